This design comes from an exercise in tuning for small area on the open sky130 flow, not from production work. RTL that was checked went through simulation tests only; none was proved equivalent to the original. The runs stand in the order in which they began. Some may have run side by side, so a run need not build on the results above it, and the first need not be the original design. The series may have gaps, and a smaller design here may also do less where the tests do not look. Only the layout flow was run in runs 2, 10 and 15; the RTL was not checked for function there.

$ cat config.mk
export PLATFORM = sky130hd
export DESIGN_NAME = synapse
export DESIGN_NICKNAME = synapse
export VERILOG_FILES = /design/flow/design.v
export SDC_FILE = /design/flow/constraint.sdc
export NUM_CORES = 4
export LEC_CHECK = 0
export CAP_MARGIN = 20
export CORE_MARGIN = 2
export CORE_UTILIZATION = 40
export SLEW_MARGIN = 20
$ cat constraint.sdc
create_clock -name core_clock -period 10.0 [get_ports {clk}]
set_input_delay 2.0000 -clock core_clock [delete_from_list [all_inputs] [get_ports {clk}]]
set_output_delay 2.0000 -clock core_clock [all_outputs]
set_load 0.01 [all_outputs]
$ cat design.v
`timescale 1ns / 1ps
module rotator_16 (
  input wire clk,
  input wire rst,
  input wire init,
  input wire [4:0] iteration,
  input wire signed [16:0] tangle,
  input wire signed  [17:0]    x_i,
  input wire signed  [17:0]    y_i,
  input wire signed  [16:0] z_i,
  output wire signed [17:0]    x_o,
  output wire signed [17:0]    y_o,
  output wire signed [16:0] z_o
  );
  reg signed [17:0] x_1;
  reg signed [17:0] y_1;
  reg signed [16:0] z_1;
  wire signed [17:0] x_i_shifted;
  wire signed [17:0] y_i_shifted;
  assign x_i_shifted = x_i >>> (iteration+1);
  assign y_i_shifted = y_i >>> (iteration+1);
  always @ (posedge clk)
    if (rst) begin
      x_1 <= 0;
      y_1 <= 0;
      z_1 <= 0;
    end else begin
      if (init) begin
        x_1 <= x_i;
        y_1 <= y_i;
        z_1 <= z_i;
      end else
      if (z_i < 0) begin
        x_1 <= x_i - y_i_shifted;  
        y_1 <= y_i - x_i_shifted;  
        z_1 <= z_i + tangle;
      end else begin
        x_1 <= x_i + y_i_shifted;  
        y_1 <= y_i + x_i_shifted;  
        z_1 <= z_i - tangle;
      end
    end
  assign x_o = x_1;
  assign y_o = y_1;
  assign z_o = z_1;
endmodule
module cordic_16 (
  input wire clk,
  input wire rst,
  input wire init,
  input wire signed [17:0]    x_i,
  input wire signed [17:0]    y_i,
  input wire signed [16:0] theta_i,
  output wire signed [17:0]    x_o,
  output wire signed [17:0]    y_o,
  output wire signed [16:0] theta_o,
  output wire signed [17:0]    exp_o,
  output reg done
);
function [16:0] tanangle;
  input [4:0] i;
  begin
    case (i)
    5'd00: tanangle = 17'd17999;    
    5'd01: tanangle = 17'd8369;    
    5'd02: tanangle = 17'd4117;      
    5'd03: tanangle = 17'd2050;      
    5'd04: tanangle = 17'd1024;      
    5'd05: tanangle = 17'd512;      
    5'd06: tanangle = 17'd256;       
    5'd07: tanangle = 17'd128;       
    5'd08: tanangle = 17'd64;       
    5'd09: tanangle = 17'd32;        
    5'd10: tanangle = 17'd16;        
    5'd11: tanangle = 17'd8;        
    5'd12: tanangle = 17'd4;         
    5'd13: tanangle = 17'd2;         
    5'd14: tanangle = 17'd1;         
    5'd15: tanangle = 17'd0;         
    default:tanangle = 17'd0;
    endcase
  end
endfunction
  reg [4:0] iteration;
  reg repeat_3;
  reg repeat_12;
  wire signed [17:0] x,y;
  wire signed [16:0] z;
  assign x = init ? x_i : x_o;
  assign y = init ? y_i : y_o;
  assign z = init ? theta_i : theta_o;
    always @ (posedge clk)
    if (init || rst) 
    begin
    iteration <= 0;
    repeat_3  <= 0;
    repeat_12 <= 0;
    end
    else if(repeat_3 == 0 && iteration == 3)
    begin
    repeat_3  <= 1;
    iteration <= 3;
    end
    else if(repeat_12 == 0 && iteration == 12)
    begin
    repeat_12 <=1;
    iteration <=12;
    end
    else 
    begin
    iteration <= iteration + 1;
    repeat_3  <= 0;
    repeat_12 <= 0;
    end
  always @ (posedge clk  )
  if (rst) done <= 0;
    else if (!init && iteration == (16-1)) done <= 1;
    else done<=0;
  rotator_16 U (clk,rst,init,iteration,tanangle(iteration),x,y,z,x_o,y_o,theta_o);
  assign exp_o = x_o+y_o;
endmodule
`timescale 1ns / 1ps
module mult_betaw (
    input wire CLK,
    input wire signed [15:0] A,
    input wire signed [15:0] B,
    input wire CE,
    output reg signed [16:0] P
);
    wire signed [31:0] prod = A * B;
    always @(posedge CLK)
        if (CE) P <= prod[31:15];
endmodule
module mult_gen_0 (
    input wire CLK,
    input wire signed [4:0] A,
    input wire signed [17:0] B,
    input wire CE,
    output reg signed [22:0] P
);
    wire signed [22:0] prod = A * B;
    always @(posedge CLK)
        if (CE) P <= prod;
endmodule
module mult_gen_1 (
    input wire CLK,
    input wire signed [15:0] A,
    input wire signed [15:0] B,
    output reg signed [15:0] P
);
    wire signed [31:0] prod = A * B;
    always @(posedge CLK)
        P <= prod[30:15];
endmodule
`timescale 1ns / 1ps
module synapse #(
    parameter DW = 16, T_DW = 4
)(
    input wire clk,
    input wire rst,
    input wire en,
    input wire [DW - 1 : 0] weights_w,
    input wire write_enable,
    output reg [DW - 1 : 0] weights_r,
    input wire read_enable,
    input wire pre_spiking,
    output reg signed [DW - 1 : 0] spking_value,
    output reg post_en,
    input wire update_en,
    input wire signed [DW - 1 : 0] learning_rate
    );
    localparam IDLE = 3'b000;
    localparam FORWARD = 3'b001;
    localparam COMPUTE = 3'b010;
    localparam UPDATE = 3'b011;
    reg [2 : 0] fsm_state;
    reg [2 : 0] fsm_next_state;
    reg compute_finish;
    always@(posedge clk) begin
        if(rst) begin
            fsm_state <= IDLE;
        end
        else if(en) fsm_state <= fsm_next_state;
    end
    always@(*) begin
        case(fsm_state)
            IDLE: begin
                if(en) begin
                    fsm_next_state = FORWARD;
                end
                else fsm_next_state = fsm_state;
            end
            FORWARD: begin
                if(en) begin
                    if(update_en) fsm_next_state = COMPUTE;
                    else fsm_next_state = fsm_state;
                end
                else fsm_next_state = fsm_state;
            end
            COMPUTE: begin
                if(en) begin
                   if(compute_finish) fsm_next_state = UPDATE;
                   else fsm_next_state = fsm_state;
                end
                else fsm_next_state = fsm_state;                
            end
            UPDATE: begin
                if(en) fsm_next_state = FORWARD;
                else fsm_next_state = fsm_state;                
            end
            default: fsm_next_state = IDLE;
        endcase
    end
    reg [T_DW - 1 : 0] pre_trace;
    reg [T_DW - 1 : 0] post_trace;
    always@(posedge clk) begin
        if (rst) begin
            pre_trace <= 0;
        end
        else begin
            if (en) begin
                if(pre_spiking) pre_trace <= pre_trace + 1;
            end
        end
    end
    reg signed [DW - 1 : 0] weights;
    always@(posedge clk) begin
        if(rst) begin 
            spking_value <= 0;
            post_en <= 0;
        end
        else if(en) begin
            if(pre_spiking)begin
                spking_value <= weights;
                post_en <= 1'b1;
            end
            else post_en <= 1'b0;
        end
    end
    wire signed [DW - 1 : 0] beta = 16'he667;  
    wire signed [DW : 0] betaw;
    mult_betaw beta_w (clk,beta,weights,1'b1,betaw);
    wire signed [DW - 1 : 0] wmax = 16'h7fff;  
    wire signed [DW - 1 : 0] wmax_w;
    assign wmax_w = wmax - weights;
    wire signed [DW : 0] betawmaxw;
    mult_betaw beta_wmax_w (clk,beta,wmax_w,1'b1,betawmaxw);
    wire cordic_opa;  
    wire signed [DW + 1 : 0] expbetaw;
    wire signed [DW + 1 : 0] expbetawmax_w;
    wire cordic_betaw_finish;
    wire cordic_betawmax_w_finish;
    assign cordic_opa = ~(fsm_state == COMPUTE);
    reg cordic_temp;
    reg cordic_init;
    always@(posedge clk) begin
        if(rst) cordic_temp <= 1'b0;
        else cordic_temp <= cordic_opa;
    end
    always@(posedge clk) begin
        if(rst) cordic_init <= 1'b0;
        else if (~cordic_opa) cordic_init <= cordic_opa ^ cordic_temp;
    end
    cordic_16 cordic_betaw (
    .clk(clk),.rst(cordic_opa),.init(cordic_init),.x_i(18'd39567),.y_i(0),.theta_i(betaw),.exp_o(expbetaw),.done(cordic_betaw_finish)
    );
    cordic_16 cordic_betawmax_w (
    .clk(clk),.rst(cordic_opa),.init(cordic_init),.x_i(18'd39567),.y_i(0),.theta_i(betawmaxw),.exp_o(expbetawmax_w),.done(cordic_betawmax_w_finish)
    );
    reg delay_for_mul1, delay_for_mul2;  
    always@(posedge clk) begin
        if(rst) delay_for_mul1 <= 0;
        else if(en) delay_for_mul1 <= cordic_betaw_finish & cordic_betawmax_w_finish;
    end
    always@(posedge clk) begin
        if(rst) delay_for_mul2 <= 0;
        else if(en) delay_for_mul2 <= delay_for_mul1;
    end       
    always@(posedge clk) begin
        if(rst) compute_finish <= 0;
        else if(en) compute_finish <= delay_for_mul2;
    end 
    reg [T_DW - 1 : 0] pre_trace_temp;
    always@(posedge clk) begin
        if(rst) begin
            pre_trace_temp <= 0;
        end
        else if(en) begin
            if(update_en) pre_trace_temp <= pre_trace;
        end
    end
    wire signed [DW + 1 : 0] diff;
    assign diff = expbetaw - expbetawmax_w;
    wire signed [DW + T_DW + 2 : 0] diff_trace;
    mult_gen_0 difftrace (clk, {1'b0,pre_trace_temp}, diff, 1'b1, diff_trace);
    wire signed [DW - 1 : 0] derta_w;
    mult_gen_1 dertaw (clk,diff_trace[DW + T_DW + 1 : T_DW + 2],learning_rate,derta_w);
    always@(posedge clk) begin
        if(rst) begin
            weights <= 0;
            weights_r <= 0;
        end
        else if(en) begin
            if(fsm_state == UPDATE) begin 
                weights <= weights + derta_w;
            end
            else if(read_enable) weights_r <= weights;
        end
        else if(write_enable) weights <= weights_w;
    end
endmodule
$ cat run.sh
#!/bin/bash
# synth_recipe.tcl (not shown) runs the flow's synth.tcl, then flattens the netlist and writes it again
# the make line also repeats each setting of config.mk as NAME=value (left out here)
make -C /OpenROAD-flow-scripts/flow DESIGN_CONFIG=/design/flow/config.mk WORK_HOME=/design/flow/orfs CLKGATE_MAP_FILE= SYNTH_SCRIPT=/design/flow/synth_recipe.tcl finish
==> reports/results.tsv, run 1 <==
metric	value	unit
antenna_found_initial	1	
dieArea	0.106	mm^2
gr-usage-all-layers	21.6	%
synthTopCellsByArea	fa_1, ha_1, dfxtp_1	
io_buffer_count	71	
synth_edf_count	0	
synthMuxAreaShare	3.56	%
cp_slowest_stage_delay	0.95	ns
min_period_over_period	80.3	%
path_common_cell	fa_1	
status	timing/DRC/antenna clean	
cts_resized	0	
async_flop_share	0	%
cts_tree	built	
skew	0.0375	ns
yosys.area_share.simple	16.3	%
syn_nets	5970	
worst_ep_arrival_time	8.52	ns
htreeDepth	2	
final_cell_mix	inv_1, fa_1, ha_1, nand2_1, nor2_1	
core_area	0.102	mm^2
tightest_slew	1.14	ns
synthDistinctLibCells	96	
place_congestion	0.936	
root_buffer	clkbuf_16	
ys_warn_count	8	
start_util	40.5	%
hold_viol	0	
ys.flop_type	dfxtp_1	
fp.dieH	325	um
drtIter0Drc	2071	
slew_headroom	23.6	%
fin_crit	8.03	ns
critPathMaxFanout	16	
routedWlPerCell	18.0	um
die-width	325	um
insertion_delay	0.57	ns
critical_path.cell_chain	clkdlybuf4s50_1 -> nand2_1 -> fa_1 -> inv_1 -> fa_1 -> inv_1 -> fa_1 -> inv_1 -> fa_1 -> inv_1 -> fa_1 -> inv_1 -> fa_1 -> ha_1 -> a21o_1 -> a21o_1 -> a2111o_1 -> and3_1 -> a21boi_0 -> nor2b_1 -> o21a_1 -> nor2_1 -> xnor2_1	
grt_max_degree	77	
drtPass1Iterations	6	
n_fill_cell	10200	
nets	5943	
synth_compound_area_share	13.3	%
cap_violations	0	
worstSetupEndpointType	register	
avgSynthCellArea	8.40	um^2
synth_top_family_by_area	adder cells	
cp-start-kind	primary input	
clkSinkCount	248	
grt_pass1_wl	185000	um
seq_area_frac_synth	12.0	%
synth_xor_area_share	5.14	%
crit_type	primary input to register	
cpMaxStageDelayCell	clkdlybuf4s50_1	
path_clk_slew	0.06	ns
drc_errors	0	
drive_above_1_share	4.09	%
slew_violations	0	
synth_area	0.0413	mm^2
setup_tns	0	ns
required	10.48	ns
netlist_instances	4919	
hpwl	90500	um
vias_per_cell	5.28	
grt_remaining_overflow	0	
grt_pass1_vias	33900	
setup_viol	0	
wl	113000	um
final_antenna_net_count	0	
postCtsHoldBufs	0	
synthAdderAreaFrac	40.1	%
cts_setup_buffers	0	
clock.fmax	0.124	GHz
vias	33200	
ys_seq_elements	248	
clockBufferDepth	3	
rsz0062_at_grt	false	
layout_commonest_cell	inv_1	
ios	72	
yosys.area.top_type_share	25.1	%
cts-buffers-inserted	34	
synth_top_area_cell	fa_1	
rows	117	
hp-class	register to register	
syn2layout_area_growth	7.87	%
[cells by family after synthesis]
family,after synthesis
AO/OA/AOI/OAI,854
flip-flops,248
XOR/XNOR,239
buffers and inverters,1048
multiplexers,116
AND/OR/NAND/NOR,1402
adder cells (fa/ha/maj),1012
[path summary, 6_finish.rpt]
kind	to	from	cells past startpoint	slack (ns)
setup / recovery	dertaw.P[5]	learning_rate[5]	23	1.97
hold / removal	cordic_betawmax_w.U.z_1[0]	beta_wmax_w.P[0]	2	0.44
setup reg to reg	cordic_betawmax_w.U.x_1[17]	cordic_betawmax_w.iteration[0]	25	2.46
hold reg to reg	cordic_betawmax_w.U.z_1[0]	beta_wmax_w.P[0]	2	0.44
[metal layers]
metal | GRT usage [%] | wire length (um) | share of wire [%]
met4 | 7.41 | 4110 | 3.6
met2 | 36.6 | 53300 | 47
met3 | 2.09 | 4810 | 4.3
met1 | 28.8 | 50800 | 45
met5 | 0 | 0 | 0
[sequential cells by signal, summed over array words and instances (netlist names), 16 cells and up]
register / count
cordic_betaw.U.z_1: 17
cordic_betaw.U.x_1: 18
cordic_betaw.U.y_1: 18
weights_r: 16
dertaw.P: 16
cordic_betawmax_w.U.y_1: 18
cordic_betawmax_w.U.x_1: 18
weights: 16
cordic_betawmax_w.U.z_1: 17
spking_value: 16
difftrace.P: 16
[synthesized netlist by cell type, drive strengths merged, types with 38 or more instances]
cell type  number
nand2         465
inv           867
ha            494
xnor2         142
nor3           95
mux2i          70
and2          153
nand3          72
fa            518
o21ai         179
o211ai         39
nor2          321
nor2b          66
a21oi         273
a21o           46
nand2b         53
xor2           95
o21a           40
dfxtp         248
buf            49
clkbuf        132
a211oi         38
[per-stage QoR]
step	instance area [um^2]	cells	hold slack [ns]	worst slack, ns	utilization, %
after floorplan	41300	4919	0.440	2.42	-
after global placement	43400	6224	0.448	1.43	42.5
after detailed placement	43400	6224	0.450	1.47	42.5
after CTS	44500	6286	0.444	2.05	43.7
after global routing	44500	6286	0.484	1.58	43.7
final	44500	6287	0.442	1.97	43.7
[cell type report]
type | instances | area, um^2 | area share, %
Sequential cell | 248 | 4970 | 11.2
Clock inverter | 17 | 215 | 0.483
Multi-Input combinational cell | 3623 | 32400 | 72.6
Clock buffer | 45 | 973 | 2.19
Timing Repair Buffer | 118 | 1060 | 2.38
Inverter | 867 | 3250 | 7.31
Tap cell | 1368 | 1710 | 3.84
Antenna cell | 1 | 2.50 | 0.00562
[critical path: cells and delay by family]
| kind | cells | cell delay, ns |
|---|---|---|
| AOI/OAI and AO/OA | 5 | 1.32 |
| buffers and inverters | 6 | 1.20 |
| adders and majority gates | 7 | 3.23 |
| xor gates and xnor gates | 1 | 0.13 |
| and+or+nand+nor | 4 | 0.64 |
Power of run 1 is not shown: the default activity estimate is doubtful for this run.
==> inputs of run 2 (changes only) <==
==> design.v (replaced) <==
`timescale 1ns / 1ps
`timescale 1ns / 1ps
`timescale 1ns / 1ps
module synapse #(
    parameter DW = 16, T_DW = 4
)(
    input wire clk,
    input wire rst,
    input wire en,
    input wire [DW - 1 : 0] weights_w,
    input wire write_enable,
    output reg [DW - 1 : 0] weights_r,
    input wire read_enable,
    input wire pre_spiking,
    output reg signed [DW - 1 : 0] spking_value,
    output reg post_en,
    input wire update_en,
    input wire signed [DW - 1 : 0] learning_rate
);
    localparam IDLE = 2'd0, FORWARD = 2'd1, COMPUTE = 2'd2, UPDATE = 2'd3;
    reg [1:0] fsm_state;
    reg compute_finish, delay_for_mul1, delay_for_mul2;
    reg [T_DW-1:0] pre_trace, pre_trace_temp;
    reg signed [DW-1:0] weights;
    always @(posedge clk)
        if (rst) fsm_state <= IDLE;
        else if (en) case (fsm_state)
            IDLE:    fsm_state <= FORWARD;
            FORWARD: if (update_en) fsm_state <= COMPUTE;
            COMPUTE: if (compute_finish) fsm_state <= UPDATE;
            default: fsm_state <= FORWARD;
        endcase
    always @(posedge clk)
        if (rst) pre_trace <= 0;
        else if (en && pre_spiking) pre_trace <= pre_trace + 1'b1;
    always @(posedge clk)
        if (rst) begin
            spking_value <= 0;
            post_en <= 0;
        end else if (en) begin
            if (pre_spiking) spking_value <= weights;
            post_en <= pre_spiking;
        end
    wire run = (fsm_state == COMPUTE);
    reg [4:0] iteration;
    reg repeated;
    always @(posedge clk)
        if (!run) begin
            iteration <= 5'd30;
            repeated <= 1'b1;
        end else if (!repeated && (iteration == 5'd3 || iteration == 5'd12))
            repeated <= 1'b1;
        else begin
            iteration <= iteration + 1'b1;
            repeated <= 1'b0;
        end
    wire done = (iteration == 5'd16);
    wire first = run & repeated & iteration[4];
    reg [15:0] tangle;
    always @(*)
        case (iteration)
            5'd0: tangle = 16'd17999;
            5'd1: tangle = 16'd8369;
            5'd2: tangle = 16'd4117;
            5'd3: tangle = 16'd2050;
            5'd4: tangle = 16'd1024;
            5'd5: tangle = 16'd512;
            5'd6: tangle = 16'd256;
            5'd7: tangle = 16'd128;
            5'd8: tangle = 16'd64;
            5'd9: tangle = 16'd32;
            5'd10: tangle = 16'd16;
            5'd11: tangle = 16'd8;
            5'd12: tangle = 16'd4;
            5'd13: tangle = 16'd2;
            5'd14: tangle = 16'd1;
            default: tangle = 16'd0;
        endcase
    reg signed [15:0] diff_trace, derta_w;
    wire to_update = compute_finish & en;
    wire theta_a = ~fsm_state[1];
    wire theta_b = first & ~to_update;
    wire sel_beta = theta_a | theta_b;
    wire signed [15:0] m_a = sel_beta ? 16'he667 : diff_trace;
    wire signed [15:0] m_b = theta_a ? weights : theta_b ? (weights ^ 16'h7fff) : learning_rate;
    wire signed [31:0] m_p = m_a * m_b;
    wire [15:0] m_q = m_p[30:15];
    reg signed [17:0] xa, ya, xb, yb;
    reg signed [15:0] za, zb;
    wire [17:0] xas, yas, xbs, ybs;
    shr18 s0 (.d(xa), .it(iteration), .q(xas));
    shr18 s1 (.d(ya), .it(iteration), .q(yas));
    shr18 s2 (.d(xb), .it(iteration), .q(xbs));
    shr18 s3 (.d(yb), .it(iteration), .q(ybs));
    wire [17:0] xa_n, ya_n, xb_n, yb_n;
    wire [15:0] za_n, zb_n;
    addsub #(18) a0 (.a(xa), .b(yas), .sub(za[15]), .s(xa_n));
    addsub #(18) a1 (.a(ya), .b(xas), .sub(za[15]), .s(ya_n));
    addsub #(16) a2 (.a(za), .b(tangle), .sub(~za[15]), .s(za_n));
    addsub #(18) a3 (.a(xb), .b(ybs), .sub(zb[15]), .s(xb_n));
    addsub #(18) a4 (.a(yb), .b(xbs), .sub(zb[15]), .s(yb_n));
    addsub #(16) a5 (.a(zb), .b(tangle), .sub(~zb[15]), .s(zb_n));
    always @(posedge clk) begin
        if (!run) begin
            xa <= 18'd39567; ya <= 0;
            xb <= 18'd39567; yb <= 0;
        end else begin
            xa <= xa_n; ya <= ya_n;
            xb <= xb_n; yb <= yb_n;
        end
        if (theta_a) za <= m_q;
        else za <= za_n;
        if (!run | theta_b) zb <= m_q;
        else zb <= zb_n;
    end
    always @(posedge clk)
        if (rst) begin
            delay_for_mul1 <= 0; delay_for_mul2 <= 0; compute_finish <= 0;
            pre_trace_temp <= 0;
        end else if (en) begin
            delay_for_mul1 <= done;
            delay_for_mul2 <= delay_for_mul1;
            compute_finish <= delay_for_mul2;
            if (update_en) pre_trace_temp <= pre_trace;
        end
    wire [17:0] ea, eb, diff;
    addsub #(18) e0 (.a(xa), .b(ya), .sub(1'b0), .s(ea));
    addsub #(18) e1 (.a(xb), .b(yb), .sub(1'b0), .s(eb));
    addsub #(18) e2 (.a(ea), .b(eb), .sub(1'b1), .s(diff));
    wire [21:0] dx = {{4{diff[17]}}, diff};
    wire [21:0] r0 = pre_trace_temp[0] ? dx : 22'd0;
    wire [21:0] r1 = pre_trace_temp[1] ? {dx[20:0], 1'b0} : 22'd0;
    wire [21:0] r2 = pre_trace_temp[2] ? {dx[19:0], 2'b0} : 22'd0;
    wire [21:0] r3 = pre_trace_temp[3] ? {dx[18:0], 3'b0} : 22'd0;
    wire [21:0] q0, q1, q2;
    addsub #(22) p0 (.a(r0), .b(r1), .sub(1'b0), .s(q0));
    addsub #(22) p1 (.a(q0), .b(r2), .sub(1'b0), .s(q1));
    addsub #(22) p2 (.a(q1), .b(r3), .sub(1'b0), .s(q2));
    always @(posedge clk) begin
        diff_trace <= q2[21:6];
        derta_w <= m_q;
    end
    wire [15:0] w_sum;
    addsub #(16) wa (.a(weights), .b(derta_w), .sub(1'b0), .s(w_sum));
    always @(posedge clk)
        if (rst) begin
            weights <= 0;
            weights_r <= 0;
        end else if (en) begin
            if (fsm_state == UPDATE) weights <= w_sum;
            else if (read_enable) weights_r <= weights;
        end else if (write_enable) weights <= weights_w;
endmodule
module addsub #(parameter W = 16) (
    input wire [W-1:0] a,
    input wire [W-1:0] b,
    input wire sub,
    output wire [W-1:0] s
);
    wire [W:0] c;
    assign c[0] = sub;
    genvar i;
    generate for (i = 0; i < W; i = i + 1) begin : bit_
        wire bb = b[i] ^ sub;
        assign s[i] = a[i] ^ bb ^ c[i];
        assign c[i+1] = (a[i] & bb) | (a[i] & c[i]) | (bb & c[i]);
    end endgenerate
endmodule
module shr18 (
    input wire [17:0] d,
    input wire [4:0] it,
    output wire [17:0] q
);
    wire signed [17:0] sd = d;
    wire signed [17:0] d1 = sd >>> 1;
    assign q = d1 >>> it;
endmodule
==> reports/results.tsv, run 2 <==
metric	value	unit
cp-start-kind	register	
setup_tns	-0.754	ns
skew	0.0187	ns
path_delay_family	adder cells	
cts_tree	built	
syn_nets	3422	
worstSetupEndpointType	register	
root_buffer	clkbuf_16	
synth_area	0.0258	mm^2
vias	19400	
start_util	40.2	%
yosys.area.top_type_share	35.8	%
die-width	258	um
synthTopCellsByArea	fa_1, dfxtp_1, inv_1	
grt_remaining_overflow	0	
grt_pass1_wl	113000	um
synth_top_area_cell	fa_1	
rows	93	
clockBufferDepth	3	
gr-usage-all-layers	21.5	%
setup_viol	2	
worst-path-buf-inv	3	
so.violations	negative setup slack	
ios	72	
place_congestion	0.922	
clock.fmax	0.0945	GHz
synthDistinctLibCells	70	
rsz0062_at_grt	true	
drc_errors	0	
synth_edf_count	0	
required	10.49	ns
ys_seq_elements	219	
fin_crit	10.58	ns
avgSynthCellArea	9.11	um^2
final_antenna_net_count	0	
hold_viol	0	
synth_most_common_cell	inv_1	
wl	69900	um
nets	3478	
crit_cells	33	
grt_pass1_vias	20700	
layout_commonest_cell	inv_1	
syn2layout_area_growth	12.0	%
ys.flop_type	dfxtp_1	
netlist_instances	2831	
drtPass1Iterations	5	
async_flop_share	0	%
grt_max_degree	63	
hpwl	57100	um
io_buffer_count	71	
hp-class	register to register	
ys_warn_count	1	
slew_violations	0	
antenna_found_initial	2	
drtIter0Drc	1558	
postCtsHoldBufs	0	
worst_ep_arrival_time	11.07	ns
path_common_cell	fa_2	
min_path_cells	2	
core_area	0.0641	mm^2
cp_slowest_stage_delay	0.54	ns
synth_common_cells	inv_1, fa_1, nand2_1	
n_fill_cell	6148	
tightest_slew	1.02	ns
htreeDepth	1	
seq_area_frac_synth	17.0	%
r2r_cells	33	
cap_violations	0	
insertion_delay	0.56	ns
path_clk_slew	0.06	ns
cts-buffers-inserted	26	
vias_per_cell	5.15	
critPathMaxFanout	2	
final_cell_mix	inv_1, nand2_1, fa_1, nor2_1, dfxtp_1	
cpMaxStageDelayCell	fa_2	
finalWorstSetupSlack	-0.580	ns
min_period_over_period	106	%
fp.dieH	258	um
status	failed layout checks	
clkSinkCount	219	
crit_type	register to register	
routedWlPerCell	18.6	um
dieArea	0.0665	mm^2
drive_above_1_share	11.2	%
slew_headroom	31.7	%
[run 2: cell type report]
class / instances / area (um^2) / share of cell area, %
flip-flops and latches: 219 / 4400 / 15.2
well taps: 855 / 1070 / 3.70
diodes: 2 / 5.00 / 0.0173
clock buffers: 30 / 676 / 2.34
repair buffers: 171 / 1480 / 5.12
inverters: 479 / 1800 / 6.22
multi-input cells: 1990 / 19300 / 66.7
clock inverters: 16 / 189 / 0.654
[run 2: final timing paths]
path | startpoint | to | slack [ns]
max | ya[0] | diff_trace[15] | -0.58
min | weights_r[8] | weights_r[8] | 0.46
max reg2reg | ya[0] | diff_trace[15] | -0.58
min reg2reg | weights_r[8] | weights_r[8] | 0.46
[run 2: worst reg2reg max path, delay by kind of cell, from the launching register on]
| kind | cells | cell delay (ns) |
|---|---|---|
| fa+ha+maj | 25 | 9.27 |
| simple gates | 1 | 0.16 |
| flops | 1 | 0.33 |
| xor+xnor | 4 | 0.64 |
| buf+inv | 3 | 0.14 |
[run 2: logic make-up after synthesis]
logic type | Yosys count | share of synthesized area (%)
and+or+nand+nor | 798 | 13.4
buffers and inverters | 622 | 9.18
adders and majority gates | 553 | 40.2
AOI/OAI and AO/OA | 359 | 8.53
DFF | 219 | 17.0
xor gates and xnor gates | 149 | 5.06
muxes | 131 | 6.58
[run 2: timing repair]
action / CTS / global route
setup endpoints to repair: 2 / 8
gates resized for setup: 5 / 9
pin swaps: 2 / 5
buffers inserted: 0 / 3
cloned: 0 / 0
[run 2: through the flow]
| step | cells | setup WS [ns] | hold WS [ns] | util (%) | area [um^2] |
|---|---|---|---|---|---|
| after floorplan | 2831 | -0.430 | 0.446 | - | 26000 |
| after global placement | 3711 | -0.590 | 0.444 | 43.6 | 28000 |
| after detailed placement | 3711 | -0.716 | 0.452 | 43.6 | 28000 |
| after CTS | 3757 | -0.633 | 0.461 | 45.0 | 28800 |
| after global routing | 3761 | -0.949 | 0.476 | 45.1 | 28900 |
| final | 3762 | -0.580 | 0.460 | 45.1 | 28900 |
[run 2: per-layer routing]
metal,global-route usage (%),part of all wire (%),vias up
met5,0,0,-
met4,7.90,3.9,0
met3,2.45,5.4,133
met2,36.7,49,624
met1,28.2,42,9732
li1,-,-,8868
Power of run 2 is left out: the tool's default activity adds up to more than one toggle a clock period on the data nets, which glitch-free logic cannot reach.
--- run 3: outline of the changes from run 2 ---
design.v: 177 -> 2140 lines; modules unchanged: 0
  synapse: edited, 150 -> 2137 lines, shown in part
  removed: addsub, shr18
==> module synapse, changes in run 3, first 45 of 2138 lines <==
@@ -18,7 +18,7 @@
     reg [1:0] fsm_state;
     reg compute_finish, delay_for_mul1, delay_for_mul2;
     reg [T_DW-1:0] pre_trace, pre_trace_temp;
-    reg signed [DW-1:0] weights;
+    reg [DW-1:0] weights;
     always @(posedge clk)
         if (rst) fsm_state <= IDLE;
         else if (en) case (fsm_state)
@@ -53,54 +53,2056 @@
         end
     wire done = (iteration == 5'd16);
     wire first = run & repeated & iteration[4];
-    reg [15:0] tangle;
-    always @(*)
-        case (iteration)
-            5'd0: tangle = 16'd17999;
-            5'd1: tangle = 16'd8369;
-            5'd2: tangle = 16'd4117;
-            5'd3: tangle = 16'd2050;
-            5'd4: tangle = 16'd1024;
-            5'd5: tangle = 16'd512;
-            5'd6: tangle = 16'd256;
-            5'd7: tangle = 16'd128;
-            5'd8: tangle = 16'd64;
-            5'd9: tangle = 16'd32;
-            5'd10: tangle = 16'd16;
-            5'd11: tangle = 16'd8;
-            5'd12: tangle = 16'd4;
-            5'd13: tangle = 16'd2;
-            5'd14: tangle = 16'd1;
-            default: tangle = 16'd0;
-        endcase
-    reg signed [15:0] diff_trace, derta_w;
-    wire to_update = compute_finish & en;
+    wire [15:0] tangle = iteration[4] ? 16'd0 :
+                         iteration[3:2] != 2'd0 ? (16'h4000 >> iteration[3:0]) :
+                         iteration[1] ? (iteration[0] ? 16'd2050 : 16'd4117) :
+                                        (iteration[0] ? 16'd8369 : 16'd17999);
+    reg [15:0] diff_trace, derta_w;
     wire theta_a = ~fsm_state[1];
-    wire theta_b = first & ~to_update;
+    wire theta_b = first;
     wire sel_beta = theta_a | theta_b;
-    wire signed [15:0] m_a = sel_beta ? 16'he667 : diff_trace;
==> reports/results.tsv, run 3 <==
metric	value	unit
status	timing/DRC/antenna clean	
critPathMaxFanout	4	
ys_seq_elements	204	
wl	69900	um
syn_nets	3207	
synthDistinctLibCells	67	
min_path_cells	2	
endpoint	diff_trace[14]	
syn2layout_area_growth	10.3	%
ys.flop_type	dfxtp_1	
dpl_cell_area	0.0250	mm^2
synth_top_area_cell	fa_1	
timing.rr.start	xa[1]	
cts-buffers-inserted	25	
reg2reg_slack	0.61	ns
root_buffer	clkbuf_16	
netlist_instances	2692	
seq_area_frac_synth	17.4	%
drive_above_1_share	5.69	%
rsz0062_at_grt	false	
routedWlPerCell	20.1	um
fin_crit	9.39	ns
final_cell_count_no_fill	3473	
cp-start-kind	register	
drc_errors	0	
grt_max_degree	63	
synth_common_cells	inv_1, fa_1, nor2_1	
ios	72	
reg2reg_to	diff_trace[14]	
drtIter0Drc	1302	
dieArea	0.0607	mm^2
path_common_cell	fa_1	
r2r_cells	35	
cap_violations	0	
fin_area	0.0259	mm^2
gr-usage-all-layers	23.7	%
async_flop_share	0	%
slew_violations	0	
layout_commonest_cell	inv_1	
synthTopCellsByArea	fa_1, dfxtp_1, inv_1	
hpwl	55000	um
crit_type	register to register	
grt_pass1_wl	111000	um
setup_tns	0	ns
final_antenna_net_count	0	
io_buffer_count	71	
antenna_cells	0	
path_clk_slew	0.07	ns
slew_headroom	23.9	%
cts_tree	built	
required	10.44	ns
core_area	0.0579	mm^2
setup_viol	0	
clockBufferDepth	3	
path_delay_family	adder cells	
cp_slowest_stage_delay	0.55	ns
rows	88	
tightest_slew	1.14	ns
skew	0.0315	ns
die-width	246	um
clkSinkCount	204	
dp.cells	3428	
start_util	40.5	%
grt_pass1_vias	19000	
antenna_found_initial	0	
ys_warn_count	1	
synth_area	0.0235	mm^2
avgSynthCellArea	8.72	um^2
vias_per_cell	5.33	
crit_start	xa[1]	
htreeDepth	1	
drtPass1Iterations	6	
cts_setup_buffers	0	
synth_edf_count	0	
cpMaxStageDelayCell	fa_2	
place_congestion	0.983	
hold_viol	0	
min_period_over_period	93.9	%
nets	3205	
worstSetupEndpointType	register	
grt_remaining_overflow	0	
clock.fmax	0.107	GHz
yosys.area.top_type_share	33.9	%
synth_most_common_cell	inv_1	
hp-class	register to register	
crit_cells	35	
worst_ep_arrival_time	9.83	ns
vias	18500	
worst-path-buf-inv	7	
fp.dieH	246	um
insertion_delay	0.56	ns
final_cell_mix	inv_1, fa_1, nor2_1, nand2_1, dfxtp_1	
## run 3: cell count changes in the layout (fill, tap and decap cells not counted), moves of 40 or more
cell	delta
o21ai_0	-79
o21ai_1	+42
xnor2_1	-40
nor2_1	+97
nand2_1	-79
buf_4	-49
fa_2	-84
## run 3: worst min path at each step
stage / from / end / slack (ns)
final: spking_value[13] / spking_value[13] / 0.45
after global routing: spking_value[13] / spking_value[13] / 0.47
after CTS: spking_value[13] / spking_value[13] / 0.46
after detailed placement: spking_value[13] / spking_value[13] / 0.45
after global placement: spking_value[6] / spking_value[6] / 0.45
after floorplan: compute_finish / compute_finish / 0.45
## run 3: stage by stage
step                      hold WS [ns]  utilization, %  setup slack (ns)
final                            0.454            44.7             0.612
after global routing             0.466            44.7            0.0688
after CTS                        0.456            44.7             0.400
after detailed placement         0.448            43.1             0.387
after global placement           0.446            43.1             0.530
after floorplan                  0.455               -              1.37
## run 3: area by class of cell
cell class              count  area, um^2
well taps                 765         957
clock buffers              31         678
fillers                  5670       32000
multi-input cells        1890       17100
flip-flops and latches    204        4100
inverters                 448        1680
repair buffers            121        1090
clock inverters            14         243
## run 3: worst reg2reg max path: cells and delay by family, from the launching register on
family	cells	cell delay [ns]
AO/OA/AOI/OAI	7	1.20
adder cells (fa/ha/maj)	18	6.83
buffers and inverters	7	0.45
flip-flops	1	0.46
AND/OR/NAND/NOR	3	0.36
## run 3: cells by family after synthesis
group           count (synthesis)  synth area share, %
fa+ha+maj                     479                 38.2
flops                         204                 17.4
buf+inv                       598                 9.70
xor+xnor                      132                 4.92
simple gates                  809                 14.7
compound gates                376                 9.92
mux                            94                 5.15
## run 3: per-layer routing
metal  GRT usage (%)  vias to the layer above  part of all wire, %
li1                -                     8405                    -
met1            33.6                     9272                   44
met2            36.3                      670                   44
met3            4.43                      154                  7.8
met4            8.20                        0                  3.9
met5               0                        -                    0
## run 3: timing repair
action                                  CTS  global route
endpoints found under the setup margin    0             1
hold buffers                              0             0
resized for setup                         0             2
Power of run 3 is left out for the same reason.
==> inputs of run 4 (changes only) <==
--- a/design.v
+++ b/design.v
@@ -846,72 +846,72 @@
     wire n767 = (ya[1] & n731) | (ya[1] & n697) | (n731 & n697);
     wire n768 = xa[1] ^ n699 ^ n700;
     wire n769 = (xa[1] & n699) | (xa[1] & n700) | (n699 & n700);
-    wire n770 = n701 ^ n702 ^ n734;
-    wire n771 = (n701 & n702) | (n701 & n734) | (n702 & n734);
-    wire n772 = n703 ^ n704 ^ n736;
-    wire n773 = (n703 & n704) | (n703 & n736) | (n704 & n736);
-    wire n774 = n705 ^ n706 ^ n738;
-    wire n775 = (n705 & n706) | (n705 & n738) | (n706 & n738);
-    wire n776 = n707 ^ n708 ^ n740;
-    wire n777 = (n707 & n708) | (n707 & n740) | (n708 & n740);
-    wire n778 = n709 ^ n710 ^ n742;
-    wire n779 = (n709 & n710) | (n709 & n742) | (n710 & n742);
-    wire n780 = n711 ^ n712 ^ n744;
-    wire n781 = (n711 & n712) | (n711 & n744) | (n712 & n744);
-    wire n782 = n713 ^ n714 ^ n746;
-    wire n783 = (n713 & n714) | (n713 & n746) | (n714 & n746);
-    wire n784 = n715 ^ n716 ^ n748;
-    wire n785 = (n715 & n716) | (n715 & n748) | (n716 & n748);
-    wire n786 = n717 ^ n718 ^ n750;
-    wire n787 = (n717 & n718) | (n717 & n750) | (n718 & n750);
-    wire n788 = n719 ^ n720 ^ n752;
-    wire n789 = (n719 & n720) | (n719 & n752) | (n720 & n752);
-    wire n790 = n721 ^ n722 ^ n754;
-    wire n791 = (n721 & n722) | (n721 & n754) | (n722 & n754);
-    wire n792 = n723 ^ n724 ^ n756;
-    wire n793 = (n723 & n724) | (n723 & n756) | (n724 & n756);
-    wire n794 = n725 ^ n726 ^ n758;
-    wire n795 = (n725 & n726) | (n725 & n758) | (n726 & n758);
-    wire n796 = n727 ^ n728 ^ n760;
-    wire n797 = (n727 & n728) | (n727 & n760) | (n728 & n760);
-    wire n798 = n729 ^ n730 ^ n762;
-    wire n799 = (n729 & n730) | (n729 & n762) | (n730 & n762);
+    wire n770 = n701 ^ n702 ^ n733;
+    wire n771 = (n701 & n702) | (n701 & n733) | (n702 & n733);
+    wire n772 = n703 ^ n704 ^ n735;
+    wire n773 = (n703 & n704) | (n703 & n735) | (n704 & n735);
+    wire n774 = n705 ^ n706 ^ n737;
+    wire n775 = (n705 & n706) | (n705 & n737) | (n706 & n737);
+    wire n776 = n707 ^ n708 ^ n739;
+    wire n777 = (n707 & n708) | (n707 & n739) | (n708 & n739);
+    wire n778 = n709 ^ n710 ^ n741;
+    wire n779 = (n709 & n710) | (n709 & n741) | (n710 & n741);
+    wire n780 = n711 ^ n712 ^ n743;
+    wire n781 = (n711 & n712) | (n711 & n743) | (n712 & n743);
+    wire n782 = n713 ^ n714 ^ n745;
+    wire n783 = (n713 & n714) | (n713 & n745) | (n714 & n745);
+    wire n784 = n715 ^ n716 ^ n747;
+    wire n785 = (n715 & n716) | (n715 & n747) | (n716 & n747);
+    wire n786 = n717 ^ n718 ^ n749;
+    wire n787 = (n717 & n718) | (n717 & n749) | (n718 & n749);
+    wire n788 = n719 ^ n720 ^ n751;
+    wire n789 = (n719 & n720) | (n719 & n751) | (n720 & n751);
+    wire n790 = n721 ^ n722 ^ n753;
+    wire n791 = (n721 & n722) | (n721 & n753) | (n722 & n753);
+    wire n792 = n723 ^ n724 ^ n755;
+    wire n793 = (n723 & n724) | (n723 & n755) | (n724 & n755);
+    wire n794 = n725 ^ n726 ^ n757;
+    wire n795 = (n725 & n726) | (n725 & n757) | (n726 & n757);
+    wire n796 = n727 ^ n728 ^ n759;
+    wire n797 = (n727 & n728) | (n727 & n759) | (n728 & n759);
+    wire n798 = n729 ^ n730 ^ n761;
+    wire n799 = (n729 & n730) | (n729 & n761) | (n730 & n761);
     wire n800 = n695 ^ n696;
     wire n801 = n695 & n696;
     wire n802 = n698 ^ n765 ^ n766;
     wire n803 = (n698 & n765) | (n698 & n766) | (n765 & n766);
     wire n804 = n732 ^ n767 ^ n768;
     wire n805 = (n732 & n767) | (n732 & n768) | (n767 & n768);
-    wire n806 = n733 ^ n769 ^ n770;
-    wire n807 = (n733 & n769) | (n733 & n770) | (n769 & n770);
-    wire n808 = n735 ^ n771 ^ n772;
-    wire n809 = (n735 & n771) | (n735 & n772) | (n771 & n772);
-    wire n810 = n737 ^ n773 ^ n774;
-    wire n811 = (n737 & n773) | (n737 & n774) | (n773 & n774);
-    wire n812 = n739 ^ n775 ^ n776;
-    wire n813 = (n739 & n775) | (n739 & n776) | (n775 & n776);
-    wire n814 = n741 ^ n777 ^ n778;
-    wire n815 = (n741 & n777) | (n741 & n778) | (n777 & n778);
-    wire n816 = n743 ^ n779 ^ n780;
-    wire n817 = (n743 & n779) | (n743 & n780) | (n779 & n780);
-    wire n818 = n745 ^ n781 ^ n782;
-    wire n819 = (n745 & n781) | (n745 & n782) | (n781 & n782);
-    wire n820 = n747 ^ n783 ^ n784;
-    wire n821 = (n747 & n783) | (n747 & n784) | (n783 & n784);
-    wire n822 = n749 ^ n785 ^ n786;
-    wire n823 = (n749 & n785) | (n749 & n786) | (n785 & n786);
-    wire n824 = n751 ^ n787 ^ n788;
-    wire n825 = (n751 & n787) | (n751 & n788) | (n787 & n788);
-    wire n826 = n753 ^ n789 ^ n790;
-    wire n827 = (n753 & n789) | (n753 & n790) | (n789 & n790);
-    wire n828 = n755 ^ n791 ^ n792;
-    wire n829 = (n755 & n791) | (n755 & n792) | (n791 & n792);
-    wire n830 = n757 ^ n793 ^ n794;
-    wire n831 = (n757 & n793) | (n757 & n794) | (n793 & n794);
-    wire n832 = n759 ^ n795 ^ n796;
-    wire n833 = (n759 & n795) | (n759 & n796) | (n795 & n796);
-    wire n834 = n761 ^ n797 ^ n798;
-    wire n835 = (n761 & n797) | (n761 & n798) | (n797 & n798);
+    wire n806 = n734 ^ n769 ^ n770;
+    wire n807 = (n734 & n769) | (n734 & n770) | (n769 & n770);
+    wire n808 = n736 ^ n771 ^ n772;
+    wire n809 = (n736 & n771) | (n736 & n772) | (n771 & n772);
+    wire n810 = n738 ^ n773 ^ n774;
+    wire n811 = (n738 & n773) | (n738 & n774) | (n773 & n774);
+    wire n812 = n740 ^ n775 ^ n776;
+    wire n813 = (n740 & n775) | (n740 & n776) | (n775 & n776);
+    wire n814 = n742 ^ n777 ^ n778;
+    wire n815 = (n742 & n777) | (n742 & n778) | (n777 & n778);
+    wire n816 = n744 ^ n779 ^ n780;
+    wire n817 = (n744 & n779) | (n744 & n780) | (n779 & n780);
+    wire n818 = n746 ^ n781 ^ n782;
+    wire n819 = (n746 & n781) | (n746 & n782) | (n781 & n782);
+    wire n820 = n748 ^ n783 ^ n784;
+    wire n821 = (n748 & n783) | (n748 & n784) | (n783 & n784);
+    wire n822 = n750 ^ n785 ^ n786;
+    wire n823 = (n750 & n785) | (n750 & n786) | (n785 & n786);
+    wire n824 = n752 ^ n787 ^ n788;
+    wire n825 = (n752 & n787) | (n752 & n788) | (n787 & n788);
+    wire n826 = n754 ^ n789 ^ n790;
+    wire n827 = (n754 & n789) | (n754 & n790) | (n789 & n790);
+    wire n828 = n756 ^ n791 ^ n792;
+    wire n829 = (n756 & n791) | (n756 & n792) | (n791 & n792);
+    wire n830 = n758 ^ n793 ^ n794;
+    wire n831 = (n758 & n793) | (n758 & n794) | (n793 & n794);
+    wire n832 = n760 ^ n795 ^ n796;
+    wire n833 = (n760 & n795) | (n760 & n796) | (n795 & n796);
+    wire n834 = n762 ^ n797 ^ n798;
+    wire n835 = (n762 & n797) | (n762 & n798) | (n797 & n798);
     wire n836 = n800 ^ n764;
     wire n837 = n800 & n764;
     wire n838 = n802 ^ n801 ^ n837;
@@ -1479,620 +1479,621 @@
     wire n1400 = (n1195 & n1210) | (n1195 & n1225) | (n1210 & n1225);
     wire n1401 = n1240 ^ n1255;
     wire n1402 = n1240 & n1255;
-    wire n1403 = ~(n1166 ^ n1181);
-    wire n1404 = n1166 | n1181;
-    wire n1405 = n1196 ^ n1211 ^ n1226;
-    wire n1406 = (n1196 & n1211) | (n1196 & n1226) | (n1211 & n1226);
-    wire n1407 = n1241 ^ n1256 ^ n1271;
-    wire n1408 = (n1241 & n1256) | (n1241 & n1271) | (n1256 & n1271);
-    wire n1409 = n1182 ^ n1197 ^ n1212;
-    wire n1410 = (n1182 & n1197) | (n1182 & n1212) | (n1197 & n1212);
-    wire n1411 = n1227 ^ n1242 ^ n1257;
-    wire n1412 = (n1227 & n1242) | (n1227 & n1257) | (n1242 & n1257);
-    wire n1413 = n1198 ^ n1213 ^ n1228;
-    wire n1414 = (n1198 & n1213) | (n1198 & n1228) | (n1213 & n1228);
-    wire n1415 = n1144 ^ n1159;
-    wire n1416 = n1144 & n1159;
-    wire n1417 = n1145 ^ n1160 ^ n1175;
-    wire n1418 = (n1145 & n1160) | (n1145 & n1175) | (n1160 & n1175);
-    wire n1419 = n1190 ^ n1205;
-    wire n1420 = n1190 & n1205;
-    wire n1421 = n1146 ^ n1161 ^ n1176;
-    wire n1422 = (n1146 & n1161) | (n1146 & n1176) | (n1161 & n1176);
-    wire n1423 = n1191 ^ n1206 ^ n1221;
-    wire n1424 = (n1191 & n1206) | (n1191 & n1221) | (n1206 & n1221);
-    wire n1425 = n1236 ^ n1251;
-    wire n1426 = n1236 & n1251;
-    wire n1427 = n1147 ^ n1162 ^ n1177;
-    wire n1428 = (n1147 & n1162) | (n1147 & n1177) | (n1162 & n1177);
-    wire n1429 = n1192 ^ n1207 ^ n1222;
-    wire n1430 = (n1192 & n1207) | (n1192 & n1222) | (n1207 & n1222);
-    wire n1431 = n1237 ^ n1252 ^ n1267;
-    wire n1432 = (n1237 & n1252) | (n1237 & n1267) | (n1252 & n1267);
-    wire n1433 = n1282 ^ n1297;
-    wire n1434 = n1282 & n1297;
-    wire n1435 = n1178 ^ n1193 ^ n1208;
-    wire n1436 = (n1178 & n1193) | (n1178 & n1208) | (n1193 & n1208);
-    wire n1437 = n1223 ^ n1238 ^ n1253;
-    wire n1438 = (n1223 & n1238) | (n1223 & n1253) | (n1238 & n1253);
-    wire n1439 = n1268 ^ n1283 ^ n1298;
-    wire n1440 = (n1268 & n1283) | (n1268 & n1298) | (n1283 & n1298);
-    wire n1441 = n1313 ^ n1328 ^ n1343;
-    wire n1442 = (n1313 & n1328) | (n1313 & n1343) | (n1328 & n1343);
-    wire n1443 = n1224 ^ n1239 ^ n1254;
-    wire n1444 = (n1224 & n1239) | (n1224 & n1254) | (n1239 & n1254);
-    wire n1445 = n1269 ^ n1284 ^ n1299;
-    wire n1446 = (n1269 & n1284) | (n1269 & n1299) | (n1284 & n1299);
-    wire n1447 = n1314 ^ n1329 ^ n1344;
-    wire n1448 = (n1314 & n1329) | (n1314 & n1344) | (n1329 & n1344);
-    wire n1449 = n1359 ^ n1395 ^ n1392;
-    wire n1450 = (n1359 & n1395) | (n1359 & n1392) | (n1395 & n1392);
-    wire n1451 = n1270 ^ n1285 ^ n1300;
-    wire n1452 = (n1270 & n1285) | (n1270 & n1300) | (n1285 & n1300);
-    wire n1453 = n1315 ^ n1330 ^ n1345;
-    wire n1454 = (n1315 & n1330) | (n1315 & n1345) | (n1330 & n1345);
-    wire n1455 = n1360 ^ n1375 ^ n1401;
-    wire n1456 = (n1360 & n1375) | (n1360 & n1401) | (n1375 & n1401);
-    wire n1457 = n1396 ^ n1394 ^ n1397;
-    wire n1458 = (n1396 & n1394) | (n1396 & n1397) | (n1394 & n1397);
-    wire n1459 = n1286 ^ n1301 ^ n1316;
-    wire n1460 = (n1286 & n1301) | (n1286 & n1316) | (n1301 & n1316);
-    wire n1461 = n1331 ^ n1346 ^ n1361;
-    wire n1462 = (n1331 & n1346) | (n1331 & n1361) | (n1346 & n1361);
-    wire n1463 = n1376 ^ n1403 ^ n1402;
-    wire n1464 = (n1376 & n1403) | (n1376 & n1402) | (n1403 & n1402);
-    wire n1465 = n1398 ^ n1400 ^ n1405;
-    wire n1466 = (n1398 & n1400) | (n1398 & n1405) | (n1400 & n1405);
-    wire n1467 = n1272 ^ n1287 ^ n1302;
-    wire n1468 = (n1272 & n1287) | (n1272 & n1302) | (n1287 & n1302);
-    wire n1469 = n1317 ^ n1332 ^ n1347;
-    wire n1470 = (n1317 & n1332) | (n1317 & n1347) | (n1332 & n1347);
-    wire n1471 = n1362 ^ n1377 ^ n1404;
-    wire n1472 = (n1362 & n1377) | (n1362 & n1404) | (n1377 & n1404);
-    wire n1473 = n1406 ^ n1408 ^ n1409;
-    wire n1474 = (n1406 & n1408) | (n1406 & n1409) | (n1408 & n1409);
-    wire n1475 = n1243 ^ n1258 ^ n1273;
-    wire n1476 = (n1243 & n1258) | (n1243 & n1273) | (n1258 & n1273);
-    wire n1477 = n1288 ^ n1303 ^ n1318;
-    wire n1478 = (n1288 & n1303) | (n1288 & n1318) | (n1303 & n1318);
-    wire n1479 = n1333 ^ n1348 ^ n1363;
-    wire n1480 = (n1333 & n1348) | (n1333 & n1363) | (n1348 & n1363);
-    wire n1481 = n1378 ^ n1410 ^ n1412;
-    wire n1482 = (n1378 & n1410) | (n1378 & n1412) | (n1410 & n1412);
-    wire n1483 = n1214 ^ n1229 ^ n1244;
-    wire n1484 = (n1214 & n1229) | (n1214 & n1244) | (n1229 & n1244);
-    wire n1485 = n1259 ^ n1274 ^ n1289;
-    wire n1486 = (n1259 & n1274) | (n1259 & n1289) | (n1274 & n1289);
-    wire n1487 = n1304 ^ n1319 ^ n1334;
-    wire n1488 = (n1304 & n1319) | (n1304 & n1334) | (n1319 & n1334);
-    wire n1489 = n1349 ^ n1364 ^ n1379;
-    wire n1490 = (n1349 & n1364) | (n1349 & n1379) | (n1364 & n1379);
-    wire n1491 = n1230 ^ n1245 ^ n1260;
-    wire n1492 = (n1230 & n1245) | (n1230 & n1260) | (n1245 & n1260);
-    wire n1493 = n1275 ^ n1290 ^ n1305;
-    wire n1494 = (n1275 & n1290) | (n1275 & n1305) | (n1290 & n1305);
-    wire n1495 = n1320 ^ n1335 ^ n1350;
-    wire n1496 = (n1320 & n1335) | (n1320 & n1350) | (n1335 & n1350);
-    wire n1497 = n1246 ^ n1261 ^ n1276;
-    wire n1498 = (n1246 & n1261) | (n1246 & n1276) | (n1261 & n1276);
-    wire n1499 = n1291 ^ n1306 ^ n1321;
-    wire n1500 = (n1291 & n1306) | (n1291 & n1321) | (n1306 & n1321);
-    wire n1501 = n1262 ^ n1277 ^ n1292;
-    wire n1502 = (n1262 & n1277) | (n1262 & n1292) | (n1277 & n1292);
-    wire n1503 = n1141 ^ n1156;
-    wire n1504 = n1141 & n1156;
-    wire n1505 = n1142 ^ n1157 ^ n1172;
-    wire n1506 = (n1142 & n1157) | (n1142 & n1172) | (n1157 & n1172);
-    wire n1507 = n1187 ^ n1202;
-    wire n1508 = n1187 & n1202;
-    wire n1509 = n1143 ^ n1158 ^ n1173;
-    wire n1510 = (n1143 & n1158) | (n1143 & n1173) | (n1158 & n1173);
-    wire n1511 = n1188 ^ n1203 ^ n1218;
-    wire n1512 = (n1188 & n1203) | (n1188 & n1218) | (n1203 & n1218);
-    wire n1513 = n1233 ^ n1248;
-    wire n1514 = n1233 & n1248;
-    wire n1515 = n1174 ^ n1189 ^ n1204;
-    wire n1516 = (n1174 & n1189) | (n1174 & n1204) | (n1189 & n1204);
-    wire n1517 = n1219 ^ n1234 ^ n1249;
-    wire n1518 = (n1219 & n1234) | (n1219 & n1249) | (n1234 & n1249);
-    wire n1519 = n1264 ^ n1279 ^ n1415;
-    wire n1520 = (n1264 & n1279) | (n1264 & n1415) | (n1279 & n1415);
-    wire n1521 = n1220 ^ n1235 ^ n1250;
-    wire n1522 = (n1220 & n1235) | (n1220 & n1250) | (n1235 & n1250);
-    wire n1523 = n1265 ^ n1280 ^ n1295;
-    wire n1524 = (n1265 & n1280) | (n1265 & n1295) | (n1280 & n1295);
-    wire n1525 = n1419 ^ n1416 ^ n1417;
-    wire n1526 = (n1419 & n1416) | (n1419 & n1417) | (n1416 & n1417);
-    wire n1527 = n1266 ^ n1281 ^ n1296;
-    wire n1528 = (n1266 & n1281) | (n1266 & n1296) | (n1281 & n1296);
-    wire n1529 = n1311 ^ n1425 ^ n1420;
-    wire n1530 = (n1311 & n1425) | (n1311 & n1420) | (n1425 & n1420);
-    wire n1531 = n1418 ^ n1421 ^ n1423;
-    wire n1532 = (n1418 & n1421) | (n1418 & n1423) | (n1421 & n1423);
-    wire n1533 = n1312 ^ n1327 ^ n1433;
-    wire n1534 = (n1312 & n1327) | (n1312 & n1433) | (n1327 & n1433);
-    wire n1535 = n1426 ^ n1422 ^ n1424;
-    wire n1536 = (n1426 & n1422) | (n1426 & n1424) | (n1422 & n1424);
-    wire n1537 = n1427 ^ n1429 ^ n1431;
-    wire n1538 = (n1427 & n1429) | (n1427 & n1431) | (n1429 & n1431);
-    wire n1539 = n1391 ^ n1434 ^ n1428;
-    wire n1540 = (n1391 & n1434) | (n1391 & n1428) | (n1434 & n1428);
-    wire n1541 = n1430 ^ n1432 ^ n1435;
-    wire n1542 = (n1430 & n1432) | (n1430 & n1435) | (n1432 & n1435);
-    wire n1543 = n1437 ^ n1439 ^ n1441;
-    wire n1544 = (n1437 & n1439) | (n1437 & n1441) | (n1439 & n1441);
-    wire n1545 = n1436 ^ n1438 ^ n1440;
-    wire n1546 = (n1436 & n1438) | (n1436 & n1440) | (n1438 & n1440);
-    wire n1547 = n1442 ^ n1443 ^ n1445;
-    wire n1548 = (n1442 & n1443) | (n1442 & n1445) | (n1443 & n1445);
-    wire n1549 = n1447 ^ n1393 ^ n1449;
-    wire n1550 = (n1447 & n1393) | (n1447 & n1449) | (n1393 & n1449);
-    wire n1551 = n1444 ^ n1446 ^ n1448;
-    wire n1552 = (n1444 & n1446) | (n1444 & n1448) | (n1446 & n1448);
-    wire n1553 = n1451 ^ n1453 ^ n1399;
-    wire n1554 = (n1451 & n1453) | (n1451 & n1399) | (n1453 & n1399);
-    wire n1555 = n1450 ^ n1455 ^ n1457;
-    wire n1556 = (n1450 & n1455) | (n1450 & n1457) | (n1455 & n1457);
-    wire n1557 = n1452 ^ n1454 ^ n1459;
-    wire n1558 = (n1452 & n1454) | (n1452 & n1459) | (n1454 & n1459);
-    wire n1559 = n1461 ^ n1407 ^ n1456;
-    wire n1560 = (n1461 & n1407) | (n1461 & n1456) | (n1407 & n1456);
-    wire n1561 = n1463 ^ n1458 ^ n1465;
-    wire n1562 = (n1463 & n1458) | (n1463 & n1465) | (n1458 & n1465);
-    wire n1563 = n1460 ^ n1462 ^ n1467;
-    wire n1564 = (n1460 & n1462) | (n1460 & n1467) | (n1462 & n1467);
-    wire n1565 = n1469 ^ n1411 ^ n1471;
-    wire n1566 = (n1469 & n1411) | (n1469 & n1471) | (n1411 & n1471);
-    wire n1567 = n1464 ^ n1466 ^ n1473;
-    wire n1568 = (n1464 & n1466) | (n1464 & n1473) | (n1466 & n1473);
-    wire n1569 = n1468 ^ n1470 ^ n1475;
-    wire n1570 = (n1468 & n1470) | (n1468 & n1475) | (n1470 & n1475);
-    wire n1571 = n1477 ^ n1479 ^ n1413;
-    wire n1572 = (n1477 & n1479) | (n1477 & n1413) | (n1479 & n1413);
-    wire n1573 = n1472 ^ n1481 ^ n1474;
-    wire n1574 = (n1472 & n1481) | (n1472 & n1474) | (n1481 & n1474);
-    wire n1575 = n1414 ^ n1476 ^ n1478;
-    wire n1576 = (n1414 & n1476) | (n1414 & n1478) | (n1476 & n1478);
-    wire n1577 = n1480 ^ n1483 ^ n1485;
-    wire n1578 = (n1480 & n1483) | (n1480 & n1485) | (n1483 & n1485);
-    wire n1579 = n1487 ^ n1489 ^ n1482;
-    wire n1580 = (n1487 & n1489) | (n1487 & n1482) | (n1489 & n1482);
-    wire n1581 = n1365 ^ n1380 ^ n1484;
-    wire n1582 = (n1365 & n1380) | (n1365 & n1484) | (n1380 & n1484);
-    wire n1583 = n1486 ^ n1488 ^ n1490;
-    wire n1584 = (n1486 & n1488) | (n1486 & n1490) | (n1488 & n1490);
-    wire n1585 = n1491 ^ n1493 ^ n1495;
-    wire n1586 = (n1491 & n1493) | (n1491 & n1495) | (n1493 & n1495);
-    wire n1587 = n1336 ^ n1351 ^ n1366;
-    wire n1588 = (n1336 & n1351) | (n1336 & n1366) | (n1351 & n1366);
-    wire n1589 = n1381 ^ n1492 ^ n1494;
-    wire n1590 = (n1381 & n1492) | (n1381 & n1494) | (n1492 & n1494);
-    wire n1591 = n1496 ^ n1497 ^ n1499;
-    wire n1592 = (n1496 & n1497) | (n1496 & n1499) | (n1497 & n1499);
-    wire n1593 = n1307 ^ n1322 ^ n1337;
-    wire n1594 = (n1307 & n1322) | (n1307 & n1337) | (n1322 & n1337);
-    wire n1595 = n1352 ^ n1367 ^ n1382;
-    wire n1596 = (n1352 & n1367) | (n1352 & n1382) | (n1367 & n1382);
-    wire n1597 = n1498 ^ n1500 ^ n1501;
-    wire n1598 = (n1498 & n1500) | (n1498 & n1501) | (n1500 & n1501);
-    wire n1599 = n1278 ^ n1293 ^ n1308;
-    wire n1600 = (n1278 & n1293) | (n1278 & n1308) | (n1293 & n1308);
-    wire n1601 = n1323 ^ n1338 ^ n1353;
-    wire n1602 = (n1323 & n1338) | (n1323 & n1353) | (n1338 & n1353);
-    wire n1603 = n1368 ^ n1383 ^ n1502;
-    wire n1604 = (n1368 & n1383) | (n1368 & n1502) | (n1383 & n1502);
-    wire n1605 = n1294 ^ n1309 ^ n1324;
-    wire n1606 = (n1294 & n1309) | (n1294 & n1324) | (n1309 & n1324);
-    wire n1607 = n1339 ^ n1354 ^ n1369;
-    wire n1608 = (n1339 & n1354) | (n1339 & n1369) | (n1354 & n1369);
-    wire n1609 = n1310 ^ n1325 ^ n1340;
-    wire n1610 = (n1310 & n1325) | (n1310 & n1340) | (n1325 & n1340);
-    wire n1611 = n1139 ^ n1154;
-    wire n1612 = n1139 & n1154;
-    wire n1613 = n1140 ^ n1155 ^ n1170;
-    wire n1614 = (n1140 & n1155) | (n1140 & n1170) | (n1155 & n1170);
-    wire n1615 = n1185 ^ n1200;
-    wire n1616 = n1185 & n1200;
-    wire n1617 = n1171 ^ n1186 ^ n1201;
-    wire n1618 = (n1171 & n1186) | (n1171 & n1201) | (n1186 & n1201);
-    wire n1619 = n1216 ^ n1231 ^ n1503;
-    wire n1620 = (n1216 & n1231) | (n1216 & n1503) | (n1231 & n1503);
-    wire n1621 = n1217 ^ n1232 ^ n1247;
-    wire n1622 = (n1217 & n1232) | (n1217 & n1247) | (n1232 & n1247);
-    wire n1623 = n1507 ^ n1504 ^ n1505;
-    wire n1624 = (n1507 & n1504) | (n1507 & n1505) | (n1504 & n1505);
-    wire n1625 = n1263 ^ n1513 ^ n1508;
-    wire n1626 = (n1263 & n1513) | (n1263 & n1508) | (n1513 & n1508);
-    wire n1627 = n1506 ^ n1509 ^ n1511;
-    wire n1628 = (n1506 & n1509) | (n1506 & n1511) | (n1509 & n1511);
-    wire n1629 = n1514 ^ n1510 ^ n1512;
-    wire n1630 = (n1514 & n1510) | (n1514 & n1512) | (n1510 & n1512);
-    wire n1631 = n1515 ^ n1517 ^ n1519;
-    wire n1632 = (n1515 & n1517) | (n1515 & n1519) | (n1517 & n1519);
-    wire n1633 = n1516 ^ n1518 ^ n1521;
-    wire n1634 = (n1516 & n1518) | (n1516 & n1521) | (n1518 & n1521);
-    wire n1635 = n1523 ^ n1520 ^ n1525;
-    wire n1636 = (n1523 & n1520) | (n1523 & n1525) | (n1520 & n1525);
-    wire n1637 = n1522 ^ n1524 ^ n1527;
-    wire n1638 = (n1522 & n1524) | (n1522 & n1527) | (n1524 & n1527);
-    wire n1639 = n1529 ^ n1526 ^ n1531;
-    wire n1640 = (n1529 & n1526) | (n1529 & n1531) | (n1526 & n1531);
-    wire n1641 = n1528 ^ n1530 ^ n1533;
-    wire n1642 = (n1528 & n1530) | (n1528 & n1533) | (n1530 & n1533);
-    wire n1643 = n1535 ^ n1532 ^ n1537;
-    wire n1644 = (n1535 & n1532) | (n1535 & n1537) | (n1532 & n1537);
-    wire n1645 = n1534 ^ n1536 ^ n1539;
-    wire n1646 = (n1534 & n1536) | (n1534 & n1539) | (n1536 & n1539);
-    wire n1647 = n1538 ^ n1541 ^ n1543;
-    wire n1648 = (n1538 & n1541) | (n1538 & n1543) | (n1541 & n1543);
-    wire n1649 = n1540 ^ n1545 ^ n1542;
-    wire n1650 = (n1540 & n1545) | (n1540 & n1542) | (n1545 & n1542);
-    wire n1651 = n1544 ^ n1547 ^ n1549;
-    wire n1652 = (n1544 & n1547) | (n1544 & n1549) | (n1547 & n1549);
-    wire n1653 = n1546 ^ n1551 ^ n1548;
-    wire n1654 = (n1546 & n1551) | (n1546 & n1548) | (n1551 & n1548);
-    wire n1655 = n1553 ^ n1550 ^ n1555;
-    wire n1656 = (n1553 & n1550) | (n1553 & n1555) | (n1550 & n1555);
-    wire n1657 = n1552 ^ n1554 ^ n1557;
-    wire n1658 = (n1552 & n1554) | (n1552 & n1557) | (n1554 & n1557);
-    wire n1659 = n1559 ^ n1556 ^ n1561;
-    wire n1660 = (n1559 & n1556) | (n1559 & n1561) | (n1556 & n1561);
-    wire n1661 = n1558 ^ n1563 ^ n1565;
-    wire n1662 = (n1558 & n1563) | (n1558 & n1565) | (n1563 & n1565);
-    wire n1663 = n1560 ^ n1562 ^ n1567;
-    wire n1664 = (n1560 & n1562) | (n1560 & n1567) | (n1562 & n1567);
-    wire n1665 = n1564 ^ n1569 ^ n1571;
-    wire n1666 = (n1564 & n1569) | (n1564 & n1571) | (n1569 & n1571);
-    wire n1667 = n1566 ^ n1573 ^ n1568;
-    wire n1668 = (n1566 & n1573) | (n1566 & n1568) | (n1573 & n1568);
-    wire n1669 = n1575 ^ n1570 ^ n1572;
-    wire n1670 = (n1575 & n1570) | (n1575 & n1572) | (n1570 & n1572);
-    wire n1671 = n1577 ^ n1579 ^ n1574;
-    wire n1672 = (n1577 & n1579) | (n1577 & n1574) | (n1579 & n1574);
-    wire n1673 = n1576 ^ n1581 ^ n1583;
-    wire n1674 = (n1576 & n1581) | (n1576 & n1583) | (n1581 & n1583);
-    wire n1675 = n1578 ^ n1585 ^ n1580;
-    wire n1676 = (n1578 & n1585) | (n1578 & n1580) | (n1585 & n1580);
-    wire n1677 = n1587 ^ n1582 ^ n1584;
-    wire n1678 = (n1587 & n1582) | (n1587 & n1584) | (n1582 & n1584);
-    wire n1679 = n1589 ^ n1586 ^ n1591;
-    wire n1680 = (n1589 & n1586) | (n1589 & n1591) | (n1586 & n1591);
-    wire n1681 = n1588 ^ n1593 ^ n1595;
-    wire n1682 = (n1588 & n1593) | (n1588 & n1595) | (n1593 & n1595);
-    wire n1683 = n1590 ^ n1592 ^ n1597;
-    wire n1684 = (n1590 & n1592) | (n1590 & n1597) | (n1592 & n1597);
-    wire n1685 = n1594 ^ n1596 ^ n1599;
-    wire n1686 = (n1594 & n1596) | (n1594 & n1599) | (n1596 & n1599);
-    wire n1687 = n1601 ^ n1603 ^ n1598;
-    wire n1688 = (n1601 & n1603) | (n1601 & n1598) | (n1603 & n1598);
-    wire n1689 = n1384 ^ n1600 ^ n1602;
-    wire n1690 = (n1384 & n1600) | (n1384 & n1602) | (n1600 & n1602);
-    wire n1691 = n1605 ^ n1607 ^ n1604;
-    wire n1692 = (n1605 & n1607) | (n1605 & n1604) | (n1607 & n1604);
-    wire n1693 = n1355 ^ n1370 ^ n1385;
-    wire n1694 = (n1355 & n1370) | (n1355 & n1385) | (n1370 & n1385);
-    wire n1695 = n1606 ^ n1608 ^ n1609;
-    wire n1696 = (n1606 & n1608) | (n1606 & n1609) | (n1608 & n1609);
-    wire n1697 = n1326 ^ n1341 ^ n1356;
-    wire n1698 = (n1326 & n1341) | (n1326 & n1356) | (n1341 & n1356);
-    wire n1699 = n1371 ^ n1386 ^ n1610;
-    wire n1700 = (n1371 & n1386) | (n1371 & n1610) | (n1386 & n1610);
-    wire n1701 = n1342 ^ n1357 ^ n1372;
-    wire n1702 = (n1342 & n1357) | (n1342 & n1372) | (n1357 & n1372);
-    wire n1703 = n1138 ^ n1153;
-    wire n1704 = n1138 & n1153;
-    wire n1705 = n1169 ^ n1184 ^ n1199;
-    wire n1706 = (n1169 & n1184) | (n1169 & n1199) | (n1184 & n1199);
-    wire n1707 = n1215 ^ n1615 ^ n1612;
-    wire n1708 = (n1215 & n1615) | (n1215 & n1612) | (n1615 & n1612);
-    wire n1709 = n1616 ^ n1614 ^ n1617;
-    wire n1710 = (n1616 & n1614) | (n1616 & n1617) | (n1614 & n1617);
-    wire n1711 = n1618 ^ n1621 ^ n1620;
-    wire n1712 = (n1618 & n1621) | (n1618 & n1620) | (n1621 & n1620);
-    wire n1713 = n1622 ^ n1625 ^ n1624;
-    wire n1714 = (n1622 & n1625) | (n1622 & n1624) | (n1625 & n1624);
-    wire n1715 = n1626 ^ n1629 ^ n1628;
-    wire n1716 = (n1626 & n1629) | (n1626 & n1628) | (n1629 & n1628);
-    wire n1717 = n1630 ^ n1633 ^ n1632;
-    wire n1718 = (n1630 & n1633) | (n1630 & n1632) | (n1633 & n1632);
-    wire n1719 = n1634 ^ n1637 ^ n1636;
-    wire n1720 = (n1634 & n1637) | (n1634 & n1636) | (n1637 & n1636);
-    wire n1721 = n1638 ^ n1641 ^ n1640;
-    wire n1722 = (n1638 & n1641) | (n1638 & n1640) | (n1641 & n1640);
-    wire n1723 = n1642 ^ n1645 ^ n1644;
-    wire n1724 = (n1642 & n1645) | (n1642 & n1644) | (n1645 & n1644);
-    wire n1725 = n1646 ^ n1649 ^ n1648;
-    wire n1726 = (n1646 & n1649) | (n1646 & n1648) | (n1649 & n1648);
-    wire n1727 = n1650 ^ n1653 ^ n1652;
-    wire n1728 = (n1650 & n1653) | (n1650 & n1652) | (n1653 & n1652);
-    wire n1729 = n1654 ^ n1657 ^ n1656;
-    wire n1730 = (n1654 & n1657) | (n1654 & n1656) | (n1657 & n1656);
-    wire n1731 = n1658 ^ n1661 ^ n1660;
-    wire n1732 = (n1658 & n1661) | (n1658 & n1660) | (n1661 & n1660);
-    wire n1733 = n1665 ^ n1662 ^ n1664;
-    wire n1734 = (n1665 & n1662) | (n1665 & n1664) | (n1662 & n1664);
-    wire n1735 = n1669 ^ n1666 ^ n1671;
-    wire n1736 = (n1669 & n1666) | (n1669 & n1671) | (n1666 & n1671);
-    wire n1737 = n1670 ^ n1673 ^ n1675;
-    wire n1738 = (n1670 & n1673) | (n1670 & n1675) | (n1673 & n1675);
-    wire n1739 = n1677 ^ n1674 ^ n1679;
-    wire n1740 = (n1677 & n1674) | (n1677 & n1679) | (n1674 & n1679);
-    wire n1741 = n1681 ^ n1678 ^ n1680;
-    wire n1742 = (n1681 & n1678) | (n1681 & n1680) | (n1678 & n1680);
-    wire n1743 = n1682 ^ n1685 ^ n1687;
-    wire n1744 = (n1682 & n1685) | (n1682 & n1687) | (n1685 & n1687);
-    wire n1745 = n1689 ^ n1686 ^ n1691;
-    wire n1746 = (n1689 & n1686) | (n1689 & n1691) | (n1686 & n1691);
-    wire n1747 = n1693 ^ n1690 ^ n1695;
-    wire n1748 = (n1693 & n1690) | (n1693 & n1695) | (n1690 & n1695);
-    wire n1749 = n1694 ^ n1697 ^ n1699;
-    wire n1750 = (n1694 & n1697) | (n1694 & n1699) | (n1697 & n1699);
-    wire n1751 = n1387 ^ n1698 ^ n1701;
-    wire n1752 = (n1387 & n1698) | (n1387 & n1701) | (n1698 & n1701);
-    wire n1753 = n1358 ^ n1373 ^ n1388;
-    wire n1754 = (n1358 & n1373) | (n1358 & n1388) | (n1373 & n1388);
-    wire n1755 = n1137 ^ n1152;
-    wire n1756 = n1137 & n1152;
-    wire n1757 = n1168 ^ n1183 ^ n1703;
-    wire n1758 = (n1168 & n1183) | (n1168 & n1703) | (n1183 & n1703);
-    wire n1759 = n1611 ^ n1704 ^ n1705;
-    wire n1760 = (n1611 & n1704) | (n1611 & n1705) | (n1704 & n1705);
-    wire n1761 = n1706 ^ n1613 ^ n1707;
-    wire n1762 = (n1706 & n1613) | (n1706 & n1707) | (n1613 & n1707);
-    wire n1763 = n1708 ^ n1619 ^ n1709;
-    wire n1764 = (n1708 & n1619) | (n1708 & n1709) | (n1619 & n1709);
-    wire n1765 = n1710 ^ n1623 ^ n1711;
-    wire n1766 = (n1710 & n1623) | (n1710 & n1711) | (n1623 & n1711);
-    wire n1767 = n1627 ^ n1712 ^ n1713;
-    wire n1768 = (n1627 & n1712) | (n1627 & n1713) | (n1712 & n1713);
-    wire n1769 = n1631 ^ n1714 ^ n1715;
-    wire n1770 = (n1631 & n1714) | (n1631 & n1715) | (n1714 & n1715);
-    wire n1771 = n1716 ^ n1635 ^ n1717;
-    wire n1772 = (n1716 & n1635) | (n1716 & n1717) | (n1635 & n1717);
-    wire n1773 = n1639 ^ n1718 ^ n1719;
-    wire n1774 = (n1639 & n1718) | (n1639 & n1719) | (n1718 & n1719);
-    wire n1775 = n1643 ^ n1720 ^ n1721;
-    wire n1776 = (n1643 & n1720) | (n1643 & n1721) | (n1720 & n1721);
-    wire n1777 = n1647 ^ n1722 ^ n1723;
-    wire n1778 = (n1647 & n1722) | (n1647 & n1723) | (n1722 & n1723);
-    wire n1779 = n1651 ^ n1724 ^ n1725;
-    wire n1780 = (n1651 & n1724) | (n1651 & n1725) | (n1724 & n1725);
-    wire n1781 = n1726 ^ n1655 ^ n1727;
-    wire n1782 = (n1726 & n1655) | (n1726 & n1727) | (n1655 & n1727);
-    wire n1783 = n1659 ^ n1728 ^ n1729;
-    wire n1784 = (n1659 & n1728) | (n1659 & n1729) | (n1728 & n1729);
-    wire n1785 = n1663 ^ n1730 ^ n1731;
-    wire n1786 = (n1663 & n1730) | (n1663 & n1731) | (n1730 & n1731);
-    wire n1787 = n1667 ^ n1732 ^ n1733;
-    wire n1788 = (n1667 & n1732) | (n1667 & n1733) | (n1732 & n1733);
-    wire n1789 = n1668 ^ n1734 ^ n1735;
-    wire n1790 = (n1668 & n1734) | (n1668 & n1735) | (n1734 & n1735);
-    wire n1791 = n1672 ^ n1737 ^ n1736;
-    wire n1792 = (n1672 & n1737) | (n1672 & n1736) | (n1737 & n1736);
-    wire n1793 = n1676 ^ n1739 ^ n1738;
-    wire n1794 = (n1676 & n1739) | (n1676 & n1738) | (n1739 & n1738);
-    wire n1795 = n1683 ^ n1740 ^ n1741;
-    wire n1796 = (n1683 & n1740) | (n1683 & n1741) | (n1740 & n1741);
-    wire n1797 = n1684 ^ n1742 ^ n1743;
-    wire n1798 = (n1684 & n1742) | (n1684 & n1743) | (n1742 & n1743);
-    wire n1799 = n1688 ^ n1745 ^ n1744;
-    wire n1800 = (n1688 & n1745) | (n1688 & n1744) | (n1745 & n1744);
-    wire n1801 = n1692 ^ n1747 ^ n1746;
-    wire n1802 = (n1692 & n1747) | (n1692 & n1746) | (n1747 & n1746);
-    wire n1803 = n1696 ^ n1749 ^ n1748;
-    wire n1804 = (n1696 & n1749) | (n1696 & n1748) | (n1749 & n1748);
-    wire n1805 = n1700 ^ n1751 ^ n1750;
-    wire n1806 = (n1700 & n1751) | (n1700 & n1750) | (n1751 & n1750);
-    wire n1807 = n1702 ^ n1753 ^ n1752;
-    wire n1808 = (n1702 & n1753) | (n1702 & n1752) | (n1753 & n1752);
-    wire n1809 = n1374 ^ n1389 ^ n1754;
-    wire n1810 = (n1374 & n1389) | (n1374 & n1754) | (n1389 & n1754);
-    wire n1811 = n1136 ^ n1151;
-    wire n1812 = n1136 & n1151;
-    wire n1813 = n1755 ^ n1167 ^ n1812;
-    wire n1814 = (n1755 & n1167) | (n1755 & n1812) | (n1167 & n1812);
-    wire n1815 = n1757 ^ n1756 ^ n1814;
-    wire n1816 = (n1757 & n1756) | (n1757 & n1814) | (n1756 & n1814);
-    wire n1817 = n1759 ^ n1758 ^ n1816;
-    wire n1818 = (n1759 & n1758) | (n1759 & n1816) | (n1758 & n1816);
-    wire n1819 = n1761 ^ n1760 ^ n1818;
-    wire n1820 = (n1761 & n1760) | (n1761 & n1818) | (n1760 & n1818);
-    wire n1821 = n1763 ^ n1762 ^ n1820;
-    wire n1822 = (n1763 & n1762) | (n1763 & n1820) | (n1762 & n1820);
-    wire n1823 = n1765 ^ n1764 ^ n1822;
-    wire n1824 = (n1765 & n1764) | (n1765 & n1822) | (n1764 & n1822);
-    wire n1825 = n1767 ^ n1766;
-    wire n1826 = n1767 & n1766;
-    wire n1827 = n1769 ^ n1768;
-    wire n1828 = n1769 & n1768;
-    wire n1829 = n1771 ^ n1770;
-    wire n1830 = n1771 & n1770;
-    wire n1831 = n1773 ^ n1772;
-    wire n1832 = n1773 & n1772;
-    wire n1833 = n1775 ^ n1774;
-    wire n1834 = n1775 & n1774;
-    wire n1835 = n1777 ^ n1776;
-    wire n1836 = n1777 & n1776;
-    wire n1837 = n1779 ^ n1778;
-    wire n1838 = n1779 & n1778;
-    wire n1839 = n1781 ^ n1780;
-    wire n1840 = n1781 & n1780;
-    wire n1841 = n1783 ^ n1782;
-    wire n1842 = n1783 & n1782;
-    wire n1843 = n1785 ^ n1784;
-    wire n1844 = n1785 & n1784;
-    wire n1845 = n1787 ^ n1786;
-    wire n1846 = n1787 & n1786;
-    wire n1847 = n1789 ^ n1788;
-    wire n1848 = n1789 & n1788;
-    wire n1849 = n1791 ^ n1790;
-    wire n1850 = n1791 & n1790;
-    wire n1851 = n1793 ^ n1792;
-    wire n1852 = n1793 & n1792;
-    wire n1853 = n1795 ^ n1794;
-    wire n1854 = n1795 & n1794;
-    wire n1855 = n1797 ^ n1796;
-    wire n1856 = n1797 & n1796;
-    wire n1857 = n1799 ^ n1798;
-    wire n1858 = n1799 & n1798;
-    wire n1859 = n1801 ^ n1800;
-    wire n1860 = n1801 & n1800;
-    wire n1861 = n1803 ^ n1802;
-    wire n1862 = n1803 & n1802;
-    wire n1863 = n1805 ^ n1804;
-    wire n1864 = n1805 & n1804;
-    wire n1865 = n1807 ^ n1806;
-    wire n1866 = n1807 & n1806;
-    wire n1867 = n1809 ^ n1808;
-    wire n1868 = n1809 & n1808;
-    wire n1869 = n1390 ^ n1810;
-    wire n1870 = n1390 & n1810;
-    wire n1871 = n1825 & n1824;
-    wire n1872 = n1826 | n1871;
-    wire n1873 = n1827 & n1872;
-    wire n1874 = n1828 | n1873;
-    wire n1875 = n1831 & n1830;
-    wire n1876 = n1832 | n1875;
-    wire n1877 = n1831 & n1829;
-    wire n1878 = n1835 & n1834;
-    wire n1879 = n1836 | n1878;
-    wire n1880 = n1835 & n1833;
-    wire n1881 = n1839 & n1838;
-    wire n1882 = n1840 | n1881;
-    wire n1883 = n1839 & n1837;
-    wire n1884 = n1843 & n1842;
-    wire n1885 = n1844 | n1884;
-    wire n1886 = n1843 & n1841;
-    wire n1887 = n1847 & n1846;
-    wire n1888 = n1848 | n1887;
-    wire n1889 = n1847 & n1845;
-    wire n1890 = n1851 & n1850;
-    wire n1891 = n1852 | n1890;
-    wire n1892 = n1851 & n1849;
-    wire n1893 = n1855 & n1854;
-    wire n1894 = n1856 | n1893;
-    wire n1895 = n1855 & n1853;
-    wire n1896 = n1859 & n1858;
-    wire n1897 = n1860 | n1896;
-    wire n1898 = n1859 & n1857;
-    wire n1899 = n1863 & n1862;
-    wire n1900 = n1864 | n1899;
-    wire n1901 = n1863 & n1861;
-    wire n1902 = n1867 & n1866;
-    wire n1903 = n1868 | n1902;
-    wire n1904 = n1867 & n1865;
-    wire n1905 = n1877 & n1874;
-    wire n1906 = n1876 | n1905;
-    wire n1907 = n1883 & n1879;
-    wire n1908 = n1882 | n1907;
-    wire n1909 = n1883 & n1880;
-    wire n1910 = n1889 & n1885;
-    wire n1911 = n1888 | n1910;
-    wire n1912 = n1889 & n1886;
-    wire n1913 = n1895 & n1891;
-    wire n1914 = n1894 | n1913;
-    wire n1915 = n1895 & n1892;
-    wire n1916 = n1901 & n1897;
-    wire n1917 = n1900 | n1916;
-    wire n1918 = n1901 & n1898;
-    wire n1919 = n1909 & n1906;
-    wire n1920 = n1908 | n1919;
-    wire n1921 = n1915 & n1911;
-    wire n1922 = n1914 | n1921;
-    wire n1923 = n1915 & n1912;
-    wire n1924 = n1923 & n1920;
-    wire n1925 = n1922 | n1924;
-    wire n1926 = n1912 & n1920;
-    wire n1927 = n1911 | n1926;
-    wire n1928 = n1918 & n1925;
-    wire n1929 = n1917 | n1928;
-    wire n1930 = n1880 & n1906;
-    wire n1931 = n1879 | n1930;
-    wire n1932 = n1886 & n1920;
-    wire n1933 = n1885 | n1932;
-    wire n1934 = n1892 & n1927;
-    wire n1935 = n1891 | n1934;
-    wire n1936 = n1898 & n1925;
-    wire n1937 = n1897 | n1936;
-    wire n1938 = n1904 & n1929;
-    wire n1939 = n1903 | n1938;
-    wire n1940 = n1829 & n1874;
-    wire n1941 = n1830 | n1940;
-    wire n1942 = n1833 & n1906;
-    wire n1943 = n1834 | n1942;
-    wire n1944 = n1837 & n1931;
-    wire n1945 = n1838 | n1944;
-    wire n1946 = n1841 & n1920;
-    wire n1947 = n1842 | n1946;
-    wire n1948 = n1845 & n1933;
-    wire n1949 = n1846 | n1948;
-    wire n1950 = n1849 & n1927;
-    wire n1951 = n1850 | n1950;
-    wire n1952 = n1853 & n1935;
-    wire n1953 = n1854 | n1952;
-    wire n1954 = n1857 & n1925;
-    wire n1955 = n1858 | n1954;
-    wire n1956 = n1861 & n1937;
-    wire n1957 = n1862 | n1956;
-    wire n1958 = n1865 & n1929;
-    wire n1959 = n1866 | n1958;
-    wire n1960 = n1869 & n1939;
-    wire n1961 = n1870 | n1960;
-    wire n1962 = n1825 ^ n1824;
-    wire n1963 = n1827 ^ n1872;
-    wire n1964 = n1829 ^ n1874;
-    wire n1965 = n1831 ^ n1941;
-    wire n1966 = n1833 ^ n1906;
-    wire n1967 = n1835 ^ n1943;
-    wire n1968 = n1837 ^ n1931;
-    wire n1969 = n1839 ^ n1945;
-    wire n1970 = n1841 ^ n1920;
-    wire n1971 = n1843 ^ n1947;
-    wire n1972 = n1845 ^ n1933;
-    wire n1973 = n1847 ^ n1949;
-    wire n1974 = n1849 ^ n1927;
-    wire n1975 = n1851 ^ n1951;
-    wire n1976 = n1853 ^ n1935;
-    wire n1977 = n1855 ^ n1953;
-    wire n1978 = n1857 ^ n1925;
-    wire n1979 = n1859 ^ n1955;
-    wire n1980 = n1861 ^ n1937;
-    wire n1981 = n1863 ^ n1957;
-    wire n1982 = n1865 ^ n1929;
-    wire n1983 = n1867 ^ n1959;
-    wire n1984 = n1869 ^ n1939;
-    wire n1985 = weights[0] ^ derta_w[0];
-    wire n1986 = weights[0] & derta_w[0];
-    wire n1987 = weights[1] ^ derta_w[1] ^ n1986;
-    wire n1988 = (weights[1] & derta_w[1]) | (weights[1] & n1986) | (derta_w[1] & n1986);
-    wire n1989 = weights[2] ^ derta_w[2] ^ n1988;
-    wire n1990 = (weights[2] & derta_w[2]) | (weights[2] & n1988) | (derta_w[2] & n1988);
-    wire n1991 = weights[3] ^ derta_w[3] ^ n1990;
-    wire n1992 = (weights[3] & derta_w[3]) | (weights[3] & n1990) | (derta_w[3] & n1990);
-    wire n1993 = weights[4] ^ derta_w[4] ^ n1992;
-    wire n1994 = (weights[4] & derta_w[4]) | (weights[4] & n1992) | (derta_w[4] & n1992);
-    wire n1995 = weights[5] ^ derta_w[5] ^ n1994;
-    wire n1996 = (weights[5] & derta_w[5]) | (weights[5] & n1994) | (derta_w[5] & n1994);
-    wire n1997 = weights[6] ^ derta_w[6] ^ n1996;
-    wire n1998 = (weights[6] & derta_w[6]) | (weights[6] & n1996) | (derta_w[6] & n1996);
-    wire n1999 = weights[7] ^ derta_w[7] ^ n1998;
-    wire n2000 = (weights[7] & derta_w[7]) | (weights[7] & n1998) | (derta_w[7] & n1998);
-    wire n2001 = weights[8] ^ derta_w[8] ^ n2000;
-    wire n2002 = (weights[8] & derta_w[8]) | (weights[8] & n2000) | (derta_w[8] & n2000);
-    wire n2003 = weights[9] ^ derta_w[9] ^ n2002;
-    wire n2004 = (weights[9] & derta_w[9]) | (weights[9] & n2002) | (derta_w[9] & n2002);
-    wire n2005 = weights[10] ^ derta_w[10] ^ n2004;
-    wire n2006 = (weights[10] & derta_w[10]) | (weights[10] & n2004) | (derta_w[10] & n2004);
-    wire n2007 = weights[11] ^ derta_w[11] ^ n2006;
-    wire n2008 = (weights[11] & derta_w[11]) | (weights[11] & n2006) | (derta_w[11] & n2006);
-    wire n2009 = weights[12] ^ derta_w[12] ^ n2008;
-    wire n2010 = (weights[12] & derta_w[12]) | (weights[12] & n2008) | (derta_w[12] & n2008);
-    wire n2011 = weights[13] ^ derta_w[13] ^ n2010;
-    wire n2012 = (weights[13] & derta_w[13]) | (weights[13] & n2010) | (derta_w[13] & n2010);
-    wire n2013 = weights[14] ^ derta_w[14] ^ n2012;
-    wire n2014 = (weights[14] & derta_w[14]) | (weights[14] & n2012) | (derta_w[14] & n2012);
-    wire n2015 = weights[15] ^ derta_w[15] ^ n2014;
-    wire n2016 = (weights[15] & derta_w[15]) | (weights[15] & n2014) | (derta_w[15] & n2014);
+    wire n1403 = n1166 ^ n1181;
+    wire n1404 = ~n1403;
+    wire n1405 = n1166 | n1181;
+    wire n1406 = n1196 ^ n1211 ^ n1226;
+    wire n1407 = (n1196 & n1211) | (n1196 & n1226) | (n1211 & n1226);
+    wire n1408 = n1241 ^ n1256 ^ n1271;
+    wire n1409 = (n1241 & n1256) | (n1241 & n1271) | (n1256 & n1271);
+    wire n1410 = n1182 ^ n1197 ^ n1212;
+    wire n1411 = (n1182 & n1197) | (n1182 & n1212) | (n1197 & n1212);
+    wire n1412 = n1227 ^ n1242 ^ n1257;
+    wire n1413 = (n1227 & n1242) | (n1227 & n1257) | (n1242 & n1257);
+    wire n1414 = n1198 ^ n1213 ^ n1228;
+    wire n1415 = (n1198 & n1213) | (n1198 & n1228) | (n1213 & n1228);
+    wire n1416 = n1144 ^ n1159;
+    wire n1417 = n1144 & n1159;
+    wire n1418 = n1145 ^ n1160 ^ n1175;
+    wire n1419 = (n1145 & n1160) | (n1145 & n1175) | (n1160 & n1175);
+    wire n1420 = n1190 ^ n1205;
+    wire n1421 = n1190 & n1205;
+    wire n1422 = n1146 ^ n1161 ^ n1176;
+    wire n1423 = (n1146 & n1161) | (n1146 & n1176) | (n1161 & n1176);
+    wire n1424 = n1191 ^ n1206 ^ n1221;
+    wire n1425 = (n1191 & n1206) | (n1191 & n1221) | (n1206 & n1221);
+    wire n1426 = n1236 ^ n1251;
+    wire n1427 = n1236 & n1251;
+    wire n1428 = n1147 ^ n1162 ^ n1177;
+    wire n1429 = (n1147 & n1162) | (n1147 & n1177) | (n1162 & n1177);
+    wire n1430 = n1192 ^ n1207 ^ n1222;
+    wire n1431 = (n1192 & n1207) | (n1192 & n1222) | (n1207 & n1222);
+    wire n1432 = n1237 ^ n1252 ^ n1267;
+    wire n1433 = (n1237 & n1252) | (n1237 & n1267) | (n1252 & n1267);
+    wire n1434 = n1282 ^ n1297;
+    wire n1435 = n1282 & n1297;
+    wire n1436 = n1178 ^ n1193 ^ n1208;
+    wire n1437 = (n1178 & n1193) | (n1178 & n1208) | (n1193 & n1208);
+    wire n1438 = n1223 ^ n1238 ^ n1253;
+    wire n1439 = (n1223 & n1238) | (n1223 & n1253) | (n1238 & n1253);
+    wire n1440 = n1268 ^ n1283 ^ n1298;
+    wire n1441 = (n1268 & n1283) | (n1268 & n1298) | (n1283 & n1298);
+    wire n1442 = n1313 ^ n1328 ^ n1343;
+    wire n1443 = (n1313 & n1328) | (n1313 & n1343) | (n1328 & n1343);
+    wire n1444 = n1224 ^ n1239 ^ n1254;
+    wire n1445 = (n1224 & n1239) | (n1224 & n1254) | (n1239 & n1254);
+    wire n1446 = n1269 ^ n1284 ^ n1299;
+    wire n1447 = (n1269 & n1284) | (n1269 & n1299) | (n1284 & n1299);
+    wire n1448 = n1314 ^ n1329 ^ n1344;
+    wire n1449 = (n1314 & n1329) | (n1314 & n1344) | (n1329 & n1344);
+    wire n1450 = n1359 ^ n1392 ^ n1395;
+    wire n1451 = (n1359 & n1392) | (n1359 & n1395) | (n1392 & n1395);
+    wire n1452 = n1270 ^ n1285 ^ n1300;
+    wire n1453 = (n1270 & n1285) | (n1270 & n1300) | (n1285 & n1300);
+    wire n1454 = n1315 ^ n1330 ^ n1345;
+    wire n1455 = (n1315 & n1330) | (n1315 & n1345) | (n1330 & n1345);
+    wire n1456 = n1360 ^ n1375 ^ n1396;
+    wire n1457 = (n1360 & n1375) | (n1360 & n1396) | (n1375 & n1396);
+    wire n1458 = n1401 ^ n1394 ^ n1397;
+    wire n1459 = (n1401 & n1394) | (n1401 & n1397) | (n1394 & n1397);
+    wire n1460 = n1286 ^ n1301 ^ n1316;
+    wire n1461 = (n1286 & n1301) | (n1286 & n1316) | (n1301 & n1316);
+    wire n1462 = n1331 ^ n1346 ^ n1361;
+    wire n1463 = (n1331 & n1346) | (n1331 & n1361) | (n1346 & n1361);
+    wire n1464 = n1376 ^ n1402 ^ n1404;
+    wire n1465 = (n1376 & n1402) | (n1376 & n1404) | (n1402 & n1404);
+    wire n1466 = n1398 ^ n1400 ^ n1406;
+    wire n1467 = (n1398 & n1400) | (n1398 & n1406) | (n1400 & n1406);
+    wire n1468 = n1272 ^ n1287 ^ n1302;
+    wire n1469 = (n1272 & n1287) | (n1272 & n1302) | (n1287 & n1302);
+    wire n1470 = n1317 ^ n1332 ^ n1347;
+    wire n1471 = (n1317 & n1332) | (n1317 & n1347) | (n1332 & n1347);
+    wire n1472 = n1362 ^ n1377 ^ n1405;
+    wire n1473 = (n1362 & n1377) | (n1362 & n1405) | (n1377 & n1405);
+    wire n1474 = n1407 ^ n1409 ^ n1410;
+    wire n1475 = (n1407 & n1409) | (n1407 & n1410) | (n1409 & n1410);
+    wire n1476 = n1243 ^ n1258 ^ n1273;
+    wire n1477 = (n1243 & n1258) | (n1243 & n1273) | (n1258 & n1273);
+    wire n1478 = n1288 ^ n1303 ^ n1318;
+    wire n1479 = (n1288 & n1303) | (n1288 & n1318) | (n1303 & n1318);
+    wire n1480 = n1333 ^ n1348 ^ n1363;
+    wire n1481 = (n1333 & n1348) | (n1333 & n1363) | (n1348 & n1363);
+    wire n1482 = n1378 ^ n1411 ^ n1413;
+    wire n1483 = (n1378 & n1411) | (n1378 & n1413) | (n1411 & n1413);
+    wire n1484 = n1214 ^ n1229 ^ n1244;
+    wire n1485 = (n1214 & n1229) | (n1214 & n1244) | (n1229 & n1244);
+    wire n1486 = n1259 ^ n1274 ^ n1289;
+    wire n1487 = (n1259 & n1274) | (n1259 & n1289) | (n1274 & n1289);
+    wire n1488 = n1304 ^ n1319 ^ n1334;
+    wire n1489 = (n1304 & n1319) | (n1304 & n1334) | (n1319 & n1334);
+    wire n1490 = n1349 ^ n1364 ^ n1379;
+    wire n1491 = (n1349 & n1364) | (n1349 & n1379) | (n1364 & n1379);
+    wire n1492 = n1230 ^ n1245 ^ n1260;
+    wire n1493 = (n1230 & n1245) | (n1230 & n1260) | (n1245 & n1260);
+    wire n1494 = n1275 ^ n1290 ^ n1305;
+    wire n1495 = (n1275 & n1290) | (n1275 & n1305) | (n1290 & n1305);
+    wire n1496 = n1320 ^ n1335 ^ n1350;
+    wire n1497 = (n1320 & n1335) | (n1320 & n1350) | (n1335 & n1350);
+    wire n1498 = n1246 ^ n1261 ^ n1276;
+    wire n1499 = (n1246 & n1261) | (n1246 & n1276) | (n1261 & n1276);
+    wire n1500 = n1291 ^ n1306 ^ n1321;
+    wire n1501 = (n1291 & n1306) | (n1291 & n1321) | (n1306 & n1321);
+    wire n1502 = n1262 ^ n1277 ^ n1292;
+    wire n1503 = (n1262 & n1277) | (n1262 & n1292) | (n1277 & n1292);
+    wire n1504 = n1141 ^ n1156;
+    wire n1505 = n1141 & n1156;
+    wire n1506 = n1142 ^ n1157 ^ n1172;
+    wire n1507 = (n1142 & n1157) | (n1142 & n1172) | (n1157 & n1172);
+    wire n1508 = n1187 ^ n1202;
+    wire n1509 = n1187 & n1202;
+    wire n1510 = n1143 ^ n1158 ^ n1173;
+    wire n1511 = (n1143 & n1158) | (n1143 & n1173) | (n1158 & n1173);
+    wire n1512 = n1188 ^ n1203 ^ n1218;
+    wire n1513 = (n1188 & n1203) | (n1188 & n1218) | (n1203 & n1218);
+    wire n1514 = n1233 ^ n1248;
+    wire n1515 = n1233 & n1248;
+    wire n1516 = n1174 ^ n1189 ^ n1204;
+    wire n1517 = (n1174 & n1189) | (n1174 & n1204) | (n1189 & n1204);
+    wire n1518 = n1219 ^ n1234 ^ n1249;
+    wire n1519 = (n1219 & n1234) | (n1219 & n1249) | (n1234 & n1249);
+    wire n1520 = n1264 ^ n1279 ^ n1416;
+    wire n1521 = (n1264 & n1279) | (n1264 & n1416) | (n1279 & n1416);
+    wire n1522 = n1220 ^ n1235 ^ n1250;
+    wire n1523 = (n1220 & n1235) | (n1220 & n1250) | (n1235 & n1250);
+    wire n1524 = n1265 ^ n1280 ^ n1295;
+    wire n1525 = (n1265 & n1280) | (n1265 & n1295) | (n1280 & n1295);
+    wire n1526 = n1417 ^ n1420 ^ n1418;
+    wire n1527 = (n1417 & n1420) | (n1417 & n1418) | (n1420 & n1418);
+    wire n1528 = n1266 ^ n1281 ^ n1296;
+    wire n1529 = (n1266 & n1281) | (n1266 & n1296) | (n1281 & n1296);
+    wire n1530 = n1311 ^ n1421 ^ n1426;
+    wire n1531 = (n1311 & n1421) | (n1311 & n1426) | (n1421 & n1426);
+    wire n1532 = n1419 ^ n1422 ^ n1424;
+    wire n1533 = (n1419 & n1422) | (n1419 & n1424) | (n1422 & n1424);
+    wire n1534 = n1312 ^ n1327 ^ n1427;
+    wire n1535 = (n1312 & n1327) | (n1312 & n1427) | (n1327 & n1427);
+    wire n1536 = n1434 ^ n1423 ^ n1425;
+    wire n1537 = (n1434 & n1423) | (n1434 & n1425) | (n1423 & n1425);
+    wire n1538 = n1428 ^ n1430 ^ n1432;
+    wire n1539 = (n1428 & n1430) | (n1428 & n1432) | (n1430 & n1432);
+    wire n1540 = n1435 ^ n1391 ^ n1429;
+    wire n1541 = (n1435 & n1391) | (n1435 & n1429) | (n1391 & n1429);
+    wire n1542 = n1431 ^ n1433 ^ n1436;
+    wire n1543 = (n1431 & n1433) | (n1431 & n1436) | (n1433 & n1436);
+    wire n1544 = n1438 ^ n1440 ^ n1442;
+    wire n1545 = (n1438 & n1440) | (n1438 & n1442) | (n1440 & n1442);
+    wire n1546 = n1437 ^ n1439 ^ n1441;
+    wire n1547 = (n1437 & n1439) | (n1437 & n1441) | (n1439 & n1441);
+    wire n1548 = n1443 ^ n1444 ^ n1446;
+    wire n1549 = (n1443 & n1444) | (n1443 & n1446) | (n1444 & n1446);
+    wire n1550 = n1448 ^ n1393 ^ n1450;
+    wire n1551 = (n1448 & n1393) | (n1448 & n1450) | (n1393 & n1450);
+    wire n1552 = n1445 ^ n1447 ^ n1449;
+    wire n1553 = (n1445 & n1447) | (n1445 & n1449) | (n1447 & n1449);
+    wire n1554 = n1452 ^ n1454 ^ n1399;
+    wire n1555 = (n1452 & n1454) | (n1452 & n1399) | (n1454 & n1399);
+    wire n1556 = n1456 ^ n1451 ^ n1458;
+    wire n1557 = (n1456 & n1451) | (n1456 & n1458) | (n1451 & n1458);
+    wire n1558 = n1453 ^ n1455 ^ n1460;
+    wire n1559 = (n1453 & n1455) | (n1453 & n1460) | (n1455 & n1460);
+    wire n1560 = n1462 ^ n1408 ^ n1457;
+    wire n1561 = (n1462 & n1408) | (n1462 & n1457) | (n1408 & n1457);
+    wire n1562 = n1464 ^ n1459 ^ n1466;
+    wire n1563 = (n1464 & n1459) | (n1464 & n1466) | (n1459 & n1466);
+    wire n1564 = n1461 ^ n1463 ^ n1468;
+    wire n1565 = (n1461 & n1463) | (n1461 & n1468) | (n1463 & n1468);
+    wire n1566 = n1470 ^ n1412 ^ n1472;
+    wire n1567 = (n1470 & n1412) | (n1470 & n1472) | (n1412 & n1472);
+    wire n1568 = n1465 ^ n1467 ^ n1474;
+    wire n1569 = (n1465 & n1467) | (n1465 & n1474) | (n1467 & n1474);
+    wire n1570 = n1469 ^ n1471 ^ n1476;
+    wire n1571 = (n1469 & n1471) | (n1469 & n1476) | (n1471 & n1476);
+    wire n1572 = n1478 ^ n1480 ^ n1414;
+    wire n1573 = (n1478 & n1480) | (n1478 & n1414) | (n1480 & n1414);
+    wire n1574 = n1473 ^ n1482 ^ n1475;
+    wire n1575 = (n1473 & n1482) | (n1473 & n1475) | (n1482 & n1475);
+    wire n1576 = n1415 ^ n1477 ^ n1479;
+    wire n1577 = (n1415 & n1477) | (n1415 & n1479) | (n1477 & n1479);
+    wire n1578 = n1481 ^ n1484 ^ n1486;
+    wire n1579 = (n1481 & n1484) | (n1481 & n1486) | (n1484 & n1486);
+    wire n1580 = n1488 ^ n1490 ^ n1483;
+    wire n1581 = (n1488 & n1490) | (n1488 & n1483) | (n1490 & n1483);
+    wire n1582 = n1365 ^ n1380 ^ n1485;
+    wire n1583 = (n1365 & n1380) | (n1365 & n1485) | (n1380 & n1485);
+    wire n1584 = n1487 ^ n1489 ^ n1491;
+    wire n1585 = (n1487 & n1489) | (n1487 & n1491) | (n1489 & n1491);
+    wire n1586 = n1492 ^ n1494 ^ n1496;
+    wire n1587 = (n1492 & n1494) | (n1492 & n1496) | (n1494 & n1496);
+    wire n1588 = n1336 ^ n1351 ^ n1366;
+    wire n1589 = (n1336 & n1351) | (n1336 & n1366) | (n1351 & n1366);
+    wire n1590 = n1381 ^ n1493 ^ n1495;
+    wire n1591 = (n1381 & n1493) | (n1381 & n1495) | (n1493 & n1495);
+    wire n1592 = n1497 ^ n1498 ^ n1500;
+    wire n1593 = (n1497 & n1498) | (n1497 & n1500) | (n1498 & n1500);
+    wire n1594 = n1307 ^ n1322 ^ n1337;
+    wire n1595 = (n1307 & n1322) | (n1307 & n1337) | (n1322 & n1337);
+    wire n1596 = n1352 ^ n1367 ^ n1382;
+    wire n1597 = (n1352 & n1367) | (n1352 & n1382) | (n1367 & n1382);
+    wire n1598 = n1499 ^ n1501 ^ n1502;
+    wire n1599 = (n1499 & n1501) | (n1499 & n1502) | (n1501 & n1502);
+    wire n1600 = n1278 ^ n1293 ^ n1308;
+    wire n1601 = (n1278 & n1293) | (n1278 & n1308) | (n1293 & n1308);
+    wire n1602 = n1323 ^ n1338 ^ n1353;
+    wire n1603 = (n1323 & n1338) | (n1323 & n1353) | (n1338 & n1353);
+    wire n1604 = n1368 ^ n1383 ^ n1503;
+    wire n1605 = (n1368 & n1383) | (n1368 & n1503) | (n1383 & n1503);
+    wire n1606 = n1294 ^ n1309 ^ n1324;
+    wire n1607 = (n1294 & n1309) | (n1294 & n1324) | (n1309 & n1324);
+    wire n1608 = n1339 ^ n1354 ^ n1369;
+    wire n1609 = (n1339 & n1354) | (n1339 & n1369) | (n1354 & n1369);
+    wire n1610 = n1310 ^ n1325 ^ n1340;
+    wire n1611 = (n1310 & n1325) | (n1310 & n1340) | (n1325 & n1340);
+    wire n1612 = n1139 ^ n1154;
+    wire n1613 = n1139 & n1154;
+    wire n1614 = n1140 ^ n1155 ^ n1170;
+    wire n1615 = (n1140 & n1155) | (n1140 & n1170) | (n1155 & n1170);
+    wire n1616 = n1185 ^ n1200;
+    wire n1617 = n1185 & n1200;
+    wire n1618 = n1171 ^ n1186 ^ n1201;
+    wire n1619 = (n1171 & n1186) | (n1171 & n1201) | (n1186 & n1201);
+    wire n1620 = n1216 ^ n1231 ^ n1504;
+    wire n1621 = (n1216 & n1231) | (n1216 & n1504) | (n1231 & n1504);
+    wire n1622 = n1217 ^ n1232 ^ n1247;
+    wire n1623 = (n1217 & n1232) | (n1217 & n1247) | (n1232 & n1247);
+    wire n1624 = n1505 ^ n1508 ^ n1506;
+    wire n1625 = (n1505 & n1508) | (n1505 & n1506) | (n1508 & n1506);
+    wire n1626 = n1263 ^ n1509 ^ n1514;
+    wire n1627 = (n1263 & n1509) | (n1263 & n1514) | (n1509 & n1514);
+    wire n1628 = n1507 ^ n1510 ^ n1512;
+    wire n1629 = (n1507 & n1510) | (n1507 & n1512) | (n1510 & n1512);
+    wire n1630 = n1515 ^ n1511 ^ n1513;
+    wire n1631 = (n1515 & n1511) | (n1515 & n1513) | (n1511 & n1513);
+    wire n1632 = n1516 ^ n1518 ^ n1520;
+    wire n1633 = (n1516 & n1518) | (n1516 & n1520) | (n1518 & n1520);
+    wire n1634 = n1517 ^ n1519 ^ n1522;
+    wire n1635 = (n1517 & n1519) | (n1517 & n1522) | (n1519 & n1522);
+    wire n1636 = n1524 ^ n1521 ^ n1526;
+    wire n1637 = (n1524 & n1521) | (n1524 & n1526) | (n1521 & n1526);
+    wire n1638 = n1523 ^ n1525 ^ n1528;
+    wire n1639 = (n1523 & n1525) | (n1523 & n1528) | (n1525 & n1528);
+    wire n1640 = n1530 ^ n1527 ^ n1532;
+    wire n1641 = (n1530 & n1527) | (n1530 & n1532) | (n1527 & n1532);
+    wire n1642 = n1529 ^ n1534 ^ n1531;
+    wire n1643 = (n1529 & n1534) | (n1529 & n1531) | (n1534 & n1531);
+    wire n1644 = n1536 ^ n1533 ^ n1538;
+    wire n1645 = (n1536 & n1533) | (n1536 & n1538) | (n1533 & n1538);
+    wire n1646 = n1535 ^ n1537 ^ n1540;
+    wire n1647 = (n1535 & n1537) | (n1535 & n1540) | (n1537 & n1540);
+    wire n1648 = n1539 ^ n1542 ^ n1544;
+    wire n1649 = (n1539 & n1542) | (n1539 & n1544) | (n1542 & n1544);
+    wire n1650 = n1541 ^ n1546 ^ n1543;
+    wire n1651 = (n1541 & n1546) | (n1541 & n1543) | (n1546 & n1543);
+    wire n1652 = n1545 ^ n1548 ^ n1550;
+    wire n1653 = (n1545 & n1548) | (n1545 & n1550) | (n1548 & n1550);
+    wire n1654 = n1547 ^ n1552 ^ n1549;
+    wire n1655 = (n1547 & n1552) | (n1547 & n1549) | (n1552 & n1549);
+    wire n1656 = n1554 ^ n1551 ^ n1556;
+    wire n1657 = (n1554 & n1551) | (n1554 & n1556) | (n1551 & n1556);
+    wire n1658 = n1553 ^ n1555 ^ n1558;
+    wire n1659 = (n1553 & n1555) | (n1553 & n1558) | (n1555 & n1558);
+    wire n1660 = n1560 ^ n1557 ^ n1562;
+    wire n1661 = (n1560 & n1557) | (n1560 & n1562) | (n1557 & n1562);
+    wire n1662 = n1559 ^ n1564 ^ n1561;
+    wire n1663 = (n1559 & n1564) | (n1559 & n1561) | (n1564 & n1561);
+    wire n1664 = n1566 ^ n1563 ^ n1568;
+    wire n1665 = (n1566 & n1563) | (n1566 & n1568) | (n1563 & n1568);
+    wire n1666 = n1565 ^ n1570 ^ n1572;
+    wire n1667 = (n1565 & n1570) | (n1565 & n1572) | (n1570 & n1572);
+    wire n1668 = n1567 ^ n1574 ^ n1569;
+    wire n1669 = (n1567 & n1574) | (n1567 & n1569) | (n1574 & n1569);
+    wire n1670 = n1576 ^ n1571 ^ n1573;
+    wire n1671 = (n1576 & n1571) | (n1576 & n1573) | (n1571 & n1573);
+    wire n1672 = n1578 ^ n1580 ^ n1575;
+    wire n1673 = (n1578 & n1580) | (n1578 & n1575) | (n1580 & n1575);
+    wire n1674 = n1577 ^ n1582 ^ n1584;
+    wire n1675 = (n1577 & n1582) | (n1577 & n1584) | (n1582 & n1584);
+    wire n1676 = n1579 ^ n1586 ^ n1581;
+    wire n1677 = (n1579 & n1586) | (n1579 & n1581) | (n1586 & n1581);
+    wire n1678 = n1588 ^ n1583 ^ n1585;
+    wire n1679 = (n1588 & n1583) | (n1588 & n1585) | (n1583 & n1585);
+    wire n1680 = n1590 ^ n1587 ^ n1592;
+    wire n1681 = (n1590 & n1587) | (n1590 & n1592) | (n1587 & n1592);
+    wire n1682 = n1589 ^ n1594 ^ n1596;
+    wire n1683 = (n1589 & n1594) | (n1589 & n1596) | (n1594 & n1596);
+    wire n1684 = n1591 ^ n1593 ^ n1598;
+    wire n1685 = (n1591 & n1593) | (n1591 & n1598) | (n1593 & n1598);
+    wire n1686 = n1595 ^ n1597 ^ n1600;
+    wire n1687 = (n1595 & n1597) | (n1595 & n1600) | (n1597 & n1600);
+    wire n1688 = n1602 ^ n1604 ^ n1599;
+    wire n1689 = (n1602 & n1604) | (n1602 & n1599) | (n1604 & n1599);
+    wire n1690 = n1384 ^ n1601 ^ n1603;
+    wire n1691 = (n1384 & n1601) | (n1384 & n1603) | (n1601 & n1603);
+    wire n1692 = n1606 ^ n1608 ^ n1605;
+    wire n1693 = (n1606 & n1608) | (n1606 & n1605) | (n1608 & n1605);
+    wire n1694 = n1355 ^ n1370 ^ n1385;
+    wire n1695 = (n1355 & n1370) | (n1355 & n1385) | (n1370 & n1385);
+    wire n1696 = n1607 ^ n1609 ^ n1610;
+    wire n1697 = (n1607 & n1609) | (n1607 & n1610) | (n1609 & n1610);
+    wire n1698 = n1326 ^ n1341 ^ n1356;
+    wire n1699 = (n1326 & n1341) | (n1326 & n1356) | (n1341 & n1356);
+    wire n1700 = n1371 ^ n1386 ^ n1611;
+    wire n1701 = (n1371 & n1386) | (n1371 & n1611) | (n1386 & n1611);
+    wire n1702 = n1342 ^ n1357 ^ n1372;
+    wire n1703 = (n1342 & n1357) | (n1342 & n1372) | (n1357 & n1372);
+    wire n1704 = n1138 ^ n1153;
+    wire n1705 = n1138 & n1153;
+    wire n1706 = n1169 ^ n1184 ^ n1199;
+    wire n1707 = (n1169 & n1184) | (n1169 & n1199) | (n1184 & n1199);
+    wire n1708 = n1215 ^ n1613 ^ n1616;
+    wire n1709 = (n1215 & n1613) | (n1215 & n1616) | (n1613 & n1616);
+    wire n1710 = n1617 ^ n1615 ^ n1618;
+    wire n1711 = (n1617 & n1615) | (n1617 & n1618) | (n1615 & n1618);
+    wire n1712 = n1619 ^ n1622 ^ n1621;
+    wire n1713 = (n1619 & n1622) | (n1619 & n1621) | (n1622 & n1621);
+    wire n1714 = n1623 ^ n1626 ^ n1625;
+    wire n1715 = (n1623 & n1626) | (n1623 & n1625) | (n1626 & n1625);
+    wire n1716 = n1627 ^ n1630 ^ n1629;
+    wire n1717 = (n1627 & n1630) | (n1627 & n1629) | (n1630 & n1629);
+    wire n1718 = n1631 ^ n1634 ^ n1633;
+    wire n1719 = (n1631 & n1634) | (n1631 & n1633) | (n1634 & n1633);
+    wire n1720 = n1635 ^ n1638 ^ n1637;
+    wire n1721 = (n1635 & n1638) | (n1635 & n1637) | (n1638 & n1637);
+    wire n1722 = n1639 ^ n1642 ^ n1641;
+    wire n1723 = (n1639 & n1642) | (n1639 & n1641) | (n1642 & n1641);
+    wire n1724 = n1643 ^ n1646 ^ n1645;
+    wire n1725 = (n1643 & n1646) | (n1643 & n1645) | (n1646 & n1645);
+    wire n1726 = n1647 ^ n1650 ^ n1649;
+    wire n1727 = (n1647 & n1650) | (n1647 & n1649) | (n1650 & n1649);
+    wire n1728 = n1651 ^ n1654 ^ n1653;
+    wire n1729 = (n1651 & n1654) | (n1651 & n1653) | (n1654 & n1653);
+    wire n1730 = n1655 ^ n1658 ^ n1657;
+    wire n1731 = (n1655 & n1658) | (n1655 & n1657) | (n1658 & n1657);
+    wire n1732 = n1659 ^ n1662 ^ n1661;
+    wire n1733 = (n1659 & n1662) | (n1659 & n1661) | (n1662 & n1661);
+    wire n1734 = n1663 ^ n1666 ^ n1665;
+    wire n1735 = (n1663 & n1666) | (n1663 & n1665) | (n1666 & n1665);
+    wire n1736 = n1670 ^ n1667 ^ n1672;
+    wire n1737 = (n1670 & n1667) | (n1670 & n1672) | (n1667 & n1672);
+    wire n1738 = n1671 ^ n1674 ^ n1676;
+    wire n1739 = (n1671 & n1674) | (n1671 & n1676) | (n1674 & n1676);
+    wire n1740 = n1678 ^ n1675 ^ n1680;
+    wire n1741 = (n1678 & n1675) | (n1678 & n1680) | (n1675 & n1680);
+    wire n1742 = n1682 ^ n1679 ^ n1681;
+    wire n1743 = (n1682 & n1679) | (n1682 & n1681) | (n1679 & n1681);
+    wire n1744 = n1683 ^ n1686 ^ n1688;
+    wire n1745 = (n1683 & n1686) | (n1683 & n1688) | (n1686 & n1688);
+    wire n1746 = n1690 ^ n1687 ^ n1692;
+    wire n1747 = (n1690 & n1687) | (n1690 & n1692) | (n1687 & n1692);
+    wire n1748 = n1694 ^ n1691 ^ n1696;
+    wire n1749 = (n1694 & n1691) | (n1694 & n1696) | (n1691 & n1696);
+    wire n1750 = n1695 ^ n1698 ^ n1700;
+    wire n1751 = (n1695 & n1698) | (n1695 & n1700) | (n1698 & n1700);
+    wire n1752 = n1387 ^ n1699 ^ n1702;
+    wire n1753 = (n1387 & n1699) | (n1387 & n1702) | (n1699 & n1702);
+    wire n1754 = n1358 ^ n1373 ^ n1388;
+    wire n1755 = (n1358 & n1373) | (n1358 & n1388) | (n1373 & n1388);
+    wire n1756 = n1137 ^ n1152;
+    wire n1757 = n1137 & n1152;
+    wire n1758 = n1168 ^ n1183 ^ n1704;
+    wire n1759 = (n1168 & n1183) | (n1168 & n1704) | (n1183 & n1704);
+    wire n1760 = n1705 ^ n1612 ^ n1706;
+    wire n1761 = (n1705 & n1612) | (n1705 & n1706) | (n1612 & n1706);
+    wire n1762 = n1707 ^ n1614 ^ n1708;
+    wire n1763 = (n1707 & n1614) | (n1707 & n1708) | (n1614 & n1708);
+    wire n1764 = n1709 ^ n1620 ^ n1710;
+    wire n1765 = (n1709 & n1620) | (n1709 & n1710) | (n1620 & n1710);
+    wire n1766 = n1711 ^ n1624 ^ n1712;
+    wire n1767 = (n1711 & n1624) | (n1711 & n1712) | (n1624 & n1712);
+    wire n1768 = n1628 ^ n1713 ^ n1714;
+    wire n1769 = (n1628 & n1713) | (n1628 & n1714) | (n1713 & n1714);
+    wire n1770 = n1632 ^ n1715 ^ n1716;
+    wire n1771 = (n1632 & n1715) | (n1632 & n1716) | (n1715 & n1716);
+    wire n1772 = n1717 ^ n1636 ^ n1718;
+    wire n1773 = (n1717 & n1636) | (n1717 & n1718) | (n1636 & n1718);
+    wire n1774 = n1640 ^ n1719 ^ n1720;
+    wire n1775 = (n1640 & n1719) | (n1640 & n1720) | (n1719 & n1720);
+    wire n1776 = n1644 ^ n1721 ^ n1722;
+    wire n1777 = (n1644 & n1721) | (n1644 & n1722) | (n1721 & n1722);
+    wire n1778 = n1648 ^ n1723 ^ n1724;
+    wire n1779 = (n1648 & n1723) | (n1648 & n1724) | (n1723 & n1724);
+    wire n1780 = n1652 ^ n1725 ^ n1726;
+    wire n1781 = (n1652 & n1725) | (n1652 & n1726) | (n1725 & n1726);
+    wire n1782 = n1727 ^ n1656 ^ n1728;
+    wire n1783 = (n1727 & n1656) | (n1727 & n1728) | (n1656 & n1728);
+    wire n1784 = n1660 ^ n1729 ^ n1730;
+    wire n1785 = (n1660 & n1729) | (n1660 & n1730) | (n1729 & n1730);
+    wire n1786 = n1664 ^ n1731 ^ n1732;
+    wire n1787 = (n1664 & n1731) | (n1664 & n1732) | (n1731 & n1732);
+    wire n1788 = n1668 ^ n1733 ^ n1734;
+    wire n1789 = (n1668 & n1733) | (n1668 & n1734) | (n1733 & n1734);
+    wire n1790 = n1669 ^ n1735 ^ n1736;
+    wire n1791 = (n1669 & n1735) | (n1669 & n1736) | (n1735 & n1736);
+    wire n1792 = n1673 ^ n1738 ^ n1737;
+    wire n1793 = (n1673 & n1738) | (n1673 & n1737) | (n1738 & n1737);
+    wire n1794 = n1677 ^ n1740 ^ n1739;
+    wire n1795 = (n1677 & n1740) | (n1677 & n1739) | (n1740 & n1739);
+    wire n1796 = n1684 ^ n1741 ^ n1742;
+    wire n1797 = (n1684 & n1741) | (n1684 & n1742) | (n1741 & n1742);
+    wire n1798 = n1685 ^ n1743 ^ n1744;
+    wire n1799 = (n1685 & n1743) | (n1685 & n1744) | (n1743 & n1744);
+    wire n1800 = n1689 ^ n1746 ^ n1745;
+    wire n1801 = (n1689 & n1746) | (n1689 & n1745) | (n1746 & n1745);
+    wire n1802 = n1693 ^ n1748 ^ n1747;
+    wire n1803 = (n1693 & n1748) | (n1693 & n1747) | (n1748 & n1747);
+    wire n1804 = n1697 ^ n1750 ^ n1749;
+    wire n1805 = (n1697 & n1750) | (n1697 & n1749) | (n1750 & n1749);
+    wire n1806 = n1701 ^ n1752 ^ n1751;
+    wire n1807 = (n1701 & n1752) | (n1701 & n1751) | (n1752 & n1751);
+    wire n1808 = n1703 ^ n1754 ^ n1753;
+    wire n1809 = (n1703 & n1754) | (n1703 & n1753) | (n1754 & n1753);
+    wire n1810 = n1374 ^ n1389 ^ n1755;
+    wire n1811 = (n1374 & n1389) | (n1374 & n1755) | (n1389 & n1755);
+    wire n1812 = n1136 ^ n1151;
+    wire n1813 = n1136 & n1151;
+    wire n1814 = n1756 ^ n1167 ^ n1813;
+    wire n1815 = (n1756 & n1167) | (n1756 & n1813) | (n1167 & n1813);
+    wire n1816 = n1758 ^ n1757 ^ n1815;
+    wire n1817 = (n1758 & n1757) | (n1758 & n1815) | (n1757 & n1815);
+    wire n1818 = n1760 ^ n1759 ^ n1817;
+    wire n1819 = (n1760 & n1759) | (n1760 & n1817) | (n1759 & n1817);
+    wire n1820 = n1762 ^ n1761 ^ n1819;
+    wire n1821 = (n1762 & n1761) | (n1762 & n1819) | (n1761 & n1819);
+    wire n1822 = n1764 ^ n1763 ^ n1821;
+    wire n1823 = (n1764 & n1763) | (n1764 & n1821) | (n1763 & n1821);
+    wire n1824 = n1766 ^ n1765 ^ n1823;
+    wire n1825 = (n1766 & n1765) | (n1766 & n1823) | (n1765 & n1823);
+    wire n1826 = n1768 ^ n1767;
+    wire n1827 = n1768 & n1767;
+    wire n1828 = n1770 ^ n1769;
+    wire n1829 = n1770 & n1769;
+    wire n1830 = n1772 ^ n1771;
+    wire n1831 = n1772 & n1771;
+    wire n1832 = n1774 ^ n1773;
+    wire n1833 = n1774 & n1773;
+    wire n1834 = n1776 ^ n1775;
+    wire n1835 = n1776 & n1775;
+    wire n1836 = n1778 ^ n1777;
+    wire n1837 = n1778 & n1777;
+    wire n1838 = n1780 ^ n1779;
+    wire n1839 = n1780 & n1779;
+    wire n1840 = n1782 ^ n1781;
+    wire n1841 = n1782 & n1781;
+    wire n1842 = n1784 ^ n1783;
+    wire n1843 = n1784 & n1783;
+    wire n1844 = n1786 ^ n1785;
+    wire n1845 = n1786 & n1785;
+    wire n1846 = n1788 ^ n1787;
+    wire n1847 = n1788 & n1787;
+    wire n1848 = n1790 ^ n1789;
+    wire n1849 = n1790 & n1789;
+    wire n1850 = n1792 ^ n1791;
+    wire n1851 = n1792 & n1791;
+    wire n1852 = n1794 ^ n1793;
+    wire n1853 = n1794 & n1793;
+    wire n1854 = n1796 ^ n1795;
+    wire n1855 = n1796 & n1795;
+    wire n1856 = n1798 ^ n1797;
+    wire n1857 = n1798 & n1797;
+    wire n1858 = n1800 ^ n1799;
+    wire n1859 = n1800 & n1799;
+    wire n1860 = n1802 ^ n1801;
+    wire n1861 = n1802 & n1801;
+    wire n1862 = n1804 ^ n1803;
+    wire n1863 = n1804 & n1803;
+    wire n1864 = n1806 ^ n1805;
+    wire n1865 = n1806 & n1805;
+    wire n1866 = n1808 ^ n1807;
+    wire n1867 = n1808 & n1807;
+    wire n1868 = n1810 ^ n1809;
+    wire n1869 = n1810 & n1809;
+    wire n1870 = n1390 ^ n1811;
+    wire n1871 = n1390 & n1811;
+    wire n1872 = n1826 & n1825;
+    wire n1873 = n1827 | n1872;
+    wire n1874 = n1828 & n1873;
+    wire n1875 = n1829 | n1874;
+    wire n1876 = n1832 & n1831;
+    wire n1877 = n1833 | n1876;
+    wire n1878 = n1832 & n1830;
+    wire n1879 = n1836 & n1835;
+    wire n1880 = n1837 | n1879;
+    wire n1881 = n1836 & n1834;
+    wire n1882 = n1840 & n1839;
+    wire n1883 = n1841 | n1882;
+    wire n1884 = n1840 & n1838;
+    wire n1885 = n1844 & n1843;
+    wire n1886 = n1845 | n1885;
+    wire n1887 = n1844 & n1842;
+    wire n1888 = n1848 & n1847;
+    wire n1889 = n1849 | n1888;
+    wire n1890 = n1848 & n1846;
+    wire n1891 = n1852 & n1851;
+    wire n1892 = n1853 | n1891;
+    wire n1893 = n1852 & n1850;
+    wire n1894 = n1856 & n1855;
+    wire n1895 = n1857 | n1894;
+    wire n1896 = n1856 & n1854;
+    wire n1897 = n1860 & n1859;
+    wire n1898 = n1861 | n1897;
+    wire n1899 = n1860 & n1858;
+    wire n1900 = n1864 & n1863;
+    wire n1901 = n1865 | n1900;
+    wire n1902 = n1864 & n1862;
+    wire n1903 = n1868 & n1867;
+    wire n1904 = n1869 | n1903;
+    wire n1905 = n1868 & n1866;
+    wire n1906 = n1878 & n1875;
+    wire n1907 = n1877 | n1906;
+    wire n1908 = n1884 & n1880;
+    wire n1909 = n1883 | n1908;
+    wire n1910 = n1884 & n1881;
+    wire n1911 = n1890 & n1886;
+    wire n1912 = n1889 | n1911;
+    wire n1913 = n1890 & n1887;
+    wire n1914 = n1896 & n1892;
+    wire n1915 = n1895 | n1914;
+    wire n1916 = n1896 & n1893;
+    wire n1917 = n1902 & n1898;
+    wire n1918 = n1901 | n1917;
+    wire n1919 = n1902 & n1899;
+    wire n1920 = n1910 & n1907;
+    wire n1921 = n1909 | n1920;
+    wire n1922 = n1916 & n1912;
+    wire n1923 = n1915 | n1922;
+    wire n1924 = n1916 & n1913;
+    wire n1925 = n1924 & n1921;
+    wire n1926 = n1923 | n1925;
+    wire n1927 = n1913 & n1921;
+    wire n1928 = n1912 | n1927;
+    wire n1929 = n1919 & n1926;
+    wire n1930 = n1918 | n1929;
+    wire n1931 = n1881 & n1907;
+    wire n1932 = n1880 | n1931;
+    wire n1933 = n1887 & n1921;
+    wire n1934 = n1886 | n1933;
+    wire n1935 = n1893 & n1928;
+    wire n1936 = n1892 | n1935;
+    wire n1937 = n1899 & n1926;
+    wire n1938 = n1898 | n1937;
+    wire n1939 = n1905 & n1930;
+    wire n1940 = n1904 | n1939;
+    wire n1941 = n1830 & n1875;
+    wire n1942 = n1831 | n1941;
+    wire n1943 = n1834 & n1907;
+    wire n1944 = n1835 | n1943;
+    wire n1945 = n1838 & n1932;
+    wire n1946 = n1839 | n1945;
+    wire n1947 = n1842 & n1921;
+    wire n1948 = n1843 | n1947;
+    wire n1949 = n1846 & n1934;
+    wire n1950 = n1847 | n1949;
+    wire n1951 = n1850 & n1928;
+    wire n1952 = n1851 | n1951;
+    wire n1953 = n1854 & n1936;
+    wire n1954 = n1855 | n1953;
+    wire n1955 = n1858 & n1926;
+    wire n1956 = n1859 | n1955;
+    wire n1957 = n1862 & n1938;
+    wire n1958 = n1863 | n1957;
+    wire n1959 = n1866 & n1930;
+    wire n1960 = n1867 | n1959;
+    wire n1961 = n1870 & n1940;
+    wire n1962 = n1871 | n1961;
+    wire n1963 = n1826 ^ n1825;
+    wire n1964 = n1828 ^ n1873;
+    wire n1965 = n1830 ^ n1875;
+    wire n1966 = n1832 ^ n1942;
+    wire n1967 = n1834 ^ n1907;
+    wire n1968 = n1836 ^ n1944;
+    wire n1969 = n1838 ^ n1932;
+    wire n1970 = n1840 ^ n1946;
+    wire n1971 = n1842 ^ n1921;
+    wire n1972 = n1844 ^ n1948;
+    wire n1973 = n1846 ^ n1934;
+    wire n1974 = n1848 ^ n1950;
+    wire n1975 = n1850 ^ n1928;
+    wire n1976 = n1852 ^ n1952;
+    wire n1977 = n1854 ^ n1936;
+    wire n1978 = n1856 ^ n1954;
+    wire n1979 = n1858 ^ n1926;
+    wire n1980 = n1860 ^ n1956;
+    wire n1981 = n1862 ^ n1938;
+    wire n1982 = n1864 ^ n1958;
+    wire n1983 = n1866 ^ n1930;
+    wire n1984 = n1868 ^ n1960;
+    wire n1985 = n1870 ^ n1940;
+    wire n1986 = weights[0] ^ derta_w[0];
+    wire n1987 = weights[0] & derta_w[0];
+    wire n1988 = weights[1] ^ derta_w[1] ^ n1987;
+    wire n1989 = (weights[1] & derta_w[1]) | (weights[1] & n1987) | (derta_w[1] & n1987);
+    wire n1990 = weights[2] ^ derta_w[2] ^ n1989;
+    wire n1991 = (weights[2] & derta_w[2]) | (weights[2] & n1989) | (derta_w[2] & n1989);
+    wire n1992 = weights[3] ^ derta_w[3] ^ n1991;
+    wire n1993 = (weights[3] & derta_w[3]) | (weights[3] & n1991) | (derta_w[3] & n1991);
+    wire n1994 = weights[4] ^ derta_w[4] ^ n1993;
+    wire n1995 = (weights[4] & derta_w[4]) | (weights[4] & n1993) | (derta_w[4] & n1993);
+    wire n1996 = weights[5] ^ derta_w[5] ^ n1995;
+    wire n1997 = (weights[5] & derta_w[5]) | (weights[5] & n1995) | (derta_w[5] & n1995);
+    wire n1998 = weights[6] ^ derta_w[6] ^ n1997;
+    wire n1999 = (weights[6] & derta_w[6]) | (weights[6] & n1997) | (derta_w[6] & n1997);
+    wire n2000 = weights[7] ^ derta_w[7] ^ n1999;
+    wire n2001 = (weights[7] & derta_w[7]) | (weights[7] & n1999) | (derta_w[7] & n1999);
+    wire n2002 = weights[8] ^ derta_w[8] ^ n2001;
+    wire n2003 = (weights[8] & derta_w[8]) | (weights[8] & n2001) | (derta_w[8] & n2001);
+    wire n2004 = weights[9] ^ derta_w[9] ^ n2003;
+    wire n2005 = (weights[9] & derta_w[9]) | (weights[9] & n2003) | (derta_w[9] & n2003);
+    wire n2006 = weights[10] ^ derta_w[10] ^ n2005;
+    wire n2007 = (weights[10] & derta_w[10]) | (weights[10] & n2005) | (derta_w[10] & n2005);
+    wire n2008 = weights[11] ^ derta_w[11] ^ n2007;
+    wire n2009 = (weights[11] & derta_w[11]) | (weights[11] & n2007) | (derta_w[11] & n2007);
+    wire n2010 = weights[12] ^ derta_w[12] ^ n2009;
+    wire n2011 = (weights[12] & derta_w[12]) | (weights[12] & n2009) | (derta_w[12] & n2009);
+    wire n2012 = weights[13] ^ derta_w[13] ^ n2011;
+    wire n2013 = (weights[13] & derta_w[13]) | (weights[13] & n2011) | (derta_w[13] & n2011);
+    wire n2014 = weights[14] ^ derta_w[14] ^ n2013;
+    wire n2015 = (weights[14] & derta_w[14]) | (weights[14] & n2013) | (derta_w[14] & n2013);
+    wire n2016 = weights[15] ^ derta_w[15] ^ n2015;
+    wire n2017 = (weights[15] & derta_w[15]) | (weights[15] & n2015) | (derta_w[15] & n2015);
     assign xa_n = {n229, n228, n227, n226, n205, n203, n201, n199, n197, n195, n193, n191, n189, n187, n185, n183, n181, n179};
     assign ya_n = {n298, n297, n296, n295, n274, n272, n270, n268, n266, n264, n262, n260, n258, n256, n254, n252, n250, n248};
     assign za_n = {n346, n344, n342, n340, n338, n336, n334, n332, n330, n328, n326, n324, n322, n320, n318, n316};
@@ -2100,8 +2101,8 @@
     assign yb_n = {n645, n644, n643, n642, n621, n619, n617, n615, n613, n611, n609, n607, n605, n603, n601, n599, n597, n595};
     assign zb_n = {n693, n691, n689, n687, n685, n683, n681, n679, n677, n675, n673, n671, n669, n667, n665, n663};
     assign dt_n = {n1134, n1133, n1132, n1131, n1130, n1129, n1128, n1127, n1126, n1125, n1073, n1071, n1069, n1067, n1065, n1063};
-    assign m_q = {n1984, n1983, n1982, n1981, n1980, n1979, n1978, n1977, n1976, n1975, n1974, n1973, n1972, n1971, n1970, n1969};
-    assign w_sum = {n2015, n2013, n2011, n2009, n2007, n2005, n2003, n2001, n1999, n1997, n1995, n1993, n1991, n1989, n1987, n1985};
+    assign m_q = {n1985, n1984, n1983, n1982, n1981, n1980, n1979, n1978, n1977, n1976, n1975, n1974, n1973, n1972, n1971, n1970};
+    assign w_sum = {n2016, n2014, n2012, n2010, n2008, n2006, n2004, n2002, n2000, n1998, n1996, n1994, n1992, n1990, n1988, n1986};
     always @(posedge clk) begin
         if (!run) begin
             xa <= 18'd39567; ya <= 18'd0;
--- a/config.mk
+++ b/config.mk
@@ -5,7 +5,9 @@
 export SDC_FILE = /design/flow/constraint.sdc
 export NUM_CORES = 4
 export LEC_CHECK = 0
-export CAP_MARGIN = 20
+export ABC_AREA = 1
+export CAP_MARGIN = 0
 export CORE_MARGIN = 2
 export CORE_UTILIZATION = 40
-export SLEW_MARGIN = 20
+export CTS_BUF_LIST = sky130_fd_sc_hd__clkbuf_4
+export SLEW_MARGIN = 0
==> reports/results.tsv, run 4 <==
metric	value	unit
synth_most_common_cell	nand2_1	
synth_top_area_cell	fa_1	
clockBufferDepth	3	
rsz0062_at_grt	false	
slew_headroom	35.4	%
status	timing/DRC/antenna clean	
dieArea	0.0590	mm^2
yosys.area.top_type_share	34.9	%
cts_resized	0	
drtPass1Iterations	5	
setup_viol	0	
ios	72	
worst_ep_arrival_time	10.01	ns
place_congestion	0.978	
wl	72600	um
postCtsHoldBufs	0	
wl_met1	31200	um
drive_above_1_share	5.75	%
hp-class	register to register	
grt_pass1_vias	19600	
netlist_instances	2884	
path_common_cell	fa_1	
top_layer	met5	
grt_max_degree	59	
syn2layout_area_growth	10.2	%
cp_slowest_stage_delay	0.55	ns
fin_crit	9.33	ns
crit_type	register to register	
dpl_cell_area	0.0244	mm^2
vias	19100	
ys_warn_count	1	
met2_length	31900	um
grt_remaining_overflow	0	
htreeDepth	2	
cts_setup_buffers	0	
required	10.68	ns
skew	0.0767	ns
cts_tree	built	
clock.fmax	0.107	GHz
critPathMaxFanout	4	
async_flop_share	0	%
r2r_cells	35	
min_period_over_period	93.3	%
routedWlPerCell	19.4	um
fp.dieH	243	um
start_util	40.5	%
cpMaxStageDelayCell	fa_1	
path_clk_slew	0.06	ns
dr_wl_met3	6400	um
slew_violations	0	
regArea	0.00409	mm^2
insertion_delay	0.83	ns
drc_errors	0	
rows	87	
hpwl	57100	um
synthDistinctLibCells	39	
synth_edf_count	0	
grt_pass1_wl	114000	um
synth_area	0.0228	mm^2
ys.flop_type	dfxtp_1	
gr-usage-all-layers	25.2	%
drtIter0Drc	1798	
io_buffer_count	71	
nets	3457	
synthTopCellsByArea	fa_1, dfxtp_1, nand2_1	
antenna_found_initial	2	
crit_cells	35	
multiInputGateArea	0.0161	mm^2
root_buffer	clkbuf_4	
cp-start-kind	register	
tightest_slew	0.967	ns
vias_per_cell	5.10	
die-width	243	um
core_area	0.0564	mm^2
hold_viol	0	
syn_nets	3399	
worstSetupEndpointType	register	
n_fill_cell	5807	
path_delay_family	adder cells	
cap_violations	0	
setup_tns	0	ns
worst-path-buf-inv	6	
layout_commonest_cell	nand2_1	
final_antenna_net_count	0	
fin_area	0.0252	mm^2
synth_common_cells	nand2_1, inv_1, fa_1	
clkSinkCount	204	
seq_area_frac_synth	17.9	%
min_path_cells	2	
cts-buffers-inserted	60	
avgSynthCellArea	7.92	um^2
ys_seq_elements	204	
final_cell_mix	nand2_1, inv_1, fa_1, o21ai_0, nor2_1	
[run 4: cell count changes after synthesis, moves of 22 or more]
cell      delta
nand2_1    +296
o21ai_0    +246
inv_1      +111
a21oi_1     -83
mux2i_1     -56
xnor2_1     -56
nor2_1      -50
o21ai_1     -43
xor2_1      +41
nand2b_1    -32
and2_1      -28
a211oi_1    -22
[run 4: path summary, 6_finish.rpt]
check,startpoint,endpoint,slack [ns]
worst min-delay path,weights_r[12],weights_r[12],0.46
worst min register to register,weights_r[12],weights_r[12],0.46
worst max-delay path,xa[1],diff_trace[14],0.67
worst max register to register,xa[1],diff_trace[14],0.67
[run 4: area by class of cell]
| type | count | share of cell area (%) |
|---|---|---|
| clock inverter | 24 | 0.438 |
| timing repair buffer | 122 | 4.35 |
| clock buffer | 87 | 2.60 |
| sequential | 204 | 16.2 |
| antenna | 1 | 0.00994 |
| inverter | 567 | 8.47 |
| multi-input combinational | 1987 | 64.1 |
| tap | 756 | 3.76 |
[run 4: worst register-to-register path, delay by kind of cell (launching register included)]
family                   cells  cell delay, ns
adder cells (fa/ha/maj)     18            6.79
AND/OR/NAND/NOR              7            0.48
buffers and inverters        6            0.43
AO/OA/AOI/OAI                4            1.06
flip-flops                   1            0.49
[run 4: kinds of logic (layout without fill, tap and decap cells)]
group,count (synthesis),in the layout,share of synthesized area [%]
multiplexers,12,12,0.526
XOR/XNOR,117,117,4.49
AND/OR/NAND/NOR,949,949,16.3
AO/OA/AOI/OAI,433,433,10.2
other,0,1,0
flip-flops,204,204,17.9
adder cells (fa/ha/maj),476,476,39.2
buffers and inverters,693,800,11.4
[run 4: metal layers]
layer | up-vias | GRT usage (%)
met1 | 9301 | 34.1
met2 | 769 | 38.2
met3 | 171 | 6.40
li1 | 8854 | -
met4 | 2 | 10.6
met5 | - | 0
[run 4: metrics by stage]
| stage | util [%] | hold slack, ns | std cells | setup WS (ns) |
|---|---|---|---|---|
| 6_report | 44.6 | 0.461 | 3748 | 0.669 |
| 3_3_place_gp | 43.3 | 0.442 | 3636 | 0.756 |
| 5_1_grt | 44.6 | 0.480 | 3748 | 0.103 |
| 2_1_floorplan | - | 0.417 | 2884 | 1.29 |
| 3_5_place_dp | 43.3 | 0.452 | 3636 | 0.598 |
| 4_1_cts | 44.6 | 0.467 | 3747 | 0.623 |
Power of run 4 is left out for the same reason.
==> inputs of run 5 (changes only) <==
==> flow/run.sh (new file) <==
#!/bin/bash
set -euo pipefail
R=orfs/results/${FLOW_PLATFORM:-sky130hd}/synapse/base
bash standard.sh synth > std_synth.log 2>&1
cp $R/1_2_yosys.v synth_standard.v
if python3 flow/polarity.py synth_standard.v synth_polarity.v > polarity.log 2>&1 \
   && bash flow/cec.sh synth_standard.v synth_polarity.v "${FLOW_TOP:-synapse}" > cec.log 2>&1 \
   && grep -q "Networks are equivalent" cec.log; then
  sleep 1
  cp synth_polarity.v $R/1_2_yosys.v
  echo "using the polarity-optimised netlist" >> polarity.log
else
  echo "keeping the standard netlist" >> polarity.log
fi
bash standard.sh > std_layout.log 2>&1
==> flow/cec.sh (new file) <==
#!/bin/bash
# cec.sh A.v B.v TOP: combinational equivalence of two mapped netlists with
# the same registers (register outputs and inputs are cut points), ABC cec.
set -euo pipefail
L=${FLOW_HOME:-/OpenROAD-flow-scripts/flow}/platforms/sky130hd/lib/sky130_fd_sc_hd__tt_025C_1v80.lib
D=$(mktemp -d -p .)
for x in A B; do
  f=$1; [ $x = B ] && f=$2
  yosys -q -l cec_yosys_$x.log -p "
read_liberty -ignore_miss_func $L
read_verilog $f
hierarchy -top $3
flatten; proc; opt_clean
techmap; opt_clean
setundef -zero
write_blif $D/$x.blif
"
done
yosys-abc -c "cec $D/A.blif $D/B.blif"
rm -rf $D
==> flow/polarity.py (new file) <==
"""Polarity optimisation of a mapped sky130 netlist.

A full adder is self-dual: FA(~a, ~b, ~c) = (~sum, ~cout).  Synthesis leaves
many inverters between full-adder cells.  This script chooses, for every
fa cell, whether it works on true or complemented signals so that as few
inverters as possible are needed, then rebuilds the inverters.  The logic
function of the netlist is unchanged; registers and ports are untouched.

usage: polarity.py IN.v OUT.v"""
import re
import sys
import random

src = open(sys.argv[1]).read()

cell_re = re.compile(r'^(\s*)(sky130_fd_sc_hd__(\w+))\s+(\S+)\s*\((.*?)\);\n', re.S | re.M)
pin_re = re.compile(r'\.(\w+)\(([^()]*)\)')
OUTPINS = {"X", "Y", "Q", "Q_N", "SUM", "COUT", "HI", "LO"}

cells = []   # dict: type, name, pins{pin: net}, span
for m in cell_re.finditer(src):
    pins = {p: n.strip() for p, n in pin_re.findall(m.group(5))}
    cells.append(dict(type=m.group(3), name=m.group(4), pins=pins, span=m.span(), indent=m.group(1),
                      full=m.group(2)))

assign_re = re.compile(r'^\s*assign\s+(.+?)\s*=\s*(.+?)\s*;\s*$', re.M)
assigns = [(m.group(1).strip(), m.group(2).strip(), m.span()) for m in assign_re.finditer(src)]

def esc(n):
    return n + " " if n.startswith("\\") else n


def is_const(n):
    return bool(re.match(r"^\d+'[bh][01xz]+$", n))

driver = {}
for i, c in enumerate(cells):
    for p, n in c['pins'].items():
        if p in OUTPINS:
            driver[n] = (i, p)

# inverters that may be rebuilt: inv_* whose output net is used only by cell pins
pinned = set()
for lhs, rhs, _ in assigns:
    pinned.add(lhs)
    pinned.add(rhs)
port_names = set()
for m in re.finditer(r'^\s*(input|output|inout)\s+(?:\[[^\]]*\]\s*)?([^;]+);', src, re.M):
    for nm in m.group(2).split(','):
        port_names.add(nm.strip())
def base_name(n):
    return re.sub(r'\s*\[\d+\]$', '', n)
removable = set()
for i, c in enumerate(cells):
    if c['type'].startswith('inv_'):
        y = c['pins']['Y']
        if y not in pinned and base_name(y) not in port_names:
            removable.add(i)

def resolve(n):
    """(root net, parity): n == root ^ parity through removable inverters."""
    par = 0
    seen = 0
    while n in driver and driver[n][0] in removable and seen < 100:
        n = cells[driver[n][0]]['pins']['A']
        par ^= 1
        seen += 1
    return n, par

fas = [i for i, c in enumerate(cells) if c['type'].startswith('fa_')]
fa_index = {i: k for k, i in enumerate(fas)}
FA_IN = ("A", "B", "CIN")

# consumers: (cell index or ('assign', k), pin, root, parity, fa_k or None)
cons_by_root = {}
consumers = []
for i, c in enumerate(cells):
    if i in removable:
        continue
    for p, n in c['pins'].items():
        if p in OUTPINS or is_const(n) or n == '':
            continue
        r, par = resolve(n)
        fk = fa_index.get(i) if p in FA_IN else None
        consumers.append((i, p, r, par, fk))
        cons_by_root.setdefault(r, []).append(len(consumers) - 1)
for k, (lhs, rhs, _) in enumerate(assigns):
    if is_const(rhs):
        continue
    r, par = resolve(rhs)
    consumers.append((('assign', k), None, r, par, None))
    cons_by_root.setdefault(r, []).append(len(consumers) - 1)

flip = [0] * len(fas)

def avail(r):
    d = driver.get(r)
    if d is not None and d[0] in fa_index:
        return flip[fa_index[d[0]]]
    return 0

def root_cost(r):
    a = avail(r)
    for ci in cons_by_root.get(r, ()):
        _, _, _, par, fk = consumers[ci]
        need = par ^ (flip[fk] if fk is not None else 0)
        if need != a:
            return 1
    return 0

# roots touched by each fa: its output roots and its input roots
fa_roots = []
for k, i in enumerate(fas):
    c = cells[i]
    rs = set()
    for p in ("SUM", "COUT"):
        if p in c['pins']:
            rs.add(c['pins'][p])
    for p in FA_IN:
        n = c['pins'][p]
        if not is_const(n):
            rs.add(resolve(n)[0])
    fa_roots.append(rs)

def total():
    return sum(root_cost(r) for r in cons_by_root)

before = sum(1 for i in removable)
improved = True
it = 0
while improved and it < 50:
    improved = False
    it += 1
    order = list(range(len(fas)))
    random.Random(it).shuffle(order)
    for k in order:
        rs = fa_roots[k]
        c0 = sum(root_cost(r) for r in rs)
        flip[k] ^= 1
        c1 = sum(root_cost(r) for r in rs)
        if c1 < c0:
            improved = True
        else:
            flip[k] ^= 1
after = total()
sys.stderr.write("polarity: %d fa cells, %d flipped, inverters %d -> %d\n" % (len(fas), sum(flip), before, after))

# rebuild
new_inv = {}   # root -> net name carrying ~avail
new_cells = []
ninv = 0
def net_for(r, need):
    global ninv
    a = avail(r)
    if need == a:
        return r
    if r not in new_inv:
        ninv += 1
        nm = "polinv_%d_" % ninv
        new_inv[r] = nm
        new_cells.append("  sky130_fd_sc_hd__inv_1 polinv_cell_%d_ (\n    .A(%s),\n    .Y(%s)\n  );\n" % (ninv, esc(r), nm))
    return new_inv[r]

edits = []  # (start, end, text)
for i in removable:
    edits.append((cells[i]['span'][0], cells[i]['span'][1], ""))
# new pin connections
newpins = {}
for ci, (i, p, r, par, fk) in enumerate(consumers):
    need = par ^ (flip[fk] if fk is not None else 0)
    nm = net_for(r, need)
    if isinstance(i, tuple):
        k = i[1]
        lhs, rhs, span = assigns[k]
        if nm != rhs:
            edits.append((span[0], span[1], "\n  assign %s = %s;" % (esc(lhs), esc(nm)) if src[span[0]] == '\n' else "  assign %s = %s;" % (esc(lhs), esc(nm))))
    else:
        newpins.setdefault(i, {})[p] = nm
for k, i in enumerate(fas):
    if flip[k]:
        for p in FA_IN:
            n = cells[i]['pins'][p]
            if is_const(n):
                newpins.setdefault(i, {})[p] = "1'h1" if n.endswith("0") else "1'h0"
for i, pm in newpins.items():
    c = cells[i]
    pins = dict(c['pins'])
    changed = False
    for p, n in pm.items():
        if pins[p] != n:
            pins[p] = n
            changed = True
    if changed:
        text = "%s%s %s (\n%s\n%s);\n" % (c['indent'], c['full'], c['name'],
                                          ",\n".join("    .%s(%s)" % (p, esc(n)) for p, n in pins.items()), c['indent'])
        edits.append((c['span'][0], c['span'][1], text))

edits.sort()
out = []
pos = 0
for s, e, t in edits:
    assert s >= pos, "overlapping edits"
    out.append(src[pos:s])
    out.append(t)
    pos = e
out.append(src[pos:])
res = "".join(out)
# declare the new nets and add the new cells before endmodule
decl = "".join("  wire %s;\n" % nm for nm in new_inv.values())
idx = res.rfind("endmodule")
res = res[:idx] + decl + "".join(new_cells) + res[idx:]
open(sys.argv[2], "w").write(res)
==> standard.sh (new file) <==
#!/bin/bash
# synth_recipe.tcl (not shown) runs the flow's synth.tcl, then flattens the netlist and writes it again
# the make line also repeats each setting of config.mk as NAME=value (left out here)
make -C /OpenROAD-flow-scripts/flow DESIGN_CONFIG=/design/flow/config.mk WORK_HOME=/design/flow/orfs CLKGATE_MAP_FILE= SYNTH_SCRIPT=/design/flow/synth_recipe.tcl "${@:-finish}"
removed: run.sh
==> reports/results.tsv, run 5 <==
metric	value	unit
status	timing/DRC/antenna clean	
io_buffer_count	71	
dieArea	0.0569	mm^2
vias_per_cell	5.34	
path_common_cell	fa_1	
core_area	0.0541	mm^2
drtIter0Drc	1588	
start_util	40.6	%
nets	3234	
root_buffer	clkbuf_4	
drc_errors	0	
grt_remaining_overflow	0	
final_cell_mix	nand2_1, fa_1, inv_1, o21ai_0, nor2_1	
rows	85	
grt_max_degree	59	
place_congestion	0.932	
worstSetupEndpointType	register	
final_cell_count_no_fill	3462	
die-width	239	um
clock.fmax	0.104	GHz
cpMaxStageDelayCell	fa_1	
synth_area	0.0220	mm^2
tightest_slew	1.14	ns
wl	69600	um
dp.cells	3352	
grt_pass1_wl	109000	um
insertion_delay	0.85	ns
hpwl	54400	um
clkSinkCount	204	
hold_viol	0	
slew_headroom	23.8	%
required	10.69	ns
path_delay_family	adder cells	
ios	72	
setup_viol	0	
cp-start-kind	register	
clockBufferDepth	3	
cts_tree	built	
syn_nets	3177	
fp.dieH	239	um
drtPass1Iterations	6	
critPathMaxFanout	3	
routedWlPerCell	20.1	um
cap_violations	0	
worst_ep_arrival_time	10.29	ns
fin_crit	9.60	ns
drive_above_1_share	6.22	%
cp_slowest_stage_delay	0.57	ns
path_clk_slew	0.06	ns
rsz0062_at_grt	false	
syn2layout_area_growth	10.2	%
skew	0.0929	ns
hp-class	register to register	
avgSynthCellArea	8.26	um^2
setup_tns	0	ns
postCtsHoldBufs	0	
grt_pass1_vias	19000	
gr-usage-all-layers	25.3	%
ys_warn_count	1	
layout_commonest_cell	nand2_1	
min_period_over_period	96.0	%
slew_violations	0	
netlist_instances	2662	
htreeDepth	2	
worst-path-buf-inv	4	
cts-buffers-inserted	60	
antenna_found_initial	1	
vias	18500	
crit_type	register to register	
final_antenna_net_count	0	
run 5: cell types whose count changed in the layout (fill, tap and decap cells not counted), moves of 4 or more:
cell | before | now
inv_1 | 553 | 332
clkbuf_4 | 87 | 77
a211oi_1 | 7 | 3
a211oi_2 | 0 | 4
clkinv_2 | 2 | 6
fa_1 | 398 | 394
fa_2 | 0 | 4
run 5: final timing paths:
check	endpoint	start	cells after the start	slack (ns)
min	weights_r[0]	weights_r[0]	2	0.46
max	diff_trace[14]	xa[1]	33	0.40
min reg2reg	weights_r[0]	weights_r[0]	2	0.46
max reg2reg	diff_trace[14]	xa[1]	33	0.40
run 5: worst reg2reg max path: cells and delay by family (launching register included):
family          cells  cell delay, ns
compound gates      4            0.95
fa+ha+maj          18            7.52
buf+inv             4            0.27
flops               1            0.34
simple gates        7            0.44
run 5: metrics by stage:
stage          setup slack [ns]  hold slack (ns)  instance area, um^2  util (%)
4_1_cts                  0.0455            0.464                24200      44.7
5_1_grt                  0.0331            0.485                24200      44.8
3_5_place_dp             0.0956            0.447                23500      43.4
2_1_floorplan             0.559            0.417                22000         -
6_report                  0.403            0.464                24200      44.8
3_3_place_gp              0.192            0.448                23500      43.4
run 5: timing repair:
item                       CTS  global route
setup endpoints to repair    0             4
buffers inserted             0             1
gates resized for setup      0             9
run 5: per-layer routing:
layer / global-route usage, % / part of all wire (%) / vias to the layer above / routed length, um
li1: - / - / 8398 / -
met1: 35.1 / 44 / 9101 / 30300
met2: 38.4 / 44 / 837 / 30700
met3: 6.09 / 9.1 / 133 / 6340
met4: 9.05 / 3.1 / 4 / 2140
met5: 0.606 / 0.13 / - / 90
run 5: cell type report:
type / instances / area, um^2
clock inverters: 30 / 135
multi-input cells: 1987 / 16200
fillers: 5375 / 29900
repair buffers: 121 / 1100
diodes: 2 / 5.00
flip-flops and latches: 204 / 4090
well taps: 696 / 871
inverters: 345 / 1290
clock buffers: 77 / 578
Power of run 5 is left out for the same reason.
==> inputs of run 6 (changes only) <==
==> flow/polarity.py (replaced) <==
"""Polarity optimisation of a mapped sky130 netlist.

A full adder is self-dual: FA(~a, ~b, ~c) = (~sum, ~cout).  Synthesis leaves
many inverters between full-adder cells.  This script chooses, for every fa
cell, whether it works on true or complemented signals, and for some simple
gates whether they drive the true or the complemented value (xor2 <-> xnor2,
nand2 <-> and2, ...), so that the inverters plus the gate changes cost the
least area; then it rebuilds the inverters.  The logic function is
unchanged; registers and ports are untouched.

usage: polarity.py IN.v OUT.v"""
import re
import sys
import random

src = open(sys.argv[1]).read()

cell_re = re.compile(r'^(\s*)sky130_fd_sc_hd__(\w+)\s+(\S+)\s*\((.*?)\);\n', re.S | re.M)
pin_re = re.compile(r'\.(\w+)\(([^()]*)\)')
OUTPINS = {"X", "Y", "Q", "Q_N", "SUM", "COUT", "HI", "LO"}
INV_AREA = 3.7536
# gate -> (complementary gate, its output pin, area change)
DUAL = {}
def dual(a, pa, area_a, b, pb, area_b):
    DUAL[a] = (b, pb, area_b - area_a, pa)
    DUAL[b] = (a, pa, area_a - area_b, pb)
dual("xor2_1", "X", 8.7584, "xnor2_1", "Y", 8.7584)
dual("nand2_1", "Y", 3.7536, "and2_1", "X", 6.256)
dual("nor2_1", "Y", 3.7536, "or2_1", "X", 6.256)
dual("a21oi_1", "Y", 5.0048, "a21o_1", "X", 7.5072)
dual("o21ai_0", "Y", 5.0048, "o21a_1", "X", 7.5072)
dual("nand3_1", "Y", 5.0048, "and3_1", "X", 6.256)
dual("nor3_1", "Y", 5.0048, "or3_1", "X", 6.256)


def esc(n):
    return n + " " if n.startswith("\\") else n


def is_const(n):
    return bool(re.match(r"^\d+'[bh][01xz]+$", n))


cells = []
for m in cell_re.finditer(src):
    pins = [(p, n.strip()) for p, n in pin_re.findall(m.group(4))]
    cells.append(dict(type=m.group(2), name=m.group(3), pins=pins, span=m.span(), indent=m.group(1)))

assign_re = re.compile(r'^\s*assign\s+(.+?)\s*=\s*(.+?)\s*;\s*$', re.M)
assigns = [(m.group(1).strip(), m.group(2).strip(), m.span()) for m in assign_re.finditer(src)]

driver = {}
for i, c in enumerate(cells):
    for p, n in c['pins']:
        if p in OUTPINS:
            driver[n] = (i, p)

pinned = set()
for lhs, rhs, _ in assigns:
    pinned.add(lhs)
    pinned.add(rhs)
port_names = set()
for m in re.finditer(r'^\s*(input|output|inout)\s+(?:\[[^\]]*\]\s*)?([^;]+);', src, re.M):
    for nm in m.group(2).split(','):
        port_names.add(nm.strip())


def base_name(n):
    return re.sub(r'\s*\[\d+\]$', '', n)


def is_port(n):
    return base_name(n) in port_names or n in port_names


removable = set()
for i, c in enumerate(cells):
    if c['type'].startswith('inv_'):
        y = dict(c['pins'])['Y']
        if y not in pinned and not is_port(y):
            removable.add(i)


def resolve(n):
    par = 0
    for _ in range(100):
        if n in driver and driver[n][0] in removable:
            n = dict(cells[driver[n][0]]['pins'])['A']
            par ^= 1
        else:
            break
    return n, par


# flippable objects: fa cells (inputs and outputs flip) and dual gates (output flips)
FA_IN = ("A", "B", "CIN")
objs = []            # (cell index, kind)
obj_of = {}
for i, c in enumerate(cells):
    if i in removable:
        continue
    if c['type'].startswith('fa_'):
        obj_of[i] = len(objs)
        objs.append((i, 'fa'))
    elif c['type'] in DUAL:
        outn = [n for p, n in c['pins'] if p in OUTPINS][0]
        if outn not in pinned and not is_port(outn):
            obj_of[i] = len(objs)
            objs.append((i, 'gate'))
flip = [0] * len(objs)
flip_cost = [0.0 if k == 'fa' else DUAL[cells[i]['type']][2] for i, k in objs]

consumers = []
cons_by_root = {}
for i, c in enumerate(cells):
    if i in removable:
        continue
    for p, n in c['pins']:
        if p in OUTPINS or is_const(n) or n == '':
            continue
        r, par = resolve(n)
        fk = obj_of.get(i) if (p in FA_IN and c['type'].startswith('fa_')) else None
        consumers.append((i, p, r, par, fk))
        cons_by_root.setdefault(r, []).append(len(consumers) - 1)
for k, (lhs, rhs, _) in enumerate(assigns):
    if is_const(rhs):
        continue
    r, par = resolve(rhs)
    consumers.append((('assign', k), None, r, par, None))
    cons_by_root.setdefault(r, []).append(len(consumers) - 1)


def avail(r):
    d = driver.get(r)
    if d is not None and d[0] in obj_of:
        return flip[obj_of[d[0]]]
    return 0


def root_cost(r):
    a = avail(r)
    for ci in cons_by_root.get(r, ()):
        _, _, _, par, fk = consumers[ci]
        if par ^ (flip[fk] if fk is not None else 0) != a:
            return INV_AREA
    return 0.0


obj_roots = []
for i, kind in objs:
    c = cells[i]
    rs = set(n for p, n in c['pins'] if p in OUTPINS)
    if kind == 'fa':
        for p, n in c['pins']:
            if p in FA_IN and not is_const(n):
                rs.add(resolve(n)[0])
    obj_roots.append([r for r in rs if r in cons_by_root or r in driver])


def total():
    return sum(root_cost(r) for r in cons_by_root) + sum(f * c for f, c in zip(flip, flip_cost))


def local_search(rng, temp0):
    cur = total()
    best, best_flip = cur, list(flip)
    steps = 40 * len(objs)
    for s in range(steps):
        temp = temp0 * (1 - s / steps)
        k = rng.randrange(len(objs))
        rs = obj_roots[k]
        c0 = sum(root_cost(r) for r in rs) + flip[k] * flip_cost[k]
        flip[k] ^= 1
        c1 = sum(root_cost(r) for r in rs) + flip[k] * flip_cost[k]
        d = c1 - c0
        if d < -1e-9 or (temp > 0 and rng.random() < pow(2.718, -max(d, 0) / temp)):
            cur += d
            if cur < best - 1e-9:
                best, best_flip = cur, list(flip)
        else:
            flip[k] ^= 1
    return best, best_flip


start = len(removable) * INV_AREA
best_all, best_flip_all = total(), list(flip)
for seed in range(6):
    rng = random.Random(seed)
    for k in range(len(objs)):
        flip[k] = 0 if seed == 0 else rng.randrange(2)
    b, bf = local_search(rng, 0.0 if seed == 0 else 4.0)
    if b < best_all:
        best_all, best_flip_all = b, bf
flip[:] = best_flip_all
nflip_fa = sum(f for f, (i, k) in zip(flip, objs) if k == 'fa')
nflip_g = sum(f for f, (i, k) in zip(flip, objs) if k == 'gate')
sys.stderr.write("polarity: %d fa, %d gates; flipped %d fa, %d gates; inverter+gate area %.1f -> %.1f\n"
                 % (sum(1 for o in objs if o[1] == 'fa'), sum(1 for o in objs if o[1] == 'gate'),
                    nflip_fa, nflip_g, start, total()))

# rebuild
new_inv = {}
new_cells = []
counter = [0]


def net_for(r, need):
    if need == avail(r):
        return r
    if r not in new_inv:
        counter[0] += 1
        nm = "polinv_%d_" % counter[0]
        new_inv[r] = nm
        new_cells.append("  sky130_fd_sc_hd__inv_1 polinv_cell_%d_ (\n    .A(%s),\n    .Y(%s)\n  );\n"
                         % (counter[0], esc(r), nm))
    return new_inv[r]


edits = []
for i in removable:
    edits.append((cells[i]['span'][0], cells[i]['span'][1], ""))
newpins = {}
for (i, p, r, par, fk) in consumers:
    need = par ^ (flip[fk] if fk is not None else 0)
    nm = net_for(r, need)
    if isinstance(i, tuple):
        lhs, rhs, span = assigns[i[1]]
        if nm != rhs:
            lead = "\n" if src[span[0]] == "\n" else ""
            edits.append((span[0], span[1], "%s  assign %s = %s;" % (lead, esc(lhs), esc(nm))))
    else:
        newpins.setdefault(i, {})[p] = nm
for k, (i, kind) in enumerate(objs):
    if flip[k] and kind == 'fa':
        for p, n in cells[i]['pins']:
            if p in FA_IN and is_const(n):
                newpins.setdefault(i, {})[p] = "1'h1" if n.endswith("0") else "1'h0"
for i in set(newpins) | set(i for k, (i, kind) in enumerate(objs) if flip[k] and kind == 'gate'):
    c = cells[i]
    typ = c['type']
    pins = list(c['pins'])
    pm = newpins.get(i, {})
    pins = [(p, pm.get(p, n)) for p, n in pins]
    k = obj_of.get(i)
    if k is not None and flip[k] and objs[k][1] == 'gate':
        ntyp, npin, _, opin = DUAL[typ]
        pins = [((npin if p == opin else p), n) for p, n in pins]
        typ = ntyp
    if typ == c['type'] and pins == c['pins']:
        continue
    text = "%ssky130_fd_sc_hd__%s %s (\n%s\n%s);\n" % (
        c['indent'], typ, c['name'], ",\n".join("    .%s(%s)" % (p, esc(n)) for p, n in pins), c['indent'])
    edits.append((c['span'][0], c['span'][1], text))

edits.sort()
out = []
pos = 0
for s, e, t in edits:
    assert s >= pos, "overlapping edits"
    out.append(src[pos:s])
    out.append(t)
    pos = e
out.append(src[pos:])
res = "".join(out)
decl = "".join("  wire %s;\n" % nm for nm in new_inv.values())
idx = res.rfind("endmodule")
res = res[:idx] + decl + "".join(new_cells) + res[idx:]
open(sys.argv[2], "w").write(res)
==> reports/results.tsv, run 6 <==
metric	value	unit
min_period_over_period	95.5	%
dp.cells	3270	
cp_slowest_stage_delay	0.56	ns
cts-buffers-inserted	57	
cts_tree	built	
slew_headroom	21.3	%
core_area	0.0540	mm^2
crit_type	register to register	
slew_violations	0	
drc_errors	0	
clkSinkCount	204	
cap_violations	0	
ios	72	
cp-start-kind	register	
hold_viol	0	
status	timing/DRC/antenna clean	
grt_max_degree	120	
hpwl	53800	um
clock.fmax	0.105	GHz
use_met3	4.47	%
drtPass1Iterations	6	
fin_crit	9.55	ns
hold_path_end	pre_trace[3]	
synth_area	0.0220	mm^2
grt_pass1_vias	18700	
cpMaxStageDelayCell	fa_1	
rows	85	
r2r_cells	32	
drive_above_1_share	6.08	%
setup_tns	0	ns
routedWlPerCell	20.4	um
reg2reg_slack	0.45	ns
wl	69100	um
n_fill_cell	5331	
required	10.70	ns
avgSynthCellArea	8.51	um^2
worstHoldStart	pre_trace[3]	
final_cell_count_no_fill	3379	
syn2layout_area_growth	10.1	%
dieArea	0.0568	mm^2
final_cell_mix	nand2_1, fa_1, o21ai_0, nor2_1, inv_1	
netlist_instances	2583	
worstSetupEndpointType	register	
gr-usage-all-layers	25.1	%
busiest_layer	met2	
fp.dieH	238	um
syn_nets	3098	
grt_pass1_wl	109000	um
clockBufferDepth	3	
hp-class	register to register	
vias_per_cell	5.38	
nets	3148	
grt_use_met1	36.4	%
insertion_delay	0.82	ns
tightest_slew	1.18	ns
layout_commonest_cell	nand2_1	
path_common_cell	fa_1	
grtUsageMet2	37.8	%
io_buffer_count	71	
min_path_cells	1	
timing.rr.start	xa[1]	
path_clk_slew	0.07	ns
grt_remaining_overflow	0	
antenna_found_initial	2	
start_util	40.7	%
root_buffer	clkbuf_4	
worst_ep_arrival_time	10.25	ns
critPathMaxFanout	4	
vias	18200	
reg2reg_to	diff_trace[14]	
crit_start	xa[1]	
place_congestion	0.932	
ys_warn_count	1	
htreeDepth	2	
skew	0.0637	ns
final_antenna_net_count	0	
setup_viol	0	
drtIter0Drc	1777	
rsz0062_at_grt	false	
die-width	238	um
[run 6: layout make-up]
cell class / count / area (um^2) / area share (%)
Multi-Input combinational cell: 1987 / 16400 / 67.9
Sequential cell: 204 / 4090 / 16.9
Timing Repair Buffer: 117 / 1080 / 4.47
Inverter: 266 / 998 / 4.13
Tap cell: 696 / 871 / 3.60
Clock buffer: 81 / 608 / 2.51
Clock inverter: 27 / 116 / 0.481
Antenna cell: 1 / 2.50 / 0.0103
[run 6: worst max-delay path by stage]
| stage | to | slack [ns] | cells past startpoint |
|---|---|---|---|
| 2_1_floorplan | diff_trace[14] | 0.66 | 32 |
| 3_3_place_gp | diff_trace[14] | 0.22 | 33 |
| 3_5_place_dp | diff_trace[14] | 0.14 | 32 |
| 4_1_cts | diff_trace[14] | 0.15 | 32 |
| 5_1_grt | diff_trace[14] | 0.01 | 32 |
| 6_report | diff_trace[14] | 0.45 | 32 |
[run 6: metal layers]
metal  share of wire (%)  routed length [um]
met3                 7.7                5340
met2                  44               30200
met5                   0                   0
met4                 3.3                2260
met1                  45               31300
[run 6: repair_timing]
action,4_1_cts,5_1_grt
endpoints found under the setup margin,0,4
hold buffers,0,0
gates resized for setup,0,5
buffers inserted,0,0
[run 6: critical path, delay by kind of cell, from the launching register on]
| family | cells | cell delay (ns) |
|---|---|---|
| compound gates | 4 | 0.69 |
| fa+ha+maj | 18 | 7.62 |
| buf+inv | 3 | 0.25 |
| simple gates | 7 | 0.57 |
| flops | 1 | 0.36 |
[run 6: per-stage QoR]
step,utilization [%],hold WS (ns),instance area [um^2],worst slack (ns)
floorplan,-,0.417,22000,0.658
global placement,43.4,0.448,23500,0.217
detailed placement,43.4,0.444,23500,0.136
CTS,44.7,0.461,24200,0.147
global route,44.8,0.484,24200,0.0119
finish,44.8,0.460,24200,0.446
Power of run 6 is left out for the same reason.
==> inputs of run 7 (changes only) <==
--- a/config.mk
+++ b/config.mk
@@ -8,6 +8,9 @@
 export ABC_AREA = 1
 export CAP_MARGIN = 0
 export CORE_MARGIN = 2
-export CORE_UTILIZATION = 40
-export CTS_BUF_LIST = sky130_fd_sc_hd__clkbuf_4
+export CORE_UTILIZATION = 55
+export CTS_BUF_LIST = sky130_fd_sc_hd__clkbuf_8
+export CTS_CLUSTER_DIAMETER = 60
+export CTS_CLUSTER_SIZE = 20
+export PLACE_DENSITY = 0.7
 export SLEW_MARGIN = 0
==> reports/results.tsv, run 7 <==
metric	value	unit
status	timing/DRC/antenna clean	
final_cell_count_no_fill	3141	
required	10.50	ns
rows	73	
clkSinkCount	204	
clockBufferDepth	3	
drc_errors	0	
hp-class	register to register	
antenna_cells	0	
holdWs	0.466	ns
grtUsageMet2	47.2	%
antenna_found_initial	1	
grt_max_degree	90	
drive_above_1_share	4.78	%
fp.dieH	204	um
timing.rr.start	xa[1]	
cts_tree	built	
cpMaxStageDelayCell	fa_1	
cts-buffers-inserted	23	
syn_nets	3098	
reg2reg_slack	0.44	ns
routedWlPerCell	21.1	um
start_util	55.6	%
hold_viol	0	
wl	66200	um
crit_type	register to register	
io_buffer_count	71	
use_met3	8.80	%
critPathMaxFanout	4	
layout_commonest_cell	nand2_1	
busiest_layer	met1	
synth_area	0.0220	mm^2
insertion_delay	0.60	ns
core_area	0.0395	mm^2
syn2layout_area_growth	8.67	%
path_common_cell	fa_1	
clock.fmax	0.105	GHz
place_congestion	1.02	
root_buffer	clkbuf_8	
dp.cells	3099	
r2r_cells	33	
dieArea	0.0416	mm^2
grt_use_met1	48.2	%
gr-usage-all-layers	32.9	%
worst_ep_arrival_time	10.06	ns
netlist_instances	2583	
slew_headroom	28.4	%
fin_crit	9.56	ns
cap_violations	0	
worstSetupEndpointType	register	
htreeDepth	1	
cp_slowest_stage_delay	0.57	ns
drtIter0Drc	1702	
reg2reg_to	diff_trace[14]	
avgSynthCellArea	8.51	um^2
dpl_cell_area	0.0232	mm^2
slew_violations	0	
ys_warn_count	1	
vias	18100	
grt_pass1_vias	18200	
final_antenna_net_count	0	
drtPass1Iterations	5	
hold_path_end	pre_trace[3]	
die-width	204	um
worstHoldStart	pre_trace[3]	
fin_area	0.0239	mm^2
final_core_util	60.4	%
n_fill_cell	3498	
cp-start-kind	register	
vias_per_cell	5.75	
grt_remaining_overflow	0	
skew	0.0258	ns
final_cell_mix	nand2_1, fa_1, o21ai_0, nor2_1, inv_1	
min_period_over_period	95.6	%
ios	72	
tightest_slew	1.07	ns
nets	3116	
grt_pass1_wl	104000	um
hpwl	52300	um
setup_viol	0	
path_clk_slew	0.12	ns
min_path_cells	1	
[run 7: changes by cell type in the layout (fill, tap and decap cells not counted), sizes merged]
cell / delta
clkinv: -19
clkinvlp: -1
inv: +8
bufinv: +2
clkbuf: -58
buf: +2
diode: -1
[run 7: routing by layer]
metal / up-vias / part of all wire, %
met5: - / 0
met3: 169 / 11
met2: 959 / 42
met1: 8822 / 43
met4: 0 / 4.0
li1: 8119 / -
[run 7: timing repair]
item                                    CTS  global route
buffers inserted                          0             2
gates resized for setup                   0            13
endpoints found under the setup margin    0             5
hold buffers                              0             0
[run 7: worst max-delay path by stage]
stage                     startpoint  depth (start not counted)             end  slack (ns)
after floorplan                xa[1]                         32  diff_trace[14]        0.66
after global placement         xa[1]                         33  diff_trace[14]        0.24
after detailed placement       xa[1]                         33  diff_trace[14]        0.07
after CTS                      xa[1]                         33  diff_trace[14]        0.01
after global routing           xa[1]                         33  diff_trace[14]       -0.03
final                          xa[1]                         33  diff_trace[14]        0.44
[run 7: area by class of cell]
cell class / count / area, um^2 / share of cell area (%)
clock buffer: 23 / 317 / 1.33
timing repair buffer: 119 / 1100 / 4.59
clock inverter: 17 / 272 / 1.14
multi-input combinational: 1987 / 16400 / 68.9
tap: 525 / 657 / 2.75
inverter: 266 / 998 / 4.18
sequential: 204 / 4090 / 17.1
[run 7: critical path: cells and delay by family, from the launching register on]
kind | cells | cell delay (ns)
flip-flops | 1 | 0.38
AO/OA/AOI/OAI | 4 | 0.80
buffers and inverters | 4 | 0.29
AND/OR/NAND/NOR | 7 | 0.51
adder cells (fa/ha/maj) | 18 | 7.47
[run 7: stage by stage]
stage	setup TNS, ns	worst slack (ns)
final	0	0.438
after global routing	-0.0251	-0.0251
after CTS	0	0.0143
after detailed placement	0	0.0735
after global placement	0	0.245
after floorplan	0	0.658
Power of run 7 is left out for the same reason.
==> inputs of run 8 (changes only) <==
==> flow/run.sh (replaced) <==
#!/bin/bash
# Own layout flow: the standard flow, with two extra steps after the
# standard synthesis, each kept only if ABC's cec finds the result
# equivalent to the standard netlist (registers as cut points):
#  1. polarity.py re-chooses the polarity of the full-adder cells (a full
#     adder is self-dual) and of some simple gates to drop inverters;
#  2. resyn.sh re-maps the logic between the adders and registers with an
#     area-oriented ABC script.
# Each tool's output goes to a log file of its own in this folder.
set -euo pipefail
R=orfs/results/${FLOW_PLATFORM:-sky130hd}/synapse/base
TOP=${FLOW_TOP:-synapse}
bash standard.sh synth > std_synth.log 2>&1
cp $R/1_2_yosys.v synth_standard.v
cur=synth_standard.v
if python3 flow/polarity.py $cur synth_polarity.v > polarity.log 2>&1 \
   && bash flow/cec.sh synth_standard.v synth_polarity.v $TOP > cec_polarity.log 2>&1 \
   && grep -q "Networks are equivalent" cec_polarity.log; then
  cur=synth_polarity.v
fi
if bash flow/resyn.sh $cur synth_resyn.v $TOP > resyn.log 2>&1 \
   && bash flow/cec.sh synth_standard.v synth_resyn.v $TOP > cec_resyn.log 2>&1 \
   && grep -q "Networks are equivalent" cec_resyn.log; then
  cur=synth_resyn.v
fi
echo "netlist used: $cur" > netlist_used.log
if [[ $cur != synth_standard.v ]]; then
  sleep 1
  cp $cur $R/1_2_yosys.v
fi
bash standard.sh > std_layout.log 2>&1
--- a/flow/cec.sh
+++ b/flow/cec.sh
@@ -6,7 +6,7 @@
 D=$(mktemp -d -p .)
 for x in A B; do
   f=$1; [ $x = B ] && f=$2
-  yosys -q -l cec_yosys_$x.log -p "
+  yosys -q -l cec_yosys_${2%.v}_$x.log -p "
 read_liberty -ignore_miss_func $L
 read_verilog $f
 hierarchy -top $3
--- a/flow/polarity.py
+++ b/flow/polarity.py
@@ -75,7 +75,7 @@
 
 removable = set()
 for i, c in enumerate(cells):
-    if c['type'].startswith('inv_'):
+    if c['type'].startswith(('inv_', 'clkinv_')):
         y = dict(c['pins'])['Y']
         if y not in pinned and not is_port(y):
             removable.add(i)
@@ -202,6 +202,10 @@
 new_inv = {}
 new_cells = []
 counter = [0]
+tag = 0
+while "pol%d_" % tag in src:
+    tag += 1
+PFX = "pol%d_" % tag
 
 
 def net_for(r, need):
@@ -209,10 +213,10 @@
         return r
     if r not in new_inv:
         counter[0] += 1
-        nm = "polinv_%d_" % counter[0]
+        nm = "%sinv_%d_" % (PFX, counter[0])
         new_inv[r] = nm
-        new_cells.append("  sky130_fd_sc_hd__inv_1 polinv_cell_%d_ (\n    .A(%s),\n    .Y(%s)\n  );\n"
-                         % (counter[0], esc(r), nm))
+        new_cells.append("  sky130_fd_sc_hd__inv_1 %scell_%d_ (\n    .A(%s),\n    .Y(%s)\n  );\n"
+                         % (PFX, counter[0], esc(r), nm))
     return new_inv[r]
 
 
==> flow/resyn.abc (new file) <==
strash
dc2
dch -f
map -a
mfs2
strash
dch -f
map -a
topo
dnsize
==> flow/resyn.sh (new file) <==
#!/bin/bash
# resyn.sh IN.v OUT.v TOP: re-map the combinational logic of a mapped netlist
# with an area-oriented ABC script. Full adders, half adders, flip-flops and
# tie cells are kept as they are (so every register keeps its cell and name);
# the logic between them is read as the library's cell functions and mapped
# again onto the platform's cells, leaving out its don't-use cells.
set -euo pipefail
FH=${FLOW_HOME:-/OpenROAD-flow-scripts/flow}
L=$FH/platforms/sky130hd/lib/sky130_fd_sc_hd__tt_025C_1v80.lib
DU=$(sed -n '/^export DONT_USE_CELLS += /,/^#/p' $FH/platforms/sky130hd/config.mk \
     | grep -o "sky130_fd_sc_hd__[a-z0-9_]*" | sed 's/^/-dont_use /' | tr '\n' ' ')
printf 'set_driving_cell sky130_fd_sc_hd__buf_1\nset_load 5\n' > resyn_abc.constr
yosys -q -l resyn_yosys.log -p "
read_liberty -ignore_miss_func $L
setattr -mod -set keep_hierarchy 1 sky130_fd_sc_hd__fa_1 sky130_fd_sc_hd__ha_1 sky130_fd_sc_hd__dfxtp_1 sky130_fd_sc_hd__conb_1
read_verilog $1
hierarchy -top $3
flatten
opt_clean
abc -D 10000 -liberty $L $DU -constr resyn_abc.constr -script flow/resyn.abc
opt_clean -purge
select $3
write_verilog -noattr -selected $2
"
==> config.mk (replaced) <==
export PLATFORM = sky130hd
export DESIGN_NAME = synapse
export DESIGN_NICKNAME = synapse
export VERILOG_FILES = /design/flow/design.v
export SDC_FILE = /design/flow/constraint.sdc
export NUM_CORES = 4
export LEC_CHECK = 0
export ABC_AREA = 1
export CAP_MARGIN = 0
export CORE_MARGIN = 2
export CORE_UTILIZATION = 40
export CTS_BUF_LIST = sky130_fd_sc_hd__clkbuf_4
export SLEW_MARGIN = 0
==> reports/results.tsv, run 8 <==
metric	value	unit
status	timing/DRC/antenna clean	
drive_above_1_share	7.08	%
final_cell_mix	fa_1, nand2_1, nor2_1, clkinv_1, o21ai_0	
io_buffer_count	71	
path_clk_slew	0.06	ns
dieArea	0.0538	mm^2
wl	65300	um
synth_area	0.0208	mm^2
slew_headroom	35.3	%
cp_slowest_stage_delay	0.53	ns
netlist_instances	2319	
vias	17200	
critPathMaxFanout	4	
core_area	0.0514	mm^2
worst_ep_arrival_time	10.23	ns
htreeDepth	2	
start_util	40.5	%
syn_nets	2834	
cap_violations	0	
ys_warn_count	1	
cpMaxStageDelayCell	fa_1	
avgSynthCellArea	8.97	um^2
hpwl	52600	um
holdWs	0.460	ns
layout_commonest_cell	fa_1	
finalWorstSetupSlack	0.399	ns
cts_tree	built	
clkSinkCount	204	
final_antenna_net_count	0	
antenna_found_initial	2	
clockBufferDepth	3	
drc_errors	0	
insertion_delay	0.81	ns
grt_remaining_overflow	0	
rows	83	
grt_pass1_vias	18200	
die-width	232	um
drtPass1Iterations	5	
tightest_slew	0.966	ns
clock.fmax	0.104	GHz
hold_viol	0	
grt_max_degree	65	
fp.dieH	232	um
setup_tns	0	ns
place_congestion	0.949	
slew_violations	0	
cts-buffers-inserted	58	
grt_pass1_wl	103000	um
syn2layout_area_growth	13.7	%
hp-class	register to register	
min_period_over_period	96.0	%
fin_crit	9.60	ns
dp.cells	3135	
routedWlPerCell	20.2	um
cp-start-kind	register	
root_buffer	clkbuf_4	
worstSetupEndpointType	register	
setup_viol	0	
required	10.63	ns
rsz0062_at_grt	true	
vias_per_cell	5.32	
ios	72	
final_cell_count_no_fill	3238	
drtIter0Drc	1253	
crit_type	register to register	
skew	0.0678	ns
gr-usage-all-layers	25.2	%
nets	3033	
path_common_cell	fa_1	
place_ws	-0.0500	ns
## run 8: critical path: cells and delay by family, from the launching register on
| kind | cells | cell delay (ns) |
|---|---|---|
| adder cells (fa/ha/maj) | 18 | 7.55 |
| AND/OR/NAND/NOR | 1 | 0.18 |
| AO/OA/AOI/OAI | 7 | 1.10 |
| buffers and inverters | 2 | 0.23 |
| flip-flops | 1 | 0.35 |
## run 8: repair_timing
item                                   in CTS  in global routing
buffers inserted                            0                  3
hold buffers                                0                  0
endpoints found under the hold margin       0                  0
setup endpoints to repair                   1                 12
gates resized for setup                     1                 14
pin swaps                                   0                  2
## run 8: routing by layer
metal	up-vias	track usage, %	wire length (um)
met2	707	42.1	31200
met4	0	10.8	2680
met5	-	0	0
met1	8465	31.8	26500
li1	7926	-	-
met3	126	4.83	4910
## run 8: cell type report
cell class / count / area (um^2)
inverter: 270 / 1020
sequential: 204 / 4090
timing repair buffer: 139 / 1250
multi-input combinational: 1845 / 15800
tap: 680 / 851
antenna: 1 / 2.50
clock inverter: 22 / 124
clock buffer: 77 / 578
fill: 5101 / 27700
## run 8: path summary, 6_finish.rpt
check                               startpoint             end  slack (ns)  depth (start not counted)
worst max register to register           xb[1]  diff_trace[14]        0.40                         28
worst min-delay path            delay_for_mul1  delay_for_mul2        0.46                          2
worst min register to register  delay_for_mul1  delay_for_mul2        0.46                          2
worst max-delay path                     xb[1]  diff_trace[14]        0.40                         28
## run 8: metrics by stage
step	util [%]	instance area [um^2]
after floorplan	-	20800
after global placement	44.5	22900
after detailed placement	44.5	22900
after CTS	45.9	23600
after global routing	46.0	23700
final	46.0	23700
Power of run 8 is left out for the same reason.
==> inputs of run 9 (changes only) <==
--- a/config.mk
+++ b/config.mk
@@ -8,6 +8,9 @@
 export ABC_AREA = 1
 export CAP_MARGIN = 0
 export CORE_MARGIN = 2
-export CORE_UTILIZATION = 40
-export CTS_BUF_LIST = sky130_fd_sc_hd__clkbuf_4
+export CORE_UTILIZATION = 55
+export CTS_BUF_LIST = sky130_fd_sc_hd__clkbuf_8
+export CTS_CLUSTER_DIAMETER = 60
+export CTS_CLUSTER_SIZE = 16
+export PLACE_DENSITY = 0.7
 export SLEW_MARGIN = 0
==> reports/results.tsv, run 9 <==
metric	value	unit
fin_crit	9.56	ns
timing.rr.start	xa[1]	
wl	65600	um
rows	71	
syn_nets	2834	
grt_remaining_overflow	0	
cts_resized	0	
path_common_cell	fa_1	
drtIter0Drc	1676	
drive_above_1_share	5.19	%
final_cell_mix	fa_1, nor2_1, nand2_1, clkinv_1, o21ai_0	
cap_violations	0	
finalWorstSetupSlack	0.442	ns
root_buffer	clkbuf_8	
routedWlPerCell	21.7	um
ys_warn_count	1	
r2r_cells	28	
setup_viol	0	
worstSetupEndpointType	register	
hold_path_end	delay_for_mul2	
vias_per_cell	5.70	
multiInputGateArea	0.0157	mm^2
cts-buffers-inserted	25	
grt_pass1_vias	17700	
io_buffer_count	71	
core_area	0.0375	mm^2
ios	72	
reg2reg_to	diff_trace[14]	
insertion_delay	0.64	ns
htreeDepth	1	
start_util	55.5	%
hp-class	register to register	
reg2reg_slack	0.44	ns
avgSynthCellArea	8.97	um^2
clockBufferDepth	3	
fp.dieH	198	um
clkSinkCount	204	
cts_tree	built	
antenna_cells	0	
gr-usage-all-layers	34.9	%
postCtsHoldBufs	0	
critPathMaxFanout	4	
grt_max_degree	74	
rsz0062_at_grt	false	
antenna_found_initial	0	
regArea	0.00409	mm^2
final_cell_count_no_fill	3016	
path_clk_slew	0.09	ns
vias	17200	
layout_commonest_cell	fa_1	
worstHoldStart	delay_for_mul1	
dieArea	0.0394	mm^2
cp_slowest_stage_delay	0.56	ns
place_congestion	0.948	
crit_type	register to register	
min_path_cells	2	
dp.cells	2971	
cp-start-kind	register	
skew	0.0591	ns
slew_headroom	10.7	%
clock.fmax	0.105	GHz
worst_ep_arrival_time	10.04	ns
setup_tns	0	ns
drtPass1Iterations	5	
final_core_util	62.2	%
nets	3002	
syn2layout_area_growth	12.1	%
grt_pass1_wl	103000	um
tightest_slew	1.33	ns
min_period_over_period	95.6	%
hold_viol	0	
netlist_instances	2319	
die-width	198	um
slew_violations	0	
status	timing/DRC/antenna clean	
final_antenna_net_count	0	
cpMaxStageDelayCell	fa_1	
place_ws	0.230	ns
n_fill_cell	3430	
hpwl	52700	um
synth_area	0.0208	mm^2
cts_setup_buffers	0	
drc_errors	0	
required	10.48	ns
-- run 9: cell types whose count changed in the layout (fill, tap and decap cells not counted), moves of 4 or more --
cell / before / now
clkbuf_4: 77 / 0
clkbuf_8: 0 / 26
clkinv_1: 282 / 267
nor2_1: 360 / 365
nor2_2: 5 / 0
clkinv_2: 6 / 2
inv_6: 1 / 5
inv_8: 0 / 4
-- run 9: cell type report --
class	instances	area share (%)
clock buffer	26	1.54
clock inverter	19	0.950
inverter	270	4.36
multi-input combinational	1845	67.4
sequential	204	17.5
tap	511	2.74
timing repair buffer	141	5.46
-- run 9: routing by layer --
layer  share of wire, %  vias up  global-route usage [%]
met5                  0        -                       0
met1                 42     8436                    48.8
met4                4.1        0                    12.7
li1                   -     7811                       -
met2                 44      820                    54.3
met3                9.6      129                    6.99
-- run 9: metrics by stage --
step,area (um^2),hold WS (ns)
4_1_cts,23300,0.460
6_report,23300,0.453
3_3_place_gp,22700,0.442
3_5_place_dp,22700,0.443
2_1_floorplan,20800,0.422
5_1_grt,23300,0.482
-- run 9: worst max path at each step --
stage                     cells after the start  slack (ns)             start        endpoint
after global routing                         27       0.004      iteration[0]          yb[17]
after detailed placement                     28        0.23             xa[1]  diff_trace[14]
after floorplan                              29       -0.03      fsm_state[1]          zb[14]
final                                        28        0.44             xa[1]  diff_trace[14]
after CTS                                    28        0.20             xa[1]  diff_trace[14]
after global placement                       26        0.36  learning_rate[3]          zb[13]
-- run 9: critical path: cells and delay by family (launching register included) --
family / cells / cell delay [ns]
and+or+nand+nor: 1 / 0.17
DFF: 1 / 0.40
buffers and inverters: 2 / 0.15
adders and majority gates: 18 / 7.49
AOI/OAI and AO/OA: 7 / 1.16
Power of run 9 is left out for the same reason.
--- run 10: outline of the changes from run 9 ---
design.v: 2141 -> 2082 lines; modules unchanged: 0
  synapse: edited, 2138 -> 2079 lines, shown in part
==> module synapse as of run 10, first 54 of 2079 lines <==
module synapse #(
    parameter DW = 16, T_DW = 4
)(
    input wire clk,
    input wire rst,
    input wire en,
    input wire [DW - 1 : 0] weights_w,
    input wire write_enable,
    output reg [DW - 1 : 0] weights_r,
    input wire read_enable,
    input wire pre_spiking,
    output reg signed [DW - 1 : 0] spking_value,
    output reg post_en,
    input wire update_en,
    input wire signed [DW - 1 : 0] learning_rate
);
    localparam IDLE = 2'd0, FORWARD = 2'd1, COMPUTE = 2'd2, UPDATE = 2'd3;
    reg [1:0] fsm_state;
    reg compute_finish, delay_for_mul1, delay_for_mul2;
    reg [T_DW-1:0] pre_trace, pre_trace_temp;
    reg [DW-1:0] weights;
    always @(posedge clk)
        if (rst) fsm_state <= IDLE;
        else if (en) case (fsm_state)
            IDLE:    fsm_state <= FORWARD;
            FORWARD: if (update_en) fsm_state <= COMPUTE;
            COMPUTE: if (compute_finish) fsm_state <= UPDATE;
            default: fsm_state <= FORWARD;
        endcase
    always @(posedge clk)
        if (rst) pre_trace <= 0;
        else if (en && pre_spiking) pre_trace <= pre_trace + 1'b1;
    always @(posedge clk)
        if (rst) begin
            spking_value <= 0;
            post_en <= 0;
        end else if (en) begin
            if (pre_spiking) spking_value <= weights;
            post_en <= pre_spiking;
        end
    wire run = (fsm_state == COMPUTE);
    reg [4:0] iteration;
    reg repeated;
    always @(posedge clk)
        if (!run) begin
            iteration <= 5'd30;
            repeated <= 1'b1;
        end else if (!repeated && (iteration == 5'd3 || iteration == 5'd12))
            repeated <= 1'b1;
        else begin
            iteration <= iteration + 1'b1;
            repeated <= 1'b0;
        end
    wire done = (iteration == 5'd16);
==> reports/results.tsv, run 10 <==
metric	value	unit
status	timing/DRC/antenna clean	
holdWs	0.461	ns
vias	17300	
grt_pass1_vias	18300	
root_buffer	clkbuf_8	
path_common_cell	fa_1	
drc_errors	0	
fin_crit	9.64	ns
avgSynthCellArea	8.81	um^2
final_cell_mix	nand2_1, fa_1, clkinv_1, nor2_1, dfxtp_1	
clkSinkCount	204	
place_congestion	0.978	
ys_warn_count	1	
rows	71	
cts_tree	built	
cts_setup_buffers	0	
syn_nets	2907	
skew	0.0269	ns
drtIter0Drc	1197	
ios	72	
cap_violations	0	
syn2layout_area_growth	11.9	%
nets	3071	
dpl_cell_area	0.0230	mm^2
worstSetupEndpointType	register	
slew_headroom	23.0	%
grt_pass1_wl	101000	um
core_area	0.0377	mm^2
gr-usage-all-layers	33.2	%
setup_viol	0	
antenna_found_initial	0	
wl_met1	25000	um
top_layer	met4	
crit_type	register to register	
layout_commonest_cell	nand2_1	
drive_above_1_share	5.09	%
routedWlPerCell	20.3	um
final_antenna_net_count	0	
cp_slowest_stage_delay	0.60	ns
insertion_delay	0.61	ns
hold_viol	0	
netlist_instances	2392	
slew_violations	0	
antenna_cells	0	
clock.fmax	0.104	GHz
dieArea	0.0399	mm^2
n_fill_cell	3429	
start_util	56.0	%
cts_resized	0	
cts-buffers-inserted	25	
tightest_slew	1.15	ns
clockBufferDepth	3	
io_buffer_count	71	
wl	62500	um
cp-start-kind	register	
fp.dieH	200	um
synth_area	0.0211	mm^2
htreeDepth	1	
grt_remaining_overflow	0	
dr_wl_met3	3540	um
vias_per_cell	5.62	
drtPass1Iterations	7	
grt_max_degree	96	
die-width	200	um
met2_length	30900	um
fin_area	0.0236	mm^2
cpMaxStageDelayCell	fa_1	
min_period_over_period	96.4	%
hp-class	register to register	
worst_ep_arrival_time	10.12	ns
critPathMaxFanout	4	
path_clk_slew	0.09	ns
hpwl	50200	um
postCtsHoldBufs	0	
required	10.48	ns
-- run 10: cell types whose count changed in the layout (fill, tap and decap cells not counted), moves of 20 or more --
cell      change
a21oi_1      -20
nor2_1       -37
o21ai_0      -47
nand2_1      +82
clkinv_1     +64
-- run 10: metrics by stage --
stage                     TNS (ns)  setup WS, ns  instances  util, %
after floorplan                  0         0.169       2392        -
after global placement           0         0.213       3040     61.0
after detailed placement         0         0.167       3040     61.0
after CTS                        0         0.166       3084     62.6
after global routing       -0.0178       -0.0178       3084     62.6
final                            0         0.358       3084     62.6
-- run 10: layout make-up --
| type | count | area [um^2] | share of cell area, % |
|---|---|---|---|
| multi-input combinational | 1854 | 15800 | 67.0 |
| sequential | 204 | 4090 | 17.3 |
| tap | 511 | 639 | 2.71 |
| timing repair buffer | 137 | 1210 | 5.15 |
| clock inverter | 17 | 228 | 0.966 |
| clock buffer | 27 | 372 | 1.58 |
| inverter | 334 | 1260 | 5.33 |
-- run 10: layer usage --
layer,vias to the layer above,track usage [%]
li1,7929,-
met1,8582,42.7
met2,645,57.5
met3,188,3.75
met4,0,13.9
met5,-,0
-- run 10: worst paths after layout --
check                                       to  slack, ns  depth (start not counted)            from
worst min register to register  delay_for_mul2       0.46                          2  delay_for_mul1
worst max register to register  diff_trace[14]       0.36                         33           xb[1]
worst max-delay path            diff_trace[14]       0.36                         33           xb[1]
worst min-delay path            delay_for_mul2       0.46                          2  delay_for_mul1
-- run 10: critical path, delay by kind of cell, from the launching register on --
family,cells,cell delay [ns]
AOI/OAI and AO/OA,8,1.09
buffers and inverters,6,0.54
adders and majority gates,18,7.41
DFF,1,0.35
and+or+nand+nor,1,0.11
Power of run 10 is left out for the same reason.
==> inputs of run 11 (changes only) <==
==> design.v: back to that of run 4 <==
--- a/config.mk
+++ b/config.mk
@@ -12,5 +12,6 @@
 export CTS_BUF_LIST = sky130_fd_sc_hd__clkbuf_8
 export CTS_CLUSTER_DIAMETER = 60
 export CTS_CLUSTER_SIZE = 16
+export GPL_TIMING_DRIVEN = 0
 export PLACE_DENSITY = 0.7
 export SLEW_MARGIN = 0
==> reports/results.tsv, run 11 <==
metric	value	unit
status	timing/DRC/antenna clean	
min_period_over_period	96.0	%
ios	72	
grt_remaining_overflow	0	
regArea	0.00410	mm^2
drc_errors	0	
cap_violations	0	
layout_commonest_cell	fa_1	
cts_tree	built	
synth_area	0.0208	mm^2
tightest_slew	1.23	ns
ys_warn_count	1	
hpwl	47900	um
worstSetupEndpointType	register	
critPathMaxFanout	4	
cp-start-kind	register	
rsz0062_at_grt	false	
nets	2951	
syn_nets	2834	
vias_per_cell	5.74	
routedWlPerCell	20.7	um
skew	0.0648	ns
start_util	55.5	%
place_congestion	0.989	
final_antenna_net_count	0	
place_ws	-3.56	ns
dieArea	0.0394	mm^2
slew_headroom	17.7	%
worst-path-buf-inv	1	
insertion_delay	0.62	ns
cts-buffers-inserted	24	
clkSinkCount	204	
gr-usage-all-layers	32.6	%
wl	61500	um
multiInputGateArea	0.0159	mm^2
drive_above_1_share	5.38	%
grt_use_met1	44.3	%
grtUsageMet2	50.3	%
postCtsHoldBufs	0	
hp-class	register to register	
cpMaxStageDelayCell	fa_2	
crit_type	register to register	
io_buffer_count	71	
final_cell_mix	fa_1, nand2_1, nor2_1, clkinv_1, o21ai_0	
worst_ep_arrival_time	10.04	ns
antenna_found_initial	0	
cp_slowest_stage_delay	0.57	ns
n_fill_cell	3237	
grt_pass1_wl	97600	um
netlist_instances	2319	
timing.rr.start	xa[1]	
vias	17000	
grt_pass1_vias	17600	
core_area	0.0375	mm^2
crit_start	xa[1]	
fp.dieH	198	um
die-width	198	um
rows	71	
finalWorstSetupSlack	0.401	ns
clockBufferDepth	3	
worstHoldStart	pre_trace[3]	
use_met3	7.48	%
final_core_util	61.8	%
path_common_cell	fa_1	
htreeDepth	1	
drtIter0Drc	1355	
busiest_layer	met2	
required	10.44	ns
path_delay_family	adder cells	
grt_max_degree	85	
root_buffer	clkbuf_8	
hold_viol	0	
setup_viol	0	
drtPass1Iterations	5	
syn2layout_area_growth	11.4	%
antenna_cells	0	
avgSynthCellArea	8.97	um^2
fin_crit	9.60	ns
path_clk_slew	0.10	ns
slew_violations	0	
clock.fmax	0.104	GHz
[run 11: worst paths after layout]
path,slack [ns],cells past startpoint,endpoint
min,0.46,2,pre_trace_temp[3]
max,0.40,28,diff_trace[14]
max reg2reg,0.40,28,diff_trace[14]
min reg2reg,0.46,2,pre_trace_temp[3]
[run 11: layout make-up]
type,instances,share of cell area [%]
Timing Repair Buffer,91,4.02
Multi-Input combinational cell,1845,68.5
Sequential cell,204,17.7
Tap cell,511,2.76
Clock inverter,15,0.750
Clock buffer,28,1.66
Inverter,270,4.62
[run 11: per-layer routing]
layer | part of all wire, % | vias to the layer above
met1 | 41 | 8333
met2 | 45 | 814
met4 | 4.8 | 0
met5 | 0 | -
met3 | 9.8 | 152
li1 | - | 7706
[run 11: worst reg2reg max path: cells and delay by family (launching register included)]
kind            cells  cell delay (ns)
fa+ha+maj          18             7.60
compound gates      8             1.21
flops               1             0.38
simple gates        1             0.15
buf+inv             1             0.06
[run 11: through the flow]
| stage | instances | area (um^2) | hold WS, ns | setup TNS (ns) |
|---|---|---|---|---|
| finish | 2964 | 23200 | 0.463 | 0 |
| global route | 2964 | 23200 | 0.487 | 0 |
| CTS | 2960 | 23000 | 0.463 | -0.0895 |
| detailed placement | 2908 | 22300 | 0.447 | -152.60 |
| global placement | 2901 | 22200 | 0.443 | -180.79 |
| floorplan | 2319 | 20800 | 0.422 | -0.0296 |
[run 11: what timing repair did]
| item | 4_1_cts | 5_1_grt |
|---|---|---|
| gates resized for setup | 32 | 39 |
| endpoints found under the setup margin | 73 | 29 |
| cloned | 0 | 0 |
| buffers inserted | 9 | 4 |
| pin swaps | 4 | 6 |
Power of run 11 is left out for the same reason.
--- run 12: outline of the changes from run 11 ---
design.v: 2141 -> 1783 lines; modules unchanged: 0
  synapse: edited, 2138 -> 1780 lines, shown in part
==> module synapse as of run 12, first 54 of 1780 lines <==
module synapse #(
    parameter DW = 16, T_DW = 4
)(
    input wire clk,
    input wire rst,
    input wire en,
    input wire [DW - 1 : 0] weights_w,
    input wire write_enable,
    output reg [DW - 1 : 0] weights_r,
    input wire read_enable,
    input wire pre_spiking,
    output reg signed [DW - 1 : 0] spking_value,
    output reg post_en,
    input wire update_en,
    input wire signed [DW - 1 : 0] learning_rate
);
    localparam IDLE = 2'd0, FORWARD = 2'd1, COMPUTE = 2'd2, UPDATE = 2'd3;
    reg [1:0] fsm_state;
    reg compute_finish, delay_for_mul1, delay_for_mul2;
    reg [T_DW-1:0] pre_trace, pre_trace_temp;
    reg [DW-1:0] weights;
    always @(posedge clk)
        if (rst) fsm_state <= IDLE;
        else if (en) case (fsm_state)
            IDLE:    fsm_state <= FORWARD;
            FORWARD: if (update_en) fsm_state <= COMPUTE;
            COMPUTE: if (compute_finish) fsm_state <= UPDATE;
            default: fsm_state <= FORWARD;
        endcase
    always @(posedge clk)
        if (rst) pre_trace <= 0;
        else if (en && pre_spiking) pre_trace <= pre_trace + 1'b1;
    always @(posedge clk)
        if (rst) begin
            spking_value <= 0;
            post_en <= 0;
        end else if (en) begin
            if (pre_spiking) spking_value <= weights;
            post_en <= pre_spiking;
        end
    wire run = (fsm_state == COMPUTE);
    reg [4:0] iteration;
    reg repeated;
    always @(posedge clk)
        if (!run) begin
            iteration <= 5'd30;
            repeated <= 1'b1;
        end else if (!repeated && (iteration == 5'd3 || iteration == 5'd12))
            repeated <= 1'b1;
        else begin
            iteration <= iteration + 1'b1;
            repeated <= 1'b0;
        end
    wire done = (iteration == 5'd16);
--- a/config.mk
+++ b/config.mk
@@ -12,6 +12,5 @@
 export CTS_BUF_LIST = sky130_fd_sc_hd__clkbuf_8
 export CTS_CLUSTER_DIAMETER = 60
 export CTS_CLUSTER_SIZE = 16
-export GPL_TIMING_DRIVEN = 0
 export PLACE_DENSITY = 0.7
 export SLEW_MARGIN = 0
==> reports/results.tsv, run 12 <==
metric	value	unit
status	timing/DRC/antenna clean	
final_cell_count_no_fill	2877	
slew_violations	0	
dp.cells	2830	
cp-start-kind	register	
clkSinkCount	204	
routedWlPerCell	20.0	um
syn_nets	2653	
worst_ep_arrival_time	10.04	ns
min_path_cells	2	
clockBufferDepth	3	
vias	16900	
ys_warn_count	1	
drc_errors	0	
worstHoldStart	delay_for_mul1	
io_buffer_count	71	
drtPass1Iterations	5	
htreeDepth	1	
skew	0.0724	ns
netlist_instances	2240	
setup_viol	0	
cts-buffers-inserted	26	
drtIter0Drc	1310	
grt_pass1_vias	17500	
reg2reg_slack	0.41	ns
gr-usage-all-layers	31.3	%
grt_max_degree	67	
regArea	0.00409	mm^2
final_antenna_net_count	0	
tightest_slew	1.12	ns
fin_crit	9.59	ns
syn2layout_area_growth	12.1	%
postCtsHoldBufs	0	
grt_remaining_overflow	0	
cpMaxStageDelayCell	fa_1	
clock.fmax	0.104	GHz
min_period_over_period	95.9	%
finalWorstSetupSlack	0.410	ns
antenna_cells	0	
slew_headroom	25.2	%
start_util	55.7	%
reg2reg_to	diff_trace[14]	
synth_area	0.0198	mm^2
timing.rr.start	xb[1]	
antenna_found_initial	0	
hpwl	44800	um
cp_slowest_stage_delay	0.54	ns
hp-class	register to register	
path_common_cell	fa_1	
ios	72	
grt_pass1_wl	93700	um
r2r_cells	29	
rows	69	
hold_path_end	delay_for_mul2	
final_cell_mix	nand2_1, fa_1, clkinv_1, xor2_1, o21ai_0	
place_congestion	0.965	
root_buffer	clkbuf_8	
nets	2812	
critPathMaxFanout	3	
cap_violations	0	
n_fill_cell	3146	
worstSetupEndpointType	register	
crit_type	register to register	
multiInputGateArea	0.0148	mm^2
wl	57400	um
place_ws	0.305	ns
avgSynthCellArea	8.83	um^2
fp.dieH	194	um
hold_viol	0	
insertion_delay	0.64	ns
dieArea	0.0375	mm^2
required	10.45	ns
path_clk_slew	0.10	ns
cts_tree	built	
layout_commonest_cell	nand2_1	
drive_above_1_share	5.26	%
core_area	0.0355	mm^2
die-width	194	um
vias_per_cell	5.87	
## run 12: routing by layer
| layer | vias up | GRT usage [%] | part of all wire (%) |
|---|---|---|---|
| met3 | 145 | 3.79 | 5.9 |
| met4 | 0 | 17.8 | 6.1 |
| met5 | - | 0 | 0 |
| met1 | 8226 | 39.1 | 40 |
| met2 | 641 | 52.8 | 48 |
| li1 | 7863 | - | - |
## run 12: per-stage QoR
| step | TNS, ns | hold WS, ns | instance area (um^2) | util (%) |
|---|---|---|---|---|
| floorplan | 0 | 0.422 | 19800 | - |
| global placement | 0 | 0.440 | 21500 | 60.7 |
| detailed placement | 0 | 0.451 | 21500 | 60.7 |
| CTS | 0 | 0.460 | 22200 | 62.4 |
| global route | -0.00798 | 0.476 | 22200 | 62.5 |
| finish | 0 | 0.459 | 22200 | 62.5 |
## run 12: layout make-up
| cell class | instances | share of cell area, % |
|---|---|---|
| well taps | 461 | 2.60 |
| clock inverters | 19 | 1.18 |
| repair buffers | 131 | 5.21 |
| inverters | 253 | 4.29 |
| flip-flops and latches | 204 | 18.4 |
| multi-input cells | 1783 | 66.7 |
| clock buffers | 26 | 1.61 |
## run 12: worst max path at each step
stage / from / end / slack [ns] / cells after the start
floorplan: iteration[4] / xa[17] / 0.1 / 28
global placement: xa[1] / diff_trace[14] / 0.46 / 29
detailed placement: xa[1] / diff_trace[14] / 0.30 / 29
CTS: xa[1] / diff_trace[14] / 0.21 / 29
global route: xb[1] / diff_trace[14] / -0.008 / 29
finish: xb[1] / diff_trace[14] / 0.41 / 29
## run 12: repair_timing
action / 4_1_cts / 5_1_grt
gates resized for setup: 0 / 4
buffers inserted: 0 / 2
setup endpoints to repair: 0 / 2
## run 12: worst max-delay path: cells and delay by family, from the launching register on
family	cells	cell delay, ns
simple gates	1	0.15
fa+ha+maj	18	7.62
buf+inv	2	0.26
compound gates	8	1.05
flops	1	0.32
Power of run 12 is left out for the same reason.
==> inputs of run 13 (changes only) <==
--- a/config.mk
+++ b/config.mk
@@ -9,8 +9,8 @@
 export CAP_MARGIN = 0
 export CORE_MARGIN = 2
 export CORE_UTILIZATION = 55
-export CTS_BUF_LIST = sky130_fd_sc_hd__clkbuf_8
-export CTS_CLUSTER_DIAMETER = 60
-export CTS_CLUSTER_SIZE = 16
+export CTS_BUF_LIST = sky130_fd_sc_hd__clkbuf_16
+export CTS_CLUSTER_DIAMETER = 80
+export CTS_CLUSTER_SIZE = 30
 export PLACE_DENSITY = 0.7
 export SLEW_MARGIN = 0
==> reports/results.tsv, run 13 <==
metric	value	unit
drive_above_1_share	4.54	%
antenna_cells	0	
vias	16800	
worst_ep_arrival_time	9.90	ns
drtIter0Drc	1300	
min_period_over_period	95.3	%
path_common_cell	fa_1	
ys_warn_count	1	
grt_pass1_vias	17400	
cpMaxStageDelayCell	fa_1	
netlist_instances	2240	
synth_area	0.0198	mm^2
routedWlPerCell	20.0	um
place_congestion	0.965	
layout_commonest_cell	nand2_1	
hpwl	44800	um
reg2reg_slack	0.47	ns
dieArea	0.0375	mm^2
gr-usage-all-layers	31.2	%
ios	72	
clockBufferDepth	3	
setup_tns	0	ns
grt_pass1_wl	93300	um
setup_viol	0	
wl	57200	um
final_antenna_net_count	0	
clkSinkCount	204	
avgSynthCellArea	8.83	um^2
antenna_found_initial	0	
start_util	55.7	%
root_buffer	clkbuf_16	
status	timing/DRC/antenna clean	
final_cell_mix	nand2_1, fa_1, clkinv_1, xor2_1, o21ai_0	
grt_remaining_overflow	0	
slew_violations	0	
fp.dieH	194	um
fin_crit	9.53	ns
io_buffer_count	71	
path_delay_family	adder cells	
rows	69	
slew_headroom	25.5	%
core_area	0.0355	mm^2
htreeDepth	1	
holdWs	0.457	ns
cts-buffers-inserted	17	
vias_per_cell	5.86	
postCtsHoldBufs	0	
cap_violations	0	
cp_slowest_stage_delay	0.56	ns
grt_max_degree	67	
required	10.37	ns
hp-class	register to register	
drc_errors	0	
crit_type	register to register	
skew	0.0441	ns
tightest_slew	1.12	ns
path_clk_slew	0.09	ns
drtPass1Iterations	8	
insertion_delay	0.52	ns
clock.fmax	0.105	GHz
syn_nets	2653	
syn2layout_area_growth	11.8	%
die-width	194	um
cts_tree	built	
worst-path-buf-inv	2	
cp-start-kind	register	
hold_viol	0	
worstSetupEndpointType	register	
rsz0062_at_grt	false	
nets	2802	
critPathMaxFanout	3	
==> run 13: path summary, 6_finish.rpt <==
check / end / cells after the start / from
worst max-delay path: diff_trace[14] / 29 / xa[1]
worst min register to register: delay_for_mul2 / 2 / delay_for_mul1
worst max register to register: diff_trace[14] / 29 / xa[1]
worst min-delay path: delay_for_mul2 / 2 / delay_for_mul1
==> run 13: timing repair <==
action	in CTS	in global routing
setup endpoints to repair	0	2
buffers inserted	0	1
resized for setup	0	3
==> run 13: cell type report <==
cell class                      instances  area, um^2
Fill cell                            3144       13400
Tap cell                              461         577
Inverter                              253         951
Clock inverter                         12         128
Sequential cell                       204        4080
Multi-Input combinational cell       1783       14800
Clock buffer                           17         425
Timing Repair Buffer                  130        1150
==> run 13: through the flow <==
step | utilization [%] | worst slack [ns] | cell area, um^2 | instances
after floorplan | - | 0.0954 | 19800 | 2240
after global placement | 60.7 | 0.460 | 21500 | 2830
after detailed placement | 60.7 | 0.305 | 21500 | 2830
after CTS | 62.2 | 0.281 | 22100 | 2859
after global routing | 62.3 | 0.0110 | 22100 | 2860
final | 62.3 | 0.471 | 22100 | 2860
==> run 13: per-layer routing <==
| layer | vias up | wire length (um) | GRT usage (%) |
|---|---|---|---|
| met4 | 0 | 3530 | 16.9 |
| li1 | 7824 | - | - |
| met3 | 146 | 3330 | 3.44 |
| met5 | - | 0 | 0 |
| met1 | 8137 | 22700 | 39.2 |
| met2 | 665 | 27600 | 52.9 |
==> run 13: tightest hold or removal path: stages, from the launching register on <==
cell,delay (ns)
dfxtp_1,0.31
clkinv_1,0.05
a211oi_1,0.05
Power of run 13 is left out for the same reason.
==> inputs of run 14 (changes only) <==
--- a/flow/run.sh
+++ b/flow/run.sh
@@ -5,7 +5,7 @@
 #  1. polarity.py re-chooses the polarity of the full-adder cells (a full
 #     adder is self-dual) and of some simple gates to drop inverters;
 #  2. resyn.sh re-maps the logic between the adders and registers with an
-#     area-oriented ABC script.
+#     area-oriented ABC script, twice (the second pass still finds savings).
 # Each tool's output goes to a log file of its own in this folder.
 set -euo pipefail
 R=orfs/results/${FLOW_PLATFORM:-sky130hd}/synapse/base
@@ -18,11 +18,13 @@
    && grep -q "Networks are equivalent" cec_polarity.log; then
   cur=synth_polarity.v
 fi
-if bash flow/resyn.sh $cur synth_resyn.v $TOP > resyn.log 2>&1 \
-   && bash flow/cec.sh synth_standard.v synth_resyn.v $TOP > cec_resyn.log 2>&1 \
-   && grep -q "Networks are equivalent" cec_resyn.log; then
-  cur=synth_resyn.v
-fi
+for pass in 1 2; do
+  if bash flow/resyn.sh $cur synth_resyn$pass.v $TOP > resyn$pass.log 2>&1 \
+     && bash flow/cec.sh synth_standard.v synth_resyn$pass.v $TOP > cec_resyn$pass.log 2>&1 \
+     && grep -q "Networks are equivalent" cec_resyn$pass.log; then
+    cur=synth_resyn$pass.v
+  fi
+done
 echo "netlist used: $cur" > netlist_used.log
 if [[ $cur != synth_standard.v ]]; then
   sleep 1
--- a/flow/resyn.sh
+++ b/flow/resyn.sh
@@ -10,7 +10,7 @@
 DU=$(sed -n '/^export DONT_USE_CELLS += /,/^#/p' $FH/platforms/sky130hd/config.mk \
      | grep -o "sky130_fd_sc_hd__[a-z0-9_]*" | sed 's/^/-dont_use /' | tr '\n' ' ')
 printf 'set_driving_cell sky130_fd_sc_hd__buf_1\nset_load 5\n' > resyn_abc.constr
-yosys -q -l resyn_yosys.log -p "
+yosys -q -l resyn_yosys_$(basename $2 .v).log -p "
 read_liberty -ignore_miss_func $L
 setattr -mod -set keep_hierarchy 1 sky130_fd_sc_hd__fa_1 sky130_fd_sc_hd__ha_1 sky130_fd_sc_hd__dfxtp_1 sky130_fd_sc_hd__conb_1
 read_verilog $1
==> reports/results.tsv, run 14 <==
metric	value	unit
n_fill_cell	3092	
rows	69	
required	10.37	ns
worst_ep_arrival_time	9.89	ns
wl	57700	um
syn2layout_area_growth	12.0	%
syn_nets	2622	
rsz0062_at_grt	false	
crit_type	register to register	
vias_per_cell	5.90	
slew_violations	0	
grt_pass1_vias	17100	
min_path_cells	2	
final_cell_mix	nand2_1, fa_1, clkinv_1, xor2_1, o21ai_0	
clkSinkCount	204	
cts-buffers-inserted	15	
cts_resized	0	
clockBufferDepth	3	
netlist_instances	2209	
postCtsHoldBufs	0	
layout_commonest_cell	nand2_1	
antenna_cells	0	
root_buffer	clkbuf_16	
cp_slowest_stage_delay	0.55	ns
r2r_cells	29	
avgSynthCellArea	8.88	um^2
fin_crit	9.52	ns
hpwl	44900	um
cap_violations	0	
grt_pass1_wl	92400	um
setup_viol	0	
clock.fmax	0.105	GHz
slew_headroom	5.64	%
io_buffer_count	71	
cp-start-kind	register	
path_delay_family	adder cells	
antenna_found_initial	0	
worstSetupEndpointType	register	
worst-path-buf-inv	3	
path_clk_slew	0.09	ns
dieArea	0.0372	mm^2
grt_remaining_overflow	0	
drtIter0Drc	1181	
hold_viol	0	
setup_tns	0	ns
skew	0.0297	ns
cpMaxStageDelayCell	fa_1	
ys_warn_count	1	
ios	72	
drc_errors	0	
fp.dieH	193	um
final_antenna_net_count	0	
routedWlPerCell	20.4	um
cts_setup_buffers	0	
critPathMaxFanout	3	
core_area	0.0353	mm^2
hp-class	register to register	
synth_area	0.0196	mm^2
vias	16700	
tightest_slew	1.41	ns
gr-usage-all-layers	32.1	%
insertion_delay	0.50	ns
min_period_over_period	95.2	%
nets	2770	
start_util	55.5	%
die-width	193	um
grt_max_degree	57	
drive_above_1_share	4.86	%
place_congestion	0.985	
drtPass1Iterations	5	
htreeDepth	1	
status	timing/DRC/antenna clean	
cts_tree	built	
path_common_cell	fa_1	
crit_cells	29	
==> run 14: worst reg2reg max path, delay by kind of cell (launching register included) <==
family                     cells  cell delay, ns
adders and majority gates     18            7.69
and+or+nand+nor                1            0.09
buffers and inverters          3            0.23
AOI/OAI and AO/OA              7            0.99
DFF                            1            0.38
==> run 14: worst paths after layout <==
path               endpoint  slack, ns      startpoint
min          delay_for_mul2       0.46  delay_for_mul2
max          diff_trace[14]       0.48           xa[1]
max reg2reg  diff_trace[14]       0.48           xa[1]
min reg2reg  delay_for_mul2       0.46  delay_for_mul2
==> run 14: area by class of cell <==
class	count	area, um^2	area share [%]
clock buffers	15	375	1.71
clock inverters	10	161	0.735
multi-input cells	1766	14700	66.9
flip-flops and latches	204	4080	18.6
well taps	461	577	2.63
repair buffers	131	1160	5.29
inverters	239	900	4.10
==> run 14: per-layer routing <==
metal	global-route usage (%)	vias to the layer above	wire (um)	share of wire (%)
met5	0	-	0	0
met4	17.4	0	3390	5.9
met3	2.95	172	3250	5.6
met2	55.2	643	28200	49
met1	39.8	8139	22900	40
li1	-	7718	-	-
==> run 14: through the flow <==
stage / setup WS (ns) / area, um^2 / instances / utilization [%] / hold WS (ns)
CTS: 0.264 / 21900 / 2826 / 62.2 / 0.469
global route: 0.0378 / 22000 / 2826 / 62.2 / 0.490
detailed placement: 0.284 / 21400 / 2801 / 60.6 / 0.447
global placement: 0.502 / 21400 / 2801 / 60.6 / 0.440
floorplan: 0.0193 / 19600 / 2209 / - / 0.432
finish: 0.475 / 22000 / 2826 / 62.2 / 0.462
Power of run 14 is left out for the same reason.
==> inputs of run 15 (changes only) <==
==> design.v (replaced) <==
`timescale 1ns / 1ps
`timescale 1ns / 1ps
`timescale 1ns / 1ps
module synapse #(
    parameter DW = 16, T_DW = 4
)(
    input wire clk,
    input wire rst,
    input wire en,
    input wire [DW - 1 : 0] weights_w,
    input wire write_enable,
    output reg [DW - 1 : 0] weights_r,
    input wire read_enable,
    input wire pre_spiking,
    output reg signed [DW - 1 : 0] spking_value,
    output reg post_en,
    input wire update_en,
    input wire signed [DW - 1 : 0] learning_rate
);
    localparam IDLE = 2'd0, FORWARD = 2'd1, COMPUTE = 2'd2, UPDATE = 2'd3;
    reg [1:0] fsm_state;
    reg compute_finish, delay_for_mul1, delay_for_mul2;
    reg [T_DW-1:0] pre_trace, pre_trace_temp;
    reg [DW-1:0] weights;
    always @(posedge clk)
        if (rst) fsm_state <= IDLE;
        else if (en) case (fsm_state)
            IDLE:    fsm_state <= FORWARD;
            FORWARD: if (update_en) fsm_state <= COMPUTE;
            COMPUTE: if (compute_finish) fsm_state <= UPDATE;
            default: fsm_state <= FORWARD;
        endcase
    always @(posedge clk)
        if (rst) pre_trace <= 0;
        else if (en && pre_spiking) pre_trace <= pre_trace + 1'b1;
    always @(posedge clk)
        if (rst) begin
            spking_value <= 0;
            post_en <= 0;
        end else if (en) begin
            if (pre_spiking) spking_value <= weights;
            post_en <= pre_spiking;
        end
    wire run = (fsm_state == COMPUTE);
    reg [4:0] iteration;
    reg repeated;
    always @(posedge clk)
        if (!run) begin
            iteration <= 5'd30;
            repeated <= 1'b1;
        end else if (!repeated && (iteration == 5'd3 || iteration == 5'd12))
            repeated <= 1'b1;
        else begin
            iteration <= iteration + 1'b1;
            repeated <= 1'b0;
        end
    wire done = (iteration == 5'd16);
    wire [3:0] it_sat = iteration[3:0] | {4{iteration[4]}};
    wire first = run & repeated & iteration[4];
    wire [15:0] tangle = iteration[4] ? 16'd0 :
                         iteration[3:2] != 2'd0 ? (16'h4000 >> iteration[3:0]) :
                         iteration[1] ? (iteration[0] ? 16'd2050 : 16'd4117) :
                                        (iteration[0] ? 16'd8369 : 16'd17999);
    reg [15:0] diff_trace, derta_w;
    wire theta_a = ~fsm_state[1];
    wire theta_b = first;
    wire sel_beta = theta_a | theta_b;
    wire [15:0] m_a = sel_beta ? 16'he667 : diff_trace;
    wire [15:0] m_b = theta_a ? weights : theta_b ? (weights ^ 16'h7fff) : learning_rate;
    reg [17:0] xa, ya, xb, yb;
    reg [15:0] za, zb;
    wire [17:0] xa_n;
    wire [17:0] ya_n;
    wire [15:0] za_n;
    wire [17:0] xb_n;
    wire [17:0] yb_n;
    wire [15:0] zb_n;
    wire [15:0] dt_n;
    wire [15:0] m_q;
    wire [15:0] w_sum;
    wire n1 = it_sat[0] ? xa[2] : xa[1];
    wire n2 = it_sat[0] ? xa[3] : xa[2];
    wire n3 = it_sat[0] ? xa[4] : xa[3];
    wire n4 = it_sat[0] ? xa[5] : xa[4];
    wire n5 = it_sat[0] ? xa[6] : xa[5];
    wire n6 = it_sat[0] ? xa[7] : xa[6];
    wire n7 = it_sat[0] ? xa[8] : xa[7];
    wire n8 = it_sat[0] ? xa[9] : xa[8];
    wire n9 = it_sat[0] ? xa[10] : xa[9];
    wire n10 = it_sat[0] ? xa[11] : xa[10];
    wire n11 = it_sat[0] ? xa[12] : xa[11];
    wire n12 = it_sat[0] ? xa[13] : xa[12];
    wire n13 = it_sat[0] ? xa[14] : xa[13];
    wire n14 = it_sat[0] ? xa[15] : xa[14];
    wire n15 = it_sat[0] ? xa[16] : xa[15];
    wire n16 = it_sat[0] ? xa[17] : xa[16];
    wire n17 = it_sat[1] ? n3 : n1;
    wire n18 = it_sat[1] ? n4 : n2;
    wire n19 = it_sat[1] ? n5 : n3;
    wire n20 = it_sat[1] ? n6 : n4;
    wire n21 = it_sat[1] ? n7 : n5;
    wire n22 = it_sat[1] ? n8 : n6;
    wire n23 = it_sat[1] ? n9 : n7;
    wire n24 = it_sat[1] ? n10 : n8;
    wire n25 = it_sat[1] ? n11 : n9;
    wire n26 = it_sat[1] ? n12 : n10;
    wire n27 = it_sat[1] ? n13 : n11;
    wire n28 = it_sat[1] ? n14 : n12;
    wire n29 = it_sat[1] ? n15 : n13;
    wire n30 = it_sat[1] ? n16 : n14;
    wire n31 = it_sat[1] ? xa[17] : n15;
    wire n32 = it_sat[1] ? xa[17] : n16;
    wire n33 = it_sat[2] ? n21 : n17;
    wire n34 = it_sat[2] ? n22 : n18;
    wire n35 = it_sat[2] ? n23 : n19;
    wire n36 = it_sat[2] ? n24 : n20;
    wire n37 = it_sat[2] ? n25 : n21;
    wire n38 = it_sat[2] ? n26 : n22;
    wire n39 = it_sat[2] ? n27 : n23;
    wire n40 = it_sat[2] ? n28 : n24;
    wire n41 = it_sat[2] ? n29 : n25;
    wire n42 = it_sat[2] ? n30 : n26;
    wire n43 = it_sat[2] ? n31 : n27;
    wire n44 = it_sat[2] ? n32 : n28;
    wire n45 = it_sat[2] ? xa[17] : n29;
    wire n46 = it_sat[2] ? xa[17] : n30;
    wire n47 = it_sat[2] ? xa[17] : n31;
    wire n48 = it_sat[2] ? xa[17] : n32;
    wire n49 = it_sat[3] ? n41 : n33;
    wire n50 = it_sat[3] ? n42 : n34;
    wire n51 = it_sat[3] ? n43 : n35;
    wire n52 = it_sat[3] ? n44 : n36;
    wire n53 = it_sat[3] ? n45 : n37;
    wire n54 = it_sat[3] ? n46 : n38;
    wire n55 = it_sat[3] ? n47 : n39;
    wire n56 = it_sat[3] ? n48 : n40;
    wire n57 = it_sat[3] ? xa[17] : n41;
    wire n58 = it_sat[3] ? xa[17] : n42;
    wire n59 = it_sat[3] ? xa[17] : n43;
    wire n60 = it_sat[3] ? xa[17] : n44;
    wire n61 = it_sat[3] ? xa[17] : n45;
    wire n62 = it_sat[3] ? xa[17] : n46;
    wire n63 = it_sat[3] ? xa[17] : n47;
    wire n64 = it_sat[3] ? xa[17] : n48;
    wire n65 = iteration[4] ? xa[17] : n49;
    wire n66 = it_sat[0] ? ya[2] : ya[1];
    wire n67 = it_sat[0] ? ya[3] : ya[2];
    wire n68 = it_sat[0] ? ya[4] : ya[3];
    wire n69 = it_sat[0] ? ya[5] : ya[4];
    wire n70 = it_sat[0] ? ya[6] : ya[5];
    wire n71 = it_sat[0] ? ya[7] : ya[6];
    wire n72 = it_sat[0] ? ya[8] : ya[7];
    wire n73 = it_sat[0] ? ya[9] : ya[8];
    wire n74 = it_sat[0] ? ya[10] : ya[9];
    wire n75 = it_sat[0] ? ya[11] : ya[10];
    wire n76 = it_sat[0] ? ya[12] : ya[11];
    wire n77 = it_sat[0] ? ya[13] : ya[12];
    wire n78 = it_sat[0] ? ya[14] : ya[13];
    wire n79 = it_sat[0] ? ya[15] : ya[14];
    wire n80 = it_sat[0] ? ya[16] : ya[15];
    wire n81 = it_sat[0] ? ya[17] : ya[16];
    wire n82 = it_sat[1] ? n68 : n66;
    wire n83 = it_sat[1] ? n69 : n67;
    wire n84 = it_sat[1] ? n70 : n68;
    wire n85 = it_sat[1] ? n71 : n69;
    wire n86 = it_sat[1] ? n72 : n70;
    wire n87 = it_sat[1] ? n73 : n71;
    wire n88 = it_sat[1] ? n74 : n72;
    wire n89 = it_sat[1] ? n75 : n73;
    wire n90 = it_sat[1] ? n76 : n74;
    wire n91 = it_sat[1] ? n77 : n75;
    wire n92 = it_sat[1] ? n78 : n76;
    wire n93 = it_sat[1] ? n79 : n77;
    wire n94 = it_sat[1] ? n80 : n78;
    wire n95 = it_sat[1] ? n81 : n79;
    wire n96 = it_sat[1] ? ya[17] : n80;
    wire n97 = it_sat[1] ? ya[17] : n81;
    wire n98 = it_sat[2] ? n86 : n82;
    wire n99 = it_sat[2] ? n87 : n83;
    wire n100 = it_sat[2] ? n88 : n84;
    wire n101 = it_sat[2] ? n89 : n85;
    wire n102 = it_sat[2] ? n90 : n86;
    wire n103 = it_sat[2] ? n91 : n87;
    wire n104 = it_sat[2] ? n92 : n88;
    wire n105 = it_sat[2] ? n93 : n89;
    wire n106 = it_sat[2] ? n94 : n90;
    wire n107 = it_sat[2] ? n95 : n91;
    wire n108 = it_sat[2] ? n96 : n92;
    wire n109 = it_sat[2] ? n97 : n93;
    wire n110 = it_sat[2] ? ya[17] : n94;
    wire n111 = it_sat[2] ? ya[17] : n95;
    wire n112 = it_sat[2] ? ya[17] : n96;
    wire n113 = it_sat[2] ? ya[17] : n97;
    wire n114 = it_sat[3] ? n106 : n98;
    wire n115 = it_sat[3] ? n107 : n99;
    wire n116 = it_sat[3] ? n108 : n100;
    wire n117 = it_sat[3] ? n109 : n101;
    wire n118 = it_sat[3] ? n110 : n102;
    wire n119 = it_sat[3] ? n111 : n103;
    wire n120 = it_sat[3] ? n112 : n104;
    wire n121 = it_sat[3] ? n113 : n105;
    wire n122 = it_sat[3] ? ya[17] : n106;
    wire n123 = it_sat[3] ? ya[17] : n107;
    wire n124 = it_sat[3] ? ya[17] : n108;
    wire n125 = it_sat[3] ? ya[17] : n109;
    wire n126 = it_sat[3] ? ya[17] : n110;
    wire n127 = it_sat[3] ? ya[17] : n111;
    wire n128 = it_sat[3] ? ya[17] : n112;
    wire n129 = it_sat[3] ? ya[17] : n113;
    wire n130 = iteration[4] ? ya[17] : n114;
    wire n131 = n130 ^ za[15];
    wire n132 = n115 ^ za[15];
    wire n133 = n116 ^ za[15];
    wire n134 = n117 ^ za[15];
    wire n135 = n118 ^ za[15];
    wire n136 = n119 ^ za[15];
    wire n137 = n120 ^ za[15];
    wire n138 = n121 ^ za[15];
    wire n139 = n122 ^ za[15];
    wire n140 = n123 ^ za[15];
    wire n141 = n124 ^ za[15];
    wire n142 = n125 ^ za[15];
    wire n143 = n126 ^ za[15];
    wire n144 = n127 ^ za[15];
    wire n145 = n128 ^ za[15];
    wire n146 = n129 ^ za[15];
    wire n147 = ya[17] ^ za[15];
    wire n148 = ya[17] ^ za[15];
    wire n149 = xa[0] ^ n131 ^ za[15];
    wire n150 = (xa[0] & n131) | (xa[0] & za[15]) | (n131 & za[15]);
    wire n151 = xa[1] ^ n132 ^ n150;
    wire n152 = (xa[1] & n132) | (xa[1] & n150) | (n132 & n150);
    wire n153 = xa[2] ^ n133 ^ n152;
    wire n154 = (xa[2] & n133) | (xa[2] & n152) | (n133 & n152);
    wire n155 = xa[3] ^ n134 ^ n154;
    wire n156 = (xa[3] & n134) | (xa[3] & n154) | (n134 & n154);
    wire n157 = xa[4] ^ n135 ^ n156;
    wire n158 = (xa[4] & n135) | (xa[4] & n156) | (n135 & n156);
    wire n159 = xa[5] ^ n136 ^ n158;
    wire n160 = (xa[5] & n136) | (xa[5] & n158) | (n136 & n158);
    wire n161 = xa[6] ^ n137 ^ n160;
    wire n162 = (xa[6] & n137) | (xa[6] & n160) | (n137 & n160);
    wire n163 = xa[7] ^ n138 ^ n162;
    wire n164 = (xa[7] & n138) | (xa[7] & n162) | (n138 & n162);
    wire n165 = xa[8] ^ n139 ^ n164;
    wire n166 = (xa[8] & n139) | (xa[8] & n164) | (n139 & n164);
    wire n167 = xa[9] ^ n140 ^ n166;
    wire n168 = (xa[9] & n140) | (xa[9] & n166) | (n140 & n166);
    wire n169 = xa[10] ^ n141 ^ n168;
    wire n170 = (xa[10] & n141) | (xa[10] & n168) | (n141 & n168);
    wire n171 = xa[11] ^ n142 ^ n170;
    wire n172 = (xa[11] & n142) | (xa[11] & n170) | (n142 & n170);
    wire n173 = xa[12] ^ n143 ^ n172;
    wire n174 = (xa[12] & n143) | (xa[12] & n172) | (n143 & n172);
    wire n175 = xa[13] ^ n144 ^ n174;
    wire n176 = (xa[13] & n144) | (xa[13] & n174) | (n144 & n174);
    wire n177 = xa[14] ^ n145 ^ n176;
    wire n178 = (xa[14] & n145) | (xa[14] & n176) | (n145 & n176);
    wire n179 = xa[15] ^ n146;
    wire n180 = xa[15] & n146;
    wire n181 = xa[16] ^ n147;
    wire n182 = xa[16] & n147;
    wire n183 = xa[17] ^ n148;
    wire n184 = xa[17] & n148;
    wire n185 = n179 & n178;
    wire n186 = n180 | n185;
    wire n187 = n181 & n186;
    wire n188 = n182 | n187;
    wire n189 = n183 & n188;
    wire n190 = n184 | n189;
    wire n191 = n179 ^ n178;
    wire n192 = n181 ^ n186;
    wire n193 = n183 ^ n188;
    wire n194 = n65 ^ za[15];
    wire n195 = n50 ^ za[15];
    wire n196 = n51 ^ za[15];
    wire n197 = n52 ^ za[15];
    wire n198 = n53 ^ za[15];
    wire n199 = n54 ^ za[15];
    wire n200 = n55 ^ za[15];
    wire n201 = n56 ^ za[15];
    wire n202 = n57 ^ za[15];
    wire n203 = n58 ^ za[15];
    wire n204 = n59 ^ za[15];
    wire n205 = n60 ^ za[15];
    wire n206 = n61 ^ za[15];
    wire n207 = n62 ^ za[15];
    wire n208 = n63 ^ za[15];
    wire n209 = n64 ^ za[15];
    wire n210 = xa[17] ^ za[15];
    wire n211 = xa[17] ^ za[15];
    wire n212 = ya[0] ^ n194 ^ za[15];
    wire n213 = (ya[0] & n194) | (ya[0] & za[15]) | (n194 & za[15]);
    wire n214 = ya[1] ^ n195 ^ n213;
    wire n215 = (ya[1] & n195) | (ya[1] & n213) | (n195 & n213);
    wire n216 = ya[2] ^ n196 ^ n215;
    wire n217 = (ya[2] & n196) | (ya[2] & n215) | (n196 & n215);
    wire n218 = ya[3] ^ n197 ^ n217;
    wire n219 = (ya[3] & n197) | (ya[3] & n217) | (n197 & n217);
    wire n220 = ya[4] ^ n198 ^ n219;
    wire n221 = (ya[4] & n198) | (ya[4] & n219) | (n198 & n219);
    wire n222 = ya[5] ^ n199 ^ n221;
    wire n223 = (ya[5] & n199) | (ya[5] & n221) | (n199 & n221);
    wire n224 = ya[6] ^ n200 ^ n223;
    wire n225 = (ya[6] & n200) | (ya[6] & n223) | (n200 & n223);
    wire n226 = ya[7] ^ n201 ^ n225;
    wire n227 = (ya[7] & n201) | (ya[7] & n225) | (n201 & n225);
    wire n228 = ya[8] ^ n202 ^ n227;
    wire n229 = (ya[8] & n202) | (ya[8] & n227) | (n202 & n227);
    wire n230 = ya[9] ^ n203 ^ n229;
    wire n231 = (ya[9] & n203) | (ya[9] & n229) | (n203 & n229);
    wire n232 = ya[10] ^ n204 ^ n231;
    wire n233 = (ya[10] & n204) | (ya[10] & n231) | (n204 & n231);
    wire n234 = ya[11] ^ n205 ^ n233;
    wire n235 = (ya[11] & n205) | (ya[11] & n233) | (n205 & n233);
    wire n236 = ya[12] ^ n206 ^ n235;
    wire n237 = (ya[12] & n206) | (ya[12] & n235) | (n206 & n235);
    wire n238 = ya[13] ^ n207 ^ n237;
    wire n239 = (ya[13] & n207) | (ya[13] & n237) | (n207 & n237);
    wire n240 = ya[14] ^ n208 ^ n239;
    wire n241 = (ya[14] & n208) | (ya[14] & n239) | (n208 & n239);
    wire n242 = ya[15] ^ n209;
    wire n243 = ya[15] & n209;
    wire n244 = ya[16] ^ n210;
    wire n245 = ya[16] & n210;
    wire n246 = ya[17] ^ n211;
    wire n247 = ya[17] & n211;
    wire n248 = n242 & n241;
    wire n249 = n243 | n248;
    wire n250 = n244 & n249;
    wire n251 = n245 | n250;
    wire n252 = n246 & n251;
    wire n253 = n247 | n252;
    wire n254 = n242 ^ n241;
    wire n255 = n244 ^ n249;
    wire n256 = n246 ^ n251;
    wire n257 = ~za[15];
    wire n258 = tangle[0] ^ n257;
    wire n259 = tangle[1] ^ n257;
    wire n260 = tangle[2] ^ n257;
    wire n261 = tangle[3] ^ n257;
    wire n262 = tangle[4] ^ n257;
    wire n263 = tangle[5] ^ n257;
    wire n264 = tangle[6] ^ n257;
    wire n265 = tangle[7] ^ n257;
    wire n266 = tangle[8] ^ n257;
    wire n267 = tangle[9] ^ n257;
    wire n268 = tangle[10] ^ n257;
    wire n269 = tangle[11] ^ n257;
    wire n270 = tangle[12] ^ n257;
    wire n271 = tangle[13] ^ n257;
    wire n272 = tangle[14] ^ n257;
    wire n273 = tangle[15] ^ n257;
    wire n274 = za[0] ^ n258 ^ n257;
    wire n275 = (za[0] & n258) | (za[0] & n257) | (n258 & n257);
    wire n276 = za[1] ^ n259 ^ n275;
    wire n277 = (za[1] & n259) | (za[1] & n275) | (n259 & n275);
    wire n278 = za[2] ^ n260 ^ n277;
    wire n279 = (za[2] & n260) | (za[2] & n277) | (n260 & n277);
    wire n280 = za[3] ^ n261 ^ n279;
    wire n281 = (za[3] & n261) | (za[3] & n279) | (n261 & n279);
    wire n282 = za[4] ^ n262 ^ n281;
    wire n283 = (za[4] & n262) | (za[4] & n281) | (n262 & n281);
    wire n284 = za[5] ^ n263 ^ n283;
    wire n285 = (za[5] & n263) | (za[5] & n283) | (n263 & n283);
    wire n286 = za[6] ^ n264 ^ n285;
    wire n287 = (za[6] & n264) | (za[6] & n285) | (n264 & n285);
    wire n288 = za[7] ^ n265 ^ n287;
    wire n289 = (za[7] & n265) | (za[7] & n287) | (n265 & n287);
    wire n290 = za[8] ^ n266 ^ n289;
    wire n291 = (za[8] & n266) | (za[8] & n289) | (n266 & n289);
    wire n292 = za[9] ^ n267 ^ n291;
    wire n293 = (za[9] & n267) | (za[9] & n291) | (n267 & n291);
    wire n294 = za[10] ^ n268 ^ n293;
    wire n295 = (za[10] & n268) | (za[10] & n293) | (n268 & n293);
    wire n296 = za[11] ^ n269 ^ n295;
    wire n297 = (za[11] & n269) | (za[11] & n295) | (n269 & n295);
    wire n298 = za[12] ^ n270 ^ n297;
    wire n299 = (za[12] & n270) | (za[12] & n297) | (n270 & n297);
    wire n300 = za[13] ^ n271 ^ n299;
    wire n301 = (za[13] & n271) | (za[13] & n299) | (n271 & n299);
    wire n302 = za[14] ^ n272 ^ n301;
    wire n303 = (za[14] & n272) | (za[14] & n301) | (n272 & n301);
    wire n304 = za[15] ^ n273 ^ n303;
    wire n305 = (za[15] & n273) | (za[15] & n303) | (n273 & n303);
    wire n306 = it_sat[0] ? xb[2] : xb[1];
    wire n307 = it_sat[0] ? xb[3] : xb[2];
    wire n308 = it_sat[0] ? xb[4] : xb[3];
    wire n309 = it_sat[0] ? xb[5] : xb[4];
    wire n310 = it_sat[0] ? xb[6] : xb[5];
    wire n311 = it_sat[0] ? xb[7] : xb[6];
    wire n312 = it_sat[0] ? xb[8] : xb[7];
    wire n313 = it_sat[0] ? xb[9] : xb[8];
    wire n314 = it_sat[0] ? xb[10] : xb[9];
    wire n315 = it_sat[0] ? xb[11] : xb[10];
    wire n316 = it_sat[0] ? xb[12] : xb[11];
    wire n317 = it_sat[0] ? xb[13] : xb[12];
    wire n318 = it_sat[0] ? xb[14] : xb[13];
    wire n319 = it_sat[0] ? xb[15] : xb[14];
    wire n320 = it_sat[0] ? xb[16] : xb[15];
    wire n321 = it_sat[0] ? xb[17] : xb[16];
    wire n322 = it_sat[1] ? n308 : n306;
    wire n323 = it_sat[1] ? n309 : n307;
    wire n324 = it_sat[1] ? n310 : n308;
    wire n325 = it_sat[1] ? n311 : n309;
    wire n326 = it_sat[1] ? n312 : n310;
    wire n327 = it_sat[1] ? n313 : n311;
    wire n328 = it_sat[1] ? n314 : n312;
    wire n329 = it_sat[1] ? n315 : n313;
    wire n330 = it_sat[1] ? n316 : n314;
    wire n331 = it_sat[1] ? n317 : n315;
    wire n332 = it_sat[1] ? n318 : n316;
    wire n333 = it_sat[1] ? n319 : n317;
    wire n334 = it_sat[1] ? n320 : n318;
    wire n335 = it_sat[1] ? n321 : n319;
    wire n336 = it_sat[1] ? xb[17] : n320;
    wire n337 = it_sat[1] ? xb[17] : n321;
    wire n338 = it_sat[2] ? n326 : n322;
    wire n339 = it_sat[2] ? n327 : n323;
    wire n340 = it_sat[2] ? n328 : n324;
    wire n341 = it_sat[2] ? n329 : n325;
    wire n342 = it_sat[2] ? n330 : n326;
    wire n343 = it_sat[2] ? n331 : n327;
    wire n344 = it_sat[2] ? n332 : n328;
    wire n345 = it_sat[2] ? n333 : n329;
    wire n346 = it_sat[2] ? n334 : n330;
    wire n347 = it_sat[2] ? n335 : n331;
    wire n348 = it_sat[2] ? n336 : n332;
    wire n349 = it_sat[2] ? n337 : n333;
    wire n350 = it_sat[2] ? xb[17] : n334;
    wire n351 = it_sat[2] ? xb[17] : n335;
    wire n352 = it_sat[2] ? xb[17] : n336;
    wire n353 = it_sat[2] ? xb[17] : n337;
    wire n354 = it_sat[3] ? n346 : n338;
    wire n355 = it_sat[3] ? n347 : n339;
    wire n356 = it_sat[3] ? n348 : n340;
    wire n357 = it_sat[3] ? n349 : n341;
    wire n358 = it_sat[3] ? n350 : n342;
    wire n359 = it_sat[3] ? n351 : n343;
    wire n360 = it_sat[3] ? n352 : n344;
    wire n361 = it_sat[3] ? n353 : n345;
    wire n362 = it_sat[3] ? xb[17] : n346;
    wire n363 = it_sat[3] ? xb[17] : n347;
    wire n364 = it_sat[3] ? xb[17] : n348;
    wire n365 = it_sat[3] ? xb[17] : n349;
    wire n366 = it_sat[3] ? xb[17] : n350;
    wire n367 = it_sat[3] ? xb[17] : n351;
    wire n368 = it_sat[3] ? xb[17] : n352;
    wire n369 = it_sat[3] ? xb[17] : n353;
    wire n370 = iteration[4] ? xb[17] : n354;
    wire n371 = it_sat[0] ? yb[2] : yb[1];
    wire n372 = it_sat[0] ? yb[3] : yb[2];
    wire n373 = it_sat[0] ? yb[4] : yb[3];
    wire n374 = it_sat[0] ? yb[5] : yb[4];
    wire n375 = it_sat[0] ? yb[6] : yb[5];
    wire n376 = it_sat[0] ? yb[7] : yb[6];
    wire n377 = it_sat[0] ? yb[8] : yb[7];
    wire n378 = it_sat[0] ? yb[9] : yb[8];
    wire n379 = it_sat[0] ? yb[10] : yb[9];
    wire n380 = it_sat[0] ? yb[11] : yb[10];
    wire n381 = it_sat[0] ? yb[12] : yb[11];
    wire n382 = it_sat[0] ? yb[13] : yb[12];
    wire n383 = it_sat[0] ? yb[14] : yb[13];
    wire n384 = it_sat[0] ? yb[15] : yb[14];
    wire n385 = it_sat[0] ? yb[16] : yb[15];
    wire n386 = it_sat[0] ? yb[17] : yb[16];
    wire n387 = it_sat[1] ? n373 : n371;
    wire n388 = it_sat[1] ? n374 : n372;
    wire n389 = it_sat[1] ? n375 : n373;
    wire n390 = it_sat[1] ? n376 : n374;
    wire n391 = it_sat[1] ? n377 : n375;
    wire n392 = it_sat[1] ? n378 : n376;
    wire n393 = it_sat[1] ? n379 : n377;
    wire n394 = it_sat[1] ? n380 : n378;
    wire n395 = it_sat[1] ? n381 : n379;
    wire n396 = it_sat[1] ? n382 : n380;
    wire n397 = it_sat[1] ? n383 : n381;
    wire n398 = it_sat[1] ? n384 : n382;
    wire n399 = it_sat[1] ? n385 : n383;
    wire n400 = it_sat[1] ? n386 : n384;
    wire n401 = it_sat[1] ? yb[17] : n385;
    wire n402 = it_sat[1] ? yb[17] : n386;
    wire n403 = it_sat[2] ? n391 : n387;
    wire n404 = it_sat[2] ? n392 : n388;
    wire n405 = it_sat[2] ? n393 : n389;
    wire n406 = it_sat[2] ? n394 : n390;
    wire n407 = it_sat[2] ? n395 : n391;
    wire n408 = it_sat[2] ? n396 : n392;
    wire n409 = it_sat[2] ? n397 : n393;
    wire n410 = it_sat[2] ? n398 : n394;
    wire n411 = it_sat[2] ? n399 : n395;
    wire n412 = it_sat[2] ? n400 : n396;
    wire n413 = it_sat[2] ? n401 : n397;
    wire n414 = it_sat[2] ? n402 : n398;
    wire n415 = it_sat[2] ? yb[17] : n399;
    wire n416 = it_sat[2] ? yb[17] : n400;
    wire n417 = it_sat[2] ? yb[17] : n401;
    wire n418 = it_sat[2] ? yb[17] : n402;
    wire n419 = it_sat[3] ? n411 : n403;
    wire n420 = it_sat[3] ? n412 : n404;
    wire n421 = it_sat[3] ? n413 : n405;
    wire n422 = it_sat[3] ? n414 : n406;
    wire n423 = it_sat[3] ? n415 : n407;
    wire n424 = it_sat[3] ? n416 : n408;
    wire n425 = it_sat[3] ? n417 : n409;
    wire n426 = it_sat[3] ? n418 : n410;
    wire n427 = it_sat[3] ? yb[17] : n411;
    wire n428 = it_sat[3] ? yb[17] : n412;
    wire n429 = it_sat[3] ? yb[17] : n413;
    wire n430 = it_sat[3] ? yb[17] : n414;
    wire n431 = it_sat[3] ? yb[17] : n415;
    wire n432 = it_sat[3] ? yb[17] : n416;
    wire n433 = it_sat[3] ? yb[17] : n417;
    wire n434 = it_sat[3] ? yb[17] : n418;
    wire n435 = iteration[4] ? yb[17] : n419;
    wire n436 = n435 ^ zb[15];
    wire n437 = n420 ^ zb[15];
    wire n438 = n421 ^ zb[15];
    wire n439 = n422 ^ zb[15];
    wire n440 = n423 ^ zb[15];
    wire n441 = n424 ^ zb[15];
    wire n442 = n425 ^ zb[15];
    wire n443 = n426 ^ zb[15];
    wire n444 = n427 ^ zb[15];
    wire n445 = n428 ^ zb[15];
    wire n446 = n429 ^ zb[15];
    wire n447 = n430 ^ zb[15];
    wire n448 = n431 ^ zb[15];
    wire n449 = n432 ^ zb[15];
    wire n450 = n433 ^ zb[15];
    wire n451 = n434 ^ zb[15];
    wire n452 = yb[17] ^ zb[15];
    wire n453 = yb[17] ^ zb[15];
    wire n454 = xb[0] ^ n436 ^ zb[15];
    wire n455 = (xb[0] & n436) | (xb[0] & zb[15]) | (n436 & zb[15]);
    wire n456 = xb[1] ^ n437 ^ n455;
    wire n457 = (xb[1] & n437) | (xb[1] & n455) | (n437 & n455);
    wire n458 = xb[2] ^ n438 ^ n457;
    wire n459 = (xb[2] & n438) | (xb[2] & n457) | (n438 & n457);
    wire n460 = xb[3] ^ n439 ^ n459;
    wire n461 = (xb[3] & n439) | (xb[3] & n459) | (n439 & n459);
    wire n462 = xb[4] ^ n440 ^ n461;
    wire n463 = (xb[4] & n440) | (xb[4] & n461) | (n440 & n461);
    wire n464 = xb[5] ^ n441 ^ n463;
    wire n465 = (xb[5] & n441) | (xb[5] & n463) | (n441 & n463);
    wire n466 = xb[6] ^ n442 ^ n465;
    wire n467 = (xb[6] & n442) | (xb[6] & n465) | (n442 & n465);
    wire n468 = xb[7] ^ n443 ^ n467;
    wire n469 = (xb[7] & n443) | (xb[7] & n467) | (n443 & n467);
    wire n470 = xb[8] ^ n444 ^ n469;
    wire n471 = (xb[8] & n444) | (xb[8] & n469) | (n444 & n469);
    wire n472 = xb[9] ^ n445 ^ n471;
    wire n473 = (xb[9] & n445) | (xb[9] & n471) | (n445 & n471);
    wire n474 = xb[10] ^ n446 ^ n473;
    wire n475 = (xb[10] & n446) | (xb[10] & n473) | (n446 & n473);
    wire n476 = xb[11] ^ n447 ^ n475;
    wire n477 = (xb[11] & n447) | (xb[11] & n475) | (n447 & n475);
    wire n478 = xb[12] ^ n448 ^ n477;
    wire n479 = (xb[12] & n448) | (xb[12] & n477) | (n448 & n477);
    wire n480 = xb[13] ^ n449 ^ n479;
    wire n481 = (xb[13] & n449) | (xb[13] & n479) | (n449 & n479);
    wire n482 = xb[14] ^ n450 ^ n481;
    wire n483 = (xb[14] & n450) | (xb[14] & n481) | (n450 & n481);
    wire n484 = xb[15] ^ n451;
    wire n485 = xb[15] & n451;
    wire n486 = xb[16] ^ n452;
    wire n487 = xb[16] & n452;
    wire n488 = xb[17] ^ n453;
    wire n489 = xb[17] & n453;
    wire n490 = n484 & n483;
    wire n491 = n485 | n490;
    wire n492 = n486 & n491;
    wire n493 = n487 | n492;
    wire n494 = n488 & n493;
    wire n495 = n489 | n494;
    wire n496 = n484 ^ n483;
    wire n497 = n486 ^ n491;
    wire n498 = n488 ^ n493;
    wire n499 = n370 ^ zb[15];
    wire n500 = n355 ^ zb[15];
    wire n501 = n356 ^ zb[15];
    wire n502 = n357 ^ zb[15];
    wire n503 = n358 ^ zb[15];
    wire n504 = n359 ^ zb[15];
    wire n505 = n360 ^ zb[15];
    wire n506 = n361 ^ zb[15];
    wire n507 = n362 ^ zb[15];
    wire n508 = n363 ^ zb[15];
    wire n509 = n364 ^ zb[15];
    wire n510 = n365 ^ zb[15];
    wire n511 = n366 ^ zb[15];
    wire n512 = n367 ^ zb[15];
    wire n513 = n368 ^ zb[15];
    wire n514 = n369 ^ zb[15];
    wire n515 = xb[17] ^ zb[15];
    wire n516 = xb[17] ^ zb[15];
    wire n517 = yb[0] ^ n499 ^ zb[15];
    wire n518 = (yb[0] & n499) | (yb[0] & zb[15]) | (n499 & zb[15]);
    wire n519 = yb[1] ^ n500 ^ n518;
    wire n520 = (yb[1] & n500) | (yb[1] & n518) | (n500 & n518);
    wire n521 = yb[2] ^ n501 ^ n520;
    wire n522 = (yb[2] & n501) | (yb[2] & n520) | (n501 & n520);
    wire n523 = yb[3] ^ n502 ^ n522;
    wire n524 = (yb[3] & n502) | (yb[3] & n522) | (n502 & n522);
    wire n525 = yb[4] ^ n503 ^ n524;
    wire n526 = (yb[4] & n503) | (yb[4] & n524) | (n503 & n524);
    wire n527 = yb[5] ^ n504 ^ n526;
    wire n528 = (yb[5] & n504) | (yb[5] & n526) | (n504 & n526);
    wire n529 = yb[6] ^ n505 ^ n528;
    wire n530 = (yb[6] & n505) | (yb[6] & n528) | (n505 & n528);
    wire n531 = yb[7] ^ n506 ^ n530;
    wire n532 = (yb[7] & n506) | (yb[7] & n530) | (n506 & n530);
    wire n533 = yb[8] ^ n507 ^ n532;
    wire n534 = (yb[8] & n507) | (yb[8] & n532) | (n507 & n532);
    wire n535 = yb[9] ^ n508 ^ n534;
    wire n536 = (yb[9] & n508) | (yb[9] & n534) | (n508 & n534);
    wire n537 = yb[10] ^ n509 ^ n536;
    wire n538 = (yb[10] & n509) | (yb[10] & n536) | (n509 & n536);
    wire n539 = yb[11] ^ n510 ^ n538;
    wire n540 = (yb[11] & n510) | (yb[11] & n538) | (n510 & n538);
    wire n541 = yb[12] ^ n511 ^ n540;
    wire n542 = (yb[12] & n511) | (yb[12] & n540) | (n511 & n540);
    wire n543 = yb[13] ^ n512 ^ n542;
    wire n544 = (yb[13] & n512) | (yb[13] & n542) | (n512 & n542);
    wire n545 = yb[14] ^ n513 ^ n544;
    wire n546 = (yb[14] & n513) | (yb[14] & n544) | (n513 & n544);
    wire n547 = yb[15] ^ n514;
    wire n548 = yb[15] & n514;
    wire n549 = yb[16] ^ n515;
    wire n550 = yb[16] & n515;
    wire n551 = yb[17] ^ n516;
    wire n552 = yb[17] & n516;
    wire n553 = n547 & n546;
    wire n554 = n548 | n553;
    wire n555 = n549 & n554;
    wire n556 = n550 | n555;
    wire n557 = n551 & n556;
    wire n558 = n552 | n557;
    wire n559 = n547 ^ n546;
    wire n560 = n549 ^ n554;
    wire n561 = n551 ^ n556;
    wire n562 = ~zb[15];
    wire n563 = tangle[0] ^ n562;
    wire n564 = tangle[1] ^ n562;
    wire n565 = tangle[2] ^ n562;
    wire n566 = tangle[3] ^ n562;
    wire n567 = tangle[4] ^ n562;
    wire n568 = tangle[5] ^ n562;
    wire n569 = tangle[6] ^ n562;
    wire n570 = tangle[7] ^ n562;
    wire n571 = tangle[8] ^ n562;
    wire n572 = tangle[9] ^ n562;
    wire n573 = tangle[10] ^ n562;
    wire n574 = tangle[11] ^ n562;
    wire n575 = tangle[12] ^ n562;
    wire n576 = tangle[13] ^ n562;
    wire n577 = tangle[14] ^ n562;
    wire n578 = tangle[15] ^ n562;
    wire n579 = zb[0] ^ n563 ^ n562;
    wire n580 = (zb[0] & n563) | (zb[0] & n562) | (n563 & n562);
    wire n581 = zb[1] ^ n564 ^ n580;
    wire n582 = (zb[1] & n564) | (zb[1] & n580) | (n564 & n580);
    wire n583 = zb[2] ^ n565 ^ n582;
    wire n584 = (zb[2] & n565) | (zb[2] & n582) | (n565 & n582);
    wire n585 = zb[3] ^ n566 ^ n584;
    wire n586 = (zb[3] & n566) | (zb[3] & n584) | (n566 & n584);
    wire n587 = zb[4] ^ n567 ^ n586;
    wire n588 = (zb[4] & n567) | (zb[4] & n586) | (n567 & n586);
    wire n589 = zb[5] ^ n568 ^ n588;
    wire n590 = (zb[5] & n568) | (zb[5] & n588) | (n568 & n588);
    wire n591 = zb[6] ^ n569 ^ n590;
    wire n592 = (zb[6] & n569) | (zb[6] & n590) | (n569 & n590);
    wire n593 = zb[7] ^ n570 ^ n592;
    wire n594 = (zb[7] & n570) | (zb[7] & n592) | (n570 & n592);
    wire n595 = zb[8] ^ n571 ^ n594;
    wire n596 = (zb[8] & n571) | (zb[8] & n594) | (n571 & n594);
    wire n597 = zb[9] ^ n572 ^ n596;
    wire n598 = (zb[9] & n572) | (zb[9] & n596) | (n572 & n596);
    wire n599 = zb[10] ^ n573 ^ n598;
    wire n600 = (zb[10] & n573) | (zb[10] & n598) | (n573 & n598);
    wire n601 = zb[11] ^ n574 ^ n600;
    wire n602 = (zb[11] & n574) | (zb[11] & n600) | (n574 & n600);
    wire n603 = zb[12] ^ n575 ^ n602;
    wire n604 = (zb[12] & n575) | (zb[12] & n602) | (n575 & n602);
    wire n605 = zb[13] ^ n576 ^ n604;
    wire n606 = (zb[13] & n576) | (zb[13] & n604) | (n576 & n604);
    wire n607 = zb[14] ^ n577 ^ n606;
    wire n608 = (zb[14] & n577) | (zb[14] & n606) | (n577 & n606);
    wire n609 = zb[15] ^ n578 ^ n608;
    wire n610 = (zb[15] & n578) | (zb[15] & n608) | (n578 & n608);
    wire n611 = ~xb[0];
    wire n612 = ~yb[0];
    wire n613 = ~xb[1];
    wire n614 = ~yb[1];
    wire n615 = ~xb[2];
    wire n616 = ~yb[2];
    wire n617 = ~xb[3];
    wire n618 = ~yb[3];
    wire n619 = ~xb[4];
    wire n620 = ~yb[4];
    wire n621 = ~xb[5];
    wire n622 = ~yb[5];
    wire n623 = ~xb[6];
    wire n624 = ~yb[6];
    wire n625 = ~xb[7];
    wire n626 = ~yb[7];
    wire n627 = ~xb[8];
    wire n628 = ~yb[8];
    wire n629 = ~xb[9];
    wire n630 = ~yb[9];
    wire n631 = ~xb[10];
    wire n632 = ~yb[10];
    wire n633 = ~xb[11];
    wire n634 = ~yb[11];
    wire n635 = ~xb[12];
    wire n636 = ~yb[12];
    wire n637 = ~xb[13];
    wire n638 = ~yb[13];
    wire n639 = ~xb[14];
    wire n640 = ~yb[14];
    wire n641 = ~xb[15];
    wire n642 = ~yb[15];
    wire n643 = ~xb[16];
    wire n644 = ~yb[16];
    wire n645 = ~xb[17];
    wire n646 = ~yb[17];
    wire n647 = ~xa[1];
    wire n648 = xa[2] ^ ya[2];
    wire n649 = xa[2] & ya[2];
    wire n650 = xa[3] ^ ya[3];
    wire n651 = xa[3] & ya[3];
    wire n652 = xa[4] ^ ya[4];
    wire n653 = xa[4] & ya[4];
    wire n654 = xa[5] ^ ya[5];
    wire n655 = xa[5] & ya[5];
    wire n656 = xa[6] ^ ya[6];
    wire n657 = xa[6] & ya[6];
    wire n658 = xa[7] ^ ya[7];
    wire n659 = xa[7] & ya[7];
    wire n660 = xa[8] ^ ya[8];
    wire n661 = xa[8] & ya[8];
    wire n662 = xa[9] ^ ya[9];
    wire n663 = xa[9] & ya[9];
    wire n664 = xa[10] ^ ya[10];
    wire n665 = xa[10] & ya[10];
    wire n666 = xa[11] ^ ya[11];
    wire n667 = xa[11] & ya[11];
    wire n668 = xa[12] ^ ya[12];
    wire n669 = xa[12] & ya[12];
    wire n670 = xa[13] ^ ya[13];
    wire n671 = xa[13] & ya[13];
    wire n672 = xa[14] ^ ya[14];
    wire n673 = xa[14] & ya[14];
    wire n674 = xa[15] ^ ya[15];
    wire n675 = xa[15] & ya[15];
    wire n676 = xa[16] ^ ya[16];
    wire n677 = xa[16] & ya[16];
    wire n678 = xa[17] ^ ya[17];
    wire n679 = xa[17] & ya[17];
    wire n680 = xa[0] ^ ya[0];
    wire n681 = xa[0] & ya[0];
    wire n682 = ya[1] ^ n647 ^ n613;
    wire n683 = (ya[1] & n647) | (ya[1] & n613) | (n647 & n613);
    wire n684 = xa[1] ^ n615 ^ n616;
    wire n685 = (xa[1] & n615) | (xa[1] & n616) | (n615 & n616);
    wire n686 = n617 ^ n618 ^ n649;
    wire n687 = (n617 & n618) | (n617 & n649) | (n618 & n649);
    wire n688 = n619 ^ n620 ^ n651;
    wire n689 = (n619 & n620) | (n619 & n651) | (n620 & n651);
    wire n690 = n621 ^ n622 ^ n653;
    wire n691 = (n621 & n622) | (n621 & n653) | (n622 & n653);
    wire n692 = n623 ^ n624 ^ n655;
    wire n693 = (n623 & n624) | (n623 & n655) | (n624 & n655);
    wire n694 = n625 ^ n626 ^ n657;
    wire n695 = (n625 & n626) | (n625 & n657) | (n626 & n657);
    wire n696 = n627 ^ n628 ^ n659;
    wire n697 = (n627 & n628) | (n627 & n659) | (n628 & n659);
    wire n698 = n629 ^ n630 ^ n661;
    wire n699 = (n629 & n630) | (n629 & n661) | (n630 & n661);
    wire n700 = n631 ^ n632 ^ n663;
    wire n701 = (n631 & n632) | (n631 & n663) | (n632 & n663);
    wire n702 = n633 ^ n634 ^ n665;
    wire n703 = (n633 & n634) | (n633 & n665) | (n634 & n665);
    wire n704 = n635 ^ n636 ^ n667;
    wire n705 = (n635 & n636) | (n635 & n667) | (n636 & n667);
    wire n706 = n637 ^ n638 ^ n669;
    wire n707 = (n637 & n638) | (n637 & n669) | (n638 & n669);
    wire n708 = n639 ^ n640 ^ n671;
    wire n709 = (n639 & n640) | (n639 & n671) | (n640 & n671);
    wire n710 = n641 ^ n642 ^ n673;
    wire n711 = (n641 & n642) | (n641 & n673) | (n642 & n673);
    wire n712 = n643 ^ n644 ^ n675;
    wire n713 = (n643 & n644) | (n643 & n675) | (n644 & n675);
    wire n714 = n645 ^ n646 ^ n677;
    wire n715 = (n645 & n646) | (n645 & n677) | (n646 & n677);
    wire n716 = n611 ^ n612;
    wire n717 = n611 & n612;
    wire n718 = n614 ^ n681 ^ n682;
    wire n719 = (n614 & n681) | (n614 & n682) | (n681 & n682);
    wire n720 = n648 ^ n683 ^ n684;
    wire n721 = (n648 & n683) | (n648 & n684) | (n683 & n684);
    wire n722 = n650 ^ n685 ^ n686;
    wire n723 = (n650 & n685) | (n650 & n686) | (n685 & n686);
    wire n724 = n652 ^ n687 ^ n688;
    wire n725 = (n652 & n687) | (n652 & n688) | (n687 & n688);
    wire n726 = n654 ^ n689 ^ n690;
    wire n727 = (n654 & n689) | (n654 & n690) | (n689 & n690);
    wire n728 = n656 ^ n691 ^ n692;
    wire n729 = (n656 & n691) | (n656 & n692) | (n691 & n692);
    wire n730 = n658 ^ n693 ^ n694;
    wire n731 = (n658 & n693) | (n658 & n694) | (n693 & n694);
    wire n732 = n660 ^ n695 ^ n696;
    wire n733 = (n660 & n695) | (n660 & n696) | (n695 & n696);
    wire n734 = n662 ^ n697 ^ n698;
    wire n735 = (n662 & n697) | (n662 & n698) | (n697 & n698);
    wire n736 = n664 ^ n699 ^ n700;
    wire n737 = (n664 & n699) | (n664 & n700) | (n699 & n700);
    wire n738 = n666 ^ n701 ^ n702;
    wire n739 = (n666 & n701) | (n666 & n702) | (n701 & n702);
    wire n740 = n668 ^ n703 ^ n704;
    wire n741 = (n668 & n703) | (n668 & n704) | (n703 & n704);
    wire n742 = n670 ^ n705 ^ n706;
    wire n743 = (n670 & n705) | (n670 & n706) | (n705 & n706);
    wire n744 = n672 ^ n707 ^ n708;
    wire n745 = (n672 & n707) | (n672 & n708) | (n707 & n708);
    wire n746 = n674 ^ n709 ^ n710;
    wire n747 = (n674 & n709) | (n674 & n710) | (n709 & n710);
    wire n748 = n676 ^ n711 ^ n712;
    wire n749 = (n676 & n711) | (n676 & n712) | (n711 & n712);
    wire n750 = n678 ^ n713 ^ n714;
    wire n751 = (n678 & n713) | (n678 & n714) | (n713 & n714);
    wire n752 = n716 ^ n680;
    wire n753 = n716 & n680;
    wire n754 = n718 ^ n717 ^ n753;
    wire n755 = (n718 & n717) | (n718 & n753) | (n717 & n753);
    wire n756 = n720 ^ n719 ^ n755;
    wire n757 = (n720 & n719) | (n720 & n755) | (n719 & n755);
    wire n758 = n722 ^ n721 ^ n757;
    wire n759 = (n722 & n721) | (n722 & n757) | (n721 & n757);
    wire n760 = n724 ^ n723 ^ n759;
    wire n761 = (n724 & n723) | (n724 & n759) | (n723 & n759);
    wire n762 = n726 ^ n725 ^ n761;
    wire n763 = (n726 & n725) | (n726 & n761) | (n725 & n761);
    wire n764 = n728 ^ n727 ^ n763;
    wire n765 = (n728 & n727) | (n728 & n763) | (n727 & n763);
    wire n766 = n730 ^ n729 ^ n765;
    wire n767 = (n730 & n729) | (n730 & n765) | (n729 & n765);
    wire n768 = n732 ^ n731 ^ n767;
    wire n769 = (n732 & n731) | (n732 & n767) | (n731 & n767);
    wire n770 = n734 ^ n733 ^ n769;
    wire n771 = (n734 & n733) | (n734 & n769) | (n733 & n769);
    wire n772 = n736 ^ n735;
    wire n773 = n736 & n735;
    wire n774 = n738 ^ n737;
    wire n775 = n738 & n737;
    wire n776 = n740 ^ n739;
    wire n777 = n740 & n739;
    wire n778 = n742 ^ n741;
    wire n779 = n742 & n741;
    wire n780 = n744 ^ n743;
    wire n781 = n744 & n743;
    wire n782 = n746 ^ n745;
    wire n783 = n746 & n745;
    wire n784 = n748 ^ n747;
    wire n785 = n748 & n747;
    wire n786 = n750 ^ n749;
    wire n787 = n750 & n749;
    wire n788 = n772 & n771;
    wire n789 = n773 | n788;
    wire n790 = n774 & n789;
    wire n791 = n775 | n790;
    wire n792 = n778 & n777;
    wire n793 = n779 | n792;
    wire n794 = n778 & n776;
    wire n795 = n782 & n781;
    wire n796 = n783 | n795;
    wire n797 = n782 & n780;
    wire n798 = n786 & n785;
    wire n799 = n787 | n798;
    wire n800 = n786 & n784;
    wire n801 = n794 & n791;
    wire n802 = n793 | n801;
    wire n803 = n800 & n796;
    wire n804 = n799 | n803;
    wire n805 = n800 & n797;
    wire n806 = n805 & n802;
    wire n807 = n804 | n806;
    wire n808 = n797 & n802;
    wire n809 = n796 | n808;
    wire n810 = n776 & n791;
    wire n811 = n777 | n810;
    wire n812 = n780 & n802;
    wire n813 = n781 | n812;
    wire n814 = n784 & n809;
    wire n815 = n785 | n814;
    wire n816 = n772 ^ n771;
    wire n817 = n774 ^ n789;
    wire n818 = n776 ^ n791;
    wire n819 = n778 ^ n811;
    wire n820 = n780 ^ n802;
    wire n821 = n782 ^ n813;
    wire n822 = n784 ^ n809;
    wire n823 = n786 ^ n815;
    wire n824 = pre_trace_temp[0] & n752;
    wire n825 = pre_trace_temp[0] & n754;
    wire n826 = pre_trace_temp[0] & n756;
    wire n827 = pre_trace_temp[0] & n758;
    wire n828 = pre_trace_temp[0] & n760;
    wire n829 = pre_trace_temp[0] & n762;
    wire n830 = pre_trace_temp[0] & n764;
    wire n831 = pre_trace_temp[0] & n766;
    wire n832 = pre_trace_temp[0] & n768;
    wire n833 = pre_trace_temp[0] & n770;
    wire n834 = pre_trace_temp[0] & n816;
    wire n835 = pre_trace_temp[0] & n817;
    wire n836 = pre_trace_temp[0] & n818;
    wire n837 = pre_trace_temp[0] & n819;
    wire n838 = pre_trace_temp[0] & n820;
    wire n839 = pre_trace_temp[0] & n821;
    wire n840 = pre_trace_temp[0] & n822;
    wire n841 = pre_trace_temp[0] & n823;
    wire n842 = ~n841;
    wire n843 = pre_trace_temp[1] & n752;
    wire n844 = pre_trace_temp[1] & n754;
    wire n845 = pre_trace_temp[1] & n756;
    wire n846 = pre_trace_temp[1] & n758;
    wire n847 = pre_trace_temp[1] & n760;
    wire n848 = pre_trace_temp[1] & n762;
    wire n849 = pre_trace_temp[1] & n764;
    wire n850 = pre_trace_temp[1] & n766;
    wire n851 = pre_trace_temp[1] & n768;
    wire n852 = pre_trace_temp[1] & n770;
    wire n853 = pre_trace_temp[1] & n816;
    wire n854 = pre_trace_temp[1] & n817;
    wire n855 = pre_trace_temp[1] & n818;
    wire n856 = pre_trace_temp[1] & n819;
    wire n857 = pre_trace_temp[1] & n820;
    wire n858 = pre_trace_temp[1] & n821;
    wire n859 = pre_trace_temp[1] & n822;
    wire n860 = pre_trace_temp[1] & n823;
    wire n861 = ~n860;
    wire n862 = pre_trace_temp[2] & n752;
    wire n863 = pre_trace_temp[2] & n754;
    wire n864 = pre_trace_temp[2] & n756;
    wire n865 = pre_trace_temp[2] & n758;
    wire n866 = pre_trace_temp[2] & n760;
    wire n867 = pre_trace_temp[2] & n762;
    wire n868 = pre_trace_temp[2] & n764;
    wire n869 = pre_trace_temp[2] & n766;
    wire n870 = pre_trace_temp[2] & n768;
    wire n871 = pre_trace_temp[2] & n770;
    wire n872 = pre_trace_temp[2] & n816;
    wire n873 = pre_trace_temp[2] & n817;
    wire n874 = pre_trace_temp[2] & n818;
    wire n875 = pre_trace_temp[2] & n819;
    wire n876 = pre_trace_temp[2] & n820;
    wire n877 = pre_trace_temp[2] & n821;
    wire n878 = pre_trace_temp[2] & n822;
    wire n879 = pre_trace_temp[2] & n823;
    wire n880 = ~n879;
    wire n881 = pre_trace_temp[3] & n752;
    wire n882 = pre_trace_temp[3] & n754;
    wire n883 = pre_trace_temp[3] & n756;
    wire n884 = pre_trace_temp[3] & n758;
    wire n885 = pre_trace_temp[3] & n760;
    wire n886 = pre_trace_temp[3] & n762;
    wire n887 = pre_trace_temp[3] & n764;
    wire n888 = pre_trace_temp[3] & n766;
    wire n889 = pre_trace_temp[3] & n768;
    wire n890 = pre_trace_temp[3] & n770;
    wire n891 = pre_trace_temp[3] & n816;
    wire n892 = pre_trace_temp[3] & n817;
    wire n893 = pre_trace_temp[3] & n818;
    wire n894 = pre_trace_temp[3] & n819;
    wire n895 = pre_trace_temp[3] & n820;
    wire n896 = pre_trace_temp[3] & n821;
    wire n897 = pre_trace_temp[3] & n822;
    wire n898 = pre_trace_temp[3] & n823;
    wire n899 = ~n898;
    wire n900 = ~n895;
    wire n901 = n881 ^ n863;
    wire n902 = n881 & n863;
    wire n903 = n882 ^ n864 ^ n846;
    wire n904 = (n882 & n864) | (n882 & n846) | (n864 & n846);
    wire n905 = n883 ^ n865 ^ n847;
    wire n906 = (n883 & n865) | (n883 & n847) | (n865 & n847);
    wire n907 = n884 ^ n866 ^ n848;
    wire n908 = (n884 & n866) | (n884 & n848) | (n866 & n848);
    wire n909 = n885 ^ n867 ^ n849;
    wire n910 = (n885 & n867) | (n885 & n849) | (n867 & n849);
    wire n911 = n886 ^ n868 ^ n850;
    wire n912 = (n886 & n868) | (n886 & n850) | (n868 & n850);
    wire n913 = n887 ^ n869 ^ n851;
    wire n914 = (n887 & n869) | (n887 & n851) | (n869 & n851);
    wire n915 = n888 ^ n870 ^ n852;
    wire n916 = (n888 & n870) | (n888 & n852) | (n870 & n852);
    wire n917 = n889 ^ n871 ^ n853;
    wire n918 = (n889 & n871) | (n889 & n853) | (n871 & n853);
    wire n919 = n890 ^ n872 ^ n854;
    wire n920 = (n890 & n872) | (n890 & n854) | (n872 & n854);
    wire n921 = n891 ^ n873 ^ n855;
    wire n922 = (n891 & n873) | (n891 & n855) | (n873 & n855);
    wire n923 = n892 ^ n874 ^ n838;
    wire n924 = (n892 & n874) | (n892 & n838) | (n874 & n838);
    wire n925 = n893 ^ n857 ^ n875;
    wire n926 = (n893 & n857) | (n893 & n875) | (n857 & n875);
    wire n927 = n876 ^ n894 ^ n840;
    wire n928 = (n876 & n894) | (n876 & n840) | (n894 & n840);
    wire n929 = n900 ^ n859 ^ n877;
    wire n930 = (n900 & n859) | (n900 & n877) | (n859 & n877);
    wire n931 = n895 ^ n878 ^ n896;
    wire n932 = (n895 & n878) | (n895 & n896) | (n878 & n896);
    wire n933 = n862 ^ n844;
    wire n934 = n862 & n844;
    wire n935 = n901 ^ n845 ^ n827;
    wire n936 = (n901 & n845) | (n901 & n827) | (n845 & n827);
    wire n937 = n902 ^ n828 ^ n903;
    wire n938 = (n902 & n828) | (n902 & n903) | (n828 & n903);
    wire n939 = n904 ^ n829 ^ n905;
    wire n940 = (n904 & n829) | (n904 & n905) | (n829 & n905);
    wire n941 = n906 ^ n830 ^ n907;
    wire n942 = (n906 & n830) | (n906 & n907) | (n830 & n907);
    wire n943 = n908 ^ n831 ^ n909;
    wire n944 = (n908 & n831) | (n908 & n909) | (n831 & n909);
    wire n945 = n910 ^ n832 ^ n911;
    wire n946 = (n910 & n832) | (n910 & n911) | (n832 & n911);
    wire n947 = n912 ^ n833 ^ n913;
    wire n948 = (n912 & n833) | (n912 & n913) | (n833 & n913);
    wire n949 = n914 ^ n834 ^ n915;
    wire n950 = (n914 & n834) | (n914 & n915) | (n834 & n915);
    wire n951 = n835 ^ n916 ^ n917;
    wire n952 = (n835 & n916) | (n835 & n917) | (n916 & n917);
    wire n953 = n918 ^ n836 ^ n919;
    wire n954 = (n918 & n836) | (n918 & n919) | (n836 & n919);
    wire n955 = n920 ^ n837 ^ n921;
    wire n956 = (n920 & n837) | (n920 & n921) | (n837 & n921);
    wire n957 = n856 ^ n922 ^ n923;
    wire n958 = (n856 & n922) | (n856 & n923) | (n922 & n923);
    wire n959 = n839 ^ n924 ^ n925;
    wire n960 = (n839 & n924) | (n839 & n925) | (n924 & n925);
    wire n961 = n858 ^ n926 ^ n927;
    wire n962 = (n858 & n926) | (n858 & n927) | (n926 & n927);
    wire n963 = n842 ^ n928 ^ n929;
    wire n964 = (n842 & n928) | (n842 & n929) | (n928 & n929);
    wire n965 = n861 ^ n930 ^ n931;
    wire n966 = (n861 & n930) | (n861 & n931) | (n930 & n931);
    wire n967 = n897 ^ n880 ^ n932;
    wire n968 = (n897 & n880) | (n897 & n932) | (n880 & n932);
    wire n969 = n843 ^ n825;
    wire n970 = n843 & n825;
    wire n971 = n933 ^ n826 ^ n970;
    wire n972 = (n933 & n826) | (n933 & n970) | (n826 & n970);
    wire n973 = n935 ^ n934 ^ n972;
    wire n974 = (n935 & n934) | (n935 & n972) | (n934 & n972);
    wire n975 = n937 ^ n936 ^ n974;
    wire n976 = (n937 & n936) | (n937 & n974) | (n936 & n974);
    wire n977 = n939 ^ n938 ^ n976;
    wire n978 = (n939 & n938) | (n939 & n976) | (n938 & n976);
    wire n979 = n941 ^ n940 ^ n978;
    wire n980 = (n941 & n940) | (n941 & n978) | (n940 & n978);
    wire n981 = n943 ^ n942 ^ n980;
    wire n982 = (n943 & n942) | (n943 & n980) | (n942 & n980);
    wire n983 = n945 ^ n944 ^ n982;
    wire n984 = (n945 & n944) | (n945 & n982) | (n944 & n982);
    wire n985 = n947 ^ n946 ^ n984;
    wire n986 = (n947 & n946) | (n947 & n984) | (n946 & n984);
    wire n987 = n949 ^ n948 ^ n986;
    wire n988 = (n949 & n948) | (n949 & n986) | (n948 & n986);
    wire n989 = n951 ^ n950 ^ n988;
    wire n990 = (n951 & n950) | (n951 & n988) | (n950 & n988);
    wire n991 = n953 ^ n952;
    wire n992 = n953 & n952;
    wire n993 = n955 ^ n954;
    wire n994 = n955 & n954;
    wire n995 = n957 ^ n956;
    wire n996 = n957 & n956;
    wire n997 = n959 ^ n958;
    wire n998 = n959 & n958;
    wire n999 = n961 ^ n960;
    wire n1000 = n961 & n960;
    wire n1001 = n963 ^ n962;
    wire n1002 = n963 & n962;
    wire n1003 = n965 ^ n964;
    wire n1004 = n965 & n964;
    wire n1005 = n967 ^ n966;
    wire n1006 = n967 & n966;
    wire n1007 = n899 ^ n968;
    wire n1008 = n899 & n968;
    wire n1009 = n991 & n990;
    wire n1010 = n992 | n1009;
    wire n1011 = n993 & n1010;
    wire n1012 = n994 | n1011;
    wire n1013 = n997 & n996;
    wire n1014 = n998 | n1013;
    wire n1015 = n997 & n995;
    wire n1016 = n1001 & n1000;
    wire n1017 = n1002 | n1016;
    wire n1018 = n1001 & n999;
    wire n1019 = n1005 & n1004;
    wire n1020 = n1006 | n1019;
    wire n1021 = n1005 & n1003;
    wire n1022 = n1015 & n1012;
    wire n1023 = n1014 | n1022;
    wire n1024 = n1021 & n1017;
    wire n1025 = n1020 | n1024;
    wire n1026 = n1021 & n1018;
    wire n1027 = n1026 & n1023;
    wire n1028 = n1025 | n1027;
    wire n1029 = n1018 & n1023;
    wire n1030 = n1017 | n1029;
    wire n1031 = n1007 & n1028;
    wire n1032 = n1008 | n1031;
    wire n1033 = n995 & n1012;
    wire n1034 = n996 | n1033;
    wire n1035 = n999 & n1023;
    wire n1036 = n1000 | n1035;
    wire n1037 = n1003 & n1030;
    wire n1038 = n1004 | n1037;
    wire n1039 = n1007 & n1028;
    wire n1040 = n1008 | n1039;
    wire n1041 = n991 ^ n990;
    wire n1042 = n993 ^ n1010;
    wire n1043 = n995 ^ n1012;
    wire n1044 = n997 ^ n1034;
    wire n1045 = n999 ^ n1023;
    wire n1046 = n1001 ^ n1036;
    wire n1047 = n1003 ^ n1030;
    wire n1048 = n1005 ^ n1038;
    wire n1049 = n1007 ^ n1028;
    wire n1050 = ~n1040;
    wire n1051 = m_a[0];
    wire n1052 = m_a[1] & ~m_a[0];
    wire n1053 = (n1051 & m_b[0]) ^ m_a[1];
    wire n1054 = ((n1051 & m_b[1]) | (n1052 & m_b[0])) ^ m_a[1];
    wire n1055 = ((n1051 & m_b[2]) | (n1052 & m_b[1])) ^ m_a[1];
    wire n1056 = ((n1051 & m_b[3]) | (n1052 & m_b[2])) ^ m_a[1];
    wire n1057 = ((n1051 & m_b[4]) | (n1052 & m_b[3])) ^ m_a[1];
    wire n1058 = ((n1051 & m_b[5]) | (n1052 & m_b[4])) ^ m_a[1];
    wire n1059 = ((n1051 & m_b[6]) | (n1052 & m_b[5])) ^ m_a[1];
    wire n1060 = ((n1051 & m_b[7]) | (n1052 & m_b[6])) ^ m_a[1];
    wire n1061 = ((n1051 & m_b[8]) | (n1052 & m_b[7])) ^ m_a[1];
    wire n1062 = ((n1051 & m_b[9]) | (n1052 & m_b[8])) ^ m_a[1];
    wire n1063 = ((n1051 & m_b[10]) | (n1052 & m_b[9])) ^ m_a[1];
    wire n1064 = ((n1051 & m_b[11]) | (n1052 & m_b[10])) ^ m_a[1];
    wire n1065 = ((n1051 & m_b[12]) | (n1052 & m_b[11])) ^ m_a[1];
    wire n1066 = ((n1051 & m_b[13]) | (n1052 & m_b[12])) ^ m_a[1];
    wire n1067 = ((n1051 & m_b[14]) | (n1052 & m_b[13])) ^ m_a[1];
    wire n1068 = ((n1051 & m_b[15]) | (n1052 & m_b[14])) ^ m_a[1];
    wire n1069 = ~(((n1051 & m_b[15]) | (n1052 & m_b[15])) ^ m_a[1]);
    wire n1070 = m_a[2] ^ m_a[1];
    wire n1071 = (m_a[3] & ~m_a[2] & ~m_a[1]) | (~m_a[3] & m_a[2] & m_a[1]);
    wire n1072 = (n1070 & m_b[0]) ^ m_a[3];
    wire n1073 = ((n1070 & m_b[1]) | (n1071 & m_b[0])) ^ m_a[3];
    wire n1074 = ((n1070 & m_b[2]) | (n1071 & m_b[1])) ^ m_a[3];
    wire n1075 = ((n1070 & m_b[3]) | (n1071 & m_b[2])) ^ m_a[3];
    wire n1076 = ((n1070 & m_b[4]) | (n1071 & m_b[3])) ^ m_a[3];
    wire n1077 = ((n1070 & m_b[5]) | (n1071 & m_b[4])) ^ m_a[3];
    wire n1078 = ((n1070 & m_b[6]) | (n1071 & m_b[5])) ^ m_a[3];
    wire n1079 = ((n1070 & m_b[7]) | (n1071 & m_b[6])) ^ m_a[3];
    wire n1080 = ((n1070 & m_b[8]) | (n1071 & m_b[7])) ^ m_a[3];
    wire n1081 = ((n1070 & m_b[9]) | (n1071 & m_b[8])) ^ m_a[3];
    wire n1082 = ((n1070 & m_b[10]) | (n1071 & m_b[9])) ^ m_a[3];
    wire n1083 = ((n1070 & m_b[11]) | (n1071 & m_b[10])) ^ m_a[3];
    wire n1084 = ((n1070 & m_b[12]) | (n1071 & m_b[11])) ^ m_a[3];
    wire n1085 = ((n1070 & m_b[13]) | (n1071 & m_b[12])) ^ m_a[3];
    wire n1086 = ((n1070 & m_b[14]) | (n1071 & m_b[13])) ^ m_a[3];
    wire n1087 = ((n1070 & m_b[15]) | (n1071 & m_b[14])) ^ m_a[3];
    wire n1088 = ~(((n1070 & m_b[15]) | (n1071 & m_b[15])) ^ m_a[3]);
    wire n1089 = m_a[4] ^ m_a[3];
    wire n1090 = (m_a[5] & ~m_a[4] & ~m_a[3]) | (~m_a[5] & m_a[4] & m_a[3]);
    wire n1091 = (n1089 & m_b[0]) ^ m_a[5];
    wire n1092 = ((n1089 & m_b[1]) | (n1090 & m_b[0])) ^ m_a[5];
    wire n1093 = ((n1089 & m_b[2]) | (n1090 & m_b[1])) ^ m_a[5];
    wire n1094 = ((n1089 & m_b[3]) | (n1090 & m_b[2])) ^ m_a[5];
    wire n1095 = ((n1089 & m_b[4]) | (n1090 & m_b[3])) ^ m_a[5];
    wire n1096 = ((n1089 & m_b[5]) | (n1090 & m_b[4])) ^ m_a[5];
    wire n1097 = ((n1089 & m_b[6]) | (n1090 & m_b[5])) ^ m_a[5];
    wire n1098 = ((n1089 & m_b[7]) | (n1090 & m_b[6])) ^ m_a[5];
    wire n1099 = ((n1089 & m_b[8]) | (n1090 & m_b[7])) ^ m_a[5];
    wire n1100 = ((n1089 & m_b[9]) | (n1090 & m_b[8])) ^ m_a[5];
    wire n1101 = ((n1089 & m_b[10]) | (n1090 & m_b[9])) ^ m_a[5];
    wire n1102 = ((n1089 & m_b[11]) | (n1090 & m_b[10])) ^ m_a[5];
    wire n1103 = ((n1089 & m_b[12]) | (n1090 & m_b[11])) ^ m_a[5];
    wire n1104 = ((n1089 & m_b[13]) | (n1090 & m_b[12])) ^ m_a[5];
    wire n1105 = ((n1089 & m_b[14]) | (n1090 & m_b[13])) ^ m_a[5];
    wire n1106 = ((n1089 & m_b[15]) | (n1090 & m_b[14])) ^ m_a[5];
    wire n1107 = ~(((n1089 & m_b[15]) | (n1090 & m_b[15])) ^ m_a[5]);
    wire n1108 = m_a[6] ^ m_a[5];
    wire n1109 = (m_a[7] & ~m_a[6] & ~m_a[5]) | (~m_a[7] & m_a[6] & m_a[5]);
    wire n1110 = (n1108 & m_b[0]) ^ m_a[7];
    wire n1111 = ((n1108 & m_b[1]) | (n1109 & m_b[0])) ^ m_a[7];
    wire n1112 = ((n1108 & m_b[2]) | (n1109 & m_b[1])) ^ m_a[7];
    wire n1113 = ((n1108 & m_b[3]) | (n1109 & m_b[2])) ^ m_a[7];
    wire n1114 = ((n1108 & m_b[4]) | (n1109 & m_b[3])) ^ m_a[7];
    wire n1115 = ((n1108 & m_b[5]) | (n1109 & m_b[4])) ^ m_a[7];
    wire n1116 = ((n1108 & m_b[6]) | (n1109 & m_b[5])) ^ m_a[7];
    wire n1117 = ((n1108 & m_b[7]) | (n1109 & m_b[6])) ^ m_a[7];
    wire n1118 = ((n1108 & m_b[8]) | (n1109 & m_b[7])) ^ m_a[7];
    wire n1119 = ((n1108 & m_b[9]) | (n1109 & m_b[8])) ^ m_a[7];
    wire n1120 = ((n1108 & m_b[10]) | (n1109 & m_b[9])) ^ m_a[7];
    wire n1121 = ((n1108 & m_b[11]) | (n1109 & m_b[10])) ^ m_a[7];
    wire n1122 = ((n1108 & m_b[12]) | (n1109 & m_b[11])) ^ m_a[7];
    wire n1123 = ((n1108 & m_b[13]) | (n1109 & m_b[12])) ^ m_a[7];
    wire n1124 = ((n1108 & m_b[14]) | (n1109 & m_b[13])) ^ m_a[7];
    wire n1125 = ((n1108 & m_b[15]) | (n1109 & m_b[14])) ^ m_a[7];
    wire n1126 = ~(((n1108 & m_b[15]) | (n1109 & m_b[15])) ^ m_a[7]);
    wire n1127 = m_a[8] ^ m_a[7];
    wire n1128 = (m_a[9] & ~m_a[8] & ~m_a[7]) | (~m_a[9] & m_a[8] & m_a[7]);
    wire n1129 = (n1127 & m_b[0]) ^ m_a[9];
    wire n1130 = ((n1127 & m_b[1]) | (n1128 & m_b[0])) ^ m_a[9];
    wire n1131 = ((n1127 & m_b[2]) | (n1128 & m_b[1])) ^ m_a[9];
    wire n1132 = ((n1127 & m_b[3]) | (n1128 & m_b[2])) ^ m_a[9];
    wire n1133 = ((n1127 & m_b[4]) | (n1128 & m_b[3])) ^ m_a[9];
    wire n1134 = ((n1127 & m_b[5]) | (n1128 & m_b[4])) ^ m_a[9];
    wire n1135 = ((n1127 & m_b[6]) | (n1128 & m_b[5])) ^ m_a[9];
    wire n1136 = ((n1127 & m_b[7]) | (n1128 & m_b[6])) ^ m_a[9];
    wire n1137 = ((n1127 & m_b[8]) | (n1128 & m_b[7])) ^ m_a[9];
    wire n1138 = ((n1127 & m_b[9]) | (n1128 & m_b[8])) ^ m_a[9];
    wire n1139 = ((n1127 & m_b[10]) | (n1128 & m_b[9])) ^ m_a[9];
    wire n1140 = ((n1127 & m_b[11]) | (n1128 & m_b[10])) ^ m_a[9];
    wire n1141 = ((n1127 & m_b[12]) | (n1128 & m_b[11])) ^ m_a[9];
    wire n1142 = ((n1127 & m_b[13]) | (n1128 & m_b[12])) ^ m_a[9];
    wire n1143 = ((n1127 & m_b[14]) | (n1128 & m_b[13])) ^ m_a[9];
    wire n1144 = ((n1127 & m_b[15]) | (n1128 & m_b[14])) ^ m_a[9];
    wire n1145 = ~(((n1127 & m_b[15]) | (n1128 & m_b[15])) ^ m_a[9]);
    wire n1146 = m_a[10] ^ m_a[9];
    wire n1147 = (m_a[11] & ~m_a[10] & ~m_a[9]) | (~m_a[11] & m_a[10] & m_a[9]);
    wire n1148 = (n1146 & m_b[0]) ^ m_a[11];
    wire n1149 = ((n1146 & m_b[1]) | (n1147 & m_b[0])) ^ m_a[11];
    wire n1150 = ((n1146 & m_b[2]) | (n1147 & m_b[1])) ^ m_a[11];
    wire n1151 = ((n1146 & m_b[3]) | (n1147 & m_b[2])) ^ m_a[11];
    wire n1152 = ((n1146 & m_b[4]) | (n1147 & m_b[3])) ^ m_a[11];
    wire n1153 = ((n1146 & m_b[5]) | (n1147 & m_b[4])) ^ m_a[11];
    wire n1154 = ((n1146 & m_b[6]) | (n1147 & m_b[5])) ^ m_a[11];
    wire n1155 = ((n1146 & m_b[7]) | (n1147 & m_b[6])) ^ m_a[11];
    wire n1156 = ((n1146 & m_b[8]) | (n1147 & m_b[7])) ^ m_a[11];
    wire n1157 = ((n1146 & m_b[9]) | (n1147 & m_b[8])) ^ m_a[11];
    wire n1158 = ((n1146 & m_b[10]) | (n1147 & m_b[9])) ^ m_a[11];
    wire n1159 = ((n1146 & m_b[11]) | (n1147 & m_b[10])) ^ m_a[11];
    wire n1160 = ((n1146 & m_b[12]) | (n1147 & m_b[11])) ^ m_a[11];
    wire n1161 = ((n1146 & m_b[13]) | (n1147 & m_b[12])) ^ m_a[11];
    wire n1162 = ((n1146 & m_b[14]) | (n1147 & m_b[13])) ^ m_a[11];
    wire n1163 = ((n1146 & m_b[15]) | (n1147 & m_b[14])) ^ m_a[11];
    wire n1164 = ~(((n1146 & m_b[15]) | (n1147 & m_b[15])) ^ m_a[11]);
    wire n1165 = m_a[12] ^ m_a[11];
    wire n1166 = (m_a[13] & ~m_a[12] & ~m_a[11]) | (~m_a[13] & m_a[12] & m_a[11]);
    wire n1167 = (n1165 & m_b[0]) ^ m_a[13];
    wire n1168 = ((n1165 & m_b[1]) | (n1166 & m_b[0])) ^ m_a[13];
    wire n1169 = ((n1165 & m_b[2]) | (n1166 & m_b[1])) ^ m_a[13];
    wire n1170 = ((n1165 & m_b[3]) | (n1166 & m_b[2])) ^ m_a[13];
    wire n1171 = ((n1165 & m_b[4]) | (n1166 & m_b[3])) ^ m_a[13];
    wire n1172 = ((n1165 & m_b[5]) | (n1166 & m_b[4])) ^ m_a[13];
    wire n1173 = ((n1165 & m_b[6]) | (n1166 & m_b[5])) ^ m_a[13];
    wire n1174 = ((n1165 & m_b[7]) | (n1166 & m_b[6])) ^ m_a[13];
    wire n1175 = ((n1165 & m_b[8]) | (n1166 & m_b[7])) ^ m_a[13];
    wire n1176 = ((n1165 & m_b[9]) | (n1166 & m_b[8])) ^ m_a[13];
    wire n1177 = ((n1165 & m_b[10]) | (n1166 & m_b[9])) ^ m_a[13];
    wire n1178 = ((n1165 & m_b[11]) | (n1166 & m_b[10])) ^ m_a[13];
    wire n1179 = ((n1165 & m_b[12]) | (n1166 & m_b[11])) ^ m_a[13];
    wire n1180 = ((n1165 & m_b[13]) | (n1166 & m_b[12])) ^ m_a[13];
    wire n1181 = ((n1165 & m_b[14]) | (n1166 & m_b[13])) ^ m_a[13];
    wire n1182 = ((n1165 & m_b[15]) | (n1166 & m_b[14])) ^ m_a[13];
    wire n1183 = ~(((n1165 & m_b[15]) | (n1166 & m_b[15])) ^ m_a[13]);
    wire n1184 = m_a[14] ^ m_a[13];
    wire n1185 = (m_a[15] & ~m_a[14] & ~m_a[13]) | (~m_a[15] & m_a[14] & m_a[13]);
    wire n1186 = (n1184 & m_b[0]) ^ m_a[15];
    wire n1187 = ((n1184 & m_b[1]) | (n1185 & m_b[0])) ^ m_a[15];
    wire n1188 = ((n1184 & m_b[2]) | (n1185 & m_b[1])) ^ m_a[15];
    wire n1189 = ((n1184 & m_b[3]) | (n1185 & m_b[2])) ^ m_a[15];
    wire n1190 = ((n1184 & m_b[4]) | (n1185 & m_b[3])) ^ m_a[15];
    wire n1191 = ((n1184 & m_b[5]) | (n1185 & m_b[4])) ^ m_a[15];
    wire n1192 = ((n1184 & m_b[6]) | (n1185 & m_b[5])) ^ m_a[15];
    wire n1193 = ((n1184 & m_b[7]) | (n1185 & m_b[6])) ^ m_a[15];
    wire n1194 = ((n1184 & m_b[8]) | (n1185 & m_b[7])) ^ m_a[15];
    wire n1195 = ((n1184 & m_b[9]) | (n1185 & m_b[8])) ^ m_a[15];
    wire n1196 = ((n1184 & m_b[10]) | (n1185 & m_b[9])) ^ m_a[15];
    wire n1197 = ((n1184 & m_b[11]) | (n1185 & m_b[10])) ^ m_a[15];
    wire n1198 = ((n1184 & m_b[12]) | (n1185 & m_b[11])) ^ m_a[15];
    wire n1199 = ((n1184 & m_b[13]) | (n1185 & m_b[12])) ^ m_a[15];
    wire n1200 = ((n1184 & m_b[14]) | (n1185 & m_b[13])) ^ m_a[15];
    wire n1201 = ((n1184 & m_b[15]) | (n1185 & m_b[14])) ^ m_a[15];
    wire n1202 = ~(((n1184 & m_b[15]) | (n1185 & m_b[15])) ^ m_a[15]);
    wire n1203 = m_a[11] ^ n1063;
    wire n1204 = m_a[11] & n1063;
    wire n1205 = n1064 ^ n1081;
    wire n1206 = n1064 & n1081;
    wire n1207 = m_a[13] ^ n1065 ^ n1082;
    wire n1208 = (m_a[13] & n1065) | (m_a[13] & n1082) | (n1065 & n1082);
    wire n1209 = n1099 ^ n1116;
    wire n1210 = n1099 & n1116;
    wire n1211 = n1066 ^ n1083 ^ n1100;
    wire n1212 = (n1066 & n1083) | (n1066 & n1100) | (n1083 & n1100);
    wire n1213 = n1117 ^ n1134;
    wire n1214 = n1117 & n1134;
    wire n1215 = m_a[15] ^ n1067 ^ n1084;
    wire n1216 = (m_a[15] & n1067) | (m_a[15] & n1084) | (n1067 & n1084);
    wire n1217 = n1101 ^ n1118 ^ n1135;
    wire n1218 = (n1101 & n1118) | (n1101 & n1135) | (n1118 & n1135);
    wire n1219 = n1152 ^ n1169;
    wire n1220 = n1152 & n1169;
    wire n1221 = n1068 ^ n1085 ^ n1102;
    wire n1222 = (n1068 & n1085) | (n1068 & n1102) | (n1085 & n1102);
    wire n1223 = n1119 ^ n1136 ^ n1153;
    wire n1224 = (n1119 & n1136) | (n1119 & n1153) | (n1136 & n1153);
    wire n1225 = n1170 ^ n1187;
    wire n1226 = n1170 & n1187;
    wire n1227 = n1069 ^ n1086;
    wire n1228 = ~n1227;
    wire n1229 = n1069 | n1086;
    wire n1230 = n1103 ^ n1120 ^ n1137;
    wire n1231 = (n1103 & n1120) | (n1103 & n1137) | (n1120 & n1137);
    wire n1232 = n1154 ^ n1171 ^ n1188;
    wire n1233 = (n1154 & n1171) | (n1154 & n1188) | (n1171 & n1188);
    wire n1234 = n1087 ^ n1104;
    wire n1235 = ~n1234;
    wire n1236 = n1087 | n1104;
    wire n1237 = n1121 ^ n1138 ^ n1155;
    wire n1238 = (n1121 & n1138) | (n1121 & n1155) | (n1138 & n1155);
    wire n1239 = n1172 ^ n1189;
    wire n1240 = n1172 & n1189;
    wire n1241 = n1088 ^ n1105 ^ n1122;
    wire n1242 = (n1088 & n1105) | (n1088 & n1122) | (n1105 & n1122);
    wire n1243 = n1139 ^ n1156 ^ n1173;
    wire n1244 = (n1139 & n1156) | (n1139 & n1173) | (n1156 & n1173);
    wire n1245 = n1106 ^ n1123;
    wire n1246 = ~n1245;
    wire n1247 = n1106 | n1123;
    wire n1248 = n1140 ^ n1157;
    wire n1249 = n1140 & n1157;
    wire n1250 = n1107 ^ n1124 ^ n1141;
    wire n1251 = (n1107 & n1124) | (n1107 & n1141) | (n1124 & n1141);
    wire n1252 = ~n1125;
    wire n1253 = m_a[7] ^ n1059;
    wire n1254 = m_a[7] & n1059;
    wire n1255 = n1060 ^ n1077;
    wire n1256 = n1060 & n1077;
    wire n1257 = m_a[9] ^ n1061 ^ n1078;
    wire n1258 = (m_a[9] & n1061) | (m_a[9] & n1078) | (n1061 & n1078);
    wire n1259 = n1095 ^ n1112;
    wire n1260 = n1095 & n1112;
    wire n1261 = n1062 ^ n1079 ^ n1096;
    wire n1262 = (n1062 & n1079) | (n1062 & n1096) | (n1079 & n1096);
    wire n1263 = n1113 ^ n1130;
    wire n1264 = n1113 & n1130;
    wire n1265 = n1080 ^ n1097 ^ n1114;
    wire n1266 = (n1080 & n1097) | (n1080 & n1114) | (n1097 & n1114);
    wire n1267 = n1131 ^ n1148 ^ n1203;
    wire n1268 = (n1131 & n1148) | (n1131 & n1203) | (n1148 & n1203);
    wire n1269 = n1098 ^ n1115 ^ n1132;
    wire n1270 = (n1098 & n1115) | (n1098 & n1132) | (n1115 & n1132);
    wire n1271 = n1149 ^ n1204 ^ n1205;
    wire n1272 = (n1149 & n1204) | (n1149 & n1205) | (n1204 & n1205);
    wire n1273 = n1133 ^ n1150 ^ n1167;
    wire n1274 = (n1133 & n1150) | (n1133 & n1167) | (n1150 & n1167);
    wire n1275 = n1206 ^ n1209 ^ n1207;
    wire n1276 = (n1206 & n1209) | (n1206 & n1207) | (n1209 & n1207);
    wire n1277 = n1151 ^ n1168 ^ n1210;
    wire n1278 = (n1151 & n1168) | (n1151 & n1210) | (n1168 & n1210);
    wire n1279 = n1213 ^ n1208 ^ n1211;
    wire n1280 = (n1213 & n1208) | (n1213 & n1211) | (n1208 & n1211);
    wire n1281 = n1186 ^ n1214 ^ n1219;
    wire n1282 = (n1186 & n1214) | (n1186 & n1219) | (n1214 & n1219);
    wire n1283 = n1212 ^ n1215 ^ n1217;
    wire n1284 = (n1212 & n1215) | (n1212 & n1217) | (n1215 & n1217);
    wire n1285 = n1220 ^ n1225 ^ n1216;
    wire n1286 = (n1220 & n1225) | (n1220 & n1216) | (n1225 & n1216);
    wire n1287 = n1218 ^ n1221 ^ n1223;
    wire n1288 = (n1218 & n1221) | (n1218 & n1223) | (n1221 & n1223);
    wire n1289 = n1226 ^ n1228 ^ n1222;
    wire n1290 = (n1226 & n1228) | (n1226 & n1222) | (n1228 & n1222);
    wire n1291 = n1224 ^ n1230 ^ n1232;
    wire n1292 = (n1224 & n1230) | (n1224 & n1232) | (n1230 & n1232);
    wire n1293 = n1229 ^ n1239 ^ n1235;
    wire n1294 = (n1229 & n1239) | (n1229 & n1235) | (n1239 & n1235);
    wire n1295 = n1231 ^ n1233 ^ n1237;
    wire n1296 = (n1231 & n1233) | (n1231 & n1237) | (n1233 & n1237);
    wire n1297 = n1190 ^ n1236 ^ n1240;
    wire n1298 = (n1190 & n1236) | (n1190 & n1240) | (n1236 & n1240);
    wire n1299 = n1238 ^ n1241 ^ n1243;
    wire n1300 = (n1238 & n1241) | (n1238 & n1243) | (n1241 & n1243);
    wire n1301 = n1174 ^ n1191 ^ n1248;
    wire n1302 = (n1174 & n1191) | (n1174 & n1248) | (n1191 & n1248);
    wire n1303 = n1246 ^ n1242 ^ n1244;
    wire n1304 = (n1246 & n1242) | (n1246 & n1244) | (n1242 & n1244);
    wire n1305 = n1158 ^ n1175 ^ n1192;
    wire n1306 = (n1158 & n1175) | (n1158 & n1192) | (n1175 & n1192);
    wire n1307 = n1247 ^ n1249 ^ n1250;
    wire n1308 = (n1247 & n1249) | (n1247 & n1250) | (n1249 & n1250);
    wire n1309 = n1142 ^ n1159 ^ n1176;
    wire n1310 = (n1142 & n1159) | (n1142 & n1176) | (n1159 & n1176);
    wire n1311 = n1193 ^ n1252 ^ n1251;
    wire n1312 = (n1193 & n1252) | (n1193 & n1251) | (n1252 & n1251);
    wire n1313 = n1126 ^ n1143 ^ n1160;
    wire n1314 = (n1126 & n1143) | (n1126 & n1160) | (n1143 & n1160);
    wire n1315 = n1177 ^ n1194 ^ n1125;
    wire n1316 = (n1177 & n1194) | (n1177 & n1125) | (n1194 & n1125);
    wire n1317 = n1144 ^ n1161;
    wire n1318 = ~n1317;
    wire n1319 = n1144 | n1161;
    wire n1320 = n1178 ^ n1195;
    wire n1321 = n1178 & n1195;
    wire n1322 = n1145 ^ n1162 ^ n1179;
    wire n1323 = (n1145 & n1162) | (n1145 & n1179) | (n1162 & n1179);
    wire n1324 = ~n1163;
    wire n1325 = m_a[5] ^ n1057;
    wire n1326 = m_a[5] & n1057;
    wire n1327 = n1058 ^ n1075;
    wire n1328 = n1058 & n1075;
    wire n1329 = n1076 ^ n1093 ^ n1110;
    wire n1330 = (n1076 & n1093) | (n1076 & n1110) | (n1093 & n1110);
    wire n1331 = n1094 ^ n1111 ^ n1254;
    wire n1332 = (n1094 & n1111) | (n1094 & n1254) | (n1111 & n1254);
    wire n1333 = n1129 ^ n1256 ^ n1259;
    wire n1334 = (n1129 & n1256) | (n1129 & n1259) | (n1256 & n1259);
    wire n1335 = n1260 ^ n1263 ^ n1258;
    wire n1336 = (n1260 & n1263) | (n1260 & n1258) | (n1263 & n1258);
    wire n1337 = n1264 ^ n1262 ^ n1265;
    wire n1338 = (n1264 & n1262) | (n1264 & n1265) | (n1262 & n1265);
    wire n1339 = n1266 ^ n1269 ^ n1268;
    wire n1340 = (n1266 & n1269) | (n1266 & n1268) | (n1269 & n1268);
    wire n1341 = n1270 ^ n1273 ^ n1272;
    wire n1342 = (n1270 & n1273) | (n1270 & n1272) | (n1273 & n1272);
    wire n1343 = n1274 ^ n1277 ^ n1276;
    wire n1344 = (n1274 & n1277) | (n1274 & n1276) | (n1277 & n1276);
    wire n1345 = n1278 ^ n1281 ^ n1280;
    wire n1346 = (n1278 & n1281) | (n1278 & n1280) | (n1281 & n1280);
    wire n1347 = n1282 ^ n1285 ^ n1284;
    wire n1348 = (n1282 & n1285) | (n1282 & n1284) | (n1285 & n1284);
    wire n1349 = n1286 ^ n1289 ^ n1288;
    wire n1350 = (n1286 & n1289) | (n1286 & n1288) | (n1289 & n1288);
    wire n1351 = n1293 ^ n1290 ^ n1292;
    wire n1352 = (n1293 & n1290) | (n1293 & n1292) | (n1290 & n1292);
    wire n1353 = n1297 ^ n1294 ^ n1296;
    wire n1354 = (n1297 & n1294) | (n1297 & n1296) | (n1294 & n1296);
    wire n1355 = n1298 ^ n1301 ^ n1303;
    wire n1356 = (n1298 & n1301) | (n1298 & n1303) | (n1301 & n1303);
    wire n1357 = n1305 ^ n1302 ^ n1304;
    wire n1358 = (n1305 & n1302) | (n1305 & n1304) | (n1302 & n1304);
    wire n1359 = n1306 ^ n1309 ^ n1311;
    wire n1360 = (n1306 & n1309) | (n1306 & n1311) | (n1309 & n1311);
    wire n1361 = n1310 ^ n1313 ^ n1315;
    wire n1362 = (n1310 & n1313) | (n1310 & n1315) | (n1313 & n1315);
    wire n1363 = n1320 ^ n1318 ^ n1314;
    wire n1364 = (n1320 & n1318) | (n1320 & n1314) | (n1318 & n1314);
    wire n1365 = n1196 ^ n1319 ^ n1321;
    wire n1366 = (n1196 & n1319) | (n1196 & n1321) | (n1319 & n1321);
    wire n1367 = n1180 ^ n1197 ^ n1324;
    wire n1368 = (n1180 & n1197) | (n1180 & n1324) | (n1197 & n1324);
    wire n1369 = n1164 ^ n1181 ^ n1198;
    wire n1370 = (n1164 & n1181) | (n1164 & n1198) | (n1181 & n1198);
    wire n1371 = ~n1182;
    wire n1372 = m_a[3] ^ n1055;
    wire n1373 = m_a[3] & n1055;
    wire n1374 = n1056 ^ n1073;
    wire n1375 = n1056 & n1073;
    wire n1376 = n1074 ^ n1091 ^ n1325;
    wire n1377 = (n1074 & n1091) | (n1074 & n1325) | (n1091 & n1325);
    wire n1378 = n1092 ^ n1326 ^ n1327;
    wire n1379 = (n1092 & n1326) | (n1092 & n1327) | (n1326 & n1327);
    wire n1380 = n1328 ^ n1253 ^ n1329;
    wire n1381 = (n1328 & n1253) | (n1328 & n1329) | (n1253 & n1329);
    wire n1382 = n1255 ^ n1330 ^ n1331;
    wire n1383 = (n1255 & n1330) | (n1255 & n1331) | (n1330 & n1331);
    wire n1384 = n1257 ^ n1332 ^ n1333;
    wire n1385 = (n1257 & n1332) | (n1257 & n1333) | (n1332 & n1333);
    wire n1386 = n1261 ^ n1334 ^ n1335;
    wire n1387 = (n1261 & n1334) | (n1261 & n1335) | (n1334 & n1335);
    wire n1388 = n1267 ^ n1336 ^ n1337;
    wire n1389 = (n1267 & n1336) | (n1267 & n1337) | (n1336 & n1337);
    wire n1390 = n1271 ^ n1338 ^ n1339;
    wire n1391 = (n1271 & n1338) | (n1271 & n1339) | (n1338 & n1339);
    wire n1392 = n1275 ^ n1340 ^ n1341;
    wire n1393 = (n1275 & n1340) | (n1275 & n1341) | (n1340 & n1341);
    wire n1394 = n1279 ^ n1342 ^ n1343;
    wire n1395 = (n1279 & n1342) | (n1279 & n1343) | (n1342 & n1343);
    wire n1396 = n1283 ^ n1344 ^ n1345;
    wire n1397 = (n1283 & n1344) | (n1283 & n1345) | (n1344 & n1345);
    wire n1398 = n1287 ^ n1346 ^ n1347;
    wire n1399 = (n1287 & n1346) | (n1287 & n1347) | (n1346 & n1347);
    wire n1400 = n1291 ^ n1348 ^ n1349;
    wire n1401 = (n1291 & n1348) | (n1291 & n1349) | (n1348 & n1349);
    wire n1402 = n1295 ^ n1350 ^ n1351;
    wire n1403 = (n1295 & n1350) | (n1295 & n1351) | (n1350 & n1351);
    wire n1404 = n1299 ^ n1352 ^ n1353;
    wire n1405 = (n1299 & n1352) | (n1299 & n1353) | (n1352 & n1353);
    wire n1406 = n1300 ^ n1354 ^ n1355;
    wire n1407 = (n1300 & n1354) | (n1300 & n1355) | (n1354 & n1355);
    wire n1408 = n1307 ^ n1357 ^ n1356;
    wire n1409 = (n1307 & n1357) | (n1307 & n1356) | (n1357 & n1356);
    wire n1410 = n1308 ^ n1358 ^ n1359;
    wire n1411 = (n1308 & n1358) | (n1308 & n1359) | (n1358 & n1359);
    wire n1412 = n1312 ^ n1361 ^ n1360;
    wire n1413 = (n1312 & n1361) | (n1312 & n1360) | (n1361 & n1360);
    wire n1414 = n1316 ^ n1363 ^ n1362;
    wire n1415 = (n1316 & n1363) | (n1316 & n1362) | (n1363 & n1362);
    wire n1416 = n1322 ^ n1365 ^ n1364;
    wire n1417 = (n1322 & n1365) | (n1322 & n1364) | (n1365 & n1364);
    wire n1418 = n1323 ^ n1367 ^ n1366;
    wire n1419 = (n1323 & n1367) | (n1323 & n1366) | (n1367 & n1366);
    wire n1420 = n1163 ^ n1368 ^ n1369;
    wire n1421 = (n1163 & n1368) | (n1163 & n1369) | (n1368 & n1369);
    wire n1422 = n1199 ^ n1371 ^ n1370;
    wire n1423 = (n1199 & n1371) | (n1199 & n1370) | (n1371 & n1370);
    wire n1424 = n1183 ^ n1200 ^ n1182;
    wire n1425 = (n1183 & n1200) | (n1183 & n1182) | (n1200 & n1182);
    wire n1426 = ~n1201;
    wire n1427 = m_a[1] ^ n1053;
    wire n1428 = m_a[1] & n1053;
    wire n1429 = n1054 ^ n1428;
    wire n1430 = n1054 & n1428;
    wire n1431 = n1372 ^ n1072 ^ n1430;
    wire n1432 = (n1372 & n1072) | (n1372 & n1430) | (n1072 & n1430);
    wire n1433 = n1374 ^ n1373 ^ n1432;
    wire n1434 = (n1374 & n1373) | (n1374 & n1432) | (n1373 & n1432);
    wire n1435 = n1376 ^ n1375 ^ n1434;
    wire n1436 = (n1376 & n1375) | (n1376 & n1434) | (n1375 & n1434);
    wire n1437 = n1378 ^ n1377 ^ n1436;
    wire n1438 = (n1378 & n1377) | (n1378 & n1436) | (n1377 & n1436);
    wire n1439 = n1380 ^ n1379 ^ n1438;
    wire n1440 = (n1380 & n1379) | (n1380 & n1438) | (n1379 & n1438);
    wire n1441 = n1382 ^ n1381 ^ n1440;
    wire n1442 = (n1382 & n1381) | (n1382 & n1440) | (n1381 & n1440);
    wire n1443 = n1384 ^ n1383 ^ n1442;
    wire n1444 = (n1384 & n1383) | (n1384 & n1442) | (n1383 & n1442);
    wire n1445 = n1386 ^ n1385 ^ n1444;
    wire n1446 = (n1386 & n1385) | (n1386 & n1444) | (n1385 & n1444);
    wire n1447 = n1388 ^ n1387;
    wire n1448 = n1388 & n1387;
    wire n1449 = n1390 ^ n1389;
    wire n1450 = n1390 & n1389;
    wire n1451 = n1392 ^ n1391;
    wire n1452 = n1392 & n1391;
    wire n1453 = n1394 ^ n1393;
    wire n1454 = n1394 & n1393;
    wire n1455 = n1396 ^ n1395;
    wire n1456 = n1396 & n1395;
    wire n1457 = n1398 ^ n1397;
    wire n1458 = n1398 & n1397;
    wire n1459 = n1400 ^ n1399;
    wire n1460 = n1400 & n1399;
    wire n1461 = n1402 ^ n1401;
    wire n1462 = n1402 & n1401;
    wire n1463 = n1404 ^ n1403;
    wire n1464 = n1404 & n1403;
    wire n1465 = n1406 ^ n1405;
    wire n1466 = n1406 & n1405;
    wire n1467 = n1408 ^ n1407;
    wire n1468 = n1408 & n1407;
    wire n1469 = n1410 ^ n1409;
    wire n1470 = n1410 & n1409;
    wire n1471 = n1412 ^ n1411;
    wire n1472 = n1412 & n1411;
    wire n1473 = n1414 ^ n1413;
    wire n1474 = n1414 & n1413;
    wire n1475 = n1416 ^ n1415;
    wire n1476 = n1416 & n1415;
    wire n1477 = n1418 ^ n1417;
    wire n1478 = n1418 & n1417;
    wire n1479 = n1420 ^ n1419;
    wire n1480 = n1420 & n1419;
    wire n1481 = n1422 ^ n1421;
    wire n1482 = n1422 & n1421;
    wire n1483 = n1424 ^ n1423;
    wire n1484 = n1424 & n1423;
    wire n1485 = n1426 ^ n1425;
    wire n1486 = n1426 & n1425;
    wire n1487 = n1202 ^ n1201;
    wire n1488 = n1202 & n1201;
    wire n1489 = n1447 & n1446;
    wire n1490 = n1448 | n1489;
    wire n1491 = n1449 & n1490;
    wire n1492 = n1450 | n1491;
    wire n1493 = n1453 & n1452;
    wire n1494 = n1454 | n1493;
    wire n1495 = n1453 & n1451;
    wire n1496 = n1457 & n1456;
    wire n1497 = n1458 | n1496;
    wire n1498 = n1457 & n1455;
    wire n1499 = n1461 & n1460;
    wire n1500 = n1462 | n1499;
    wire n1501 = n1461 & n1459;
    wire n1502 = n1465 & n1464;
    wire n1503 = n1466 | n1502;
    wire n1504 = n1465 & n1463;
    wire n1505 = n1469 & n1468;
    wire n1506 = n1470 | n1505;
    wire n1507 = n1469 & n1467;
    wire n1508 = n1473 & n1472;
    wire n1509 = n1474 | n1508;
    wire n1510 = n1473 & n1471;
    wire n1511 = n1477 & n1476;
    wire n1512 = n1478 | n1511;
    wire n1513 = n1477 & n1475;
    wire n1514 = n1481 & n1480;
    wire n1515 = n1482 | n1514;
    wire n1516 = n1481 & n1479;
    wire n1517 = n1485 & n1484;
    wire n1518 = n1486 | n1517;
    wire n1519 = n1485 & n1483;
    wire n1520 = n1495 & n1492;
    wire n1521 = n1494 | n1520;
    wire n1522 = n1501 & n1497;
    wire n1523 = n1500 | n1522;
    wire n1524 = n1501 & n1498;
    wire n1525 = n1507 & n1503;
    wire n1526 = n1506 | n1525;
    wire n1527 = n1507 & n1504;
    wire n1528 = n1513 & n1509;
    wire n1529 = n1512 | n1528;
    wire n1530 = n1513 & n1510;
    wire n1531 = n1519 & n1515;
    wire n1532 = n1518 | n1531;
    wire n1533 = n1519 & n1516;
    wire n1534 = n1524 & n1521;
    wire n1535 = n1523 | n1534;
    wire n1536 = n1530 & n1526;
    wire n1537 = n1529 | n1536;
    wire n1538 = n1530 & n1527;
    wire n1539 = n1538 & n1535;
    wire n1540 = n1537 | n1539;
    wire n1541 = n1527 & n1535;
    wire n1542 = n1526 | n1541;
    wire n1543 = n1533 & n1540;
    wire n1544 = n1532 | n1543;
    wire n1545 = n1498 & n1521;
    wire n1546 = n1497 | n1545;
    wire n1547 = n1504 & n1535;
    wire n1548 = n1503 | n1547;
    wire n1549 = n1510 & n1542;
    wire n1550 = n1509 | n1549;
    wire n1551 = n1516 & n1540;
    wire n1552 = n1515 | n1551;
    wire n1553 = n1451 & n1492;
    wire n1554 = n1452 | n1553;
    wire n1555 = n1455 & n1521;
    wire n1556 = n1456 | n1555;
    wire n1557 = n1459 & n1546;
    wire n1558 = n1460 | n1557;
    wire n1559 = n1463 & n1535;
    wire n1560 = n1464 | n1559;
    wire n1561 = n1467 & n1548;
    wire n1562 = n1468 | n1561;
    wire n1563 = n1471 & n1542;
    wire n1564 = n1472 | n1563;
    wire n1565 = n1475 & n1550;
    wire n1566 = n1476 | n1565;
    wire n1567 = n1479 & n1540;
    wire n1568 = n1480 | n1567;
    wire n1569 = n1483 & n1552;
    wire n1570 = n1484 | n1569;
    wire n1571 = n1487 & n1544;
    wire n1572 = n1488 | n1571;
    wire n1573 = n1447 ^ n1446;
    wire n1574 = n1449 ^ n1490;
    wire n1575 = n1451 ^ n1492;
    wire n1576 = n1453 ^ n1554;
    wire n1577 = n1455 ^ n1521;
    wire n1578 = n1457 ^ n1556;
    wire n1579 = n1459 ^ n1546;
    wire n1580 = n1461 ^ n1558;
    wire n1581 = n1463 ^ n1535;
    wire n1582 = n1465 ^ n1560;
    wire n1583 = n1467 ^ n1548;
    wire n1584 = n1469 ^ n1562;
    wire n1585 = n1471 ^ n1542;
    wire n1586 = n1473 ^ n1564;
    wire n1587 = n1475 ^ n1550;
    wire n1588 = n1477 ^ n1566;
    wire n1589 = n1479 ^ n1540;
    wire n1590 = n1481 ^ n1568;
    wire n1591 = n1483 ^ n1552;
    wire n1592 = n1485 ^ n1570;
    wire n1593 = n1487 ^ n1544;
    wire n1594 = weights[0] ^ derta_w[0];
    wire n1595 = weights[0] & derta_w[0];
    wire n1596 = weights[1] ^ derta_w[1] ^ n1595;
    wire n1597 = (weights[1] & derta_w[1]) | (weights[1] & n1595) | (derta_w[1] & n1595);
    wire n1598 = weights[2] ^ derta_w[2] ^ n1597;
    wire n1599 = (weights[2] & derta_w[2]) | (weights[2] & n1597) | (derta_w[2] & n1597);
    wire n1600 = weights[3] ^ derta_w[3] ^ n1599;
    wire n1601 = (weights[3] & derta_w[3]) | (weights[3] & n1599) | (derta_w[3] & n1599);
    wire n1602 = weights[4] ^ derta_w[4] ^ n1601;
    wire n1603 = (weights[4] & derta_w[4]) | (weights[4] & n1601) | (derta_w[4] & n1601);
    wire n1604 = weights[5] ^ derta_w[5] ^ n1603;
    wire n1605 = (weights[5] & derta_w[5]) | (weights[5] & n1603) | (derta_w[5] & n1603);
    wire n1606 = weights[6] ^ derta_w[6] ^ n1605;
    wire n1607 = (weights[6] & derta_w[6]) | (weights[6] & n1605) | (derta_w[6] & n1605);
    wire n1608 = weights[7] ^ derta_w[7] ^ n1607;
    wire n1609 = (weights[7] & derta_w[7]) | (weights[7] & n1607) | (derta_w[7] & n1607);
    wire n1610 = weights[8] ^ derta_w[8] ^ n1609;
    wire n1611 = (weights[8] & derta_w[8]) | (weights[8] & n1609) | (derta_w[8] & n1609);
    wire n1612 = weights[9] ^ derta_w[9] ^ n1611;
    wire n1613 = (weights[9] & derta_w[9]) | (weights[9] & n1611) | (derta_w[9] & n1611);
    wire n1614 = weights[10] ^ derta_w[10] ^ n1613;
    wire n1615 = (weights[10] & derta_w[10]) | (weights[10] & n1613) | (derta_w[10] & n1613);
    wire n1616 = weights[11] ^ derta_w[11] ^ n1615;
    wire n1617 = (weights[11] & derta_w[11]) | (weights[11] & n1615) | (derta_w[11] & n1615);
    wire n1618 = weights[12] ^ derta_w[12] ^ n1617;
    wire n1619 = (weights[12] & derta_w[12]) | (weights[12] & n1617) | (derta_w[12] & n1617);
    wire n1620 = weights[13] ^ derta_w[13] ^ n1619;
    wire n1621 = (weights[13] & derta_w[13]) | (weights[13] & n1619) | (derta_w[13] & n1619);
    wire n1622 = weights[14] ^ derta_w[14] ^ n1621;
    wire n1623 = (weights[14] & derta_w[14]) | (weights[14] & n1621) | (derta_w[14] & n1621);
    wire n1624 = weights[15] ^ derta_w[15] ^ n1623;
    wire n1625 = (weights[15] & derta_w[15]) | (weights[15] & n1623) | (derta_w[15] & n1623);
    assign xa_n = {n193, n192, n191, n177, n175, n173, n171, n169, n167, n165, n163, n161, n159, n157, n155, n153, n151, n149};
    assign ya_n = {n256, n255, n254, n240, n238, n236, n234, n232, n230, n228, n226, n224, n222, n220, n218, n216, n214, n212};
    assign za_n = {n304, n302, n300, n298, n296, n294, n292, n290, n288, n286, n284, n282, n280, n278, n276, n274};
    assign xb_n = {n498, n497, n496, n482, n480, n478, n476, n474, n472, n470, n468, n466, n464, n462, n460, n458, n456, n454};
    assign yb_n = {n561, n560, n559, n545, n543, n541, n539, n537, n535, n533, n531, n529, n527, n525, n523, n521, n519, n517};
    assign zb_n = {n609, n607, n605, n603, n601, n599, n597, n595, n593, n591, n589, n587, n585, n583, n581, n579};
    assign dt_n = {n1050, n1049, n1048, n1047, n1046, n1045, n1044, n1043, n1042, n1041, n989, n987, n985, n983, n981, n979};
    assign m_q = {n1593, n1592, n1591, n1590, n1589, n1588, n1587, n1586, n1585, n1584, n1583, n1582, n1581, n1580, n1579, n1578};
    assign w_sum = {n1624, n1622, n1620, n1618, n1616, n1614, n1612, n1610, n1608, n1606, n1604, n1602, n1600, n1598, n1596, n1594};
    always @(posedge clk) begin
        if (!run) begin
            xa <= 18'd39567; ya <= 18'd0;
            xb <= 18'd39567; yb <= 18'd0;
        end else begin
            xa <= xa_n; ya <= ya_n;
            xb <= xb_n; yb <= yb_n;
        end
        if (theta_a) za <= m_q;
        else za <= za_n;
        if (!run | theta_b) zb <= m_q;
        else zb <= zb_n;
    end
    always @(posedge clk)
        if (rst) begin
            delay_for_mul1 <= 0; delay_for_mul2 <= 0; compute_finish <= 0;
            pre_trace_temp <= 0;
        end else if (en) begin
            delay_for_mul1 <= done;
            delay_for_mul2 <= delay_for_mul1;
            compute_finish <= delay_for_mul2;
            if (update_en) pre_trace_temp <= pre_trace;
        end
    always @(posedge clk) begin
        diff_trace <= dt_n;
        derta_w <= first ? 16'd0 : m_q;
    end
    always @(posedge clk)
        if (rst) begin
            weights <= 0;
            weights_r <= 0;
        end else if (en) begin
            if (fsm_state == UPDATE) weights <= w_sum;
            else if (read_enable) weights_r <= weights;
        end else if (write_enable) weights <= weights_w;
endmodule
==> reports/results.tsv, run 15 <==
metric	value	unit
cts_tree	built	
rows	69	
die-width	193	um
fin_crit	9.66	ns
final_antenna_net_count	0	
syn_nets	2657	
clockBufferDepth	3	
synth_area	0.0197	mm^2
clock.fmax	0.104	GHz
drive_above_1_share	5.64	%
nets	2815	
grt_pass1_wl	92300	um
hpwl	44700	um
drtIter0Drc	1225	
rsz0062_at_grt	false	
cp-start-kind	register	
ys_warn_count	1	
fp.dieH	193	um
vias	16700	
drtPass1Iterations	8	
gr-usage-all-layers	31.9	%
tightest_slew	1.14	ns
grt_pass1_vias	17000	
io_buffer_count	71	
hold_viol	0	
status	timing/DRC/antenna clean	
setup_viol	0	
drc_errors	0	
antenna_found_initial	0	
slew_headroom	24.1	%
layout_commonest_cell	nand2_1	
hp-class	register to register	
setup_tns	0	ns
root_buffer	clkbuf_16	
crit_type	register to register	
final_cell_mix	nand2_1, fa_1, o21ai_0, clkinv_1, xor2_1	
cap_violations	0	
syn2layout_area_growth	12.6	%
core_area	0.0354	mm^2
start_util	55.5	%
routedWlPerCell	20.0	um
worst_ep_arrival_time	10.04	ns
antenna_cells	0	
path_common_cell	fa_1	
dieArea	0.0373	mm^2
cts-buffers-inserted	16	
min_period_over_period	96.6	%
cpMaxStageDelayCell	fa_2	
critPathMaxFanout	3	
skew	0.0410	ns
path_clk_slew	0.07	ns
clkSinkCount	204	
grt_max_degree	58	
worstSetupEndpointType	register	
grt_remaining_overflow	0	
cp_slowest_stage_delay	0.57	ns
avgSynthCellArea	8.75	um^2
insertion_delay	0.53	ns
htreeDepth	1	
netlist_instances	2246	
wl	57600	um
slew_violations	0	
ios	72	
required	10.38	ns
place_congestion	0.963	
vias_per_cell	5.81	
==> run 15: worst paths after layout <==
path | start | end | slack, ns | cells past startpoint
max | xa[1] | diff_trace[14] | 0.34 | 29
min | weights_r[15] | weights_r[15] | 0.46 | 2
max reg2reg | xa[1] | diff_trace[14] | 0.34 | 29
min reg2reg | weights_r[15] | weights_r[15] | 0.46 | 2
==> run 15: layout make-up <==
cell class,instances,area [um^2]
sequential,204,4090
clock inverter,10,134
clock buffer,17,425
fill,3078,13300
multi-input combinational,1805,14800
tap,461,577
timing repair buffer,140,1230
inverter,237,892
==> run 15: repair_timing <==
item | in CTS | in global routing
hold buffers | 0 | 0
setup endpoints to repair | 0 | 4
resized for setup | 0 | 8
setup buffers | 0 | 1
==> run 15: routing by layer <==
metal / up-vias / wire length, um / share of wire (%) / global-route usage (%)
met5: - / 0 / 0 / 0
met1: 8082 / 22800 / 40 / 39.8
met2: 648 / 28600 / 50 / 55.6
li1: 7836 / - / - / -
met3: 141 / 3380 / 5.9 / 3.24
met4: 0 / 2850 / 5.0 / 15.1
==> run 15: per-stage QoR <==
step | instances | worst slack [ns] | util, % | hold slack (ns) | instance area (um^2)
after floorplan | 2246 | 0.168 | - | 0.432 | 19700
after global placement | 2846 | 0.245 | 60.9 | 0.441 | 21600
after detailed placement | 2846 | 0.0609 | 60.9 | 0.444 | 21600
after CTS | 2873 | 0.0249 | 62.5 | 0.463 | 22100
after global routing | 2874 | 0.0283 | 62.5 | 0.480 | 22100
final | 2874 | 0.340 | 62.5 | 0.460 | 22100
==> run 15: critical path, delay by kind of cell (launching register included) <==
kind            cells  cell delay, ns
fa+ha+maj          18            7.58
compound gates      8            1.13
flops               1            0.36
simple gates        1            0.32
buf+inv             2            0.14
Power of run 15 is left out for the same reason.
==> inputs of run 16 (changes only) <==
==> design.v: back to that of run 12 <==
--- a/config.mk
+++ b/config.mk
@@ -8,9 +8,9 @@
 export ABC_AREA = 1
 export CAP_MARGIN = 0
 export CORE_MARGIN = 2
-export CORE_UTILIZATION = 55
+export CORE_UTILIZATION = 65
 export CTS_BUF_LIST = sky130_fd_sc_hd__clkbuf_16
 export CTS_CLUSTER_DIAMETER = 80
 export CTS_CLUSTER_SIZE = 30
-export PLACE_DENSITY = 0.7
+export PLACE_DENSITY = 0.8
 export SLEW_MARGIN = 0
==> reports/results.tsv, run 16 <==
metric	value	unit
cts-buffers-inserted	15	
syn_nets	2622	
clockBufferDepth	3	
fin_crit	9.55	ns
min_period_over_period	95.5	%
drtPass1Iterations	6	
netlist_instances	2209	
grt_pass1_wl	94800	um
hold_path_end	weights_r[2]	
vias	17400	
core_area	0.0296	mm^2
crit_type	register to register	
worstHoldStart	weights_r[2]	
min_path_cells	2	
status	timing/DRC/antenna clean	
skew	0.0450	ns
antenna_found_initial	0	
vias_per_cell	6.30	
reg2reg_to	diff_trace[14]	
htreeDepth	1	
finalWorstSetupSlack	0.451	ns
required	10.37	ns
fp.dieH	178	um
final_cell_mix	nand2_1, fa_1, clkinv_1, xor2_1, o21ai_0	
tightest_slew	1.30	ns
setup_viol	0	
cp_slowest_stage_delay	0.57	ns
cap_violations	0	
ios	72	
worstSetupEndpointType	register	
cts_tree	built	
grt_max_degree	58	
cp-start-kind	register	
ys_warn_count	1	
gr-usage-all-layers	38.7	%
reg2reg_slack	0.45	ns
hold_viol	0	
synth_area	0.0196	mm^2
insertion_delay	0.52	ns
place_ws	0.311	ns
die-width	178	um
drc_errors	0	
worst_ep_arrival_time	9.91	ns
routedWlPerCell	21.4	um
critPathMaxFanout	3	
clkSinkCount	204	
postCtsHoldBufs	0	
nets	2770	
n_fill_cell	2268	
drive_above_1_share	4.82	%
r2r_cells	29	
cts_resized	0	
hp-class	register to register	
cts_setup_buffers	0	
io_buffer_count	71	
drtIter0Drc	1772	
clock.fmax	0.105	GHz
antenna_cells	0	
path_common_cell	fa_1	
grt_remaining_overflow	0	
place_congestion	1.01	
setup_tns	0	ns
slew_violations	0	
final_antenna_net_count	0	
root_buffer	clkbuf_16	
slew_headroom	13.6	%
dieArea	0.0316	mm^2
timing.rr.start	xa[1]	
path_clk_slew	0.10	ns
hpwl	45200	um
start_util	66.1	%
grt_pass1_vias	17700	
syn2layout_area_growth	11.5	%
avgSynthCellArea	8.88	um^2
wl	59000	um
rows	63	
layout_commonest_cell	nand2_1	
cpMaxStageDelayCell	fa_1	
rsz0062_at_grt	false	
[run 16: changes by cell type in the layout (fill, tap and decap cells not counted), sizes merged, moves of 3 or more]
cell and delta:
nand2 -17, o221ai +9, o21ai -24, a21oi -5, xnor2 +4, nor2 -17, a31oi +3, nand3 +4
o21bai +4, buf -9, mux2i +3
[run 16: layout make-up]
| cell class | instances | area, um^2 | area share (%) |
|---|---|---|---|
| Inverter | 239 | 900 | 4.12 |
| Timing Repair Buffer | 131 | 1190 | 5.43 |
| Clock buffer | 15 | 375 | 1.72 |
| Tap cell | 390 | 488 | 2.23 |
| Multi-Input combinational cell | 1766 | 14700 | 67.2 |
| Sequential cell | 204 | 4080 | 18.7 |
| Clock inverter | 8 | 139 | 0.635 |
[run 16: worst max path at each step]
| stage | startpoint | end | cells past startpoint |
|---|---|---|---|
| global placement | xa[1] | diff_trace[14] | 29 |
| global route | xa[1] | diff_trace[14] | 30 |
| finish | xa[1] | diff_trace[14] | 29 |
| detailed placement | xa[1] | diff_trace[14] | 29 |
| floorplan | fsm_state[1] | zb[13] | 32 |
| CTS | xa[1] | diff_trace[14] | 29 |
[run 16: metrics by stage]
| stage | util (%) | hold slack, ns | area [um^2] | instances |
|---|---|---|---|---|
| 6_report | 73.7 | 0.470 | 21900 | 2753 |
| 5_1_grt | 73.7 | 0.491 | 21900 | 2753 |
| 4_1_cts | 73.7 | 0.470 | 21800 | 2753 |
| 3_5_place_dp | 72.0 | 0.444 | 21300 | 2730 |
| 3_3_place_gp | 72.0 | 0.438 | 21300 | 2730 |
| 2_1_floorplan | - | 0.432 | 19600 | 2209 |
[run 16: metal layers]
| metal | routed length (um) | track usage (%) | vias to the layer above |
|---|---|---|---|
| met2 | 28600 | 65.4 | 994 |
| met3 | 4910 | 5.59 | 255 |
| met1 | 21400 | 47.2 | 8369 |
| met4 | 4140 | 22.7 | 0 |
| li1 | - | - | 7734 |
| met5 | 0 | 0 | - |
[run 16: worst max-delay path: cells and delay by family (launching register included)]
kind                     cells  cell delay [ns]
AO/OA/AOI/OAI                7             0.93
adder cells (fa/ha/maj)     18             7.75
buffers and inverters        3             0.25
flip-flops                   1             0.40
AND/OR/NAND/NOR              1             0.09
Power of run 16 is left out for the same reason.

-- re-timing with driven ports --
In the flow no input, the clock included, has a driving cell. The finished layouts below were timed again as built, in two steps. Step 1 sets driving cells, clkbuf_16 on the clock port and buf_2 on the other inputs (assumed; they add their load-dependent delay and slew). Step 2 times the ports against the registers' clock, not the clock port: input delays grow and output delays shrink by t, the midpoint of the rising clock arrivals with the driver on. Three values: no drivers, after step 1, after step 2; two values: the first two.
run	t (ns)	slack for setup (ns)	hold WS [ns]	worst setup path at the end	slew at the worst register clock pin (ns)
run 1	0.621	1.966 / 2.009 / 1.388	0.442 / 0.442 / 0.442	input to register	0.07 / 0.07
run 2	0.609	-0.580 / -0.580 / -0.580	0.460 / 0.460 / 0.460	register to register	0.07 / 0.07
run 3	0.609	0.612 / 0.612 / 0.543	0.454 / 0.454 / 0.454	input to register	0.07 / 0.07
run 4	0.846	0.669 / 0.669 / 0.669	0.461 / 0.461 / 0.461	register to register	0.07 / 0.07
run 5	0.853	0.403 / 0.403 / 0.403	0.464 / 0.464 / 0.464	register to register	0.09 / 0.09
run 6	0.836	0.446 / 0.446 / 0.446	0.460 / 0.460 / 0.460	register to register	0.08 / 0.08
run 7	0.643	0.438 / 0.438 / 0.438	0.466 / 0.466 / 0.466	register to register	0.12 / 0.12
run 8	0.825	0.399 / 0.399 / 0.399	0.460 / 0.460 / 0.460	register to register	0.07 / 0.07
run 9	0.660	0.442 / 0.442 / 0.274	0.453 / 0.453 / 0.453	input to register	0.10 / 0.10
run 10	0.649	0.358 / 0.358 / 0.358	0.461 / 0.461 / 0.461	register to register	0.10 / 0.10
run 11	0.641	0.401 / 0.401 / 0.188	0.463 / 0.463 / 0.463	input to register	0.10 / 0.10
run 12	0.654	0.410 / 0.410 / 0.410	0.459 / 0.459 / 0.459	register to register	0.11 / 0.11
run 13	0.554	0.471 / 0.471 / 0.471	0.457 / 0.457 / 0.457	register to register	0.10 / 0.10
run 14	0.538	0.475 / 0.475 / 0.475	0.462 / 0.462 / 0.462	register to register	0.11 / 0.11
run 15	0.562	0.340 / 0.340 / 0.340	0.460 / 0.460 / 0.460	register to register	0.11 / 0.11
run 16	0.555	0.451 / 0.451 / 0.451	0.470 / 0.470 / 0.470	register to register	0.12 / 0.12
For run 1, which loses most, drivers alone change the setup slack by +0.043 ns; drivers and shift together by -0.578 ns.
